Context: an optimization exercise on an open-source flow, tuned for small area. The choices shown serve that exercise and are no tape-out recipe. Where RTL was checked, it was by simulation tests only, not by an equivalence proof against the original. Runs are listed by start time; runs that overlapped did not see each other's results, and the first one shown may already differ from the original design. The series may have gaps, and a smaller design here may also do less where the tests do not look. The RTL of runs 12, 14 and 20 was laid out without a check of its function. In runs 28 to 30 the design's own scripts or RTL, not TritonCTS, make the clock network. The clock input has no modelled driver; a real chip could not lean on it and would need a root buffer or a full tree. No activity file was given, so power comes from the tool's default toggle rates.

===== design.v =====
module coord_list(
    input clk,
    input rst,
    input NE1,  
    input NWE,  
    input [2:0] ADDR,  
    input [7:0] DATA,  
    output reg [27:0] ram
);
    parameter [2:0] COLOR_ADDR = 'd1;
    parameter [2:0] XCOORD_ADDR_LOWER = 'd2;
    parameter [2:0] XCOORD_ADDR_UPPER = 'd3;
    parameter [2:0] YCOORD_ADDR_LOWER = 'd4;
    parameter [2:0] YCOORD_ADDR_UPPER = 'd5;
    reg [27:0] n_ram;
    wire d_latch_enable;
    assign d_latch_enable = ~NE1 & ~NWE;
    always @* begin
        n_ram = ram;
        case(ADDR)
        XCOORD_ADDR_LOWER : begin
            n_ram[0] = DATA[0];
            n_ram[1] = DATA[1];
            n_ram[2] = DATA[2];
            n_ram[3] = DATA[3];
            n_ram[4] = DATA[4];
            n_ram[5] = DATA[5];
            n_ram[6] = DATA[6];
            n_ram[7] = DATA[7];
        end
        XCOORD_ADDR_UPPER : begin
            n_ram[8] = DATA[0];
            n_ram[9] = DATA[1];
            n_ram[10] = DATA[2];
            n_ram[11] = DATA[3];
            n_ram[12] = DATA[4];
        end
        YCOORD_ADDR_LOWER : begin
            n_ram[13+0] = DATA[0];
            n_ram[13+1] = DATA[1];
            n_ram[13+2] = DATA[2];
            n_ram[13+3] = DATA[3];
            n_ram[13+4] = DATA[4];
            n_ram[13+5] = DATA[5];
            n_ram[13+6] = DATA[6];
            n_ram[13+7] = DATA[7];
        end
        YCOORD_ADDR_UPPER : begin
            n_ram[13+8] = DATA[0];
            n_ram[13+9] = DATA[1];
            n_ram[13+10] = DATA[2];
            n_ram[13+11] = DATA[3];
            n_ram[13+12] = DATA[4];
        end
        COLOR_ADDR : begin
            n_ram[26] = DATA[0];
            n_ram[27] = DATA[1];
        end
        endcase
    end
    always@(posedge clk) begin
       if (rst) begin
            ram <= 28'd0;
       end else if (d_latch_enable) begin
            ram[12:0] <= n_ram[12:0];
            ram[25:13] <= n_ram[25:13];
            ram[27:26] <= n_ram[27:26];
        end
    end
endmodule
module driver(
	input clk,
	input rst,  
	input NE1,  
	input NWE,  
	input [2:0] ADDR,  
	input [7:0] DATA,  
	output r,
	output g,
	output b,
	output reg h_sync,
	output reg v_sync
);
    wire [27:0] ram;
    coord_list inst(
    .clk(clk),
    .rst(rst),
    .NE1(NE1),
    .NWE(NWE), 
    .ADDR(ADDR),
    .DATA(DATA), 
    .ram(ram)
    );
    reg [25:0] lut_input;
wire lut_output;
reg[57:0] w_or;
assign lut_output = |w_or;
always @* begin
	w_or = 'd0;
	w_or[6'd1] = {13'd40, 13'd0} == lut_input;
	w_or[6'd2] = {13'd40, 13'd1} == lut_input;
	w_or[6'd3] = {13'd40, 13'd2} == lut_input;
	w_or[6'd4] = {13'd40, 13'd3} == lut_input;
	w_or[6'd5] = {13'd40, 13'd4} == lut_input;
	w_or[6'd6] = {13'd40, 13'd5} == lut_input;
	w_or[6'd7] = {13'd40, 13'd6} == lut_input;
	w_or[6'd8] = {13'd39, 13'd7} == lut_input;
	w_or[6'd9] = {13'd39, 13'd8} == lut_input;
	w_or[6'd10] = {13'd39, 13'd9} == lut_input;
	w_or[6'd11] = {13'd39, 13'd10} == lut_input;
	w_or[6'd12] = {13'd38, 13'd11} == lut_input;
	w_or[6'd13] = {13'd38, 13'd12} == lut_input;
	w_or[6'd14] = {13'd38, 13'd13} == lut_input;
	w_or[6'd15] = {13'd38, 13'd14} == lut_input;
	w_or[6'd16] = {13'd37, 13'd15} == lut_input;
	w_or[6'd17] = {13'd37, 13'd16} == lut_input;
	w_or[6'd18] = {13'd36, 13'd17} == lut_input;
	w_or[6'd19] = {13'd36, 13'd18} == lut_input;
	w_or[6'd20] = {13'd35, 13'd19} == lut_input;
	w_or[6'd21] = {13'd35, 13'd20} == lut_input;
	w_or[6'd22] = {13'd34, 13'd21} == lut_input;
	w_or[6'd23] = {13'd34, 13'd22} == lut_input;
	w_or[6'd24] = {13'd33, 13'd23} == lut_input;
	w_or[6'd25] = {13'd32, 13'd24} == lut_input;
	w_or[6'd26] = {13'd31, 13'd25} == lut_input;
	w_or[6'd27] = {13'd31, 13'd26} == lut_input;
	w_or[6'd28] = {13'd30, 13'd27} == lut_input;
	w_or[6'd29] = {13'd29, 13'd28} == lut_input;
	w_or[6'd30] = {13'd28, 13'd29} == lut_input;
	w_or[6'd31] = {13'd27, 13'd30} == lut_input;
	w_or[6'd32] = {13'd26, 13'd31} == lut_input;
	w_or[6'd33] = {13'd25, 13'd31} == lut_input;
	w_or[6'd34] = {13'd24, 13'd32} == lut_input;
	w_or[6'd35] = {13'd23, 13'd33} == lut_input;
	w_or[6'd36] = {13'd22, 13'd34} == lut_input;
	w_or[6'd37] = {13'd21, 13'd34} == lut_input;
	w_or[6'd38] = {13'd20, 13'd35} == lut_input;
	w_or[6'd39] = {13'd19, 13'd35} == lut_input;
	w_or[6'd40] = {13'd18, 13'd36} == lut_input;
	w_or[6'd41] = {13'd17, 13'd36} == lut_input;
	w_or[6'd42] = {13'd16, 13'd37} == lut_input;
	w_or[6'd43] = {13'd15, 13'd37} == lut_input;
	w_or[6'd44] = {13'd14, 13'd38} == lut_input;
	w_or[6'd45] = {13'd13, 13'd38} == lut_input;
	w_or[6'd46] = {13'd12, 13'd38} == lut_input;
	w_or[6'd47] = {13'd11, 13'd38} == lut_input;
	w_or[6'd48] = {13'd10, 13'd39} == lut_input;
	w_or[6'd49] = {13'd9, 13'd39} == lut_input;
	w_or[6'd50] = {13'd8, 13'd39} == lut_input;
	w_or[6'd51] = {13'd7, 13'd39} == lut_input;
	w_or[6'd52] = {13'd6, 13'd40} == lut_input;
	w_or[6'd53] = {13'd5, 13'd40} == lut_input;
	w_or[6'd54] = {13'd4, 13'd40} == lut_input;
	w_or[6'd55] = {13'd3, 13'd40} == lut_input;
	w_or[6'd56] = {13'd2, 13'd40} == lut_input;
	w_or[6'd57] = {13'd1, 13'd40} == lut_input;
	w_or[6'd0] = {13'd0, 13'd40} == lut_input;
end
    reg [13:0] dx, next_dx;
    reg [13:0] dy, next_dy;
    reg [12:0] x_center, y_center;
    wire [12:0]  next_x_center, next_y_center;
    assign next_x_center = ram[12:0];
    assign next_y_center = ram[24:13];
	parameter [9:0] H_ACTIVE = 10'd639;
	parameter [9:0] H_FRONT = 10'd15;
	parameter [9:0] H_PULSE = 10'd95;
	parameter [9:0] H_BACK = 10'd47;
	parameter [9:0] V_ACTIVE = 10'd479;
	parameter [9:0] V_FRONT = 10'd9;
	parameter [9:0] V_PULSE = 10'd1;
	parameter [9:0] V_BACK = 10'd32;
	parameter [1:0] H_ACTIVE_STATE = 2'd0;
	parameter [1:0] H_FRONT_STATE = 2'd1;
	parameter [1:0] H_PULSE_STATE = 2'd2;
	parameter [1:0] H_BACK_STATE = 2'd3;
	parameter [1:0] V_ACTIVE_STATE = 2'd0;
	parameter [1:0] V_FRONT_STATE = 2'd1;
	parameter [1:0] V_PULSE_STATE = 2'd2;
	parameter [1:0] V_BACK_STATE = 2'd3;
	reg [1:0] h_state, v_state, next_h_state, next_v_state;
	reg [12:0] H_Counter, V_Counter, Next_H_Counter, Next_V_Counter;
	reg next_h_sync, next_v_sync, line_done, next_line_done;
    reg [2:0] color, next_color;
	always @* begin
		Next_H_Counter = H_Counter;
		Next_V_Counter = V_Counter;
		next_h_state = h_state;
		next_v_state = v_state;
		next_h_sync = h_sync;
		next_v_sync = v_sync;
        next_line_done   = line_done;
		if (h_state == H_ACTIVE_STATE) begin
			Next_H_Counter = (H_Counter == H_ACTIVE) ? 10'd0 : (H_Counter + 10'd1);
			next_h_sync = 1;
			next_line_done = 0;
			next_h_state = (H_Counter == H_ACTIVE) ? H_FRONT_STATE : H_ACTIVE_STATE;
		end else if (h_state == H_FRONT_STATE) begin
			Next_H_Counter = (H_Counter == H_FRONT) ? 10'd0 : (H_Counter + 10'd1);
			next_h_sync = 1;
			next_h_state = (H_Counter == H_FRONT) ? H_PULSE_STATE : H_FRONT_STATE;
		end else if (h_state == H_PULSE_STATE) begin
			Next_H_Counter = (H_Counter == H_PULSE) ? 10'd0 : (H_Counter + 10'd1);
			next_h_sync = 0;
			next_h_state = (H_Counter == H_PULSE) ? H_BACK_STATE : H_PULSE_STATE;
		end else if (h_state == H_BACK_STATE) begin
			Next_H_Counter = (H_Counter == H_BACK) ? 10'd0 : (H_Counter + 10'd1);
			next_h_sync = 1;
			next_h_state = (H_Counter == H_BACK) ? H_ACTIVE_STATE : H_BACK_STATE;
			next_line_done = (H_Counter == (H_BACK - 1)) ? 1 : 0;
		end
		if (v_state == V_ACTIVE_STATE) begin
			Next_V_Counter = (line_done) ? ((V_Counter == V_ACTIVE) ? 10'd0 : (V_Counter + 10'd1)) : V_Counter;
			next_v_sync = 1;
			next_v_state = (line_done) ? ((V_Counter == V_ACTIVE) ? V_FRONT_STATE : V_ACTIVE_STATE) : V_ACTIVE_STATE;
		end else if (v_state == V_FRONT_STATE) begin
			Next_V_Counter = (line_done) ? ((V_Counter == V_FRONT) ? 10'd0 : (V_Counter + 10'd1)) : V_Counter;
			next_v_sync = 1;
			next_v_state = (line_done) ? ((V_Counter == V_FRONT) ? V_PULSE_STATE : V_FRONT_STATE) : V_FRONT_STATE;
		end else if (v_state == V_PULSE_STATE) begin
			Next_V_Counter = (line_done) ? ((V_Counter == V_PULSE) ? 10'd0 : (V_Counter + 10'd1)) : V_Counter;
			next_v_sync = 0;
			next_v_state = (line_done) ? ((V_Counter == V_PULSE) ? V_BACK_STATE : V_PULSE_STATE) : V_PULSE_STATE;
		end else if (v_state == V_BACK_STATE) begin
			Next_V_Counter = (line_done) ? ((V_Counter == V_BACK) ? 10'd0 : (V_Counter + 10'd1)) : V_Counter;
			next_v_sync = 1;
			next_v_state = (line_done) ? ((V_Counter == V_BACK) ? V_ACTIVE_STATE : V_BACK_STATE) : V_BACK_STATE;
		end
	end
    always @* begin
        next_color = 3'b000;
        lut_input = 26'd0;
        if(h_state == H_ACTIVE_STATE && v_state == V_ACTIVE_STATE) begin
            lut_input = {{1'b0, dx[11:0]}, {1'b0, dy[11:0]}};
            if(lut_output) begin
                next_color[0] = ram[27:26] == 2'd1;
                next_color[1] = ram[27:26] == 2'd2 || ram[27:26] == 2'd1;
                next_color[2] = ram[27:26] == 2'd3;
            end
        end
    end
    assign r = color[2];
    assign g = color[1];
    assign b = color[0];
    always @* begin
        next_dx = (H_Counter > x_center) ? (H_Counter - x_center) : (x_center - H_Counter);
        next_dy = (V_Counter > y_center) ? (V_Counter - y_center) : (y_center - V_Counter);
    end
	always @(posedge clk) begin
		if (rst) begin
			H_Counter <= 13'd0;
			V_Counter <= 13'd0;
			h_state <= H_ACTIVE_STATE;
			v_state <= V_ACTIVE_STATE;
			h_sync <= 1'b1;
			v_sync <= 1'b1;
			line_done <= 1'b0;
			color <= 3'b000;
			x_center <= 13'd0;
			y_center <= 13'd0;
			dx <= 14'd0;
			dy <= 14'd0;
		end else begin 
			H_Counter <= Next_H_Counter;
			V_Counter <= Next_V_Counter;
			h_state <= next_h_state;
			v_state <= next_v_state;
			h_sync <= next_h_sync;
			v_sync <= next_v_sync;
            line_done <= next_line_done;
            color <= next_color;
            x_center <= next_x_center;
            y_center <= next_y_center;
            dx <= next_dx;
            dy <= next_dy;
		end
	end
endmodule

===== run.sh =====
#!/bin/bash
# synth_recipe.tcl (not shown) runs the flow's synth.tcl, then flattens the netlist and writes it again
# the make line also repeats each setting of config.mk as NAME=value (left out here)
make -C /OpenROAD-flow-scripts/flow DESIGN_CONFIG=/design/flow/config.mk WORK_HOME=/design/flow/orfs CLKGATE_MAP_FILE= SYNTH_SCRIPT=/design/flow/synth_recipe.tcl finish

===== config.mk =====
export PLATFORM = sky130hd
export DESIGN_NAME = driver
export DESIGN_NICKNAME = driver
export VERILOG_FILES = /design/flow/design.v
export SDC_FILE = /design/flow/constraint.sdc
export NUM_CORES = 4
export LEC_CHECK = 0
export CAP_MARGIN = 20
export CORE_MARGIN = 2
export CORE_UTILIZATION = 40
export PLACE_DENSITY = 0.6
export SLEW_MARGIN = 20

===== constraint.sdc =====
create_clock -name core_clock -period 5.0 [get_ports {clk}]
set_input_delay 1.0000 -clock core_clock [delete_from_list [all_inputs] [get_ports {clk}]]
set_output_delay 1.0000 -clock core_clock [all_outputs]
set_load 0.01 [all_outputs]

==> metrics.cfg, run 1 <==
[detailed_routing]
vias=5585
drc_errors=0
viasPerCell=5.27
detail_route.first_pass.iterations=5
postRouteAntennaNets=0
drt-initial-drc-count=446
routed_wl_mm=15.8
post_drt_wl_per_cell_um=14.9

[placement]
dp_hpwl_mm=12.0
placed_area_um2=7140
gp_congestion=0.894
portBuffers=19

[power]
powerDensity_nw_per_um2=267
p_leak_nw=3.03
peakVddDrop_uv=175

[floorplanning]
start_util_pct=41.0
io_pins=20
core_um2=16600
die_x_um=135
die-area_um2=18100
die_h_um=135
rows=47

[timing]
worstMarginPinSlew_ps=948
fmax_ghz=0.335
timing.hold.ws_ps=464
maxSlewHeadroom_pct=36.2
timing.final.crit_share_pct=59.7
tns_ps=0
fin_skew_ps=10.9
rsz0062_at_grt=no
slew_violations=0
hold_viol=0
setup_viol=0
min_period_ps=2980

[clocking]
numCtsBuffers=9
cts_tree=done
clock_path_buffers=2
clk_latency_ps=360
cts_sinks=112
post_cts_resized=0
cts-htree-levels=3
post-cts-setup-buffers=0
ctsRootBufferMaster=clkbuf_16
cts_hold_buffers=0
clk_pin_slew_worst_paths_ps=70

[final_layout]
nets=907
drive_above_1_share_pct=4.77
stdcell_area_um2=7470
final_util_pct=44.9
area_growth_pct=9.53
antenna_cells=0

[grt]
overflow=0
grt_use_total_pct=18.5
grt_pass1_vias=5288
antenna_found_initial=0
grt_pass1_wl_mm=26.8
grt_max_degree=51

[setup_path]
critPathSlowestCell=a21oi_2
cp_max_fo=14
endpoint=dx[6]
max_stage_delay_ps=680
crit_required_ps=5220
crit_path_end_kind=register
path_class=register to register
worstPathCellList=ha_1 > and2_1 > a221o_1 > a21oi_1 > o211ai_1 > a21oi_2 > mux2i_1 > xor2_1 > nor2_1
r2r_slack_ps=2020
worst_setup_path_start_kind=register
r2r-start=H_Counter[7]
critPathLaunch=H_Counter[7]
rr_worst_depth=9
arrival_ps=3210
reg2reg_to=dx[6]

[synthesis]
synth_edf_count=0
synth_cells=839
ys_ff_latch=112
ys_seq_area_share_pct=32.9
synth_top_area_share_pct=32.9
synth_flop_cell=dfxtp_1
synth_area_leaders=dfxtp_1, ha_1, mux2i_1, nor2_1, a21oi_1
yosysTopAreaCell=dfxtp_1
async_flop_share_pct=0
syn_nets=912
avgSynthCellArea_um2=8.13
yosysUniqueCellTypes=67
yosysWarnings=2
netlist_area_um2=6820

[status]
status=timing/DRC/antenna clean

[hold_path]
hp-class=register to register

[job]
cap_violations=0

## critical path: cells and delay by family, from the launching register on
kind	cells	cell delay, ps
multiplexers	1	310
adder cells (fa/ha/maj)	1	350
AND/OR/NAND/NOR	2	260
XOR/XNOR	1	160
flip-flops	1	480
AO/OA/AOI/OAI	4	1310
## sequential cells by signal (all words and copies together), names as in the netlist
| signal | cells |
|---|---|
| inst.ram | 27 |
| H_Counter | 13 |
| V_Counter | 13 |
| x_center | 13 |
| dx | 12 |
| dy | 12 |
| y_center | 12 |
| color | 3 |
| h_state | 2 |
| v_state | 2 |
| h_sync | 1 |
| line_done | 1 |
| v_sync | 1 |
## worst min path at each step
stage,start,to,slack [ps],cells after the start
final,inst.ram[4],x_center[4],460,1
after global routing,inst.ram[22],y_center[9],480,1
after CTS,inst.ram[22],y_center[9],460,1
after detailed placement,inst.ram[4],x_center[4],450,1
after global placement,inst.ram[3],x_center[3],450,1
after floorplan,inst.ram[0],x_center[0],440,1
## per-layer routing
metal	GRT usage, %	share of wire (%)	up-vias
li1	-	-	2911
met5	0	0	-
met2	27.8	43	125
met4	6.61	1.6	0
met1	26.7	51	2532
met3	2.89	4.0	17
## synth_stat cells (all sizes together) (9+ instances only)
library cell and number:
a21o 11, xnor2 13, nand2 48, a21oi 60
nor2b 42, mux2i 38, o21ai 44, a221oi 9
ha 54, xor2 10, inv 68, and3 12
nand4 14, dfxtp 112, nand3 20, nand2b 16
a31oi 13, nor2 98, nor3 22, nor4 11
clkbuf 29
## cells by family (layout without fill, tap and decap cells)
logic type               Yosys count  count (layout)  synth area share [%]
buffers and inverters            105             105                  6.05
adder cells (fa/ha/maj)           58              58                  11.1
flip-flops                       112             112                  32.9
multiplexers                      41              41                  6.07
XOR/XNOR                          23              23                  2.95
AO/OA/AOI/OAI                    183             183                  17.3
AND/OR/NAND/NOR                  317             317                  23.7
## power breakdown
group          switching (mW)  total (mW)  leakage (nW)  internal [mW]
logic                   0.135       0.242          1.96          0.107
clock network           0.360       0.811         0.164          0.452
registers              0.0276       0.944         0.906          0.916
## per-stage QoR
step	setup WS, ps	cells	power, mW
finish	2020	1059	2.00
global route	1710	1059	2.09
CTS	2020	1059	2.02
detailed placement	2030	1043	1.21
global placement	2090	1043	1.21
floorplan	2510	839	1.15
## placed cells by master (no fill, tap or decap), drive strengths merged, types with 3 or more instances in the layout
master,synthesis,layout
a211oi,8,8
a21o,11,11
a21oi,60,60
a221oi,9,9
a22oi,3,3
a31oi,13,13
and2,8,8
and3,12,12
clkbuf,29,9
clkdlybuf4s50,0,18
dfxtp,112,112
fa,4,4
ha,54,54
inv,68,72
mux2,3,3
mux2i,38,38
nand2,48,48
nand2b,16,16
nand3,20,20
nand4,14,14
nand4b,3,3
nor2,98,98
nor2b,42,42
nor3,22,22
nor3b,7,7
nor4,11,11
nor4b,3,3
o211ai,4,4
o21a,4,4
o21ai,44,44
o21bai,4,4
o31ai,4,4
o41ai,3,3
or2,5,5
or3,3,3
xnor2,13,13
xor2,10,10
## cell type report
class	count	area, um^2
Fill cell	1641	9170
Multi-Input combinational cell	622	4170
Sequential cell	112	2240
Tap cell	220	275
Inverter	69	259
Clock buffer	9	225
Timing Repair Buffer	20	195
Clock inverter	7	109
==> run 2, diff against run 1 <==
==> design.v (replaced) <==
module coord_list(
    input clk,
    input rst,
    input NE1,
    input NWE,
    input [2:0] ADDR,
    input [7:0] DATA,
    output reg [12:0] xc,
    output reg [11:0] yc,
    output reg [1:0] col
);
    wire we = ~NE1 & ~NWE;
    wire [7:0] d = rst ? 8'd0 : DATA;
    always @(posedge clk) begin
        if (rst | (we & (ADDR == 3'd2))) xc[7:0]  <= d;
        if (rst | (we & (ADDR == 3'd3))) xc[12:8] <= d[4:0];
        if (rst | (we & (ADDR == 3'd4))) yc[7:0]  <= d;
        if (rst | (we & (ADDR == 3'd5))) yc[11:8] <= d[3:0];
        if (rst | (we & (ADDR == 3'd1))) col      <= d[1:0];
    end
endmodule
module driver(
    input clk,
    input rst,
    input NE1,
    input NWE,
    input [2:0] ADDR,
    input [7:0] DATA,
    output r,
    output g,
    output b,
    output h_sync,
    output v_sync
);
    wire [12:0] xc;
    wire [11:0] yc;
    wire [1:0] col;
    coord_list regs(
        .clk(clk), .rst(rst), .NE1(NE1), .NWE(NWE), .ADDR(ADDR), .DATA(DATA),
        .xc(xc), .yc(yc), .col(col)
    );
    reg [9:0] hc, vc;
    reg p, m;
    reg [2:0] color;
    wire [9:0] hc_n, vc_n;
    wire p_n, m_n;
    wire [2:0] color_n;
    core c(
        .rst(rst), .hc(hc), .vc(vc), .xc(xc), .yc(yc), .col(col), .p(p), .m(m),
        .hc_n(hc_n), .vc_n(vc_n), .p_n(p_n), .m_n(m_n), .color_n(color_n),
        .h_sync(h_sync), .v_sync(v_sync)
    );
    always @(posedge clk) begin
        hc <= hc_n;
        vc <= vc_n;
        p <= p_n;
        m <= m_n;
        color <= color_n;
    end
    assign r = color[2];
    assign g = color[1];
    assign b = color[0];
endmodule
module core(
    input rst,
    input [9:0] hc, input [9:0] vc,
    input [12:0] xc, input [11:0] yc, input [1:0] col,
    input p, input m,
    output [9:0] hc_n, output [9:0] vc_n,
    output p_n, output m_n, output [2:0] color_n,
    output h_sync, output v_sync
);
  wire new_n79, new_n80, new_n81, new_n83, new_n84, new_n85, new_n87,
    new_n88, new_n89, new_n91, new_n92, new_n93, new_n95, new_n96, new_n97,
    new_n98, new_n99, new_n100, new_n102, new_n103, new_n104, new_n106,
    new_n107, new_n108, new_n110, new_n111, new_n112, new_n114, new_n116,
    new_n117, new_n118, new_n119, new_n120, new_n121, new_n122, new_n124,
    new_n125, new_n126, new_n128, new_n129, new_n130, new_n132, new_n133,
    new_n134, new_n136, new_n137, new_n138, new_n140, new_n141, new_n142,
    new_n144, new_n145, new_n146, new_n148, new_n149, new_n150, new_n152,
    new_n153, new_n154, new_n155, new_n156, new_n157, new_n159, new_n161,
    new_n162, new_n163, new_n164, new_n165, new_n166, new_n167, new_n168,
    new_n169, new_n170, new_n171, new_n172, new_n173, new_n174, new_n175,
    new_n176, new_n177, new_n178, new_n179, new_n180, new_n181, new_n182,
    new_n183, new_n184, new_n185, new_n186, new_n187, new_n188, new_n189,
    new_n190, new_n191, new_n192, new_n193, new_n194, new_n195, new_n196,
    new_n197, new_n198, new_n199, new_n200, new_n201, new_n202, new_n203,
    new_n204, new_n205, new_n206, new_n207, new_n208, new_n209, new_n210,
    new_n211, new_n212, new_n213, new_n214, new_n215, new_n216, new_n217,
    new_n218, new_n219, new_n220, new_n221, new_n222, new_n223, new_n224,
    new_n225, new_n226, new_n227, new_n228, new_n229, new_n230, new_n231,
    new_n232, new_n233, new_n234, new_n235, new_n236, new_n237, new_n238,
    new_n239, new_n240, new_n241, new_n242, new_n243, new_n244, new_n245,
    new_n246, new_n247, new_n248, new_n249, new_n250, new_n251, new_n252,
    new_n253, new_n254, new_n255, new_n256, new_n257, new_n258, new_n259,
    new_n260, new_n261, new_n262, new_n263, new_n264, new_n265, new_n266,
    new_n267, new_n268, new_n269, new_n270, new_n271, new_n272, new_n273,
    new_n274, new_n275, new_n276, new_n277, new_n278, new_n279, new_n280,
    new_n281, new_n282, new_n283, new_n284, new_n285, new_n286, new_n287,
    new_n288, new_n289, new_n290, new_n291, new_n292, new_n293, new_n294,
    new_n295, new_n296, new_n297, new_n298, new_n299, new_n300, new_n301,
    new_n302, new_n303, new_n304, new_n305, new_n306, new_n307, new_n308,
    new_n309, new_n310, new_n311, new_n312, new_n313, new_n314, new_n315,
    new_n316, new_n317, new_n318, new_n319, new_n320, new_n321, new_n322,
    new_n323, new_n324, new_n325, new_n326, new_n327, new_n328, new_n329,
    new_n330, new_n331, new_n332, new_n333, new_n334, new_n335, new_n336,
    new_n337, new_n338, new_n339, new_n340, new_n341, new_n342, new_n343,
    new_n344, new_n345, new_n346, new_n347, new_n348, new_n349, new_n350,
    new_n351, new_n352, new_n353, new_n354, new_n355, new_n356, new_n357,
    new_n358, new_n359, new_n360, new_n361, new_n362, new_n363, new_n364,
    new_n365, new_n366, new_n367, new_n368, new_n369, new_n370, new_n371,
    new_n372, new_n373, new_n374, new_n375, new_n376, new_n377, new_n378,
    new_n379, new_n380, new_n381, new_n382, new_n383, new_n384, new_n385,
    new_n386, new_n387, new_n388, new_n389, new_n390, new_n391, new_n392,
    new_n393, new_n394, new_n395, new_n396, new_n397, new_n398, new_n399,
    new_n400, new_n401, new_n402, new_n403, new_n404, new_n405, new_n406,
    new_n407, new_n408, new_n409, new_n410, new_n411, new_n412, new_n413,
    new_n414, new_n415, new_n416, new_n417, new_n418, new_n419, new_n420,
    new_n421, new_n422, new_n423, new_n424, new_n425, new_n426, new_n427,
    new_n428, new_n429, new_n430, new_n431, new_n432, new_n433, new_n434,
    new_n435, new_n436, new_n437, new_n438, new_n439, new_n440, new_n441,
    new_n442, new_n443, new_n444, new_n445, new_n446, new_n447, new_n448,
    new_n449, new_n450, new_n451, new_n452, new_n453, new_n454, new_n455,
    new_n456, new_n457, new_n458, new_n459, new_n460, new_n461, new_n462,
    new_n463, new_n464, new_n465, new_n466, new_n467, new_n468, new_n469,
    new_n470, new_n471, new_n472, new_n473, new_n474, new_n475, new_n476,
    new_n477, new_n478, new_n479, new_n481, new_n482, new_n483, new_n484,
    new_n485, new_n487, new_n488, new_n489, new_n490, new_n494, new_n495,
    new_n496, new_n497, new_n498, new_n499, new_n500, new_n501, new_n502,
    new_n504, new_n505, new_n506, new_n507, new_n508, new_n509, new_n510,
    new_n511, new_n512, new_n513, new_n514, new_n515;
  assign hc_n[0] = rst | ~hc[0];
  assign new_n79 = ~hc[0] & ~hc[1];
  assign new_n80 = hc[0] & hc[1];
  assign new_n81 = ~rst & ~new_n80;
  assign hc_n[1] = ~new_n79 & new_n81;
  assign new_n83 = ~hc[2] & ~new_n80;
  assign new_n84 = hc[2] & new_n80;
  assign new_n85 = ~rst & ~new_n84;
  assign hc_n[2] = ~new_n83 & new_n85;
  assign new_n87 = hc[3] & new_n84;
  assign new_n88 = ~hc[3] & ~new_n84;
  assign new_n89 = ~rst & ~new_n88;
  assign hc_n[3] = ~new_n87 & new_n89;
  assign new_n91 = hc[4] & new_n87;
  assign new_n92 = ~hc[4] & ~new_n87;
  assign new_n93 = ~rst & ~new_n92;
  assign hc_n[4] = ~new_n91 & new_n93;
  assign new_n95 = hc[8] & hc[9];
  assign new_n96 = new_n91 & new_n95;
  assign new_n97 = ~rst & ~new_n96;
  assign new_n98 = hc[5] & new_n91;
  assign new_n99 = ~hc[5] & ~new_n91;
  assign new_n100 = ~new_n98 & ~new_n99;
  assign hc_n[5] = new_n97 & new_n100;
  assign new_n102 = hc[6] & new_n98;
  assign new_n103 = ~hc[6] & ~new_n98;
  assign new_n104 = new_n97 & ~new_n103;
  assign hc_n[6] = ~new_n102 & new_n104;
  assign new_n106 = hc[7] & new_n102;
  assign new_n107 = ~hc[7] & ~new_n102;
  assign new_n108 = new_n97 & ~new_n107;
  assign hc_n[7] = ~new_n106 & new_n108;
  assign new_n110 = hc[8] & new_n106;
  assign new_n111 = ~hc[8] & ~new_n106;
  assign new_n112 = new_n97 & ~new_n111;
  assign hc_n[8] = ~new_n110 & new_n112;
  assign new_n114 = ~hc[9] & ~new_n110;
  assign hc_n[9] = new_n97 & ~new_n114;
  assign new_n116 = vc[2] & vc[3];
  assign new_n117 = vc[9] & new_n116;
  assign new_n118 = new_n96 & new_n117;
  assign new_n119 = ~rst & ~new_n118;
  assign new_n120 = vc[0] & new_n96;
  assign new_n121 = ~vc[0] & ~new_n96;
  assign new_n122 = ~new_n120 & ~new_n121;
  assign vc_n[0] = new_n119 & new_n122;
  assign new_n124 = vc[1] & new_n120;
  assign new_n125 = ~vc[1] & ~new_n120;
  assign new_n126 = new_n119 & ~new_n125;
  assign vc_n[1] = ~new_n124 & new_n126;
  assign new_n128 = ~vc[2] & ~new_n124;
  assign new_n129 = vc[2] & new_n124;
  assign new_n130 = new_n119 & ~new_n129;
  assign vc_n[2] = ~new_n128 & new_n130;
  assign new_n132 = ~vc[3] & ~new_n129;
  assign new_n133 = new_n116 & new_n124;
  assign new_n134 = new_n119 & ~new_n133;
  assign vc_n[3] = ~new_n132 & new_n134;
  assign new_n136 = vc[4] & new_n133;
  assign new_n137 = ~vc[4] & ~new_n133;
  assign new_n138 = new_n119 & ~new_n137;
  assign vc_n[4] = ~new_n136 & new_n138;
  assign new_n140 = ~vc[5] & ~new_n136;
  assign new_n141 = vc[5] & new_n136;
  assign new_n142 = new_n119 & ~new_n141;
  assign vc_n[5] = ~new_n140 & new_n142;
  assign new_n144 = vc[6] & new_n141;
  assign new_n145 = ~vc[6] & ~new_n141;
  assign new_n146 = new_n119 & ~new_n145;
  assign vc_n[6] = ~new_n144 & new_n146;
  assign new_n148 = vc[7] & new_n144;
  assign new_n149 = ~vc[7] & ~new_n144;
  assign new_n150 = new_n119 & ~new_n149;
  assign vc_n[7] = ~new_n148 & new_n150;
  assign new_n152 = ~vc[8] & ~new_n148;
  assign new_n153 = vc[5] & vc[6];
  assign new_n154 = vc[7] & vc[8];
  assign new_n155 = new_n153 & new_n154;
  assign new_n156 = new_n136 & new_n155;
  assign new_n157 = new_n119 & ~new_n156;
  assign vc_n[8] = ~new_n152 & new_n157;
  assign new_n159 = ~vc[9] & ~new_n156;
  assign vc_n[9] = new_n119 & ~new_n159;
  assign new_n161 = ~hc[0] & xc[0];
  assign new_n162 = hc[0] & ~xc[0];
  assign new_n163 = ~new_n161 & ~new_n162;
  assign new_n164 = ~hc[1] & xc[1];
  assign new_n165 = hc[1] & ~xc[1];
  assign new_n166 = ~new_n164 & ~new_n165;
  assign new_n167 = ~hc[5] & ~new_n95;
  assign new_n168 = xc[5] & new_n167;
  assign new_n169 = ~xc[5] & ~new_n167;
  assign new_n170 = ~new_n168 & ~new_n169;
  assign new_n171 = hc[4] & ~new_n95;
  assign new_n172 = xc[4] & ~new_n171;
  assign new_n173 = ~hc[3] & xc[3];
  assign new_n174 = hc[3] & ~xc[3];
  assign new_n175 = ~new_n173 & ~new_n174;
  assign new_n176 = hc[2] & ~xc[2];
  assign new_n177 = ~hc[2] & xc[2];
  assign new_n178 = ~new_n161 & ~new_n164;
  assign new_n179 = ~new_n165 & ~new_n178;
  assign new_n180 = ~new_n177 & ~new_n179;
  assign new_n181 = ~new_n176 & ~new_n180;
  assign new_n182 = new_n175 & new_n181;
  assign new_n183 = ~new_n173 & ~new_n182;
  assign new_n184 = ~xc[4] & new_n171;
  assign new_n185 = ~new_n172 & ~new_n184;
  assign new_n186 = ~new_n183 & new_n185;
  assign new_n187 = ~new_n172 & ~new_n186;
  assign new_n188 = new_n170 & ~new_n187;
  assign new_n189 = ~new_n168 & ~new_n188;
  assign new_n190 = hc[6] & ~xc[6];
  assign new_n191 = ~hc[6] & xc[6];
  assign new_n192 = ~new_n190 & ~new_n191;
  assign new_n193 = new_n189 & new_n192;
  assign new_n194 = ~new_n189 & ~new_n192;
  assign new_n195 = ~new_n193 & ~new_n194;
  assign new_n196 = new_n166 & new_n195;
  assign new_n197 = ~new_n166 & ~new_n195;
  assign new_n198 = ~new_n196 & ~new_n197;
  assign new_n199 = new_n161 & ~new_n198;
  assign new_n200 = new_n162 & new_n198;
  assign new_n201 = ~new_n199 & ~new_n200;
  assign new_n202 = ~new_n163 & new_n201;
  assign new_n203 = ~new_n176 & ~new_n177;
  assign new_n204 = new_n163 & new_n166;
  assign new_n205 = ~new_n179 & ~new_n204;
  assign new_n206 = new_n195 & new_n205;
  assign new_n207 = new_n179 & ~new_n195;
  assign new_n208 = ~new_n206 & ~new_n207;
  assign new_n209 = new_n203 & ~new_n208;
  assign new_n210 = ~new_n203 & new_n208;
  assign new_n211 = ~new_n209 & ~new_n210;
  assign new_n212 = new_n202 & ~new_n211;
  assign new_n213 = ~new_n175 & ~new_n181;
  assign new_n214 = ~new_n182 & ~new_n213;
  assign new_n215 = new_n204 & new_n211;
  assign new_n216 = new_n195 & ~new_n215;
  assign new_n217 = new_n214 & ~new_n216;
  assign new_n218 = ~new_n214 & new_n216;
  assign new_n219 = ~new_n217 & ~new_n218;
  assign new_n220 = ~new_n212 & ~new_n219;
  assign new_n221 = vc[1] & ~yc[1];
  assign new_n222 = ~vc[1] & yc[1];
  assign new_n223 = ~vc[0] & yc[0];
  assign new_n224 = ~new_n222 & ~new_n223;
  assign new_n225 = ~new_n221 & ~new_n224;
  assign new_n226 = yc[2] & new_n225;
  assign new_n227 = vc[2] & ~vc[9];
  assign new_n228 = ~yc[2] & ~new_n225;
  assign new_n229 = ~new_n226 & ~new_n228;
  assign new_n230 = ~new_n227 & new_n229;
  assign new_n231 = ~new_n226 & ~new_n230;
  assign new_n232 = vc[3] & ~vc[9];
  assign new_n233 = yc[3] & ~new_n232;
  assign new_n234 = ~yc[3] & new_n232;
  assign new_n235 = ~new_n233 & ~new_n234;
  assign new_n236 = ~new_n231 & new_n235;
  assign new_n237 = new_n231 & ~new_n235;
  assign new_n238 = ~new_n236 & ~new_n237;
  assign new_n239 = new_n227 & ~new_n229;
  assign new_n240 = ~new_n230 & ~new_n239;
  assign new_n241 = ~new_n221 & ~new_n222;
  assign new_n242 = vc[0] & ~yc[0];
  assign new_n243 = ~new_n223 & ~new_n242;
  assign new_n244 = new_n241 & new_n243;
  assign new_n245 = new_n240 & new_n244;
  assign new_n246 = ~new_n238 & new_n245;
  assign new_n247 = new_n220 & new_n246;
  assign new_n248 = ~new_n202 & new_n211;
  assign new_n249 = new_n219 & ~new_n248;
  assign new_n250 = ~new_n241 & new_n243;
  assign new_n251 = ~new_n212 & new_n250;
  assign new_n252 = ~vc[4] & yc[4];
  assign new_n253 = vc[4] & ~yc[4];
  assign new_n254 = ~new_n252 & ~new_n253;
  assign new_n255 = ~new_n233 & ~new_n236;
  assign new_n256 = new_n254 & ~new_n255;
  assign new_n257 = ~new_n252 & ~new_n256;
  assign new_n258 = yc[5] & ~new_n257;
  assign new_n259 = ~vc[5] & ~vc[9];
  assign new_n260 = ~yc[5] & new_n257;
  assign new_n261 = ~new_n258 & ~new_n260;
  assign new_n262 = new_n259 & new_n261;
  assign new_n263 = ~new_n258 & ~new_n262;
  assign new_n264 = vc[6] & ~yc[6];
  assign new_n265 = ~vc[6] & yc[6];
  assign new_n266 = ~new_n264 & ~new_n265;
  assign new_n267 = ~new_n263 & ~new_n266;
  assign new_n268 = ~vc[6] & yc[7];
  assign new_n269 = yc[8] & new_n268;
  assign new_n270 = new_n267 & ~new_n269;
  assign new_n271 = ~yc[7] & ~yc[8];
  assign new_n272 = new_n264 & ~new_n271;
  assign new_n273 = ~new_n265 & ~new_n272;
  assign new_n274 = new_n263 & new_n273;
  assign new_n275 = ~new_n270 & ~new_n274;
  assign new_n276 = ~yc[9] & ~new_n275;
  assign new_n277 = new_n241 & ~new_n276;
  assign new_n278 = ~new_n241 & new_n276;
  assign new_n279 = ~new_n277 & ~new_n278;
  assign new_n280 = ~new_n223 & new_n279;
  assign new_n281 = ~new_n242 & ~new_n279;
  assign new_n282 = ~new_n280 & ~new_n281;
  assign new_n283 = new_n212 & ~new_n243;
  assign new_n284 = ~new_n282 & new_n283;
  assign new_n285 = ~new_n251 & ~new_n284;
  assign new_n286 = new_n249 & new_n285;
  assign new_n287 = ~new_n249 & ~new_n282;
  assign new_n288 = ~new_n244 & ~new_n276;
  assign new_n289 = new_n240 & ~new_n288;
  assign new_n290 = ~new_n240 & new_n288;
  assign new_n291 = ~new_n289 & ~new_n290;
  assign new_n292 = ~new_n287 & new_n291;
  assign new_n293 = ~new_n286 & new_n292;
  assign new_n294 = ~new_n245 & ~new_n276;
  assign new_n295 = new_n238 & new_n294;
  assign new_n296 = ~new_n238 & ~new_n294;
  assign new_n297 = ~new_n295 & ~new_n296;
  assign new_n298 = ~new_n220 & new_n297;
  assign new_n299 = new_n293 & new_n298;
  assign new_n300 = ~new_n247 & ~new_n299;
  assign new_n301 = new_n183 & ~new_n185;
  assign new_n302 = ~new_n186 & ~new_n301;
  assign new_n303 = new_n214 & new_n215;
  assign new_n304 = new_n195 & ~new_n303;
  assign new_n305 = new_n302 & new_n304;
  assign new_n306 = ~new_n302 & ~new_n304;
  assign new_n307 = ~new_n305 & ~new_n306;
  assign new_n308 = ~new_n300 & new_n307;
  assign new_n309 = ~new_n219 & new_n297;
  assign new_n310 = new_n211 & new_n309;
  assign new_n311 = new_n282 & ~new_n291;
  assign new_n312 = ~new_n202 & new_n244;
  assign new_n313 = ~new_n311 & ~new_n312;
  assign new_n314 = ~new_n202 & ~new_n291;
  assign new_n315 = ~new_n313 & ~new_n314;
  assign new_n316 = ~new_n291 & ~new_n315;
  assign new_n317 = new_n310 & ~new_n316;
  assign new_n318 = ~new_n254 & new_n255;
  assign new_n319 = ~new_n256 & ~new_n318;
  assign new_n320 = ~new_n238 & ~new_n319;
  assign new_n321 = new_n238 & new_n319;
  assign new_n322 = ~new_n320 & ~new_n321;
  assign new_n323 = new_n219 & ~new_n322;
  assign new_n324 = new_n276 & new_n319;
  assign new_n325 = ~new_n276 & ~new_n319;
  assign new_n326 = ~new_n324 & ~new_n325;
  assign new_n327 = new_n323 & new_n326;
  assign new_n328 = ~new_n211 & new_n327;
  assign new_n329 = ~new_n317 & ~new_n328;
  assign new_n330 = ~new_n244 & ~new_n291;
  assign new_n331 = new_n204 & ~new_n244;
  assign new_n332 = ~new_n201 & new_n244;
  assign new_n333 = ~new_n331 & ~new_n332;
  assign new_n334 = ~new_n282 & ~new_n333;
  assign new_n335 = new_n285 & new_n334;
  assign new_n336 = ~new_n330 & ~new_n335;
  assign new_n337 = new_n163 & ~new_n166;
  assign new_n338 = new_n311 & ~new_n337;
  assign new_n339 = ~new_n282 & new_n314;
  assign new_n340 = ~new_n338 & ~new_n339;
  assign new_n341 = ~new_n336 & new_n340;
  assign new_n342 = ~new_n329 & new_n341;
  assign new_n343 = new_n310 & new_n315;
  assign new_n344 = new_n211 & new_n327;
  assign new_n345 = new_n293 & new_n344;
  assign new_n346 = ~new_n343 & ~new_n345;
  assign new_n347 = ~new_n204 & ~new_n346;
  assign new_n348 = new_n215 & new_n297;
  assign new_n349 = new_n323 & new_n348;
  assign new_n350 = ~new_n340 & new_n349;
  assign new_n351 = new_n336 & new_n350;
  assign new_n352 = new_n285 & ~new_n331;
  assign new_n353 = ~new_n211 & ~new_n291;
  assign new_n354 = new_n309 & new_n353;
  assign new_n355 = ~new_n334 & new_n354;
  assign new_n356 = ~new_n352 & new_n355;
  assign new_n357 = ~new_n351 & ~new_n356;
  assign new_n358 = ~new_n347 & new_n357;
  assign new_n359 = ~new_n342 & new_n358;
  assign new_n360 = ~new_n307 & ~new_n359;
  assign new_n361 = ~new_n308 & ~new_n360;
  assign new_n362 = ~new_n259 & ~new_n261;
  assign new_n363 = ~new_n262 & ~new_n362;
  assign new_n364 = new_n276 & new_n363;
  assign new_n365 = ~new_n170 & new_n187;
  assign new_n366 = ~new_n188 & ~new_n365;
  assign new_n367 = ~new_n195 & ~new_n366;
  assign new_n368 = ~new_n302 & ~new_n366;
  assign new_n369 = ~new_n214 & ~new_n366;
  assign new_n370 = ~new_n368 & ~new_n369;
  assign new_n371 = new_n195 & new_n370;
  assign new_n372 = ~new_n367 & ~new_n371;
  assign new_n373 = ~new_n276 & ~new_n363;
  assign new_n374 = new_n372 & ~new_n373;
  assign new_n375 = ~new_n364 & new_n374;
  assign new_n376 = ~new_n327 & ~new_n375;
  assign new_n377 = ~new_n361 & ~new_n376;
  assign new_n378 = ~new_n282 & new_n337;
  assign new_n379 = ~new_n201 & new_n282;
  assign new_n380 = new_n291 & ~new_n379;
  assign new_n381 = ~new_n378 & new_n380;
  assign new_n382 = ~new_n297 & new_n340;
  assign new_n383 = ~new_n381 & new_n382;
  assign new_n384 = ~new_n299 & ~new_n383;
  assign new_n385 = ~new_n211 & ~new_n384;
  assign new_n386 = ~new_n349 & ~new_n385;
  assign new_n387 = ~new_n319 & ~new_n363;
  assign new_n388 = new_n319 & new_n363;
  assign new_n389 = ~new_n387 & ~new_n388;
  assign new_n390 = new_n219 & ~new_n384;
  assign new_n391 = ~new_n389 & ~new_n390;
  assign new_n392 = ~new_n386 & new_n391;
  assign new_n393 = new_n334 & new_n354;
  assign new_n394 = ~new_n244 & new_n381;
  assign new_n395 = ~new_n312 & ~new_n394;
  assign new_n396 = new_n317 & new_n395;
  assign new_n397 = ~new_n393 & ~new_n396;
  assign new_n398 = new_n322 & ~new_n397;
  assign new_n399 = new_n246 & new_n303;
  assign new_n400 = new_n326 & new_n399;
  assign new_n401 = ~new_n398 & ~new_n400;
  assign new_n402 = ~new_n392 & new_n401;
  assign new_n403 = ~new_n372 & ~new_n402;
  assign new_n404 = ~new_n377 & ~new_n403;
  assign new_n405 = ~xc[12] & ~new_n368;
  assign new_n406 = new_n302 & new_n366;
  assign new_n407 = new_n303 & new_n406;
  assign new_n408 = ~new_n405 & ~new_n407;
  assign new_n409 = hc[8] & ~hc[9];
  assign new_n410 = ~xc[8] & new_n409;
  assign new_n411 = xc[8] & ~new_n409;
  assign new_n412 = ~new_n410 & ~new_n411;
  assign new_n413 = hc[7] & ~xc[7];
  assign new_n414 = new_n191 & ~new_n413;
  assign new_n415 = new_n412 & ~new_n414;
  assign new_n416 = ~hc[8] & hc[9];
  assign new_n417 = ~new_n410 & ~new_n416;
  assign new_n418 = ~hc[7] & xc[7];
  assign new_n419 = ~new_n417 & new_n418;
  assign new_n420 = ~new_n412 & new_n419;
  assign new_n421 = ~new_n415 & ~new_n420;
  assign new_n422 = ~new_n413 & ~new_n418;
  assign new_n423 = ~new_n191 & ~new_n422;
  assign new_n424 = ~new_n421 & ~new_n423;
  assign new_n425 = ~new_n195 & new_n424;
  assign new_n426 = ~new_n408 & new_n425;
  assign new_n427 = ~new_n214 & ~new_n302;
  assign new_n428 = new_n366 & ~new_n427;
  assign new_n429 = ~new_n412 & ~new_n413;
  assign new_n430 = new_n190 & ~new_n418;
  assign new_n431 = new_n412 & new_n430;
  assign new_n432 = ~new_n190 & ~new_n422;
  assign new_n433 = ~new_n431 & ~new_n432;
  assign new_n434 = ~new_n429 & new_n433;
  assign new_n435 = ~new_n428 & new_n434;
  assign new_n436 = new_n195 & new_n435;
  assign new_n437 = ~new_n426 & ~new_n436;
  assign new_n438 = ~new_n320 & new_n363;
  assign new_n439 = vc[8] & ~yc[8];
  assign new_n440 = ~vc[8] & yc[8];
  assign new_n441 = ~new_n439 & ~new_n440;
  assign new_n442 = ~vc[7] & yc[7];
  assign new_n443 = vc[7] & ~yc[7];
  assign new_n444 = ~new_n442 & ~new_n443;
  assign new_n445 = new_n441 & new_n444;
  assign new_n446 = ~new_n264 & ~new_n445;
  assign new_n447 = ~new_n267 & ~new_n446;
  assign new_n448 = ~new_n438 & new_n447;
  assign new_n449 = ~new_n276 & new_n448;
  assign new_n450 = ~new_n441 & ~new_n442;
  assign new_n451 = ~new_n265 & ~new_n444;
  assign new_n452 = new_n265 & ~new_n443;
  assign new_n453 = new_n441 & new_n452;
  assign new_n454 = ~new_n451 & ~new_n453;
  assign new_n455 = ~new_n450 & new_n454;
  assign new_n456 = ~new_n387 & new_n455;
  assign new_n457 = new_n276 & new_n456;
  assign new_n458 = ~new_n449 & ~new_n457;
  assign new_n459 = ~new_n441 & new_n443;
  assign new_n460 = new_n441 & new_n442;
  assign new_n461 = new_n264 & ~new_n460;
  assign new_n462 = ~new_n459 & new_n461;
  assign new_n463 = new_n263 & new_n462;
  assign new_n464 = ~xc[8] & new_n416;
  assign new_n465 = ~new_n189 & ~new_n464;
  assign new_n466 = ~new_n417 & ~new_n465;
  assign new_n467 = ~xc[9] & new_n466;
  assign new_n468 = xc[9] & ~new_n466;
  assign new_n469 = yc[9] & ~new_n439;
  assign new_n470 = ~rst & ~xc[10];
  assign new_n471 = ~xc[11] & ~yc[10];
  assign new_n472 = ~yc[11] & new_n471;
  assign new_n473 = new_n470 & new_n472;
  assign new_n474 = ~new_n469 & new_n473;
  assign new_n475 = ~new_n468 & new_n474;
  assign new_n476 = ~new_n467 & new_n475;
  assign new_n477 = ~new_n463 & new_n476;
  assign new_n478 = ~new_n458 & new_n477;
  assign new_n479 = ~new_n437 & new_n478;
  assign p_n = ~new_n404 & new_n479;
  assign new_n481 = ~hc[7] & ~hc[8];
  assign new_n482 = hc[9] & ~new_n481;
  assign new_n483 = ~rst & ~vc[9];
  assign new_n484 = p & new_n483;
  assign new_n485 = ~new_n155 & new_n484;
  assign m_n = ~new_n482 & new_n485;
  assign new_n487 = ~col[0] & ~col[1];
  assign new_n488 = ~rst & m;
  assign new_n489 = col[0] & col[1];
  assign new_n490 = new_n488 & ~new_n489;
  assign color_n[1] = ~new_n487 & new_n490;
  assign color_n[0] = col[0] & color_n[1];
  assign color_n[2] = new_n488 & new_n489;
  assign new_n494 = ~hc[1] & ~hc[2];
  assign new_n495 = ~hc[3] & new_n494;
  assign new_n496 = hc[4] & ~new_n495;
  assign new_n497 = ~hc[5] & ~hc[6];
  assign new_n498 = ~new_n496 & new_n497;
  assign new_n499 = hc[5] & hc[6];
  assign new_n500 = new_n496 & new_n499;
  assign new_n501 = hc[7] & new_n416;
  assign new_n502 = ~new_n500 & new_n501;
  assign h_sync = new_n498 | ~new_n502;
  assign new_n504 = ~hc[4] & ~hc[9];
  assign new_n505 = ~vc[0] & new_n504;
  assign new_n506 = new_n481 & new_n497;
  assign new_n507 = new_n505 & new_n506;
  assign new_n508 = new_n495 & new_n507;
  assign new_n509 = ~vc[1] & vc[2];
  assign new_n510 = new_n508 & ~new_n509;
  assign new_n511 = vc[1] & ~vc[2];
  assign new_n512 = ~new_n508 & ~new_n511;
  assign new_n513 = ~vc[4] & new_n232;
  assign new_n514 = new_n155 & new_n513;
  assign new_n515 = ~new_n512 & new_n514;
  assign v_sync = new_n510 | ~new_n515;
endmodule
--- a/config.mk
+++ b/config.mk
@@ -6,4 +6,5 @@
 export NUM_CORES = 4
 export LEC_CHECK = 0
+export ABC_AREA = 1
 export CAP_MARGIN = 20
 export CORE_MARGIN = 2
==> metrics.cfg, run 2 <==
[status]
status=timing/DRC/antenna clean

[setup_path]
rr_worst_depth=29
r2r_slack_ps=960
timing.critical_path.mode_cell=nand2_1
path_class=register to register
cp_max_fo=9
worst_setup_path_start_kind=register
critPathLaunch=vc[0]
reg2reg_to=p
crit_required_ps=5240
endpoint=p
r2r-start=vc[0]
max_stage_delay_ps=410
critPathSlowestCell=fa_1
arrival_ps=4280
crit_path_end_kind=register

[synthesis]
yosysTopAreaCell=edfxtp_1
netlist_area_um2=3450
syn_nets=501
synthTopCellsByCount=inv_1, nand2_1, nor2_1
avgSynthCellArea_um2=7.58
ys_ff_latch=52
yosysWarnings=2
synth_edf_count=27
ys_seq_area_share_pct=38.0
yosysUniqueCellTypes=36
yosysMostFrequentCell=inv_1
synth_area_leaders=edfxtp_1, dfxtp_1, inv_1, nand2_1, ha_1
async_flop_share_pct=0
synth_top_area_share_pct=23.5
synth_cells=455
synth_flop_cell=edfxtp_1

[placement]
placed_area_um2=3780
dp_hpwl_mm=6.17
gp_congestion=0.868
dp_slack_ps=1000
dp_cells=579
portBuffers=19

[detailed_routing]
viasPerCell=4.82
post_drt_wl_per_cell_um=12.9
routed_wl_mm=7.55
postRouteAntennaNets=0
detail_route.first_pass.iterations=4
drc_errors=0
drt-initial-drc-count=111
vias=2827

[power]
clock_power_share_pct=22.4
power_switching_uw=347
p_comb_share_pct=30.3
peakVddDrop_uv=204
powerDensity_nw_per_um2=266
intPower_uw=679
p_leak_nw=1.76
p_sw_share_pct=33.8
power_mw=1.03
seqPwrFrac_pct=47.3

[grt]
grt_max_degree=16
grt_pass1_vias=2842
overflow=0
grt_pass1_wl_mm=13.0
antenna_found_initial=0
grt_use_total_pct=16.9

[timing]
timing.final.crit_share_pct=80.8
hold_viol=0
timing.hold.ws_ps=461
tns_ps=0
fmax_ghz=0.248
setup_viol=0
postLayoutSetupSlackWorst_ps=960
slew_violations=0
maxSlewHeadroom_pct=46.6
worstMarginPinSlew_ps=792
rsz0062_at_grt=no
fin_skew_ps=5.16
min_period_ps=4040

[final_layout]
fin_cells=587
antenna_cells=0
nets=527
top_regs=regs.xc (13), regs.yc (12)
fillers=837
final_util_pct=46.5
layout_commonest_cell=inv_1
stdcell_area_um2=3860
largest_register_ff_count=13
area_growth_pct=12.0
largest-register=regs.xc
final_cell_mix=inv_1, nand2_1, nor2_1
drive_above_1_share_pct=7.26

[clocking]
clk_pin_slew_worst_paths_ps=90
cts-htree-levels=2
numCtsBuffers=5
clk_latency_ps=300
cts_sinks=52
post_cts_resized=0
cts_hold_buffers=0
cts_tree=done
clock_path_buffers=2
ctsRootBufferMaster=clkbuf_8
post-cts-setup-buffers=0

[floorplanning]
core_um2=8300
die-area_um2=9380
rows=33
die_x_um=96.9
io_pins=20
die_h_um=96.9
start_util_pct=41.5

[hold_path]
hp-class=register to register

[job]
cap_violations=0

run 2: per-layer routing:
layer | GRT usage, % | wire length [um] | vias up
met3 | 2.67 | 259 | 14
met5 | 0 | 0 | -
li1 | - | - | 1492
met1 | 21.3 | 3520 | 1265
met2 | 29.8 | 3590 | 56
met4 | 5.42 | 181 | 0
run 2: critical path, delay by kind of cell, from the launching register on:
| family | cells | cell delay (ps) |
|---|---|---|
| fa+ha+maj | 5 | 1550 |
| buf+inv | 5 | 480 |
| flops | 1 | 370 |
| compound gates | 3 | 420 |
| simple gates | 16 | 1150 |
run 2: worst min path at each step:
stage               endpoint  startpoint  slack [ps]  cells after the start
finish                 hc[0]       hc[0]         460                      1
global route           hc[0]       hc[0]         490                      1
CTS                    hc[0]       hc[0]         460                      1
detailed placement     hc[0]       hc[0]         440                      1
global placement       hc[0]       hc[0]         430                      1
floorplan              hc[0]       hc[0]         400                      1
run 2: power groups by stage:
stage | sequential (mW) | clock [mW] | combinational, mW
after global routing | 0.489 | 0.255 | 0.360
after floorplan | 0.491 | 0 | 0.236
after CTS | 0.486 | 0.238 | 0.311
after global placement | 0.495 | 0 | 0.312
after detailed placement | 0.496 | 0 | 0.309
final | 0.485 | 0.230 | 0.311
run 2: logic make-up after synthesis:
| group | count (synthesis) | share of synthesized area [%] |
|---|---|---|
| buffers and inverters | 100 | 10.9 |
| DFF | 52 | 38.0 |
| xor gates and xnor gates | 3 | 0.762 |
| and+or+nand+nor | 223 | 29.4 |
| AOI/OAI and AO/OA | 46 | 8.16 |
| adders and majority gates | 31 | 12.8 |
run 2: final cells by class:
class                           count  area [um^2]  share of cell area [%]
Clock buffer                        6         72.6                    1.88
Clock inverter                      2         11.3                   0.292
Inverter                           98          368                    9.53
Multi-Input combinational cell    303         1760                    45.6
Sequential cell                    52         1310                    34.0
Tap cell                          105          131                    3.40
Timing Repair Buffer               21          205                    5.31
==> run 3, diff against run 2 <==
==> flow/run.sh (new file) <==
#!/bin/bash
# Own layout flow: the standard ORFS flow, with two changes:
#  - synthesis is the standard script, but ABC maps with flow/abc.script
#    (area-oriented) and the full-adder extraction step is skipped;
#  - port buffers use the smallest buffer (buf_1).
# Registers are untouched: the flip-flop mapping happens before ABC exactly
# as in the standard synthesis.
set -euo pipefail
W=$PWD
sed "s#log_cmd abc {\*}\$abc_args#log_cmd abc -script $W/flow/abc.script {*}[lrange \$abc_args 2 end]#" \
    "$FLOW_HOME/scripts/synth.tcl" > "$W/synth_mod.tcl"
grep -q "flow/abc.script" "$W/synth_mod.tcl"
sed "s#\$::env(SCRIPTS_DIR)/synth.tcl#$W/synth_mod.tcl#" "$W/synth_recipe.tcl" > "$W/my_synth.tcl"
grep -q "synth_mod.tcl" "$W/my_synth.tcl"
sed "s#SYNTH_SCRIPT=[^ ]*#SYNTH_SCRIPT=$W/my_synth.tcl#" "$W/standard.sh" > "$W/my_standard.sh"
grep -q "my_synth.tcl" "$W/my_standard.sh"
bash "$W/my_standard.sh" ADDER_MAP_FILE= \
    "BUFFER_PORTS_ARGS=-buffer_cell sky130_fd_sc_hd__buf_1" \
    finish > "$W/flow_make.log" 2>&1
==> flow/abc.script (new file) <==
strash
dch -f
amap
topo
stime -c
==> standard.sh (new file) <==
#!/bin/bash
# synth_recipe.tcl (not shown) runs the flow's synth.tcl, then flattens the netlist and writes it again
# the make line also repeats each setting of config.mk as NAME=value (left out here)
make -C /OpenROAD-flow-scripts/flow DESIGN_CONFIG=/design/flow/config.mk WORK_HOME=/design/flow/orfs CLKGATE_MAP_FILE= SYNTH_SCRIPT=/design/flow/synth_recipe.tcl "${@:-finish}"
--- a/config.mk
+++ b/config.mk
@@ -6,5 +6,4 @@
 export NUM_CORES = 4
 export LEC_CHECK = 0
-export ABC_AREA = 1
 export CAP_MARGIN = 20
 export CORE_MARGIN = 2
removed: run.sh
==> metrics.cfg, run 3 <==
[setup_path]
cp_max_fo=6
reg2reg_to=p
crit_required_ps=5220
worst_setup_path_start_kind=register
rr_worst_depth=28
r2r-start=regs.yc[1]
arrival_ps=4670
cpLargestDelayFamily=simple AND/OR/NAND/NOR gates
cp_num_buf_inv=2
path_class=register to register
critPathLaunch=regs.yc[1]
cp_num_cells=28
timing.critical_path.mode_cell=nor2_1
max_stage_delay_ps=430
endpoint=p
critPathSlowestCell=edfxtp_1
crit_path_end_kind=register
r2r_slack_ps=550

[grt]
grt_max_degree=20
grt_pass1_wl_mm=11.8
grt_use_total_pct=17.9
overflow=0
grt_pass1_vias=2564
antenna_found_initial=0

[power]
powerDensity_nw_per_um2=301
peakVddDrop_uv=141
p_leak_nw=1.12

[detailed_routing]
post_drt_wl_per_cell_um=13.3
detail_route.first_pass.iterations=4
drc_errors=0
routed_wl_mm=7.01
vias=2728
postRouteAntennaNets=0
viasPerCell=5.17
drt-initial-drc-count=108

[synthesis]
synth_cells=389
syn_nets=404
netlist_area_um2=2950
yosysUniqueCellTypes=37
ys_seq_area_share_pct=44.5
avgSynthCellArea_um2=7.58
yosysMostFrequentCell=nor2_1
synthTopCellsByCount=nor2_1, clkinv_1, nand2_1
synth_edf_count=27
yosysWarnings=2
synth_top_area_share_pct=27.5
ys_ff_latch=52
synth_flop_cell=edfxtp_1
yosysTopAreaCell=edfxtp_1
async_flop_share_pct=0
synth_area_leaders=edfxtp_1, dfxtp_1, nor2_1, clkinv_1, o21ai_0

[placement]
dp_cells=519
portBuffers=19
dp_slack_ps=193
gp_congestion=0.895
dp_hpwl_mm=5.50

[timing]
hold_viol=0
setup_viol=0
maxSlewHeadroom_pct=47.3
timing.final.crit_share_pct=89.0
timing.hold.ws_ps=407
tns_ps=0
fmax_ghz=0.225
worstMarginPinSlew_ps=782
postLayoutSetupSlackWorst_ps=550
min_period_ps=4450
slew_violations=0
fin_skew_ps=7.77

[final_layout]
area_growth_pct=15.6
fin_cells=528
layout_commonest_cell=nor2_1
largest_register_ff_count=13
drive_above_1_share_pct=8.39
largest-register=regs.xc
nets=443
top_regs=regs.xc (13), regs.yc (12)
final_cell_mix=nor2_1, clkinv_1, nand2_1
antenna_cells=0
final_util_pct=47.5

[clocking]
ctsRootBufferMaster=clkbuf_8
cts_sinks=52
cts-htree-levels=2
numCtsBuffers=5
clk_pin_slew_worst_paths_ps=100
clk_latency_ps=310
clock_path_buffers=2
cts_tree=done

[hold_path]
holdCritStartpoint=hc[0]
hp-class=register to register
min_delay_path_depth=1

[status]
status=timing/DRC/antenna clean

[floorplanning]
die_h_um=89.8
rows=31
start_util_pct=41.1
core_um2=7180
io_pins=20
die_x_um=89.8
die-area_um2=8070

[job]
cap_violations=0

run 3: cell families after synthesis:
| group | synth area share, % |
|---|---|
| buffers and inverters | 6.11 |
| DFF | 44.5 |
| and+or+nand+nor | 26.4 |
| AOI/OAI and AO/OA | 23.0 |
run 3: how the worst min path moves through the flow:
stage,endpoint,slack [ps]
4_1_cts,hc[0],410
6_report,hc[0],410
5_1_grt,hc[0],440
3_5_place_dp,hc[0],390
3_3_place_gp,hc[0],380
2_1_floorplan,hc[0],370
run 3: area by class of cell:
cell class / instances / area [um^2]
Fill cell: 718 / 3770
Multi-Input combinational cell: 289 / 1520
Sequential cell: 52 / 1310
Inverter: 48 / 180
Timing Repair Buffer: 32 / 169
Tap cell: 99 / 124
Clock buffer: 5 / 68.8
Clock inverter: 3 / 33.8
run 3: report_power, final:
group | internal, mW | switching [mW] | leakage, nW | total (mW)
clock network | 0.106 | 0.155 | 0.0515 | 0.260
logic | 0.105 | 0.173 | 0.601 | 0.278
registers | 0.473 | 0.0140 | 0.464 | 0.487
total | 0.683 | 0.342 | 1.12 | 1.03
run 3: worst reg2reg max path, delay by kind of cell, from the launching register on:
family | cells | cell delay [ps]
compound gates | 14 | 1790
buf+inv | 2 | 270
flops | 1 | 430
simple gates | 12 | 1880
run 3: repair_timing:
action / CTS / global route
hold endpoints to repair: 0 / 0
gates resized for setup: 0 / 20
endpoints found under the setup margin: 0 / 1
hold buffers: 0 / 0
buffers inserted: 0 / 1
run 3: stage by stage:
stage	power, mW	area (um^2)
after floorplan	0.673	2950
after global placement	0.750	3230
after detailed placement	0.752	3240
after CTS	1.01	3340
after global routing	1.09	3410
final	1.03	3410
run 3: routing by layer:
| layer | wire length [um] | vias to the layer above | GRT usage [%] |
|---|---|---|---|
| met5 | 0 | - | 0 |
| met4 | 84 | 0 | 4.87 |
| met3 | 216 | 9 | 2.35 |
| met2 | 3390 | 42 | 31.1 |
| met1 | 3320 | 1226 | 23.4 |
| li1 | - | 1451 | - |
==> run 4, diff against run 3 <==
==> flow/run.sh (replaced) <==
#!/bin/bash
# Own layout flow: the standard ORFS flow (standard.sh), with these
# changes only:
#  - synthesis is the standard script, but ABC maps with flow/abc.script
#    (area-oriented) and the full-adder extraction step is skipped; the
#    flip-flops are mapped before ABC exactly as in the standard synthesis;
#  - port buffers use the smallest buffer (buf_1);
#  - clock tree synthesis inserts no dummy loads.
set -euo pipefail
W=$PWD
sed "s#log_cmd abc {\*}\$abc_args#log_cmd abc -script $W/flow/abc.script {*}[lrange \$abc_args 2 end]#" \
    "$FLOW_HOME/scripts/synth.tcl" > "$W/synth_mod.tcl"
grep -q "flow/abc.script" "$W/synth_mod.tcl"
sed "s#\$::env(SCRIPTS_DIR)/synth.tcl#$W/synth_mod.tcl#" "$W/synth_recipe.tcl" > "$W/my_synth.tcl"
grep -q "synth_mod.tcl" "$W/my_synth.tcl"
sed "s#SYNTH_SCRIPT=[^ ]*#SYNTH_SCRIPT=$W/my_synth.tcl#" "$W/standard.sh" > "$W/my_standard.sh"
grep -q "my_synth.tcl" "$W/my_standard.sh"
CTS="-sink_clustering_enable -repair_clock_nets -dont_use_dummy_load"
[ -f "$W/flow/cts_args" ] && CTS="$CTS $(cat "$W/flow/cts_args")"
bash "$W/my_standard.sh" ADDER_MAP_FILE= \
    "BUFFER_PORTS_ARGS=-buffer_cell sky130_fd_sc_hd__buf_1" \
    "CTS_ARGS=$CTS" \
    finish > "$W/flow_make.log" 2>&1
--- a/config.mk
+++ b/config.mk
@@ -8,5 +8,6 @@
 export CAP_MARGIN = 20
 export CORE_MARGIN = 2
-export CORE_UTILIZATION = 40
-export PLACE_DENSITY = 0.6
+export CORE_UTILIZATION = 55
+export GPL_TIMING_DRIVEN = 0
+export PLACE_DENSITY = 0.7
 export SLEW_MARGIN = 20
==> metrics.cfg, run 4 <==
[final_layout]
nets=438
fin_cells=491
largest-register=regs.xc
largest_register_ff_count=13
drive_above_1_share_pct=10.5
final_util_pct=65.4
stdcell_area_um2=3360
antenna_cells=0
layout_commonest_cell=nor2_1
top_regs=regs.xc (13), regs.yc (12)
area_growth_pct=14.0
final_cell_mix=nor2_1, clkinv_1, nand2_1

[synthesis]
synth_top_area_share_pct=27.5
yosysTopAreaCell=edfxtp_1
syn_nets=404
yosysWarnings=2
yosysMostFrequentCell=nor2_1
synth_edf_count=27
synth_cells=389
synth_flop_cell=edfxtp_1
synthTopCellsByCount=nor2_1, clkinv_1, nand2_1
yosysUniqueCellTypes=37
avgSynthCellArea_um2=7.58
synth_area_leaders=edfxtp_1, dfxtp_1, nor2_1, clkinv_1, o21ai_0
ys_ff_latch=52
ys_seq_area_share_pct=44.5
async_flop_share_pct=0
netlist_area_um2=2950

[timing]
setup_viol=0
min_period_ps=4570
postLayoutSetupSlackWorst_ps=427
tns_ps=0
worstMarginPinSlew_ps=851
hold_viol=0
maxSlewHeadroom_pct=42.7
fmax_ghz=0.219
timing.final.crit_share_pct=91.5
fin_skew_ps=33.9
timing.hold.ws_ps=400
slew_violations=0

[placement]
portBuffers=19
placed_area_um2=3110
gp_congestion=0.825
dp_hpwl_mm=5.20
dp_slack_ps=-770
dp_cells=478

[detailed_routing]
drc_errors=0
vias=2700
postRouteAntennaNets=0
drt-initial-drc-count=147
post_drt_wl_per_cell_um=13.8
viasPerCell=5.50
detail_route.first_pass.iterations=4
routed_wl_mm=6.77

[clocking]
clk_latency_ps=310
cts_sinks=52
clock_path_buffers=2
clk_pin_slew_worst_paths_ps=110
cts_hold_buffers=0
numCtsBuffers=5
cts_tree=done
cts-htree-levels=2
ctsRootBufferMaster=clkbuf_8

[setup_path]
max_stage_delay_ps=430
path_class=register to register
reg2reg_to=p
cp_max_fo=6
arrival_ps=4780
timing.critical_path.mode_cell=nor2_1
rr_worst_depth=31
critPathSlowestCell=edfxtp_1
r2r_slack_ps=430
r2r-start=regs.xc[1]
worst_setup_path_start_kind=register
crit_required_ps=5200
crit_path_end_kind=register

[power]
p_leak_nw=1.10
peakVddDrop_uv=177
powerDensity_nw_per_um2=293
power_uw=985

[grt]
grt_max_degree=19
overflow=0
antenna_found_initial=0
grt_pass1_wl_mm=11.1
grt_pass1_vias=2440
grt_use_total_pct=23.6

[floorplanning]
die_h_um=77.2
die-area_um2=5960
io_pins=20
start_util_pct=57.4
rows=26
core_um2=5140
die_x_um=77.2

[hold_path]
hp-class=register to register
min_delay_path_depth=1
min_to=hc[0]
holdCritStartpoint=hc[0]

[status]
status=timing/DRC/antenna clean

[job]
cap_violations=0

[run 4: worst max path at each step]
stage	depth (start not counted)	to	startpoint
6_report	31	p	regs.xc[1]
5_1_grt	32	p	vc[0]
4_1_cts	30	p	vc[0]
3_5_place_dp	31	p	vc[0]
3_3_place_gp	31	p	vc[0]
2_1_floorplan	31	p	vc[0]
[run 4: layer usage]
layer,vias up,global-route usage [%],part of all wire (%),wire length [um]
met2,45,38.6,47,3170
met3,6,4.35,3.4,232
met4,0,6.79,1.4,92
met1,1201,32.1,48,3270
met5,-,0,0,0
li1,1448,-,-,-
[run 4: cell families (layout without fill, tap and decap cells)]
| kind of cell | after synthesis | after routing | share of synthesized area, % |
|---|---|---|---|
| AO/OA/AOI/OAI | 109 | 109 | 23.0 |
| buffers and inverters | 48 | 80 | 6.11 |
| flip-flops | 52 | 52 | 44.5 |
| AND/OR/NAND/NOR | 180 | 180 | 26.4 |
[run 4: area by class of cell]
| cell class | instances | area (um^2) |
|---|---|---|
| fill | 484 | 1780 |
| multi-input combinational | 289 | 1580 |
| sequential | 52 | 1310 |
| inverter | 48 | 181 |
| timing repair buffer | 27 | 131 |
| tap | 70 | 87.6 |
| clock buffer | 5 | 68.8 |
[run 4: power breakdown]
group | total, mW | switching (mW) | internal [mW]
Clock | 0.212 | 0.122 | 0.0906
Sequential | 0.487 | 0.0140 | 0.473
Combinational | 0.286 | 0.181 | 0.105
Total | 0.985 | 0.316 | 0.669
[run 4: what timing repair did]
action | in CTS | in global routing
setup endpoints to repair | 1 | 1
buffers inserted | 3 | 5
resized for setup | 9 | 30
pin swaps | 1 | 3
[run 4: critical path: cells and delay by family (launching register included)]
kind | cells | cell delay [ps]
buffers and inverters | 1 | 170
flip-flops | 1 | 430
AO/OA/AOI/OAI | 14 | 2030
AND/OR/NAND/NOR | 16 | 1810
==> run 5, diff against run 4 <==
==> design.v (replaced) <==
module coord_list(
    input clk,
    input rst,
    input NE1,
    input NWE,
    input [2:0] ADDR,
    input [7:0] DATA,
    output reg [9:0] xc,
    output reg xn,
    output reg [9:0] yc,
    output reg [1:0] col
);
    wire we = ~NE1 & ~NWE;
    wire [7:0] d = rst ? 8'd0 : DATA;
    wire [1:0] hi = (d[3] | d[2]) ? 2'd3 : d[1:0];
    always @(posedge clk) begin
        if (rst | (we & (ADDR == 3'd2))) xc[7:0] <= d;
        if (rst | (we & (ADDR == 3'd3))) begin
            xc[9:8] <= hi;
            xn <= d[4];
        end
        if (rst | (we & (ADDR == 3'd4))) yc[7:0] <= d;
        if (rst | (we & (ADDR == 3'd5))) yc[9:8] <= hi;
        if (rst | (we & (ADDR == 3'd1))) col <= d[1:0];
    end
endmodule
module driver(
    input clk,
    input rst,
    input NE1,
    input NWE,
    input [2:0] ADDR,
    input [7:0] DATA,
    output r,
    output g,
    output b,
    output h_sync,
    output v_sync
);
    wire [9:0] xc, yc;
    wire xn;
    wire [1:0] col;
    coord_list regs(
        .clk(clk), .rst(rst), .NE1(NE1), .NWE(NWE), .ADDR(ADDR), .DATA(DATA),
        .xc(xc), .xn(xn), .yc(yc), .col(col)
    );
    reg [9:0] hc, vc;
    reg p, m;
    reg [1:0] cc;
    wire [9:0] hc_n, vc_n;
    wire p_n, m_n;
    wire [1:0] cc_n;
    core c(
        .rst(rst), .hc(hc), .vc(vc), .xc(xc), .xn(xn), .yc(yc), .col(col),
        .p(p), .m(m), .cc(cc),
        .hc_n(hc_n), .vc_n(vc_n), .p_n(p_n), .m_n(m_n), .cc_n(cc_n),
        .h_sync(h_sync), .v_sync(v_sync), .r(r), .g(g), .b(b)
    );
    always @(posedge clk) begin
        hc <= hc_n;
        vc <= vc_n;
        p <= p_n;
        m <= m_n;
        cc <= cc_n;
    end
endmodule
module core(
    input rst,
    input [9:0] hc, input [9:0] vc,
    input [9:0] xc, input xn, input [9:0] yc, input [1:0] col,
    input p, input m, input [1:0] cc,
    output [9:0] hc_n, output [9:0] vc_n,
    output p_n, output m_n, output [1:0] cc_n,
    output h_sync, output v_sync,
    output r, output g, output b
);
  wire new_n79, new_n80, new_n81, new_n83, new_n84, new_n85, new_n87,
    new_n88, new_n89, new_n91, new_n92, new_n93, new_n95, new_n96, new_n97,
    new_n98, new_n99, new_n100, new_n102, new_n103, new_n104, new_n106,
    new_n107, new_n108, new_n110, new_n111, new_n112, new_n114, new_n116,
    new_n117, new_n118, new_n119, new_n120, new_n121, new_n122, new_n124,
    new_n125, new_n126, new_n128, new_n129, new_n130, new_n132, new_n133,
    new_n134, new_n136, new_n137, new_n138, new_n140, new_n141, new_n142,
    new_n144, new_n145, new_n146, new_n147, new_n149, new_n150, new_n151,
    new_n153, new_n154, new_n155, new_n157, new_n159, new_n160, new_n161,
    new_n162, new_n163, new_n164, new_n165, new_n166, new_n167, new_n168,
    new_n169, new_n170, new_n171, new_n172, new_n173, new_n174, new_n175,
    new_n176, new_n177, new_n178, new_n179, new_n180, new_n181, new_n182,
    new_n183, new_n184, new_n185, new_n186, new_n187, new_n188, new_n189,
    new_n190, new_n191, new_n192, new_n193, new_n194, new_n195, new_n196,
    new_n197, new_n198, new_n199, new_n200, new_n201, new_n202, new_n203,
    new_n204, new_n205, new_n206, new_n207, new_n208, new_n209, new_n210,
    new_n211, new_n212, new_n213, new_n214, new_n215, new_n216, new_n217,
    new_n218, new_n219, new_n220, new_n221, new_n222, new_n223, new_n224,
    new_n225, new_n226, new_n227, new_n228, new_n229, new_n230, new_n231,
    new_n232, new_n233, new_n234, new_n235, new_n236, new_n237, new_n238,
    new_n239, new_n240, new_n241, new_n242, new_n243, new_n244, new_n245,
    new_n246, new_n247, new_n248, new_n249, new_n250, new_n251, new_n252,
    new_n253, new_n254, new_n255, new_n256, new_n257, new_n258, new_n259,
    new_n260, new_n261, new_n262, new_n263, new_n264, new_n265, new_n266,
    new_n267, new_n268, new_n269, new_n270, new_n271, new_n272, new_n273,
    new_n274, new_n275, new_n276, new_n277, new_n278, new_n279, new_n280,
    new_n281, new_n282, new_n283, new_n284, new_n285, new_n286, new_n287,
    new_n288, new_n289, new_n290, new_n291, new_n292, new_n293, new_n294,
    new_n295, new_n296, new_n297, new_n298, new_n299, new_n300, new_n301,
    new_n302, new_n303, new_n304, new_n305, new_n306, new_n307, new_n308,
    new_n309, new_n310, new_n311, new_n312, new_n313, new_n314, new_n315,
    new_n316, new_n317, new_n318, new_n319, new_n320, new_n321, new_n322,
    new_n323, new_n324, new_n325, new_n326, new_n327, new_n328, new_n329,
    new_n330, new_n331, new_n332, new_n333, new_n334, new_n335, new_n336,
    new_n337, new_n338, new_n339, new_n340, new_n341, new_n342, new_n343,
    new_n344, new_n345, new_n346, new_n347, new_n348, new_n349, new_n350,
    new_n351, new_n352, new_n353, new_n354, new_n355, new_n356, new_n357,
    new_n358, new_n359, new_n360, new_n361, new_n362, new_n363, new_n364,
    new_n365, new_n366, new_n367, new_n368, new_n369, new_n370, new_n371,
    new_n372, new_n373, new_n374, new_n375, new_n376, new_n377, new_n378,
    new_n379, new_n380, new_n381, new_n382, new_n383, new_n384, new_n385,
    new_n386, new_n387, new_n388, new_n389, new_n390, new_n391, new_n392,
    new_n393, new_n394, new_n395, new_n396, new_n397, new_n398, new_n399,
    new_n400, new_n401, new_n402, new_n403, new_n404, new_n405, new_n406,
    new_n407, new_n408, new_n409, new_n410, new_n411, new_n412, new_n413,
    new_n414, new_n415, new_n416, new_n417, new_n418, new_n419, new_n420,
    new_n421, new_n422, new_n423, new_n424, new_n425, new_n426, new_n427,
    new_n428, new_n429, new_n430, new_n431, new_n432, new_n433, new_n434,
    new_n435, new_n436, new_n437, new_n438, new_n439, new_n440, new_n441,
    new_n442, new_n443, new_n444, new_n445, new_n446, new_n447, new_n448,
    new_n449, new_n450, new_n451, new_n452, new_n453, new_n454, new_n455,
    new_n456, new_n457, new_n458, new_n459, new_n460, new_n461, new_n462,
    new_n463, new_n464, new_n465, new_n466, new_n467, new_n468, new_n469,
    new_n470, new_n471, new_n472, new_n473, new_n474, new_n475, new_n476,
    new_n478, new_n479, new_n480, new_n481, new_n482, new_n483, new_n484,
    new_n486, new_n489, new_n490, new_n491, new_n492, new_n493, new_n494,
    new_n495, new_n496, new_n497, new_n499, new_n500, new_n501, new_n502,
    new_n503, new_n504, new_n505, new_n506, new_n507, new_n508, new_n509,
    new_n510, new_n513;
  assign hc_n[0] = rst | ~hc[0];
  assign new_n79 = hc[0] & hc[1];
  assign new_n80 = ~hc[0] & ~hc[1];
  assign new_n81 = ~rst & ~new_n80;
  assign hc_n[1] = ~new_n79 & new_n81;
  assign new_n83 = ~hc[2] & ~new_n79;
  assign new_n84 = hc[2] & new_n79;
  assign new_n85 = ~rst & ~new_n84;
  assign hc_n[2] = ~new_n83 & new_n85;
  assign new_n87 = ~hc[3] & ~new_n84;
  assign new_n88 = hc[3] & new_n84;
  assign new_n89 = ~rst & ~new_n88;
  assign hc_n[3] = ~new_n87 & new_n89;
  assign new_n91 = ~hc[4] & ~new_n88;
  assign new_n92 = hc[4] & new_n88;
  assign new_n93 = ~rst & ~new_n92;
  assign hc_n[4] = ~new_n91 & new_n93;
  assign new_n95 = hc[8] & hc[9];
  assign new_n96 = new_n92 & new_n95;
  assign new_n97 = ~rst & ~new_n96;
  assign new_n98 = ~hc[5] & ~new_n92;
  assign new_n99 = hc[5] & new_n92;
  assign new_n100 = ~new_n98 & ~new_n99;
  assign hc_n[5] = new_n97 & new_n100;
  assign new_n102 = hc[6] & new_n99;
  assign new_n103 = ~hc[6] & ~new_n99;
  assign new_n104 = new_n97 & ~new_n103;
  assign hc_n[6] = ~new_n102 & new_n104;
  assign new_n106 = hc[7] & new_n102;
  assign new_n107 = ~hc[7] & ~new_n102;
  assign new_n108 = new_n97 & ~new_n107;
  assign hc_n[7] = ~new_n106 & new_n108;
  assign new_n110 = hc[8] & new_n106;
  assign new_n111 = ~hc[8] & ~new_n106;
  assign new_n112 = new_n97 & ~new_n111;
  assign hc_n[8] = ~new_n110 & new_n112;
  assign new_n114 = ~hc[9] & ~new_n110;
  assign hc_n[9] = new_n97 & ~new_n114;
  assign new_n116 = vc[2] & vc[3];
  assign new_n117 = vc[9] & new_n116;
  assign new_n118 = new_n96 & new_n117;
  assign new_n119 = ~rst & ~new_n118;
  assign new_n120 = vc[0] & new_n96;
  assign new_n121 = ~vc[0] & ~new_n96;
  assign new_n122 = ~new_n120 & ~new_n121;
  assign vc_n[0] = new_n119 & new_n122;
  assign new_n124 = vc[1] & new_n120;
  assign new_n125 = ~vc[1] & ~new_n120;
  assign new_n126 = new_n119 & ~new_n125;
  assign vc_n[1] = ~new_n124 & new_n126;
  assign new_n128 = ~vc[2] & ~new_n124;
  assign new_n129 = vc[2] & new_n124;
  assign new_n130 = new_n119 & ~new_n129;
  assign vc_n[2] = ~new_n128 & new_n130;
  assign new_n132 = ~vc[3] & ~new_n129;
  assign new_n133 = vc[3] & new_n129;
  assign new_n134 = new_n119 & ~new_n133;
  assign vc_n[3] = ~new_n132 & new_n134;
  assign new_n136 = ~vc[4] & ~new_n133;
  assign new_n137 = vc[4] & new_n133;
  assign new_n138 = new_n119 & ~new_n137;
  assign vc_n[4] = ~new_n136 & new_n138;
  assign new_n140 = ~vc[5] & ~new_n137;
  assign new_n141 = vc[5] & new_n137;
  assign new_n142 = new_n119 & ~new_n141;
  assign vc_n[5] = ~new_n140 & new_n142;
  assign new_n144 = ~vc[6] & ~new_n141;
  assign new_n145 = vc[5] & vc[6];
  assign new_n146 = new_n137 & new_n145;
  assign new_n147 = new_n119 & ~new_n146;
  assign vc_n[6] = ~new_n144 & new_n147;
  assign new_n149 = ~vc[7] & ~new_n146;
  assign new_n150 = vc[7] & new_n146;
  assign new_n151 = new_n119 & ~new_n150;
  assign vc_n[7] = ~new_n149 & new_n151;
  assign new_n153 = ~vc[8] & ~new_n150;
  assign new_n154 = vc[8] & new_n150;
  assign new_n155 = new_n119 & ~new_n154;
  assign vc_n[8] = ~new_n153 & new_n155;
  assign new_n157 = ~vc[9] & ~new_n154;
  assign vc_n[9] = new_n119 & ~new_n157;
  assign new_n159 = ~hc[5] & ~new_n95;
  assign new_n160 = xc[5] & new_n159;
  assign new_n161 = hc[4] & ~new_n95;
  assign new_n162 = xc[4] & ~new_n161;
  assign new_n163 = ~xc[4] & new_n161;
  assign new_n164 = ~new_n162 & ~new_n163;
  assign new_n165 = ~hc[3] & xc[3];
  assign new_n166 = hc[3] & ~xc[3];
  assign new_n167 = ~hc[2] & xc[2];
  assign new_n168 = hc[2] & ~xc[2];
  assign new_n169 = ~hc[1] & xc[1];
  assign new_n170 = hc[1] & ~xc[1];
  assign new_n171 = ~hc[0] & xc[0];
  assign new_n172 = ~new_n170 & new_n171;
  assign new_n173 = ~new_n169 & ~new_n172;
  assign new_n174 = ~new_n168 & ~new_n173;
  assign new_n175 = ~new_n167 & ~new_n174;
  assign new_n176 = ~new_n166 & ~new_n175;
  assign new_n177 = ~new_n165 & ~new_n176;
  assign new_n178 = new_n164 & ~new_n177;
  assign new_n179 = ~new_n162 & ~new_n178;
  assign new_n180 = ~xc[5] & ~new_n159;
  assign new_n181 = ~new_n160 & ~new_n180;
  assign new_n182 = ~new_n179 & new_n181;
  assign new_n183 = ~new_n160 & ~new_n182;
  assign new_n184 = hc[6] & ~xc[6];
  assign new_n185 = new_n183 & new_n184;
  assign new_n186 = xc[6] & ~new_n183;
  assign new_n187 = ~new_n185 & ~new_n186;
  assign new_n188 = xc[7] & ~new_n187;
  assign new_n189 = ~hc[6] & xc[6];
  assign new_n190 = new_n183 & new_n189;
  assign new_n191 = ~new_n184 & ~new_n189;
  assign new_n192 = ~new_n183 & new_n191;
  assign new_n193 = ~new_n190 & ~new_n192;
  assign new_n194 = ~new_n188 & new_n193;
  assign new_n195 = hc[8] & ~hc[9];
  assign new_n196 = xc[8] & ~new_n195;
  assign new_n197 = ~xc[8] & new_n195;
  assign new_n198 = ~new_n196 & ~new_n197;
  assign new_n199 = new_n194 & new_n198;
  assign new_n200 = ~new_n194 & ~new_n198;
  assign new_n201 = ~new_n199 & ~new_n200;
  assign new_n202 = ~new_n169 & ~new_n170;
  assign new_n203 = hc[0] & ~xc[0];
  assign new_n204 = ~new_n171 & ~new_n203;
  assign new_n205 = new_n202 & new_n204;
  assign new_n206 = ~new_n167 & ~new_n168;
  assign new_n207 = new_n173 & ~new_n205;
  assign new_n208 = new_n201 & new_n207;
  assign new_n209 = ~new_n173 & ~new_n201;
  assign new_n210 = ~new_n208 & ~new_n209;
  assign new_n211 = new_n206 & new_n210;
  assign new_n212 = ~new_n206 & ~new_n210;
  assign new_n213 = ~new_n211 & ~new_n212;
  assign new_n214 = new_n205 & ~new_n213;
  assign new_n215 = new_n201 & ~new_n214;
  assign new_n216 = ~new_n165 & ~new_n166;
  assign new_n217 = new_n175 & new_n216;
  assign new_n218 = ~new_n175 & ~new_n216;
  assign new_n219 = ~new_n217 & ~new_n218;
  assign new_n220 = new_n215 & ~new_n219;
  assign new_n221 = ~new_n215 & new_n219;
  assign new_n222 = ~new_n220 & ~new_n221;
  assign new_n223 = new_n201 & ~new_n202;
  assign new_n224 = ~new_n201 & new_n202;
  assign new_n225 = ~new_n223 & ~new_n224;
  assign new_n226 = new_n171 & ~new_n225;
  assign new_n227 = new_n203 & new_n225;
  assign new_n228 = ~new_n226 & ~new_n227;
  assign new_n229 = ~new_n213 & new_n228;
  assign new_n230 = new_n213 & ~new_n228;
  assign new_n231 = vc[0] & ~yc[0];
  assign new_n232 = vc[1] & ~yc[1];
  assign new_n233 = ~vc[1] & yc[1];
  assign new_n234 = ~new_n232 & ~new_n233;
  assign new_n235 = vc[3] & ~vc[9];
  assign new_n236 = yc[3] & ~new_n235;
  assign new_n237 = ~vc[0] & yc[0];
  assign new_n238 = ~new_n233 & ~new_n237;
  assign new_n239 = ~new_n232 & ~new_n238;
  assign new_n240 = yc[2] & new_n239;
  assign new_n241 = vc[2] & ~vc[9];
  assign new_n242 = ~yc[2] & ~new_n239;
  assign new_n243 = ~new_n240 & ~new_n242;
  assign new_n244 = ~new_n241 & new_n243;
  assign new_n245 = ~new_n240 & ~new_n244;
  assign new_n246 = ~yc[3] & new_n235;
  assign new_n247 = ~new_n236 & ~new_n246;
  assign new_n248 = ~new_n245 & new_n247;
  assign new_n249 = ~new_n236 & ~new_n248;
  assign new_n250 = ~vc[5] & ~vc[9];
  assign new_n251 = yc[5] & new_n250;
  assign new_n252 = ~yc[5] & ~new_n250;
  assign new_n253 = ~new_n251 & ~new_n252;
  assign new_n254 = ~vc[4] & yc[4];
  assign new_n255 = vc[4] & ~yc[4];
  assign new_n256 = ~new_n254 & ~new_n255;
  assign new_n257 = new_n253 & new_n256;
  assign new_n258 = new_n249 & new_n257;
  assign new_n259 = ~new_n252 & ~new_n255;
  assign new_n260 = ~new_n251 & ~new_n259;
  assign new_n261 = ~new_n258 & ~new_n260;
  assign new_n262 = vc[6] & ~yc[6];
  assign new_n263 = ~vc[6] & yc[6];
  assign new_n264 = ~new_n262 & ~new_n263;
  assign new_n265 = new_n261 & ~new_n264;
  assign new_n266 = ~new_n261 & new_n264;
  assign new_n267 = ~new_n265 & ~new_n266;
  assign new_n268 = ~new_n234 & new_n267;
  assign new_n269 = new_n234 & ~new_n267;
  assign new_n270 = ~new_n268 & ~new_n269;
  assign new_n271 = new_n231 & new_n270;
  assign new_n272 = new_n237 & ~new_n270;
  assign new_n273 = ~new_n271 & ~new_n272;
  assign new_n274 = ~new_n230 & new_n273;
  assign new_n275 = ~new_n229 & new_n274;
  assign new_n276 = new_n245 & ~new_n247;
  assign new_n277 = ~new_n248 & ~new_n276;
  assign new_n278 = new_n241 & ~new_n243;
  assign new_n279 = ~new_n244 & ~new_n278;
  assign new_n280 = ~new_n231 & ~new_n237;
  assign new_n281 = new_n234 & new_n280;
  assign new_n282 = new_n279 & new_n281;
  assign new_n283 = new_n267 & ~new_n282;
  assign new_n284 = ~new_n277 & new_n283;
  assign new_n285 = new_n277 & ~new_n283;
  assign new_n286 = ~new_n284 & ~new_n285;
  assign new_n287 = new_n213 & new_n286;
  assign new_n288 = new_n267 & ~new_n281;
  assign new_n289 = ~new_n279 & ~new_n288;
  assign new_n290 = new_n279 & new_n288;
  assign new_n291 = ~new_n289 & ~new_n290;
  assign new_n292 = ~new_n202 & new_n204;
  assign new_n293 = ~new_n273 & ~new_n292;
  assign new_n294 = new_n291 & ~new_n293;
  assign new_n295 = new_n287 & new_n294;
  assign new_n296 = ~new_n275 & new_n295;
  assign new_n297 = new_n222 & ~new_n296;
  assign new_n298 = ~new_n286 & ~new_n291;
  assign new_n299 = ~new_n273 & new_n298;
  assign new_n300 = new_n230 & new_n299;
  assign new_n301 = new_n297 & ~new_n300;
  assign new_n302 = new_n287 & ~new_n291;
  assign new_n303 = new_n203 & ~new_n225;
  assign new_n304 = new_n171 & new_n225;
  assign new_n305 = ~new_n273 & ~new_n304;
  assign new_n306 = ~new_n303 & new_n305;
  assign new_n307 = new_n273 & ~new_n292;
  assign new_n308 = ~new_n306 & ~new_n307;
  assign new_n309 = new_n302 & new_n308;
  assign new_n310 = new_n301 & ~new_n309;
  assign new_n311 = ~new_n249 & ~new_n267;
  assign new_n312 = new_n277 & new_n282;
  assign new_n313 = new_n249 & ~new_n312;
  assign new_n314 = new_n267 & new_n313;
  assign new_n315 = ~new_n311 & ~new_n314;
  assign new_n316 = new_n253 & new_n267;
  assign new_n317 = ~new_n253 & ~new_n267;
  assign new_n318 = ~new_n316 & ~new_n317;
  assign new_n319 = new_n254 & ~new_n318;
  assign new_n320 = new_n255 & new_n318;
  assign new_n321 = ~new_n319 & ~new_n320;
  assign new_n322 = ~new_n315 & new_n321;
  assign new_n323 = ~new_n257 & new_n315;
  assign new_n324 = ~new_n322 & ~new_n323;
  assign new_n325 = ~new_n310 & new_n324;
  assign new_n326 = ~new_n286 & new_n291;
  assign new_n327 = new_n237 & new_n270;
  assign new_n328 = new_n231 & ~new_n270;
  assign new_n329 = ~new_n327 & ~new_n328;
  assign new_n330 = new_n205 & ~new_n329;
  assign new_n331 = new_n228 & new_n281;
  assign new_n332 = ~new_n205 & new_n331;
  assign new_n333 = ~new_n330 & ~new_n332;
  assign new_n334 = ~new_n308 & ~new_n333;
  assign new_n335 = ~new_n281 & new_n329;
  assign new_n336 = new_n275 & new_n335;
  assign new_n337 = new_n230 & ~new_n329;
  assign new_n338 = new_n229 & ~new_n273;
  assign new_n339 = ~new_n337 & ~new_n338;
  assign new_n340 = ~new_n336 & new_n339;
  assign new_n341 = new_n205 & ~new_n340;
  assign new_n342 = ~new_n334 & ~new_n341;
  assign new_n343 = new_n326 & ~new_n342;
  assign new_n344 = new_n213 & ~new_n343;
  assign new_n345 = ~new_n253 & new_n256;
  assign new_n346 = ~new_n315 & ~new_n345;
  assign new_n347 = new_n315 & new_n321;
  assign new_n348 = ~new_n346 & ~new_n347;
  assign new_n349 = ~new_n281 & ~new_n308;
  assign new_n350 = new_n298 & ~new_n331;
  assign new_n351 = ~new_n349 & new_n350;
  assign new_n352 = ~new_n273 & new_n326;
  assign new_n353 = ~new_n213 & ~new_n352;
  assign new_n354 = ~new_n229 & ~new_n353;
  assign new_n355 = ~new_n277 & new_n282;
  assign new_n356 = new_n205 & new_n355;
  assign new_n357 = ~new_n354 & ~new_n356;
  assign new_n358 = ~new_n351 & new_n357;
  assign new_n359 = new_n348 & ~new_n358;
  assign new_n360 = ~new_n344 & new_n359;
  assign new_n361 = ~new_n325 & ~new_n360;
  assign new_n362 = ~new_n286 & ~new_n299;
  assign new_n363 = new_n214 & new_n362;
  assign new_n364 = ~new_n222 & ~new_n363;
  assign new_n365 = ~new_n361 & ~new_n364;
  assign new_n366 = new_n179 & ~new_n181;
  assign new_n367 = ~new_n182 & ~new_n366;
  assign new_n368 = ~new_n164 & new_n177;
  assign new_n369 = ~new_n178 & ~new_n368;
  assign new_n370 = new_n214 & new_n216;
  assign new_n371 = new_n201 & ~new_n370;
  assign new_n372 = new_n369 & ~new_n371;
  assign new_n373 = new_n201 & ~new_n372;
  assign new_n374 = new_n367 & ~new_n373;
  assign new_n375 = ~new_n367 & new_n373;
  assign new_n376 = ~new_n374 & ~new_n375;
  assign new_n377 = ~new_n365 & new_n376;
  assign new_n378 = new_n214 & new_n312;
  assign new_n379 = ~new_n222 & ~new_n378;
  assign new_n380 = new_n255 & ~new_n318;
  assign new_n381 = new_n254 & new_n318;
  assign new_n382 = ~new_n315 & ~new_n381;
  assign new_n383 = ~new_n380 & new_n382;
  assign new_n384 = new_n315 & ~new_n345;
  assign new_n385 = ~new_n383 & ~new_n384;
  assign new_n386 = ~new_n379 & new_n385;
  assign new_n387 = ~new_n205 & ~new_n340;
  assign new_n388 = new_n286 & ~new_n291;
  assign new_n389 = ~new_n213 & new_n388;
  assign new_n390 = new_n387 & new_n389;
  assign new_n391 = ~new_n281 & new_n296;
  assign new_n392 = new_n302 & new_n334;
  assign new_n393 = ~new_n391 & ~new_n392;
  assign new_n394 = ~new_n390 & new_n393;
  assign new_n395 = new_n348 & ~new_n394;
  assign new_n396 = ~new_n386 & ~new_n395;
  assign new_n397 = new_n298 & ~new_n333;
  assign new_n398 = ~new_n354 & ~new_n397;
  assign new_n399 = new_n326 & new_n387;
  assign new_n400 = new_n205 & new_n352;
  assign new_n401 = new_n213 & ~new_n400;
  assign new_n402 = ~new_n399 & new_n401;
  assign new_n403 = ~new_n398 & ~new_n402;
  assign new_n404 = new_n222 & ~new_n403;
  assign new_n405 = ~new_n396 & ~new_n404;
  assign new_n406 = ~new_n369 & new_n371;
  assign new_n407 = ~new_n372 & ~new_n406;
  assign new_n408 = ~new_n405 & new_n407;
  assign new_n409 = new_n298 & ~new_n340;
  assign new_n410 = ~new_n297 & ~new_n409;
  assign new_n411 = new_n301 & ~new_n355;
  assign new_n412 = new_n385 & ~new_n411;
  assign new_n413 = ~new_n410 & new_n412;
  assign new_n414 = new_n367 & new_n369;
  assign new_n415 = ~new_n367 & ~new_n369;
  assign new_n416 = ~new_n370 & new_n415;
  assign new_n417 = ~new_n414 & ~new_n416;
  assign new_n418 = ~new_n413 & ~new_n417;
  assign new_n419 = new_n370 & new_n414;
  assign new_n420 = xn & ~new_n419;
  assign new_n421 = new_n183 & ~new_n191;
  assign new_n422 = ~hc[7] & ~xc[7];
  assign new_n423 = hc[7] & xc[7];
  assign new_n424 = ~new_n422 & ~new_n423;
  assign new_n425 = ~new_n184 & ~new_n424;
  assign new_n426 = ~new_n183 & new_n425;
  assign new_n427 = ~new_n189 & new_n424;
  assign new_n428 = ~new_n426 & ~new_n427;
  assign new_n429 = ~new_n421 & new_n428;
  assign new_n430 = ~new_n420 & new_n429;
  assign new_n431 = ~new_n201 & ~new_n430;
  assign new_n432 = ~hc[8] & hc[9];
  assign new_n433 = ~new_n197 & ~new_n432;
  assign new_n434 = ~xc[9] & ~new_n433;
  assign new_n435 = ~new_n200 & new_n434;
  assign new_n436 = new_n193 & ~new_n424;
  assign new_n437 = ~new_n185 & new_n424;
  assign new_n438 = ~new_n414 & ~new_n437;
  assign new_n439 = ~new_n436 & new_n438;
  assign new_n440 = ~new_n434 & ~new_n439;
  assign new_n441 = ~new_n199 & new_n440;
  assign new_n442 = vc[7] & ~yc[7];
  assign new_n443 = vc[8] & ~yc[8];
  assign new_n444 = ~vc[8] & yc[8];
  assign new_n445 = ~new_n443 & ~new_n444;
  assign new_n446 = ~vc[7] & yc[7];
  assign new_n447 = new_n445 & ~new_n446;
  assign new_n448 = ~new_n442 & new_n447;
  assign new_n449 = ~new_n262 & new_n448;
  assign new_n450 = ~new_n442 & ~new_n445;
  assign new_n451 = ~yc[6] & ~new_n447;
  assign new_n452 = ~new_n450 & new_n451;
  assign new_n453 = ~new_n449 & ~new_n452;
  assign new_n454 = ~new_n261 & new_n453;
  assign new_n455 = ~new_n263 & new_n448;
  assign new_n456 = ~new_n445 & ~new_n446;
  assign new_n457 = ~new_n442 & ~new_n443;
  assign new_n458 = new_n263 & ~new_n457;
  assign new_n459 = ~new_n456 & new_n458;
  assign new_n460 = new_n260 & ~new_n264;
  assign new_n461 = ~new_n459 & ~new_n460;
  assign new_n462 = ~new_n455 & new_n461;
  assign new_n463 = xc[9] & new_n433;
  assign new_n464 = ~yc[7] & new_n443;
  assign new_n465 = ~yc[9] & new_n464;
  assign new_n466 = yc[9] & ~new_n464;
  assign new_n467 = ~rst & ~new_n466;
  assign new_n468 = ~new_n465 & new_n467;
  assign new_n469 = ~new_n463 & new_n468;
  assign new_n470 = ~new_n462 & new_n469;
  assign new_n471 = ~new_n454 & new_n470;
  assign new_n472 = ~new_n441 & new_n471;
  assign new_n473 = ~new_n435 & new_n472;
  assign new_n474 = ~new_n431 & new_n473;
  assign new_n475 = ~new_n418 & new_n474;
  assign new_n476 = ~new_n408 & new_n475;
  assign p_n = ~new_n377 & new_n476;
  assign new_n478 = ~hc[7] & ~hc[8];
  assign new_n479 = hc[9] & ~new_n478;
  assign new_n480 = vc[7] & vc[8];
  assign new_n481 = new_n145 & new_n480;
  assign new_n482 = ~rst & ~vc[9];
  assign new_n483 = p & new_n482;
  assign new_n484 = ~new_n481 & new_n483;
  assign m_n = ~new_n479 & new_n484;
  assign new_n486 = ~rst & m;
  assign cc_n[0] = col[0] & new_n486;
  assign cc_n[1] = col[1] & new_n486;
  assign new_n489 = ~hc[1] & ~hc[2];
  assign new_n490 = ~hc[3] & new_n489;
  assign new_n491 = hc[4] & ~new_n490;
  assign new_n492 = ~hc[5] & ~hc[6];
  assign new_n493 = ~new_n491 & new_n492;
  assign new_n494 = hc[5] & hc[6];
  assign new_n495 = new_n491 & new_n494;
  assign new_n496 = hc[7] & new_n432;
  assign new_n497 = ~new_n495 & new_n496;
  assign h_sync = new_n493 | ~new_n497;
  assign new_n499 = ~hc[4] & ~hc[9];
  assign new_n500 = ~vc[0] & new_n499;
  assign new_n501 = new_n478 & new_n492;
  assign new_n502 = new_n500 & new_n501;
  assign new_n503 = new_n490 & new_n502;
  assign new_n504 = ~vc[1] & vc[2];
  assign new_n505 = new_n503 & ~new_n504;
  assign new_n506 = vc[1] & ~vc[2];
  assign new_n507 = ~new_n503 & ~new_n506;
  assign new_n508 = ~vc[4] & new_n235;
  assign new_n509 = new_n481 & new_n508;
  assign new_n510 = ~new_n507 & new_n509;
  assign v_sync = new_n505 | ~new_n510;
  assign r = cc[0] & cc[1];
  assign new_n513 = ~cc[0] & ~cc[1];
  assign g = ~r & ~new_n513;
  assign b = cc[0] & ~cc[1];
endmodule
==> flow/abc.script (replaced) <==
strash
dch -f
amap
topo
==> metrics.cfg, run 5 <==
[timing]
hold_viol=0
fmax_ghz=0.214
fin_skew_ps=21.6
maxSlewHeadroom_pct=27.4
worstMarginPinSlew_ps=1080
timing.hold.ws_ps=404
timing.final.crit_share_pct=93.6
setup_viol=0
postLayoutSetupSlackWorst_ps=321
slew_violations=0
tns_ps=0
min_period_ps=4680

[job]
cap_violations=0

[floorplanning]
die_x_um=76.2
io_pins=20
rows=26
core_um2=5070
die-area_um2=5810
die_h_um=76.2
start_util_pct=56.5

[clocking]
cts_tree=done
clk_latency_ps=300
ctsRootBufferMaster=clkbuf_8
cts_sinks=47
clock_path_buffers=2
cts-htree-levels=2
numCtsBuffers=5
clk_pin_slew_worst_paths_ps=90

[synthesis]
syn_nets=411
synthTopCellsByCount=nor2_1, clkinv_1, nand2_1
yosysTopAreaCell=edfxtp_1
yosysUniqueCellTypes=32
yosysWarnings=2
ys_seq_area_share_pct=40.8
synth_cells=396
avgSynthCellArea_um2=7.24
synth_edf_count=23
yosysMostFrequentCell=nor2_1
ys_ff_latch=47
synth_flop_cell=dfxtp_1
synth_top_area_share_pct=24.1
netlist_area_um2=2870
synth_area_leaders=edfxtp_1, dfxtp_1, nor2_1, clkinv_1, o21ai_0
async_flop_share_pct=0

[final_layout]
stdcell_area_um2=3280
drive_above_1_share_pct=8.94
antenna_cells=0
layout_commonest_cell=nor2_1
final_cell_mix=nor2_1, clkinv_1, nand2_1
fillers=458
nets=442
area_growth_pct=14.5

[grt]
overflow=0
grt_use_total_pct=23.0
grt_util_met1_pct=32.1
antenna_found_initial=0
grt_max_degree=17
grt_pass1_wl_mm=10.9
met2_usage_pct=38.3
grt_use_met3_pct=3.08
grt_pass1_vias=2421
grt_busiest_layer=met2

[detailed_routing]
drc_errors=0
vias=2807
viasPerCell=5.67
postRouteAntennaNets=0
routed_wl_mm=6.76
drt-initial-drc-count=252
detail_route.first_pass.iterations=5
post_drt_wl_per_cell_um=13.7

[hold_path]
hp-class=register to register

[setup_path]
path_class=register to register
cpLargestDelayFamily=compound AO/OA/AOI/OAI gates
cp_num_buf_inv=6
arrival_ps=4870
critPathSlowestCell=dfxtp_1
worst_setup_path_start_kind=register
crit_required_ps=5190
max_stage_delay_ps=420
cp_max_fo=6
crit_path_end_kind=register

[placement]
gp_congestion=0.879
portBuffers=19
placed_area_um2=3030
dp_slack_ps=-796
dp_hpwl_mm=5.16

[power]
peakVddDrop_uv=207
p_leak_nw=1.10
powerDensity_nw_per_um2=293

[status]
status=timing/DRC/antenna clean

[run 5: worst reg2reg max path: cells and delay by family (launching register included)]
family                 cells  cell delay [ps]
buffers and inverters      6              720
and+or+nand+nor           12             1540
DFF                        1              420
AOI/OAI and AO/OA         11             1890
[run 5: cells by family (layout without fill, tap and decap cells)]
logic type / Yosys count / in the layout / share of synthesized area, %
buffers and inverters: 62 / 91 / 8.12
AND/OR/NAND/NOR: 183 / 183 / 27.9
AO/OA/AOI/OAI: 104 / 104 / 23.2
flip-flops: 47 / 47 / 40.8
[run 5: layer usage]
metal / routed length [um] / up-vias
met1: 3220 / 1292
met4: 62 / 0
met5: 0 / -
li1: - / 1451
met2: 3230 / 58
met3: 252 / 6
[run 5: per-stage QoR]
stage	instances	utilization, %	power, mW
6_report	495	64.7	0.961
5_1_grt	495	64.7	1.01
4_1_cts	492	62.0	0.913
3_5_place_dp	485	59.7	0.695
3_3_place_gp	485	59.6	0.690
2_1_floorplan	396	-	0.639
[run 5: path summary, 6_finish.rpt]
check	cells after the start	end	from	slack (ps)
max	29	p	hc[8]	320
min	1	hc[0]	hc[0]	400
max reg2reg	29	p	hc[8]	320
min reg2reg	1	hc[0]	hc[0]	400
[run 5: layout make-up]
cell class	count	area, um^2	share of cell area (%)
clock buffers	5	68.8	2.10
well taps	70	87.6	2.67
inverters	62	235	7.16
multi-input cells	287	1610	49.1
flip-flops and latches	47	1170	35.7
repair buffers	24	109	3.32
[run 5: power breakdown]
group          total, mW  internal (mW)  leakage [nW]  switching (mW)
Clock              0.206         0.0904        0.0359           0.115
Sequential         0.438          0.426         0.418          0.0125
Combinational      0.317          0.121         0.645           0.196
[run 5: timing repair]
action / 4_1_cts / 5_1_grt
gates resized for setup: 11 / 32
buffers inserted: 2 / 3
pin swaps: 1 / 5
hold buffers: 0 / 0
endpoints found under the setup margin: 1 / 1
gates cloned: 0 / 0
==> run 6, diff against run 5 <==
==> flow/abc.script (replaced) <==
strash
dch -f
amap
topo
upsize -D 3800
dnsize -D 3800
==> metrics.cfg, run 6 <==
[detailed_routing]
vias=2726
viasPerCell=5.52
drt-initial-drc-count=236
detail_route.first_pass.iterations=6
drc_errors=0
routed_wl_mm=6.64
postRouteAntennaNets=0
post_drt_wl_per_cell_um=13.4

[timing]
hold_viol=0
slew_violations=0
fmax_ghz=0.216
maxSlewHeadroom_pct=43.8
fin_skew_ps=24.9
setup_viol=0
timing.final.crit_share_pct=92.6
worstMarginPinSlew_ps=837
min_period_ps=4630
tns_ps=0

[clocking]
clock_path_buffers=2
cts_sinks=47
cts_hold_buffers=0
cts-htree-levels=2
clk_pin_slew_worst_paths_ps=90
cts_tree=done
numCtsBuffers=5
ctsRootBufferMaster=clkbuf_8
clk_latency_ps=310

[setup_path]
path_class=register to register
crit_required_ps=5180
cp_num_buf_inv=4
worst_setup_path_start_kind=register
crit_path_end_kind=register
arrival_ps=4810
max_stage_delay_ps=390
cpLargestDelayFamily=compound AO/OA/AOI/OAI gates
r2r_slack_ps=370
critPathSlowestCell=dfxtp_1
cp_max_fo=7

[synthesis]
netlist_area_um2=2890
ys_ff_latch=47
yosysMostFrequentCell=nor2_1
synth_area_leaders=edfxtp_1, dfxtp_1, nor2_1, clkinv_1, nand2_1
synthTopCellsByCount=nor2_1, clkinv_1, nand2_1
yosysWarnings=2
synth_cells=396
yosysUniqueCellTypes=37
async_flop_share_pct=0
avgSynthCellArea_um2=7.31
synth_edf_count=23
ys_seq_area_share_pct=40.5
syn_nets=411
synth_flop_cell=dfxtp_1
synth_top_area_share_pct=23.9
yosysTopAreaCell=edfxtp_1

[floorplanning]
rows=26
die_h_um=76.5
die-area_um2=5860
io_pins=20
die_x_um=76.5
start_util_pct=56.7
core_um2=5110

[power]
p_comb_share_pct=32.5
power_switching_uw=324
powerDensity_nw_per_um2=293
seqPwrFrac_pct=45.9
clock_power_share_pct=21.7
p_leak_nw=1.09
power_uw=956
p_sw_share_pct=33.9
peakVddDrop_uv=195
intPower_uw=632

[grt]
grt_use_total_pct=23.1
antenna_found_initial=0
grt_pass1_wl_mm=10.8
met2_usage_pct=39.4
grt_use_met3_pct=3.55
grt_busiest_layer=met2
overflow=0
grt_pass1_vias=2403
grt_util_met1_pct=30.6
grt_max_degree=17

[placement]
portBuffers=19
dp_cells=485
gp_congestion=0.875
placed_area_um2=3060
dp_hpwl_mm=5.20

[hold_path]
hp-class=register to register

[job]
cap_violations=0

[final_layout]
multi_input_area_um2=1600
nets=441
fin_cells=494
stdcell_area_um2=3260
antenna_cells=0
area_growth_pct=12.8
layout_commonest_cell=nor2_1
drive_above_1_share_pct=8.49
final_cell_mix=nor2_1, clkinv_1, nand2_1
register_area_um2=1170
fillers=472

[status]
status=timing/DRC/antenna clean

run 6: repair_timing:
item                       in CTS  in global routing
setup buffers                   0                  4
setup endpoints to repair       0                  1
resized for setup               0                 22
hold endpoints to repair        0                  0
run 6: cells by family (layout without fill, tap and decap cells):
| kind of cell | count (synthesis) | in the layout | synth area share, % |
|---|---|---|---|
| flip-flops | 47 | 47 | 40.5 |
| AND/OR/NAND/NOR | 183 | 183 | 27.9 |
| buffers and inverters | 62 | 90 | 8.04 |
| AO/OA/AOI/OAI | 104 | 104 | 23.6 |
run 6: metal layers:
layer,part of all wire [%],up-vias
li1,-,1448
met1,47,1205
met2,48,62
met3,4.6,11
met4,1.3,0
met5,0,-
run 6: final cells by class:
| class | count | share of cell area, % |
|---|---|---|
| clock buffers | 5 | 2.11 |
| inverters | 62 | 7.13 |
| multi-input cells | 287 | 49.1 |
| flip-flops and latches | 47 | 35.9 |
| well taps | 70 | 2.68 |
| repair buffers | 23 | 3.10 |
run 6: through the flow:
stage                     util [%]  setup WS (ps)  hold WS, ps
after floorplan                  -            897          378
after global placement        59.8            330          388
after detailed placement      59.9            284          391
after CTS                     61.2            220          414
after global routing          63.9          -41.7          433
final                         63.9            371          410
run 6: power groups by stage:
stage	registers, mW	logic, mW	clock network [mW]
2_1_floorplan	0.443	0.207	0
3_3_place_gp	0.446	0.255	0
3_5_place_dp	0.447	0.258	0
5_1_grt	0.441	0.345	0.221
6_report	0.439	0.310	0.207
4_1_cts	0.438	0.259	0.208
run 6: final timing paths:
check	depth (start not counted)	to	startpoint
setup reg to reg	28	p	hc[9]
setup / recovery	28	p	hc[9]
hold reg to reg	1	hc[0]	hc[0]
hold / removal	1	hc[0]	hc[0]
==> run 7, diff against run 6 <==
==> flow/abc.script (replaced) <==
strash
dch -f
amap
topo
upsize -D 3400
dnsize -D 3400
==> metrics.cfg, run 7 <==
[status]
status=timing/DRC/antenna clean

[setup_path]
crit_path_end_kind=register
arrival_ps=4770
reg2reg_to=p
cp_num_cells=30
rr_worst_depth=30
r2r-start=regs.xc[0]
crit_required_ps=5170
critPathSlowestCell=edfxtp_1
cpLargestDelayFamily=compound AO/OA/AOI/OAI gates
max_stage_delay_ps=430
worst_setup_path_start_kind=register
timing.critical_path.mode_cell=o21ai_2
path_class=register to register
endpoint=p
cp_max_fo=7
critPathLaunch=regs.xc[0]
cp_num_buf_inv=2
r2r_slack_ps=400

[clocking]
cts_sinks=47
clock_path_buffers=2
clk_pin_slew_worst_paths_ps=100
clk_latency_ps=310
cts_hold_buffers=0
numCtsBuffers=5
cts_tree=done
ctsRootBufferMaster=clkbuf_8
cts-htree-levels=2

[synthesis]
avgSynthCellArea_um2=7.58
synth_cells=396
yosysWarnings=2
yosysTopAreaCell=edfxtp_1
synthTopCellsByCount=nor2_1, clkinv_1, nand2_1
ys_seq_area_share_pct=39.0
async_flop_share_pct=0
synth_area_leaders=edfxtp_1, dfxtp_1, nor2_1, clkinv_1, o22ai_1
netlist_area_um2=3000
ys_ff_latch=47
yosysUniqueCellTypes=49
yosysMostFrequentCell=nor2_1
synth_edf_count=23
syn_nets=411
synth_top_area_share_pct=23.0
synth_flop_cell=dfxtp_1

[grt]
antenna_found_initial=0
overflow=0
grt_pass1_vias=2424
grt_use_total_pct=23.2
grt_max_degree=18
grt_pass1_wl_mm=11.1

[detailed_routing]
drt-initial-drc-count=175
routed_wl_mm=6.50
drc_errors=0
viasPerCell=5.52
post_drt_wl_per_cell_um=13.3
detail_route.first_pass.iterations=5
vias=2707
postRouteAntennaNets=0

[power]
p_leak_nw=1.09
peakVddDrop_uv=230
powerDensity_nw_per_um2=287

[timing]
timing.hold.ws_ps=416
postLayoutSetupSlackWorst_ps=396
setup_viol=0
tns_ps=0
fmax_ghz=0.217
hold_viol=0
timing.final.crit_share_pct=92.1
slew_violations=0
fin_skew_ps=32.4
worstMarginPinSlew_ps=859
maxSlewHeadroom_pct=42.4
rsz0062_at_grt=no
min_period_ps=4600

[final_layout]
final_util_pct=62.9
fin_cells=490
area_growth_pct=8.51
layout_commonest_cell=nor2_1
nets=437
final_cell_mix=nor2_1, clkinv_1, nand2_1
drive_above_1_share_pct=10.5
antenna_cells=0

[placement]
portBuffers=19
dp_hpwl_mm=5.26
dp_cells=485
gp_congestion=0.855
dp_slack_ps=375

[floorplanning]
die_x_um=77.9
core_um2=5170
die-area_um2=6060
start_util_pct=58.0
rows=26
die_h_um=77.9
io_pins=20

[job]
cap_violations=0

[hold_path]
hp-class=register to register

run 7: cell types whose count changed after synthesis, sizes merged:
cell	before	now
clkinv	56	51
and2b	0	1
inv	6	11
nor2b	15	14
run 7: cell families after synthesis:
logic type | Yosys count | share of synthesized area [%]
simple gates | 183 | 28.8
compound gates | 104 | 24.3
flops | 47 | 39.0
buf+inv | 62 | 7.84
run 7: metrics by stage:
stage | power [mW] | instance area [um^2]
after floorplan | 0.670 | 3000
after global placement | 0.724 | 3160
after detailed placement | 0.729 | 3160
after CTS | 0.931 | 3230
after global routing | 0.994 | 3260
final | 0.934 | 3260
run 7: report_power, final:
group	leakage [nW]	internal, mW	switching (mW)
clock network	0.0359	0.0903	0.114
logic	0.636	0.104	0.186
registers	0.418	0.426	0.0129
total	1.09	0.620	0.313
run 7: timing repair:
action,in CTS,in global routing
setup endpoints to repair,0,1
setup buffers,0,0
resized for setup,0,5
run 7: worst register-to-register path: cells and delay by family, from the launching register on:
kind                   cells  cell delay (ps)
AND/OR/NAND/NOR           15             1880
flip-flops                 1              430
buffers and inverters      2              200
AO/OA/AOI/OAI             13             1950
run 7: worst min-delay path by stage:
stage	start	endpoint	slack (ps)	depth (start not counted)
floorplan	hc[0]	hc[0]	380	1
global placement	hc[0]	hc[0]	390	1
detailed placement	hc[0]	hc[0]	390	1
CTS	hc[0]	hc[0]	410	1
global route	hc[0]	hc[0]	430	1
finish	hc[0]	hc[0]	420	1
run 7: final cells by class:
type                            instances  area, um^2
Fill cell                             469        1920
Multi-Input combinational cell        287        1620
Sequential cell                        47        1170
Inverter                               62         235
Tap cell                               70        87.6
Timing Repair Buffer                   19        71.3
Clock buffer                            5        68.8
run 7: layer usage:
metal	wire, um	GRT usage (%)	vias up
met1	3220	32.6	1203
met2	2980	37.0	57
met4	56	6.25	0
met5	0	0	-
met3	239	3.72	5
li1	-	-	1442
==> run 8, diff against run 7 <==
==> flow/cts_args (new file) <==
-buf_list sky130_fd_sc_hd__clkbuf_8 -root_buf sky130_fd_sc_hd__clkbuf_8 -sink_clustering_size 24 -sink_clustering_max_diameter 80
==> metrics.cfg, run 8 <==
[setup_path]
arrival_ps=4770
r2r-start=regs.xc[0]
path_class=register to register
reg2reg_to=p
critPathLaunch=regs.xc[0]
max_stage_delay_ps=430
crit_required_ps=5170
r2r_slack_ps=400
worst_setup_path_start_kind=register
rr_worst_depth=30
timing.critical_path.mode_cell=o21ai_2
endpoint=p
critPathSlowestCell=edfxtp_1
crit_path_end_kind=register
cp_max_fo=7

[power]
clock_power_share_pct=21.9
p_leak_nw=1.09
seqPwrFrac_pct=47.0
p_comb_share_pct=31.1
peakVddDrop_uv=230
p_sw_share_pct=33.5
powerDensity_nw_per_um2=287
intPower_uw=620
power_switching_uw=313

[final_layout]
area_growth_pct=8.51
final_util_pct=62.9
fillers=469
drive_above_1_share_pct=10.5
final_cell_mix=nor2_1, clkinv_1, nand2_1
antenna_cells=0
layout_commonest_cell=nor2_1
nets=437

[floorplanning]
start_util_pct=58.0
io_pins=20
rows=26
core_um2=5170
die_h_um=77.9
die_x_um=77.9
die-area_um2=6060

[grt]
grt_pass1_wl_mm=11.1
grt_max_degree=18
overflow=0
grt_use_total_pct=23.2
grt_pass1_vias=2424
antenna_found_initial=0

[synthesis]
netlist_area_um2=3000
synth_area_leaders=edfxtp_1, dfxtp_1, nor2_1, clkinv_1, o22ai_1
ys_ff_latch=47
yosysTopAreaCell=edfxtp_1
ys_seq_area_share_pct=39.0
yosysWarnings=2
syn_nets=411
synth_xor_area_share_pct=0
synthTopCellsByCount=nor2_1, clkinv_1, nand2_1
synth_edf_count=23
async_flop_share_pct=0
synth_adder_area_share_pct=0
synth_cells=396
synth_flop_cell=dfxtp_1
synth-compound-area-share_pct=24.3
synthSimpleGateAreaFrac_pct=28.8
synth_top_family_by_area=simple AND/OR/NAND/NOR gates
yosysUniqueCellTypes=49
avgSynthCellArea_um2=7.58
yosysMostFrequentCell=nor2_1
synthMuxAreaShare_pct=0
synth_top_area_share_pct=23.0

[timing]
fin_skew_ps=32.4
min_period_ps=4600
maxSlewHeadroom_pct=42.4
fmax_ghz=0.217
slew_violations=0
rsz0062_at_grt=no
tns_ps=0
hold_viol=0
postLayoutSetupSlackWorst_ps=396
worstMarginPinSlew_ps=859
timing.final.crit_share_pct=92.1
setup_viol=0

[placement]
gp_congestion=0.855
dp_hpwl_mm=5.26
portBuffers=19
dp_slack_ps=375

[detailed_routing]
viasPerCell=5.52
drc_errors=0
detail_route.first_pass.iterations=5
routed_wl_mm=6.50
post_drt_wl_per_cell_um=13.3
drt-initial-drc-count=175
vias=2707
postRouteAntennaNets=0

[clocking]
clk_latency_ps=310
clk_pin_slew_worst_paths_ps=100
clock_path_buffers=2
cts_tree=done
post-cts-setup-buffers=0
ctsRootBufferMaster=clkbuf_8
cts_sinks=47
numCtsBuffers=5
cts-htree-levels=2

[hold_path]
hp-class=register to register

[status]
status=timing/DRC/antenna clean

[job]
cap_violations=0

run 8: cell counts in the layout (fill, tap and decap cells not counted):
No cell type changed its count.
run 8: area by class of cell:
cell class / instances / area [um^2] / share of cell area (%)
multi-input cells: 287 / 1620 / 49.8
flip-flops and latches: 47 / 1170 / 36.0
inverters: 62 / 235 / 7.23
well taps: 70 / 87.6 / 2.69
repair buffers: 19 / 71.3 / 2.19
clock buffers: 5 / 68.8 / 2.11
run 8: cell families (layout without fill, tap and decap cells):
kind of cell,after synthesis,after routing
AO/OA/AOI/OAI,104,104
AND/OR/NAND/NOR,183,183
flip-flops,47,47
buffers and inverters,62,86
run 8: how the worst min path moves through the flow:
| stage | slack [ps] | depth (start not counted) | end | from |
|---|---|---|---|---|
| finish | 420 | 1 | hc[0] | hc[0] |
| global route | 430 | 1 | hc[0] | hc[0] |
| CTS | 410 | 1 | hc[0] | hc[0] |
| detailed placement | 390 | 1 | hc[0] | hc[0] |
| global placement | 390 | 1 | hc[0] | hc[0] |
| floorplan | 380 | 1 | hc[0] | hc[0] |
run 8: metrics by stage:
| stage | hold slack, ps | instances | power [mW] | cell area (um^2) |
|---|---|---|---|---|
| after floorplan | 378 | 396 | 0.670 | 3000 |
| after global placement | 389 | 485 | 0.724 | 3160 |
| after detailed placement | 390 | 485 | 0.729 | 3160 |
| after CTS | 415 | 490 | 0.931 | 3230 |
| after global routing | 430 | 490 | 0.994 | 3260 |
| final | 416 | 490 | 0.934 | 3260 |
run 8: timing repair:
| action | 4_1_cts | 5_1_grt |
|---|---|---|
| endpoints found under the setup margin | 0 | 1 |
| hold buffers | 0 | 0 |
| gates resized for setup | 0 | 5 |
| endpoints found under the hold margin | 0 | 0 |
run 8: power by group through the flow:
stage | logic [mW] | registers (mW) | clock network [mW]
floorplan | 0.227 | 0.444 | 0
global placement | 0.277 | 0.447 | 0
detailed placement | 0.282 | 0.447 | 0
CTS | 0.283 | 0.439 | 0.210
global route | 0.330 | 0.441 | 0.223
finish | 0.290 | 0.439 | 0.204
run 8: layer usage:
metal / vias up / global-route usage (%) / wire [um]
met3: 5 / 3.72 / 239
met2: 57 / 37.0 / 2980
met4: 0 / 6.25 / 56
li1: 1442 / - / -
met1: 1203 / 32.6 / 3220
met5: - / 0 / 0
run 8: worst max-delay path, delay by kind of cell (launching register included):
kind / cells / cell delay (ps)
compound gates: 13 / 1940
buf+inv: 2 / 200
flops: 1 / 430
simple gates: 15 / 1880
==> run 9, diff against run 8 <==
--- a/flow/run.sh
+++ b/flow/run.sh
@@ -17,5 +17,5 @@
 grep -q "my_synth.tcl" "$W/my_standard.sh"
 CTS="-sink_clustering_enable -repair_clock_nets -dont_use_dummy_load"
-[ -f "$W/flow/cts_args" ] && CTS="$CTS $(cat "$W/flow/cts_args")"
+[ -f "$W/flow/cts_args" ] && CTS="$(cat "$W/flow/cts_args")"
 bash "$W/my_standard.sh" ADDER_MAP_FILE= \
     "BUFFER_PORTS_ARGS=-buffer_cell sky130_fd_sc_hd__buf_1" \
==> flow/cts_args (replaced) <==
-repair_clock_nets -dont_use_dummy_load -buf_list sky130_fd_sc_hd__clkbuf_8
==> metrics.cfg, run 9 <==
[status]
status=timing/DRC/antenna clean

[clocking]
cts_tree=done
clk_pin_slew_worst_paths_ps=100
ctsRootBufferMaster=clkbuf_8
cts-htree-levels=2
clock_path_buffers=2
cts_sinks=47
clk_latency_ps=310
numCtsBuffers=5

[floorplanning]
io_pins=20
rows=26
die_h_um=77.9
core_um2=5170
die_x_um=77.9
start_util_pct=58.0
die-area_um2=6060

[placement]
portBuffers=19
gp_congestion=0.855
dp_hpwl_mm=5.26

[detailed_routing]
vias=2707
routed_wl_mm=6.50
drc_errors=0
postRouteAntennaNets=0
detail_route.first_pass.iterations=5
drt-initial-drc-count=175
post_drt_wl_per_cell_um=13.3
viasPerCell=5.52

[final_layout]
layout_commonest_cell=nor2_1
nets=437
antenna_cells=0
drive_above_1_share_pct=10.5
area_growth_pct=8.51
final_cell_mix=nor2_1, clkinv_1, nand2_1

[hold_path]
hp-class=register to register
holdCritStartpoint=hc[0]

[setup_path]
crit_path_end_kind=register
crit_required_ps=5170
arrival_ps=4770
critPathSlowestCell=edfxtp_1
r2r-start=regs.xc[0]
timing.critical_path.mode_cell=o21ai_2
cp_num_buf_inv=2
worst_setup_path_start_kind=register
cpLargestDelayFamily=compound AO/OA/AOI/OAI gates
path_class=register to register
cp_max_fo=7
critPathLaunch=regs.xc[0]
max_stage_delay_ps=430

[job]
cap_violations=0

[grt]
grt_max_degree=18
grt_use_total_pct=23.2
antenna_found_initial=0
grt_pass1_wl_mm=11.1
overflow=0
grt_pass1_vias=2424

[timing]
worstMarginPinSlew_ps=859
fin_skew_ps=32.4
min_period_ps=4600
timing.final.crit_share_pct=92.1
slew_violations=0
tns_ps=0
fmax_ghz=0.217
hold_viol=0
rsz0062_at_grt=no
setup_viol=0
maxSlewHeadroom_pct=42.4

[synthesis]
synth_area_leaders=edfxtp_1, dfxtp_1, nor2_1, clkinv_1, o22ai_1
synth_top_area_share_pct=23.0
synthTopCellsByCount=nor2_1, clkinv_1, nand2_1
avgSynthCellArea_um2=7.58
ys_ff_latch=47
yosysMostFrequentCell=nor2_1
synth_cells=396
yosysUniqueCellTypes=49
netlist_area_um2=3000
yosysTopAreaCell=edfxtp_1
syn_nets=411
synth_flop_cell=dfxtp_1
yosysWarnings=2
synth_edf_count=23
async_flop_share_pct=0
ys_seq_area_share_pct=39.0

[power]
peakVddDrop_uv=230
power_uw=934
powerDensity_nw_per_um2=287
p_leak_nw=1.09

run 9: layout make-up:
type                    instances  area, um^2
well taps                      70        87.6
fillers                       469        1920
repair buffers                 19        71.3
inverters                      62         235
flip-flops and latches         47        1170
clock buffers                   5        68.8
multi-input cells             287        1620
run 9: worst paths after layout:
path,to,slack (ps),cells after the start
worst max-delay path,p,400,30
worst min-delay path,hc[0],420,1
worst max register to register,p,400,30
worst min register to register,hc[0],420,1
run 9: repair_timing:
action / CTS / global route
hold endpoints to repair: 0 / 0
setup endpoints to repair: 0 / 1
setup buffers: 0 / 0
gates resized for setup: 0 / 5
hold buffers: 0 / 0
run 9: cell families after synthesis:
| logic type | after synthesis | share of synthesized area [%] |
|---|---|---|
| DFF | 47 | 39.0 |
| AOI/OAI and AO/OA | 104 | 24.3 |
| buffers and inverters | 62 | 7.84 |
| and+or+nand+nor | 183 | 28.8 |
run 9: stage by stage:
step / util, % / worst slack (ps) / instance area (um^2) / hold slack [ps] / instances
4_1_cts: 62.5 / 294 / 3230 / 415 / 490
3_5_place_dp: 61.2 / 375 / 3160 / 390 / 485
3_3_place_gp: 61.1 / 436 / 3160 / 389 / 485
5_1_grt: 62.9 / 21.1 / 3260 / 430 / 490
2_1_floorplan: - / 999 / 3000 / 378 / 396
6_report: 62.9 / 396 / 3260 / 416 / 490
run 9: power breakdown:
| group | switching [mW] | internal, mW |
|---|---|---|
| logic | 0.186 | 0.104 |
| clock network | 0.114 | 0.0903 |
| registers | 0.0129 | 0.426 |
| total | 0.313 | 0.620 |
run 9: metal layers:
metal | up-vias | wire length (um) | GRT usage, %
met5 | - | 0 | 0
met4 | 0 | 56 | 6.25
met3 | 5 | 239 | 3.72
met2 | 57 | 2980 | 37.0
met1 | 1203 | 3220 | 32.6
li1 | 1442 | - | -
==> run 10, diff against run 9 <==
==> flow/cts_args (replaced) <==
-sink_clustering_enable -repair_clock_nets -dont_use_dummy_load -buf_list sky130_fd_sc_hd__clkbuf_16 -root_buf sky130_fd_sc_hd__clkbuf_16 -sink_clustering_size 50 -sink_clustering_max_diameter 300
==> metrics.cfg, run 10 <==
[clocking]
cts_hold_buffers=0
clk_latency_ps=290
clk_pin_slew_worst_paths_ps=70
post-cts-setup-buffers=0
clock_path_buffers=2
ctsRootBufferMaster=clkbuf_16
numCtsBuffers=5
cts_sinks=47
cts-htree-levels=2
cts_tree=done

[synthesis]
synth_top_area_share_pct=23.0
ys_seq_area_share_pct=39.0
avgSynthCellArea_um2=7.58
yosysWarnings=2
synth_cells=396
syn_nets=411
synth_edf_count=23
synthTopCellsByCount=nor2_1, clkinv_1, nand2_1
ys_ff_latch=47
async_flop_share_pct=0
yosysTopAreaCell=edfxtp_1
netlist_area_um2=3000
yosysMostFrequentCell=nor2_1
yosysUniqueCellTypes=49
synth_flop_cell=dfxtp_1
synth_area_leaders=edfxtp_1, dfxtp_1, nor2_1, clkinv_1, o22ai_1

[setup_path]
rr_worst_depth=30
timing.critical_path.mode_cell=o21ai_2
cp_max_fo=7
critPathSlowestCell=edfxtp_1
worst_setup_path_start_kind=register
path_class=register to register
r2r_slack_ps=410
crit_required_ps=5160
reg2reg_to=p
crit_path_end_kind=register
arrival_ps=4750
r2r-start=regs.xc[0]
max_stage_delay_ps=420

[floorplanning]
rows=26
die_x_um=77.9
core_um2=5170
io_pins=20
start_util_pct=58.0
die_h_um=77.9
die-area_um2=6060

[power]
peakVddDrop_uv=283
powerDensity_nw_per_um2=311
intPower_uw=707
power_mw=1.03
p_leak_nw=1.11
p_comb_share_pct=28.3
power_switching_uw=321
clock_power_share_pct=29.0
p_sw_share_pct=31.3
seqPwrFrac_pct=42.7

[job]
cap_violations=0

[hold_path]
holdCritStartpoint=hc[0]
min_delay_path_depth=1
hp-class=register to register
min_to=hc[0]

[final_layout]
fin_cells=490
stdcell_area_um2=3310
layout_commonest_cell=nor2_1
antenna_cells=0
drive_above_1_share_pct=10.5
final_cell_mix=nor2_1, clkinv_1, nand2_1
area_growth_pct=10.4
nets=437

[timing]
worstMarginPinSlew_ps=848
fin_skew_ps=18.9
maxSlewHeadroom_pct=43.1
tns_ps=0
slew_violations=0
hold_viol=0
rsz0062_at_grt=no
min_period_ps=4590
timing.hold.ws_ps=408
setup_viol=0
fmax_ghz=0.218
timing.final.crit_share_pct=91.8

[placement]
gp_congestion=0.855
placed_area_um2=3160
dp_cells=485
dp_hpwl_mm=5.26
portBuffers=19

[detailed_routing]
post_drt_wl_per_cell_um=13.4
detail_route.first_pass.iterations=4
vias=2717
drt-initial-drc-count=128
routed_wl_mm=6.55
postRouteAntennaNets=0
drc_errors=0
viasPerCell=5.54

[status]
status=timing/DRC/antenna clean

[grt]
grt_pass1_vias=2444
grt_max_degree=18
antenna_found_initial=0
grt_pass1_wl_mm=11.2
grt_use_total_pct=23.3
overflow=0

-- run 10: how the worst max path moves through the flow --
stage | startpoint | end | slack, ps | cells past startpoint
2_1_floorplan | regs.xc[0] | p | 1000 | 30
3_3_place_gp | regs.yc[0] | p | 440 | 23
5_1_grt | regs.xc[0] | p | 40 | 30
4_1_cts | regs.yc[0] | p | 320 | 23
6_report | regs.xc[0] | p | 410 | 30
3_5_place_dp | regs.yc[0] | p | 370 | 23
-- run 10: cells by family (layout without fill, tap and decap cells) --
logic type	Yosys count	after routing	share of synthesized area, %
DFF	47	47	39.0
buffers and inverters	62	86	7.84
AOI/OAI and AO/OA	104	104	24.3
and+or+nand+nor	183	183	28.8
-- run 10: power by group through the flow --
stage / clock (mW) / sequential [mW] / combinational, mW
2_1_floorplan: 0 / 0.444 / 0.227
3_3_place_gp: 0 / 0.447 / 0.277
3_5_place_dp: 0 / 0.447 / 0.282
4_1_cts: 0.306 / 0.439 / 0.284
5_1_grt: 0.320 / 0.442 / 0.330
6_report: 0.298 / 0.440 / 0.291
-- run 10: per-layer routing --
| layer | global-route usage (%) | routed length [um] | vias up |
|---|---|---|---|
| met3 | 4.42 | 305 | 7 |
| met4 | 5.18 | 63 | 0 |
| met2 | 37.6 | 3000 | 59 |
| met1 | 32.5 | 3180 | 1197 |
| li1 | - | - | 1454 |
| met5 | 0 | 0 | - |
-- run 10: cell type report --
cell class	count	area [um^2]
well taps	70	87.6
flip-flops and latches	47	1170
inverters	62	235
fillers	460	1860
clock buffers	5	125
repair buffers	19	71.3
multi-input cells	287	1620
-- run 10: critical path: cells and delay by family, from the launching register on --
| family | cells | cell delay [ps] |
|---|---|---|
| buffers and inverters | 2 | 200 |
| AO/OA/AOI/OAI | 13 | 1950 |
| AND/OR/NAND/NOR | 15 | 1890 |
| flip-flops | 1 | 420 |
-- run 10: per-stage QoR --
step,setup WS (ps),utilization (%)
floorplan,999,-
global placement,436,61.1
detailed placement,375,61.2
CTS,316,63.6
global route,42.7,64.0
finish,409,64.0
-- run 10: repair_timing --
item | CTS | global route
gates resized for setup | 0 | 5
endpoints found under the setup margin | 0 | 1
endpoints found under the hold margin | 0 | 0
==> run 11, diff against run 10 <==
--- a/config.mk
+++ b/config.mk
@@ -8,6 +8,6 @@
 export CAP_MARGIN = 20
 export CORE_MARGIN = 2
-export CORE_UTILIZATION = 55
+export CORE_UTILIZATION = 70
 export GPL_TIMING_DRIVEN = 0
-export PLACE_DENSITY = 0.7
+export PLACE_DENSITY = 0.85
 export SLEW_MARGIN = 20
removed: flow/cts_args
==> metrics.cfg, run 11 <==
[clocking]
cts_hold_buffers=0
clk_pin_slew_worst_paths_ps=80
numCtsBuffers=5
ctsRootBufferMaster=clkbuf_8
clock_path_buffers=2
cts-htree-levels=2
clk_latency_ps=290
cts_sinks=47
cts_tree=done
post-cts-setup-buffers=0
post_cts_resized=0

[final_layout]
final_util_pct=79.2
nets=437
final_cell_mix=nor2_1, clkinv_1, nand2_1
stdcell_area_um2=3210
fin_cells=470
antenna_cells=0
layout_commonest_cell=nor2_1
register_area_um2=1170
area_growth_pct=7.13
fillers=288
multi_input_area_um2=1610
drive_above_1_share_pct=9.76

[synthesis]
synthTopCellsByCount=nor2_1, clkinv_1, nand2_1
ys_seq_area_share_pct=39.0
ys_ff_latch=47
avgSynthCellArea_um2=7.58
yosysMostFrequentCell=nor2_1
syn_nets=411
async_flop_share_pct=0
synth_edf_count=23
yosysTopAreaCell=edfxtp_1
yosysUniqueCellTypes=49
synth_top_area_share_pct=23.0
synth_area_leaders=edfxtp_1, dfxtp_1, nor2_1, clkinv_1, o22ai_1
netlist_area_um2=3000
yosysWarnings=2
synth_cells=396
synth_flop_cell=dfxtp_1

[timing]
tns_ps=0
setup_viol=0
min_period_ps=4540
postLayoutSetupSlackWorst_ps=463
maxSlewHeadroom_pct=44.6
timing.final.crit_share_pct=90.7
worstMarginPinSlew_ps=826
slew_violations=0
timing.hold.ws_ps=407
fin_skew_ps=12.1
hold_viol=0
rsz0062_at_grt=no
fmax_ghz=0.220

[status]
status=timing/DRC/antenna clean

[detailed_routing]
detail_route.first_pass.iterations=5
drt-initial-drc-count=180
routed_wl_mm=6.44
postRouteAntennaNets=0
viasPerCell=5.93
post_drt_wl_per_cell_um=13.7
vias=2786
drc_errors=0

[placement]
dp_slack_ps=455
placed_area_um2=3140
gp_congestion=0.896
portBuffers=19
dp_hpwl_mm=5.13
dp_cells=465

[floorplanning]
die_x_um=69.5
core_um2=4060
start_util_pct=73.9
rows=23
die_h_um=69.5
io_pins=20
die-area_um2=4830

[grt]
overflow=0
grt_pass1_vias=2505
grt_use_total_pct=27.7
grt_pass1_wl_mm=10.9
antenna_found_initial=0
grt_max_degree=17

[hold_path]
hp-class=register to register
holdCritStartpoint=hc[0]

[job]
cap_violations=0

[setup_path]
crit_path_end_kind=register
timing.critical_path.mode_cell=o21ai_2
critPathSlowestCell=edfxtp_1
crit_required_ps=5180
r2r-start=regs.xc[0]
arrival_ps=4720
max_stage_delay_ps=440
critPathLaunch=regs.xc[0]
path_class=register to register
worst_setup_path_start_kind=register
cp_max_fo=7

[power]
p_leak_nw=1.08
power_uw=929
peakVddDrop_uv=231
powerDensity_nw_per_um2=289

[run 11: cell type report]
| class | count | share of cell area [%] |
|---|---|---|
| Timing Repair Buffer | 19 | 2.22 |
| Multi-Input combinational cell | 287 | 49.9 |
| Inverter | 62 | 7.32 |
| Tap cell | 50 | 1.95 |
| Clock buffer | 5 | 2.14 |
| Sequential cell | 47 | 36.4 |
[run 11: kinds of logic (layout without fill, tap and decap cells)]
group	Yosys count	after routing	share of synthesized area, %
AOI/OAI and AO/OA	104	104	24.3
buffers and inverters	62	86	7.84
and+or+nand+nor	183	183	28.8
DFF	47	47	39.0
[run 11: path summary, 6_finish.rpt]
kind / endpoint / slack [ps] / cells after the start
hold reg to reg: hc[0] / 410 / 1
hold / removal: hc[0] / 410 / 1
setup / recovery: p / 460 / 30
setup reg to reg: p / 460 / 30
[run 11: critical path: cells and delay by family (launching register included)]
family                 cells  cell delay (ps)
AOI/OAI and AO/OA         13             1940
buffers and inverters      2              180
DFF                        1              440
and+or+nand+nor           15             1890
[run 11: routing by layer]
layer	part of all wire, %	global-route usage, %	vias up
met3	5.0	5.81	4
met4	0.64	6.75	0
met5	0	0	-
met1	47	36.8	1259
li1	-	-	1447
met2	47	46.5	76
[run 11: power by group]
| part | switching (mW) | internal [mW] | total (mW) | leakage (nW) |
|---|---|---|---|---|
| sequential | 0.0130 | 0.426 | 0.439 | 0.418 |
| combinational | 0.183 | 0.103 | 0.285 | 0.631 |
| clock | 0.115 | 0.0904 | 0.205 | 0.0359 |
| total | 0.310 | 0.619 | 0.929 | 1.08 |
==> run 12, diff against run 11 <==
==> design.v (replaced) <==
module coord_list(
    input clk,
    input rst,
    input NE1,
    input NWE,
    input [2:0] ADDR,
    input [7:0] DATA,
    output reg [9:0] xc,
    output reg xn,
    output reg [9:0] yc,
    output reg [1:0] col
);
    wire we = ~NE1 & ~NWE;
    wire [7:0] d = rst ? 8'd0 : DATA;
    wire [1:0] hi = (d[3] | d[2]) ? 2'd3 : d[1:0];
    always @(posedge clk) begin
        if (rst | (we & (ADDR == 3'd2))) xc[7:0] <= d;
        if (rst | (we & (ADDR == 3'd3))) begin
            xc[9:8] <= hi;
            xn <= d[4];
        end
        if (rst | (we & (ADDR == 3'd4))) yc[7:0] <= d;
        if (rst | (we & (ADDR == 3'd5))) yc[9:8] <= hi;
        if (rst | (we & (ADDR == 3'd1))) col <= d[1:0];
    end
endmodule
module driver(
    input clk,
    input rst,
    input NE1,
    input NWE,
    input [2:0] ADDR,
    input [7:0] DATA,
    output r,
    output g,
    output b,
    output h_sync,
    output v_sync
);
    wire [9:0] xc, yc;
    wire xn;
    wire [1:0] col;
    coord_list regs(
        .clk(clk), .rst(rst), .NE1(NE1), .NWE(NWE), .ADDR(ADDR), .DATA(DATA),
        .xc(xc), .xn(xn), .yc(yc), .col(col)
    );
    reg [9:0] hc, vc;
    reg p, m;
    reg [1:0] cc;
    wire [9:0] hc_n, vc_n;
    wire p_n, m_n;
    wire [1:0] cc_n;
    core c(
        .rst(rst), .hc(hc), .vc(vc), .xc(xc), .xn(xn), .yc(yc), .col(col),
        .p(p), .m(m), .cc(cc),
        .hc_n(hc_n), .vc_n(vc_n), .p_n(p_n), .m_n(m_n), .cc_n(cc_n),
        .h_sync(h_sync), .v_sync(v_sync), .r(r), .g(g), .b(b)
    );
    always @(posedge clk) begin
        hc <= hc_n;
        vc <= vc_n;
        p <= p_n;
        m <= m_n;
        cc <= cc_n;
    end
endmodule
module core(
    input rst,
    input [9:0] hc, input [9:0] vc,
    input [9:0] xc, input xn, input [9:0] yc, input [1:0] col,
    input p, input m, input [1:0] cc,
    output [9:0] hc_n, output [9:0] vc_n,
    output p_n, output m_n, output [1:0] cc_n,
    output h_sync, output v_sync,
    output r, output g, output b
);
  wire new_n79, new_n80, new_n81, new_n83, new_n84, new_n85, new_n87,
    new_n88, new_n89, new_n91, new_n92, new_n93, new_n95, new_n96, new_n97,
    new_n98, new_n99, new_n100, new_n102, new_n103, new_n104, new_n106,
    new_n107, new_n108, new_n110, new_n111, new_n112, new_n113, new_n115,
    new_n117, new_n118, new_n119, new_n120, new_n121, new_n122, new_n123,
    new_n125, new_n126, new_n127, new_n129, new_n130, new_n131, new_n133,
    new_n134, new_n135, new_n137, new_n138, new_n139, new_n141, new_n142,
    new_n143, new_n145, new_n146, new_n147, new_n149, new_n150, new_n151,
    new_n153, new_n154, new_n155, new_n156, new_n158, new_n160, new_n161,
    new_n162, new_n163, new_n164, new_n165, new_n166, new_n167, new_n168,
    new_n169, new_n170, new_n171, new_n172, new_n173, new_n174, new_n175,
    new_n176, new_n177, new_n178, new_n179, new_n180, new_n181, new_n182,
    new_n183, new_n184, new_n185, new_n186, new_n187, new_n188, new_n189,
    new_n190, new_n191, new_n192, new_n193, new_n194, new_n195, new_n196,
    new_n197, new_n198, new_n199, new_n200, new_n201, new_n202, new_n203,
    new_n204, new_n205, new_n206, new_n207, new_n208, new_n209, new_n210,
    new_n211, new_n212, new_n213, new_n214, new_n215, new_n216, new_n217,
    new_n218, new_n219, new_n220, new_n221, new_n222, new_n223, new_n224,
    new_n225, new_n226, new_n227, new_n228, new_n229, new_n230, new_n231,
    new_n232, new_n233, new_n234, new_n235, new_n236, new_n237, new_n238,
    new_n239, new_n240, new_n241, new_n242, new_n243, new_n244, new_n245,
    new_n246, new_n247, new_n248, new_n249, new_n250, new_n251, new_n252,
    new_n253, new_n254, new_n255, new_n256, new_n257, new_n258, new_n259,
    new_n260, new_n261, new_n262, new_n263, new_n264, new_n265, new_n266,
    new_n267, new_n268, new_n269, new_n270, new_n271, new_n272, new_n273,
    new_n274, new_n275, new_n276, new_n277, new_n278, new_n279, new_n280,
    new_n281, new_n282, new_n283, new_n284, new_n285, new_n286, new_n287,
    new_n288, new_n289, new_n290, new_n291, new_n292, new_n293, new_n294,
    new_n295, new_n296, new_n297, new_n298, new_n299, new_n300, new_n301,
    new_n302, new_n303, new_n304, new_n305, new_n306, new_n307, new_n308,
    new_n309, new_n310, new_n311, new_n312, new_n313, new_n314, new_n315,
    new_n316, new_n317, new_n318, new_n319, new_n320, new_n321, new_n322,
    new_n323, new_n324, new_n325, new_n326, new_n327, new_n328, new_n329,
    new_n330, new_n331, new_n332, new_n333, new_n334, new_n335, new_n336,
    new_n337, new_n338, new_n339, new_n340, new_n341, new_n342, new_n343,
    new_n344, new_n345, new_n346, new_n347, new_n348, new_n349, new_n350,
    new_n351, new_n352, new_n353, new_n354, new_n355, new_n356, new_n357,
    new_n358, new_n359, new_n360, new_n361, new_n362, new_n363, new_n364,
    new_n365, new_n366, new_n367, new_n368, new_n369, new_n370, new_n371,
    new_n372, new_n373, new_n374, new_n375, new_n376, new_n377, new_n378,
    new_n379, new_n380, new_n381, new_n382, new_n383, new_n384, new_n385,
    new_n386, new_n387, new_n388, new_n389, new_n390, new_n391, new_n392,
    new_n393, new_n394, new_n395, new_n396, new_n397, new_n398, new_n399,
    new_n400, new_n401, new_n402, new_n403, new_n404, new_n405, new_n406,
    new_n407, new_n408, new_n409, new_n410, new_n411, new_n412, new_n413,
    new_n414, new_n415, new_n416, new_n417, new_n418, new_n419, new_n420,
    new_n421, new_n422, new_n423, new_n424, new_n425, new_n426, new_n427,
    new_n428, new_n429, new_n430, new_n431, new_n432, new_n433, new_n434,
    new_n435, new_n436, new_n437, new_n438, new_n439, new_n440, new_n441,
    new_n442, new_n443, new_n444, new_n445, new_n446, new_n447, new_n448,
    new_n449, new_n450, new_n451, new_n452, new_n453, new_n454, new_n455,
    new_n456, new_n457, new_n458, new_n459, new_n460, new_n461, new_n462,
    new_n463, new_n464, new_n465, new_n466, new_n467, new_n468, new_n469,
    new_n470, new_n471, new_n472, new_n473, new_n474, new_n475, new_n476,
    new_n477, new_n478, new_n479, new_n480, new_n481, new_n482, new_n483,
    new_n484, new_n485, new_n486, new_n487, new_n489, new_n490, new_n491,
    new_n492, new_n493, new_n494, new_n495, new_n497, new_n500, new_n501,
    new_n502, new_n503, new_n504, new_n505, new_n506, new_n507, new_n509,
    new_n510, new_n511, new_n512, new_n513, new_n514, new_n515, new_n516,
    new_n517, new_n518, new_n519, new_n520, new_n521, new_n525;
  assign hc_n[0] = rst | ~hc[0];
  assign new_n79 = hc[0] & hc[1];
  assign new_n80 = ~hc[0] & ~hc[1];
  assign new_n81 = ~rst & ~new_n80;
  assign hc_n[1] = ~new_n79 & new_n81;
  assign new_n83 = hc[2] & new_n79;
  assign new_n84 = ~hc[2] & ~new_n79;
  assign new_n85 = ~rst & ~new_n84;
  assign hc_n[2] = ~new_n83 & new_n85;
  assign new_n87 = hc[3] & new_n83;
  assign new_n88 = ~hc[3] & ~new_n83;
  assign new_n89 = ~rst & ~new_n88;
  assign hc_n[3] = ~new_n87 & new_n89;
  assign new_n91 = hc[4] & new_n87;
  assign new_n92 = ~hc[4] & ~new_n87;
  assign new_n93 = ~rst & ~new_n92;
  assign hc_n[4] = ~new_n91 & new_n93;
  assign new_n95 = hc[8] & hc[9];
  assign new_n96 = new_n91 & new_n95;
  assign new_n97 = ~rst & ~new_n96;
  assign new_n98 = hc[5] & new_n91;
  assign new_n99 = ~hc[5] & ~new_n91;
  assign new_n100 = ~new_n98 & ~new_n99;
  assign hc_n[5] = new_n97 & new_n100;
  assign new_n102 = hc[6] & new_n98;
  assign new_n103 = ~hc[6] & ~new_n98;
  assign new_n104 = new_n97 & ~new_n103;
  assign hc_n[6] = ~new_n102 & new_n104;
  assign new_n106 = hc[7] & new_n102;
  assign new_n107 = ~hc[7] & ~new_n102;
  assign new_n108 = new_n97 & ~new_n107;
  assign hc_n[7] = ~new_n106 & new_n108;
  assign new_n110 = hc[8] & ~new_n96;
  assign new_n111 = ~new_n106 & ~new_n110;
  assign new_n112 = hc[8] & new_n106;
  assign new_n113 = ~rst & ~new_n112;
  assign hc_n[8] = ~new_n111 & new_n113;
  assign new_n115 = ~hc[9] & ~new_n112;
  assign hc_n[9] = new_n97 & ~new_n115;
  assign new_n117 = vc[2] & vc[3];
  assign new_n118 = vc[9] & new_n117;
  assign new_n119 = new_n96 & new_n118;
  assign new_n120 = ~rst & ~new_n119;
  assign new_n121 = vc[0] & new_n96;
  assign new_n122 = ~vc[0] & ~new_n96;
  assign new_n123 = ~new_n121 & ~new_n122;
  assign vc_n[0] = new_n120 & new_n123;
  assign new_n125 = vc[1] & new_n121;
  assign new_n126 = ~vc[1] & ~new_n121;
  assign new_n127 = new_n120 & ~new_n126;
  assign vc_n[1] = ~new_n125 & new_n127;
  assign new_n129 = vc[2] & new_n125;
  assign new_n130 = ~vc[2] & ~new_n125;
  assign new_n131 = new_n120 & ~new_n130;
  assign vc_n[2] = ~new_n129 & new_n131;
  assign new_n133 = ~vc[3] & ~new_n129;
  assign new_n134 = new_n117 & new_n125;
  assign new_n135 = new_n120 & ~new_n134;
  assign vc_n[3] = ~new_n133 & new_n135;
  assign new_n137 = vc[4] & new_n134;
  assign new_n138 = ~vc[4] & ~new_n134;
  assign new_n139 = new_n120 & ~new_n138;
  assign vc_n[4] = ~new_n137 & new_n139;
  assign new_n141 = vc[5] & new_n137;
  assign new_n142 = ~vc[5] & ~new_n137;
  assign new_n143 = new_n120 & ~new_n142;
  assign vc_n[5] = ~new_n141 & new_n143;
  assign new_n145 = vc[6] & new_n141;
  assign new_n146 = ~vc[6] & ~new_n141;
  assign new_n147 = new_n120 & ~new_n146;
  assign vc_n[6] = ~new_n145 & new_n147;
  assign new_n149 = vc[7] & new_n145;
  assign new_n150 = ~vc[7] & ~new_n145;
  assign new_n151 = new_n120 & ~new_n150;
  assign vc_n[7] = ~new_n149 & new_n151;
  assign new_n153 = ~vc[8] & ~new_n149;
  assign new_n154 = vc[7] & vc[8];
  assign new_n155 = new_n145 & new_n154;
  assign new_n156 = new_n120 & ~new_n155;
  assign vc_n[8] = ~new_n153 & new_n156;
  assign new_n158 = ~vc[9] & ~new_n155;
  assign vc_n[9] = new_n120 & ~new_n158;
  assign new_n160 = hc[2] & ~xc[2];
  assign new_n161 = ~hc[2] & xc[2];
  assign new_n162 = ~new_n160 & ~new_n161;
  assign new_n163 = ~hc[6] & xc[6];
  assign new_n164 = hc[6] & ~xc[6];
  assign new_n165 = ~new_n163 & ~new_n164;
  assign new_n166 = ~hc[5] & ~new_n95;
  assign new_n167 = xc[5] & new_n166;
  assign new_n168 = hc[4] & ~new_n95;
  assign new_n169 = ~xc[4] & new_n168;
  assign new_n170 = hc[3] & ~xc[3];
  assign new_n171 = ~hc[3] & xc[3];
  assign new_n172 = ~new_n170 & ~new_n171;
  assign new_n173 = hc[1] & ~xc[1];
  assign new_n174 = ~hc[1] & xc[1];
  assign new_n175 = ~hc[0] & xc[0];
  assign new_n176 = ~new_n174 & ~new_n175;
  assign new_n177 = ~new_n173 & ~new_n176;
  assign new_n178 = ~new_n161 & ~new_n177;
  assign new_n179 = ~new_n160 & ~new_n178;
  assign new_n180 = new_n172 & ~new_n179;
  assign new_n181 = ~new_n170 & ~new_n180;
  assign new_n182 = xc[4] & ~new_n168;
  assign new_n183 = ~new_n169 & ~new_n182;
  assign new_n184 = ~new_n181 & new_n183;
  assign new_n185 = ~new_n169 & ~new_n184;
  assign new_n186 = ~xc[5] & ~new_n166;
  assign new_n187 = ~new_n167 & ~new_n186;
  assign new_n188 = new_n185 & new_n187;
  assign new_n189 = ~new_n167 & ~new_n188;
  assign new_n190 = new_n165 & new_n189;
  assign new_n191 = ~new_n165 & ~new_n189;
  assign new_n192 = ~new_n190 & ~new_n191;
  assign new_n193 = ~new_n173 & ~new_n174;
  assign new_n194 = hc[0] & ~xc[0];
  assign new_n195 = ~new_n175 & ~new_n194;
  assign new_n196 = new_n193 & new_n195;
  assign new_n197 = ~new_n177 & ~new_n196;
  assign new_n198 = new_n192 & new_n197;
  assign new_n199 = new_n177 & ~new_n192;
  assign new_n200 = ~new_n198 & ~new_n199;
  assign new_n201 = new_n162 & ~new_n200;
  assign new_n202 = ~new_n162 & new_n200;
  assign new_n203 = ~new_n201 & ~new_n202;
  assign new_n204 = new_n192 & new_n193;
  assign new_n205 = ~new_n192 & ~new_n193;
  assign new_n206 = ~new_n204 & ~new_n205;
  assign new_n207 = ~new_n175 & new_n206;
  assign new_n208 = ~new_n194 & ~new_n206;
  assign new_n209 = ~new_n207 & ~new_n208;
  assign new_n210 = new_n203 & ~new_n209;
  assign new_n211 = vc[1] & ~yc[1];
  assign new_n212 = ~vc[1] & yc[1];
  assign new_n213 = ~new_n211 & ~new_n212;
  assign new_n214 = ~vc[0] & yc[0];
  assign new_n215 = vc[0] & ~yc[0];
  assign new_n216 = ~new_n214 & ~new_n215;
  assign new_n217 = ~new_n213 & new_n216;
  assign new_n218 = ~new_n210 & new_n217;
  assign new_n219 = ~vc[5] & ~vc[9];
  assign new_n220 = ~yc[5] & ~new_n219;
  assign new_n221 = yc[5] & new_n219;
  assign new_n222 = vc[4] & ~yc[4];
  assign new_n223 = ~new_n221 & new_n222;
  assign new_n224 = ~new_n220 & ~new_n223;
  assign new_n225 = vc[3] & ~vc[9];
  assign new_n226 = yc[3] & ~new_n225;
  assign new_n227 = ~yc[3] & new_n225;
  assign new_n228 = ~new_n226 & ~new_n227;
  assign new_n229 = vc[2] & ~vc[9];
  assign new_n230 = yc[2] & ~new_n229;
  assign new_n231 = ~yc[2] & new_n229;
  assign new_n232 = ~new_n230 & ~new_n231;
  assign new_n233 = ~new_n212 & ~new_n214;
  assign new_n234 = ~new_n211 & ~new_n233;
  assign new_n235 = new_n232 & new_n234;
  assign new_n236 = ~new_n230 & ~new_n235;
  assign new_n237 = new_n228 & ~new_n236;
  assign new_n238 = ~new_n226 & ~new_n237;
  assign new_n239 = ~new_n220 & ~new_n221;
  assign new_n240 = ~vc[4] & yc[4];
  assign new_n241 = new_n239 & ~new_n240;
  assign new_n242 = new_n238 & new_n241;
  assign new_n243 = new_n224 & ~new_n242;
  assign new_n244 = vc[6] & ~yc[6];
  assign new_n245 = ~vc[6] & yc[6];
  assign new_n246 = ~new_n244 & ~new_n245;
  assign new_n247 = ~new_n243 & new_n246;
  assign new_n248 = new_n243 & ~new_n246;
  assign new_n249 = ~new_n247 & ~new_n248;
  assign new_n250 = new_n213 & new_n249;
  assign new_n251 = ~new_n213 & ~new_n249;
  assign new_n252 = ~new_n250 & ~new_n251;
  assign new_n253 = ~new_n214 & new_n252;
  assign new_n254 = ~new_n215 & ~new_n252;
  assign new_n255 = ~new_n253 & ~new_n254;
  assign new_n256 = new_n210 & new_n255;
  assign new_n257 = ~new_n218 & ~new_n256;
  assign new_n258 = new_n213 & new_n216;
  assign new_n259 = ~new_n232 & ~new_n234;
  assign new_n260 = ~new_n235 & ~new_n259;
  assign new_n261 = new_n258 & new_n260;
  assign new_n262 = new_n249 & ~new_n261;
  assign new_n263 = ~new_n228 & new_n236;
  assign new_n264 = ~new_n237 & ~new_n263;
  assign new_n265 = new_n262 & new_n264;
  assign new_n266 = ~new_n262 & ~new_n264;
  assign new_n267 = ~new_n265 & ~new_n266;
  assign new_n268 = new_n249 & ~new_n258;
  assign new_n269 = new_n260 & new_n268;
  assign new_n270 = ~new_n260 & ~new_n268;
  assign new_n271 = ~new_n269 & ~new_n270;
  assign new_n272 = new_n267 & ~new_n271;
  assign new_n273 = ~new_n172 & new_n179;
  assign new_n274 = ~new_n180 & ~new_n273;
  assign new_n275 = new_n162 & new_n196;
  assign new_n276 = new_n192 & ~new_n275;
  assign new_n277 = new_n274 & ~new_n276;
  assign new_n278 = ~new_n274 & new_n276;
  assign new_n279 = ~new_n277 & ~new_n278;
  assign new_n280 = new_n272 & ~new_n279;
  assign new_n281 = ~new_n257 & new_n280;
  assign new_n282 = ~new_n203 & new_n209;
  assign new_n283 = new_n261 & ~new_n264;
  assign new_n284 = new_n279 & new_n283;
  assign new_n285 = ~new_n282 & ~new_n284;
  assign new_n286 = ~new_n281 & new_n285;
  assign new_n287 = ~new_n255 & new_n279;
  assign new_n288 = ~new_n215 & new_n252;
  assign new_n289 = ~new_n214 & ~new_n252;
  assign new_n290 = ~new_n288 & ~new_n289;
  assign new_n291 = ~new_n279 & ~new_n290;
  assign new_n292 = new_n272 & ~new_n291;
  assign new_n293 = ~new_n287 & new_n292;
  assign new_n294 = new_n282 & ~new_n293;
  assign new_n295 = new_n261 & new_n264;
  assign new_n296 = new_n249 & ~new_n295;
  assign new_n297 = new_n238 & ~new_n296;
  assign new_n298 = ~new_n238 & new_n296;
  assign new_n299 = ~new_n297 & ~new_n298;
  assign new_n300 = ~new_n222 & ~new_n240;
  assign new_n301 = ~new_n239 & new_n300;
  assign new_n302 = ~new_n299 & ~new_n301;
  assign new_n303 = new_n239 & new_n249;
  assign new_n304 = ~new_n239 & ~new_n249;
  assign new_n305 = ~new_n303 & ~new_n304;
  assign new_n306 = new_n240 & new_n305;
  assign new_n307 = new_n222 & ~new_n305;
  assign new_n308 = new_n299 & ~new_n307;
  assign new_n309 = ~new_n306 & new_n308;
  assign new_n310 = ~new_n302 & ~new_n309;
  assign new_n311 = new_n181 & ~new_n183;
  assign new_n312 = ~new_n184 & ~new_n311;
  assign new_n313 = new_n172 & new_n275;
  assign new_n314 = new_n192 & ~new_n313;
  assign new_n315 = new_n312 & ~new_n314;
  assign new_n316 = ~new_n312 & new_n314;
  assign new_n317 = ~new_n315 & ~new_n316;
  assign new_n318 = ~new_n185 & ~new_n187;
  assign new_n319 = ~new_n188 & ~new_n318;
  assign new_n320 = new_n312 & new_n319;
  assign new_n321 = ~new_n312 & ~new_n319;
  assign new_n322 = ~new_n320 & ~new_n321;
  assign new_n323 = ~new_n192 & ~new_n319;
  assign new_n324 = new_n192 & new_n319;
  assign new_n325 = ~new_n323 & ~new_n324;
  assign new_n326 = new_n322 & new_n325;
  assign new_n327 = new_n317 & new_n326;
  assign new_n328 = new_n310 & new_n327;
  assign new_n329 = ~new_n294 & new_n328;
  assign new_n330 = ~new_n286 & ~new_n329;
  assign new_n331 = new_n300 & new_n302;
  assign new_n332 = ~new_n222 & new_n305;
  assign new_n333 = ~new_n240 & ~new_n305;
  assign new_n334 = ~new_n332 & ~new_n333;
  assign new_n335 = new_n299 & new_n334;
  assign new_n336 = ~new_n331 & ~new_n335;
  assign new_n337 = new_n317 & ~new_n322;
  assign new_n338 = ~new_n172 & new_n275;
  assign new_n339 = new_n267 & new_n338;
  assign new_n340 = new_n337 & new_n339;
  assign new_n341 = ~new_n336 & new_n340;
  assign new_n342 = new_n286 & ~new_n341;
  assign new_n343 = ~new_n330 & ~new_n342;
  assign new_n344 = ~new_n317 & new_n325;
  assign new_n345 = new_n196 & new_n295;
  assign new_n346 = ~new_n279 & ~new_n345;
  assign new_n347 = new_n310 & ~new_n346;
  assign new_n348 = new_n344 & new_n347;
  assign new_n349 = new_n258 & ~new_n272;
  assign new_n350 = ~new_n258 & new_n272;
  assign new_n351 = ~new_n209 & ~new_n350;
  assign new_n352 = ~new_n349 & ~new_n351;
  assign new_n353 = ~new_n196 & ~new_n352;
  assign new_n354 = ~new_n290 & ~new_n353;
  assign new_n355 = ~new_n196 & new_n290;
  assign new_n356 = new_n272 & ~new_n355;
  assign new_n357 = ~new_n354 & new_n356;
  assign new_n358 = new_n279 & ~new_n357;
  assign new_n359 = new_n348 & ~new_n358;
  assign new_n360 = new_n279 & new_n337;
  assign new_n361 = ~new_n299 & ~new_n334;
  assign new_n362 = new_n299 & ~new_n301;
  assign new_n363 = ~new_n361 & ~new_n362;
  assign new_n364 = new_n360 & new_n363;
  assign new_n365 = new_n267 & new_n271;
  assign new_n366 = new_n348 & new_n365;
  assign new_n367 = ~new_n364 & ~new_n366;
  assign new_n368 = ~new_n261 & ~new_n352;
  assign new_n369 = new_n255 & ~new_n271;
  assign new_n370 = ~new_n194 & new_n206;
  assign new_n371 = ~new_n175 & ~new_n206;
  assign new_n372 = ~new_n370 & ~new_n371;
  assign new_n373 = new_n369 & new_n372;
  assign new_n374 = ~new_n193 & new_n195;
  assign new_n375 = ~new_n369 & new_n374;
  assign new_n376 = ~new_n373 & ~new_n375;
  assign new_n377 = new_n258 & ~new_n365;
  assign new_n378 = new_n255 & new_n365;
  assign new_n379 = ~new_n377 & ~new_n378;
  assign new_n380 = new_n376 & new_n379;
  assign new_n381 = ~new_n368 & ~new_n380;
  assign new_n382 = ~new_n353 & new_n381;
  assign new_n383 = ~new_n367 & new_n382;
  assign new_n384 = ~new_n279 & new_n363;
  assign new_n385 = new_n344 & new_n384;
  assign new_n386 = ~new_n267 & ~new_n271;
  assign new_n387 = new_n385 & new_n386;
  assign new_n388 = ~new_n196 & ~new_n257;
  assign new_n389 = new_n387 & new_n388;
  assign new_n390 = new_n203 & ~new_n389;
  assign new_n391 = ~new_n383 & new_n390;
  assign new_n392 = ~new_n359 & new_n391;
  assign new_n393 = new_n364 & new_n365;
  assign new_n394 = new_n257 & new_n387;
  assign new_n395 = ~new_n393 & ~new_n394;
  assign new_n396 = new_n258 & ~new_n372;
  assign new_n397 = new_n196 & ~new_n255;
  assign new_n398 = ~new_n258 & ~new_n397;
  assign new_n399 = ~new_n396 & ~new_n398;
  assign new_n400 = ~new_n395 & new_n399;
  assign new_n401 = ~new_n336 & new_n360;
  assign new_n402 = ~new_n258 & new_n271;
  assign new_n403 = new_n385 & new_n402;
  assign new_n404 = ~new_n401 & ~new_n403;
  assign new_n405 = ~new_n255 & new_n271;
  assign new_n406 = ~new_n267 & ~new_n405;
  assign new_n407 = ~new_n376 & new_n406;
  assign new_n408 = new_n267 & ~new_n369;
  assign new_n409 = new_n209 & ~new_n406;
  assign new_n410 = ~new_n408 & new_n409;
  assign new_n411 = ~new_n407 & ~new_n410;
  assign new_n412 = ~new_n404 & ~new_n411;
  assign new_n413 = new_n209 & ~new_n290;
  assign new_n414 = ~new_n196 & ~new_n217;
  assign new_n415 = ~new_n397 & ~new_n414;
  assign new_n416 = ~new_n209 & ~new_n415;
  assign new_n417 = ~new_n413 & ~new_n416;
  assign new_n418 = new_n366 & new_n417;
  assign new_n419 = ~new_n203 & ~new_n418;
  assign new_n420 = ~new_n412 & new_n419;
  assign new_n421 = ~new_n400 & new_n420;
  assign new_n422 = ~new_n392 & ~new_n421;
  assign new_n423 = ~new_n343 & ~new_n422;
  assign new_n424 = new_n313 & new_n322;
  assign new_n425 = xn & ~new_n424;
  assign new_n426 = ~hc[8] & hc[9];
  assign new_n427 = xc[9] & ~new_n426;
  assign new_n428 = hc[8] & ~hc[9];
  assign new_n429 = ~xc[8] & new_n428;
  assign new_n430 = ~new_n427 & ~new_n429;
  assign new_n431 = ~xc[9] & new_n426;
  assign new_n432 = xc[8] & ~new_n428;
  assign new_n433 = ~new_n431 & ~new_n432;
  assign new_n434 = new_n430 & new_n433;
  assign new_n435 = xc[8] & ~new_n427;
  assign new_n436 = ~new_n429 & ~new_n435;
  assign new_n437 = ~hc[7] & xc[7];
  assign new_n438 = ~new_n426 & ~new_n428;
  assign new_n439 = ~xc[9] & ~new_n438;
  assign new_n440 = new_n437 & new_n439;
  assign new_n441 = ~new_n436 & new_n440;
  assign new_n442 = ~new_n434 & ~new_n441;
  assign new_n443 = new_n163 & ~new_n442;
  assign new_n444 = hc[7] & ~xc[7];
  assign new_n445 = new_n434 & ~new_n444;
  assign new_n446 = ~new_n437 & new_n445;
  assign new_n447 = ~new_n443 & ~new_n446;
  assign new_n448 = new_n163 & new_n445;
  assign new_n449 = ~new_n447 & ~new_n448;
  assign new_n450 = ~new_n192 & new_n449;
  assign new_n451 = ~new_n425 & new_n450;
  assign new_n452 = new_n164 & new_n446;
  assign new_n453 = ~new_n439 & new_n444;
  assign new_n454 = ~new_n436 & new_n453;
  assign new_n455 = ~new_n445 & ~new_n454;
  assign new_n456 = ~new_n164 & ~new_n446;
  assign new_n457 = ~new_n455 & ~new_n456;
  assign new_n458 = ~new_n452 & new_n457;
  assign new_n459 = new_n192 & new_n458;
  assign new_n460 = ~new_n451 & ~new_n459;
  assign new_n461 = ~vc[7] & yc[7];
  assign new_n462 = ~yc[9] & ~new_n461;
  assign new_n463 = ~vc[8] & yc[8];
  assign new_n464 = new_n244 & ~new_n463;
  assign new_n465 = new_n462 & new_n464;
  assign new_n466 = vc[7] & ~yc[7];
  assign new_n467 = ~new_n461 & ~new_n466;
  assign new_n468 = ~new_n244 & ~new_n467;
  assign new_n469 = vc[8] & ~yc[8];
  assign new_n470 = ~new_n463 & ~new_n469;
  assign new_n471 = ~new_n466 & ~new_n470;
  assign new_n472 = ~new_n468 & ~new_n471;
  assign new_n473 = ~new_n465 & new_n472;
  assign new_n474 = ~new_n243 & ~new_n473;
  assign new_n475 = new_n245 & ~new_n466;
  assign new_n476 = new_n470 & ~new_n475;
  assign new_n477 = new_n461 & new_n469;
  assign new_n478 = ~new_n476 & ~new_n477;
  assign new_n479 = ~new_n245 & ~new_n467;
  assign new_n480 = ~new_n478 & ~new_n479;
  assign new_n481 = new_n224 & ~new_n480;
  assign new_n482 = ~yc[7] & new_n469;
  assign new_n483 = yc[9] & ~new_n482;
  assign new_n484 = ~rst & ~new_n483;
  assign new_n485 = ~new_n481 & new_n484;
  assign new_n486 = ~new_n474 & new_n485;
  assign new_n487 = ~new_n460 & new_n486;
  assign p_n = ~new_n423 & new_n487;
  assign new_n489 = ~rst & ~vc[9];
  assign new_n490 = p & new_n489;
  assign new_n491 = ~new_n95 & new_n490;
  assign new_n492 = hc[7] & new_n426;
  assign new_n493 = vc[5] & vc[6];
  assign new_n494 = new_n154 & new_n493;
  assign new_n495 = ~new_n492 & ~new_n494;
  assign m_n = new_n491 & new_n495;
  assign new_n497 = ~rst & m;
  assign cc_n[0] = col[0] & new_n497;
  assign cc_n[1] = col[1] & new_n497;
  assign new_n500 = ~hc[1] & ~hc[2];
  assign new_n501 = ~hc[3] & new_n500;
  assign new_n502 = hc[4] & ~new_n501;
  assign new_n503 = ~hc[5] & ~hc[6];
  assign new_n504 = ~new_n502 & new_n503;
  assign new_n505 = hc[5] & hc[6];
  assign new_n506 = new_n502 & new_n505;
  assign new_n507 = new_n492 & ~new_n506;
  assign h_sync = new_n504 | ~new_n507;
  assign new_n509 = ~hc[8] & ~hc[9];
  assign new_n510 = ~vc[0] & new_n509;
  assign new_n511 = ~hc[4] & ~hc[7];
  assign new_n512 = new_n503 & new_n511;
  assign new_n513 = new_n510 & new_n512;
  assign new_n514 = new_n501 & new_n513;
  assign new_n515 = ~vc[1] & vc[2];
  assign new_n516 = new_n514 & ~new_n515;
  assign new_n517 = vc[1] & ~vc[2];
  assign new_n518 = ~new_n514 & ~new_n517;
  assign new_n519 = ~vc[4] & new_n225;
  assign new_n520 = new_n494 & new_n519;
  assign new_n521 = ~new_n518 & new_n520;
  assign v_sync = new_n516 | ~new_n521;
  assign r = cc[0] & cc[1];
  assign b = cc[0] & ~cc[1];
  assign new_n525 = ~cc[0] & cc[1];
  assign g = b | new_n525;
endmodule
==> flow/abc.script (replaced) <==
strash
dch -f
amap
topo
--- a/config.mk
+++ b/config.mk
@@ -8,6 +8,6 @@
 export CAP_MARGIN = 20
 export CORE_MARGIN = 2
-export CORE_UTILIZATION = 70
+export CORE_UTILIZATION = 55
 export GPL_TIMING_DRIVEN = 0
-export PLACE_DENSITY = 0.85
+export PLACE_DENSITY = 0.7
 export SLEW_MARGIN = 20
==> metrics.cfg, run 12 <==
[timing]
setup_viol=0
slew_violations=0
postLayoutSetupSlackWorst_ps=558
fmax_ghz=0.225
tns_ps=0
fin_skew_ps=27.5
worstMarginPinSlew_ps=1110
timing.final.crit_share_pct=88.8
maxSlewHeadroom_pct=25.4
hold_viol=0
rsz0062_at_grt=no
min_period_ps=4440

[synthesis]
netlist_area_um2=2910
yosysWarnings=2
ys_ff_latch=47
syn_nets=424
synthTopCellsByCount=nor2_1, clkinv_1, nand2_1
synth_top_area_share_pct=23.8
avgSynthCellArea_um2=7.10
yosysTopAreaCell=edfxtp_1
synth_area_leaders=edfxtp_1, dfxtp_1, nor2_1, clkinv_1, nand2_1
async_flop_share_pct=0
yosysMostFrequentCell=nor2_1
ys_seq_area_share_pct=40.3
synth_flop_cell=dfxtp_1
synth_cells=409
synth_edf_count=23
yosysUniqueCellTypes=34

[detailed_routing]
drc_errors=0
post_drt_wl_per_cell_um=13.3
drt-initial-drc-count=146
met1_length_mm=3.21
dr.max_layer_used=met4
vias=2785
detail_route.first_pass.iterations=4
met2_length_mm=3.12
postRouteAntennaNets=0
routed_wl_mm=6.72
viasPerCell=5.53
dr_wl_met3_um=290

[final_layout]
stdcell_area_um2=3150
antenna_cells=0
nets=451
layout_commonest_cell=nor2_1
final_cell_mix=nor2_1, clkinv_1, nand2_1
multi_input_area_um2=1520
area_growth_pct=8.31
fin_cells=504
register_area_um2=1170
fillers=515
drive_above_1_share_pct=1.84

[clocking]
post-cts-setup-buffers=0
cts_sinks=47
clk_latency_ps=310
cts_tree=done
ctsRootBufferMaster=clkbuf_8
clock_path_buffers=2
cts-htree-levels=2
numCtsBuffers=5
clk_pin_slew_worst_paths_ps=70
post_cts_resized=0
cts_hold_buffers=0

[setup_path]
worst_setup_path_start_kind=register
crit_path_end_kind=register
cp_max_fo=4
path_class=register to register
critPathSlowestCell=dfxtp_1
crit_required_ps=5180
timing.critical_path.mode_cell=nor2_1
arrival_ps=4620
r2r_slack_ps=560
max_stage_delay_ps=390

[power]
power_uw=879
peakVddDrop_uv=181
powerDensity_nw_per_um2=279
p_leak_nw=1.05

[floorplanning]
core_um2=5110
die_h_um=76.7
start_util_pct=56.9
io_pins=20
rows=26
die_x_um=76.7
die-area_um2=5880

[placement]
dp_hpwl_mm=5.48
gp_congestion=0.937
placed_area_um2=3070
dp_cells=499
portBuffers=19
dp_slack_ps=388

[grt]
overflow=0
grt_use_total_pct=24.6
grt_pass1_vias=2556
grt_pass1_wl_mm=11.5
grt_max_degree=18
antenna_found_initial=0

[status]
status=timing/DRC/antenna clean

[hold_path]
hp-class=register to register

[job]
cap_violations=0

[run 12: changes by cell type in the layout (fill, tap and decap cells not counted), moves of 4 or more]
cell      previous run  this run
a211oi_1             9        13
a21oi_1             13        22
clkinv_1            51        59
inv_2               10         0
nand2_1             31        45
nand2_2              4         0
nor2_1              88       100
o21ai_0             18        30
o21ai_2              5         0
o22ai_1             18        14
[run 12: layout make-up]
type | instances | area share, %
Timing Repair Buffer | 20 | 2.43
Sequential cell | 47 | 37.2
Clock buffer | 5 | 2.19
Tap cell | 70 | 2.78
Inverter | 59 | 7.04
Multi-Input combinational cell | 303 | 48.3
[run 12: final timing paths]
| kind | endpoint | depth (start not counted) | start |
|---|---|---|---|
| max | p | 28 | vc[0] |
| min | hc[0] | 1 | hc[0] |
| max reg2reg | p | 28 | vc[0] |
| min reg2reg | hc[0] | 1 | hc[0] |
[run 12: cell families (layout without fill, tap and decap cells)]
group	count (synthesis)	after routing	synth area share [%]
simple gates	196	196	28.9
compound gates	107	107	23.1
buf+inv	59	84	7.62
flops	47	47	40.3
[run 12: through the flow]
step	hold slack, ps	utilization (%)
floorplan	370	-
global placement	380	60.0
detailed placement	385	60.1
CTS	402	61.4
global route	430	61.6
finish	398	61.6
[run 12: where the power goes]
| part | internal (mW) | switching [mW] |
|---|---|---|
| logic | 0.0765 | 0.159 |
| registers | 0.426 | 0.0125 |
| clock network | 0.0903 | 0.115 |
[run 12: layer usage]
metal / vias up / global-route usage, %
li1: 1481 / -
met1: 1232 / 31.7
met4: 0 / 8.36
met5: - / 0
met3: 10 / 4.35
met2: 62 / 41.8
[run 12: critical path, delay by kind of cell (launching register included)]
family          cells  cell delay (ps)
simple gates       16             1830
compound gates      7             1360
flops               1              390
buf+inv             5              770
==> run 13, diff against run 12 <==
==> design.v (replaced) <==
module coord_list(
    input clk,
    input rst,
    input NE1,
    input NWE,
    input [2:0] ADDR,
    input [7:0] DATA,
    output reg [9:0] xc,
    output reg xn,
    output reg [9:0] yc,
    output reg [1:0] col
);
    wire we = ~NE1 & ~NWE;
    wire [7:0] d = rst ? 8'd0 : DATA;
    wire [1:0] hi = (d[3] | d[2]) ? 2'd3 : d[1:0];
    always @(posedge clk) begin
        if (rst | (we & (ADDR == 3'd2))) xc[7:0] <= d;
        if (rst | (we & (ADDR == 3'd3))) begin
            xc[9:8] <= hi;
            xn <= d[4];
        end
        if (rst | (we & (ADDR == 3'd4))) yc[7:0] <= d;
        if (rst | (we & (ADDR == 3'd5))) yc[9:8] <= hi;
        if (rst | (we & (ADDR == 3'd1))) col <= d[1:0];
    end
endmodule
module driver(
    input clk,
    input rst,
    input NE1,
    input NWE,
    input [2:0] ADDR,
    input [7:0] DATA,
    output r,
    output g,
    output b,
    output h_sync,
    output v_sync
);
    wire [9:0] xc, yc;
    wire xn;
    wire [1:0] col;
    coord_list regs(
        .clk(clk), .rst(rst), .NE1(NE1), .NWE(NWE), .ADDR(ADDR), .DATA(DATA),
        .xc(xc), .xn(xn), .yc(yc), .col(col)
    );
    reg [9:0] hc, vc;
    reg p, m;
    reg [1:0] cc;
    wire [9:0] hc_n, vc_n;
    wire p_n, m_n;
    wire [1:0] cc_n;
    core c(
        .rst(rst), .hc(hc), .vc(vc), .xc(xc), .xn(xn), .yc(yc), .col(col),
        .p(p), .m(m), .cc(cc),
        .hc_n(hc_n), .vc_n(vc_n), .p_n(p_n), .m_n(m_n), .cc_n(cc_n),
        .h_sync(h_sync), .v_sync(v_sync), .r(r), .g(g), .b(b)
    );
    always @(posedge clk) begin
        hc <= hc_n;
        vc <= vc_n;
        p <= p_n;
        m <= m_n;
        cc <= cc_n;
    end
endmodule
module core(
    input rst,
    input [9:0] hc, input [9:0] vc,
    input [9:0] xc, input xn, input [9:0] yc, input [1:0] col,
    input p, input m, input [1:0] cc,
    output [9:0] hc_n, output [9:0] vc_n,
    output p_n, output m_n, output [1:0] cc_n,
    output h_sync, output v_sync,
    output r, output g, output b
);
  wire new_n79, new_n80, new_n81, new_n83, new_n84, new_n85, new_n87,
    new_n88, new_n89, new_n91, new_n92, new_n93, new_n95, new_n96, new_n97,
    new_n98, new_n99, new_n100, new_n102, new_n103, new_n104, new_n105,
    new_n107, new_n108, new_n109, new_n111, new_n112, new_n113, new_n115,
    new_n117, new_n118, new_n119, new_n120, new_n121, new_n122, new_n123,
    new_n125, new_n126, new_n127, new_n129, new_n130, new_n131, new_n133,
    new_n134, new_n135, new_n137, new_n138, new_n139, new_n141, new_n142,
    new_n143, new_n145, new_n146, new_n147, new_n149, new_n150, new_n151,
    new_n153, new_n154, new_n155, new_n156, new_n157, new_n158, new_n160,
    new_n162, new_n163, new_n164, new_n165, new_n166, new_n167, new_n168,
    new_n169, new_n170, new_n171, new_n172, new_n173, new_n174, new_n175,
    new_n176, new_n177, new_n178, new_n179, new_n180, new_n181, new_n182,
    new_n183, new_n184, new_n185, new_n186, new_n187, new_n188, new_n189,
    new_n190, new_n191, new_n192, new_n193, new_n194, new_n195, new_n196,
    new_n197, new_n198, new_n199, new_n200, new_n201, new_n202, new_n203,
    new_n204, new_n205, new_n206, new_n207, new_n208, new_n209, new_n210,
    new_n211, new_n212, new_n213, new_n214, new_n215, new_n216, new_n217,
    new_n218, new_n219, new_n220, new_n221, new_n222, new_n223, new_n224,
    new_n225, new_n226, new_n227, new_n228, new_n229, new_n230, new_n231,
    new_n232, new_n233, new_n234, new_n235, new_n236, new_n237, new_n238,
    new_n239, new_n240, new_n241, new_n242, new_n243, new_n244, new_n245,
    new_n246, new_n247, new_n248, new_n249, new_n250, new_n251, new_n252,
    new_n253, new_n254, new_n255, new_n256, new_n257, new_n258, new_n259,
    new_n260, new_n261, new_n262, new_n263, new_n264, new_n265, new_n266,
    new_n267, new_n268, new_n269, new_n270, new_n271, new_n272, new_n273,
    new_n274, new_n275, new_n276, new_n277, new_n278, new_n279, new_n280,
    new_n281, new_n282, new_n283, new_n284, new_n285, new_n286, new_n287,
    new_n288, new_n289, new_n290, new_n291, new_n292, new_n293, new_n294,
    new_n295, new_n296, new_n297, new_n298, new_n299, new_n300, new_n301,
    new_n302, new_n303, new_n304, new_n305, new_n306, new_n307, new_n308,
    new_n309, new_n310, new_n311, new_n312, new_n313, new_n314, new_n315,
    new_n316, new_n317, new_n318, new_n319, new_n320, new_n321, new_n322,
    new_n323, new_n324, new_n325, new_n326, new_n327, new_n328, new_n329,
    new_n330, new_n331, new_n332, new_n333, new_n334, new_n335, new_n336,
    new_n337, new_n338, new_n339, new_n340, new_n341, new_n342, new_n343,
    new_n344, new_n345, new_n346, new_n347, new_n348, new_n349, new_n350,
    new_n351, new_n352, new_n353, new_n354, new_n355, new_n356, new_n357,
    new_n358, new_n359, new_n360, new_n361, new_n362, new_n363, new_n364,
    new_n365, new_n366, new_n367, new_n368, new_n369, new_n370, new_n371,
    new_n372, new_n373, new_n374, new_n375, new_n376, new_n377, new_n378,
    new_n379, new_n380, new_n381, new_n382, new_n383, new_n384, new_n385,
    new_n386, new_n387, new_n388, new_n389, new_n390, new_n391, new_n392,
    new_n393, new_n394, new_n395, new_n396, new_n397, new_n398, new_n399,
    new_n400, new_n401, new_n402, new_n403, new_n404, new_n405, new_n406,
    new_n407, new_n408, new_n409, new_n410, new_n411, new_n412, new_n413,
    new_n414, new_n415, new_n416, new_n417, new_n418, new_n419, new_n420,
    new_n421, new_n422, new_n423, new_n424, new_n425, new_n426, new_n427,
    new_n428, new_n429, new_n430, new_n431, new_n432, new_n433, new_n434,
    new_n435, new_n436, new_n437, new_n438, new_n439, new_n440, new_n441,
    new_n442, new_n443, new_n444, new_n445, new_n446, new_n447, new_n448,
    new_n449, new_n450, new_n451, new_n452, new_n453, new_n454, new_n455,
    new_n456, new_n457, new_n458, new_n459, new_n460, new_n461, new_n462,
    new_n463, new_n464, new_n465, new_n466, new_n467, new_n468, new_n469,
    new_n470, new_n471, new_n472, new_n473, new_n474, new_n476, new_n477,
    new_n478, new_n479, new_n480, new_n482, new_n485, new_n486, new_n487,
    new_n488, new_n489, new_n490, new_n491, new_n492, new_n494, new_n495,
    new_n496, new_n497, new_n498, new_n499, new_n500, new_n501, new_n502,
    new_n503, new_n504, new_n505, new_n506, new_n510;
  assign hc_n[0] = rst | ~hc[0];
  assign new_n79 = ~hc[0] & ~hc[1];
  assign new_n80 = hc[0] & hc[1];
  assign new_n81 = ~rst & ~new_n80;
  assign hc_n[1] = ~new_n79 & new_n81;
  assign new_n83 = ~hc[2] & ~new_n80;
  assign new_n84 = hc[2] & new_n80;
  assign new_n85 = ~rst & ~new_n84;
  assign hc_n[2] = ~new_n83 & new_n85;
  assign new_n87 = ~hc[3] & ~new_n84;
  assign new_n88 = hc[3] & new_n84;
  assign new_n89 = ~rst & ~new_n88;
  assign hc_n[3] = ~new_n87 & new_n89;
  assign new_n91 = ~hc[4] & ~new_n88;
  assign new_n92 = hc[4] & new_n88;
  assign new_n93 = ~rst & ~new_n92;
  assign hc_n[4] = ~new_n91 & new_n93;
  assign new_n95 = hc[8] & hc[9];
  assign new_n96 = new_n92 & new_n95;
  assign new_n97 = ~rst & ~new_n96;
  assign new_n98 = hc[5] & new_n92;
  assign new_n99 = ~hc[5] & ~new_n92;
  assign new_n100 = ~new_n98 & ~new_n99;
  assign hc_n[5] = new_n97 & new_n100;
  assign new_n102 = ~hc[6] & ~new_n98;
  assign new_n103 = hc[5] & hc[6];
  assign new_n104 = new_n92 & new_n103;
  assign new_n105 = new_n97 & ~new_n104;
  assign hc_n[6] = ~new_n102 & new_n105;
  assign new_n107 = hc[7] & new_n104;
  assign new_n108 = ~hc[7] & ~new_n104;
  assign new_n109 = new_n97 & ~new_n108;
  assign hc_n[7] = ~new_n107 & new_n109;
  assign new_n111 = hc[8] & new_n107;
  assign new_n112 = ~hc[8] & ~new_n107;
  assign new_n113 = new_n97 & ~new_n112;
  assign hc_n[8] = ~new_n111 & new_n113;
  assign new_n115 = ~hc[9] & ~new_n111;
  assign hc_n[9] = new_n97 & ~new_n115;
  assign new_n117 = vc[2] & vc[3];
  assign new_n118 = vc[9] & new_n117;
  assign new_n119 = new_n96 & new_n118;
  assign new_n120 = ~rst & ~new_n119;
  assign new_n121 = vc[0] & new_n96;
  assign new_n122 = ~vc[0] & ~new_n96;
  assign new_n123 = ~new_n121 & ~new_n122;
  assign vc_n[0] = new_n120 & new_n123;
  assign new_n125 = ~vc[1] & ~new_n121;
  assign new_n126 = vc[1] & new_n121;
  assign new_n127 = new_n120 & ~new_n126;
  assign vc_n[1] = ~new_n125 & new_n127;
  assign new_n129 = ~vc[2] & ~new_n126;
  assign new_n130 = vc[2] & new_n126;
  assign new_n131 = new_n120 & ~new_n130;
  assign vc_n[2] = ~new_n129 & new_n131;
  assign new_n133 = ~vc[3] & ~new_n130;
  assign new_n134 = new_n117 & new_n126;
  assign new_n135 = new_n120 & ~new_n134;
  assign vc_n[3] = ~new_n133 & new_n135;
  assign new_n137 = ~vc[4] & ~new_n134;
  assign new_n138 = vc[4] & new_n134;
  assign new_n139 = new_n120 & ~new_n138;
  assign vc_n[4] = ~new_n137 & new_n139;
  assign new_n141 = ~vc[5] & ~new_n138;
  assign new_n142 = vc[5] & new_n138;
  assign new_n143 = new_n120 & ~new_n142;
  assign vc_n[5] = ~new_n141 & new_n143;
  assign new_n145 = vc[6] & new_n142;
  assign new_n146 = ~vc[6] & ~new_n142;
  assign new_n147 = new_n120 & ~new_n146;
  assign vc_n[6] = ~new_n145 & new_n147;
  assign new_n149 = ~vc[7] & ~new_n145;
  assign new_n150 = vc[7] & new_n145;
  assign new_n151 = new_n120 & ~new_n150;
  assign vc_n[7] = ~new_n149 & new_n151;
  assign new_n153 = ~vc[8] & ~new_n150;
  assign new_n154 = vc[5] & vc[6];
  assign new_n155 = vc[7] & vc[8];
  assign new_n156 = new_n154 & new_n155;
  assign new_n157 = new_n138 & new_n156;
  assign new_n158 = new_n120 & ~new_n157;
  assign vc_n[8] = ~new_n153 & new_n158;
  assign new_n160 = ~vc[9] & ~new_n157;
  assign vc_n[9] = new_n120 & ~new_n160;
  assign new_n162 = vc[1] & ~yc[1];
  assign new_n163 = ~vc[1] & yc[1];
  assign new_n164 = ~new_n162 & ~new_n163;
  assign new_n165 = ~vc[0] & yc[0];
  assign new_n166 = vc[8] & ~yc[8];
  assign new_n167 = vc[7] & ~yc[7];
  assign new_n168 = vc[6] & ~yc[6];
  assign new_n169 = ~vc[5] & ~vc[9];
  assign new_n170 = ~yc[5] & ~new_n169;
  assign new_n171 = vc[4] & ~yc[4];
  assign new_n172 = vc[3] & ~vc[9];
  assign new_n173 = ~yc[3] & new_n172;
  assign new_n174 = vc[2] & ~vc[9];
  assign new_n175 = yc[2] & ~new_n174;
  assign new_n176 = ~yc[2] & new_n174;
  assign new_n177 = ~new_n175 & ~new_n176;
  assign new_n178 = ~new_n163 & ~new_n165;
  assign new_n179 = ~new_n162 & ~new_n178;
  assign new_n180 = new_n177 & new_n179;
  assign new_n181 = ~new_n175 & ~new_n180;
  assign new_n182 = yc[3] & ~new_n172;
  assign new_n183 = ~new_n173 & ~new_n182;
  assign new_n184 = new_n181 & new_n183;
  assign new_n185 = ~new_n173 & ~new_n184;
  assign new_n186 = ~vc[4] & yc[4];
  assign new_n187 = ~new_n171 & ~new_n186;
  assign new_n188 = ~new_n185 & new_n187;
  assign new_n189 = ~new_n171 & ~new_n188;
  assign new_n190 = yc[5] & new_n169;
  assign new_n191 = ~new_n170 & ~new_n190;
  assign new_n192 = ~new_n189 & new_n191;
  assign new_n193 = ~new_n170 & ~new_n192;
  assign new_n194 = ~vc[6] & yc[6];
  assign new_n195 = ~new_n168 & ~new_n194;
  assign new_n196 = ~new_n193 & new_n195;
  assign new_n197 = ~new_n168 & ~new_n196;
  assign new_n198 = ~vc[7] & yc[7];
  assign new_n199 = ~new_n167 & ~new_n198;
  assign new_n200 = ~new_n197 & new_n199;
  assign new_n201 = ~new_n167 & ~new_n200;
  assign new_n202 = ~vc[8] & yc[8];
  assign new_n203 = ~new_n166 & ~new_n202;
  assign new_n204 = ~new_n201 & new_n203;
  assign new_n205 = ~new_n166 & ~new_n204;
  assign new_n206 = ~yc[9] & ~new_n205;
  assign new_n207 = ~new_n165 & new_n206;
  assign new_n208 = vc[0] & ~yc[0];
  assign new_n209 = ~new_n206 & ~new_n208;
  assign new_n210 = ~new_n207 & ~new_n209;
  assign new_n211 = new_n164 & new_n210;
  assign new_n212 = ~new_n164 & ~new_n210;
  assign new_n213 = ~new_n211 & ~new_n212;
  assign new_n214 = ~hc[0] & xc[0];
  assign new_n215 = hc[0] & ~xc[0];
  assign new_n216 = ~new_n214 & ~new_n215;
  assign new_n217 = ~hc[8] & hc[9];
  assign new_n218 = ~xc[9] & new_n217;
  assign new_n219 = hc[8] & ~hc[9];
  assign new_n220 = ~xc[8] & new_n219;
  assign new_n221 = hc[7] & ~xc[7];
  assign new_n222 = hc[6] & ~xc[6];
  assign new_n223 = ~hc[5] & ~new_n95;
  assign new_n224 = ~xc[5] & ~new_n223;
  assign new_n225 = hc[4] & ~new_n95;
  assign new_n226 = ~xc[4] & new_n225;
  assign new_n227 = hc[3] & ~xc[3];
  assign new_n228 = ~hc[3] & xc[3];
  assign new_n229 = ~new_n227 & ~new_n228;
  assign new_n230 = ~hc[2] & xc[2];
  assign new_n231 = hc[2] & ~xc[2];
  assign new_n232 = ~hc[1] & xc[1];
  assign new_n233 = hc[1] & ~xc[1];
  assign new_n234 = ~new_n232 & ~new_n233;
  assign new_n235 = new_n214 & new_n234;
  assign new_n236 = ~new_n232 & ~new_n235;
  assign new_n237 = ~new_n231 & ~new_n236;
  assign new_n238 = ~new_n230 & ~new_n237;
  assign new_n239 = new_n229 & new_n238;
  assign new_n240 = ~new_n227 & ~new_n239;
  assign new_n241 = xc[4] & ~new_n225;
  assign new_n242 = ~new_n226 & ~new_n241;
  assign new_n243 = ~new_n240 & new_n242;
  assign new_n244 = ~new_n226 & ~new_n243;
  assign new_n245 = xc[5] & new_n223;
  assign new_n246 = ~new_n224 & ~new_n245;
  assign new_n247 = ~new_n244 & new_n246;
  assign new_n248 = ~new_n224 & ~new_n247;
  assign new_n249 = ~hc[6] & xc[6];
  assign new_n250 = ~new_n222 & ~new_n249;
  assign new_n251 = ~new_n248 & new_n250;
  assign new_n252 = ~new_n222 & ~new_n251;
  assign new_n253 = ~hc[7] & xc[7];
  assign new_n254 = ~new_n221 & ~new_n253;
  assign new_n255 = ~new_n252 & new_n254;
  assign new_n256 = ~new_n221 & ~new_n255;
  assign new_n257 = xc[8] & ~new_n219;
  assign new_n258 = ~new_n220 & ~new_n257;
  assign new_n259 = ~new_n256 & new_n258;
  assign new_n260 = ~new_n220 & ~new_n259;
  assign new_n261 = xc[9] & ~new_n217;
  assign new_n262 = ~new_n218 & ~new_n261;
  assign new_n263 = ~new_n260 & new_n262;
  assign new_n264 = ~new_n218 & ~new_n263;
  assign new_n265 = ~new_n216 & new_n264;
  assign new_n266 = ~new_n214 & ~new_n234;
  assign new_n267 = ~new_n235 & ~new_n266;
  assign new_n268 = new_n265 & new_n267;
  assign new_n269 = ~new_n265 & ~new_n267;
  assign new_n270 = ~new_n268 & ~new_n269;
  assign new_n271 = ~new_n216 & ~new_n270;
  assign new_n272 = new_n216 & new_n234;
  assign new_n273 = new_n264 & ~new_n272;
  assign new_n274 = ~new_n230 & ~new_n231;
  assign new_n275 = new_n236 & ~new_n274;
  assign new_n276 = ~new_n236 & new_n274;
  assign new_n277 = ~new_n275 & ~new_n276;
  assign new_n278 = new_n273 & new_n277;
  assign new_n279 = ~new_n273 & ~new_n277;
  assign new_n280 = ~new_n278 & ~new_n279;
  assign new_n281 = new_n271 & ~new_n280;
  assign new_n282 = ~new_n271 & new_n280;
  assign new_n283 = ~new_n229 & ~new_n238;
  assign new_n284 = ~new_n239 & ~new_n283;
  assign new_n285 = new_n272 & new_n274;
  assign new_n286 = new_n264 & ~new_n285;
  assign new_n287 = new_n284 & new_n286;
  assign new_n288 = ~new_n284 & ~new_n286;
  assign new_n289 = ~new_n287 & ~new_n288;
  assign new_n290 = new_n240 & ~new_n242;
  assign new_n291 = ~new_n243 & ~new_n290;
  assign new_n292 = ~new_n284 & new_n285;
  assign new_n293 = new_n264 & ~new_n292;
  assign new_n294 = new_n291 & new_n293;
  assign new_n295 = ~new_n291 & ~new_n293;
  assign new_n296 = ~new_n294 & ~new_n295;
  assign new_n297 = ~new_n289 & new_n296;
  assign new_n298 = ~new_n282 & new_n297;
  assign new_n299 = ~new_n281 & new_n298;
  assign new_n300 = new_n289 & ~new_n296;
  assign new_n301 = ~new_n281 & new_n300;
  assign new_n302 = ~new_n289 & ~new_n296;
  assign new_n303 = new_n281 & new_n302;
  assign new_n304 = new_n289 & new_n296;
  assign new_n305 = ~new_n272 & new_n304;
  assign new_n306 = ~new_n303 & ~new_n305;
  assign new_n307 = ~new_n301 & new_n306;
  assign new_n308 = ~new_n299 & new_n307;
  assign new_n309 = ~new_n213 & ~new_n308;
  assign new_n310 = new_n213 & new_n308;
  assign new_n311 = ~new_n309 & ~new_n310;
  assign new_n312 = ~new_n177 & ~new_n179;
  assign new_n313 = ~new_n180 & ~new_n312;
  assign new_n314 = ~new_n165 & ~new_n208;
  assign new_n315 = new_n164 & new_n314;
  assign new_n316 = ~new_n206 & ~new_n315;
  assign new_n317 = new_n313 & ~new_n316;
  assign new_n318 = ~new_n313 & new_n316;
  assign new_n319 = ~new_n317 & ~new_n318;
  assign new_n320 = ~new_n281 & new_n302;
  assign new_n321 = new_n285 & new_n304;
  assign new_n322 = ~new_n320 & ~new_n321;
  assign new_n323 = ~new_n298 & new_n322;
  assign new_n324 = new_n319 & ~new_n323;
  assign new_n325 = ~new_n280 & new_n305;
  assign new_n326 = new_n244 & ~new_n246;
  assign new_n327 = ~new_n247 & ~new_n326;
  assign new_n328 = ~new_n291 & new_n292;
  assign new_n329 = new_n264 & ~new_n328;
  assign new_n330 = new_n327 & new_n329;
  assign new_n331 = ~new_n327 & ~new_n329;
  assign new_n332 = ~new_n330 & ~new_n331;
  assign new_n333 = ~new_n285 & new_n304;
  assign new_n334 = ~new_n181 & ~new_n183;
  assign new_n335 = ~new_n184 & ~new_n334;
  assign new_n336 = new_n313 & new_n315;
  assign new_n337 = ~new_n206 & ~new_n336;
  assign new_n338 = new_n335 & new_n337;
  assign new_n339 = ~new_n335 & ~new_n337;
  assign new_n340 = ~new_n338 & ~new_n339;
  assign new_n341 = new_n185 & ~new_n187;
  assign new_n342 = ~new_n188 & ~new_n341;
  assign new_n343 = ~new_n335 & new_n336;
  assign new_n344 = ~new_n206 & ~new_n343;
  assign new_n345 = new_n342 & new_n344;
  assign new_n346 = ~new_n342 & ~new_n344;
  assign new_n347 = ~new_n345 & ~new_n346;
  assign new_n348 = new_n340 & new_n347;
  assign new_n349 = new_n333 & ~new_n348;
  assign new_n350 = ~new_n332 & ~new_n349;
  assign new_n351 = ~new_n325 & new_n350;
  assign new_n352 = new_n320 & ~new_n340;
  assign new_n353 = new_n189 & ~new_n191;
  assign new_n354 = ~new_n192 & ~new_n353;
  assign new_n355 = ~new_n342 & new_n343;
  assign new_n356 = ~new_n206 & ~new_n355;
  assign new_n357 = new_n354 & new_n356;
  assign new_n358 = ~new_n354 & ~new_n356;
  assign new_n359 = ~new_n357 & ~new_n358;
  assign new_n360 = ~new_n333 & ~new_n347;
  assign new_n361 = new_n359 & ~new_n360;
  assign new_n362 = ~new_n352 & ~new_n361;
  assign new_n363 = new_n351 & new_n362;
  assign new_n364 = ~new_n324 & new_n363;
  assign new_n365 = ~new_n319 & new_n323;
  assign new_n366 = ~new_n320 & new_n340;
  assign new_n367 = new_n359 & ~new_n366;
  assign new_n368 = ~new_n333 & ~new_n367;
  assign new_n369 = ~new_n365 & ~new_n368;
  assign new_n370 = new_n364 & new_n369;
  assign new_n371 = ~new_n271 & ~new_n272;
  assign new_n372 = new_n280 & new_n289;
  assign new_n373 = ~new_n371 & new_n372;
  assign new_n374 = ~new_n289 & new_n371;
  assign new_n375 = new_n296 & ~new_n374;
  assign new_n376 = ~new_n373 & new_n375;
  assign new_n377 = new_n282 & new_n300;
  assign new_n378 = ~new_n281 & ~new_n377;
  assign new_n379 = ~new_n376 & new_n378;
  assign new_n380 = ~new_n314 & new_n379;
  assign new_n381 = new_n314 & ~new_n379;
  assign new_n382 = ~new_n380 & ~new_n381;
  assign new_n383 = new_n370 & new_n382;
  assign new_n384 = ~new_n311 & new_n383;
  assign new_n385 = ~new_n336 & new_n348;
  assign new_n386 = new_n332 & new_n385;
  assign new_n387 = ~new_n359 & ~new_n386;
  assign new_n388 = new_n296 & ~new_n385;
  assign new_n389 = ~new_n315 & new_n319;
  assign new_n390 = ~new_n332 & new_n389;
  assign new_n391 = ~new_n388 & ~new_n390;
  assign new_n392 = new_n387 & new_n391;
  assign new_n393 = ~new_n351 & new_n392;
  assign new_n394 = ~new_n213 & ~new_n314;
  assign new_n395 = new_n319 & new_n394;
  assign new_n396 = ~new_n340 & ~new_n395;
  assign new_n397 = ~new_n347 & new_n396;
  assign new_n398 = ~new_n385 & ~new_n397;
  assign new_n399 = new_n289 & new_n398;
  assign new_n400 = ~new_n289 & ~new_n398;
  assign new_n401 = ~new_n399 & ~new_n400;
  assign new_n402 = ~new_n347 & ~new_n396;
  assign new_n403 = ~new_n340 & new_n347;
  assign new_n404 = ~new_n319 & ~new_n394;
  assign new_n405 = new_n403 & new_n404;
  assign new_n406 = ~new_n385 & ~new_n405;
  assign new_n407 = ~new_n402 & new_n406;
  assign new_n408 = new_n280 & ~new_n407;
  assign new_n409 = ~new_n280 & new_n407;
  assign new_n410 = ~new_n408 & ~new_n409;
  assign new_n411 = new_n401 & new_n410;
  assign new_n412 = new_n393 & new_n411;
  assign new_n413 = ~new_n395 & ~new_n404;
  assign new_n414 = new_n402 & ~new_n413;
  assign new_n415 = ~new_n315 & ~new_n394;
  assign new_n416 = new_n403 & ~new_n415;
  assign new_n417 = ~new_n319 & ~new_n415;
  assign new_n418 = new_n348 & ~new_n417;
  assign new_n419 = ~new_n416 & ~new_n418;
  assign new_n420 = ~new_n414 & new_n419;
  assign new_n421 = ~new_n216 & ~new_n420;
  assign new_n422 = new_n216 & new_n420;
  assign new_n423 = ~new_n421 & ~new_n422;
  assign new_n424 = new_n340 & new_n395;
  assign new_n425 = new_n402 & ~new_n424;
  assign new_n426 = new_n403 & new_n413;
  assign new_n427 = ~new_n315 & new_n348;
  assign new_n428 = ~new_n426 & ~new_n427;
  assign new_n429 = ~new_n425 & new_n428;
  assign new_n430 = ~new_n270 & ~new_n429;
  assign new_n431 = new_n270 & new_n429;
  assign new_n432 = ~new_n430 & ~new_n431;
  assign new_n433 = ~new_n423 & ~new_n432;
  assign new_n434 = new_n412 & new_n433;
  assign new_n435 = ~new_n384 & ~new_n434;
  assign new_n436 = new_n260 & ~new_n262;
  assign new_n437 = ~new_n263 & ~new_n436;
  assign new_n438 = new_n256 & ~new_n258;
  assign new_n439 = ~new_n259 & ~new_n438;
  assign new_n440 = new_n252 & ~new_n254;
  assign new_n441 = ~new_n255 & ~new_n440;
  assign new_n442 = new_n248 & ~new_n250;
  assign new_n443 = ~new_n251 & ~new_n442;
  assign new_n444 = ~new_n327 & new_n328;
  assign new_n445 = xn & ~new_n444;
  assign new_n446 = ~new_n443 & ~new_n445;
  assign new_n447 = ~new_n441 & new_n446;
  assign new_n448 = ~new_n439 & new_n447;
  assign new_n449 = ~new_n437 & new_n448;
  assign new_n450 = ~new_n264 & new_n449;
  assign new_n451 = new_n443 & ~new_n444;
  assign new_n452 = new_n441 & new_n451;
  assign new_n453 = new_n439 & new_n452;
  assign new_n454 = new_n437 & new_n453;
  assign new_n455 = ~new_n450 & ~new_n454;
  assign new_n456 = yc[9] & new_n205;
  assign new_n457 = new_n201 & ~new_n203;
  assign new_n458 = ~new_n204 & ~new_n457;
  assign new_n459 = new_n197 & ~new_n199;
  assign new_n460 = ~new_n200 & ~new_n459;
  assign new_n461 = new_n193 & ~new_n195;
  assign new_n462 = ~new_n196 & ~new_n461;
  assign new_n463 = ~new_n354 & new_n355;
  assign new_n464 = new_n462 & ~new_n463;
  assign new_n465 = new_n460 & new_n464;
  assign new_n466 = new_n458 & new_n465;
  assign new_n467 = ~new_n206 & new_n466;
  assign new_n468 = ~new_n456 & new_n467;
  assign new_n469 = ~new_n460 & ~new_n462;
  assign new_n470 = ~new_n458 & new_n469;
  assign new_n471 = new_n206 & new_n470;
  assign new_n472 = ~new_n468 & ~new_n471;
  assign new_n473 = ~rst & ~new_n472;
  assign new_n474 = ~new_n455 & new_n473;
  assign p_n = ~new_n435 & new_n474;
  assign new_n476 = ~hc[7] & ~hc[8];
  assign new_n477 = hc[9] & ~new_n476;
  assign new_n478 = ~rst & ~vc[9];
  assign new_n479 = p & new_n478;
  assign new_n480 = ~new_n156 & new_n479;
  assign m_n = ~new_n477 & new_n480;
  assign new_n482 = ~rst & m;
  assign cc_n[0] = col[0] & new_n482;
  assign cc_n[1] = col[1] & new_n482;
  assign new_n485 = ~hc[1] & ~hc[2];
  assign new_n486 = ~hc[3] & new_n485;
  assign new_n487 = hc[4] & ~new_n486;
  assign new_n488 = ~hc[5] & ~hc[6];
  assign new_n489 = ~new_n487 & new_n488;
  assign new_n490 = new_n103 & new_n487;
  assign new_n491 = hc[7] & new_n217;
  assign new_n492 = ~new_n490 & new_n491;
  assign h_sync = new_n489 | ~new_n492;
  assign new_n494 = ~hc[4] & ~hc[9];
  assign new_n495 = ~vc[0] & new_n494;
  assign new_n496 = new_n476 & new_n488;
  assign new_n497 = new_n495 & new_n496;
  assign new_n498 = new_n486 & new_n497;
  assign new_n499 = vc[1] & ~vc[2];
  assign new_n500 = vc[3] & new_n499;
  assign new_n501 = ~new_n498 & new_n500;
  assign new_n502 = ~vc[1] & new_n117;
  assign new_n503 = new_n498 & new_n502;
  assign new_n504 = ~new_n501 & ~new_n503;
  assign new_n505 = ~vc[4] & ~vc[9];
  assign new_n506 = new_n156 & new_n505;
  assign v_sync = new_n504 | ~new_n506;
  assign r = cc[0] & cc[1];
  assign b = cc[0] & ~cc[1];
  assign new_n510 = ~cc[0] & cc[1];
  assign g = b | new_n510;
endmodule
==> flow/abc.script (replaced) <==
strash
dch
amap
topo
==> metrics.cfg, run 13 <==
[job]
cap_violations=0

[grt]
grt_use_total_pct=22.5
grt_pass1_wl_mm=9.64
overflow=0
grt_pass1_vias=2154
grt_max_degree=17
antenna_found_initial=0

[detailed_routing]
drc_errors=0
postRouteAntennaNets=0
routed_wl_mm=6.00
viasPerCell=5.41
detail_route.first_pass.iterations=4
vias=2625
post_drt_wl_per_cell_um=12.4
drt-initial-drc-count=124

[synthesis]
yosysUniqueCellTypes=31
yosysTopAreaCell=edfxtp_1
synth_edf_count=23
netlist_area_um2=2810
synth_flop_cell=dfxtp_1
synth_area_leaders=edfxtp_1, dfxtp_1, nor2_1, a21oi_1, o21ai_0
avgSynthCellArea_um2=7.12
syn_nets=409
synth_top_area_share_pct=24.6
ys_ff_latch=47
synthTopCellsByCount=nor2_1, clkinv_1, nand2_1
async_flop_share_pct=0
yosysWarnings=2
synth_cells=394
ys_seq_area_share_pct=41.7
yosysMostFrequentCell=nor2_1

[floorplanning]
start_util_pct=58.2
rows=25
io_pins=20
die_x_um=75.4
die-area_um2=5690
core_um2=4820
die_h_um=75.4

[final_layout]
final_util_pct=63.9
area_growth_pct=9.72
drive_above_1_share_pct=4.07
layout_commonest_cell=nor2_1
antenna_cells=0
final_cell_mix=nor2_1, nand2_1, clkinv_1
nets=435

[setup_path]
crit_required_ps=5230
worst_setup_path_start_kind=register
worstPathCellList=clkinv_1 > o21ai_0 > nand2_1 > o21ai_0 > o22ai_1 > nand2_1 > o21ai_0 > a21o_1 > nand2_1 > o21ai_0 > a21o_1 > a21oi_1 > clkinv_1 > nor2_1 > nand2_1 > o21ai_2 > clkinv_1 > nand2_1 > nor2_1 > a221o_1 > a2111oi_1 > a31oi_1 > nor3_1
path_class=register to register
critPathSlowestCell=dfxtp_1
cp_num_buf_inv=3
crit_path_end_kind=register
cp_max_fo=7
max_stage_delay_ps=390
arrival_ps=4630
cpLargestDelayFamily=compound AO/OA/AOI/OAI gates
timing.critical_path.mode_cell=nand2_1

[timing]
timing.hold.ws_ps=403
fmax_ghz=0.227
rsz0062_at_grt=no
min_period_ps=4400
timing.final.crit_share_pct=87.9
slew_violations=0
maxSlewHeadroom_pct=44.8
hold_viol=0
tns_ps=0
worstMarginPinSlew_ps=823
setup_viol=0
fin_skew_ps=25.9

[power]
clock_power_share_pct=23.3
intPower_uw=594
seqPwrFrac_pct=50.4
powerDensity_nw_per_um2=283
p_comb_share_pct=26.3
power_switching_uw=277
p_sw_share_pct=31.8
peakVddDrop_uv=178
p_leak_nw=1.05

[clocking]
clock_path_buffers=2
cts-htree-levels=2
clk_pin_slew_worst_paths_ps=90
ctsRootBufferMaster=clkbuf_8
numCtsBuffers=5
cts_sinks=47
post-cts-setup-buffers=0
cts_tree=done
clk_latency_ps=300
cts_hold_buffers=0
post_cts_resized=0

[status]
status=timing/DRC/antenna clean

[placement]
gp_congestion=0.861
dp_hpwl_mm=4.79
portBuffers=19

[hold_path]
hp-class=register to register

## run 13: worst register-to-register path, stage by stage, from the launching register on
cell and delay (ps):
dfxtp_1 390, clkinv_1 130, o21ai_0 360, nand2_1 90, o21ai_0 140, o22ai_1 140
nand2_1 100, o21ai_0 130, a21o_1 190, nand2_1 60, o21ai_0 130, a21o_1 210
a21oi_1 210, clkinv_1 190, nor2_1 180, nand2_1 90, o21ai_2 140, clkinv_1 160
nand2_1 150, nor2_1 80, a221o_1 370, a2111oi_1 390, a31oi_1 160, nor3_1 140
## run 13: area by class of cell
cell class              count  area (um^2)
fillers                   464         1740
multi-input cells         302         1510
flip-flops and latches     47         1170
inverters                  45          169
well taps                  67         83.8
repair buffers             19         71.3
clock buffers               5         68.8
## run 13: per-stage QoR
step	power, mW	cells	cell area, um^2	setup WS, ps
after global routing	0.927	485	3080	0.580
final	0.872	485	3080	603
after detailed placement	0.664	480	2970	108
after floorplan	0.615	394	2810	834
after global placement	0.659	480	2960	184
after CTS	0.866	485	3030	85.4
## run 13: final timing paths
check        startpoint  endpoint  slack [ps]  depth (start not counted)
max               hc[9]         p         600                         23
min               hc[0]     hc[0]         400                          1
max reg2reg       hc[9]         p         600                         23
min reg2reg       hc[0]     hc[0]         400                          1
## run 13: cells by family (layout without fill, tap and decap cells)
kind of cell	Yosys count	in the layout	share of synthesized area, %
AOI/OAI and AO/OA	123	123	25.7
buffers and inverters	45	69	6.02
DFF	47	47	41.7
and+or+nand+nor	179	179	26.5
## run 13: power groups by stage
stage	Sequential, mW	Clock, mW	Combinational (mW)
3_5_place_dp	0.447	0	0.217
2_1_floorplan	0.442	0	0.173
5_1_grt	0.441	0.222	0.264
6_report	0.439	0.203	0.230
3_3_place_gp	0.446	0	0.213
4_1_cts	0.438	0.210	0.218
## run 13: per-layer routing
metal / GRT usage (%) / vias to the layer above / routed length, um
met5: 0 / - / 0
met4: 4.68 / 0 / 37
met3: 3.57 / 5 / 195
met2: 36.3 / 32 / 2730
met1: 32.2 / 1140 / 3040
li1: - / 1448 / -
==> run 14, diff against run 13 <==
==> design.v (replaced) <==
module coord_list(
    input clk,
    input rst,
    input NE1,
    input NWE,
    input [2:0] ADDR,
    input [7:0] DATA,
    output reg [9:0] xc,
    output reg xn,
    output reg [9:0] yc,
    output reg [1:0] col
);
    wire we = ~NE1 & ~NWE;
    wire [7:0] d = rst ? 8'd0 : DATA;
    wire [1:0] hi = (d[3] | d[2]) ? 2'd3 : d[1:0];
    always @(posedge clk) begin
        if (rst | (we & (ADDR == 3'd2))) xc[7:0] <= d;
        if (rst | (we & (ADDR == 3'd3))) begin
            xc[9:8] <= hi;
            xn <= d[4];
        end
        if (rst | (we & (ADDR == 3'd4))) yc[7:0] <= d;
        if (rst | (we & (ADDR == 3'd5))) yc[9:8] <= hi;
        if (rst | (we & (ADDR == 3'd1))) col <= d[1:0];
    end
endmodule
module driver(
    input clk,
    input rst,
    input NE1,
    input NWE,
    input [2:0] ADDR,
    input [7:0] DATA,
    output r,
    output g,
    output b,
    output h_sync,
    output v_sync
);
    wire [9:0] xc, yc;
    wire xn;
    wire [1:0] col;
    coord_list regs(
        .clk(clk), .rst(rst), .NE1(NE1), .NWE(NWE), .ADDR(ADDR), .DATA(DATA),
        .xc(xc), .xn(xn), .yc(yc), .col(col)
    );
    reg [9:0] hc, vc;
    reg p, m;
    reg [1:0] cc;
    wire [9:0] hc_n, vc_n;
    wire p_n, m_n;
    wire [1:0] cc_n;
    core c(
        .rst(rst), .hc(hc), .vc(vc), .xc(xc), .xn(xn), .yc(yc), .col(col),
        .p(p), .m(m), .cc(cc),
        .hc_n(hc_n), .vc_n(vc_n), .p_n(p_n), .m_n(m_n), .cc_n(cc_n),
        .h_sync(h_sync), .v_sync(v_sync), .r(r), .g(g), .b(b)
    );
    always @(posedge clk) begin
        hc <= hc_n;
        vc <= vc_n;
        p <= p_n;
        m <= m_n;
        cc <= cc_n;
    end
endmodule
module core(
    input rst,
    input [9:0] hc, input [9:0] vc,
    input [9:0] xc, input xn, input [9:0] yc, input [1:0] col,
    input p, input m, input [1:0] cc,
    output [9:0] hc_n, output [9:0] vc_n,
    output p_n, output m_n, output [1:0] cc_n,
    output h_sync, output v_sync,
    output r, output g, output b
);
  wire new_n79, new_n80, new_n81, new_n83, new_n84, new_n85, new_n87,
    new_n88, new_n89, new_n91, new_n92, new_n93, new_n95, new_n96, new_n97,
    new_n98, new_n99, new_n100, new_n102, new_n103, new_n104, new_n105,
    new_n107, new_n108, new_n109, new_n111, new_n112, new_n113, new_n115,
    new_n117, new_n118, new_n119, new_n120, new_n121, new_n122, new_n123,
    new_n125, new_n126, new_n127, new_n129, new_n130, new_n131, new_n133,
    new_n134, new_n135, new_n137, new_n138, new_n139, new_n141, new_n142,
    new_n143, new_n145, new_n146, new_n147, new_n149, new_n150, new_n151,
    new_n153, new_n154, new_n155, new_n156, new_n158, new_n160, new_n161,
    new_n162, new_n163, new_n164, new_n165, new_n166, new_n167, new_n168,
    new_n169, new_n170, new_n171, new_n172, new_n173, new_n174, new_n175,
    new_n176, new_n177, new_n178, new_n179, new_n180, new_n181, new_n182,
    new_n183, new_n184, new_n185, new_n186, new_n187, new_n188, new_n189,
    new_n190, new_n191, new_n192, new_n193, new_n194, new_n195, new_n196,
    new_n197, new_n198, new_n199, new_n200, new_n201, new_n202, new_n203,
    new_n204, new_n205, new_n206, new_n207, new_n208, new_n209, new_n210,
    new_n211, new_n212, new_n213, new_n214, new_n215, new_n216, new_n217,
    new_n218, new_n219, new_n220, new_n221, new_n222, new_n223, new_n224,
    new_n225, new_n226, new_n227, new_n228, new_n229, new_n230, new_n231,
    new_n232, new_n233, new_n234, new_n235, new_n236, new_n237, new_n238,
    new_n239, new_n240, new_n241, new_n242, new_n243, new_n244, new_n245,
    new_n246, new_n247, new_n248, new_n249, new_n250, new_n251, new_n252,
    new_n253, new_n254, new_n255, new_n256, new_n257, new_n258, new_n259,
    new_n260, new_n261, new_n262, new_n263, new_n264, new_n265, new_n266,
    new_n267, new_n268, new_n269, new_n270, new_n271, new_n272, new_n273,
    new_n274, new_n275, new_n276, new_n277, new_n278, new_n279, new_n280,
    new_n281, new_n282, new_n283, new_n284, new_n285, new_n286, new_n287,
    new_n288, new_n289, new_n290, new_n291, new_n292, new_n293, new_n294,
    new_n295, new_n296, new_n297, new_n298, new_n299, new_n300, new_n301,
    new_n302, new_n303, new_n304, new_n305, new_n306, new_n307, new_n308,
    new_n309, new_n310, new_n311, new_n312, new_n313, new_n314, new_n315,
    new_n316, new_n317, new_n318, new_n319, new_n320, new_n321, new_n322,
    new_n323, new_n324, new_n325, new_n326, new_n327, new_n328, new_n329,
    new_n330, new_n331, new_n332, new_n333, new_n334, new_n335, new_n336,
    new_n337, new_n338, new_n339, new_n340, new_n341, new_n342, new_n343,
    new_n344, new_n345, new_n346, new_n347, new_n348, new_n349, new_n350,
    new_n351, new_n352, new_n353, new_n354, new_n355, new_n356, new_n357,
    new_n358, new_n359, new_n360, new_n361, new_n362, new_n363, new_n364,
    new_n365, new_n366, new_n367, new_n368, new_n369, new_n370, new_n371,
    new_n372, new_n373, new_n374, new_n375, new_n376, new_n377, new_n378,
    new_n379, new_n380, new_n381, new_n382, new_n383, new_n384, new_n385,
    new_n386, new_n387, new_n388, new_n389, new_n390, new_n391, new_n392,
    new_n393, new_n394, new_n395, new_n396, new_n397, new_n398, new_n399,
    new_n400, new_n401, new_n402, new_n403, new_n404, new_n405, new_n406,
    new_n407, new_n408, new_n409, new_n410, new_n411, new_n412, new_n413,
    new_n414, new_n415, new_n416, new_n417, new_n418, new_n419, new_n420,
    new_n421, new_n422, new_n423, new_n424, new_n425, new_n426, new_n427,
    new_n428, new_n429, new_n430, new_n431, new_n432, new_n433, new_n434,
    new_n435, new_n436, new_n437, new_n438, new_n439, new_n440, new_n441,
    new_n442, new_n443, new_n444, new_n445, new_n446, new_n447, new_n448,
    new_n449, new_n450, new_n451, new_n452, new_n453, new_n454, new_n455,
    new_n456, new_n457, new_n458, new_n459, new_n460, new_n461, new_n462,
    new_n463, new_n464, new_n465, new_n466, new_n467, new_n468, new_n470,
    new_n471, new_n472, new_n473, new_n474, new_n475, new_n476, new_n478,
    new_n481, new_n482, new_n483, new_n484, new_n485, new_n486, new_n487,
    new_n488, new_n490, new_n491, new_n492, new_n493, new_n494, new_n495,
    new_n496, new_n497, new_n498, new_n499, new_n500, new_n501, new_n504;
  assign hc_n[0] = rst | ~hc[0];
  assign new_n79 = hc[0] & hc[1];
  assign new_n80 = ~hc[0] & ~hc[1];
  assign new_n81 = ~rst & ~new_n80;
  assign hc_n[1] = ~new_n79 & new_n81;
  assign new_n83 = hc[2] & new_n79;
  assign new_n84 = ~hc[2] & ~new_n79;
  assign new_n85 = ~rst & ~new_n84;
  assign hc_n[2] = ~new_n83 & new_n85;
  assign new_n87 = hc[3] & new_n83;
  assign new_n88 = ~hc[3] & ~new_n83;
  assign new_n89 = ~rst & ~new_n88;
  assign hc_n[3] = ~new_n87 & new_n89;
  assign new_n91 = hc[4] & new_n87;
  assign new_n92 = ~hc[4] & ~new_n87;
  assign new_n93 = ~rst & ~new_n92;
  assign hc_n[4] = ~new_n91 & new_n93;
  assign new_n95 = hc[8] & hc[9];
  assign new_n96 = new_n91 & new_n95;
  assign new_n97 = ~rst & ~new_n96;
  assign new_n98 = hc[5] & new_n91;
  assign new_n99 = ~hc[5] & ~new_n91;
  assign new_n100 = ~new_n98 & ~new_n99;
  assign hc_n[5] = new_n97 & new_n100;
  assign new_n102 = ~hc[6] & ~new_n98;
  assign new_n103 = hc[5] & hc[6];
  assign new_n104 = new_n91 & new_n103;
  assign new_n105 = new_n97 & ~new_n104;
  assign hc_n[6] = ~new_n102 & new_n105;
  assign new_n107 = hc[7] & new_n104;
  assign new_n108 = ~hc[7] & ~new_n104;
  assign new_n109 = new_n97 & ~new_n108;
  assign hc_n[7] = ~new_n107 & new_n109;
  assign new_n111 = hc[8] & new_n107;
  assign new_n112 = ~hc[8] & ~new_n107;
  assign new_n113 = new_n97 & ~new_n112;
  assign hc_n[8] = ~new_n111 & new_n113;
  assign new_n115 = ~hc[9] & ~new_n111;
  assign hc_n[9] = new_n97 & ~new_n115;
  assign new_n117 = vc[2] & vc[3];
  assign new_n118 = vc[9] & new_n117;
  assign new_n119 = new_n96 & new_n118;
  assign new_n120 = ~rst & ~new_n119;
  assign new_n121 = vc[0] & new_n96;
  assign new_n122 = ~vc[0] & ~new_n96;
  assign new_n123 = ~new_n121 & ~new_n122;
  assign vc_n[0] = new_n120 & new_n123;
  assign new_n125 = vc[1] & new_n121;
  assign new_n126 = ~vc[1] & ~new_n121;
  assign new_n127 = new_n120 & ~new_n126;
  assign vc_n[1] = ~new_n125 & new_n127;
  assign new_n129 = vc[2] & new_n125;
  assign new_n130 = ~vc[2] & ~new_n125;
  assign new_n131 = new_n120 & ~new_n130;
  assign vc_n[2] = ~new_n129 & new_n131;
  assign new_n133 = ~vc[3] & ~new_n129;
  assign new_n134 = new_n117 & new_n125;
  assign new_n135 = new_n120 & ~new_n134;
  assign vc_n[3] = ~new_n133 & new_n135;
  assign new_n137 = vc[4] & new_n134;
  assign new_n138 = ~vc[4] & ~new_n134;
  assign new_n139 = new_n120 & ~new_n138;
  assign vc_n[4] = ~new_n137 & new_n139;
  assign new_n141 = vc[5] & new_n137;
  assign new_n142 = ~vc[5] & ~new_n137;
  assign new_n143 = new_n120 & ~new_n142;
  assign vc_n[5] = ~new_n141 & new_n143;
  assign new_n145 = vc[6] & new_n141;
  assign new_n146 = ~vc[6] & ~new_n141;
  assign new_n147 = new_n120 & ~new_n146;
  assign vc_n[6] = ~new_n145 & new_n147;
  assign new_n149 = vc[7] & new_n145;
  assign new_n150 = ~vc[7] & ~new_n145;
  assign new_n151 = new_n120 & ~new_n150;
  assign vc_n[7] = ~new_n149 & new_n151;
  assign new_n153 = ~vc[8] & ~new_n149;
  assign new_n154 = vc[7] & vc[8];
  assign new_n155 = new_n145 & new_n154;
  assign new_n156 = new_n120 & ~new_n155;
  assign vc_n[8] = ~new_n153 & new_n156;
  assign new_n158 = ~vc[9] & ~new_n155;
  assign vc_n[9] = new_n120 & ~new_n158;
  assign new_n160 = ~vc[0] & yc[0];
  assign new_n161 = ~vc[1] & yc[1];
  assign new_n162 = vc[1] & ~yc[1];
  assign new_n163 = ~new_n161 & ~new_n162;
  assign new_n164 = ~hc[3] & xc[3];
  assign new_n165 = hc[3] & ~xc[3];
  assign new_n166 = ~new_n164 & ~new_n165;
  assign new_n167 = hc[2] & ~xc[2];
  assign new_n168 = ~hc[2] & xc[2];
  assign new_n169 = hc[1] & ~xc[1];
  assign new_n170 = ~hc[0] & xc[0];
  assign new_n171 = ~hc[1] & xc[1];
  assign new_n172 = ~new_n170 & ~new_n171;
  assign new_n173 = ~new_n169 & ~new_n172;
  assign new_n174 = ~new_n168 & ~new_n173;
  assign new_n175 = ~new_n167 & ~new_n174;
  assign new_n176 = new_n166 & new_n175;
  assign new_n177 = ~new_n164 & ~new_n176;
  assign new_n178 = xc[4] & ~new_n177;
  assign new_n179 = hc[4] & ~new_n95;
  assign new_n180 = ~xc[4] & new_n177;
  assign new_n181 = ~new_n178 & ~new_n180;
  assign new_n182 = ~new_n179 & new_n181;
  assign new_n183 = ~new_n178 & ~new_n182;
  assign new_n184 = ~xc[5] & new_n183;
  assign new_n185 = ~hc[5] & ~new_n95;
  assign new_n186 = xc[5] & ~new_n183;
  assign new_n187 = ~new_n184 & ~new_n186;
  assign new_n188 = ~new_n185 & new_n187;
  assign new_n189 = ~new_n184 & ~new_n188;
  assign new_n190 = hc[8] & ~hc[9];
  assign new_n191 = ~hc[8] & hc[9];
  assign new_n192 = ~new_n190 & ~new_n191;
  assign new_n193 = ~xc[9] & ~new_n192;
  assign new_n194 = ~xc[8] & new_n193;
  assign new_n195 = xc[8] & ~new_n190;
  assign new_n196 = xc[9] & ~new_n191;
  assign new_n197 = ~new_n195 & ~new_n196;
  assign new_n198 = ~new_n194 & new_n197;
  assign new_n199 = ~hc[7] & xc[7];
  assign new_n200 = hc[7] & ~xc[7];
  assign new_n201 = ~new_n199 & ~new_n200;
  assign new_n202 = new_n198 & new_n201;
  assign new_n203 = hc[6] & ~xc[6];
  assign new_n204 = ~hc[6] & xc[6];
  assign new_n205 = ~new_n203 & ~new_n204;
  assign new_n206 = new_n202 & new_n205;
  assign new_n207 = new_n189 & ~new_n206;
  assign new_n208 = new_n202 & new_n204;
  assign new_n209 = new_n198 & new_n199;
  assign new_n210 = xc[8] & ~new_n191;
  assign new_n211 = xc[9] & new_n210;
  assign new_n212 = ~xc[8] & ~new_n190;
  assign new_n213 = new_n200 & ~new_n212;
  assign new_n214 = ~new_n193 & new_n213;
  assign new_n215 = ~new_n211 & new_n214;
  assign new_n216 = ~new_n209 & ~new_n215;
  assign new_n217 = new_n203 & ~new_n216;
  assign new_n218 = ~new_n208 & ~new_n217;
  assign new_n219 = ~new_n189 & new_n218;
  assign new_n220 = ~new_n207 & ~new_n219;
  assign new_n221 = hc[0] & ~xc[0];
  assign new_n222 = ~new_n170 & ~new_n221;
  assign new_n223 = ~new_n169 & ~new_n171;
  assign new_n224 = new_n222 & new_n223;
  assign new_n225 = ~new_n167 & ~new_n168;
  assign new_n226 = ~new_n173 & ~new_n224;
  assign new_n227 = new_n220 & ~new_n226;
  assign new_n228 = ~new_n173 & ~new_n220;
  assign new_n229 = ~new_n227 & ~new_n228;
  assign new_n230 = new_n225 & ~new_n229;
  assign new_n231 = ~new_n225 & new_n229;
  assign new_n232 = ~new_n230 & ~new_n231;
  assign new_n233 = new_n224 & ~new_n232;
  assign new_n234 = new_n220 & ~new_n233;
  assign new_n235 = ~new_n166 & ~new_n175;
  assign new_n236 = ~new_n176 & ~new_n235;
  assign new_n237 = ~new_n234 & new_n236;
  assign new_n238 = new_n234 & ~new_n236;
  assign new_n239 = ~new_n237 & ~new_n238;
  assign new_n240 = new_n179 & ~new_n181;
  assign new_n241 = ~new_n182 & ~new_n240;
  assign new_n242 = new_n166 & new_n233;
  assign new_n243 = new_n220 & ~new_n242;
  assign new_n244 = new_n241 & ~new_n243;
  assign new_n245 = ~new_n241 & new_n243;
  assign new_n246 = ~new_n244 & ~new_n245;
  assign new_n247 = new_n224 & new_n246;
  assign new_n248 = new_n239 & ~new_n247;
  assign new_n249 = ~new_n239 & new_n246;
  assign new_n250 = new_n220 & new_n223;
  assign new_n251 = ~new_n220 & ~new_n223;
  assign new_n252 = ~new_n250 & ~new_n251;
  assign new_n253 = new_n221 & ~new_n252;
  assign new_n254 = new_n170 & new_n252;
  assign new_n255 = ~new_n253 & ~new_n254;
  assign new_n256 = ~new_n232 & new_n255;
  assign new_n257 = new_n249 & ~new_n256;
  assign new_n258 = ~new_n248 & ~new_n257;
  assign new_n259 = new_n163 & ~new_n258;
  assign new_n260 = ~new_n163 & new_n258;
  assign new_n261 = ~new_n259 & ~new_n260;
  assign new_n262 = ~vc[5] & ~vc[9];
  assign new_n263 = ~yc[5] & ~new_n262;
  assign new_n264 = yc[5] & new_n262;
  assign new_n265 = ~vc[4] & yc[4];
  assign new_n266 = vc[4] & ~yc[4];
  assign new_n267 = vc[3] & ~vc[9];
  assign new_n268 = yc[3] & ~new_n267;
  assign new_n269 = ~yc[3] & new_n267;
  assign new_n270 = new_n160 & new_n163;
  assign new_n271 = ~new_n161 & ~new_n270;
  assign new_n272 = ~yc[2] & new_n271;
  assign new_n273 = vc[2] & ~vc[9];
  assign new_n274 = yc[2] & ~new_n271;
  assign new_n275 = ~new_n272 & ~new_n274;
  assign new_n276 = new_n273 & new_n275;
  assign new_n277 = ~new_n272 & ~new_n276;
  assign new_n278 = ~new_n269 & new_n277;
  assign new_n279 = ~new_n268 & ~new_n278;
  assign new_n280 = ~new_n266 & ~new_n279;
  assign new_n281 = ~new_n265 & ~new_n280;
  assign new_n282 = ~new_n264 & new_n281;
  assign new_n283 = ~new_n263 & ~new_n282;
  assign new_n284 = ~vc[6] & yc[6];
  assign new_n285 = vc[6] & ~yc[6];
  assign new_n286 = ~new_n284 & ~new_n285;
  assign new_n287 = new_n283 & new_n286;
  assign new_n288 = ~new_n283 & ~new_n286;
  assign new_n289 = ~new_n287 & ~new_n288;
  assign new_n290 = ~new_n224 & new_n232;
  assign new_n291 = new_n266 & new_n279;
  assign new_n292 = new_n265 & ~new_n279;
  assign new_n293 = ~new_n281 & ~new_n292;
  assign new_n294 = ~new_n291 & ~new_n293;
  assign new_n295 = ~new_n289 & ~new_n294;
  assign new_n296 = new_n289 & new_n294;
  assign new_n297 = ~new_n295 & ~new_n296;
  assign new_n298 = new_n233 & new_n297;
  assign new_n299 = ~new_n290 & ~new_n298;
  assign new_n300 = ~new_n289 & new_n299;
  assign new_n301 = new_n289 & ~new_n299;
  assign new_n302 = ~new_n300 & ~new_n301;
  assign new_n303 = new_n261 & new_n302;
  assign new_n304 = ~new_n261 & ~new_n302;
  assign new_n305 = ~new_n303 & ~new_n304;
  assign new_n306 = new_n160 & new_n305;
  assign new_n307 = ~new_n232 & ~new_n249;
  assign new_n308 = ~new_n247 & new_n255;
  assign new_n309 = ~new_n307 & ~new_n308;
  assign new_n310 = new_n248 & new_n256;
  assign new_n311 = ~new_n309 & ~new_n310;
  assign new_n312 = vc[0] & ~yc[0];
  assign new_n313 = ~new_n305 & new_n312;
  assign new_n314 = ~new_n311 & ~new_n313;
  assign new_n315 = ~new_n306 & new_n314;
  assign new_n316 = ~new_n160 & ~new_n312;
  assign new_n317 = new_n261 & new_n316;
  assign new_n318 = new_n311 & ~new_n317;
  assign new_n319 = new_n163 & new_n316;
  assign new_n320 = ~new_n273 & ~new_n275;
  assign new_n321 = ~new_n276 & ~new_n320;
  assign new_n322 = new_n289 & new_n321;
  assign new_n323 = ~new_n319 & new_n322;
  assign new_n324 = new_n319 & ~new_n321;
  assign new_n325 = ~new_n289 & ~new_n321;
  assign new_n326 = ~new_n324 & ~new_n325;
  assign new_n327 = ~new_n323 & new_n326;
  assign new_n328 = ~new_n233 & new_n246;
  assign new_n329 = ~new_n327 & ~new_n328;
  assign new_n330 = new_n239 & new_n246;
  assign new_n331 = new_n299 & new_n330;
  assign new_n332 = new_n327 & new_n328;
  assign new_n333 = ~new_n331 & ~new_n332;
  assign new_n334 = ~new_n329 & new_n333;
  assign new_n335 = ~new_n268 & ~new_n269;
  assign new_n336 = new_n277 & new_n335;
  assign new_n337 = ~new_n277 & ~new_n335;
  assign new_n338 = ~new_n336 & ~new_n337;
  assign new_n339 = ~new_n322 & ~new_n338;
  assign new_n340 = ~new_n319 & new_n338;
  assign new_n341 = new_n289 & new_n338;
  assign new_n342 = ~new_n340 & ~new_n341;
  assign new_n343 = new_n326 & ~new_n342;
  assign new_n344 = ~new_n339 & ~new_n343;
  assign new_n345 = ~new_n297 & ~new_n330;
  assign new_n346 = ~new_n344 & ~new_n345;
  assign new_n347 = new_n185 & ~new_n187;
  assign new_n348 = ~new_n188 & ~new_n347;
  assign new_n349 = new_n241 & new_n242;
  assign new_n350 = new_n220 & ~new_n349;
  assign new_n351 = new_n348 & new_n350;
  assign new_n352 = ~new_n348 & ~new_n350;
  assign new_n353 = ~new_n351 & ~new_n352;
  assign new_n354 = new_n294 & new_n338;
  assign new_n355 = ~new_n294 & ~new_n338;
  assign new_n356 = ~new_n354 & ~new_n355;
  assign new_n357 = ~new_n246 & new_n294;
  assign new_n358 = new_n356 & ~new_n357;
  assign new_n359 = ~new_n353 & ~new_n358;
  assign new_n360 = ~new_n291 & ~new_n292;
  assign new_n361 = ~new_n263 & ~new_n264;
  assign new_n362 = new_n360 & ~new_n361;
  assign new_n363 = ~new_n360 & new_n361;
  assign new_n364 = ~new_n362 & ~new_n363;
  assign new_n365 = ~new_n330 & new_n344;
  assign new_n366 = ~new_n364 & ~new_n365;
  assign new_n367 = new_n359 & new_n366;
  assign new_n368 = ~new_n346 & new_n367;
  assign new_n369 = ~new_n334 & new_n368;
  assign new_n370 = ~new_n318 & new_n369;
  assign new_n371 = ~new_n315 & new_n370;
  assign new_n372 = ~new_n299 & new_n327;
  assign new_n373 = new_n330 & new_n372;
  assign new_n374 = new_n359 & new_n373;
  assign new_n375 = ~new_n324 & ~new_n364;
  assign new_n376 = ~new_n239 & ~new_n375;
  assign new_n377 = new_n299 & ~new_n376;
  assign new_n378 = ~new_n299 & new_n376;
  assign new_n379 = ~new_n377 & ~new_n378;
  assign new_n380 = new_n297 & ~new_n356;
  assign new_n381 = ~new_n239 & ~new_n380;
  assign new_n382 = ~new_n233 & ~new_n381;
  assign new_n383 = ~new_n246 & new_n353;
  assign new_n384 = ~new_n382 & new_n383;
  assign new_n385 = ~new_n379 & new_n384;
  assign new_n386 = ~new_n374 & ~new_n385;
  assign new_n387 = new_n289 & new_n316;
  assign new_n388 = ~new_n160 & ~new_n163;
  assign new_n389 = ~new_n270 & ~new_n388;
  assign new_n390 = ~new_n387 & ~new_n389;
  assign new_n391 = ~new_n321 & ~new_n390;
  assign new_n392 = ~new_n341 & new_n391;
  assign new_n393 = new_n321 & new_n390;
  assign new_n394 = new_n364 & ~new_n393;
  assign new_n395 = ~new_n392 & new_n394;
  assign new_n396 = new_n339 & new_n390;
  assign new_n397 = new_n340 & ~new_n390;
  assign new_n398 = new_n324 & ~new_n338;
  assign new_n399 = ~new_n397 & ~new_n398;
  assign new_n400 = ~new_n364 & ~new_n399;
  assign new_n401 = ~new_n396 & ~new_n400;
  assign new_n402 = ~new_n395 & new_n401;
  assign new_n403 = ~new_n356 & new_n364;
  assign new_n404 = ~new_n391 & ~new_n403;
  assign new_n405 = ~new_n393 & new_n404;
  assign new_n406 = new_n223 & new_n405;
  assign new_n407 = ~new_n223 & ~new_n405;
  assign new_n408 = new_n222 & ~new_n407;
  assign new_n409 = ~new_n406 & new_n408;
  assign new_n410 = ~new_n402 & ~new_n409;
  assign new_n411 = new_n297 & ~new_n327;
  assign new_n412 = ~new_n344 & ~new_n411;
  assign new_n413 = ~new_n222 & new_n255;
  assign new_n414 = ~new_n412 & new_n413;
  assign new_n415 = ~new_n255 & new_n412;
  assign new_n416 = new_n402 & ~new_n415;
  assign new_n417 = ~new_n414 & new_n416;
  assign new_n418 = ~new_n297 & ~new_n364;
  assign new_n419 = new_n297 & new_n364;
  assign new_n420 = ~new_n418 & ~new_n419;
  assign new_n421 = ~new_n417 & new_n420;
  assign new_n422 = ~new_n410 & new_n421;
  assign new_n423 = ~new_n386 & new_n422;
  assign new_n424 = ~new_n371 & ~new_n423;
  assign new_n425 = ~new_n348 & new_n349;
  assign new_n426 = new_n220 & ~new_n425;
  assign new_n427 = xn & ~new_n425;
  assign new_n428 = ~xc[9] & new_n199;
  assign new_n429 = ~new_n198 & ~new_n428;
  assign new_n430 = ~xc[6] & new_n202;
  assign new_n431 = ~new_n210 & ~new_n212;
  assign new_n432 = xc[7] & ~new_n431;
  assign new_n433 = new_n204 & ~new_n432;
  assign new_n434 = ~new_n202 & new_n433;
  assign new_n435 = ~new_n430 & ~new_n434;
  assign new_n436 = new_n189 & ~new_n435;
  assign new_n437 = ~new_n206 & ~new_n436;
  assign new_n438 = ~new_n429 & ~new_n437;
  assign new_n439 = ~new_n427 & new_n438;
  assign new_n440 = ~new_n426 & ~new_n439;
  assign new_n441 = vc[8] & ~yc[8];
  assign new_n442 = ~vc[8] & yc[8];
  assign new_n443 = ~yc[9] & ~new_n442;
  assign new_n444 = ~new_n441 & new_n443;
  assign new_n445 = new_n283 & new_n284;
  assign new_n446 = vc[7] & ~new_n445;
  assign new_n447 = yc[7] & ~new_n446;
  assign new_n448 = new_n444 & ~new_n447;
  assign new_n449 = ~vc[7] & new_n445;
  assign new_n450 = ~yc[9] & new_n441;
  assign new_n451 = new_n449 & new_n450;
  assign new_n452 = ~new_n283 & new_n285;
  assign new_n453 = ~new_n451 & ~new_n452;
  assign new_n454 = ~new_n448 & new_n453;
  assign new_n455 = ~new_n446 & ~new_n449;
  assign new_n456 = yc[9] & ~new_n441;
  assign new_n457 = ~new_n443 & ~new_n456;
  assign new_n458 = ~yc[7] & ~new_n457;
  assign new_n459 = ~new_n455 & new_n458;
  assign new_n460 = vc[7] & ~yc[7];
  assign new_n461 = ~vc[7] & yc[7];
  assign new_n462 = new_n444 & new_n461;
  assign new_n463 = ~new_n460 & ~new_n462;
  assign new_n464 = new_n452 & new_n463;
  assign new_n465 = ~rst & ~new_n464;
  assign new_n466 = ~new_n459 & new_n465;
  assign new_n467 = ~new_n454 & new_n466;
  assign new_n468 = ~new_n440 & new_n467;
  assign p_n = ~new_n424 & new_n468;
  assign new_n470 = vc[5] & vc[6];
  assign new_n471 = new_n154 & new_n470;
  assign new_n472 = ~hc[7] & ~hc[8];
  assign new_n473 = hc[9] & ~new_n472;
  assign new_n474 = ~rst & ~vc[9];
  assign new_n475 = p & new_n474;
  assign new_n476 = ~new_n473 & new_n475;
  assign m_n = ~new_n471 & new_n476;
  assign new_n478 = ~rst & m;
  assign cc_n[0] = col[0] & new_n478;
  assign cc_n[1] = col[1] & new_n478;
  assign new_n481 = ~hc[1] & ~hc[2];
  assign new_n482 = ~hc[3] & new_n481;
  assign new_n483 = hc[4] & ~new_n482;
  assign new_n484 = ~hc[5] & ~hc[6];
  assign new_n485 = ~new_n483 & new_n484;
  assign new_n486 = new_n103 & new_n483;
  assign new_n487 = hc[7] & new_n191;
  assign new_n488 = ~new_n486 & new_n487;
  assign h_sync = new_n485 | ~new_n488;
  assign new_n490 = ~hc[4] & ~hc[9];
  assign new_n491 = ~vc[0] & new_n490;
  assign new_n492 = new_n472 & new_n484;
  assign new_n493 = new_n491 & new_n492;
  assign new_n494 = new_n482 & new_n493;
  assign new_n495 = ~vc[1] & vc[2];
  assign new_n496 = new_n494 & ~new_n495;
  assign new_n497 = vc[1] & ~vc[2];
  assign new_n498 = ~new_n494 & ~new_n497;
  assign new_n499 = ~vc[4] & new_n267;
  assign new_n500 = new_n471 & new_n499;
  assign new_n501 = ~new_n498 & new_n500;
  assign v_sync = new_n496 | ~new_n501;
  assign r = cc[0] & cc[1];
  assign new_n504 = ~cc[0] & ~cc[1];
  assign g = ~r & ~new_n504;
  assign b = cc[0] & ~cc[1];
endmodule
==> metrics.cfg, run 14 <==
[placement]
gp_congestion=0.845
dp_cells=475
dp_hpwl_mm=5.08
portBuffers=19
placed_area_um2=3000

[power]
p_leak_nw=1.10
powerDensity_nw_per_um2=283
intPower_uw=633
p_comb_share_pct=31.7
power_switching_uw=305
clock_power_share_pct=21.6
p_sw_share_pct=32.6
peakVddDrop_uv=218
seqPwrFrac_pct=46.8

[synthesis]
syn_nets=400
ys_ff_latch=47
yosysMostFrequentCell=nor2_1
ys_seq_area_share_pct=41.5
synthTopCellsByCount=nor2_1, clkinv_1, nand2_1
netlist_area_um2=2820
synth_area_leaders=edfxtp_1, dfxtp_1, nor2_1, clkinv_1, o21ai_0
avgSynthCellArea_um2=7.33
yosysTopAreaCell=edfxtp_1
synth_cells=385
synth_top_area_share_pct=24.5
synth_flop_cell=dfxtp_1
yosysWarnings=2
async_flop_share_pct=0
yosysUniqueCellTypes=36
synth_edf_count=23

[final_layout]
antenna_cells=0
stdcell_area_um2=3310
final_util_pct=65.7
drive_above_1_share_pct=11.5
area_growth_pct=17.4
fin_cells=495
layout_commonest_cell=nor2_1
final_cell_mix=nor2_1, clkinv_1, nand2_1
nets=442

[setup_path]
critPathLaunch=regs.xc[1]
crit_required_ps=5250
r2r-start=regs.xc[1]
arrival_ps=5010
critPathSlowestCell=edfxtp_1
cpLargestDelayFamily=compound AO/OA/AOI/OAI gates
crit_path_end_kind=register
cp_num_buf_inv=4
max_stage_delay_ps=440
worst_setup_path_start_kind=register
path_class=register to register
cp_max_fo=4

[detailed_routing]
vias=2824
drc_errors=0
detail_route.first_pass.iterations=4
post_drt_wl_per_cell_um=13.8
postRouteAntennaNets=0
viasPerCell=5.71
drt-initial-drc-count=121
routed_wl_mm=6.82

[floorplanning]
die_x_um=75.7
die_h_um=75.7
start_util_pct=56.0
die-area_um2=5720
io_pins=20
core_um2=5040
rows=26

[timing]
timing.hold.ws_ps=413
worstMarginPinSlew_ps=749
fin_skew_ps=20.3
hold_viol=0
timing.final.crit_share_pct=95.3
tns_ps=0
maxSlewHeadroom_pct=49.8
min_period_ps=4760
fmax_ghz=0.210
setup_viol=0
slew_violations=0

[grt]
antenna_found_initial=0
grt_use_total_pct=24.1
grt_pass1_wl_mm=10.1
overflow=0
grt_pass1_vias=2399
grt_max_degree=16

[status]
status=timing/DRC/antenna clean

[clocking]
cts_hold_buffers=0
ctsRootBufferMaster=clkbuf_8
cts_tree=done
clock_path_buffers=2
clk_pin_slew_worst_paths_ps=90
clk_latency_ps=300
numCtsBuffers=5
cts_sinks=47
cts-htree-levels=2

[hold_path]
hp-class=register to register
holdCritStartpoint=hc[0]

[job]
cap_violations=0

[run 14: per-stage QoR]
| stage | setup slack [ps] | power, mW |
|---|---|---|
| after floorplan | 232 | 0.617 |
| after CTS | 34.4 | 0.894 |
| after global routing | -168 | 0.990 |
| after detailed placement | -740 | 0.668 |
| after global placement | -571 | 0.661 |
| final | 237 | 0.938 |
[run 14: path summary, 6_finish.rpt]
check / slack (ps) / depth (start not counted) / endpoint
max: 240 / 30 / p
min: 410 / 1 / hc[0]
max reg2reg: 240 / 30 / p
min reg2reg: 410 / 1 / hc[0]
[run 14: layer usage]
layer	global-route usage (%)	wire length, um	vias to the layer above
met5	0	0	-
met4	7.60	124	0
met3	4.89	276	13
met2	41.6	3360	59
met1	30.5	3060	1301
li1	-	-	1451
[run 14: power by group through the flow]
| stage | sequential, mW | combinational, mW | clock, mW |
|---|---|---|---|
| global route | 0.442 | 0.327 | 0.222 |
| finish | 0.439 | 0.297 | 0.202 |
| global placement | 0.446 | 0.215 | 0 |
| CTS | 0.438 | 0.249 | 0.208 |
| floorplan | 0.442 | 0.175 | 0 |
| detailed placement | 0.446 | 0.222 | 0 |
[run 14: cells by family (layout without fill, tap and decap cells)]
kind of cell,after synthesis,after routing,synth area share (%)
and+or+nand+nor,168,168,26.1
buffers and inverters,57,97,7.58
AOI/OAI and AO/OA,113,113,24.9
DFF,47,47,41.5
[run 14: cell type report]
cell class	instances	area, um^2
clock buffers	5	68.8
fillers	470	1730
inverters	57	221
multi-input cells	281	1570
flip-flops and latches	47	1170
well taps	70	87.6
repair buffers	35	191
[run 14: repair_timing]
item,in CTS,in global routing
setup buffers,3,12
cloned,0,0
endpoints found under the setup margin,1,1
resized for setup,20,24
pin swaps,2,4
[run 14: worst reg2reg max path: cells and delay by family (launching register included)]
kind	cells	cell delay, ps
buffers and inverters	4	500
and+or+nand+nor	11	1450
DFF	1	440
AOI/OAI and AO/OA	15	2310
==> run 15, diff against run 14 <==
==> design.v (replaced) <==
module coord_list(
    input clk,
    input rst,
    input NE1,
    input NWE,
    input [2:0] ADDR,
    input [7:0] DATA,
    output reg [9:0] xc,
    output reg xn,
    output reg [9:0] yc,
    output reg [1:0] col
);
    wire we = ~NE1 & ~NWE;
    wire [7:0] d = rst ? 8'd0 : DATA;
    wire [1:0] hi = (d[3] | d[2]) ? 2'd3 : d[1:0];
    always @(posedge clk) begin
        if (rst | (we & (ADDR == 3'd2))) xc[7:0] <= d;
        if (rst | (we & (ADDR == 3'd3))) begin
            xc[9:8] <= hi;
            xn <= d[4];
        end
        if (rst | (we & (ADDR == 3'd4))) yc[7:0] <= d;
        if (rst | (we & (ADDR == 3'd5))) yc[9:8] <= hi;
        if (rst | (we & (ADDR == 3'd1))) col <= d[1:0];
    end
endmodule
module driver(
    input clk,
    input rst,
    input NE1,
    input NWE,
    input [2:0] ADDR,
    input [7:0] DATA,
    output r,
    output g,
    output b,
    output h_sync,
    output v_sync
);
    wire [9:0] xc, yc;
    wire xn;
    wire [1:0] col;
    coord_list regs(
        .clk(clk), .rst(rst), .NE1(NE1), .NWE(NWE), .ADDR(ADDR), .DATA(DATA),
        .xc(xc), .xn(xn), .yc(yc), .col(col)
    );
    reg [9:0] hc, vc;
    reg p, m;
    reg [1:0] cc;
    wire [9:0] hc_n, vc_n;
    wire p_n, m_n;
    wire [1:0] cc_n;
    core c(
        .rst(rst), .hc(hc), .vc(vc), .xc(xc), .xn(xn), .yc(yc), .col(col),
        .p(p), .m(m), .cc(cc),
        .hc_n(hc_n), .vc_n(vc_n), .p_n(p_n), .m_n(m_n), .cc_n(cc_n),
        .h_sync(h_sync), .v_sync(v_sync), .r(r), .g(g), .b(b)
    );
    always @(posedge clk) begin
        hc <= hc_n;
        vc <= vc_n;
        p <= p_n;
        m <= m_n;
        cc <= cc_n;
    end
endmodule
module core(
    input rst,
    input [9:0] hc, input [9:0] vc,
    input [9:0] xc, input xn, input [9:0] yc, input [1:0] col,
    input p, input m, input [1:0] cc,
    output [9:0] hc_n, output [9:0] vc_n,
    output p_n, output m_n, output [1:0] cc_n,
    output h_sync, output v_sync,
    output r, output g, output b
);
  wire new_n79, new_n80, new_n81, new_n83, new_n84, new_n85, new_n87,
    new_n88, new_n89, new_n91, new_n92, new_n93, new_n95, new_n96, new_n97,
    new_n98, new_n99, new_n100, new_n102, new_n103, new_n104, new_n106,
    new_n107, new_n108, new_n110, new_n111, new_n112, new_n114, new_n116,
    new_n117, new_n118, new_n119, new_n120, new_n121, new_n122, new_n124,
    new_n125, new_n126, new_n128, new_n129, new_n130, new_n132, new_n133,
    new_n134, new_n136, new_n137, new_n138, new_n140, new_n141, new_n142,
    new_n144, new_n145, new_n146, new_n148, new_n149, new_n150, new_n152,
    new_n153, new_n154, new_n155, new_n156, new_n157, new_n159, new_n161,
    new_n162, new_n163, new_n164, new_n165, new_n166, new_n167, new_n168,
    new_n169, new_n170, new_n171, new_n172, new_n173, new_n174, new_n175,
    new_n176, new_n177, new_n178, new_n179, new_n180, new_n181, new_n182,
    new_n183, new_n184, new_n185, new_n186, new_n187, new_n188, new_n189,
    new_n190, new_n191, new_n192, new_n193, new_n194, new_n195, new_n196,
    new_n197, new_n198, new_n199, new_n200, new_n201, new_n202, new_n203,
    new_n204, new_n205, new_n206, new_n207, new_n208, new_n209, new_n210,
    new_n211, new_n212, new_n213, new_n214, new_n215, new_n216, new_n217,
    new_n218, new_n219, new_n220, new_n221, new_n222, new_n223, new_n224,
    new_n225, new_n226, new_n227, new_n228, new_n229, new_n230, new_n231,
    new_n232, new_n233, new_n234, new_n235, new_n236, new_n237, new_n238,
    new_n239, new_n240, new_n241, new_n242, new_n243, new_n244, new_n245,
    new_n246, new_n247, new_n248, new_n249, new_n250, new_n251, new_n252,
    new_n253, new_n254, new_n255, new_n256, new_n257, new_n258, new_n259,
    new_n260, new_n261, new_n262, new_n263, new_n264, new_n265, new_n266,
    new_n267, new_n268, new_n269, new_n270, new_n271, new_n272, new_n273,
    new_n274, new_n275, new_n276, new_n277, new_n278, new_n279, new_n280,
    new_n281, new_n282, new_n283, new_n284, new_n285, new_n286, new_n287,
    new_n288, new_n289, new_n290, new_n291, new_n292, new_n293, new_n294,
    new_n295, new_n296, new_n297, new_n298, new_n299, new_n300, new_n301,
    new_n302, new_n303, new_n304, new_n305, new_n306, new_n307, new_n308,
    new_n309, new_n310, new_n311, new_n312, new_n313, new_n314, new_n315,
    new_n316, new_n317, new_n318, new_n319, new_n320, new_n321, new_n322,
    new_n323, new_n324, new_n325, new_n326, new_n327, new_n328, new_n329,
    new_n330, new_n331, new_n332, new_n333, new_n334, new_n335, new_n336,
    new_n337, new_n338, new_n339, new_n340, new_n341, new_n342, new_n343,
    new_n344, new_n345, new_n346, new_n347, new_n348, new_n349, new_n350,
    new_n351, new_n352, new_n353, new_n354, new_n355, new_n356, new_n357,
    new_n358, new_n359, new_n360, new_n361, new_n362, new_n363, new_n364,
    new_n365, new_n366, new_n367, new_n368, new_n369, new_n370, new_n371,
    new_n372, new_n373, new_n374, new_n375, new_n376, new_n377, new_n378,
    new_n379, new_n380, new_n381, new_n382, new_n383, new_n384, new_n385,
    new_n386, new_n387, new_n388, new_n389, new_n390, new_n391, new_n392,
    new_n393, new_n394, new_n395, new_n396, new_n397, new_n398, new_n399,
    new_n400, new_n401, new_n402, new_n403, new_n404, new_n405, new_n406,
    new_n407, new_n408, new_n409, new_n410, new_n411, new_n412, new_n413,
    new_n414, new_n415, new_n416, new_n417, new_n418, new_n419, new_n420,
    new_n421, new_n422, new_n423, new_n424, new_n425, new_n426, new_n427,
    new_n428, new_n429, new_n430, new_n431, new_n432, new_n433, new_n434,
    new_n435, new_n436, new_n437, new_n438, new_n439, new_n440, new_n441,
    new_n442, new_n443, new_n444, new_n445, new_n446, new_n447, new_n448,
    new_n449, new_n450, new_n451, new_n452, new_n453, new_n454, new_n455,
    new_n456, new_n457, new_n458, new_n460, new_n461, new_n462, new_n463,
    new_n464, new_n466, new_n469, new_n470, new_n471, new_n472, new_n473,
    new_n474, new_n475, new_n476, new_n477, new_n479, new_n480, new_n481,
    new_n482, new_n483, new_n484, new_n485, new_n486, new_n487, new_n488,
    new_n489, new_n490, new_n493;
  assign hc_n[0] = rst | ~hc[0];
  assign new_n79 = hc[0] & hc[1];
  assign new_n80 = ~hc[0] & ~hc[1];
  assign new_n81 = ~rst & ~new_n80;
  assign hc_n[1] = ~new_n79 & new_n81;
  assign new_n83 = hc[2] & new_n79;
  assign new_n84 = ~hc[2] & ~new_n79;
  assign new_n85 = ~rst & ~new_n84;
  assign hc_n[2] = ~new_n83 & new_n85;
  assign new_n87 = hc[3] & new_n83;
  assign new_n88 = ~hc[3] & ~new_n83;
  assign new_n89 = ~rst & ~new_n88;
  assign hc_n[3] = ~new_n87 & new_n89;
  assign new_n91 = hc[4] & new_n87;
  assign new_n92 = ~hc[4] & ~new_n87;
  assign new_n93 = ~rst & ~new_n92;
  assign hc_n[4] = ~new_n91 & new_n93;
  assign new_n95 = hc[8] & hc[9];
  assign new_n96 = new_n91 & new_n95;
  assign new_n97 = ~rst & ~new_n96;
  assign new_n98 = hc[5] & new_n91;
  assign new_n99 = ~hc[5] & ~new_n91;
  assign new_n100 = ~new_n98 & ~new_n99;
  assign hc_n[5] = new_n97 & new_n100;
  assign new_n102 = hc[6] & new_n98;
  assign new_n103 = ~hc[6] & ~new_n98;
  assign new_n104 = new_n97 & ~new_n103;
  assign hc_n[6] = ~new_n102 & new_n104;
  assign new_n106 = hc[7] & new_n102;
  assign new_n107 = ~hc[7] & ~new_n102;
  assign new_n108 = new_n97 & ~new_n107;
  assign hc_n[7] = ~new_n106 & new_n108;
  assign new_n110 = hc[8] & new_n106;
  assign new_n111 = ~hc[8] & ~new_n106;
  assign new_n112 = new_n97 & ~new_n111;
  assign hc_n[8] = ~new_n110 & new_n112;
  assign new_n114 = ~hc[9] & ~new_n110;
  assign hc_n[9] = new_n97 & ~new_n114;
  assign new_n116 = vc[2] & vc[3];
  assign new_n117 = vc[9] & new_n116;
  assign new_n118 = new_n96 & new_n117;
  assign new_n119 = ~rst & ~new_n118;
  assign new_n120 = vc[0] & new_n96;
  assign new_n121 = ~vc[0] & ~new_n96;
  assign new_n122 = ~new_n120 & ~new_n121;
  assign vc_n[0] = new_n119 & new_n122;
  assign new_n124 = ~vc[1] & ~new_n120;
  assign new_n125 = vc[1] & new_n120;
  assign new_n126 = new_n119 & ~new_n125;
  assign vc_n[1] = ~new_n124 & new_n126;
  assign new_n128 = vc[2] & new_n125;
  assign new_n129 = ~vc[2] & ~new_n125;
  assign new_n130 = new_n119 & ~new_n129;
  assign vc_n[2] = ~new_n128 & new_n130;
  assign new_n132 = ~vc[3] & ~new_n128;
  assign new_n133 = new_n116 & new_n125;
  assign new_n134 = new_n119 & ~new_n133;
  assign vc_n[3] = ~new_n132 & new_n134;
  assign new_n136 = vc[4] & new_n133;
  assign new_n137 = ~vc[4] & ~new_n133;
  assign new_n138 = new_n119 & ~new_n137;
  assign vc_n[4] = ~new_n136 & new_n138;
  assign new_n140 = vc[5] & new_n136;
  assign new_n141 = ~vc[5] & ~new_n136;
  assign new_n142 = new_n119 & ~new_n141;
  assign vc_n[5] = ~new_n140 & new_n142;
  assign new_n144 = vc[6] & new_n140;
  assign new_n145 = ~vc[6] & ~new_n140;
  assign new_n146 = new_n119 & ~new_n145;
  assign vc_n[6] = ~new_n144 & new_n146;
  assign new_n148 = vc[7] & new_n144;
  assign new_n149 = ~vc[7] & ~new_n144;
  assign new_n150 = new_n119 & ~new_n149;
  assign vc_n[7] = ~new_n148 & new_n150;
  assign new_n152 = ~vc[8] & ~new_n148;
  assign new_n153 = vc[5] & vc[6];
  assign new_n154 = vc[7] & vc[8];
  assign new_n155 = new_n153 & new_n154;
  assign new_n156 = new_n136 & new_n155;
  assign new_n157 = new_n119 & ~new_n156;
  assign vc_n[8] = ~new_n152 & new_n157;
  assign new_n159 = ~vc[9] & ~new_n156;
  assign vc_n[9] = new_n119 & ~new_n159;
  assign new_n161 = hc[8] & ~hc[9];
  assign new_n162 = xc[8] & ~new_n161;
  assign new_n163 = ~xc[8] & new_n161;
  assign new_n164 = ~new_n162 & ~new_n163;
  assign new_n165 = ~hc[6] & xc[6];
  assign new_n166 = hc[6] & ~xc[6];
  assign new_n167 = ~new_n165 & ~new_n166;
  assign new_n168 = ~hc[5] & ~new_n95;
  assign new_n169 = xc[5] & new_n168;
  assign new_n170 = hc[4] & ~new_n95;
  assign new_n171 = xc[4] & ~new_n170;
  assign new_n172 = ~hc[3] & xc[3];
  assign new_n173 = hc[3] & ~xc[3];
  assign new_n174 = ~new_n172 & ~new_n173;
  assign new_n175 = hc[2] & ~xc[2];
  assign new_n176 = hc[0] & ~xc[0];
  assign new_n177 = ~hc[0] & xc[0];
  assign new_n178 = ~new_n176 & ~new_n177;
  assign new_n179 = hc[1] & ~xc[1];
  assign new_n180 = ~hc[1] & xc[1];
  assign new_n181 = ~new_n179 & ~new_n180;
  assign new_n182 = new_n178 & new_n181;
  assign new_n183 = ~new_n176 & ~new_n179;
  assign new_n184 = ~new_n180 & ~new_n183;
  assign new_n185 = ~new_n182 & ~new_n184;
  assign new_n186 = ~hc[2] & xc[2];
  assign new_n187 = ~new_n185 & ~new_n186;
  assign new_n188 = ~new_n175 & ~new_n187;
  assign new_n189 = new_n174 & new_n188;
  assign new_n190 = ~new_n172 & ~new_n189;
  assign new_n191 = ~xc[4] & new_n170;
  assign new_n192 = ~new_n171 & ~new_n191;
  assign new_n193 = ~new_n190 & new_n192;
  assign new_n194 = ~new_n171 & ~new_n193;
  assign new_n195 = ~xc[5] & ~new_n168;
  assign new_n196 = ~new_n169 & ~new_n195;
  assign new_n197 = ~new_n194 & new_n196;
  assign new_n198 = ~new_n169 & ~new_n197;
  assign new_n199 = ~new_n167 & new_n198;
  assign new_n200 = ~xc[6] & ~xc[7];
  assign new_n201 = new_n199 & ~new_n200;
  assign new_n202 = ~xc[7] & new_n165;
  assign new_n203 = ~new_n166 & ~new_n202;
  assign new_n204 = ~new_n198 & new_n203;
  assign new_n205 = ~new_n201 & ~new_n204;
  assign new_n206 = ~new_n164 & ~new_n205;
  assign new_n207 = new_n164 & new_n205;
  assign new_n208 = ~new_n206 & ~new_n207;
  assign new_n209 = new_n190 & ~new_n192;
  assign new_n210 = ~new_n193 & ~new_n209;
  assign new_n211 = ~new_n175 & ~new_n186;
  assign new_n212 = new_n182 & new_n211;
  assign new_n213 = new_n174 & new_n212;
  assign new_n214 = new_n210 & new_n213;
  assign new_n215 = new_n208 & ~new_n214;
  assign new_n216 = new_n194 & ~new_n196;
  assign new_n217 = ~new_n197 & ~new_n216;
  assign new_n218 = new_n215 & new_n217;
  assign new_n219 = ~new_n215 & ~new_n217;
  assign new_n220 = ~new_n218 & ~new_n219;
  assign new_n221 = vc[2] & ~vc[9];
  assign new_n222 = yc[2] & ~new_n221;
  assign new_n223 = ~yc[2] & new_n221;
  assign new_n224 = ~new_n222 & ~new_n223;
  assign new_n225 = vc[1] & ~yc[1];
  assign new_n226 = ~vc[1] & yc[1];
  assign new_n227 = ~yc[0] & ~new_n226;
  assign new_n228 = ~new_n225 & ~new_n227;
  assign new_n229 = ~vc[6] & yc[6];
  assign new_n230 = vc[6] & ~yc[6];
  assign new_n231 = ~new_n229 & ~new_n230;
  assign new_n232 = ~vc[5] & ~vc[9];
  assign new_n233 = ~yc[5] & ~new_n232;
  assign new_n234 = yc[5] & new_n232;
  assign new_n235 = ~vc[4] & yc[4];
  assign new_n236 = ~new_n234 & ~new_n235;
  assign new_n237 = ~new_n233 & ~new_n236;
  assign new_n238 = ~new_n223 & new_n228;
  assign new_n239 = vc[3] & ~vc[9];
  assign new_n240 = yc[3] & ~new_n239;
  assign new_n241 = ~new_n222 & ~new_n240;
  assign new_n242 = ~new_n238 & new_n241;
  assign new_n243 = ~new_n233 & ~new_n234;
  assign new_n244 = vc[4] & ~yc[4];
  assign new_n245 = new_n243 & ~new_n244;
  assign new_n246 = ~yc[3] & new_n239;
  assign new_n247 = new_n245 & ~new_n246;
  assign new_n248 = ~new_n242 & new_n247;
  assign new_n249 = ~new_n237 & ~new_n248;
  assign new_n250 = new_n231 & ~new_n249;
  assign new_n251 = ~new_n231 & new_n249;
  assign new_n252 = ~new_n250 & ~new_n251;
  assign new_n253 = ~new_n228 & new_n252;
  assign new_n254 = ~new_n225 & ~new_n226;
  assign new_n255 = vc[0] & ~yc[0];
  assign new_n256 = ~vc[0] & yc[0];
  assign new_n257 = ~new_n255 & ~new_n256;
  assign new_n258 = new_n254 & new_n257;
  assign new_n259 = new_n228 & ~new_n252;
  assign new_n260 = ~new_n258 & ~new_n259;
  assign new_n261 = ~new_n253 & new_n260;
  assign new_n262 = new_n224 & new_n261;
  assign new_n263 = ~new_n224 & ~new_n261;
  assign new_n264 = ~new_n262 & ~new_n263;
  assign new_n265 = new_n220 & ~new_n264;
  assign new_n266 = ~new_n235 & ~new_n244;
  assign new_n267 = ~new_n240 & ~new_n246;
  assign new_n268 = new_n222 & new_n252;
  assign new_n269 = new_n223 & ~new_n252;
  assign new_n270 = ~new_n268 & ~new_n269;
  assign new_n271 = ~new_n262 & new_n270;
  assign new_n272 = new_n267 & new_n271;
  assign new_n273 = new_n246 & new_n252;
  assign new_n274 = new_n240 & ~new_n252;
  assign new_n275 = ~new_n273 & ~new_n274;
  assign new_n276 = ~new_n272 & new_n275;
  assign new_n277 = new_n266 & ~new_n276;
  assign new_n278 = new_n244 & new_n252;
  assign new_n279 = new_n235 & ~new_n252;
  assign new_n280 = ~new_n278 & ~new_n279;
  assign new_n281 = ~new_n277 & new_n280;
  assign new_n282 = ~new_n243 & new_n281;
  assign new_n283 = new_n243 & ~new_n281;
  assign new_n284 = ~new_n282 & ~new_n283;
  assign new_n285 = ~new_n265 & ~new_n284;
  assign new_n286 = ~new_n176 & new_n208;
  assign new_n287 = ~new_n177 & ~new_n208;
  assign new_n288 = ~new_n286 & ~new_n287;
  assign new_n289 = new_n181 & new_n288;
  assign new_n290 = ~new_n181 & ~new_n288;
  assign new_n291 = ~new_n289 & ~new_n290;
  assign new_n292 = ~new_n178 & ~new_n291;
  assign new_n293 = ~new_n285 & ~new_n292;
  assign new_n294 = new_n252 & ~new_n256;
  assign new_n295 = ~new_n252 & ~new_n255;
  assign new_n296 = ~new_n294 & ~new_n295;
  assign new_n297 = new_n254 & new_n296;
  assign new_n298 = ~new_n254 & ~new_n296;
  assign new_n299 = ~new_n297 & ~new_n298;
  assign new_n300 = ~new_n257 & ~new_n299;
  assign new_n301 = ~new_n284 & ~new_n300;
  assign new_n302 = ~new_n293 & ~new_n301;
  assign new_n303 = ~new_n184 & new_n208;
  assign new_n304 = ~new_n185 & ~new_n208;
  assign new_n305 = ~new_n303 & ~new_n304;
  assign new_n306 = new_n211 & ~new_n305;
  assign new_n307 = ~new_n211 & new_n305;
  assign new_n308 = ~new_n306 & ~new_n307;
  assign new_n309 = new_n220 & ~new_n308;
  assign new_n310 = new_n264 & ~new_n284;
  assign new_n311 = ~new_n309 & ~new_n310;
  assign new_n312 = ~new_n266 & new_n276;
  assign new_n313 = ~new_n277 & ~new_n312;
  assign new_n314 = ~new_n267 & ~new_n271;
  assign new_n315 = ~new_n272 & ~new_n314;
  assign new_n316 = new_n313 & ~new_n315;
  assign new_n317 = new_n208 & ~new_n213;
  assign new_n318 = new_n210 & ~new_n317;
  assign new_n319 = ~new_n210 & new_n317;
  assign new_n320 = ~new_n318 & ~new_n319;
  assign new_n321 = ~new_n174 & ~new_n188;
  assign new_n322 = ~new_n189 & ~new_n321;
  assign new_n323 = new_n208 & ~new_n212;
  assign new_n324 = new_n322 & ~new_n323;
  assign new_n325 = ~new_n322 & new_n323;
  assign new_n326 = ~new_n324 & ~new_n325;
  assign new_n327 = new_n320 & ~new_n326;
  assign new_n328 = ~new_n316 & ~new_n327;
  assign new_n329 = ~new_n311 & ~new_n328;
  assign new_n330 = ~new_n302 & new_n329;
  assign new_n331 = ~new_n257 & ~new_n285;
  assign new_n332 = ~new_n284 & ~new_n331;
  assign new_n333 = ~new_n315 & new_n332;
  assign new_n334 = new_n182 & new_n320;
  assign new_n335 = new_n258 & new_n313;
  assign new_n336 = ~new_n334 & ~new_n335;
  assign new_n337 = ~new_n326 & ~new_n332;
  assign new_n338 = new_n336 & ~new_n337;
  assign new_n339 = ~new_n333 & new_n338;
  assign new_n340 = ~new_n284 & new_n308;
  assign new_n341 = ~new_n265 & ~new_n340;
  assign new_n342 = ~new_n178 & ~new_n284;
  assign new_n343 = ~new_n331 & ~new_n342;
  assign new_n344 = new_n311 & ~new_n343;
  assign new_n345 = ~new_n341 & ~new_n344;
  assign new_n346 = new_n328 & ~new_n345;
  assign new_n347 = ~new_n339 & new_n346;
  assign new_n348 = ~new_n330 & ~new_n347;
  assign new_n349 = ~new_n339 & new_n341;
  assign new_n350 = new_n339 & ~new_n341;
  assign new_n351 = ~new_n349 & ~new_n350;
  assign new_n352 = ~new_n315 & ~new_n326;
  assign new_n353 = ~new_n311 & ~new_n352;
  assign new_n354 = ~new_n302 & new_n336;
  assign new_n355 = new_n343 & ~new_n354;
  assign new_n356 = ~new_n343 & new_n354;
  assign new_n357 = ~new_n355 & ~new_n356;
  assign new_n358 = new_n353 & new_n357;
  assign new_n359 = new_n302 & new_n311;
  assign new_n360 = ~new_n299 & ~new_n332;
  assign new_n361 = ~new_n291 & new_n332;
  assign new_n362 = ~new_n360 & ~new_n361;
  assign new_n363 = new_n359 & ~new_n362;
  assign new_n364 = ~new_n359 & new_n362;
  assign new_n365 = ~new_n363 & ~new_n364;
  assign new_n366 = ~new_n358 & new_n365;
  assign new_n367 = ~new_n351 & new_n366;
  assign new_n368 = new_n348 & new_n367;
  assign new_n369 = new_n315 & new_n326;
  assign new_n370 = ~new_n352 & ~new_n369;
  assign new_n371 = new_n343 & new_n370;
  assign new_n372 = new_n341 & ~new_n371;
  assign new_n373 = ~new_n365 & ~new_n372;
  assign new_n374 = ~new_n348 & new_n373;
  assign new_n375 = ~new_n368 & ~new_n374;
  assign new_n376 = new_n220 & ~new_n369;
  assign new_n377 = new_n326 & new_n359;
  assign new_n378 = ~new_n376 & ~new_n377;
  assign new_n379 = ~new_n313 & ~new_n378;
  assign new_n380 = new_n284 & ~new_n379;
  assign new_n381 = new_n315 & ~new_n343;
  assign new_n382 = ~new_n264 & ~new_n381;
  assign new_n383 = ~new_n313 & new_n315;
  assign new_n384 = new_n320 & ~new_n383;
  assign new_n385 = ~new_n382 & new_n384;
  assign new_n386 = ~new_n313 & ~new_n315;
  assign new_n387 = ~new_n182 & new_n313;
  assign new_n388 = ~new_n326 & ~new_n387;
  assign new_n389 = ~new_n265 & new_n388;
  assign new_n390 = ~new_n386 & ~new_n389;
  assign new_n391 = ~new_n320 & ~new_n390;
  assign new_n392 = ~new_n352 & ~new_n391;
  assign new_n393 = ~new_n385 & new_n392;
  assign new_n394 = ~new_n220 & new_n320;
  assign new_n395 = ~hc[8] & hc[9];
  assign new_n396 = ~new_n163 & ~new_n395;
  assign new_n397 = ~new_n206 & ~new_n396;
  assign new_n398 = ~xc[9] & ~new_n397;
  assign new_n399 = xc[9] & new_n397;
  assign new_n400 = ~new_n398 & ~new_n399;
  assign new_n401 = new_n214 & new_n217;
  assign new_n402 = ~hc[7] & ~xc[7];
  assign new_n403 = hc[7] & xc[7];
  assign new_n404 = ~new_n402 & ~new_n403;
  assign new_n405 = xc[6] & new_n404;
  assign new_n406 = new_n166 & ~new_n404;
  assign new_n407 = ~new_n405 & ~new_n406;
  assign new_n408 = ~new_n401 & new_n407;
  assign new_n409 = new_n208 & ~new_n408;
  assign new_n410 = xn & ~new_n401;
  assign new_n411 = new_n162 & ~new_n395;
  assign new_n412 = ~new_n199 & ~new_n411;
  assign new_n413 = ~new_n410 & new_n412;
  assign new_n414 = ~new_n208 & ~new_n413;
  assign new_n415 = ~hc[6] & new_n405;
  assign new_n416 = ~new_n165 & ~new_n404;
  assign new_n417 = new_n164 & new_n416;
  assign new_n418 = ~new_n415 & ~new_n417;
  assign new_n419 = ~new_n199 & new_n418;
  assign new_n420 = ~new_n231 & ~new_n237;
  assign new_n421 = vc[7] & ~yc[7];
  assign new_n422 = ~vc[7] & yc[7];
  assign new_n423 = ~new_n421 & ~new_n422;
  assign new_n424 = ~new_n229 & ~new_n423;
  assign new_n425 = vc[8] & ~yc[8];
  assign new_n426 = new_n229 & ~new_n421;
  assign new_n427 = ~new_n425 & new_n426;
  assign new_n428 = ~vc[8] & yc[8];
  assign new_n429 = ~yc[9] & ~new_n428;
  assign new_n430 = ~new_n422 & new_n425;
  assign new_n431 = new_n429 & ~new_n430;
  assign new_n432 = ~new_n427 & new_n431;
  assign new_n433 = ~new_n424 & new_n432;
  assign new_n434 = ~new_n420 & new_n433;
  assign new_n435 = yc[9] & ~new_n425;
  assign new_n436 = new_n421 & ~new_n429;
  assign new_n437 = ~new_n435 & new_n436;
  assign new_n438 = ~yc[6] & ~new_n422;
  assign new_n439 = ~new_n425 & new_n429;
  assign new_n440 = ~new_n438 & new_n439;
  assign new_n441 = ~new_n437 & ~new_n440;
  assign new_n442 = yc[6] & ~new_n423;
  assign new_n443 = ~new_n245 & ~new_n442;
  assign new_n444 = new_n420 & new_n443;
  assign new_n445 = ~new_n441 & new_n444;
  assign new_n446 = ~new_n434 & ~new_n445;
  assign new_n447 = ~rst & ~new_n446;
  assign new_n448 = ~new_n419 & new_n447;
  assign new_n449 = ~new_n414 & new_n448;
  assign new_n450 = ~new_n409 & new_n449;
  assign new_n451 = ~new_n400 & new_n450;
  assign new_n452 = ~new_n394 & new_n451;
  assign new_n453 = ~new_n393 & new_n452;
  assign new_n454 = ~new_n353 & ~new_n357;
  assign new_n455 = ~new_n284 & ~new_n378;
  assign new_n456 = ~new_n454 & ~new_n455;
  assign new_n457 = new_n453 & new_n456;
  assign new_n458 = ~new_n380 & new_n457;
  assign p_n = ~new_n375 & new_n458;
  assign new_n460 = ~hc[7] & ~hc[8];
  assign new_n461 = hc[9] & ~new_n460;
  assign new_n462 = ~rst & ~vc[9];
  assign new_n463 = p & new_n462;
  assign new_n464 = ~new_n155 & new_n463;
  assign m_n = ~new_n461 & new_n464;
  assign new_n466 = ~rst & m;
  assign cc_n[0] = col[0] & new_n466;
  assign cc_n[1] = col[1] & new_n466;
  assign new_n469 = ~hc[1] & ~hc[2];
  assign new_n470 = ~hc[3] & new_n469;
  assign new_n471 = hc[4] & ~new_n470;
  assign new_n472 = ~hc[5] & ~hc[6];
  assign new_n473 = ~new_n471 & new_n472;
  assign new_n474 = hc[5] & hc[6];
  assign new_n475 = new_n471 & new_n474;
  assign new_n476 = hc[7] & new_n395;
  assign new_n477 = ~new_n475 & new_n476;
  assign h_sync = new_n473 | ~new_n477;
  assign new_n479 = ~hc[4] & ~hc[9];
  assign new_n480 = ~vc[0] & new_n479;
  assign new_n481 = new_n460 & new_n472;
  assign new_n482 = new_n480 & new_n481;
  assign new_n483 = new_n470 & new_n482;
  assign new_n484 = ~vc[1] & vc[2];
  assign new_n485 = new_n483 & ~new_n484;
  assign new_n486 = vc[1] & ~vc[2];
  assign new_n487 = ~new_n483 & ~new_n486;
  assign new_n488 = ~vc[4] & new_n239;
  assign new_n489 = new_n155 & new_n488;
  assign new_n490 = ~new_n487 & new_n489;
  assign v_sync = new_n485 | ~new_n490;
  assign r = cc[0] & cc[1];
  assign new_n493 = ~cc[0] & ~cc[1];
  assign g = ~r & ~new_n493;
  assign b = cc[0] & ~cc[1];
endmodule
==> metrics.cfg, run 15 <==
[clocking]
ctsRootBufferMaster=clkbuf_8
cts_tree=done
clk_latency_ps=300
clock_path_buffers=2
cts-htree-levels=2
clk_pin_slew_worst_paths_ps=70
cts_sinks=47
numCtsBuffers=5
cts_hold_buffers=0

[detailed_routing]
postRouteAntennaNets=0
detail_route.first_pass.iterations=5
vias=2587
drt-initial-drc-count=197
routed_wl_mm=6.30
viasPerCell=5.69
post_drt_wl_per_cell_um=13.9
drc_errors=0

[timing]
timing.hold.ws_ps=414
slew_violations=0
worstMarginPinSlew_ps=787
fin_skew_ps=16.1
hold_viol=0
min_period_ps=4620
fmax_ghz=0.216
timing.final.crit_share_pct=92.4
tns_ps=0
setup_viol=0
maxSlewHeadroom_pct=47.2

[grt]
grt_pass1_vias=2261
grt_use_total_pct=24.5
grt_pass1_wl_mm=10.3
grt_max_degree=17
overflow=0
antenna_found_initial=0

[final_layout]
antenna_cells=0
area_growth_pct=10.5
fillers=453
nets=405
final_cell_mix=nor2_1, clkinv_1, nand2_1
final_util_pct=63.2
layout_commonest_cell=nor2_1
drive_above_1_share_pct=5.15

[synthesis]
synthTopCellsByCount=nor2_1, clkinv_1, nand2_1
synth_adder_area_share_pct=0
yosysWarnings=2
synth_cells=363
synth_flop_cell=dfxtp_1
async_flop_share_pct=0
yosysUniqueCellTypes=34
synth_xor_area_share_pct=0
ys_seq_area_share_pct=43.1
synth_top_family_by_area=compound AO/OA/AOI/OAI gates
synth_edf_count=23
yosysTopAreaCell=edfxtp_1
ys_ff_latch=47
synth_top_area_share_pct=25.4
synthSimpleGateAreaFrac_pct=24.9
synth_area_leaders=edfxtp_1, dfxtp_1, nor2_1, clkinv_1, o21ai_0
yosysMostFrequentCell=nor2_1
syn_nets=378
synthMuxAreaShare_pct=0
synth-compound-area-share_pct=25.3
avgSynthCellArea_um2=7.49
netlist_area_um2=2720

[power]
peakVddDrop_uv=156
power_uw=925
powerDensity_nw_per_um2=308
p_leak_nw=0.989

[placement]
dp_hpwl_mm=4.86
portBuffers=19
gp_congestion=0.932

[setup_path]
crit_required_ps=5220
arrival_ps=4840
cp_max_fo=6
rr_worst_depth=27
worst_setup_path_start_kind=register
path_class=register to register
crit_path_end_kind=register

[hold_path]
min_delay_path_depth=1
hp-class=register to register

[job]
cap_violations=0

[floorplanning]
rows=25
io_pins=20
start_util_pct=57.2
die_x_um=74.3
die-area_um2=5520
core_um2=4750
die_h_um=74.3

[status]
status=timing/DRC/antenna clean

-- run 15: per-layer routing --
layer	vias up	part of all wire, %	wire [um]	track usage, %
met2	84	44	2790	38.3
met5	-	0	0	0
met4	0	1.9	122	7.54
met3	15	5.6	352	4.34
met1	1139	48	3040	34.8
li1	1349	-	-	-
-- run 15: through the flow --
stage	worst slack, ps	instance area, um^2	instances
after global placement	-153	2870	449
final	381	3000	455
after CTS	58.1	2950	454
after floorplan	670	2720	363
after global routing	-37.3	3000	455
after detailed placement	-192	2870	449
-- run 15: repair_timing --
item / 4_1_cts / 5_1_grt
gates cloned: 0 / 0
setup buffers: 0 / 1
endpoints found under the setup margin: 1 / 1
gates resized for setup: 4 / 13
pin swaps: 0 / 2
-- run 15: worst paths after layout --
kind,startpoint,endpoint,slack (ps)
max,hc[0],p,380
min,hc[0],hc[0],410
max reg2reg,hc[0],p,380
min reg2reg,hc[0],hc[0],410
-- run 15: kinds of logic (layout without fill, tap and decap cells) --
family          Yosys count  after routing
compound gates          108            108
buf+inv                  49             74
flops                    47             47
simple gates            159            159
-- run 15: area by class of cell --
class / instances / area [um^2] / share of cell area [%]
sequential: 47 / 1170 / 39.0
inverter: 49 / 184 / 6.12
tap: 67 / 83.8 / 2.79
multi-input combinational: 267 / 1420 / 47.2
timing repair buffer: 20 / 78.8 / 2.62
clock buffer: 5 / 68.8 / 2.29
-- run 15: critical path, cell delays in order, from the launching register on --
cell and delay [ps]:
dfxtp_1 360, clkinv_1 110, nor2_1 190, nor2_1 100, nand2_1 150, nand2_1 100
o21ai_0 200, nand2_1 90, o21ai_0 100, nand2_1 90, o21ai_0 140, a22oi_1 170
o21ai_1 190, o32ai_2 140, o21ai_2 330, nor2_1 110, nor2_1 120, a21oi_1 100
nor2b_2 200, nor2_2 80, o21ai_2 210, clkinv_1 150, a221oi_2 310, o21ai_0 130
a2111oi_0 380, a31o_1 160, clkinv_1 60, nor2_1 100
-- run 15: power by group --
part	total, mW	internal (mW)	switching, mW
Clock	0.207	0.0904	0.116
Combinational	0.278	0.0963	0.182
Sequential	0.441	0.426	0.0146
==> run 16, diff against run 15 <==
==> flow/abc.script (replaced) <==
strash
dch
amap
topo
mfs3 -a
topo
==> metrics.cfg, run 16 <==
[status]
status=timing/DRC/antenna clean

[power]
clock_power_share_pct=22.3
intPower_uw=613
p_sw_share_pct=33.4
peakVddDrop_uv=232
power_uw=919
p_leak_nw=0.991
p_comb_share_pct=29.9
powerDensity_nw_per_um2=308
seqPwrFrac_pct=47.9
power_switching_uw=307

[setup_path]
crit_path_end_kind=register
max_stage_delay_ps=340
critPathSlowestCell=edfxtp_1
path_class=register to register
cp_num_buf_inv=3
worst_setup_path_start_kind=register
timing.critical_path.mode_cell=nor2_1
arrival_ps=4720
crit_required_ps=5210
cp_max_fo=6
cpLargestDelayFamily=compound AO/OA/AOI/OAI gates

[grt]
grt_pass1_wl_mm=9.81
overflow=0
grt_use_total_pct=23.8
grt_pass1_vias=2131
antenna_found_initial=0
grt_max_degree=18

[synthesis]
async_flop_share_pct=0
synth_area_leaders=edfxtp_1, dfxtp_1, nor2_1, o21ai_0, clkinv_1
yosysMostFrequentCell=nor2_1
avgSynthCellArea_um2=7.68
synth_flop_cell=dfxtp_1
ys_seq_area_share_pct=43.3
synth_cells=352
yosysUniqueCellTypes=33
ys_ff_latch=47
netlist_area_um2=2700
synth_edf_count=23
yosysTopAreaCell=edfxtp_1
syn_nets=367
synth_top_area_share_pct=25.6
synthTopCellsByCount=nor2_1, clkinv_1, o21ai_0
yosysWarnings=2

[timing]
rsz0062_at_grt=no
tns_ps=0
fmax_ghz=0.222
slew_violations=0
setup_viol=0
maxSlewHeadroom_pct=45.9
fin_skew_ps=18.7
hold_viol=0
timing.final.crit_share_pct=90.1
min_period_ps=4500
worstMarginPinSlew_ps=807

[detailed_routing]
post_drt_wl_per_cell_um=14.0
drt-initial-drc-count=120
viasPerCell=5.58
postRouteAntennaNets=0
routed_wl_mm=6.22
vias=2482
detail_route.first_pass.iterations=4
drc_errors=0

[final_layout]
fillers=414
drive_above_1_share_pct=5.29
final_cell_mix=nor2_1, clkinv_1, nand2_1
area_growth_pct=10.6
final_util_pct=63.3
layout_commonest_cell=nor2_1
antenna_cells=0
nets=395

[hold_path]
hp-class=register to register

[clocking]
cts_hold_buffers=0
cts_tree=done
clock_path_buffers=2
clk_pin_slew_worst_paths_ps=90
cts_sinks=47
cts-htree-levels=2
ctsRootBufferMaster=clkbuf_8
numCtsBuffers=5
clk_latency_ps=290

[floorplanning]
die_h_um=74.1
core_um2=4720
die-area_um2=5490
start_util_pct=57.2
io_pins=20
rows=25
die_x_um=74.1

[placement]
portBuffers=19
gp_congestion=0.885
dp_hpwl_mm=4.82

[job]
cap_violations=0

==> run 16: cell count changes after synthesis, sizes merged, moves of 3 or more <==
cell    previous run  this run
clkinv            49        40
nand2             39        34
nand2b             0         5
nor2              78        71
nor2b             12        17
nor3              17        14
==> run 16: cells by family (layout without fill, tap and decap cells) <==
kind of cell,count (synthesis),in the layout,synth area share [%]
and+or+nand+nor,155,155,25.4
AOI/OAI and AO/OA,110,110,25.7
DFF,47,47,43.3
buffers and inverters,40,66,5.56
==> run 16: worst paths after layout <==
| path | startpoint | endpoint | slack (ps) | cells after the start |
|---|---|---|---|---|
| worst max-delay path | regs.yc[1] | p | 500 | 26 |
| worst min-delay path | p | m | 420 | 2 |
| worst max register to register | regs.yc[1] | p | 500 | 26 |
| worst min register to register | p | m | 420 | 2 |
==> run 16: layer usage <==
layer | vias to the layer above | part of all wire [%] | GRT usage [%]
li1 | 1332 | - | -
met1 | 1095 | 48 | 33.1
met2 | 47 | 47 | 37.5
met3 | 8 | 3.5 | 4.47
met4 | 0 | 1.6 | 8.28
met5 | - | 0 | 0
==> run 16: area by class of cell <==
type | instances | area, um^2 | share of cell area (%)
Sequential cell | 47 | 1170 | 39.2
Tap cell | 67 | 83.8 | 2.80
Clock buffer | 5 | 68.8 | 2.30
Multi-Input combinational cell | 265 | 1430 | 47.8
Inverter | 40 | 150 | 5.02
Timing Repair Buffer | 21 | 86.3 | 2.89
==> run 16: per-stage QoR <==
stage	hold WS, ps	setup WS, ps	instances	area [um^2]
after floorplan	384	680	352	2700
after global placement	394	-137	438	2860
after detailed placement	414	-138	438	2860
after CTS	426	78.8	443	2940
after global routing	446	1.13	445	2990
final	423	495	445	2990
==> run 16: tightest hold or removal path, stage by stage (launching register included) <==
cell and delay [ps]:
dfxtp_1 310, nand2_1 60, nor3_1 40
==> run 16: power groups by stage <==
stage	Sequential [mW]	Clock (mW)	Combinational, mW
2_1_floorplan	0.442	0	0.196
3_3_place_gp	0.448	0	0.244
3_5_place_dp	0.449	0	0.249
4_1_cts	0.440	0.212	0.254
5_1_grt	0.442	0.226	0.307
6_report	0.440	0.205	0.275
==> run 16: timing repair <==
action,in CTS,in global routing
cloned,0,0
setup endpoints to repair,1,1
pin swaps,0,1
gates resized for setup,4,13
buffers inserted,0,2
==> run 17, diff against run 16 <==
--- a/config.mk
+++ b/config.mk
@@ -8,6 +8,6 @@
 export CAP_MARGIN = 20
 export CORE_MARGIN = 2
-export CORE_UTILIZATION = 55
+export CORE_UTILIZATION = 70
 export GPL_TIMING_DRIVEN = 0
-export PLACE_DENSITY = 0.7
+export PLACE_DENSITY = 0.85
 export SLEW_MARGIN = 20
==> metrics.cfg, run 17 <==
[grt]
grt_max_degree=18
overflow=0
grt_pass1_vias=2420
antenna_found_initial=0
grt_pass1_wl_mm=10.8
grt_use_total_pct=33.1

[job]
cap_violations=0

[timing]
hold_viol=0
postLayoutSetupSlackWorst_ps=390
setup_viol=0
fmax_ghz=0.217
worstMarginPinSlew_ps=821
maxSlewHeadroom_pct=44.9
timing.final.crit_share_pct=92.2
timing.hold.ws_ps=425
fin_skew_ps=19.5
slew_violations=0
min_period_ps=4610

[setup_path]
crit_required_ps=5220
critPathSlowestCell=dfxtp_1
cp_max_fo=5
reg2reg_to=p
path_class=register to register
worst_setup_path_start_kind=register
max_stage_delay_ps=360
r2r-start=hc[0]
crit_path_end_kind=register
arrival_ps=4830
r2r_slack_ps=390
rr_worst_depth=26

[hold_path]
min_to=hc[0]
hp-class=register to register
min_delay_path_depth=1
holdCritStartpoint=hc[0]

[power]
intPower_uw=622
powerDensity_nw_per_um2=312
power_uw=939
p_leak_nw=1.01
p_sw_share_pct=33.8
peakVddDrop_uv=274
power_switching_uw=318
clock_power_share_pct=21.9
seqPwrFrac_pct=46.9
p_comb_share_pct=31.2

[clocking]
numCtsBuffers=5
clock_path_buffers=2
cts-htree-levels=2
clk_pin_slew_worst_paths_ps=70
clk_latency_ps=300
cts_hold_buffers=0
cts_tree=done
cts_sinks=47
ctsRootBufferMaster=clkbuf_8

[synthesis]
synth_edf_count=23
ys_ff_latch=47
async_flop_share_pct=0
netlist_area_um2=2700
synthTopCellsByCount=nor2_1, clkinv_1, o21ai_0
synth_top_area_share_pct=25.6
yosysUniqueCellTypes=33
syn_nets=367
yosysMostFrequentCell=nor2_1
yosysWarnings=2
yosysTopAreaCell=edfxtp_1
synth_area_leaders=edfxtp_1, dfxtp_1, nor2_1, o21ai_0, clkinv_1
synth_flop_cell=dfxtp_1
ys_seq_area_share_pct=43.3
synth_cells=352
avgSynthCellArea_um2=7.68

[detailed_routing]
routed_wl_mm=6.88
drt-initial-drc-count=293
post_drt_wl_per_cell_um=16.0
postRouteAntennaNets=0
drc_errors=0
viasPerCell=6.41
vias=2755
detail_route.first_pass.iterations=9

[placement]
dp_slack_ps=-242
dp_cells=419
portBuffers=19
gp_congestion=0.833
dp_hpwl_mm=5.04

[floorplanning]
core_um2=3690
rows=22
start_util_pct=73.3
io_pins=20
die-area_um2=4370
die_h_um=66.1
die_x_um=66.1

[final_layout]
drive_above_1_share_pct=7.07
nets=399
fillers=240
final_cell_mix=nor2_1, clkinv_1, nand2_1
area_growth_pct=11.2
fin_cells=430
antenna_cells=0
final_util_pct=81.5
layout_commonest_cell=nor2_1

[status]
status=timing/DRC/antenna clean

-- run 17: cell count changes in the layout (fill, tap and decap cells not counted) --
cell | previous run | this run
a22oi_1 | 3 | 2
o21ai_0 | 31 | 30
nor2_2 | 1 | 2
buf_4 | 2 | 6
nor2_1 | 70 | 69
a22oi_2 | 0 | 1
a21oi_1 | 17 | 16
a21oi_2 | 3 | 4
o21ai_1 | 3 | 4
-- run 17: per-layer routing --
| metal | GRT usage (%) | routed length, um |
|---|---|---|
| met5 | 0 | 0 |
| met4 | 16.8 | 233 |
| met3 | 7.16 | 484 |
| met2 | 53.4 | 3310 |
| met1 | 41.8 | 2850 |
-- run 17: power by group through the flow --
stage	sequential, mW	clock (mW)	combinational (mW)
2_1_floorplan	0.442	0	0.196
3_3_place_gp	0.447	0	0.242
3_5_place_dp	0.448	0	0.247
4_1_cts	0.440	0.205	0.251
5_1_grt	0.443	0.220	0.326
6_report	0.441	0.205	0.293
-- run 17: stage by stage --
stage / TNS (ps) / area, um^2
6_report: 0 / 3010
5_1_grt: -39.7 / 3010
4_1_cts: 0 / 2910
3_5_place_dp: -242 / 2830
3_3_place_gp: -83.9 / 2830
2_1_floorplan: 0 / 2700
-- run 17: timing repair --
action                                 in CTS  in global routing
setup buffers                               0                  6
setup endpoints to repair                   1                  1
resized for setup                           4                 17
endpoints found under the hold margin       0                  0
pin swaps                                   0                  2
-- run 17: cell families (layout without fill, tap and decap cells) --
| kind of cell | Yosys count | after routing | synth area share, % |
|---|---|---|---|
| AND/OR/NAND/NOR | 155 | 155 | 25.4 |
| flip-flops | 47 | 47 | 43.3 |
| buffers and inverters | 40 | 70 | 5.56 |
| AO/OA/AOI/OAI | 110 | 110 | 25.7 |
-- run 17: worst max-delay path by stage --
| stage | cells past startpoint | end | slack (ps) | startpoint |
|---|---|---|---|---|
| 6_report | 26 | p | 390 | hc[0] |
| 5_1_grt | 26 | p | -40 | hc[0] |
| 4_1_cts | 26 | p | 50 | regs.yc[1] |
| 3_5_place_dp | 26 | p | -240 | hc[0] |
| 3_3_place_gp | 24 | p | -80 | vc[9] |
| 2_1_floorplan | 24 | p | 680 | vc[9] |
-- run 17: cell type report --
class	count	area (um^2)	share of cell area, %
Clock buffer	5	68.8	2.29
Timing Repair Buffer	25	116	3.87
Tap cell	48	60.1	2.00
Inverter	40	150	4.99
Multi-Input combinational cell	265	1440	47.9
Sequential cell	47	1170	39.0
-- run 17: worst max-delay path: cells and delay by family (launching register included) --
family	cells	cell delay, ps
simple gates	11	1390
buf+inv	2	270
compound gates	13	2500
flops	1	360
==> run 18, diff against run 17 <==
--- a/config.mk
+++ b/config.mk
@@ -8,6 +8,6 @@
 export CAP_MARGIN = 20
 export CORE_MARGIN = 2
-export CORE_UTILIZATION = 70
-export GPL_TIMING_DRIVEN = 0
-export PLACE_DENSITY = 0.85
+export CORE_UTILIZATION = 55
+export GPL_TIMING_DRIVEN = 1
+export PLACE_DENSITY = 0.7
 export SLEW_MARGIN = 20
==> metrics.cfg, run 18 <==
[synthesis]
synth_cells=352
synthTopCellsByCount=nor2_1, clkinv_1, o21ai_0
synth_flop_cell=dfxtp_1
avgSynthCellArea_um2=7.68
yosysTopAreaCell=edfxtp_1
yosysMostFrequentCell=nor2_1
ys_ff_latch=47
ys_seq_area_share_pct=43.3
synth_top_area_share_pct=25.6
yosysUniqueCellTypes=33
synth_area_leaders=edfxtp_1, dfxtp_1, nor2_1, o21ai_0, clkinv_1
netlist_area_um2=2700
yosysWarnings=2
syn_nets=367
async_flop_share_pct=0
synth_edf_count=23

[setup_path]
worst_setup_path_start_kind=register
r2r-start=regs.xc[0]
path_class=register to register
crit_required_ps=5230
reg2reg_to=p
arrival_ps=4710
critPathSlowestCell=a2111oi_0
r2r_slack_ps=520
cp_max_fo=5
cp_num_cells=27
cp_num_buf_inv=1
max_stage_delay_ps=420
crit_path_end_kind=register
rr_worst_depth=27
cpLargestDelayFamily=compound AO/OA/AOI/OAI gates

[grt]
grt_use_total_pct=24.8
grt_max_degree=18
grt_pass1_vias=2184
overflow=0
antenna_found_initial=0
grt_pass1_wl_mm=10.1

[final_layout]
antenna_cells=0
final_cell_mix=nor2_1, clkinv_1, o21ai_0, nand2_1, dfxtp_1
area_growth_pct=10.6
layout_commonest_cell=nor2_1
stdcell_area_um2=2990
nets=398
final_util_pct=63.3
drive_above_1_share_pct=4.72
fillers=421

[timing]
fmax_ghz=0.223
slew_violations=0
min_period_ps=4480
fin_skew_ps=24.8
worstMarginPinSlew_ps=766
setup_viol=0
timing.final.crit_share_pct=89.6
tns_ps=0
maxSlewHeadroom_pct=48.4
rsz0062_at_grt=no
hold_viol=0

[job]
cap_violations=0

[floorplanning]
start_util_pct=57.2
rows=25
die-area_um2=5490
die_x_um=74.1
core_um2=4720
die_h_um=74.1
io_pins=20

[detailed_routing]
post_drt_wl_per_cell_um=13.9
viasPerCell=5.67
drt-initial-drc-count=246
vias=2542
postRouteAntennaNets=0
detail_route.first_pass.iterations=4
routed_wl_mm=6.22
drc_errors=0

[placement]
dp_hpwl_mm=4.80
placed_area_um2=2890
portBuffers=19
gp_congestion=0.907

[clocking]
clk_latency_ps=310
ctsRootBufferMaster=clkbuf_8
clock_path_buffers=2
cts_tree=done
numCtsBuffers=5
cts_sinks=47
clk_pin_slew_worst_paths_ps=60
cts-htree-levels=2

[hold_path]
holdCritStartpoint=hc[0]
min_delay_path_depth=1
min_to=hc[0]
hp-class=register to register

[status]
status=timing/DRC/antenna clean

[power]
powerDensity_nw_per_um2=307
p_leak_nw=0.995
peakVddDrop_uv=168

-- run 18: cell counts after synthesis --
Identical to the previous run, type by type.
-- run 18: cell families after synthesis --
group	count (synthesis)	synth area share, %
and+or+nand+nor	155	25.4
AOI/OAI and AO/OA	110	25.7
DFF	47	43.3
buffers and inverters	40	5.56
-- run 18: routing by layer --
layer / wire, um / vias up / track usage [%]
met3: 204 / 8 / 4.20
met1: 3040 / 1150 / 34.2
met5: 0 / - / 0
li1: - / 1336 / -
met2: 2890 / 48 / 40.4
met4: 88 / 0 / 7.27
-- run 18: worst max-delay path by stage --
| stage | start | endpoint |
|---|---|---|
| final | regs.xc[0] | p |
| after global placement | vc[9] | p |
| after global routing | hc[0] | p |
| after detailed placement | vc[9] | p |
| after CTS | vc[9] | p |
| after floorplan | vc[9] | p |
-- run 18: cell type report --
class / count / area [um^2] / area share, %
multi-input cells: 265 / 1410 / 47.1
repair buffers: 24 / 106 / 3.56
inverters: 40 / 150 / 5.02
well taps: 67 / 83.8 / 2.80
flip-flops and latches: 47 / 1170 / 39.2
clock buffers: 5 / 68.8 / 2.30
-- run 18: what timing repair did --
| item | CTS | global route |
|---|---|---|
| setup buffers | 0 | 0 |
| resized for setup | 0 | 10 |
| hold buffers | 0 | 0 |
| setup endpoints to repair | 0 | 1 |
-- run 18: per-stage QoR --
step                hold WS, ps  std cells  power, mW  worst slack [ps]
global route                433        448      0.970              36.2
global placement            396        442      0.697               496
finish                      416        448      0.917               522
detailed placement          398        443      0.700               228
floorplan                   384        352      0.638               680
CTS                         414        448      0.905               167
-- run 18: report_power, final --
group / internal (mW) / leakage [nW] / switching, mW / total (mW)
combinational: 0.0946 / 0.541 / 0.172 / 0.267
clock: 0.0904 / 0.0359 / 0.120 / 0.210
sequential: 0.426 / 0.418 / 0.0141 / 0.440
==> run 19, diff against run 18 <==
==> flow/cts_args (new file) <==
-sink_clustering_enable -repair_clock_nets -dont_use_dummy_load -buf_list sky130_fd_sc_hd__clkbuf_16 -root_buf sky130_fd_sc_hd__clkbuf_16 -sink_clustering_size 50 -sink_clustering_max_diameter 500 -distance_between_buffers 500
--- a/config.mk
+++ b/config.mk
@@ -9,5 +9,5 @@
 export CORE_MARGIN = 2
 export CORE_UTILIZATION = 55
-export GPL_TIMING_DRIVEN = 1
+export GPL_TIMING_DRIVEN = 0
 export PLACE_DENSITY = 0.7
 export SLEW_MARGIN = 20
==> metrics.cfg, run 19 <==
[final_layout]
area_growth_pct=12.4
fillers=404
drive_above_1_share_pct=5.04
final_cell_mix=nor2_1, clkinv_1, nand2_1
final_util_pct=64.3
nets=394
layout_commonest_cell=nor2_1
antenna_cells=0

[synthesis]
synthTopCellsByCount=nor2_1, clkinv_1, o21ai_0
avgSynthCellArea_um2=7.68
synth_cells=352
netlist_area_um2=2700
synth_xor_area_share_pct=0
synthMuxAreaShare_pct=0
synth_area_leaders=edfxtp_1, dfxtp_1, nor2_1, o21ai_0, clkinv_1
yosysMostFrequentCell=nor2_1
synth_top_family_by_area=compound AO/OA/AOI/OAI gates
ys_seq_area_share_pct=43.3
synth_adder_area_share_pct=0
syn_nets=367
synthSimpleGateAreaFrac_pct=25.4
async_flop_share_pct=0
synth-compound-area-share_pct=25.7
yosysTopAreaCell=edfxtp_1
yosysWarnings=2
synth_flop_cell=dfxtp_1
yosysUniqueCellTypes=33
ys_ff_latch=47
synth_top_area_share_pct=25.6
synth_edf_count=23

[setup_path]
crit_required_ps=5210
cp_max_fo=6
critPathSlowestCell=a21oi_1
arrival_ps=4750
reg2reg_to=p
r2r-start=hc[0]
worst_setup_path_start_kind=register
path_class=register to register
max_stage_delay_ps=400
rr_worst_depth=26
crit_path_end_kind=register
r2r_slack_ps=460

[timing]
worstMarginPinSlew_ps=815
min_period_ps=4540
fin_skew_ps=13.3
tns_ps=0
maxSlewHeadroom_pct=45.1
fmax_ghz=0.220
timing.hold.ws_ps=418
setup_viol=0
timing.final.crit_share_pct=90.8
hold_viol=0
slew_violations=0

[placement]
portBuffers=19
dp_hpwl_mm=4.82
gp_congestion=0.885

[grt]
grt_use_total_pct=24.3
antenna_found_initial=0
overflow=0
grt_pass1_vias=2172
grt_max_degree=18
grt_pass1_wl_mm=10.0

[clocking]
cts_hold_buffers=0
cts_sinks=47
ctsRootBufferMaster=clkbuf_16
numCtsBuffers=5
cts-htree-levels=2
clock_path_buffers=2
clk_latency_ps=280
clk_pin_slew_worst_paths_ps=50
cts_tree=done

[detailed_routing]
drc_errors=0
met2_length_mm=2.99
detail_route.first_pass.iterations=4
viasPerCell=5.66
met1_length_mm=3.02
dr_wl_met3_um=200
drt-initial-drc-count=131
vias=2513
postRouteAntennaNets=0
dr.max_layer_used=met4
post_drt_wl_per_cell_um=14.2
routed_wl_mm=6.30

[power]
power_mw=1.02
powerDensity_nw_per_um2=335
p_leak_nw=1.01
peakVddDrop_uv=244

[hold_path]
min_delay_path_depth=1
min_to=hc[0]
hp-class=register to register
holdCritStartpoint=hc[0]

[floorplanning]
die_x_um=74.1
die_h_um=74.1
core_um2=4720
start_util_pct=57.2
die-area_um2=5490
io_pins=20
rows=25

[job]
cap_violations=0

[status]
status=timing/DRC/antenna clean

[run 19: cell counts after synthesis]
No cell type changed its count.
[run 19: per-stage QoR]
step	std cells	area [um^2]	worst slack [ps]
3_5_place_dp	438	2860	-138
5_1_grt	444	3040	-6.18
3_3_place_gp	438	2860	-137
4_1_cts	443	3000	77.9
6_report	444	3040	460
2_1_floorplan	352	2700	680
[run 19: final cells by class]
cell class | count | area, um^2 | share of cell area (%)
sequential | 47 | 1170 | 38.6
clock buffer | 5 | 125 | 4.12
tap | 67 | 83.8 | 2.76
inverter | 40 | 150 | 4.94
timing repair buffer | 20 | 78.8 | 2.59
multi-input combinational | 265 | 1430 | 47.0
[run 19: where the power goes]
| part | internal, mW | switching (mW) | total [mW] |
|---|---|---|---|
| Sequential | 0.427 | 0.0143 | 0.441 |
| Clock | 0.177 | 0.126 | 0.303 |
| Combinational | 0.0944 | 0.179 | 0.273 |
[run 19: timing repair]
| item | 4_1_cts | 5_1_grt |
|---|---|---|
| endpoints found under the setup margin | 1 | 1 |
| pin swaps | 0 | 1 |
| resized for setup | 4 | 13 |
| buffers inserted | 0 | 1 |
[run 19: per-layer routing]
layer	up-vias	global-route usage, %
li1	1334	-
met1	1136	33.1
met3	6	4.88
met4	0	7.68
met5	-	0
met2	37	39.1
[run 19: worst max path at each step]
stage / start / end / cells after the start
after CTS: regs.yc[1] / p / 26
after floorplan: vc[9] / p / 24
after global routing: regs.yc[1] / p / 28
after detailed placement: vc[9] / p / 24
after global placement: vc[9] / p / 24
final: hc[0] / p / 26
[run 19: cells by family (layout without fill, tap and decap cells)]
logic type      after synthesis  after routing
simple gates                155            155
compound gates              110            110
flops                        47             47
buf+inv                      40             65
[run 19: critical path, delay by kind of cell (launching register included)]
kind | cells | cell delay [ps]
buffers and inverters | 1 | 120
DFF | 1 | 350
AOI/OAI and AO/OA | 13 | 2480
and+or+nand+nor | 12 | 1520
==> run 20, diff against run 19 <==
==> design.v (replaced) <==
module coord_list(
    input clk,
    input rst,
    input NE1,
    input NWE,
    input [2:0] ADDR,
    input [7:0] DATA,
    output reg [9:0] xc,
    output reg xn,
    output reg [9:0] yc,
    output reg [1:0] col
);
    wire we = ~NE1 & ~NWE;
    wire [7:0] d = rst ? 8'd0 : DATA;
    wire [1:0] hi = (d[3] | d[2]) ? 2'd3 : d[1:0];
    always @(posedge clk) begin
        if (rst | (we & (ADDR == 3'd2))) xc[7:0] <= d;
        if (rst | (we & (ADDR == 3'd3))) begin
            xc[9:8] <= hi;
            xn <= d[4];
        end
        if (rst | (we & (ADDR == 3'd4))) yc[7:0] <= d;
        if (rst | (we & (ADDR == 3'd5))) yc[9:8] <= hi;
        if (rst | (we & (ADDR == 3'd1))) col <= d[1:0];
    end
endmodule
module driver(
    input clk,
    input rst,
    input NE1,
    input NWE,
    input [2:0] ADDR,
    input [7:0] DATA,
    output r,
    output g,
    output b,
    output h_sync,
    output v_sync
);
    wire [9:0] xc, yc;
    wire xn;
    wire [1:0] col;
    coord_list regs(
        .clk(clk), .rst(rst), .NE1(NE1), .NWE(NWE), .ADDR(ADDR), .DATA(DATA),
        .xc(xc), .xn(xn), .yc(yc), .col(col)
    );
    reg [9:0] hc, vc;
    reg p, m;
    reg [1:0] cc;
    wire [9:0] hc_n, vc_n;
    wire p_n, m_n;
    wire [1:0] cc_n;
    core c(
        .rst(rst), .hc(hc), .vc(vc), .xc(xc), .xn(xn), .yc(yc), .col(col),
        .p(p), .m(m), .cc(cc),
        .hc_n(hc_n), .vc_n(vc_n), .p_n(p_n), .m_n(m_n), .cc_n(cc_n),
        .h_sync(h_sync), .v_sync(v_sync), .r(r), .g(g), .b(b)
    );
    always @(posedge clk) begin
        hc <= hc_n;
        vc <= vc_n;
        p <= p_n;
        m <= m_n;
        cc <= cc_n;
    end
endmodule
module core(
    input rst,
    input [9:0] hc, input [9:0] vc,
    input [9:0] xc, input xn, input [9:0] yc, input [1:0] col,
    input p, input m, input [1:0] cc,
    output [9:0] hc_n, output [9:0] vc_n,
    output p_n, output m_n, output [1:0] cc_n,
    output h_sync, output v_sync,
    output r, output g, output b
);
  wire new_n79, new_n80, new_n81, new_n83, new_n84, new_n85, new_n87,
    new_n88, new_n89, new_n91, new_n92, new_n93, new_n95, new_n96, new_n97,
    new_n98, new_n99, new_n100, new_n102, new_n103, new_n104, new_n106,
    new_n107, new_n108, new_n110, new_n111, new_n112, new_n114, new_n116,
    new_n117, new_n118, new_n119, new_n120, new_n121, new_n122, new_n124,
    new_n125, new_n126, new_n128, new_n129, new_n130, new_n132, new_n133,
    new_n134, new_n136, new_n137, new_n138, new_n140, new_n141, new_n142,
    new_n144, new_n145, new_n146, new_n148, new_n149, new_n150, new_n152,
    new_n153, new_n154, new_n155, new_n156, new_n157, new_n159, new_n161,
    new_n162, new_n163, new_n164, new_n165, new_n166, new_n167, new_n168,
    new_n169, new_n170, new_n171, new_n172, new_n173, new_n174, new_n175,
    new_n176, new_n177, new_n178, new_n179, new_n180, new_n181, new_n182,
    new_n183, new_n184, new_n185, new_n186, new_n187, new_n188, new_n189,
    new_n190, new_n191, new_n192, new_n193, new_n194, new_n195, new_n196,
    new_n197, new_n198, new_n199, new_n200, new_n201, new_n202, new_n203,
    new_n204, new_n205, new_n206, new_n207, new_n208, new_n209, new_n210,
    new_n211, new_n212, new_n213, new_n214, new_n215, new_n216, new_n217,
    new_n218, new_n219, new_n220, new_n221, new_n222, new_n223, new_n224,
    new_n225, new_n226, new_n227, new_n228, new_n229, new_n230, new_n231,
    new_n232, new_n233, new_n234, new_n235, new_n236, new_n237, new_n238,
    new_n239, new_n240, new_n241, new_n242, new_n243, new_n244, new_n245,
    new_n246, new_n247, new_n248, new_n249, new_n250, new_n251, new_n252,
    new_n253, new_n254, new_n255, new_n256, new_n257, new_n258, new_n259,
    new_n260, new_n261, new_n262, new_n263, new_n264, new_n265, new_n266,
    new_n267, new_n268, new_n269, new_n270, new_n271, new_n272, new_n273,
    new_n274, new_n275, new_n276, new_n277, new_n278, new_n279, new_n280,
    new_n281, new_n282, new_n283, new_n284, new_n285, new_n286, new_n287,
    new_n288, new_n289, new_n290, new_n291, new_n292, new_n293, new_n294,
    new_n295, new_n296, new_n297, new_n298, new_n299, new_n300, new_n301,
    new_n302, new_n303, new_n304, new_n305, new_n306, new_n307, new_n308,
    new_n309, new_n310, new_n311, new_n312, new_n313, new_n314, new_n315,
    new_n316, new_n317, new_n318, new_n319, new_n320, new_n321, new_n322,
    new_n323, new_n324, new_n325, new_n326, new_n327, new_n328, new_n329,
    new_n330, new_n331, new_n332, new_n333, new_n334, new_n335, new_n336,
    new_n337, new_n338, new_n339, new_n340, new_n341, new_n342, new_n343,
    new_n344, new_n345, new_n346, new_n347, new_n348, new_n349, new_n350,
    new_n351, new_n352, new_n353, new_n354, new_n355, new_n356, new_n357,
    new_n358, new_n359, new_n360, new_n361, new_n362, new_n363, new_n364,
    new_n365, new_n366, new_n367, new_n368, new_n369, new_n370, new_n371,
    new_n372, new_n373, new_n374, new_n375, new_n376, new_n377, new_n378,
    new_n379, new_n380, new_n381, new_n382, new_n383, new_n384, new_n385,
    new_n386, new_n387, new_n388, new_n389, new_n390, new_n391, new_n392,
    new_n393, new_n394, new_n395, new_n396, new_n397, new_n398, new_n399,
    new_n400, new_n401, new_n402, new_n403, new_n404, new_n405, new_n406,
    new_n407, new_n408, new_n409, new_n410, new_n411, new_n412, new_n413,
    new_n414, new_n415, new_n416, new_n417, new_n418, new_n419, new_n420,
    new_n421, new_n422, new_n423, new_n424, new_n425, new_n426, new_n427,
    new_n428, new_n429, new_n430, new_n431, new_n432, new_n433, new_n434,
    new_n435, new_n436, new_n437, new_n438, new_n439, new_n440, new_n441,
    new_n442, new_n443, new_n444, new_n445, new_n446, new_n447, new_n448,
    new_n449, new_n450, new_n451, new_n452, new_n453, new_n454, new_n455,
    new_n456, new_n457, new_n458, new_n459, new_n461, new_n462, new_n463,
    new_n464, new_n465, new_n467, new_n470, new_n471, new_n472, new_n473,
    new_n474, new_n475, new_n476, new_n477, new_n478, new_n480, new_n481,
    new_n482, new_n483, new_n484, new_n485, new_n486, new_n487, new_n488,
    new_n489, new_n490, new_n491, new_n494;
  assign hc_n[0] = rst | ~hc[0];
  assign new_n79 = hc[0] & hc[1];
  assign new_n80 = ~hc[0] & ~hc[1];
  assign new_n81 = ~rst & ~new_n80;
  assign hc_n[1] = ~new_n79 & new_n81;
  assign new_n83 = ~hc[2] & ~new_n79;
  assign new_n84 = hc[2] & new_n79;
  assign new_n85 = ~rst & ~new_n84;
  assign hc_n[2] = ~new_n83 & new_n85;
  assign new_n87 = ~hc[3] & ~new_n84;
  assign new_n88 = hc[3] & new_n84;
  assign new_n89 = ~rst & ~new_n88;
  assign hc_n[3] = ~new_n87 & new_n89;
  assign new_n91 = ~hc[4] & ~new_n88;
  assign new_n92 = hc[4] & new_n88;
  assign new_n93 = ~rst & ~new_n92;
  assign hc_n[4] = ~new_n91 & new_n93;
  assign new_n95 = hc[8] & hc[9];
  assign new_n96 = new_n92 & new_n95;
  assign new_n97 = ~rst & ~new_n96;
  assign new_n98 = ~hc[5] & ~new_n92;
  assign new_n99 = hc[5] & new_n92;
  assign new_n100 = ~new_n98 & ~new_n99;
  assign hc_n[5] = new_n97 & new_n100;
  assign new_n102 = hc[6] & new_n99;
  assign new_n103 = ~hc[6] & ~new_n99;
  assign new_n104 = new_n97 & ~new_n103;
  assign hc_n[6] = ~new_n102 & new_n104;
  assign new_n106 = ~hc[7] & ~new_n102;
  assign new_n107 = hc[7] & new_n102;
  assign new_n108 = new_n97 & ~new_n107;
  assign hc_n[7] = ~new_n106 & new_n108;
  assign new_n110 = ~hc[8] & ~new_n107;
  assign new_n111 = hc[8] & new_n107;
  assign new_n112 = new_n97 & ~new_n111;
  assign hc_n[8] = ~new_n110 & new_n112;
  assign new_n114 = ~hc[9] & ~new_n111;
  assign hc_n[9] = new_n97 & ~new_n114;
  assign new_n116 = vc[2] & vc[3];
  assign new_n117 = vc[9] & new_n116;
  assign new_n118 = new_n96 & new_n117;
  assign new_n119 = ~rst & ~new_n118;
  assign new_n120 = vc[0] & new_n96;
  assign new_n121 = ~vc[0] & ~new_n96;
  assign new_n122 = ~new_n120 & ~new_n121;
  assign vc_n[0] = new_n119 & new_n122;
  assign new_n124 = ~vc[1] & ~new_n120;
  assign new_n125 = vc[1] & new_n120;
  assign new_n126 = new_n119 & ~new_n125;
  assign vc_n[1] = ~new_n124 & new_n126;
  assign new_n128 = vc[2] & new_n125;
  assign new_n129 = ~vc[2] & ~new_n125;
  assign new_n130 = new_n119 & ~new_n129;
  assign vc_n[2] = ~new_n128 & new_n130;
  assign new_n132 = ~vc[3] & ~new_n128;
  assign new_n133 = vc[3] & new_n128;
  assign new_n134 = new_n119 & ~new_n133;
  assign vc_n[3] = ~new_n132 & new_n134;
  assign new_n136 = ~vc[4] & ~new_n133;
  assign new_n137 = vc[4] & new_n133;
  assign new_n138 = new_n119 & ~new_n137;
  assign vc_n[4] = ~new_n136 & new_n138;
  assign new_n140 = ~vc[5] & ~new_n137;
  assign new_n141 = vc[5] & new_n137;
  assign new_n142 = new_n119 & ~new_n141;
  assign vc_n[5] = ~new_n140 & new_n142;
  assign new_n144 = ~vc[6] & ~new_n141;
  assign new_n145 = vc[6] & new_n141;
  assign new_n146 = new_n119 & ~new_n145;
  assign vc_n[6] = ~new_n144 & new_n146;
  assign new_n148 = ~vc[7] & ~new_n145;
  assign new_n149 = vc[7] & new_n145;
  assign new_n150 = new_n119 & ~new_n149;
  assign vc_n[7] = ~new_n148 & new_n150;
  assign new_n152 = ~vc[8] & ~new_n149;
  assign new_n153 = vc[5] & vc[6];
  assign new_n154 = vc[7] & vc[8];
  assign new_n155 = new_n153 & new_n154;
  assign new_n156 = new_n137 & new_n155;
  assign new_n157 = new_n119 & ~new_n156;
  assign vc_n[8] = ~new_n152 & new_n157;
  assign new_n159 = ~vc[9] & ~new_n156;
  assign vc_n[9] = new_n119 & ~new_n159;
  assign new_n161 = ~vc[5] & ~vc[9];
  assign new_n162 = ~yc[5] & ~new_n161;
  assign new_n163 = yc[5] & new_n161;
  assign new_n164 = ~new_n162 & ~new_n163;
  assign new_n165 = vc[0] & ~yc[0];
  assign new_n166 = ~vc[0] & yc[0];
  assign new_n167 = ~new_n165 & ~new_n166;
  assign new_n168 = vc[1] & ~yc[1];
  assign new_n169 = ~vc[1] & yc[1];
  assign new_n170 = ~new_n168 & ~new_n169;
  assign new_n171 = new_n167 & new_n170;
  assign new_n172 = yc[0] & ~new_n168;
  assign new_n173 = ~new_n169 & ~new_n172;
  assign new_n174 = ~vc[6] & yc[6];
  assign new_n175 = vc[6] & ~yc[6];
  assign new_n176 = ~new_n174 & ~new_n175;
  assign new_n177 = ~vc[4] & yc[4];
  assign new_n178 = ~new_n163 & ~new_n177;
  assign new_n179 = ~new_n162 & ~new_n178;
  assign new_n180 = vc[2] & ~vc[9];
  assign new_n181 = ~yc[2] & new_n180;
  assign new_n182 = ~new_n173 & ~new_n181;
  assign new_n183 = vc[3] & ~vc[9];
  assign new_n184 = yc[3] & ~new_n183;
  assign new_n185 = yc[2] & ~new_n180;
  assign new_n186 = ~new_n184 & ~new_n185;
  assign new_n187 = ~new_n182 & new_n186;
  assign new_n188 = ~yc[3] & new_n183;
  assign new_n189 = vc[4] & ~yc[4];
  assign new_n190 = new_n164 & ~new_n189;
  assign new_n191 = ~new_n188 & new_n190;
  assign new_n192 = ~new_n187 & new_n191;
  assign new_n193 = ~new_n179 & ~new_n192;
  assign new_n194 = ~new_n176 & ~new_n193;
  assign new_n195 = new_n176 & new_n193;
  assign new_n196 = ~new_n194 & ~new_n195;
  assign new_n197 = new_n173 & new_n196;
  assign new_n198 = ~new_n173 & ~new_n196;
  assign new_n199 = ~new_n197 & ~new_n198;
  assign new_n200 = ~new_n171 & ~new_n199;
  assign new_n201 = ~new_n181 & ~new_n185;
  assign new_n202 = new_n200 & new_n201;
  assign new_n203 = ~new_n185 & ~new_n196;
  assign new_n204 = ~new_n181 & new_n196;
  assign new_n205 = ~new_n203 & ~new_n204;
  assign new_n206 = ~new_n202 & ~new_n205;
  assign new_n207 = ~new_n184 & ~new_n188;
  assign new_n208 = new_n206 & new_n207;
  assign new_n209 = ~new_n188 & ~new_n196;
  assign new_n210 = ~new_n184 & new_n196;
  assign new_n211 = ~new_n209 & ~new_n210;
  assign new_n212 = ~new_n208 & ~new_n211;
  assign new_n213 = ~new_n177 & ~new_n189;
  assign new_n214 = ~new_n212 & new_n213;
  assign new_n215 = ~new_n189 & ~new_n196;
  assign new_n216 = ~new_n177 & new_n196;
  assign new_n217 = ~new_n215 & ~new_n216;
  assign new_n218 = ~new_n214 & ~new_n217;
  assign new_n219 = ~new_n164 & ~new_n218;
  assign new_n220 = new_n164 & new_n218;
  assign new_n221 = ~new_n219 & ~new_n220;
  assign new_n222 = ~new_n200 & ~new_n201;
  assign new_n223 = ~new_n202 & ~new_n222;
  assign new_n224 = hc[4] & ~new_n95;
  assign new_n225 = xc[4] & ~new_n224;
  assign new_n226 = ~xc[4] & new_n224;
  assign new_n227 = ~new_n225 & ~new_n226;
  assign new_n228 = ~hc[3] & xc[3];
  assign new_n229 = hc[3] & ~xc[3];
  assign new_n230 = ~hc[2] & xc[2];
  assign new_n231 = hc[2] & ~xc[2];
  assign new_n232 = hc[1] & ~xc[1];
  assign new_n233 = ~hc[1] & xc[1];
  assign new_n234 = ~new_n232 & ~new_n233;
  assign new_n235 = hc[0] & ~xc[0];
  assign new_n236 = ~hc[0] & xc[0];
  assign new_n237 = ~new_n235 & ~new_n236;
  assign new_n238 = new_n234 & new_n237;
  assign new_n239 = ~new_n233 & new_n235;
  assign new_n240 = ~new_n232 & ~new_n239;
  assign new_n241 = ~new_n238 & new_n240;
  assign new_n242 = ~new_n231 & new_n241;
  assign new_n243 = ~new_n230 & ~new_n242;
  assign new_n244 = ~new_n229 & ~new_n243;
  assign new_n245 = ~new_n228 & ~new_n244;
  assign new_n246 = new_n227 & ~new_n245;
  assign new_n247 = ~new_n225 & ~new_n246;
  assign new_n248 = ~hc[5] & ~new_n95;
  assign new_n249 = ~xc[5] & ~new_n248;
  assign new_n250 = xc[5] & new_n248;
  assign new_n251 = ~new_n249 & ~new_n250;
  assign new_n252 = new_n247 & new_n251;
  assign new_n253 = ~new_n247 & ~new_n251;
  assign new_n254 = ~new_n252 & ~new_n253;
  assign new_n255 = hc[8] & ~hc[9];
  assign new_n256 = ~xc[8] & new_n255;
  assign new_n257 = xc[8] & ~new_n255;
  assign new_n258 = ~new_n256 & ~new_n257;
  assign new_n259 = ~new_n249 & ~new_n252;
  assign new_n260 = hc[6] & ~xc[6];
  assign new_n261 = ~hc[6] & xc[6];
  assign new_n262 = ~new_n260 & ~new_n261;
  assign new_n263 = ~new_n259 & ~new_n262;
  assign new_n264 = ~xc[6] & ~xc[7];
  assign new_n265 = new_n263 & ~new_n264;
  assign new_n266 = ~xc[7] & new_n261;
  assign new_n267 = ~new_n260 & ~new_n266;
  assign new_n268 = new_n259 & new_n267;
  assign new_n269 = ~new_n265 & ~new_n268;
  assign new_n270 = ~new_n258 & ~new_n269;
  assign new_n271 = new_n258 & new_n269;
  assign new_n272 = ~new_n270 & ~new_n271;
  assign new_n273 = ~new_n227 & new_n245;
  assign new_n274 = ~new_n246 & ~new_n273;
  assign new_n275 = ~new_n230 & ~new_n231;
  assign new_n276 = new_n238 & new_n275;
  assign new_n277 = ~new_n228 & ~new_n229;
  assign new_n278 = new_n276 & new_n277;
  assign new_n279 = new_n274 & new_n278;
  assign new_n280 = new_n272 & ~new_n279;
  assign new_n281 = new_n254 & new_n280;
  assign new_n282 = ~new_n254 & ~new_n280;
  assign new_n283 = ~new_n281 & ~new_n282;
  assign new_n284 = ~new_n223 & ~new_n283;
  assign new_n285 = new_n221 & ~new_n284;
  assign new_n286 = ~new_n167 & ~new_n285;
  assign new_n287 = new_n221 & ~new_n286;
  assign new_n288 = ~new_n206 & ~new_n207;
  assign new_n289 = ~new_n208 & ~new_n288;
  assign new_n290 = new_n287 & ~new_n289;
  assign new_n291 = new_n272 & ~new_n276;
  assign new_n292 = new_n243 & new_n277;
  assign new_n293 = ~new_n243 & ~new_n277;
  assign new_n294 = ~new_n292 & ~new_n293;
  assign new_n295 = new_n291 & ~new_n294;
  assign new_n296 = ~new_n291 & new_n294;
  assign new_n297 = ~new_n295 & ~new_n296;
  assign new_n298 = ~new_n287 & new_n297;
  assign new_n299 = new_n272 & ~new_n278;
  assign new_n300 = new_n274 & new_n299;
  assign new_n301 = ~new_n274 & ~new_n299;
  assign new_n302 = ~new_n300 & ~new_n301;
  assign new_n303 = new_n238 & ~new_n302;
  assign new_n304 = new_n212 & ~new_n213;
  assign new_n305 = ~new_n214 & ~new_n304;
  assign new_n306 = new_n171 & new_n305;
  assign new_n307 = ~new_n303 & ~new_n306;
  assign new_n308 = ~new_n298 & new_n307;
  assign new_n309 = ~new_n290 & new_n308;
  assign new_n310 = new_n241 & ~new_n272;
  assign new_n311 = ~new_n240 & new_n272;
  assign new_n312 = ~new_n310 & ~new_n311;
  assign new_n313 = new_n275 & new_n312;
  assign new_n314 = ~new_n275 & ~new_n312;
  assign new_n315 = ~new_n313 & ~new_n314;
  assign new_n316 = new_n221 & new_n315;
  assign new_n317 = ~new_n284 & ~new_n316;
  assign new_n318 = ~new_n283 & ~new_n315;
  assign new_n319 = new_n221 & new_n223;
  assign new_n320 = ~new_n318 & ~new_n319;
  assign new_n321 = new_n221 & ~new_n237;
  assign new_n322 = ~new_n286 & ~new_n321;
  assign new_n323 = new_n320 & ~new_n322;
  assign new_n324 = ~new_n317 & ~new_n323;
  assign new_n325 = new_n297 & ~new_n302;
  assign new_n326 = ~new_n289 & new_n305;
  assign new_n327 = ~new_n325 & ~new_n326;
  assign new_n328 = ~new_n324 & new_n327;
  assign new_n329 = ~new_n309 & new_n328;
  assign new_n330 = ~new_n236 & ~new_n272;
  assign new_n331 = ~new_n235 & new_n272;
  assign new_n332 = ~new_n330 & ~new_n331;
  assign new_n333 = ~new_n234 & new_n332;
  assign new_n334 = new_n234 & ~new_n332;
  assign new_n335 = ~new_n333 & ~new_n334;
  assign new_n336 = ~new_n237 & new_n335;
  assign new_n337 = ~new_n285 & ~new_n336;
  assign new_n338 = ~new_n166 & ~new_n196;
  assign new_n339 = ~new_n165 & new_n196;
  assign new_n340 = ~new_n338 & ~new_n339;
  assign new_n341 = ~new_n170 & new_n340;
  assign new_n342 = new_n170 & ~new_n340;
  assign new_n343 = ~new_n341 & ~new_n342;
  assign new_n344 = ~new_n167 & new_n343;
  assign new_n345 = new_n221 & ~new_n344;
  assign new_n346 = ~new_n337 & ~new_n345;
  assign new_n347 = ~new_n320 & ~new_n327;
  assign new_n348 = ~new_n346 & new_n347;
  assign new_n349 = ~new_n329 & ~new_n348;
  assign new_n350 = new_n309 & ~new_n317;
  assign new_n351 = ~new_n309 & new_n317;
  assign new_n352 = ~new_n350 & ~new_n351;
  assign new_n353 = new_n320 & new_n346;
  assign new_n354 = new_n287 & new_n335;
  assign new_n355 = ~new_n287 & new_n343;
  assign new_n356 = ~new_n354 & ~new_n355;
  assign new_n357 = ~new_n353 & new_n356;
  assign new_n358 = new_n353 & ~new_n356;
  assign new_n359 = ~new_n357 & ~new_n358;
  assign new_n360 = ~new_n289 & new_n297;
  assign new_n361 = ~new_n320 & ~new_n360;
  assign new_n362 = new_n307 & ~new_n346;
  assign new_n363 = new_n322 & new_n362;
  assign new_n364 = ~new_n322 & ~new_n362;
  assign new_n365 = ~new_n363 & ~new_n364;
  assign new_n366 = new_n361 & ~new_n365;
  assign new_n367 = new_n359 & ~new_n366;
  assign new_n368 = ~new_n352 & new_n367;
  assign new_n369 = new_n349 & ~new_n368;
  assign new_n370 = new_n289 & ~new_n297;
  assign new_n371 = ~new_n360 & ~new_n370;
  assign new_n372 = new_n322 & new_n371;
  assign new_n373 = new_n317 & ~new_n372;
  assign new_n374 = ~new_n359 & ~new_n373;
  assign new_n375 = ~new_n349 & ~new_n374;
  assign new_n376 = ~new_n283 & ~new_n370;
  assign new_n377 = ~new_n297 & new_n353;
  assign new_n378 = ~new_n376 & ~new_n377;
  assign new_n379 = ~new_n221 & new_n378;
  assign new_n380 = new_n283 & ~new_n302;
  assign new_n381 = ~new_n254 & new_n279;
  assign new_n382 = xn & ~new_n381;
  assign new_n383 = ~hc[8] & hc[9];
  assign new_n384 = new_n257 & ~new_n383;
  assign new_n385 = ~new_n263 & ~new_n384;
  assign new_n386 = ~new_n382 & new_n385;
  assign new_n387 = ~new_n272 & new_n386;
  assign new_n388 = hc[7] & ~xc[7];
  assign new_n389 = ~hc[7] & xc[7];
  assign new_n390 = ~new_n388 & ~new_n389;
  assign new_n391 = ~xc[6] & ~new_n390;
  assign new_n392 = ~new_n260 & new_n390;
  assign new_n393 = ~new_n391 & ~new_n392;
  assign new_n394 = ~new_n381 & ~new_n393;
  assign new_n395 = new_n272 & new_n394;
  assign new_n396 = ~new_n387 & ~new_n395;
  assign new_n397 = ~new_n256 & ~new_n383;
  assign new_n398 = ~new_n270 & ~new_n397;
  assign new_n399 = ~xc[9] & new_n398;
  assign new_n400 = xc[9] & ~new_n398;
  assign new_n401 = new_n261 & ~new_n390;
  assign new_n402 = ~new_n261 & new_n390;
  assign new_n403 = new_n258 & new_n402;
  assign new_n404 = ~new_n401 & ~new_n403;
  assign new_n405 = ~new_n263 & new_n404;
  assign new_n406 = ~new_n176 & ~new_n179;
  assign new_n407 = vc[7] & ~yc[7];
  assign new_n408 = ~vc[8] & yc[8];
  assign new_n409 = ~yc[9] & ~new_n408;
  assign new_n410 = ~new_n407 & ~new_n409;
  assign new_n411 = ~vc[7] & yc[7];
  assign new_n412 = ~new_n407 & ~new_n411;
  assign new_n413 = yc[6] & ~new_n412;
  assign new_n414 = vc[8] & ~yc[8];
  assign new_n415 = yc[9] & ~new_n414;
  assign new_n416 = ~new_n413 & ~new_n415;
  assign new_n417 = ~new_n410 & new_n416;
  assign new_n418 = ~yc[6] & ~new_n411;
  assign new_n419 = ~new_n414 & ~new_n418;
  assign new_n420 = new_n409 & ~new_n419;
  assign new_n421 = ~new_n190 & ~new_n420;
  assign new_n422 = new_n417 & new_n421;
  assign new_n423 = new_n406 & ~new_n422;
  assign new_n424 = new_n174 & ~new_n407;
  assign new_n425 = ~new_n414 & new_n424;
  assign new_n426 = ~new_n174 & ~new_n412;
  assign new_n427 = ~new_n411 & new_n414;
  assign new_n428 = new_n409 & ~new_n427;
  assign new_n429 = ~new_n426 & new_n428;
  assign new_n430 = ~new_n425 & new_n429;
  assign new_n431 = ~new_n406 & ~new_n430;
  assign new_n432 = ~rst & ~new_n431;
  assign new_n433 = ~new_n423 & new_n432;
  assign new_n434 = ~new_n405 & new_n433;
  assign new_n435 = ~new_n400 & new_n434;
  assign new_n436 = ~new_n399 & new_n435;
  assign new_n437 = ~new_n396 & new_n436;
  assign new_n438 = ~new_n380 & new_n437;
  assign new_n439 = ~new_n379 & new_n438;
  assign new_n440 = ~new_n361 & new_n365;
  assign new_n441 = ~new_n221 & ~new_n305;
  assign new_n442 = ~new_n378 & ~new_n441;
  assign new_n443 = new_n289 & ~new_n322;
  assign new_n444 = ~new_n223 & ~new_n443;
  assign new_n445 = new_n289 & ~new_n305;
  assign new_n446 = ~new_n302 & ~new_n445;
  assign new_n447 = ~new_n444 & new_n446;
  assign new_n448 = ~new_n289 & ~new_n305;
  assign new_n449 = ~new_n284 & new_n297;
  assign new_n450 = ~new_n448 & ~new_n449;
  assign new_n451 = ~new_n238 & new_n305;
  assign new_n452 = new_n302 & ~new_n451;
  assign new_n453 = ~new_n450 & new_n452;
  assign new_n454 = ~new_n360 & ~new_n453;
  assign new_n455 = ~new_n447 & new_n454;
  assign new_n456 = ~new_n442 & ~new_n455;
  assign new_n457 = ~new_n440 & new_n456;
  assign new_n458 = new_n439 & new_n457;
  assign new_n459 = ~new_n375 & new_n458;
  assign p_n = ~new_n369 & new_n459;
  assign new_n461 = ~hc[7] & ~hc[8];
  assign new_n462 = hc[9] & ~new_n461;
  assign new_n463 = ~rst & ~vc[9];
  assign new_n464 = p & new_n463;
  assign new_n465 = ~new_n155 & new_n464;
  assign m_n = ~new_n462 & new_n465;
  assign new_n467 = ~rst & m;
  assign cc_n[0] = col[0] & new_n467;
  assign cc_n[1] = col[1] & new_n467;
  assign new_n470 = ~hc[1] & ~hc[2];
  assign new_n471 = ~hc[3] & new_n470;
  assign new_n472 = hc[4] & ~new_n471;
  assign new_n473 = hc[5] & hc[6];
  assign new_n474 = new_n472 & new_n473;
  assign new_n475 = ~hc[5] & ~hc[6];
  assign new_n476 = ~new_n472 & new_n475;
  assign new_n477 = hc[7] & new_n383;
  assign new_n478 = ~new_n476 & new_n477;
  assign h_sync = new_n474 | ~new_n478;
  assign new_n480 = ~hc[4] & ~hc[9];
  assign new_n481 = ~vc[0] & new_n480;
  assign new_n482 = new_n461 & new_n475;
  assign new_n483 = new_n481 & new_n482;
  assign new_n484 = new_n471 & new_n483;
  assign new_n485 = ~vc[1] & vc[2];
  assign new_n486 = new_n484 & new_n485;
  assign new_n487 = vc[1] & ~vc[2];
  assign new_n488 = ~new_n484 & new_n487;
  assign new_n489 = ~new_n486 & ~new_n488;
  assign new_n490 = ~vc[4] & new_n183;
  assign new_n491 = new_n155 & new_n490;
  assign v_sync = new_n489 | ~new_n491;
  assign r = cc[0] & cc[1];
  assign new_n494 = ~cc[0] & ~cc[1];
  assign g = ~r & ~new_n494;
  assign b = cc[0] & ~cc[1];
endmodule
removed: flow/cts_args
==> metrics.cfg, run 20 <==
[clocking]
cts_tree=done
clk_pin_slew_worst_paths_ps=80
clock_path_buffers=2
cts_hold_buffers=0
clk_latency_ps=290
ctsRootBufferMaster=clkbuf_8
cts_sinks=47
cts-htree-levels=2
numCtsBuffers=5

[synthesis]
yosysUniqueCellTypes=37
ys_ff_latch=47
yosysMostFrequentCell=nor2_1
synth_edf_count=23
synthTopCellsByCount=nor2_1, nand2_1, clkinv_1, o21ai_0, dfxtp_1
yosysWarnings=2
avgSynthCellArea_um2=7.63
async_flop_share_pct=0
netlist_area_um2=2740
syn_nets=374
synth_top_area_share_pct=25.2
synth_area_leaders=edfxtp_1, dfxtp_1, nor2_1, o21ai_0, nand2_1
synth_flop_cell=dfxtp_1
yosysTopAreaCell=edfxtp_1
ys_seq_area_share_pct=42.8
synth_cells=359

[timing]
slew_violations=0
fmax_ghz=0.215
min_period_ps=4650
timing.hold.ws_ps=411
postLayoutSetupSlackWorst_ps=346
fin_skew_ps=15.4
setup_viol=0
maxSlewHeadroom_pct=40.5
worstMarginPinSlew_ps=883
timing.final.crit_share_pct=93.1
hold_viol=0
tns_ps=0

[hold_path]
hp-class=register to register
min_to=hc[0]
min_delay_path_depth=1
holdCritStartpoint=hc[0]

[setup_path]
rr_worst_depth=26
worst_setup_path_start_kind=register
crit_required_ps=5210
r2r_slack_ps=350
path_class=register to register
cp_max_fo=6
r2r-start=regs.yc[1]
crit_path_end_kind=register
max_stage_delay_ps=390
reg2reg_to=p
critPathSlowestCell=edfxtp_1
cp_num_buf_inv=3
critPathLaunch=regs.yc[1]
arrival_ps=4860
cpLargestDelayFamily=compound AO/OA/AOI/OAI gates

[floorplanning]
die_x_um=74.6
die-area_um2=5560
die_h_um=74.6
core_um2=4750
rows=25
io_pins=20
start_util_pct=57.6

[power]
powerDensity_nw_per_um2=304
power_switching_uw=318
seqPwrFrac_pct=46.0
p_comb_share_pct=33.2
p_sw_share_pct=33.4
clock_power_share_pct=20.8
intPower_uw=634
peakVddDrop_uv=204
p_leak_nw=1.06

[detailed_routing]
vias=2563
postRouteAntennaNets=0
viasPerCell=5.60
detail_route.first_pass.iterations=4
routed_wl_mm=6.43
drc_errors=0
drt-initial-drc-count=111
post_drt_wl_per_cell_um=14.0

[final_layout]
final_util_pct=65.8
fillers=433
area_growth_pct=14.3
antenna_cells=0
layout_commonest_cell=nor2_1
nets=408
fin_cells=458
drive_above_1_share_pct=9.72
final_cell_mix=nor2_1, nand2_1, clkinv_1

[placement]
dp_cells=445
dp_slack_ps=-626
portBuffers=19
dp_hpwl_mm=4.85
gp_congestion=0.860

[grt]
grt_pass1_wl_mm=9.89
grt_use_total_pct=23.8
grt_pass1_vias=2159
overflow=0
grt_max_degree=19
antenna_found_initial=0

[status]
status=timing/DRC/antenna clean

[job]
cap_violations=0

==> run 20: cell count changes in the layout (fill, tap and decap cells not counted), moves of 3 or more <==
cell	delta
nor2_1	+9
a21o_1	+3
clkbuf_8	+5
clkinv_1	-8
o2111ai_1	-3
buf_4	+7
nor3_1	-5
clkbuf_16	-5
o21ai_0	-7
o221ai_1	-3
nor2_2	+4
nor2b_1	+3
==> run 20: power by group through the flow <==
stage                     Sequential [mW]  Combinational [mW]  Clock, mW
after floorplan                     0.442               0.203          0
after global placement              0.445               0.253          0
after detailed placement            0.446               0.257          0
after CTS                           0.437               0.269      0.203
after global routing                0.441               0.349      0.217
final                               0.438               0.316      0.198
==> run 20: cell families after synthesis <==
logic type / share of synthesized area, %
AO/OA/AOI/OAI: 24.1
flip-flops: 42.8
buffers and inverters: 4.66
XOR/XNOR: 0.640
AND/OR/NAND/NOR: 27.8
==> run 20: stage by stage <==
| step | power [mW] | cell area, um^2 |
|---|---|---|
| after global placement | 0.698 | 2890 |
| after global routing | 1.01 | 3130 |
| after floorplan | 0.646 | 2740 |
| after detailed placement | 0.703 | 2900 |
| after CTS | 0.909 | 2990 |
| final | 0.951 | 3130 |
==> run 20: routing by layer <==
metal / vias up / track usage (%) / share of wire, %
met1: 1148 / 32.0 / 45
met2: 48 / 39.0 / 49
met4: 0 / 6.94 / 2.1
met5: - / 0 / 0
met3: 12 / 4.88 / 4.3
li1: 1355 / - / -
==> run 20: final cells by class <==
class | count | area [um^2] | share of cell area, %
Inverter | 34 | 128 | 4.08
Tap cell | 67 | 83.8 | 2.68
Sequential cell | 47 | 1170 | 37.5
Timing Repair Buffer | 27 | 131 | 4.20
Multi-Input combinational cell | 278 | 1540 | 49.3
Clock buffer | 5 | 68.8 | 2.20
==> run 20: worst max path at each step <==
stage | end | slack (ps) | depth (start not counted)
final | p | 350 | 26
after global placement | p | -580 | 29
after global routing | p | -90 | 30
after detailed placement | p | -630 | 29
after floorplan | p | 440 | 29
after CTS | p | 40 | 27
==> run 20: repair_timing <==
item,in CTS,in global routing
buffers inserted,1,7
pin swaps,1,6
setup endpoints to repair,1,1
gates resized for setup,9,26
==> run 21, diff against run 20 <==
==> design.v: back to that of run 15 <==
--- a/flow/run.sh
+++ b/flow/run.sh
@@ -6,5 +6,7 @@
 #    flip-flops are mapped before ABC exactly as in the standard synthesis;
 #  - port buffers use the smallest buffer (buf_1);
-#  - clock tree synthesis inserts no dummy loads.
+#  - clock tree synthesis inserts no dummy loads;
+#  - after the global-route timing repair, gates off the critical paths
+#    are downsized again (RECOVER_POWER).
 set -euo pipefail
 W=$PWD
@@ -21,3 +23,4 @@
     "BUFFER_PORTS_ARGS=-buffer_cell sky130_fd_sc_hd__buf_1" \
     "CTS_ARGS=$CTS" \
+    RECOVER_POWER=100 \
     finish > "$W/flow_make.log" 2>&1
==> metrics.cfg, run 21 <==
[status]
status=timing/DRC/antenna clean

[clocking]
clk_latency_ps=300
cts_sinks=47
cts_tree=done
ctsRootBufferMaster=clkbuf_8
clock_path_buffers=2
numCtsBuffers=5
cts-htree-levels=2
clk_pin_slew_worst_paths_ps=80

[placement]
gp_congestion=0.885
portBuffers=19
dp_slack_ps=-138
dp_cells=438
dp_hpwl_mm=4.82

[floorplanning]
die-area_um2=5490
io_pins=20
die_h_um=74.1
start_util_pct=57.2
die_x_um=74.1
core_um2=4720
rows=25

[synthesis]
synth_cells=352
netlist_area_um2=2700
async_flop_share_pct=0
yosysMostFrequentCell=nor2_1
ys_seq_area_share_pct=43.3
synthTopCellsByCount=nor2_1, clkinv_1, o21ai_0
yosysTopAreaCell=edfxtp_1
synth_flop_cell=dfxtp_1
yosysUniqueCellTypes=33
ys_ff_latch=47
synth_top_area_share_pct=25.6
avgSynthCellArea_um2=7.68
yosysWarnings=2
synth_edf_count=23
syn_nets=367
synth_area_leaders=edfxtp_1, dfxtp_1, nor2_1, o21ai_0, clkinv_1

[detailed_routing]
detail_route.first_pass.iterations=4
viasPerCell=5.63
vias=2504
post_drt_wl_per_cell_um=14.0
drc_errors=0
routed_wl_mm=6.21
drt-initial-drc-count=145
postRouteAntennaNets=0

[setup_path]
critPathLaunch=regs.yc[1]
endpoint=p
critPathSlowestCell=a222oi_1
max_stage_delay_ps=350
cp_max_fo=6
path_class=register to register
r2r-start=regs.yc[1]
cpLargestDelayFamily=compound AO/OA/AOI/OAI gates
timing.critical_path.mode_cell=nor2_1
crit_path_end_kind=register
cp_num_cells=26
worst_setup_path_start_kind=register
arrival_ps=4760
r2r_slack_ps=460
reg2reg_to=p
cp_num_buf_inv=3
crit_required_ps=5220
rr_worst_depth=26

[grt]
grt_pass1_wl_mm=9.81
overflow=0
antenna_found_initial=0
grt_use_total_pct=23.8
grt_pass1_vias=2131
grt_use_met3_pct=4.47
met2_usage_pct=37.5
grt_busiest_layer=met2
grt_max_degree=18
grt_util_met1_pct=33.1

[timing]
fmax_ghz=0.220
hold_viol=0
timing.hold.ws_ps=424
postLayoutSetupSlackWorst_ps=459
setup_viol=0
timing.final.crit_share_pct=90.8
fin_skew_ps=18.0
maxSlewHeadroom_pct=14.8
min_period_ps=4540
slew_violations=0
worstMarginPinSlew_ps=1270

[hold_path]
hp-class=register to register
min_delay_path_depth=1

[final_layout]
final_cell_mix=nor2_1, clkinv_1, nand2_1
layout_commonest_cell=nor2_1
antenna_cells=0
nets=395
fin_cells=445
final_util_pct=63.1
drive_above_1_share_pct=4.76
area_growth_pct=10.3

[power]
power_uw=919
powerDensity_nw_per_um2=308
p_leak_nw=0.989
peakVddDrop_uv=232

[job]
cap_violations=0

-- run 21: cell type report --
type | instances | area [um^2]
Tap cell | 67 | 83.8
Sequential cell | 47 | 1170
Multi-Input combinational cell | 265 | 1420
Fill cell | 415 | 1740
Timing Repair Buffer | 21 | 86.3
Inverter | 40 | 150
Clock buffer | 5 | 68.8
-- run 21: cell families after synthesis --
kind of cell	Yosys count	share of synthesized area, %
AO/OA/AOI/OAI	110	25.7
AND/OR/NAND/NOR	155	25.4
flip-flops	47	43.3
buffers and inverters	40	5.56
-- run 21: worst min-delay path by stage --
stage / startpoint / endpoint / slack, ps
floorplan: hc[0] / hc[0] / 380
global placement: hc[0] / hc[0] / 390
detailed placement: hc[0] / hc[0] / 410
CTS: p / m / 430
global route: p / m / 450
finish: hc[0] / hc[0] / 420
-- run 21: power by group --
part	switching, mW	total (mW)	leakage, nW	internal [mW]
sequential	0.0142	0.440	0.418	0.426
combinational	0.177	0.273	0.536	0.0959
clock	0.116	0.206	0.0359	0.0904
total	0.307	0.919	0.989	0.612
-- run 21: per-stage QoR --
stage | setup TNS [ps] | cell area [um^2]
2_1_floorplan | 0 | 2700
3_3_place_gp | -137 | 2860
3_5_place_dp | -138 | 2860
4_1_cts | 0 | 2940
5_1_grt | -21.9 | 2980
6_report | 0 | 2980
-- run 21: layer usage --
metal,up-vias,wire (um)
li1,1331,-
met1,1109,2930
met2,54,2940
met3,10,242
met4,0,101
met5,-,0
-- run 21: what timing repair did --
action,CTS,global route
pin swaps,0,1
gates cloned,0,0
setup endpoints to repair,1,1
hold buffers,0,0
resized for setup,4,13
buffers inserted,0,2
==> run 22, diff against run 21 <==
==> flow/abc.script (replaced) <==
strash
dch
amap
topo
mfs3 -a
topo
mfs3 -a
topo
==> metrics.cfg, run 22 <==
[synthesis]
yosysMostFrequentCell=nor2_1
synth_xor_area_share_pct=0
synth_cells=352
synthSimpleGateAreaFrac_pct=25.6
yosysUniqueCellTypes=34
syn_nets=367
async_flop_share_pct=0
yosysWarnings=2
synthTopCellsByCount=nor2_1, clkinv_1, o21ai_0
synth_flop_cell=dfxtp_1
yosysTopAreaCell=edfxtp_1
synth_edf_count=23
ys_ff_latch=47
netlist_area_um2=2700
synthMuxAreaShare_pct=0
synth_area_leaders=edfxtp_1, dfxtp_1, nor2_1, o21ai_0, clkinv_1
synth_top_area_share_pct=25.6
synth_adder_area_share_pct=0
synth-compound-area-share_pct=25.7
ys_seq_area_share_pct=43.3
avgSynthCellArea_um2=7.68
synth_top_family_by_area=compound AO/OA/AOI/OAI gates

[clocking]
clock_path_buffers=2
clk_pin_slew_worst_paths_ps=90
cts_sinks=47
ctsRootBufferMaster=clkbuf_8
clk_latency_ps=300
cts_hold_buffers=0
numCtsBuffers=5
cts_tree=done
cts-htree-levels=2

[placement]
dp_slack_ps=-172
gp_congestion=0.907
portBuffers=19
placed_area_um2=2860
dp_hpwl_mm=4.79
dp_cells=438

[final_layout]
nets=398
fin_cells=448
drive_above_1_share_pct=6.04
area_growth_pct=11.4
final_cell_mix=nor2_1, clkinv_1, nand2_1
fillers=420
antenna_cells=0
stdcell_area_um2=3010
layout_commonest_cell=nor2_1

[floorplanning]
die-area_um2=5490
core_um2=4720
rows=25
io_pins=20
start_util_pct=57.2
die_x_um=74.1
die_h_um=74.1

[setup_path]
cp_max_fo=5
cp_num_buf_inv=1
timing.critical_path.mode_cell=nand2_1
path_class=register to register
arrival_ps=4740
critPathSlowestCell=edfxtp_1
worst_setup_path_start_kind=register
crit_required_ps=5210
crit_path_end_kind=register
cpLargestDelayFamily=compound AO/OA/AOI/OAI gates
max_stage_delay_ps=420

[timing]
min_period_ps=4530
worstMarginPinSlew_ps=1250
fin_skew_ps=19.8
timing.final.crit_share_pct=90.6
hold_viol=0
slew_violations=0
maxSlewHeadroom_pct=16.2
postLayoutSetupSlackWorst_ps=471
setup_viol=0
fmax_ghz=0.221

[detailed_routing]
detail_route.first_pass.iterations=5
routed_wl_mm=6.22
drt-initial-drc-count=177
drc_errors=0
postRouteAntennaNets=0
viasPerCell=5.70
vias=2555
post_drt_wl_per_cell_um=13.9

[grt]
overflow=0
grt_pass1_wl_mm=10.2
grt_max_degree=18
grt_use_total_pct=24.4
grt_pass1_vias=2233
antenna_found_initial=0

[power]
power_uw=930
peakVddDrop_uv=204
p_leak_nw=1.00
powerDensity_nw_per_um2=309

[job]
cap_violations=0

[hold_path]
hp-class=register to register

[status]
status=timing/DRC/antenna clean

run 22: cells by family (layout without fill, tap and decap cells):
logic type	after synthesis	after routing
AND/OR/NAND/NOR	156	156
AO/OA/AOI/OAI	110	110
flip-flops	47	47
buffers and inverters	39	68
run 22: cell type report:
type	count	area (um^2)	area share, %
inverters	39	146	4.86
multi-input cells	266	1430	47.5
flip-flops and latches	47	1170	38.9
clock buffers	5	68.8	2.29
repair buffers	24	109	3.62
well taps	67	83.8	2.78
run 22: layer usage:
layer	global-route usage (%)	wire length, um	vias up	share of wire [%]
met1	32.7	2940	1147	47
met2	38.6	2840	67	46
li1	-	-	1332	-
met3	5.83	320	9	5.1
met4	9.09	118	0	1.9
met5	0	0	-	0
run 22: power by group:
group	switching (mW)	internal [mW]	leakage, nW	total (mW)
combinational	0.180	0.102	0.548	0.282
sequential	0.0143	0.426	0.418	0.440
clock	0.117	0.0904	0.0359	0.207
total	0.311	0.619	1.00	0.930
run 22: final timing paths:
kind	slack (ps)	cells past startpoint	endpoint	startpoint
max	470	26	p	regs.xc[1]
min reg2reg	410	1	hc[0]	hc[0]
min	410	1	hc[0]	hc[0]
max reg2reg	470	26	p	regs.xc[1]
run 22: per-stage QoR:
step	TNS, ps	hold WS, ps	util (%)
after CTS	0	415	62.3
after floorplan	0	384	-
after global routing	-3.38	438	63.7
after detailed placement	-172	398	60.6
after global placement	-128	392	60.5
final	0	415	63.7
run 22: worst reg2reg max path, cell delays in order, from the launching register on:
cell       delay (ps)
edfxtp_1          420
nor2b_1           160
nor2_1            170
nand2_1           160
nand2_1           110
o21ai_0           100
nand2_1           110
o21ai_0           100
nand2_1            80
o21ai_0           120
a22oi_1           250
o21ai_1           180
o32ai_2           170
nand2_1           130
o21ai_2           130
nor2_1            120
nor2_1            150
a21oi_2            90
nor2b_2           210
nor2_2             70
o21ai_2           190
clkinv_1          150
a221oi_2          330
o21ai_0           150
a2111oi_1         350
a31oi_1            90
nor2_1            140
run 22: what timing repair did:
action,4_1_cts,5_1_grt
resized for setup,4,15
endpoints found under the setup margin,1,1
setup buffers,0,5
pin swaps,0,3
==> run 23, diff against run 22 <==
--- a/flow/run.sh
+++ b/flow/run.sh
@@ -24,3 +24,4 @@
     "CTS_ARGS=$CTS" \
     RECOVER_POWER=100 \
+    SETUP_MOVE_SEQUENCE=unbuffer,sizeup,swap \
     finish > "$W/flow_make.log" 2>&1
==> flow/abc.script (replaced) <==
strash
dch
amap
topo
mfs3 -a
topo
==> metrics.cfg, run 23 <==
[status]
status=timing/DRC/antenna clean

[synthesis]
yosysTopAreaCell=edfxtp_1
synthTopCellsByCount=nor2_1, clkinv_1, o21ai_0
yosysWarnings=2
synth_edf_count=23
yosysMostFrequentCell=nor2_1
yosysUniqueCellTypes=33
netlist_area_um2=2700
synth_flop_cell=dfxtp_1
synth_top_area_share_pct=25.6
synth_area_leaders=edfxtp_1, dfxtp_1, nor2_1, o21ai_0, clkinv_1
ys_seq_area_share_pct=43.3
ys_ff_latch=47
async_flop_share_pct=0
syn_nets=367
synth_cells=352
avgSynthCellArea_um2=7.68

[setup_path]
crit_path_end_kind=register
max_stage_delay_ps=340
worst_setup_path_start_kind=register
arrival_ps=4700
critPathSlowestCell=edfxtp_1
path_class=register to register
cp_max_fo=6
crit_required_ps=5220

[hold_path]
hp-class=register to register

[timing]
worstMarginPinSlew_ps=1280
postLayoutSetupSlackWorst_ps=516
fin_skew_ps=17.8
fmax_ghz=0.223
timing.final.crit_share_pct=89.7
hold_viol=0
tns_ps=0
min_period_ps=4480
slew_violations=0
setup_viol=0
maxSlewHeadroom_pct=14.1

[clocking]
cts-htree-levels=2
ctsRootBufferMaster=clkbuf_8
clk_pin_slew_worst_paths_ps=90
cts_tree=done
cts_sinks=47
cts_hold_buffers=0
numCtsBuffers=5
clk_latency_ps=300
clock_path_buffers=2

[job]
cap_violations=0

[power]
intPower_uw=609
p_leak_nw=0.980
seqPwrFrac_pct=48.0
peakVddDrop_uv=233
power_switching_uw=307
powerDensity_nw_per_um2=308
power_uw=917
p_comb_share_pct=29.4
clock_power_share_pct=22.6
p_sw_share_pct=33.5

[final_layout]
drive_above_1_share_pct=4.79
area_growth_pct=9.95
final_cell_mix=nor2_1, clkinv_1, nand2_1
multi_input_area_um2=1430
layout_commonest_cell=nor2_1
register_area_um2=1170
fillers=417
final_util_pct=62.9
antenna_cells=0
nets=393

[grt]
grt_util_met1_pct=33.1
grt_busiest_layer=met2
grt_pass1_wl_mm=9.81
grt_use_total_pct=23.8
met2_usage_pct=37.5
antenna_found_initial=0
grt_use_met3_pct=4.47
grt_pass1_vias=2131
overflow=0
grt_max_degree=18

[floorplanning]
rows=25
io_pins=20
core_um2=4720
die-area_um2=5490
die_h_um=74.1
start_util_pct=57.2
die_x_um=74.1

[placement]
portBuffers=19
gp_congestion=0.885
dp_slack_ps=-138
dp_hpwl_mm=4.82

[detailed_routing]
vias=2490
routed_wl_mm=6.21
post_drt_wl_per_cell_um=14.0
drc_errors=0
viasPerCell=5.62
postRouteAntennaNets=0
detail_route.first_pass.iterations=4
drt-initial-drc-count=116

run 23: cell types whose count changed after synthesis, sizes merged:
| cell | change |
|---|---|
| and3 | +1 |
| clkinv | +1 |
| nand2 | -1 |
| nor2 | -1 |
| nor3 | +1 |
| nor3b | -1 |
run 23: power by group through the flow:
stage          logic (mW)  clock network, mW  registers (mW)
6_report            0.269              0.207           0.440
5_1_grt             0.301              0.226           0.442
4_1_cts             0.254              0.212           0.440
3_5_place_dp        0.249                  0           0.449
3_3_place_gp        0.244                  0           0.448
2_1_floorplan       0.196                  0           0.442
run 23: routing by layer:
| layer | up-vias | share of wire [%] | routed length (um) |
|---|---|---|---|
| met2 | 51 | 47 | 2950 |
| met3 | 6 | 3.2 | 201 |
| li1 | 1332 | - | - |
| met1 | 1101 | 48 | 2970 |
| met4 | 0 | 1.5 | 93 |
| met5 | - | 0 | 0 |
run 23: critical path: cells and delay by family (launching register included):
family,cells,cell delay (ps)
AOI/OAI and AO/OA,16,2910
and+or+nand+nor,7,840
buffers and inverters,3,310
DFF,1,340
run 23: worst paths after layout:
check	cells past startpoint	from	to	slack (ps)
min	1	hc[0]	hc[0]	420
min reg2reg	1	hc[0]	hc[0]	420
max reg2reg	26	regs.yc[1]	p	520
max	26	regs.yc[1]	p	520
run 23: cell families after synthesis:
group / share of synthesized area [%]
and+or+nand+nor: 25.4
AOI/OAI and AO/OA: 25.7
buffers and inverters: 5.56
DFF: 43.3
run 23: repair_timing:
action	CTS	global route
gates resized for setup	4	14
pin swaps	0	2
setup endpoints to repair	1	1
setup buffers	0	0
run 23: final cells by class:
class	instances	share of cell area, %
Tap cell	67	2.82
Clock buffer	5	2.32
Timing Repair Buffer	19	2.40
Sequential cell	47	39.4
Multi-Input combinational cell	265	48.0
Inverter	40	5.05
run 23: metrics by stage:
| step | instances | cell area, um^2 | hold slack [ps] |
|---|---|---|---|
| 5_1_grt | 443 | 2970 | 446 |
| 2_1_floorplan | 352 | 2700 | 384 |
| 3_3_place_gp | 438 | 2860 | 394 |
| 4_1_cts | 443 | 2940 | 426 |
| 3_5_place_dp | 438 | 2860 | 414 |
| 6_report | 443 | 2970 | 424 |
==> run 24, diff against run 23 <==
--- a/flow/run.sh
+++ b/flow/run.sh
@@ -7,6 +7,7 @@
 #  - port buffers use the smallest buffer (buf_1);
 #  - clock tree synthesis inserts no dummy loads;
-#  - after the global-route timing repair, gates off the critical paths
-#    are downsized again (RECOVER_POWER).
+#  - timing repair only resizes and swaps pins (no new buffers), and after
+#    the global-route repair, gates off the critical paths are downsized
+#    again (RECOVER_POWER).
 set -euo pipefail
 W=$PWD
==> metrics.cfg, run 24 <==
[timing]
setup_viol=0
hold_viol=0
tns_ps=0
slew_violations=0
timing.final.crit_share_pct=89.7
maxSlewHeadroom_pct=14.1
min_period_ps=4480
fin_skew_ps=17.8
timing.hold.ws_ps=424
postLayoutSetupSlackWorst_ps=516
fmax_ghz=0.223
worstMarginPinSlew_ps=1280

[setup_path]
path_class=register to register
critPathSlowestCell=edfxtp_1
arrival_ps=4700
crit_path_end_kind=register
worst_setup_path_start_kind=register
max_stage_delay_ps=340
cp_max_fo=6
crit_required_ps=5220

[synthesis]
synth_adder_area_share_pct=0
synthSimpleGateAreaFrac_pct=25.4
synth_flop_cell=dfxtp_1
syn_nets=367
synthMuxAreaShare_pct=0
synth_area_leaders=edfxtp_1, dfxtp_1, nor2_1, o21ai_0, clkinv_1
yosysWarnings=2
ys_ff_latch=47
netlist_area_um2=2700
synth-compound-area-share_pct=25.7
synth_top_family_by_area=compound AO/OA/AOI/OAI gates
synth_top_area_share_pct=25.6
synthTopCellsByCount=nor2_1, clkinv_1, o21ai_0
yosysMostFrequentCell=nor2_1
avgSynthCellArea_um2=7.68
synth_cells=352
ys_seq_area_share_pct=43.3
async_flop_share_pct=0
yosysTopAreaCell=edfxtp_1
synth_edf_count=23
synth_xor_area_share_pct=0
yosysUniqueCellTypes=33

[floorplanning]
die_x_um=74.1
rows=25
io_pins=20
core_um2=4720
start_util_pct=57.2
die-area_um2=5490
die_h_um=74.1

[grt]
grt_max_degree=18
grt_pass1_wl_mm=9.81
antenna_found_initial=0
grt_use_total_pct=23.8
overflow=0
grt_pass1_vias=2131

[clocking]
clock_path_buffers=2
cts_tree=done
clk_latency_ps=300
clk_pin_slew_worst_paths_ps=90
cts-htree-levels=2
cts_sinks=47
ctsRootBufferMaster=clkbuf_8
numCtsBuffers=5
post-cts-setup-buffers=0

[power]
clock_power_share_pct=22.6
p_sw_share_pct=33.5
power_uw=917
power_switching_uw=307
peakVddDrop_uv=233
powerDensity_nw_per_um2=308
seqPwrFrac_pct=48.0
p_leak_nw=0.980
p_comb_share_pct=29.4
intPower_uw=609

[placement]
dp_cells=438
gp_congestion=0.885
portBuffers=19
placed_area_um2=2860
dp_slack_ps=-138
dp_hpwl_mm=4.82

[job]
cap_violations=0

[final_layout]
stdcell_area_um2=2970
final_cell_mix=nor2_1, clkinv_1, nand2_1
nets=393
area_growth_pct=9.95
drive_above_1_share_pct=4.79
final_util_pct=62.9
antenna_cells=0
fin_cells=443
layout_commonest_cell=nor2_1

[hold_path]
hp-class=register to register

[status]
status=timing/DRC/antenna clean

[detailed_routing]
postRouteAntennaNets=0
post_drt_wl_per_cell_um=14.0
drc_errors=0
viasPerCell=5.62
drt-initial-drc-count=116
routed_wl_mm=6.21
vias=2490
detail_route.first_pass.iterations=4

## run 24: cell counts in the layout (fill, tap and decap cells not counted)
Identical to the previous run, type by type.
## run 24: final cells by class
cell class                      count  area [um^2]
Inverter                           40          150
Multi-Input combinational cell    265         1430
Fill cell                         417         1750
Clock buffer                        5         68.8
Tap cell                           67         83.8
Sequential cell                    47         1170
Timing Repair Buffer               19         71.3
## run 24: path summary, 6_finish.rpt
kind | from | end | slack (ps) | depth (start not counted)
hold reg to reg | hc[0] | hc[0] | 420 | 1
setup / recovery | regs.yc[1] | p | 520 | 26
setup reg to reg | regs.yc[1] | p | 520 | 26
hold / removal | hc[0] | hc[0] | 420 | 1
## run 24: kinds of logic (layout without fill, tap and decap cells)
family / after synthesis / after routing
AND/OR/NAND/NOR: 155 / 155
flip-flops: 47 / 47
buffers and inverters: 40 / 64
AO/OA/AOI/OAI: 110 / 110
## run 24: worst max-delay path, delay by kind of cell, from the launching register on
kind,cells,cell delay [ps]
AO/OA/AOI/OAI,16,2910
AND/OR/NAND/NOR,7,840
flip-flops,1,340
buffers and inverters,3,310
## run 24: timing repair
action / in CTS / in global routing
gates resized for setup: 4 / 14
pin swaps: 0 / 2
setup endpoints to repair: 1 / 1
hold buffers: 0 / 0
## run 24: power groups by stage
stage / combinational, mW / sequential [mW] / clock [mW]
4_1_cts: 0.254 / 0.440 / 0.212
3_3_place_gp: 0.244 / 0.448 / 0
2_1_floorplan: 0.196 / 0.442 / 0
6_report: 0.269 / 0.440 / 0.207
5_1_grt: 0.301 / 0.442 / 0.226
3_5_place_dp: 0.249 / 0.449 / 0
## run 24: layer usage
metal	track usage, %	up-vias	part of all wire [%]
met1	33.1	1101	48
met4	8.28	0	1.5
met5	0	-	0
met3	4.47	6	3.2
met2	37.5	51	47
li1	-	1332	-
==> run 25, diff against run 24 <==
--- a/flow/run.sh
+++ b/flow/run.sh
@@ -6,5 +6,6 @@
 #    flip-flops are mapped before ABC exactly as in the standard synthesis;
 #  - port buffers use the smallest buffer (buf_1);
-#  - clock tree synthesis inserts no dummy loads;
+#  - instead of clock tree synthesis, flow/clock.tcl drives all flip-flops
+#    from one clock buffer;
 #  - timing repair only resizes and swaps pins (no new buffers), and after
 #    the global-route repair, gates off the critical paths are downsized
@@ -19,9 +20,14 @@
 sed "s#SYNTH_SCRIPT=[^ ]*#SYNTH_SCRIPT=$W/my_synth.tcl#" "$W/standard.sh" > "$W/my_standard.sh"
 grep -q "my_synth.tcl" "$W/my_standard.sh"
-CTS="-sink_clustering_enable -repair_clock_nets -dont_use_dummy_load"
-[ -f "$W/flow/cts_args" ] && CTS="$(cat "$W/flow/cts_args")"
+# ORFS scripts with clock_tree_synthesis replaced by flow/clock.tcl
+rm -rf "$W/scripts"
+cp -r "$FLOW_HOME/scripts" "$W/scripts"
+sed -i 's#^log_cmd clock_tree_synthesis {\*}\$cts_args#source $::env(CLOCK_TCL)#' "$W/scripts/cts.tcl"
+grep -q 'CLOCK_TCL' "$W/scripts/cts.tcl"
 bash "$W/my_standard.sh" ADDER_MAP_FILE= \
     "BUFFER_PORTS_ARGS=-buffer_cell sky130_fd_sc_hd__buf_1" \
-    "CTS_ARGS=$CTS" \
+    "SCRIPTS_DIR=$W/scripts" \
+    "CLOCK_TCL=$W/flow/clock.tcl" \
+    CLOCK_BUF_CELL=sky130_fd_sc_hd__clkbuf_16 \
     RECOVER_POWER=100 \
     SETUP_MOVE_SEQUENCE=unbuffer,sizeup,swap \
==> flow/clock.tcl (new file) <==
# Clock distribution in place of clock_tree_synthesis: one clock buffer,
# placed at the centroid of the flip-flops, drives every clock pin; the
# clock port drives only that buffer.
set block [ord::get_db_block]
set clk_net [$block findNet clk]
set xs 0.0
set ys 0.0
set n 0
foreach it [$clk_net getITerms] {
  set bb [[$it getInst] getBBox]
  set xs [expr {$xs + ([$bb xMin] + [$bb xMax]) / 2.0}]
  set ys [expr {$ys + ([$bb yMin] + [$bb yMax]) / 2.0}]
  incr n
}
set dbu [$block getDbUnitsPerMicron]
set loc [list [expr {$xs / $n / $dbu}] [expr {$ys / $n / $dbu}]]
puts "clock.tcl: $n clock pins, buffer at $loc"
log_cmd insert_buffer -buffer_cell $::env(CLOCK_BUF_CELL) -net clk -location $loc \
  -buffer_name clkbuf_root -net_name clknet_root
$clk_net setSigType CLOCK
[$block findNet clknet_root] setSigType CLOCK
==> metrics.cfg, run 25 <==
[synthesis]
yosysWarnings=2
syn_nets=367
synth_cells=352
synthTopCellsByCount=nor2_1, clkinv_1, o21ai_0
synth_area_leaders=edfxtp_1, dfxtp_1, nor2_1, o21ai_0, clkinv_1
netlist_area_um2=2700
yosysMostFrequentCell=nor2_1
yosysTopAreaCell=edfxtp_1
ys_seq_area_share_pct=43.3
synth_flop_cell=dfxtp_1
synth_top_area_share_pct=25.6
synth_edf_count=23
async_flop_share_pct=0
avgSynthCellArea_um2=7.68
yosysUniqueCellTypes=33
ys_ff_latch=47

[floorplanning]
start_util_pct=57.2
rows=25
io_pins=20
die_h_um=74.1
die_x_um=74.1

[status]
stop_error=Error: cts.tcl, 36 invalid command name "NULL"
failed_stage=clock tree synthesis (4_1_cts)
status=stopped before the end

[placement]
portBuffers=19
gp_congestion=0.885
dp_cells=438
dp_hpwl_mm=4.82

## run 25: cell counts after synthesis
No cell type changed its count.
## run 25: power by group through the flow
| stage | registers (mW) | logic (mW) | clock network (mW) |
|---|---|---|---|
| floorplan | 0.442 | 0.196 | 0 |
| global placement | 0.448 | 0.244 | 0 |
| detailed placement | 0.449 | 0.249 | 0 |
## run 25: cell families after synthesis
group                  after synthesis  share of synthesized area [%]
AND/OR/NAND/NOR                    155                           25.4
flip-flops                          47                           43.3
AO/OA/AOI/OAI                      110                           25.7
buffers and inverters               40                           5.56
## run 25: stage by stage
stage	hold WS, ps	instance area (um^2)	setup slack (ps)
floorplan	384	2700	680
global placement	394	2860	-137
detailed placement	414	2860	-138
## run 25: worst max-delay path by stage
| stage | startpoint | endpoint | slack [ps] | cells past startpoint |
|---|---|---|---|---|
| 2_1_floorplan | vc[9] | p | 680 | 24 |
| 3_3_place_gp | vc[9] | p | -140 | 24 |
| 3_5_place_dp | vc[9] | p | -140 | 24 |
==> run 26, diff against run 25 <==
--- a/flow/clock.tcl
+++ b/flow/clock.tcl
@@ -18,4 +18,8 @@
 log_cmd insert_buffer -buffer_cell $::env(CLOCK_BUF_CELL) -net clk -location $loc \
   -buffer_name clkbuf_root -net_name clknet_root
-$clk_net setSigType CLOCK
-[$block findNet clknet_root] setSigType CLOCK
+set buf [$block findInst clkbuf_root]
+if { $buf == "NULL" } { error "clock.tcl: no clock buffer inserted" }
+set out_net [[$buf findITerm X] getNet]
+puts "clock.tcl: [$buf getName] ([[$buf getMaster] getName]) drives [$out_net getName], [llength [$out_net getITerms]] pins"
+[[$buf findITerm A] getNet] setSigType CLOCK
+$out_net setSigType CLOCK
==> metrics.cfg, run 26 <==
[synthesis]
synth_area_leaders=edfxtp_1, dfxtp_1, nor2_1, o21ai_0, clkinv_1
netlist_area_um2=2700
synth_cells=352
yosysTopAreaCell=edfxtp_1
synth_edf_count=23
synthMuxAreaShare_pct=0
synth_adder_area_share_pct=0
synthTopCellsByCount=nor2_1, clkinv_1, o21ai_0
avgSynthCellArea_um2=7.68
async_flop_share_pct=0
yosysWarnings=2
synth_xor_area_share_pct=0
synth_flop_cell=dfxtp_1
synth-compound-area-share_pct=25.7
synth_top_area_share_pct=25.6
syn_nets=367
synth_top_family_by_area=compound AO/OA/AOI/OAI gates
yosysMostFrequentCell=nor2_1
yosysUniqueCellTypes=33
ys_seq_area_share_pct=43.3
synthSimpleGateAreaFrac_pct=25.4
ys_ff_latch=47

[floorplanning]
die_x_um=74.1
rows=25
die_h_um=74.1
start_util_pct=57.2
io_pins=20

[status]
stop_error=Error: cts.tcl, 36 clock.tcl: no clock buffer inserted
status=stopped before the end
failed_stage=clock tree synthesis (4_1_cts)

[placement]
gp_congestion=0.885
portBuffers=19
placed_area_um2=2860
dp_hpwl_mm=4.82

[run 26: metrics by stage]
stage	setup TNS [ps]	util (%)	std cells	worst slack [ps]	power (mW)
floorplan	0	-	352	680	0.638
global placement	-137	60.5	438	-137	0.692
detailed placement	-138	60.6	438	-138	0.698
[run 26: worst max path at each step]
stage | startpoint | to | slack, ps | cells past startpoint
3_3_place_gp | vc[9] | p | -140 | 24
3_5_place_dp | vc[9] | p | -140 | 24
2_1_floorplan | vc[9] | p | 680 | 24
[run 26: cell families after synthesis]
| kind of cell | after synthesis |
|---|---|
| buffers and inverters | 40 |
| DFF | 47 |
| and+or+nand+nor | 155 |
| AOI/OAI and AO/OA | 110 |
[run 26: power groups by stage]
stage	sequential (mW)	combinational, mW	clock [mW]
2_1_floorplan	0.442	0.196	0
3_3_place_gp	0.448	0.244	0
3_5_place_dp	0.449	0.249	0
==> run 27, diff against run 26 <==
--- a/flow/clock.tcl
+++ b/flow/clock.tcl
@@ -18,6 +18,7 @@
 log_cmd insert_buffer -buffer_cell $::env(CLOCK_BUF_CELL) -net clk -location $loc \
   -buffer_name clkbuf_root -net_name clknet_root
-set buf [$block findInst clkbuf_root]
-if { $buf == "NULL" } { error "clock.tcl: no clock buffer inserted" }
+set its [$clk_net getITerms]
+if { [llength $its] != 1 } { error "clock.tcl: clock port drives [llength $its] pins" }
+set buf [[lindex $its 0] getInst]
 set out_net [[$buf findITerm X] getNet]
 puts "clock.tcl: [$buf getName] ([[$buf getMaster] getName]) drives [$out_net getName], [llength [$out_net getITerms]] pins"
==> metrics.cfg, run 27 <==
[status]
status=stopped before the end
failed_stage=clock tree synthesis (4_1_cts)
stop_error=Error: cts.tcl, 36 clock.tcl: clock port drives 48 pins

[placement]
gp_congestion=0.885
portBuffers=19
placed_area_um2=2860
dp_hpwl_mm=4.82

[synthesis]
ys_ff_latch=47
netlist_area_um2=2700
synth_flop_cell=dfxtp_1
syn_nets=367
avgSynthCellArea_um2=7.68
async_flop_share_pct=0
synth_area_leaders=edfxtp_1, dfxtp_1, nor2_1, o21ai_0, clkinv_1
ys_seq_area_share_pct=43.3
yosysTopAreaCell=edfxtp_1
yosysMostFrequentCell=nor2_1
synth_cells=352
yosysWarnings=2
synthTopCellsByCount=nor2_1, clkinv_1, o21ai_0
synth_edf_count=23
yosysUniqueCellTypes=33
synth_top_area_share_pct=25.6

[floorplanning]
die_h_um=74.1
rows=25
start_util_pct=57.2
io_pins=20
die_x_um=74.1

## run 27: cell counts after synthesis
No cell type changed its count.
## run 27: cells by family after synthesis
kind of cell,synth area share (%)
DFF,43.3
buffers and inverters,5.56
and+or+nand+nor,25.4
AOI/OAI and AO/OA,25.7
## run 27: worst min path at each step
stage,slack (ps),endpoint,start
floorplan,380,hc[0],hc[0]
detailed placement,410,hc[0],hc[0]
global placement,390,hc[0],hc[0]
## run 27: power by group through the flow
stage / combinational [mW] / sequential [mW] / clock [mW]
global placement: 0.244 / 0.448 / 0
floorplan: 0.196 / 0.442 / 0
detailed placement: 0.249 / 0.449 / 0
## run 27: through the flow
step	power, mW	instances	setup WS (ps)
3_3_place_gp	0.692	438	-137
2_1_floorplan	0.638	352	680
3_5_place_dp	0.698	438	-138
==> run 28, diff against run 27 <==
--- a/flow/run.sh
+++ b/flow/run.sh
@@ -29,5 +29,5 @@
     "SCRIPTS_DIR=$W/scripts" \
     "CLOCK_TCL=$W/flow/clock.tcl" \
-    CLOCK_BUF_CELL=sky130_fd_sc_hd__clkbuf_16 \
+    CLOCK_BUF_CELL=sky130_fd_sc_hd__clkbuf_8 CLOCK_BUF_COUNT=3 \
     RECOVER_POWER=100 \
     SETUP_MOVE_SEQUENCE=unbuffer,sizeup,swap \
==> flow/clock.tcl (replaced) <==
# Clock distribution in place of clock_tree_synthesis: the flip-flops are
# split by x position into CLOCK_BUF_COUNT groups of (nearly) equal size,
# and each group is driven by one CLOCK_BUF_CELL buffer placed at the
# group's centroid. The clock port drives only these buffers.
set block [ord::get_db_block]
set dbu [$block getDbUnitsPerMicron]
set clk_net [$block findNet clk]
set sinks {}
foreach it [$clk_net getITerms] {
  set bb [[$it getInst] getBBox]
  set x [expr {([$bb xMin] + [$bb xMax]) / 2.0 / $dbu}]
  set y [expr {([$bb yMin] + [$bb yMax]) / 2.0 / $dbu}]
  lappend sinks [list $x $y "[[$it getInst] getName]/[[$it getMTerm] getName]"]
}
set sinks [lsort -real -index 0 $sinks]
set n [llength $sinks]
set k $::env(CLOCK_BUF_COUNT)
puts "clock.tcl: $n clock pins, $k buffers"
for {set g 0} {$g < $k} {incr g} {
  set lo [expr {($g * $n) / $k}]
  set hi [expr {(($g + 1) * $n) / $k - 1}]
  set group [lrange $sinks $lo $hi]
  # within the group, the buffer goes to the centroid
  set xs 0.0
  set ys 0.0
  set pins {}
  foreach s $group {
    set xs [expr {$xs + [lindex $s 0]}]
    set ys [expr {$ys + [lindex $s 1]}]
    lappend pins [get_pins [lindex $s 2]]
  }
  set m [llength $group]
  set loc [list [expr {$xs / $m}] [expr {$ys / $m}]]
  puts "clock.tcl: group $g: $m pins, buffer at $loc"
  insert_buffer -buffer_cell $::env(CLOCK_BUF_CELL) -net clk -location $loc \
    -buffer_name clkbuf_g$g -net_name clknet_g$g -load_pins $pins
}
set its [$clk_net getITerms]
if { [llength $its] != $k } { error "clock.tcl: clock port drives [llength $its] pins" }
$clk_net setSigType CLOCK
foreach it $its {
  set buf [$it getInst]
  set out_net [[$buf findITerm X] getNet]
  $out_net setSigType CLOCK
  puts "clock.tcl: [$buf getName] ([[$buf getMaster] getName]) drives [$out_net getName], [llength [$out_net getITerms]] pins"
}
==> metrics.cfg, run 28 <==
[status]
status=timing/DRC/antenna clean

[floorplanning]
io_pins=20
rows=25
die_h_um=74.1
start_util_pct=57.2
core_um2=4720
die-area_um2=5490
die_x_um=74.1

[setup_path]
max_stage_delay_ps=340
path_class=register to register
worst_setup_path_start_kind=register
cp_max_fo=6
arrival_ps=4630
reg2reg_to=p
critPathSlowestCell=edfxtp_1
crit_path_end_kind=register
r2r-start=regs.yc[1]
crit_required_ps=5100
r2r_slack_ps=470
timing.critical_path.mode_cell=nor2_1
rr_worst_depth=26

[timing]
timing.final.crit_share_pct=90.6
slew_violations=0
min_period_ps=4530
setup_viol=0
fmax_ghz=0.221
maxSlewHeadroom_pct=14.5
tns_ps=0
fin_skew_ps=17.2
hold_viol=0
worstMarginPinSlew_ps=1270

[placement]
gp_congestion=0.885
portBuffers=19
dp_cells=438
dp_hpwl_mm=4.82

[synthesis]
ys_ff_latch=47
yosysTopAreaCell=edfxtp_1
avgSynthCellArea_um2=7.68
synth_flop_cell=dfxtp_1
synth_area_leaders=edfxtp_1, dfxtp_1, nor2_1, o21ai_0, clkinv_1
ys_seq_area_share_pct=43.3
yosysWarnings=2
synth_edf_count=23
yosysMostFrequentCell=nor2_1
yosysUniqueCellTypes=33
synth_top_area_share_pct=25.6
netlist_area_um2=2700
synthTopCellsByCount=nor2_1, clkinv_1, o21ai_0
async_flop_share_pct=0
syn_nets=367
synth_cells=352

[power]
clock_power_share_pct=17.7
p_leak_nw=0.966
power_switching_uw=288
p_comb_share_pct=31.3
intPower_uw=575
p_sw_share_pct=33.4
seqPwrFrac_pct=51.0
powerDensity_nw_per_um2=293
peakVddDrop_uv=254

[hold_path]
min_delay_path_depth=1
holdCritStartpoint=hc[0]
min_to=hc[0]
hp-class=register to register

[grt]
antenna_found_initial=0
grt_max_degree=18
grt_pass1_vias=2112
grt_use_total_pct=22.6
grt_pass1_wl_mm=9.73
overflow=0

[clocking]
cts_hold_buffers=0
clk_pin_slew_worst_paths_ps=110
post-cts-setup-buffers=0
clk_latency_ps=160

[final_layout]
area_growth_pct=8.84
drive_above_1_share_pct=4.01
fin_cells=441
final_cell_mix=nor2_1, clkinv_1, nand2_1
nets=391
antenna_cells=0
fillers=422
layout_commonest_cell=nor2_1

[detailed_routing]
drt-initial-drc-count=143
detail_route.first_pass.iterations=4
vias=2493
drc_errors=0
routed_wl_mm=6.22
post_drt_wl_per_cell_um=14.1
viasPerCell=5.65
postRouteAntennaNets=0

[job]
cap_violations=0

==> run 28: cell counts after synthesis <==
Identical to the previous run, type by type.
==> run 28: power by group through the flow <==
stage | Clock, mW | Combinational [mW] | Sequential (mW)
final | 0.153 | 0.270 | 0.440
after floorplan | 0 | 0.196 | 0.442
after detailed placement | 0 | 0.249 | 0.449
after CTS | 0.111 | 0.251 | 0.449
after global placement | 0 | 0.244 | 0.448
after global routing | 0.167 | 0.302 | 0.442
==> run 28: critical path, delay by kind of cell, from the launching register on <==
family | cells | cell delay, ps
AOI/OAI and AO/OA | 16 | 2980
buffers and inverters | 3 | 300
DFF | 1 | 340
and+or+nand+nor | 7 | 900
==> run 28: layout make-up, clock buffers not listed <==
cell class	instances	area (um^2)	area share (%)
Inverter	40	150	5.10
Timing Repair Buffer	19	71.3	2.42
Multi-Input combinational cell	265	1420	48.4
Tap cell	67	83.8	2.85
Sequential cell	47	1170	39.8
==> run 28: worst max path at each step <==
stage,endpoint,slack (ps),cells past startpoint,from
2_1_floorplan,p,680,24,vc[9]
3_3_place_gp,p,-140,24,vc[9]
3_5_place_dp,p,-140,24,vc[9]
4_1_cts,p,40,26,regs.yc[1]
5_1_grt,p,-20,28,regs.yc[1]
6_report,p,470,26,regs.yc[1]
==> run 28: logic make-up (layout without fill, tap and decap cells) <==
kind of cell    Yosys count  after routing  synth area share (%)
simple gates            155            155                  25.4
flops                    47             47                  43.3
buf+inv                  40             62                  5.56
compound gates          110            110                  25.7
==> run 28: per-stage QoR <==
step / hold slack, ps / setup WS, ps / instance area (um^2) / total power, mW / util [%]
after global placement: 394 / -137 / 2860 / 0.692 / 60.5
after detailed placement: 414 / -138 / 2860 / 0.698 / 60.6
final: 435 / 472 / 2940 / 0.862 / 62.3
after global routing: 463 / -18.3 / 2940 / 0.912 / 62.3
after floorplan: 384 / 680 / 2700 / 0.638 / -
after CTS: 413 / 43.9 / 2910 / 0.811 / 61.6
==> run 28: timing repair <==
item | in CTS | in global routing
endpoints found under the hold margin | 0 | 0
pin swaps | 0 | 2
setup endpoints to repair | 1 | 1
gates resized for setup | 3 | 14
cloned | 0 | 0
==> run 28: routing by layer <==
layer / GRT usage [%] / wire, um / up-vias
li1: - / - / 1321
met1: 32.2 / 2910 / 1117
met2: 38.8 / 3010 / 51
met3: 1.76 / 210 / 4
met4: 3.23 / 87 / 0
met5: 0 / 0 / -
==> run 29, diff against run 28 <==
--- a/flow/run.sh
+++ b/flow/run.sh
@@ -29,5 +29,5 @@
     "SCRIPTS_DIR=$W/scripts" \
     "CLOCK_TCL=$W/flow/clock.tcl" \
-    CLOCK_BUF_CELL=sky130_fd_sc_hd__clkbuf_8 CLOCK_BUF_COUNT=3 \
+    CLOCK_BUF_CELL=sky130_fd_sc_hd__clkbuf_16 CLOCK_BUF_COUNT=2 \
     RECOVER_POWER=100 \
     SETUP_MOVE_SEQUENCE=unbuffer,sizeup,swap \
==> metrics.cfg, run 29 <==
[status]
status=timing/DRC/antenna clean

[clocking]
clk_latency_ps=160
post-cts-setup-buffers=0
cts_hold_buffers=0
clk_pin_slew_worst_paths_ps=100

[floorplanning]
core_um2=4720
start_util_pct=57.2
rows=25
die_x_um=74.1
die_h_um=74.1
io_pins=20
die-area_um2=5490

[placement]
portBuffers=19
dp_hpwl_mm=4.82
dp_slack_ps=-138
gp_congestion=0.885

[detailed_routing]
routed_wl_mm=6.27
drc_errors=0
met1_length_mm=2.97
drt-initial-drc-count=114
vias=2469
met2_length_mm=2.98
dr.max_layer_used=met4
dr_wl_met3_um=206
post_drt_wl_per_cell_um=14.2
viasPerCell=5.61
postRouteAntennaNets=0
detail_route.first_pass.iterations=4

[synthesis]
yosysTopAreaCell=edfxtp_1
synthTopCellsByCount=nor2_1, clkinv_1, o21ai_0
ys_ff_latch=47
synth_edf_count=23
synth_area_leaders=edfxtp_1, dfxtp_1, nor2_1, o21ai_0, clkinv_1
yosysWarnings=2
synth_flop_cell=dfxtp_1
netlist_area_um2=2700
yosysUniqueCellTypes=33
yosysMostFrequentCell=nor2_1
ys_seq_area_share_pct=43.3
async_flop_share_pct=0
avgSynthCellArea_um2=7.68
synth_cells=352
synth_top_area_share_pct=25.6
syn_nets=367

[setup_path]
crit_path_end_kind=register
cp_num_cells=26
arrival_ps=4630
max_stage_delay_ps=410
cp_max_fo=6
rr_worst_depth=26
critPathSlowestCell=a21oi_1
crit_required_ps=5100
path_class=register to register
cpLargestDelayFamily=compound AO/OA/AOI/OAI gates
cp_num_buf_inv=1
worst_setup_path_start_kind=register

[timing]
postLayoutSetupSlackWorst_ps=466
hold_viol=0
setup_viol=0
tns_ps=0
fmax_ghz=0.221
min_period_ps=4530
timing.final.crit_share_pct=90.7
maxSlewHeadroom_pct=15.5
fin_skew_ps=11.3
worstMarginPinSlew_ps=1260
slew_violations=0

[final_layout]
drive_above_1_share_pct=4.02
final_util_pct=62.5
register_area_um2=1170
final_cell_mix=nor2_1, clkinv_1, nand2_1
area_growth_pct=9.26
multi_input_area_um2=1430
nets=390
layout_commonest_cell=nor2_1
fillers=417
antenna_cells=0

[grt]
grt_max_degree=25
overflow=0
grt_use_total_pct=22.8
grt_pass1_wl_mm=9.80
antenna_found_initial=0
grt_pass1_vias=2129

[job]
cap_violations=0

[power]
peakVddDrop_uv=262
power_uw=881
powerDensity_nw_per_um2=298
p_leak_nw=0.969

[hold_path]
min_delay_path_depth=1
hp-class=register to register

## run 29: cell families (layout without fill, tap and decap cells)
group           count (synthesis)  after routing  synth area share (%)
compound gates                110            110                  25.7
buf+inv                        40             61                  5.56
flops                          47             47                  43.3
simple gates                  155            155                  25.4
## run 29: area by class of cell, clock buffers not listed
| cell class | instances | area share, % |
|---|---|---|
| inverters | 40 | 5.08 |
| repair buffers | 19 | 2.42 |
| well taps | 67 | 2.84 |
| multi-input cells | 265 | 48.3 |
| flip-flops and latches | 47 | 39.7 |
## run 29: report_power, final
group | internal [mW] | switching, mW
Sequential | 0.426 | 0.0143
Clock | 0.0735 | 0.0965
Combinational | 0.0929 | 0.178
## run 29: final timing paths
| check | start | endpoint | slack (ps) |
|---|---|---|---|
| setup / recovery | hc[0] | p | 470 |
| hold / removal | hc[0] | hc[0] | 430 |
| setup reg to reg | hc[0] | p | 470 |
| hold reg to reg | hc[0] | hc[0] | 430 |
## run 29: timing repair
item	in CTS	in global routing
endpoints found under the setup margin	1	1
pin swaps	0	2
resized for setup	3	15
## run 29: routing by layer
metal,global-route usage (%),vias up
met3,1.76,6
li1,-,1324
met5,0,-
met4,3.43,0
met1,32.2,1098
met2,39.2,41
## run 29: through the flow
stage / hold slack (ps) / area (um^2) / cells
after detailed placement: 414 / 2860 / 438
after global placement: 394 / 2860 / 438
final: 432 / 2950 / 440
after CTS: 413 / 2920 / 440
after floorplan: 384 / 2700 / 352
after global routing: 460 / 2950 / 440
==> run 30, diff against run 29 <==
--- a/flow/run.sh
+++ b/flow/run.sh
@@ -6,6 +6,7 @@
 #    flip-flops are mapped before ABC exactly as in the standard synthesis;
 #  - port buffers use the smallest buffer (buf_1);
-#  - instead of clock tree synthesis, flow/clock.tcl drives all flip-flops
-#    from one clock buffer;
+#  - instead of clock tree synthesis, flow/clock.tcl splits the flip-flops
+#    into three groups by position, each driven by one clkbuf_8 at the
+#    group's centroid (the clock port drives just these three buffers);
 #  - timing repair only resizes and swaps pins (no new buffers), and after
 #    the global-route repair, gates off the critical paths are downsized
@@ -29,5 +30,5 @@
     "SCRIPTS_DIR=$W/scripts" \
     "CLOCK_TCL=$W/flow/clock.tcl" \
-    CLOCK_BUF_CELL=sky130_fd_sc_hd__clkbuf_16 CLOCK_BUF_COUNT=2 \
+    CLOCK_BUF_CELL=sky130_fd_sc_hd__clkbuf_8 CLOCK_BUF_COUNT=3 \
     RECOVER_POWER=100 \
     SETUP_MOVE_SEQUENCE=unbuffer,sizeup,swap \
==> metrics.cfg, run 30 <==
[power]
p_leak_nw=0.966
power_uw=862
powerDensity_nw_per_um2=293
peakVddDrop_uv=254

[final_layout]
antenna_cells=0
final_util_pct=62.3
area_growth_pct=8.84
fillers=422
stdcell_area_um2=2940
layout_commonest_cell=nor2_1
fin_cells=441
nets=391
final_cell_mix=nor2_1, clkinv_1, nand2_1
drive_above_1_share_pct=4.01

[timing]
min_period_ps=4530
setup_viol=0
postLayoutSetupSlackWorst_ps=472
fmax_ghz=0.221
timing.hold.ws_ps=435
tns_ps=0
timing.final.crit_share_pct=90.6
slew_violations=0
hold_viol=0
worstMarginPinSlew_ps=1270
maxSlewHeadroom_pct=14.5
fin_skew_ps=17.2

[setup_path]
path_class=register to register
critPathLaunch=regs.yc[1]
crit_required_ps=5100
arrival_ps=4630
cp_max_fo=6
crit_path_end_kind=register
worst_setup_path_start_kind=register
r2r-start=regs.yc[1]

[grt]
grt_pass1_wl_mm=9.73
overflow=0
grt_pass1_vias=2112
grt_use_total_pct=22.6
antenna_found_initial=0
grt_max_degree=18

[detailed_routing]
postRouteAntennaNets=0
routed_wl_mm=6.22
viasPerCell=5.65
post_drt_wl_per_cell_um=14.1
drc_errors=0
drt-initial-drc-count=143
detail_route.first_pass.iterations=4
vias=2493

[synthesis]
yosysUniqueCellTypes=33
synth_cells=352
netlist_area_um2=2700
yosysTopAreaCell=edfxtp_1
avgSynthCellArea_um2=7.68
yosysMostFrequentCell=nor2_1
ys_seq_area_share_pct=43.3
yosysWarnings=2
synth_top_area_share_pct=25.6
ys_ff_latch=47
synth_edf_count=23
synth_area_leaders=edfxtp_1, dfxtp_1, nor2_1, o21ai_0, clkinv_1
synth_flop_cell=dfxtp_1
syn_nets=367
async_flop_share_pct=0
synthTopCellsByCount=nor2_1, clkinv_1, o21ai_0

[clocking]
clk_latency_ps=160
clk_pin_slew_worst_paths_ps=110

[status]
status=timing/DRC/antenna clean

[floorplanning]
die_x_um=74.1
core_um2=4720
die_h_um=74.1
io_pins=20
start_util_pct=57.2
rows=25
die-area_um2=5490

[job]
cap_violations=0

[placement]
dp_slack_ps=-138
gp_congestion=0.885
dp_hpwl_mm=4.82
portBuffers=19
placed_area_um2=2860
dp_cells=438

[hold_path]
holdCritStartpoint=hc[0]
hp-class=register to register

-- run 30: changes by cell type in the layout (fill, tap and decap cells not counted) --
cell | previous run | this run
clkbuf_16 | 2 | 0
nor2_1 | 69 | 70
clkbuf_8 | 0 | 3
nor2_2 | 2 | 1
-- run 30: worst max-delay path: stages, from the launching register on --
cell       delay (ps)
edfxtp_1          340
clkinv_1           80
nor2_1            160
a21oi_1           120
a21oi_2           220
o211ai_1          130
a31oi_1           230
nor2_1            100
a21oi_2           250
inv_2             110
o21ai_0           160
a21oi_1            80
a222oi_1          340
nand2_1           120
o221ai_1          100
nand2_1           100
o221ai_1          120
nor2_1             90
a21oi_2           240
inv_2             110
nor2_2            200
o21ai_2           100
a221oi_2          340
o21ai_0           140
a2111oi_1         320
a31oi_1            90
nor2_1            130
-- run 30: repair_timing --
action,in CTS,in global routing
hold buffers,0,0
setup endpoints to repair,1,1
pin swaps,0,2
buffers inserted,0,0
resized for setup,3,14
-- run 30: kinds of logic (layout without fill, tap and decap cells) --
kind of cell / Yosys count / count (layout) / share of synthesized area (%)
buffers and inverters: 40 / 62 / 5.56
AO/OA/AOI/OAI: 110 / 110 / 25.7
AND/OR/NAND/NOR: 155 / 155 / 25.4
flip-flops: 47 / 47 / 43.3
-- run 30: worst paths after layout --
kind / endpoint / slack (ps) / cells past startpoint
setup / recovery: p / 470 / 26
hold / removal: hc[0] / 430 / 1
hold reg to reg: hc[0] / 430 / 1
setup reg to reg: p / 470 / 26
-- run 30: per-layer routing --
metal / up-vias / share of wire (%) / GRT usage, %
li1: 1321 / - / -
met2: 51 / 48 / 38.8
met1: 1117 / 47 / 32.2
met3: 4 / 3.4 / 1.76
met5: - / 0 / 0
met4: 0 / 1.4 / 3.23
-- run 30: report_power, final --
part	switching [mW]	internal [mW]	leakage (nW)	total (mW)
Clock	0.0970	0.0557	0.0216	0.153
Sequential	0.0140	0.426	0.418	0.440
Combinational	0.177	0.0928	0.526	0.270
Total	0.288	0.575	0.966	0.862
-- run 30: area by class of cell, clock buffers not listed --
class	count	area [um^2]	share of cell area (%)
tap	67	83.8	2.85
multi-input combinational	265	1420	48.4
inverter	40	150	5.10
sequential	47	1170	39.8
timing repair buffer	19	71.3	2.42

==> port drivers added, routing unchanged <==
How much do the figures lean on ideal ports? The routed layouts below were timed once more, with nothing changed but the port constraints.
Step 1 assumes that a clkbuf_16 drives the clock port and a buf_2 every other input.
Step 2 also shifts input and output timing later by t, the mid clock arrival at the registers, as if the neighbouring blocks saw the same clock.
a / b / c = ideal ports / drivers / drivers and shift; a / b = the first two.
run	t, ns	slack for setup (ns)	hold WS [ns]	worst setup path at the end	latest minus earliest clock arrival (ns)
run 1	0.394	2.017 / 2.017 / 2.017	0.464 / 0.464 / 0.464	register to register	0.011 / 0.011
run 2	0.325	0.960 / 0.960 / 0.960	0.461 / 0.461 / 0.461	register to register	0.006 / 0.005
run 3	0.340	0.550 / 0.550 / 0.550	0.407 / 0.407 / 0.407	register to register	0.009 / 0.008
run 4	0.320	0.427 / 0.427 / 0.427	0.400 / 0.400 / 0.400	register to register	0.034 / 0.034
run 5	0.315	0.321 / 0.321 / 0.321	0.404 / 0.404 / 0.404	register to register	0.022 / 0.022
run 6	0.326	0.371 / 0.371 / 0.371	0.410 / 0.410 / 0.410	register to register	0.025 / 0.025
run 7	0.323	0.396 / 0.396 / 0.396	0.416 / 0.416 / 0.416	register to register	0.032 / 0.032
run 8	0.323	0.396 / 0.396 / 0.396	0.416 / 0.416 / 0.416	register to register	0.032 / 0.032
run 9	0.323	0.396 / 0.396 / 0.396	0.416 / 0.416 / 0.416	register to register	0.032 / 0.032
run 10	0.314	0.409 / 0.409 / 0.409	0.408 / 0.408 / 0.408	register to register	0.019 / 0.020
run 11	0.315	0.463 / 0.463 / 0.463	0.407 / 0.407 / 0.407	register to register	0.012 / 0.012
run 12	0.327	0.558 / 0.558 / 0.558	0.398 / 0.398 / 0.398	register to register	0.028 / 0.028
run 13	0.316	0.603 / 0.603 / 0.603	0.403 / 0.403 / 0.403	register to register	0.027 / 0.026
run 14	0.324	0.237 / 0.237 / 0.237	0.413 / 0.413 / 0.413	register to register	0.020 / 0.020
run 15	0.317	0.381 / 0.381 / 0.381	0.414 / 0.414 / 0.414	register to register	0.016 / 0.016
run 16	0.311	0.495 / 0.495 / 0.495	0.423 / 0.423 / 0.423	register to register	0.019 / 0.019
run 17	0.318	0.390 / 0.390 / 0.390	0.425 / 0.425 / 0.425	register to register	0.020 / 0.019
run 18	0.328	0.522 / 0.522 / 0.522	0.416 / 0.416 / 0.416	register to register	0.025 / 0.026
run 19	0.309	0.460 / 0.460 / 0.460	0.418 / 0.418 / 0.418	register to register	0.014 / 0.014
run 20	0.308	0.346 / 0.346 / 0.346	0.411 / 0.411 / 0.411	register to register	0.015 / 0.016
run 21	0.314	0.459 / 0.459 / 0.459	0.424 / 0.424 / 0.424	register to register	0.018 / 0.018
run 22	0.319	0.471 / 0.471 / 0.471	0.415 / 0.415 / 0.415	register to register	0.020 / 0.020
run 23	0.314	0.516 / 0.516 / 0.516	0.424 / 0.424 / 0.424	register to register	0.018 / 0.017
run 24	0.314	0.516 / 0.516 / 0.516	0.424 / 0.424 / 0.424	register to register	0.018 / 0.017
run 28	0.198	0.472 / 0.472 / 0.472	0.435 / 0.435 / 0.435	register to register	0.017 / 0.017
run 29	0.201	0.466 / 0.466 / 0.466	0.432 / 0.432 / 0.432	register to register	0.013 / 0.013
run 30	0.198	0.472 / 0.472 / 0.472	0.435 / 0.435 / 0.435	register to register	0.017 / 0.017
After both steps every run listed still meets setup and hold.
